From an optimization exercise on the open Yosys and OpenROAD flow, aimed at small area and a short achievable clock period; shortcuts taken in it are not production practice. RTL that was checked went through simulation tests only; none was proved equivalent to the original. Order is by start time. A run may have started before the one above it ended, and the first run may already hold edits. The series may have gaps, and a smaller design here may also do less where the tests do not look. The RTL of runs 1 to 4, 12 and 13 was laid out without a check of its function.

==> flow/design.v <==
		module cordic_vec(clk,a0,b0,r,ang);
input signed[15:0]a0,b0;
input clk;
  output signed [15:0]r,ang;
  wire signed [15:0] a1,a2,a3,a4,a5,a6,a7,a8,a9,a10,a11,a12,a13,a14,a15,a16;
  wire signed [15:0] b1,b2,b3,b4,b5,b6,b7,b8,b9,b10,b11,b12,b13,b14,b15,b16;
  wire signed [15:0] angle_x1,angle_x2,angle_x3,angle_x4,angle_x5,angle_x6,angle_x7,angle_x8,angle_x9,angle_x10,angle_x11,angle_x12,angle_x13,angle_x14,angle_x15,angle_x16;
wire signed [15:0] v = 16'd0607;
  vec k1(clk,a0,b0,b0,4'b0,16'b0,a1,b1,angle_x1);
  vec k2(clk,a1,b1,b1,4'd1,angle_x1,a2,b2,angle_x2);
  vec k3(clk,a2,b2,b2,4'd2,angle_x2,a3,b3,angle_x3);
  vec k4(clk,a3,b3,b3,4'd3,angle_x3,a4,b4,angle_x4);
  vec k5(clk,a4,b4,b4,4'd4,angle_x4,a5,b5,angle_x5);
  vec k6(clk,a5,b5,b5,4'd5,angle_x5,a6,b6,angle_x6);
  vec k7(clk,a6,b6,b6,4'd6,angle_x6,a7,b7,angle_x7);
  vec k8(clk,a7,b7,b7,4'd7,angle_x7,a8,b8,angle_x8);
  vec k9(clk,a8,b8,b8,4'd8,angle_x8,a9,b9,angle_x9);
  vec k10(clk,a9,b9,b9,4'd9,angle_x9,a10,b10,angle_x10);
  vec k11(clk,a10,b10,b10,4'd10,angle_x10,a11,b11,angle_x11);
  vec k12(clk,a11,b11,b11,4'd11,angle_x11,a12,b12,angle_x12);
  vec k13(clk,a12,b12,b12,4'd12,angle_x12,a13,b13,angle_x13);
  vec k14(clk,a13,b13,b13,4'd13,angle_x13,a14,b14,angle_x14);
  vec k15(clk,a14,b14,b14,4'd14,angle_x14,a15,b15,angle_x15);
  vec k16(clk,a15,b15,b15,4'd15,angle_x15,a16,b16,angle_x16);
assign  r=v*a16/1000;
assign ang=angle_x16;
endmodule
  module vec(clk,a,b,z,i,angle_y,af,bf,angle_x);
    input signed [15:0]a,b,angle_y,z;
  input clk;
  input [3:0]i;
  output reg signed [15:0]af,bf,angle_x;
    wire [15:0]angle[15:0];
  assign angle[0]=16'd45000;
  assign angle[1]=16'd26570;
  assign angle[2]=16'd14040;
  assign angle[3]=16'd7130;
  assign angle[4]=16'd3580;
  assign angle[5]=16'd1790;
  assign angle[6]=16'd0895;
  assign angle[7]=16'd0448;
  assign angle[8]=16'd0224;
  assign angle[9]=16'd0112;
  assign angle[10]=16'd0056;
  assign angle[11]=16'd0028;
  assign angle[12]=16'd0013;
  assign angle[13]=16'd0007;
  assign angle[14]=16'd0003;
  assign angle[15]=16'd0001;
  always@(posedge clk)
    begin
      if(z < 0)  
   begin
     af<= a - (b>>>i);
     bf<= b + (a>>>i);
     angle_x<=angle_y-angle[i];
     end
  else
    begin
      af<=a+(b>>>i);
      bf<=b-(a>>>i);
      angle_x<=angle_y+angle[i];
      end
    end 
endmodule
==> flow/run.sh <==
#!/bin/bash
# synth_recipe.tcl (not shown) runs the flow's synth.tcl, then flattens the netlist and writes it again
# the make line also repeats each setting of config.mk as NAME=value (left out here)
make -C /OpenROAD-flow-scripts/flow DESIGN_CONFIG=/design/flow/config.mk WORK_HOME=/design/flow/orfs CLKGATE_MAP_FILE= SYNTH_SCRIPT=/design/flow/synth_recipe.tcl finish
==> flow/config.mk <==
export PLATFORM = sky130hd
export DESIGN_NAME = cordic_vec
export DESIGN_NICKNAME = cordic_vec
export VERILOG_FILES = /design/flow/design.v
export SDC_FILE = /design/flow/constraint.sdc
export NUM_CORES = 4
export LEC_CHECK = 0
export CAP_MARGIN = 20
export CORE_MARGIN = 2
export CORE_UTILIZATION = 40
export SLEW_MARGIN = 20
==> flow/constraint.sdc <==
create_clock -name core_clock -period 32.0 [get_ports {clk}]
set_input_delay 6.4000 -clock core_clock [delete_from_list [all_inputs] [get_ports {clk}]]
set_output_delay 6.4000 -clock core_clock [all_outputs]
set_load 0.01 [all_outputs]
==> results of run 1 <==
-- layer usage --
layer / track usage / vias up / wire length (um)
li1: - / 21200 / -
met1: 0.215 / 18700 / 54700
met2: 0.284 / 504 / 53800
met3: 0.0218 / 150 / 3340
met4: 0.0372 / 0 / 2330
met5: 0 / - / 0
-- worst paths after layout --
path / endpoint / slack, ns / cells after the start
max: r[6] / 3.08 / 63
min: k10.angle_x[1] / 0.32 / 0
max reg2reg: k14.af[15] / 27.53 / 17
min reg2reg: k10.angle_x[1] / 0.32 / 0
-- layout make-up --
type | instances | area [um^2]
clock buffer | 109 | 2260
clock inverter | 28 | 337
fill | 13100 | 75700
inverter | 732 | 2750
multi-input combinational | 4578 | 36900
sequential | 699 | 14000
tap | 1781 | 2230
timing repair buffer | 91 | 836
-- cells in the final DEF, fill, tap and decap left out, types with 16 or more instances in the layout --
| cell type | instances |
|---|---|
| nand3_1 | 52 |
| o21ai_1 | 16 |
| a21oi_1 | 687 |
| clkbuf_16 | 78 |
| ha_1 | 784 |
| and2_1 | 28 |
| nand2b_1 | 31 |
| o21ai_0 | 243 |
| clkbuf_8 | 19 |
| buf_4 | 28 |
| xor2_1 | 310 |
| mux2i_1 | 39 |
| a21o_1 | 174 |
| o21a_1 | 23 |
| nor2_1 | 355 |
| fa_1 | 119 |
| and3_1 | 25 |
| or3_1 | 25 |
| dfxtp_1 | 699 |
| a211oi_1 | 19 |
| a31oi_1 | 35 |
| o21bai_1 | 283 |
| nor3_1 | 114 |
| xnor2_1 | 585 |
| inv_1 | 727 |
| nor4_1 | 27 |
| nand2_1 | 200 |
| nor2b_1 | 17 |
| clkdlybuf4s50_1 | 62 |
| mux2_2 | 25 |
-- through the flow --
stage | util | hold slack [ns] | worst slack, ns | instance area, um^2
2_1_floorplan | - | 0.310 | 7.56 | 54200
3_3_place_gp | 0.420 | 0.310 | 4.48 | 56700
3_5_place_dp | 0.420 | 0.312 | 4.13 | 56700
4_1_cts | 0.439 | 0.308 | 3.30 | 59300
5_1_grt | 0.439 | 0.327 | 1.40 | 59300
6_report | 0.439 | 0.315 | 3.08 | 59300
-- critical path: cells and delay by family (launching register included) --
family	cells	cell delay, ns
AOI/OAI and AO/OA	29	10.15
xor gates and xnor gates	3	0.72
adders and majority gates	7	2.85
buffers and inverters	6	1.20
DFF	1	0.49
muxes	5	2.22
and+or+nand+nor	13	4.15
-- cells by family after synthesis --
| kind of cell | count (synthesis) | synth area share |
|---|---|---|
| mux | 72 | 0.0145 |
| xor+xnor | 903 | 0.147 |
| compound gates | 1707 | 0.205 |
| fa+ha+maj | 904 | 0.225 |
| simple gates | 991 | 0.0889 |
| buf+inv | 832 | 0.0612 |
| other cells | 1 | 0.0000692 |
| flops | 699 | 0.258 |
==> metrics.cfg, run 1 <==
[placement]
place.gp.congestion=0.866
dp.cells=7881
dp_hpwl_um=93500
io_buffers=63

[synth]
ys_seq_area_frac=0.258
ys_ff_latch=699
synth_most_common_cell=ha_1
syn_area_per_cell_um2=8.87
synth_ff_type=dfxtp_1
synth_edf_count=0
synth_area_leader_cell=dfxtp_1
syn_inst=6109
synth_warnings=1
synth_top_area_share=0.258
netlist_area_mm2=0.0542
netlist_top_cells_count=784 x ha_1, 727 x inv_1, 699 x dfxtp_1, 687 x a21oi_1, 585 x xnor2_1
synth_area_leaders=dfxtp_1 26%, ha_1 18%, xnor2_1 9.5%
netlist-cell-type-count=148
async_flop_share=0
syn_nets=7045

[clock_network]
clock_path_buffers=3
tritoncts=done
htreeDepth=3
cts_resized=0
postCtsHoldBufs=0
numCtsBuffers=78
post_cts_buffers=0
cts_sinks=699
path_clk_slew_ns=0.07
ctsRootBufferMaster=clkbuf_16
clk_latency_ns=0.66

[grt]
track_usage=0.164
grt_max_degree=57
antenna_found_initial=0
grt_overflow=0
grt_pass1_wl_um=190000
grt_pass1_vias=39200

[timing]
rsz0062_at_grt=false
layout_min_cycle_time_ns=28.92
fin_crit_sh=0.904
finalSetupTns_ns=0
hold_viol=0
fmax_mhz=34.6
drv_slew=0
worst_pin_slew_ns=1.09
relSlewSlack=0.257
finClkSkew_ns=0.0381
setup_viol=0

[floorplanning]
ios=65
row_count=135
core_area_mm2=0.135
die-area_mm2=0.138
start_util=0.402
die_w_um=372
die_y_um=372

[worst_setup_path]
worst_ep_required_time_ns=25.60
crit_path_max_fanout=14
r2r_start=k13.bf[15]
worstSetupEndpointType=output pin
startpoint=k16.af[5]
crit_arrival_ns=22.52
slowest_stage=a2111oi_0
criticalPathCategory=register to output pin
cp-start-kind=register
slowest_delay_ns=0.87

[drt]
postRouteAntennaNets=0
via_per_inst=5.06
vias=40600
drt_first_pass_iters=6
routedWlPerCell_um=14.2
drt_iter0_markers=1876
wirelength_um=114000
drc=0

[finish]
final_layout_size_suffix_gt1_frac=0.0494
final_nets=7116
area_growth_pct=9.43
antenna_cells=0
fin_cells=8018

[flow_run]
maxCapViolations=0

[min_path]
hold_start=k9.angle_x[1]
hold_path.class=register to register

[status]
status=complete, no violations

Power of run 1 is not shown: default switching activity piles up to over one toggle a cycle in this logic, so the estimate is an artifact.
==> run 2, diff against run 1 <==
==> flow/design.v (replaced) <==
module cordic_vec(clk,a0,b0,r,ang);
  input signed [15:0] a0,b0;
  input clk;
  output signed [15:0] r,ang;
  reg signed [15:0] x0r, y0r;
  always @(posedge clk) begin
    x0r <= a0;
    y0r <= b0;
  end
  genvar k;
  generate
    for (k = 1; k <= 12; k = k + 1) begin : st
      wire signed [15:0] xi, yi;
      wire [k-1:0] di;
      reg signed [15:0] x, y;
      reg [k-1:0] d;
      if (k == 1) begin : f
        assign xi = x0r;
        assign yi = y0r;
      end else begin : n
        assign xi = st[k-1].x;
        assign yi = st[k-1].y;
        assign di[k-2:0] = st[k-1].d;
      end
      assign di[k-1] = yi[15];
      always @(posedge clk) begin
        if (yi[15]) begin
          x <= xi - (yi >>> (k-1));
          y <= yi + (xi >>> (k-1));
        end else begin
          x <= xi + (yi >>> (k-1));
          y <= yi - (xi >>> (k-1));
        end
        d <= di;
      end
    end
  endgenerate
  wire signed [15:0] x12 = st[12].x, y12 = st[12].y;
  wire d12 = y12[15];
  wire signed [15:0] x13 = d12 ? x12 - (y12 >>> 12) : x12 + (y12 >>> 12);
  wire signed [15:0] y13 = d12 ? y12 + (x12 >>> 12) : y12 - (x12 >>> 12);
  wire d13 = y13[15];
  wire signed [15:0] x14 = d13 ? x13 - (y13 >>> 13) : x13 + (y13 >>> 13);
  wire signed [15:0] y14 = d13 ? y13 + (x13 >>> 13) : y13 - (x13 >>> 13);
  wire d14 = y14[15];
  wire signed [15:0] x15 = d14 ? x14 - (y14 >>> 14) : x14 + (y14 >>> 14);
  wire signed [15:0] y15 = d14 ? y14 + (x14 >>> 14) : y14 - (x14 >>> 14);
  reg signed [15:0] x15r;
  reg [15:0] dr;
  always @(posedge clk) begin
    x15r <= x15;
    dr <= {y15[15], d14, d13, d12, st[12].d};
  end
  wire [15:0] x16 = x15r + {15'd0, dr[15]};
  wire neg = x16[15];
  wire [14:0] u = x16[14:0] ^ {15{neg}};
  wire [18:0] t9 = {4'd0, u} + {1'b0, u, 3'd0};
  wire [15:0] zs = 16'd34361
    + ({16{dr[0]}}  & 16'd41072) + ({16{dr[1]}}  & 16'd12396)
    + ({16{dr[2]}}  & 16'd37456) + ({16{dr[3]}}  & 16'd51276)
    + ({16{dr[4]}}  & 16'd58376) + ({16{dr[5]}}  & 16'd61956)
    + ({16{dr[6]}}  & 16'd63746) + ({16{dr[7]}}  & 16'd64640)
    + ({16{dr[8]}}  & 16'd65088) + ({16{dr[9]}}  & 16'd65312)
    + ({16{dr[10]}} & 16'd65424) + ({16{dr[11]}} & 16'd65480)
    + ({16{dr[12]}} & 16'd65510) + ({16{dr[13]}} & 16'd65522)
    + ({16{dr[14]}} & 16'd65530) + ({16{dr[15]}} & 16'd65534);
  reg [18:0] t9r;
  reg negr;
  reg [15:0] zr;
  always @(posedge clk) begin
    t9r <= t9;
    negr <= neg;
    zr <= zs;
  end
  wire [24:0] t585 = {6'd0, t9r} + {t9r, 6'd0};
  wire [28:0] w = {4'd0, t585} + {t585, 4'd0};
  wire [21:0] t45 = {3'd0, t9r} + {1'b0, t9r, 2'd0};
  wire signed [29:0] s = $signed({1'b0, w}) + $signed({17'd0, t45[21:9]})
                       + (negr ? -30'sd6426 : 30'sd8);
  reg [15:0] rr, angr;
  always @(posedge clk) begin
    rr <= s[29:14] ^ {16{negr}};
    angr <= zr;
  end
  assign r = rr;
  assign ang = angr;
endmodule
==> metrics.cfg, run 2 <==
[placement]
dp_slack_ns=22.76  ; was 4.13 ns
dp_hpwl_um=71600  ; was 93500 um
place.gp.congestion=0.832  ; was 0.866
io_buffers=63  ; unchanged

[synth]
muxShareOfSynthArea=0.0125  ; was 0.0145
ys_seq_area_frac=0.276  ; was 0.258
ys_ff_latch=591  ; was 699
synth_area_leaders=dfxtp_1 28%, ha_1 19%, xnor2_1 9.6%  ; was dfxtp_1 26%, ha_1 18%, xnor2_1 9.5%
syn_inst=4825  ; was 6109
syn_nets=5625  ; was 7045
synth_xor_area_frac=0.132  ; was 0.147
netlist_top_cells_count=649 x ha_1, 591 x dfxtp_1, 521 x inv_1, 468 x xnor2_1, 422 x a21oi_1  ; was 784 x ha_1, 727 x inv_1, 699 x dfxtp_1, 687 x a21oi_1, 585 x xnor2_1
synth_top_family_by_area=adder cells  ; unchanged
synth_ff_type=dfxtp_1  ; unchanged
syn_area_per_cell_um2=8.87  ; about the same
synth-simple-area-share=0.111  ; was 0.0889
netlist_area_mm2=0.0428  ; was 0.0542 mm^2
synth_edf_count=0  ; unchanged
synth_warnings=1  ; unchanged
synth_most_common_cell=ha_1  ; unchanged
async_flop_share=0  ; unchanged
synth-adder-area-share=0.246  ; was 0.225
synth_area_leader_cell=dfxtp_1  ; unchanged
synth_top_area_share=0.276  ; was 0.258
netlist-cell-type-count=89  ; was 148
synth_compound_area_frac=0.171  ; was 0.205

[drt]
drt_first_pass_iters=6  ; unchanged
wirelength_um=88500  ; was 114000 um
vias=31600  ; was 40600
via_per_inst=4.96  ; was 5.06
drt_iter0_markers=1477  ; was 1876
drc=0  ; unchanged
routedWlPerCell_um=13.9  ; was 14.2 um
postRouteAntennaNets=0  ; unchanged

[finish]
largestRegisters=st.y (192), st.x (191), st.d (78)
area_growth_pct=10.9  ; was 9.43%
num-fill-cells=10400  ; was 13100
final_layout_size_suffix_gt1_frac=0.0387  ; was 0.0494
final_nets=5708  ; was 7116
final_common_cell=ha_1  ; unchanged
antenna_cells=0  ; unchanged
largest_reg_flops=192
top_register=st.y
layout_common_cells=649 x ha_1, 590 x dfxtp_1, 521 x inv_1  ; was 784 x ha_1, 727 x inv_1, 699 x dfxtp_1

[timing]
relSlewSlack=0.339  ; was 0.257
finalWorstSetupSlack_ns=22.59  ; was 3.08 ns
finalSetupTns_ns=0  ; unchanged
worst_pin_slew_ns=0.966  ; was 1.09 ns
hold_viol=0  ; unchanged
drv_slew=0  ; unchanged
fmax_mhz=106  ; was 34.6 MHz
fin_crit_sh=0.294  ; was 0.904
rsz0062_at_grt=false  ; unchanged
finClkSkew_ns=0.0180  ; was 0.0381 ns
setup_viol=0  ; unchanged
layout_min_cycle_time_ns=9.41  ; was 28.92 ns
whs_ns=0.320  ; was 0.315 ns

[grt]
antenna_found_initial=0  ; unchanged
grt_pass1_vias=30600  ; was 39200
grt_overflow=0  ; unchanged
grt_max_degree=43  ; was 57
track_usage=0.163  ; was 0.164
grt_pass1_wl_um=149000  ; was 190000 um

[worst_setup_path]
reg2reg_slack_ns=22.59  ; was 27.53 ns
endpoint=dr[15]  ; was r[6]
slowest_stage=xor2_1  ; was a2111oi_0
r2r_cells=36  ; was 17
crit_arrival_ns=9.96  ; was 22.52 ns
crit_path_max_fanout=11  ; was 14
crit_path_frequent_cell=a21oi_1
r2r_start=st[12].x[14]  ; was k13.bf[15]
slowest_delay_ns=0.73  ; was 0.87 ns
worstSetupEndpointType=register  ; was output pin
cp-start-kind=register  ; unchanged
r2r-end=dr[15]  ; was k14.af[15]
startpoint=st[12].x[14]  ; was k16.af[5]
worst_ep_required_time_ns=32.55  ; was 25.60 ns
criticalPathCategory=register to register  ; was register to output pin

[clock_network]
cts_resized=0  ; unchanged
ctsRootBufferMaster=clkbuf_16  ; unchanged
postCtsHoldBufs=0  ; unchanged
cts_sinks=591  ; was 699
post_cts_buffers=0  ; unchanged
clk_latency_ns=0.63  ; was 0.66 ns
numCtsBuffers=71  ; was 78
htreeDepth=3  ; unchanged
clock_path_buffers=3  ; unchanged
path_clk_slew_ns=0.06  ; was 0.07 ns
tritoncts=done  ; unchanged

[floorplanning]
die_w_um=331  ; was 372 um
row_count=120  ; was 135
ios=65  ; unchanged
die_y_um=331  ; was 372 um
start_util=0.402  ; about the same
die-area_mm2=0.110  ; was 0.138 mm^2
core_area_mm2=0.107  ; was 0.135 mm^2

[status]
status=complete, no violations  ; unchanged

[min_path]
hold_depth=0  ; unchanged
hold_path.class=register to register  ; unchanged

[flow_run]
maxCapViolations=0  ; unchanged

[run 2: cell count changes in the layout (fill, tap and decap cells not counted), moves of 109 or more]
cell | previous run | this run
dfxtp_1 | 699 | 590
a21oi_1 | 687 | 422
xnor2_1 | 585 | 467
inv_1 | 727 | 521
o21bai_1 | 283 | 163
ha_1 | 784 | 649
xor2_1 | 310 | 165
[run 2: worst min-delay path by stage]
stage                  from           to  slack (ns)
6_report        st[11].d[0]  st[12].d[0]        0.32
5_1_grt        st[12].d[10]       dr[10]        0.32
4_1_cts         st[11].d[0]  st[12].d[0]        0.32
3_5_place_dp          zr[3]      angr[3]        0.31
3_3_place_gp    st[12].d[2]        dr[2]        0.31
2_1_floorplan        zr[10]     angr[10]        0.31
[run 2: cells by family (layout without fill, tap and decap cells)]
family                     after synthesis  after routing
other                                    1              1
xor gates and xnor gates               637            637
muxes                                   48             48
DFF                                    591            591
and+or+nand+nor                       1012           1012
buffers and inverters                  588            724
adders and majority gates              770            770
AOI/OAI and AO/OA                     1178           1178
[run 2: critical path, delay by kind of cell (launching register included)]
kind                     cells  cell delay [ns]
AO/OA/AOI/OAI               15             3.08
AND/OR/NAND/NOR              8             1.88
XOR/XNOR                     3             1.43
adder cells (fa/ha/maj)      5             1.40
multiplexers                 3             0.86
flip-flops                   1             0.36
buffers and inverters        2             0.32
[run 2: cell type report]
| cell class | instances | area, um^2 | area share |
|---|---|---|---|
| clock buffers | 93 | 2020 | 0.0426 |
| clock inverters | 33 | 434 | 0.00914 |
| inverters | 522 | 1960 | 0.0414 |
| multi-input cells | 3646 | 28800 | 0.605 |
| flip-flops and latches | 591 | 11800 | 0.249 |
| well taps | 1403 | 1760 | 0.0370 |
| repair buffers | 76 | 728 | 0.0153 |
[run 2: layer usage]
layer  vias up  part of all wire  track usage
li1      16700                 -            -
met1     14400              0.50        0.220
met2       369              0.45        0.269
met3       121             0.029       0.0217
met4         0             0.025       0.0473
met5         -                 0            0
[run 2: stage by stage]
| step | utilization | cells | cell area [um^2] |
|---|---|---|---|
| 6_report | 0.445 | 6364 | 47500 |
| 5_1_grt | 0.445 | 6364 | 47500 |
| 4_1_cts | 0.445 | 6364 | 47500 |
| 3_5_place_dp | 0.422 | 6238 | 45000 |
| 3_3_place_gp | 0.422 | 6238 | 45000 |
| 2_1_floorplan | - | 4825 | 42800 |
Power of run 2 is left out for the same reason.
==> run 3, diff against run 2 <==
==> flow/design.v (replaced) <==
module rca #(parameter W = 16) (
  input  [W-1:0] a, b,
  input          ci,
  output [W-1:0] s
);
  wire [W:0] c;
  assign c[0] = ci;
  genvar j;
  generate
    for (j = 0; j < W; j = j + 1) begin : b_
      assign s[j] = a[j] ^ b[j] ^ c[j];
      assign c[j+1] = (a[j] & b[j]) | (c[j] & (a[j] ^ b[j]));
    end
  endgenerate
endmodule
module cstage #(parameter I = 0) (
  input  [15:0] x, y,
  output [15:0] xn, yn
);
  wire d = y[15];
  wire [15:0] ys = $signed(y) >>> I;
  wire [15:0] xs = $signed(x) >>> I;
  rca #(16) ax (.a(x), .b(ys ^ {16{d}}),  .ci(d),  .s(xn));
  rca #(16) ay (.a(y), .b(xs ^ {16{~d}}), .ci(~d), .s(yn));
endmodule
module cordic_vec(clk,a0,b0,r,ang);
  input signed [15:0] a0,b0;
  input clk;
  output signed [15:0] r,ang;
  reg [15:0] x0r, y0r;
  always @(posedge clk) begin
    x0r <= a0;
    y0r <= b0;
  end
  genvar k;
  generate
    for (k = 1; k <= 11; k = k + 1) begin : st
      wire [15:0] xi, yi, xo, yo;
      wire [k-1:0] di;
      reg [15:0] x, y;
      reg [k-1:0] d;
      if (k == 1) begin : f
        assign xi = x0r;
        assign yi = y0r;
      end else begin : n
        assign xi = st[k-1].x;
        assign yi = st[k-1].y;
        assign di[k-2:0] = st[k-1].d;
      end
      assign di[k-1] = yi[15];
      cstage #(k-1) cs (.x(xi), .y(yi), .xn(xo), .yn(yo));
      always @(posedge clk) begin
        x <= xo;
        y <= yo;
        d <= di;
      end
    end
  endgenerate
  wire [15:0] x12, y12, x13, y13;
  cstage #(11) c11 (.x(st[11].x), .y(st[11].y), .xn(x12), .yn(y12));
  cstage #(12) c12 (.x(x12), .y(y12), .xn(x13), .yn(y13));
  reg [15:0] x13r, y13r;
  reg [12:0] d13r;
  always @(posedge clk) begin
    x13r <= x13;
    y13r <= y13;
    d13r <= {y12[15], st[11].y[15], st[11].d};
  end
  wire [15:0] x14, y14, x15, y15;
  cstage #(13) c13 (.x(x13r), .y(y13r), .xn(x14), .yn(y14));
  cstage #(14) c14 (.x(x14), .y(y14), .xn(x15), .yn(y15));
  wire [15:0] x16 = x15 + {15'd0, y15[15]};
  reg [15:0] x16r;
  reg [15:0] dr;
  always @(posedge clk) begin
    x16r <= x16;
    dr <= {y15[15], y14[15], y13r[15], d13r};
  end
  wire neg = x16r[15];
  wire [14:0] u = x16r[14:0] ^ {15{neg}};
  wire [18:0] t9 = {4'd0, u} + {1'b0, u, 3'd0};
  wire [15:0] zs = 16'd34361
    + ({16{dr[0]}}  & 16'd41072) + ({16{dr[1]}}  & 16'd12396)
    + ({16{dr[2]}}  & 16'd37456) + ({16{dr[3]}}  & 16'd51276)
    + ({16{dr[4]}}  & 16'd58376) + ({16{dr[5]}}  & 16'd61956)
    + ({16{dr[6]}}  & 16'd63746) + ({16{dr[7]}}  & 16'd64640)
    + ({16{dr[8]}}  & 16'd65088) + ({16{dr[9]}}  & 16'd65312)
    + ({16{dr[10]}} & 16'd65424) + ({16{dr[11]}} & 16'd65480)
    + ({16{dr[12]}} & 16'd65510) + ({16{dr[13]}} & 16'd65522)
    + ({16{dr[14]}} & 16'd65530) + ({16{dr[15]}} & 16'd65534);
  reg [18:0] t9r;
  reg negr;
  reg [15:0] zr;
  always @(posedge clk) begin
    t9r <= t9;
    negr <= neg;
    zr <= zs;
  end
  wire [21:0] t45 = {3'd0, t9r} + {1'b0, t9r, 2'd0};
  wire signed [29:0] s = $signed({11'd0, t9r})
                       + $signed({7'd0, t9r, 4'd0})
                       + $signed({5'd0, t9r, 6'd0})
                       + $signed({1'd0, t9r, 10'd0})
                       + $signed({17'd0, t45[21:9]})
                       + (negr ? -30'sd6426 : 30'sd8);
  reg [15:0] rr, angr;
  always @(posedge clk) begin
    rr <= s[29:14] ^ {16{negr}};
    angr <= zr;
  end
  assign r = rr;
  assign ang = angr;
endmodule
==> metrics.cfg, run 3 <==
[grt]
grt_pass1_vias=18800  ; was 30600
grt_max_degree=35  ; was 43
grt_overflow=0  ; unchanged
track_usage=0.134  ; was 0.163
grt_pass1_wl_um=88300  ; was 149000 um
antenna_found_initial=0  ; unchanged

[min_path]
min_to=angr[12]  ; was st[12].d[0]
hold_depth=0  ; unchanged
hold_start=zr[12]  ; was st[11].d[0]
hold_path.class=register to register  ; unchanged

[synth]
synth_warnings=1  ; unchanged
ys_seq_area_frac=0.378  ; was 0.276
netlist_top_cells_count=709 x inv_1, 593 x dfxtp_1, 434 x fa_1, 252 x ha_1, 195 x xnor2_1  ; was 649 x ha_1, 591 x dfxtp_1, 521 x inv_1, 468 x xnor2_1, 422 x a21oi_1
synth_area_leaders=dfxtp_1 38%, fa_1 28%, ha_1 10%  ; was dfxtp_1 28%, ha_1 19%, xnor2_1 9.6%
syn_area_per_cell_um2=11.8  ; was 8.87 um^2
netlist-cell-type-count=51  ; was 89
syn_inst=2658  ; was 4825
syn_nets=3377  ; was 5625
async_flop_share=0  ; unchanged
synth_edf_count=0  ; unchanged
netlist_area_mm2=0.0314  ; was 0.0428 mm^2
synth_area_leader_cell=dfxtp_1  ; unchanged
ys_ff_latch=593  ; was 591
synth_top_area_share=0.378  ; was 0.276
synth_most_common_cell=inv_1  ; was ha_1
synth_ff_type=dfxtp_1  ; unchanged

[finish]
layout_common_cells=709 x inv_1, 591 x dfxtp_1, 434 x fa_1  ; was 649 x ha_1, 590 x dfxtp_1, 521 x inv_1
largestRegisters=st.x (176), st.y (176), st.d (66)  ; was st.y (192), st.x (191), st.d (78)
area_growth_pct=14.1  ; was 10.9%
final_common_cell=inv_1  ; was ha_1
final_layout_size_suffix_gt1_frac=0.0534  ; was 0.0387
final_nets=3494  ; was 5708
antenna_cells=0  ; unchanged

[clock_network]
path_clk_slew_ns=0.06  ; about the same
cts_resized=0  ; unchanged
ctsRootBufferMaster=clkbuf_16  ; unchanged
postCtsHoldBufs=0  ; unchanged
tritoncts=done  ; unchanged
clock_path_buffers=3  ; unchanged
clk_latency_ns=0.62  ; was 0.63 ns
cts_sinks=593  ; was 591
htreeDepth=3  ; unchanged
post_cts_buffers=0  ; unchanged
numCtsBuffers=69  ; was 71

[floorplanning]
die_y_um=284  ; was 331 um
die_w_um=284  ; was 331 um
ios=65  ; unchanged
row_count=102  ; was 120
die-area_mm2=0.0808  ; was 0.110 mm^2
core_area_mm2=0.0776  ; was 0.107 mm^2
start_util=0.405  ; was 0.402

[timing]
rsz0062_at_grt=false  ; unchanged
setup_viol=0  ; unchanged
finClkSkew_ns=0.0392  ; was 0.0180 ns
drv_slew=0  ; unchanged
fin_crit_sh=0.448  ; was 0.294
worst_pin_slew_ns=1.04  ; was 0.966 ns
finalWorstSetupSlack_ns=17.67  ; was 22.59 ns
fmax_mhz=69.8  ; was 106 MHz
hold_viol=0  ; unchanged
layout_min_cycle_time_ns=14.33  ; was 9.41 ns
finalSetupTns_ns=0  ; unchanged
relSlewSlack=0.304  ; was 0.339

[worst_setup_path]
crit_path_frequent_cell=fa_1  ; was a21oi_1
slowest_delay_ns=0.61  ; was 0.73 ns
startpoint=st[11].y[15]  ; was st[12].x[14]
slowest_stage=dfxtp_1  ; was xor2_1
r2r_start=st[11].y[15]  ; was st[12].x[14]
criticalPathCategory=register to register  ; unchanged
cp-start-kind=register  ; unchanged
r2r-end=y13r[15]  ; was dr[15]
worstSetupEndpointType=register  ; unchanged
crit_path_max_fanout=10  ; was 11
crit_arrival_ns=14.83  ; was 9.96 ns
reg2reg_slack_ns=17.67  ; was 22.59 ns
worst_ep_required_time_ns=32.50  ; was 32.55 ns
r2r_cells=33  ; was 36

[drt]
drt_iter0_markers=403  ; was 1477
drc=0  ; unchanged
vias=16300  ; was 31600
via_per_inst=4.22  ; was 4.96
wirelength_um=49900  ; was 88500 um
postRouteAntennaNets=0  ; unchanged
routedWlPerCell_um=12.9  ; was 13.9 um
drt_first_pass_iters=6  ; unchanged

[placement]
dp_slack_ns=17.57  ; was 22.76 ns
io_buffers=63  ; unchanged
place.gp.congestion=0.822  ; was 0.832
dp_hpwl_um=40200  ; was 71600 um

[flow_run]
maxCapViolations=0  ; unchanged

[status]
status=complete, no violations  ; unchanged

-- run 3: worst max path at each step --
stage | endpoint | slack [ns] | cells after the start
4_1_cts | y13r[15] | 17.51 | 33
3_5_place_dp | y13r[15] | 17.57 | 33
2_1_floorplan | y13r[15] | 18.21 | 34
5_1_grt | y13r[15] | 17.03 | 33
3_3_place_gp | y13r[15] | 17.72 | 33
6_report | y13r[15] | 17.67 | 33
-- run 3: per-stage QoR --
step	util	hold slack [ns]	cell area, um^2	instances
final	0.462	0.320	35900	3870
after global routing	0.462	0.322	35900	3870
after CTS	0.462	0.322	35900	3870
after detailed placement	0.430	0.312	33400	3744
after global placement	0.430	0.310	33400	3744
after floorplan	-	0.310	31400	2658
-- run 3: area by class of cell --
class | instances | area, um^2
Fill cell | 7159 | 41700
Timing Repair Buffer | 79 | 751
Clock inverter | 39 | 593
Multi-Input combinational cell | 1323 | 16800
Inverter | 709 | 2660
Tap cell | 1040 | 1300
Sequential cell | 593 | 11900
Clock buffer | 87 | 1910
-- run 3: per-layer routing --
| layer | global-route usage | vias to the layer above | routed length [um] |
|---|---|---|---|
| met3 | 0.0249 | 89 | 1820 |
| met4 | 0.0504 | 0 | 1500 |
| li1 | - | 8031 | - |
| met5 | 0 | - | 0 |
| met1 | 0.152 | 8052 | 20500 |
| met2 | 0.248 | 176 | 26000 |
-- run 3: cell families after synthesis --
family / share of synthesized area
AOI/OAI and AO/OA: 0.0258
xor gates and xnor gates: 0.108
adders and majority gates: 0.377
buffers and inverters: 0.0887
DFF: 0.378
muxes: 0.00482
other: 0.000119
and+or+nand+nor: 0.0176
-- run 3: critical path: cells and delay by family, from the launching register on --
kind / cells / cell delay, ns
adder cells (fa/ha/maj): 28 / 12.38
XOR/XNOR: 2 / 0.71
flip-flops: 1 / 0.61
AO/OA/AOI/OAI: 1 / 0.22
multiplexers: 1 / 0.22
buffers and inverters: 1 / 0.08
Power of run 3 is left out for the same reason.
==> run 4, diff against run 3 <==
--- a/flow/design.v
+++ b/flow/design.v
@@ -22,6 +22,46 @@
   wire [15:0] xs = $signed(x) >>> I;
   rca #(16) ax (.a(x), .b(ys ^ {16{d}}),  .ci(d),  .s(xn));
   rca #(16) ay (.a(y), .b(xs ^ {16{~d}}), .ci(~d), .s(yn));
+endmodule
+module cstage_late #(parameter I = 11) (
+  input  [15:0] x, y,
+  output [15:0] xn, yn
+);
+  localparam L = 16 - I;   
+  wire d = y[15];
+  wire [L-2:0] ox = y[14:I] ^ {(L-1){d}};
+  wire [I:0] xu = x[15:L-1];
+  wire [I:0] fx;
+  wire [L-1:0] oy = x[15:I] ^ {L{~d}};
+  wire [L:0] yl = {1'b0, y[L-1:0]} + {1'b0, oy} + {{L{1'b0}}, ~d};
+  wire e = oy[L-1];
+  wire inc = yl[L] & ~e;
+  wire dec = ~yl[L] & e;
+  wire [I-1:0] yu = y[15:L];
+  wire [I-1:0] fy;
+  genvar j;
+  generate
+    for (j = 0; j < I; j = j + 1) begin : f
+      if (j == 0) begin : z
+        assign fy[j] = inc | dec;
+      end else begin : o
+        assign fy[j] = (inc & (&yu[j-1:0])) | (dec & ~(|yu[j-1:0]));
+      end
+    end
+  endgenerate
+  assign yn = {yu ^ fy, yl[L-1:0]};
+  wire [L-1:0] xs = {1'b0, x[L-2:0]} + {1'b0, ox} + {{(L-1){1'b0}}, d};
+  wire c = xs[L-1];
+  generate
+    for (j = 0; j <= I; j = j + 1) begin : g
+      if (j == 0) begin : z
+        assign fx[j] = c;
+      end else begin : o
+        assign fx[j] = c & (&xu[j-1:0]);
+      end
+    end
+  endgenerate
+  assign xn = {xu ^ fx, xs[L-2:0]};
 endmodule
 module cordic_vec(clk,a0,b0,r,ang);
   input signed [15:0] a0,b0;
@@ -57,8 +97,8 @@
     end
   endgenerate
   wire [15:0] x12, y12, x13, y13;
-  cstage #(11) c11 (.x(st[11].x), .y(st[11].y), .xn(x12), .yn(y12));
-  cstage #(12) c12 (.x(x12), .y(y12), .xn(x13), .yn(y13));
+  cstage_late #(11) c11 (.x(st[11].x), .y(st[11].y), .xn(x12), .yn(y12));
+  cstage_late #(12) c12 (.x(x12), .y(y12), .xn(x13), .yn(y13));
   reg [15:0] x13r, y13r;
   reg [12:0] d13r;
   always @(posedge clk) begin
@@ -67,8 +107,8 @@
     d13r <= {y12[15], st[11].y[15], st[11].d};
   end
   wire [15:0] x14, y14, x15, y15;
-  cstage #(13) c13 (.x(x13r), .y(y13r), .xn(x14), .yn(y14));
-  cstage #(14) c14 (.x(x14), .y(y14), .xn(x15), .yn(y15));
+  cstage_late #(13) c13 (.x(x13r), .y(y13r), .xn(x14), .yn(y14));
+  cstage_late #(14) c14 (.x(x14), .y(y14), .xn(x15), .yn(y15));
   wire [15:0] x16 = x15 + {15'd0, y15[15]};
   reg [15:0] x16r;
   reg [15:0] dr;
==> metrics.cfg, run 4 <==
[drt]
routedWlPerCell_um=12.5  ; was 12.9 um
vias=17600  ; was 16300
drc=0  ; unchanged
drt_first_pass_iters=5  ; was 6
drt_iter0_markers=541  ; was 403
wirelength_um=51200  ; was 49900 um
postRouteAntennaNets=0  ; unchanged
via_per_inst=4.29  ; was 4.22

[synth]
ys_ff_latch=593  ; unchanged
ys_seq_area_frac=0.368  ; was 0.378
synth_ff_type=dfxtp_1  ; unchanged
synth_edf_count=0  ; unchanged
syn_area_per_cell_um2=11.1  ; was 11.8 um^2
async_flop_share=0  ; unchanged
synth_most_common_cell=inv_1  ; unchanged
syn_nets=3541  ; was 3377
synth_area_leader_cell=dfxtp_1  ; unchanged
synth_warnings=1  ; unchanged
netlist_top_cells_count=702 x inv_1, 593 x dfxtp_1, 392 x fa_1, 229 x xnor2_1, 221 x xor2_1  ; was 709 x inv_1, 593 x dfxtp_1, 434 x fa_1, 252 x ha_1, 195 x xnor2_1
syn_inst=2902  ; was 2658
synth_top_area_share=0.368  ; was 0.378
netlist_area_mm2=0.0322  ; was 0.0314 mm^2
synth_area_leaders=dfxtp_1 37%, fa_1 24%, ha_1 8.3%  ; was dfxtp_1 38%, fa_1 28%, ha_1 10%
netlist-cell-type-count=78  ; was 51

[placement]
dp_hpwl_um=41400  ; was 40200 um
io_buffers=63  ; unchanged
dp_slack_ns=24.43  ; was 17.57 ns
place.gp.congestion=0.820  ; was 0.822

[finish]
final_common_cell=inv_1  ; unchanged
multi_input_comb_area_mm2=0.0175  ; was 0.0168 mm^2
largestRegisters=st.x (176), st.y (176), st.d (66)  ; unchanged
area_growth_pct=12.9  ; was 14.1%
final_nets=3628  ; was 3494
num-fill-cells=7569  ; was 7159
regArea_mm2=0.0119  ; about the same
final_layout_size_suffix_gt1_frac=0.0500  ; was 0.0534
antenna_cells=0  ; unchanged
layout_common_cells=702 x inv_1, 592 x dfxtp_1, 392 x fa_1  ; was 709 x inv_1, 591 x dfxtp_1, 434 x fa_1

[timing]
finalWorstSetupSlack_ns=24.15  ; was 17.67 ns
drv_slew=0  ; unchanged
finClkSkew_ns=0.0477  ; was 0.0392 ns
fin_crit_sh=0.245  ; was 0.448
relSlewSlack=0.323  ; was 0.304
rsz0062_at_grt=false  ; unchanged
layout_min_cycle_time_ns=7.85  ; was 14.33 ns
hold_viol=0  ; unchanged
worst_pin_slew_ns=1.02  ; was 1.04 ns
fmax_mhz=127  ; was 69.8 MHz
setup_viol=0  ; unchanged
finalSetupTns_ns=0  ; unchanged

[clock_network]
cts_sinks=593  ; unchanged
postCtsHoldBufs=0  ; unchanged
clock_path_buffers=3  ; unchanged
post_cts_buffers=0  ; unchanged
ctsRootBufferMaster=clkbuf_16  ; unchanged
cts_resized=0  ; unchanged
htreeDepth=3  ; unchanged
numCtsBuffers=68  ; was 69
path_clk_slew_ns=0.06  ; about the same
clk_latency_ns=0.63  ; was 0.62 ns
tritoncts=done  ; unchanged

[worst_setup_path]
criticalPathCategory=register to output pin  ; was register to register
crit_family=buffers and inverters  ; was adder cells
worst_ep_required_time_ns=25.60  ; was 32.50 ns
path_cells=clkdlybuf4s50_1
cp-start-kind=register  ; unchanged
slowest_delay_ns=0.52  ; was 0.61 ns
reg2reg_slack_ns=24.41  ; was 17.67 ns
crit_path_max_fanout=1  ; was 10
path_buf_inv=1  ; unchanged
worstSetupEndpointType=output pin  ; was register
crit_arrival_ns=1.45  ; was 14.83 ns
slowest_stage=clkdlybuf4s50_1  ; was dfxtp_1

[floorplanning]
ios=65  ; unchanged
die_y_um=288  ; was 284 um
die-area_mm2=0.0829  ; was 0.0808 mm^2
start_util=0.402  ; was 0.405
die_w_um=288  ; was 284 um
row_count=104  ; was 102
core_area_mm2=0.0802  ; was 0.0776 mm^2

[grt]
track_usage=0.133  ; was 0.134
grt_pass1_wl_um=90400  ; was 88300 um
antenna_found_initial=0  ; unchanged
grt_max_degree=35  ; unchanged
grt_pass1_vias=19200  ; was 18800
grt_overflow=0  ; unchanged

[flow_run]
maxCapViolations=0  ; unchanged

[min_path]
hold_path.class=register to register  ; unchanged

[status]
status=complete, no violations  ; unchanged

==> run 4: worst paths after layout <==
kind / startpoint / end / depth (start not counted)
worst min-delay path: st[9].d[0] / st[10].d[0] / 0
worst max register to register: t9r[7] / rr[14] / 24
worst max-delay path: angr[3] / ang[3] / 1
worst min register to register: st[9].d[0] / st[10].d[0] / 0
==> run 4: final cells by class <==
| type | count | share of cell area |
|---|---|---|
| sequential | 593 | 0.326 |
| multi-input combinational | 1549 | 0.481 |
| clock buffer | 90 | 0.0523 |
| timing repair buffer | 74 | 0.0196 |
| inverter | 703 | 0.0725 |
| clock inverter | 33 | 0.0122 |
| tap | 1060 | 0.0364 |
==> run 4: logic make-up (layout without fill, tap and decap cells) <==
| family | Yosys count | after routing | synth area share |
|---|---|---|---|
| flops | 593 | 593 | 0.368 |
| buf+inv | 760 | 900 | 0.0887 |
| compound gates | 184 | 184 | 0.0379 |
| simple gates | 278 | 278 | 0.0462 |
| other cells | 1 | 1 | 0.000116 |
| xor+xnor | 451 | 451 | 0.123 |
| mux | 28 | 28 | 0.00916 |
| fa+ha+maj | 607 | 607 | 0.327 |
==> run 4: per-stage QoR <==
stage / hold WS, ns / cell area, um^2 / util / instances
detailed placement: 0.312 / 34100 / 0.425 / 3979
finish: 0.299 / 36400 / 0.454 / 4102
global route: 0.308 / 36400 / 0.454 / 4102
global placement: 0.310 / 34100 / 0.425 / 3979
CTS: 0.294 / 36400 / 0.454 / 4102
floorplan: 0.310 / 32200 / - / 2902
==> run 4: layer usage <==
| metal | vias to the layer above | global-route usage | part of all wire | routed length (um) |
|---|---|---|---|---|
| li1 | 8901 | - | - | - |
| met1 | 8462 | 0.165 | 0.45 | 22900 |
| met2 | 188 | 0.237 | 0.50 | 25600 |
| met3 | 67 | 0.0219 | 0.031 | 1600 |
| met4 | 0 | 0.0402 | 0.020 | 1030 |
| met5 | - | 0 | 0 | 0 |
Power of run 4 is left out for the same reason.
==> run 5, diff against run 4 <==
--- a/flow/design.v
+++ b/flow/design.v
@@ -18,8 +18,10 @@
   output [15:0] xn, yn
 );
   wire d = y[15];
-  wire [15:0] ys = $signed(y) >>> I;
-  wire [15:0] xs = $signed(x) >>> I;
+  wire [31:0] ye = {{16{y[15]}}, y};
+  wire [31:0] xe = {{16{x[15]}}, x};
+  wire [15:0] ys = ye[15+I:I];
+  wire [15:0] xs = xe[15+I:I];
   rca #(16) ax (.a(x), .b(ys ^ {16{d}}),  .ci(d),  .s(xn));
   rca #(16) ay (.a(y), .b(xs ^ {16{~d}}), .ci(~d), .s(yn));
 endmodule
@@ -137,12 +139,9 @@
     zr <= zs;
   end
   wire [21:0] t45 = {3'd0, t9r} + {1'b0, t9r, 2'd0};
-  wire signed [29:0] s = $signed({11'd0, t9r})
-                       + $signed({7'd0, t9r, 4'd0})
-                       + $signed({5'd0, t9r, 6'd0})
-                       + $signed({1'd0, t9r, 10'd0})
-                       + $signed({17'd0, t45[21:9]})
-                       + (negr ? -30'sd6426 : 30'sd8);
+  wire [29:0] s = {11'd0, t9r} + {7'd0, t9r, 4'd0} + {5'd0, t9r, 6'd0}
+                + {1'd0, t9r, 10'd0} + {17'd0, t45[21:9]}
+                + (negr ? 30'h3fffe6e6 : 30'd8);
   reg [15:0] rr, angr;
   always @(posedge clk) begin
     rr <= s[29:14] ^ {16{negr}};
==> metrics.cfg, run 5 <==
[min_path]
min_to=st[8].d[4]  ; was st[10].d[0]
hold_depth=0  ; unchanged
hold_start=st[7].d[4]  ; was st[9].d[0]
hold_path.class=register to register  ; unchanged

[synth]
syn_nets=3539  ; was 3541
async_flop_share=0  ; unchanged
synth_area_leaders=dfxtp_1 37%, fa_1 24%, ha_1 8.3%  ; unchanged
synth_top_area_share=0.368  ; about the same
netlist_top_cells_count=708 x inv_1, 593 x dfxtp_1, 392 x fa_1, 229 x xor2_1, 214 x ha_1  ; was 702 x inv_1, 593 x dfxtp_1, 392 x fa_1, 229 x xnor2_1, 221 x xor2_1
synth_edf_count=0  ; unchanged
netlist-cell-type-count=90  ; was 78
synth_warnings=1  ; unchanged
syn_inst=2900  ; was 2902
synth_most_common_cell=inv_1  ; unchanged
synth_ff_type=dfxtp_1  ; unchanged
netlist_area_mm2=0.0323  ; was 0.0322 mm^2
synth_area_leader_cell=dfxtp_1  ; unchanged
ys_ff_latch=593  ; unchanged
ys_seq_area_frac=0.368  ; about the same
syn_area_per_cell_um2=11.1  ; about the same

[grt]
grt_max_degree=35  ; unchanged
antenna_found_initial=0  ; unchanged
track_usage=0.134  ; was 0.133
grt_pass1_wl_um=90900  ; was 90400 um
grt_pass1_vias=19200  ; about the same
grt_overflow=0  ; unchanged

[floorplanning]
die_w_um=288  ; about the same
ios=65  ; unchanged
die-area_mm2=0.0830  ; was 0.0829 mm^2
start_util=0.403  ; was 0.402
core_area_mm2=0.0802  ; unchanged
row_count=104  ; unchanged
die_y_um=288  ; about the same

[worst_setup_path]
worstSetupEndpointType=output pin  ; unchanged
cp-start-kind=register  ; unchanged
worst_ep_required_time_ns=25.60  ; about the same
r2r_cells=16  ; was 24
slowest_stage=clkdlybuf4s50_1  ; unchanged
crit_arrival_ns=1.46  ; was 1.45 ns
path_buf_inv=1  ; unchanged
crit_family=buffers and inverters  ; unchanged
crit_path_max_fanout=1  ; unchanged
path_cells=clkdlybuf4s50_1  ; unchanged
reg2reg_slack_ns=24.72  ; was 24.41 ns
r2r-end=st[10].y[15]  ; was rr[14]
r2r_start=st[9].y[15]  ; was t9r[7]
criticalPathCategory=register to output pin  ; unchanged
slowest_delay_ns=0.53  ; was 0.52 ns

[drt]
wirelength_um=51800  ; was 51200 um
routedWlPerCell_um=12.6  ; was 12.5 um
postRouteAntennaNets=0  ; unchanged
drt-met1-wl_um=23100  ; was 22900 um
vias=17700  ; was 17600
via_per_inst=4.32  ; was 4.29
drt_iter0_markers=562  ; was 541
dr_wl_met3_um=1640  ; was 1600 um
wl_met2_um=25900  ; was 25600 um
highest_layer=met4  ; unchanged
drc=0  ; unchanged
drt_first_pass_iters=5  ; unchanged

[clock_network]
numCtsBuffers=67  ; was 68
clk_latency_ns=0.63  ; about the same
clock_path_buffers=3  ; unchanged
postCtsHoldBufs=0  ; unchanged
cts_sinks=593  ; unchanged
post_cts_buffers=0  ; unchanged
cts_resized=0  ; unchanged
ctsRootBufferMaster=clkbuf_16  ; unchanged
tritoncts=done  ; unchanged
htreeDepth=3  ; unchanged
path_clk_slew_ns=0.06  ; about the same

[flow_run]
maxCapViolations=0  ; unchanged

[finish]
fin_cells=4097  ; was 4102
area_growth_pct=12.5  ; was 12.9%
final_common_cell=inv_1  ; unchanged
final_nets=3628  ; unchanged
num-fill-cells=7516  ; was 7569
antenna_cells=0  ; unchanged
layout_common_cells=708 x inv_1, 592 x dfxtp_1, 392 x fa_1  ; was 702 x inv_1, 592 x dfxtp_1, 392 x fa_1
final_layout_size_suffix_gt1_frac=0.0504  ; was 0.0500
largestRegisters=st.x (176), st.y (176), st.d (66)  ; unchanged

[placement]
dp.cells=3980  ; was 3979
io_buffers=63  ; unchanged
place.gp.congestion=0.810  ; was 0.820
dp_hpwl_um=41100  ; was 41400 um

[timing]
setup_viol=0  ; unchanged
layout_min_cycle_time_ns=7.86  ; was 7.85 ns
relSlewSlack=0.339  ; was 0.323
fmax_mhz=127  ; about the same
fin_crit_sh=0.245  ; about the same
hold_viol=0  ; unchanged
finalSetupTns_ns=0  ; unchanged
rsz0062_at_grt=false  ; unchanged
worst_pin_slew_ns=0.989  ; was 1.02 ns
finClkSkew_ns=0.0465  ; was 0.0477 ns
drv_slew=0  ; unchanged

[status]
status=complete, no violations  ; unchanged

==> run 5: per-stage QoR <==
step                      area, um^2  worst slack [ns]  utilization  hold WS [ns]
after floorplan                32300             24.78            -         0.310
after global placement         34100             24.74        0.425         0.310
after detailed placement       34100             24.64        0.425         0.312
after CTS                      36300             24.09        0.453         0.306
after global routing           36300             24.10        0.453         0.306
final                          36300             24.14        0.453         0.312
==> run 5: layout make-up <==
class	count	area [um^2]	share of cell area
multi-input combinational	1543	17500	0.482
sequential	593	11900	0.327
inverter	709	2660	0.0733
clock buffer	83	1790	0.0492
tap	1060	1330	0.0365
timing repair buffer	75	721	0.0198
clock inverter	34	434	0.0120
==> run 5: cell families after synthesis <==
| group | after synthesis | share of synthesized area |
|---|---|---|
| XOR/XNOR | 439 | 0.120 |
| multiplexers | 20 | 0.00620 |
| other | 1 | 0.000116 |
| buffers and inverters | 764 | 0.0896 |
| AND/OR/NAND/NOR | 283 | 0.0489 |
| AO/OA/AOI/OAI | 193 | 0.0411 |
| flip-flops | 593 | 0.368 |
| adder cells (fa/ha/maj) | 607 | 0.326 |
==> run 5: worst max path at each step <==
stage	start	to	slack [ns]	depth (start not counted)
CTS	angr[9]	ang[9]	24.09	1
global placement	st[9].y[15]	st[10].y[15]	24.74	16
global route	rr[0]	r[0]	24.10	1
detailed placement	st[9].y[15]	st[10].y[15]	24.64	16
finish	angr[9]	ang[9]	24.14	1
floorplan	st[9].y[15]	st[10].y[15]	24.78	18
==> run 5: per-layer routing <==
metal | vias to the layer above | global-route usage
met5 | - | 0
met2 | 179 | 0.238
met1 | 8502 | 0.166
met3 | 84 | 0.0214
li1 | 8929 | -
met4 | 0 | 0.0437
Power of run 5 is left out for the same reason.
==> run 6, diff against run 5 <==
==> flow/design.v (replaced) <==
module rca #(parameter W = 16) (
  input  [W-1:0] a, b,
  input          ci,
  output [W-1:0] s
);
  wire [W:0] c;
  assign c[0] = ci;
  genvar j;
  generate
    for (j = 0; j < W; j = j + 1) begin : b_
      assign s[j] = a[j] ^ b[j] ^ c[j];
      assign c[j+1] = (a[j] & b[j]) | (c[j] & (a[j] ^ b[j]));
    end
  endgenerate
endmodule
module cstage #(parameter I = 0) (
  input  [15:0] x, w,
  input         d,
  output [15:0] xn, wn
);
  wire [14:0] nm = w[14:0] ^ {15{~w[15]}};    
  wire [31:0] xe = {{16{x[15]}}, x};
  wire [31:0] ne = {17'h1ffff, nm};
  wire [15:0] xs = xe[15+I:I];                 
  wire [15:0] ns = ne[15+I:I];                 
  rca #(16) ax (.a(x), .b(~ns), .ci(d), .s(xn));             
  rca #(16) aw (.a({1'b1, nm}), .b(xs), .ci(1'b0), .s(wn));  
endmodule
module cstage_late #(parameter I = 12) (
  input  [15:0] x, w,
  input         d,
  output [15:0] xn, wn
);
  localparam L = 16 - I;   
  wire [14:0] nm = w[14:0] ^ {15{~w[15]}};
  wire [14:0] m = ~nm;
  wire [L-1:0] xl = {1'b0, x[L-2:0]} + {1'b0, m[14:I]} + {{(L-1){1'b0}}, d};
  wire cx = xl[L-1];
  wire [I:0] xu = x[15:L-1];
  wire [I:0] fx;
  wire [L:0] wl = {1'b0, nm[L-1:0]} + {1'b0, x[15:I]};
  wire e = x[15];
  wire [15-L:0] wu = {1'b1, nm[14:L]};
  wire inc = wl[L] & ~e;
  wire dec = ~wl[L] & e;
  wire [15-L:0] fw;
  genvar j;
  generate
    for (j = 0; j <= I; j = j + 1) begin : g
      if (j == 0) begin : z
        assign fx[j] = cx;
      end else begin : o
        assign fx[j] = cx & (&xu[j-1:0]);
      end
    end
    for (j = 0; j <= 15 - L; j = j + 1) begin : f
      if (j == 0) begin : z
        assign fw[j] = inc | dec;
      end else begin : o
        assign fw[j] = (inc & (&wu[j-1:0])) | (dec & ~(|wu[j-1:0]));
      end
    end
  endgenerate
  assign xn = {xu ^ fx, xl[L-2:0]};
  assign wn = {wu ^ fw, wl[L-1:0]};
endmodule
module cordic_vec(clk,a0,b0,r,ang);
  input signed [15:0] a0,b0;
  input clk;
  output signed [15:0] r,ang;
  reg [15:0] x0r, w0r;
  always @(posedge clk) begin
    x0r <= a0;
    w0r <= b0;
  end
  genvar k;
  generate
    for (k = 1; k <= 12; k = k + 1) begin : st
      wire [15:0] xi, wi, xo, wo;
      wire di;                
      wire [k-1:0] dhi;
      reg [15:0] x, w;
      reg [k-1:0] dh;
      if (k == 1) begin : f
        assign xi = x0r;
        assign wi = w0r;
        assign di = w0r[15];
        assign dhi = di;
      end else begin : n
        assign xi = st[k-1].x;
        assign wi = st[k-1].w;
        assign di = st[k-1].dh[k-2] ^ ~st[k-1].w[15];
        assign dhi = {di, st[k-1].dh};
      end
      cstage #(k-1) cs (.x(xi), .w(wi), .d(di), .xn(xo), .wn(wo));
      always @(posedge clk) begin
        x <= xo;
        w <= wo;
        dh <= dhi;
      end
    end
  endgenerate
  wire d12 = st[12].dh[11] ^ ~st[12].w[15];
  wire [15:0] x13, w13, x14, w14;
  cstage_late #(12) ca (.x(st[12].x), .w(st[12].w), .d(d12), .xn(x13), .wn(w13));
  wire d13 = d12 ^ ~w13[15];
  cstage_late #(13) cb (.x(x13), .w(w13), .d(d13), .xn(x14), .wn(w14));
  reg [15:0] x14r, w14r;
  reg [13:0] dh14r;
  always @(posedge clk) begin
    x14r <= x14;
    w14r <= w14;
    dh14r <= {d13, d12, st[12].dh};
  end
  wire d14 = dh14r[13] ^ ~w14r[15];
  wire [15:0] x15, w15;
  cstage_late #(14) cc (.x(x14r), .w(w14r), .d(d14), .xn(x15), .wn(w15));
  wire d15 = d14 ^ ~w15[15];
  wire [15:0] x16 = x15 + {15'd0, d15};
  wire neg = x16[15];
  reg [14:0] ur;
  reg negr;
  reg [15:0] dr;
  always @(posedge clk) begin
    ur <= x16[14:0] ^ {15{neg}};
    negr <= neg;
    dr <= {d15, d14, dh14r};
  end
  wire sc_1 = negr ^ ur[11] ^ ur[2];
  wire sc_2 = (negr & ur[11]) | (negr & ur[2]) | (ur[11] & ur[2]);
  wire sc_3 = ur[5] ^ ~ur[7] ^ ~ur[9];
  wire sc_4 = (ur[5] & ~ur[7]) | (ur[5] & ~ur[9]) | (~ur[7] & ~ur[9]);
  wire sc_5 = 1'b1 ^ negr ^ ur[12];
  wire sc_6 = (1'b1 & negr) | (1'b1 & ur[12]) | (negr & ur[12]);
  wire sc_7 = ur[3] ^ ur[6] ^ ~ur[0];
  wire sc_8 = (ur[3] & ur[6]) | (ur[3] & ~ur[0]) | (ur[6] & ~ur[0]);
  wire sc_9 = ~ur[10] ^ ~ur[8] ^ sc_2;
  wire sc_10 = (~ur[10] & ~ur[8]) | (~ur[10] & sc_2) | (~ur[8] & sc_2);
  wire sc_11 = sc_4 ^ sc_5 ^ sc_7;
  wire sc_12 = (sc_4 & sc_5) | (sc_4 & sc_7) | (sc_5 & sc_7);
  wire sc_13 = 1'b1 ^ negr ^ ur[13];
  wire sc_14 = (1'b1 & negr) | (1'b1 & ur[13]) | (negr & ur[13]);
  wire sc_15 = ur[4] ^ ur[7] ^ ~ur[11];
  wire sc_16 = (ur[4] & ur[7]) | (ur[4] & ~ur[11]) | (ur[7] & ~ur[11]);
  wire sc_17 = ~ur[1] ^ ~ur[9] ^ sc_13;
  wire sc_18 = (~ur[1] & ~ur[9]) | (~ur[1] & sc_13) | (~ur[9] & sc_13);
  wire sc_19 = sc_15 ^ sc_6 ^ sc_8;
  wire sc_20 = (sc_15 & sc_6) | (sc_15 & sc_8) | (sc_6 & sc_8);
  wire sc_21 = sc_10 ^ sc_12 ^ sc_17;
  wire sc_22 = (sc_10 & sc_12) | (sc_10 & sc_17) | (sc_12 & sc_17);
  wire sc_23 = 1'b1 ^ ur[14] ^ ur[5];
  wire sc_24 = (1'b1 & ur[14]) | (1'b1 & ur[5]) | (ur[14] & ur[5]);
  wire sc_25 = ur[8] ^ ~ur[0] ^ ~ur[10];
  wire sc_26 = (ur[8] & ~ur[0]) | (ur[8] & ~ur[10]) | (~ur[0] & ~ur[10]);
  wire sc_27 = ~ur[12] ^ ~ur[2] ^ sc_14;
  wire sc_28 = (~ur[12] & ~ur[2]) | (~ur[12] & sc_14) | (~ur[2] & sc_14);
  wire sc_29 = sc_16 ^ sc_23 ^ sc_25;
  wire sc_30 = (sc_16 & sc_23) | (sc_16 & sc_25) | (sc_23 & sc_25);
  wire sc_31 = sc_18 ^ sc_20 ^ sc_27;
  wire sc_32 = (sc_18 & sc_20) | (sc_18 & sc_27) | (sc_20 & sc_27);
  wire sc_33 = sc_29 ^ sc_22 ^ sc_31;
  wire sc_34 = (sc_29 & sc_22) | (sc_29 & sc_31) | (sc_22 & sc_31);
  wire sc_35 = negr ^ ur[6] ^ ur[9];
  wire sc_36 = (negr & ur[6]) | (negr & ur[9]) | (ur[6] & ur[9]);
  wire sc_37 = ~ur[11] ^ ~ur[13] ^ ~ur[1];
  wire sc_38 = (~ur[11] & ~ur[13]) | (~ur[11] & ~ur[1]) | (~ur[13] & ~ur[1]);
  wire sc_39 = ~ur[3] ^ sc_24 ^ sc_26;
  wire sc_40 = (~ur[3] & sc_24) | (~ur[3] & sc_26) | (sc_24 & sc_26);
  wire sc_41 = sc_35 ^ sc_37 ^ sc_28;
  wire sc_42 = (sc_35 & sc_37) | (sc_35 & sc_28) | (sc_37 & sc_28);
  wire sc_43 = sc_30 ^ sc_39 ^ sc_32;
  wire sc_44 = (sc_30 & sc_39) | (sc_30 & sc_32) | (sc_39 & sc_32);
  wire sc_45 = sc_41 ^ sc_34 ^ sc_43;
  wire sc_46 = (sc_41 & sc_34) | (sc_41 & sc_43) | (sc_34 & sc_43);
  wire sc_47 = negr ^ ur[10] ^ ur[7];
  wire sc_48 = (negr & ur[10]) | (negr & ur[7]) | (ur[10] & ur[7]);
  wire sc_49 = ~ur[12] ^ ~ur[14] ^ ~ur[2];
  wire sc_50 = (~ur[12] & ~ur[14]) | (~ur[12] & ~ur[2]) | (~ur[14] & ~ur[2]);
  wire sc_51 = ~ur[4] ^ sc_36 ^ sc_38;
  wire sc_52 = (~ur[4] & sc_36) | (~ur[4] & sc_38) | (sc_36 & sc_38);
  wire sc_53 = sc_47 ^ sc_49 ^ sc_40;
  wire sc_54 = (sc_47 & sc_49) | (sc_47 & sc_40) | (sc_49 & sc_40);
  wire sc_55 = sc_51 ^ sc_42 ^ sc_53;
  wire sc_56 = (sc_51 & sc_42) | (sc_51 & sc_53) | (sc_42 & sc_53);
  wire sc_57 = sc_44 ^ sc_55 ^ sc_46;
  wire sc_58 = (sc_44 & sc_55) | (sc_44 & sc_46) | (sc_55 & sc_46);
  wire sc_59 = ur[11] ^ ur[8] ^ ~ur[0];
  wire sc_60 = (ur[11] & ur[8]) | (ur[11] & ~ur[0]) | (ur[8] & ~ur[0]);
  wire sc_61 = ~ur[13] ^ ~ur[3] ^ ~ur[5];
  wire sc_62 = (~ur[13] & ~ur[3]) | (~ur[13] & ~ur[5]) | (~ur[3] & ~ur[5]);
  wire sc_63 = sc_48 ^ sc_50 ^ sc_59;
  wire sc_64 = (sc_48 & sc_50) | (sc_48 & sc_59) | (sc_50 & sc_59);
  wire sc_65 = sc_61 ^ sc_52 ^ sc_63;
  wire sc_66 = (sc_61 & sc_52) | (sc_61 & sc_63) | (sc_52 & sc_63);
  wire sc_67 = sc_54 ^ sc_65 ^ sc_56;
  wire sc_68 = (sc_54 & sc_65) | (sc_54 & sc_56) | (sc_65 & sc_56);
  wire sc_69 = negr ^ ur[12] ^ ur[9];
  wire sc_70 = (negr & ur[12]) | (negr & ur[9]) | (ur[12] & ur[9]);
  wire sc_71 = ~ur[14] ^ ~ur[1] ^ ~ur[4];
  wire sc_72 = (~ur[14] & ~ur[1]) | (~ur[14] & ~ur[4]) | (~ur[1] & ~ur[4]);
  wire sc_73 = ~ur[6] ^ sc_60 ^ sc_62;
  wire sc_74 = (~ur[6] & sc_60) | (~ur[6] & sc_62) | (sc_60 & sc_62);
  wire sc_75 = sc_69 ^ sc_71 ^ sc_64;
  wire sc_76 = (sc_69 & sc_71) | (sc_69 & sc_64) | (sc_71 & sc_64);
  wire sc_77 = sc_73 ^ sc_66 ^ sc_75;
  wire sc_78 = (sc_73 & sc_66) | (sc_73 & sc_75) | (sc_66 & sc_75);
  wire sc_79 = 1'b1 ^ negr ^ ur[10];
  wire sc_80 = (1'b1 & negr) | (1'b1 & ur[10]) | (negr & ur[10]);
  wire sc_81 = ur[13] ^ ~ur[2] ^ ~ur[5];
  wire sc_82 = (ur[13] & ~ur[2]) | (ur[13] & ~ur[5]) | (~ur[2] & ~ur[5]);
  wire sc_83 = ~ur[7] ^ sc_70 ^ sc_72;
  wire sc_84 = (~ur[7] & sc_70) | (~ur[7] & sc_72) | (sc_70 & sc_72);
  wire sc_85 = sc_79 ^ sc_81 ^ sc_74;
  wire sc_86 = (sc_79 & sc_81) | (sc_79 & sc_74) | (sc_81 & sc_74);
  wire sc_87 = sc_83 ^ sc_76 ^ sc_85;
  wire sc_88 = (sc_83 & sc_76) | (sc_83 & sc_85) | (sc_76 & sc_85);
  wire sc_89 = 1'b1 ^ ur[0] ^ ur[11];
  wire sc_90 = (1'b1 & ur[0]) | (1'b1 & ur[11]) | (ur[0] & ur[11]);
  wire sc_91 = ur[14] ^ ~ur[3] ^ ~ur[6];
  wire sc_92 = (ur[14] & ~ur[3]) | (ur[14] & ~ur[6]) | (~ur[3] & ~ur[6]);
  wire sc_93 = ~ur[8] ^ sc_80 ^ sc_82;
  wire sc_94 = (~ur[8] & sc_80) | (~ur[8] & sc_82) | (sc_80 & sc_82);
  wire sc_95 = sc_89 ^ sc_91 ^ sc_84;
  wire sc_96 = (sc_89 & sc_91) | (sc_89 & sc_84) | (sc_91 & sc_84);
  wire sc_97 = sc_93 ^ sc_86 ^ sc_95;
  wire sc_98 = (sc_93 & sc_86) | (sc_93 & sc_95) | (sc_86 & sc_95);
  wire sc_99 = 1'b1 ^ ur[12] ^ ur[1];
  wire sc_100 = (1'b1 & ur[12]) | (1'b1 & ur[1]) | (ur[12] & ur[1]);
  wire sc_101 = ~ur[4] ^ ~ur[7] ^ ~ur[9];
  wire sc_102 = (~ur[4] & ~ur[7]) | (~ur[4] & ~ur[9]) | (~ur[7] & ~ur[9]);
  wire sc_103 = sc_101 ^ sc_90 ^ sc_92;
  wire sc_104 = (sc_101 & sc_90) | (sc_101 & sc_92) | (sc_90 & sc_92);
  wire sc_105 = sc_99 ^ sc_103 ^ sc_94;
  wire sc_106 = (sc_99 & sc_103) | (sc_99 & sc_94) | (sc_103 & sc_94);
  wire sc_107 = sc_105 ^ sc_96 ^ sc_98;
  wire sc_108 = (sc_105 & sc_96) | (sc_105 & sc_98) | (sc_96 & sc_98);
  wire sc_109 = 1'b1 ^ negr ^ ur[0];
  wire sc_110 = (1'b1 & negr) | (1'b1 & ur[0]) | (negr & ur[0]);
  wire sc_111 = ur[13] ^ ur[2] ^ ~ur[10];
  wire sc_112 = (ur[13] & ur[2]) | (ur[13] & ~ur[10]) | (ur[2] & ~ur[10]);
  wire sc_113 = ~ur[5] ^ ~ur[8] ^ sc_100;
  wire sc_114 = (~ur[5] & ~ur[8]) | (~ur[5] & sc_100) | (~ur[8] & sc_100);
  wire sc_115 = sc_102 ^ sc_109 ^ sc_111;
  wire sc_116 = (sc_102 & sc_109) | (sc_102 & sc_111) | (sc_109 & sc_111);
  wire sc_117 = sc_104 ^ sc_113 ^ sc_115;
  wire sc_118 = (sc_104 & sc_113) | (sc_104 & sc_115) | (sc_113 & sc_115);
  wire sc_119 = sc_106 ^ sc_117 ^ sc_108;
  wire sc_120 = (sc_106 & sc_117) | (sc_106 & sc_108) | (sc_117 & sc_108);
  wire sc_121 = 1'b1 ^ negr ^ ur[14];
  wire sc_122 = (1'b1 & negr) | (1'b1 & ur[14]) | (negr & ur[14]);
  wire sc_123 = ur[1] ^ ur[3] ^ ~ur[11];
  wire sc_124 = (ur[1] & ur[3]) | (ur[1] & ~ur[11]) | (ur[3] & ~ur[11]);
  wire sc_125 = ~ur[6] ^ ~ur[9] ^ sc_110;
  wire sc_126 = (~ur[6] & ~ur[9]) | (~ur[6] & sc_110) | (~ur[9] & sc_110);
  wire sc_127 = sc_112 ^ sc_121 ^ sc_123;
  wire sc_128 = (sc_112 & sc_121) | (sc_112 & sc_123) | (sc_121 & sc_123);
  wire sc_129 = sc_114 ^ sc_116 ^ sc_125;
  wire sc_130 = (sc_114 & sc_116) | (sc_114 & sc_125) | (sc_116 & sc_125);
  wire sc_131 = sc_127 ^ sc_118 ^ sc_129;
  wire sc_132 = (sc_127 & sc_118) | (sc_127 & sc_129) | (sc_118 & sc_129);
  wire sc_133 = 1'b1 ^ negr ^ ur[2];
  wire sc_134 = (1'b1 & negr) | (1'b1 & ur[2]) | (negr & ur[2]);
  wire sc_135 = ur[4] ^ ~ur[10] ^ ~ur[12];
  wire sc_136 = (ur[4] & ~ur[10]) | (ur[4] & ~ur[12]) | (~ur[10] & ~ur[12]);
  wire sc_137 = ~ur[7] ^ sc_122 ^ sc_124;
  wire sc_138 = (~ur[7] & sc_122) | (~ur[7] & sc_124) | (sc_122 & sc_124);
  wire sc_139 = sc_133 ^ sc_135 ^ sc_126;
  wire sc_140 = (sc_133 & sc_135) | (sc_133 & sc_126) | (sc_135 & sc_126);
  wire sc_141 = sc_128 ^ sc_137 ^ sc_130;
  wire sc_142 = (sc_128 & sc_137) | (sc_128 & sc_130) | (sc_137 & sc_130);
  wire sc_143 = sc_139 ^ sc_132 ^ sc_141;
  wire sc_144 = (sc_139 & sc_132) | (sc_139 & sc_141) | (sc_132 & sc_141);
  wire sc_145 = 1'b1 ^ negr ^ ur[3];
  wire sc_146 = (1'b1 & negr) | (1'b1 & ur[3]) | (negr & ur[3]);
  wire sc_147 = ur[5] ^ ~ur[11] ^ ~ur[13];
  wire sc_148 = (ur[5] & ~ur[11]) | (ur[5] & ~ur[13]) | (~ur[11] & ~ur[13]);
  wire sc_149 = ~ur[8] ^ sc_134 ^ sc_136;
  wire sc_150 = (~ur[8] & sc_134) | (~ur[8] & sc_136) | (sc_134 & sc_136);
  wire sc_151 = sc_145 ^ sc_147 ^ sc_138;
  wire sc_152 = (sc_145 & sc_147) | (sc_145 & sc_138) | (sc_147 & sc_138);
  wire sc_153 = sc_149 ^ sc_140 ^ sc_151;
  wire sc_154 = (sc_149 & sc_140) | (sc_149 & sc_151) | (sc_140 & sc_151);
  wire sc_155 = sc_142 ^ sc_153 ^ sc_144;
  wire sc_156 = (sc_142 & sc_153) | (sc_142 & sc_144) | (sc_153 & sc_144);
  wire sc_157 = 1'b1 ^ negr ^ ur[4];
  wire sc_158 = (1'b1 & negr) | (1'b1 & ur[4]) | (negr & ur[4]);
  wire sc_159 = ur[6] ^ ~ur[12] ^ ~ur[14];
  wire sc_160 = (ur[6] & ~ur[12]) | (ur[6] & ~ur[14]) | (~ur[12] & ~ur[14]);
  wire sc_161 = ~ur[9] ^ sc_146 ^ sc_148;
  wire sc_162 = (~ur[9] & sc_146) | (~ur[9] & sc_148) | (sc_146 & sc_148);
  wire sc_163 = sc_157 ^ sc_159 ^ sc_150;
  wire sc_164 = (sc_157 & sc_159) | (sc_157 & sc_150) | (sc_159 & sc_150);
  wire sc_165 = sc_161 ^ sc_152 ^ sc_163;
  wire sc_166 = (sc_161 & sc_152) | (sc_161 & sc_163) | (sc_152 & sc_163);
  wire sc_167 = sc_154 ^ sc_165 ^ sc_156;
  wire sc_168 = (sc_154 & sc_165) | (sc_154 & sc_156) | (sc_165 & sc_156);
  wire sc_169 = negr ^ ur[5] ^ ur[7];
  wire sc_170 = (negr & ur[5]) | (negr & ur[7]) | (ur[5] & ur[7]);
  wire sc_171 = ~ur[10] ^ ~ur[13] ^ sc_158;
  wire sc_172 = (~ur[10] & ~ur[13]) | (~ur[10] & sc_158) | (~ur[13] & sc_158);
  wire sc_173 = sc_160 ^ sc_169 ^ sc_162;
  wire sc_174 = (sc_160 & sc_169) | (sc_160 & sc_162) | (sc_169 & sc_162);
  wire sc_175 = sc_171 ^ sc_164 ^ sc_173;
  wire sc_176 = (sc_171 & sc_164) | (sc_171 & sc_173) | (sc_164 & sc_173);
  wire sc_177 = sc_166 ^ sc_175 ^ sc_168;
  wire sc_178 = (sc_166 & sc_175) | (sc_166 & sc_168) | (sc_175 & sc_168);
  wire sc_179 = 1'b1 ^ negr ^ ur[6];
  wire sc_180 = (1'b1 & negr) | (1'b1 & ur[6]) | (negr & ur[6]);
  wire sc_181 = ur[8] ^ ~ur[11] ^ ~ur[14];
  wire sc_182 = (ur[8] & ~ur[11]) | (ur[8] & ~ur[14]) | (~ur[11] & ~ur[14]);
  wire sc_183 = sc_170 ^ sc_179 ^ sc_181;
  wire sc_184 = (sc_170 & sc_179) | (sc_170 & sc_181) | (sc_179 & sc_181);
  wire sc_185 = sc_172 ^ sc_183 ^ sc_174;
  wire sc_186 = (sc_172 & sc_183) | (sc_172 & sc_174) | (sc_183 & sc_174);
  wire sc_187 = sc_176 ^ sc_185 ^ sc_178;
  wire sc_188 = (sc_176 & sc_185) | (sc_176 & sc_178) | (sc_185 & sc_178);
  wire sc_189 = negr ^ ur[7] ^ ur[9];
  wire sc_190 = (negr & ur[7]) | (negr & ur[9]) | (ur[7] & ur[9]);
  wire sc_191 = ~ur[12] ^ sc_180 ^ sc_182;
  wire sc_192 = (~ur[12] & sc_180) | (~ur[12] & sc_182) | (sc_180 & sc_182);
  wire sc_193 = sc_189 ^ sc_184 ^ sc_191;
  wire sc_194 = (sc_189 & sc_184) | (sc_189 & sc_191) | (sc_184 & sc_191);
  wire sc_195 = sc_193 ^ sc_186 ^ sc_188;
  wire sc_196 = (sc_193 & sc_186) | (sc_193 & sc_188) | (sc_186 & sc_188);
  wire sc_197 = 1'b1 ^ negr ^ ur[10];
  wire sc_198 = (1'b1 & negr) | (1'b1 & ur[10]) | (negr & ur[10]);
  wire sc_199 = ur[8] ^ ~ur[13] ^ sc_190;
  wire sc_200 = (ur[8] & ~ur[13]) | (ur[8] & sc_190) | (~ur[13] & sc_190);
  wire sc_201 = sc_197 ^ sc_192 ^ sc_199;
  wire sc_202 = (sc_197 & sc_192) | (sc_197 & sc_199) | (sc_192 & sc_199);
  wire sc_203 = sc_194 ^ sc_201 ^ sc_196;
  wire sc_204 = (sc_194 & sc_201) | (sc_194 & sc_196) | (sc_201 & sc_196);
  wire sc_205 = 1'b1 ^ negr ^ ur[11];
  wire sc_206 = (1'b1 & negr) | (1'b1 & ur[11]) | (negr & ur[11]);
  wire sc_207 = ur[9] ^ ~ur[14] ^ sc_198;
  wire sc_208 = (ur[9] & ~ur[14]) | (ur[9] & sc_198) | (~ur[14] & sc_198);
  wire sc_209 = sc_205 ^ sc_200 ^ sc_207;
  wire sc_210 = (sc_205 & sc_200) | (sc_205 & sc_207) | (sc_200 & sc_207);
  wire sc_211 = sc_202 ^ sc_209 ^ sc_204;
  wire sc_212 = (sc_202 & sc_209) | (sc_202 & sc_204) | (sc_209 & sc_204);
  wire sc_213 = negr ^ ur[10] ^ ur[12];
  wire sc_214 = (negr & ur[10]) | (negr & ur[12]) | (ur[10] & ur[12]);
  wire sc_215 = sc_206 ^ sc_213 ^ sc_208;
  wire sc_216 = (sc_206 & sc_213) | (sc_206 & sc_208) | (sc_213 & sc_208);
  wire sc_217 = sc_210 ^ sc_215 ^ sc_212;
  wire sc_218 = (sc_210 & sc_215) | (sc_210 & sc_212) | (sc_215 & sc_212);
  wire sc_219 = 1'b1 ^ negr ^ ur[11];
  wire sc_220 = (1'b1 & negr) | (1'b1 & ur[11]) | (negr & ur[11]);
  wire sc_221 = ur[13] ^ sc_214 ^ sc_219;
  wire sc_222 = (ur[13] & sc_214) | (ur[13] & sc_219) | (sc_214 & sc_219);
  wire sc_223 = sc_221 ^ sc_216 ^ sc_218;
  wire sc_224 = (sc_221 & sc_216) | (sc_221 & sc_218) | (sc_216 & sc_218);
  wire sc_225 = 1'b1 ^ negr ^ ur[12];
  wire sc_226 = (1'b1 & negr) | (1'b1 & ur[12]) | (negr & ur[12]);
  wire sc_227 = ur[14] ^ sc_220 ^ sc_225;
  wire sc_228 = (ur[14] & sc_220) | (ur[14] & sc_225) | (sc_220 & sc_225);
  wire sc_229 = sc_222 ^ sc_227 ^ sc_224;
  wire sc_230 = (sc_222 & sc_227) | (sc_222 & sc_224) | (sc_227 & sc_224);
  wire sc_231 = 1'b1 ^ negr ^ ur[13];
  wire sc_232 = (1'b1 & negr) | (1'b1 & ur[13]) | (negr & ur[13]);
  wire sc_233 = sc_226 ^ sc_231 ^ sc_228;
  wire sc_234 = (sc_226 & sc_231) | (sc_226 & sc_228) | (sc_231 & sc_228);
  wire sc_235 = 1'b1 ^ negr ^ ur[14];
  wire sc_236 = (1'b1 & negr) | (1'b1 & ur[14]) | (negr & ur[14]);
  wire sc_237 = sc_232 ^ sc_235 ^ sc_234;
  wire sc_238 = (sc_232 & sc_235) | (sc_232 & sc_234) | (sc_235 & sc_234);
  wire sc_239 = 1'b1 ^ negr ^ sc_236;
  wire sc_240 = (1'b1 & negr) | (1'b1 & sc_236) | (negr & sc_236);
  wire sc_241 = 1'b1 ^ negr ^ sc_240;
  wire sc_242 = (1'b1 & negr) | (1'b1 & sc_240) | (negr & sc_240);
  wire [38:0] sc_243 = {sc_241, sc_238, sc_237, sc_230, sc_229, sc_223, sc_217, sc_211, sc_203, sc_195, sc_187, sc_177, sc_167, sc_155, sc_143, sc_120, sc_119, sc_107, sc_88, sc_78, sc_68, sc_58, sc_57, sc_45, sc_33, sc_19, sc_9, sc_1, 1'b0, 1'b1, 1'b1, 1'b1, 1'b1, 1'b1, 1'b1, 1'b1, 1'b1, 1'b1, 1'b1};
  wire [38:0] sc_244 = {1'b0, sc_239, 1'b0, sc_233, 1'b0, 1'b0, 1'b0, 1'b0, 1'b0, 1'b0, 1'b0, 1'b0, 1'b0, 1'b0, 1'b0, sc_131, 1'b0, 1'b0, sc_97, sc_87, sc_77, sc_67, 1'b0, 1'b0, 1'b0, sc_21, sc_11, sc_3, 1'b0, 1'b0, 1'b0, 1'b0, 1'b0, 1'b0, 1'b0, 1'b0, 1'b0, 1'b0, 1'b0};
  wire [38:0] sc_245 = sc_243 + sc_244;
  wire zs_1 = dr[13] ^ dr[14] ^ dr[6];
  wire zs_2 = (dr[13] & dr[14]) | (dr[13] & dr[6]) | (dr[14] & dr[6]);
  wire zs_3 = ~dr[12] ^ ~dr[15] ^ zs_1;
  wire zs_4 = (~dr[12] & ~dr[15]) | (~dr[12] & zs_1) | (~dr[15] & zs_1);
  wire zs_5 = 1'b1 ^ dr[5] ^ ~dr[1];
  wire zs_6 = (1'b1 & dr[5]) | (1'b1 & ~dr[1]) | (dr[5] & ~dr[1]);
  wire zs_7 = ~dr[3] ^ zs_2 ^ zs_5;
  wire zs_8 = (~dr[3] & zs_2) | (~dr[3] & zs_5) | (zs_2 & zs_5);
  wire zs_9 = dr[11] ^ dr[12] ^ dr[4];
  wire zs_10 = (dr[11] & dr[12]) | (dr[11] & dr[4]) | (dr[12] & dr[4]);
  wire zs_11 = ~dr[14] ^ zs_6 ^ zs_9;
  wire zs_12 = (~dr[14] & zs_6) | (~dr[14] & zs_9) | (zs_6 & zs_9);
  wire zs_13 = 1'b1 ^ dr[10] ^ dr[2];
  wire zs_14 = (1'b1 & dr[10]) | (1'b1 & dr[2]) | (dr[10] & dr[2]);
  wire zs_15 = dr[3] ^ ~dr[0] ^ ~dr[13];
  wire zs_16 = (dr[3] & ~dr[0]) | (dr[3] & ~dr[13]) | (~dr[0] & ~dr[13]);
  wire zs_17 = ~dr[1] ^ zs_10 ^ zs_13;
  wire zs_18 = (~dr[1] & zs_10) | (~dr[1] & zs_13) | (zs_10 & zs_13);
  wire zs_19 = zs_15 ^ zs_12 ^ zs_17;
  wire zs_20 = (zs_15 & zs_12) | (zs_15 & zs_17) | (zs_12 & zs_17);
  wire zs_21 = dr[9] ^ ~dr[12] ^ zs_14;
  wire zs_22 = (dr[9] & ~dr[12]) | (dr[9] & zs_14) | (~dr[12] & zs_14);
  wire zs_23 = zs_16 ^ zs_18 ^ zs_21;
  wire zs_24 = (zs_16 & zs_18) | (zs_16 & zs_21) | (zs_18 & zs_21);
  wire zs_25 = dr[2] ^ dr[3] ^ dr[8];
  wire zs_26 = (dr[2] & dr[3]) | (dr[2] & dr[8]) | (dr[3] & dr[8]);
  wire zs_27 = ~dr[11] ^ zs_25 ^ zs_22;
  wire zs_28 = (~dr[11] & zs_25) | (~dr[11] & zs_22) | (zs_25 & zs_22);
  wire zs_29 = dr[0] ^ dr[1] ^ dr[7];
  wire zs_30 = (dr[0] & dr[1]) | (dr[0] & dr[7]) | (dr[1] & dr[7]);
  wire zs_31 = ~dr[10] ^ zs_26 ^ zs_29;
  wire zs_32 = (~dr[10] & zs_26) | (~dr[10] & zs_29) | (zs_26 & zs_29);
  wire zs_33 = dr[6] ^ ~dr[9] ^ zs_30;
  wire zs_34 = (dr[6] & ~dr[9]) | (dr[6] & zs_30) | (~dr[9] & zs_30);
  wire zs_35 = 1'b1 ^ dr[2] ^ dr[5];
  wire zs_36 = (1'b1 & dr[2]) | (1'b1 & dr[5]) | (dr[2] & dr[5]);
  wire zs_37 = ~dr[8] ^ zs_35 ^ zs_34;
  wire zs_38 = (~dr[8] & zs_35) | (~dr[8] & zs_34) | (zs_35 & zs_34);
  wire zs_39 = 1'b1 ^ dr[4] ^ ~dr[7];
  wire zs_40 = (1'b1 & dr[4]) | (1'b1 & ~dr[7]) | (dr[4] & ~dr[7]);
  wire zs_41 = zs_36 ^ zs_39 ^ zs_38;
  wire zs_42 = (zs_36 & zs_39) | (zs_36 & zs_38) | (zs_39 & zs_38);
  wire zs_43 = dr[3] ^ ~dr[6] ^ zs_40;
  wire zs_44 = (dr[3] & ~dr[6]) | (dr[3] & zs_40) | (~dr[6] & zs_40);
  wire zs_45 = 1'b1 ^ dr[2] ^ ~dr[1];
  wire zs_46 = (1'b1 & dr[2]) | (1'b1 & ~dr[1]) | (dr[2] & ~dr[1]);
  wire zs_47 = ~dr[5] ^ zs_45 ^ zs_44;
  wire zs_48 = (~dr[5] & zs_45) | (~dr[5] & zs_44) | (zs_45 & zs_44);
  wire zs_49 = 1'b1 ^ dr[0] ^ ~dr[4];
  wire zs_50 = (1'b1 & dr[0]) | (1'b1 & ~dr[4]) | (dr[0] & ~dr[4]);
  wire zs_51 = zs_46 ^ zs_49 ^ zs_48;
  wire zs_52 = (zs_46 & zs_49) | (zs_46 & zs_48) | (zs_49 & zs_48);
  wire zs_53 = 1'b1 ^ dr[1] ^ ~dr[3];
  wire zs_54 = (1'b1 & dr[1]) | (1'b1 & ~dr[3]) | (dr[1] & ~dr[3]);
  wire zs_55 = zs_50 ^ zs_53 ^ zs_52;
  wire zs_56 = (zs_50 & zs_53) | (zs_50 & zs_52) | (zs_53 & zs_52);
  wire zs_57 = dr[0] ^ ~dr[2] ^ zs_54;
  wire zs_58 = (dr[0] & ~dr[2]) | (dr[0] & zs_54) | (~dr[2] & zs_54);
  wire [15:0] zs_59 = {zs_56, zs_55, zs_51, zs_47, zs_42, zs_41, zs_37, zs_32, zs_28, zs_24, zs_20, zs_19, zs_8, zs_4, zs_3, 1'b1};
  wire [15:0] zs_60 = {zs_57, 1'b0, 1'b0, 1'b0, zs_43, 1'b0, 1'b0, zs_33, zs_31, zs_27, zs_23, 1'b0, zs_11, zs_7, 1'b0, 1'b0};
  wire [15:0] zs_61 = zs_59 + zs_60;
  reg [15:0] rr, angr;
  always @(posedge clk) begin
    rr <= sc_245[38:23] ^ {16{negr}};
    angr <= zs_61;
  end
  assign r = rr;
  assign ang = angr;
endmodule
==> metrics.cfg, run 6 <==
[synth]
synth_area_leaders=dfxtp_1 42%, fa_1 28%, xor2_1 6.7%  ; was dfxtp_1 37%, fa_1 24%, ha_1 8.3%
synth_edf_count=0  ; unchanged
synth_area_leader_cell=dfxtp_1  ; unchanged
syn_nets=2882  ; was 3539
synth_top_area_share=0.417  ; was 0.368
syn_area_per_cell_um2=12.6  ; was 11.1 um^2
netlist_top_cells_count=603 x dfxtp_1, 463 x inv_1, 411 x fa_1, 220 x xor2_1, 139 x xnor2_1  ; was 708 x inv_1, 593 x dfxtp_1, 392 x fa_1, 229 x xor2_1, 214 x ha_1
synth_warnings=1  ; unchanged
synth_ff_type=dfxtp_1  ; unchanged
syn_inst=2303  ; was 2900
netlist-cell-type-count=74  ; was 90
ys_seq_area_frac=0.417  ; was 0.368
netlist_area_mm2=0.0289  ; was 0.0323 mm^2
synth_most_common_cell=dfxtp_1  ; was inv_1
ys_ff_latch=603  ; was 593
async_flop_share=0  ; unchanged

[drt]
routedWlPerCell_um=14.0  ; was 12.6 um
drt_first_pass_iters=5  ; unchanged
drt_iter0_markers=385  ; was 562
via_per_inst=4.27  ; was 4.32
wirelength_um=47600  ; was 51800 um
vias=14500  ; was 17700
drc=0  ; unchanged
postRouteAntennaNets=0  ; unchanged

[finish]
final_layout_size_suffix_gt1_frac=0.0536  ; was 0.0504
final_nets=2977  ; was 3628
antenna_cells=0  ; unchanged
layout_common_cells=603 x dfxtp_1, 463 x inv_1, 411 x fa_1  ; was 708 x inv_1, 592 x dfxtp_1, 392 x fa_1
utilization=0.459  ; was 0.453
regArea_mm2=0.0121  ; was 0.0119 mm^2
multi_input_comb_area_mm2=0.0149  ; was 0.0175 mm^2
final_common_cell=dfxtp_1  ; was inv_1
area_growth_pct=13.4  ; was 12.5%
largestRegisters=st.w (192), st.x (192), st.dh (78)  ; was st.x (176), st.y (176), st.d (66)
num-fill-cells=6423  ; was 7516

[grt]
grt_max_degree=44  ; was 35
track_usage=0.136  ; was 0.134
antenna_found_initial=0  ; unchanged
grt_pass1_wl_um=81000  ; was 90900 um
grt_pass1_vias=16400  ; was 19200
grt_overflow=0  ; unchanged

[placement]
io_buffers=63  ; unchanged
place.gp.congestion=0.806  ; was 0.810
dp_hpwl_um=38700  ; was 41100 um

[clock_network]
ctsRootBufferMaster=clkbuf_16  ; unchanged
clk_latency_ns=0.59  ; was 0.63 ns
path_clk_slew_ns=0.05  ; was 0.06 ns
post_cts_buffers=0  ; unchanged
clock_path_buffers=3  ; unchanged
cts_sinks=603  ; was 593
htreeDepth=3  ; unchanged
tritoncts=done  ; unchanged
cts_resized=0  ; unchanged
numCtsBuffers=66  ; was 67
postCtsHoldBufs=0  ; unchanged

[worst_setup_path]
cp-start-kind=register  ; unchanged
crit_path_max_fanout=22  ; was 1
worst_ep_required_time_ns=32.46  ; was 25.60 ns
crit_arrival_ns=9.44  ; was 1.46 ns
worstSetupEndpointType=register  ; was output pin
criticalPathCategory=register to register  ; was register to output pin

[floorplanning]
core_area_mm2=0.0715  ; was 0.0802 mm^2
die_y_um=273  ; was 288 um
ios=65  ; unchanged
die-area_mm2=0.0745  ; was 0.0830 mm^2
die_w_um=273  ; was 288 um
start_util=0.405  ; was 0.403
row_count=98  ; was 104

[timing]
fin_crit_sh=0.280  ; was 0.245
setup_viol=0  ; unchanged
whs_ns=0.322  ; was 0.312 ns
finClkSkew_ns=0.0171  ; was 0.0465 ns
rsz0062_at_grt=false  ; unchanged
drv_slew=0  ; unchanged
finalSetupTns_ns=0  ; unchanged
layout_min_cycle_time_ns=8.97  ; was 7.86 ns
fmax_mhz=111  ; was 127 MHz
relSlewSlack=0.334  ; was 0.339
worst_pin_slew_ns=0.998  ; was 0.989 ns
hold_viol=0  ; unchanged

[flow_run]
maxCapViolations=0  ; unchanged

[status]
status=complete, no violations  ; unchanged

[min_path]
hold_path.class=register to register  ; unchanged

==> run 6: changes by cell type after synthesis, moves of 12 or more <==
cell,change
nor3_1,-23
buf_1,-12
xnor2_1,-70
mux2i_1,-16
inv_1,-245
nand2_1,-23
ha_1,-79
fa_1,+19
o21ai_0,-14
a21oi_1,-42
nor2_1,-34
==> run 6: logic make-up after synthesis <==
kind of cell	share of synthesized area
other	0.000130
AOI/OAI and AO/OA	0.0234
and+or+nand+nor	0.0371
DFF	0.417
muxes	0.00216
buffers and inverters	0.0675
adders and majority gates	0.343
xor gates and xnor gates	0.109
==> run 6: layout make-up <==
type	instances	share of cell area
Clock inverter	15	0.00626
Clock buffer	101	0.0601
Timing Repair Buffer	73	0.0215
Tap cell	950	0.0362
Sequential cell	603	0.368
Inverter	463	0.0530
Multi-Input combinational cell	1191	0.455
==> run 6: per-layer routing <==
| metal | vias to the layer above | GRT usage | share of wire |
|---|---|---|---|
| met5 | - | 0 | 0 |
| met4 | 0 | 0.0437 | 0.026 |
| met3 | 80 | 0.0254 | 0.029 |
| met2 | 168 | 0.253 | 0.54 |
| met1 | 7119 | 0.158 | 0.41 |
| li1 | 7118 | - | - |
==> run 6: path summary, 6_finish.rpt <==
check | startpoint | endpoint | slack [ns] | cells past startpoint
setup / recovery | negr | rr[15] | 23.03 | 24
hold / removal | st[7].dh[2] | st[8].dh[2] | 0.32 | 0
setup reg to reg | negr | rr[15] | 23.03 | 24
hold reg to reg | st[7].dh[2] | st[8].dh[2] | 0.32 | 0
==> run 6: stage by stage <==
step | cells | area [um^2] | setup WS (ns)
floorplan | 2303 | 28900 | 22.75
global placement | 3280 | 30600 | 23.03
detailed placement | 3280 | 30600 | 22.96
CTS | 3396 | 32800 | 22.94
global route | 3396 | 32800 | 22.60
finish | 3396 | 32800 | 23.03
==> run 6: critical path, stage by stage, from the launching register on <==
cell and delay [ns]:
dfxtp_1 0.30, buf_4 0.34, inv_1 0.40, ha_1 0.42, fa_1 0.50, inv_1 0.05, fa_1 0.44, fa_1 0.43
fa_1 0.43, fa_1 0.46, fa_1 0.46, fa_1 0.46, fa_1 0.47, fa_1 0.47, fa_1 0.46, fa_1 0.47
fa_1 0.46, fa_1 0.42, inv_1 0.08, fa_1 0.44, nand4b_1 0.19, o31a_1 0.27, nor2_1 0.17, a21oi_1 0.11
xnor2_1 0.13
Power of run 6 is left out for the same reason.
==> run 7, diff against run 6 <==
==> flow/design.v (replaced) <==
module rca #(parameter W = 16) (
  input  [W-1:0] a, b,
  input          ci,
  output [W-1:0] s
);
  wire [W:0] c;
  assign c[0] = ci;
  genvar j;
  generate
    for (j = 0; j < W; j = j + 1) begin : b_
      assign s[j] = a[j] ^ b[j] ^ c[j];
      assign c[j+1] = (a[j] & b[j]) | (c[j] & (a[j] ^ b[j]));
    end
  endgenerate
endmodule
module cstage #(parameter I = 0) (
  input  [15:0] x, w,
  input         d,
  output [15:0] xn, wn
);
  wire [14:0] nm = w[14:0] ^ {15{~w[15]}};    
  wire [31:0] xe = {{16{x[15]}}, x};
  wire [31:0] ne = {17'h1ffff, nm};
  wire [15:0] xs = xe[15+I:I];                 
  wire [15:0] ns = ne[15+I:I];                 
  rca #(16) ax (.a(x), .b(~ns), .ci(d), .s(xn));             
  rca #(16) aw (.a({1'b1, nm}), .b(xs), .ci(1'b0), .s(wn));  
endmodule
module cstage_late #(parameter I = 12) (
  input  [15:0] x, w,
  input         d,
  output [15:0] xn, wn
);
  localparam L = 16 - I;   
  wire [14:0] nm = w[14:0] ^ {15{~w[15]}};
  wire [14:0] m = ~nm;
  wire [L-1:0] xl = {1'b0, x[L-2:0]} + {1'b0, m[14:I]} + {{(L-1){1'b0}}, d};
  wire cx = xl[L-1];
  wire [I:0] xu = x[15:L-1];
  wire [I:0] fx;
  wire [L:0] wl = {1'b0, nm[L-1:0]} + {1'b0, x[15:I]};
  wire e = x[15];
  wire [15-L:0] wu = {1'b1, nm[14:L]};
  wire inc = wl[L] & ~e;
  wire dec = ~wl[L] & e;
  wire [15-L:0] fw;
  genvar j;
  generate
    for (j = 0; j <= I; j = j + 1) begin : g
      if (j == 0) begin : z
        assign fx[j] = cx;
      end else begin : o
        assign fx[j] = cx & (&xu[j-1:0]);
      end
    end
    for (j = 0; j <= 15 - L; j = j + 1) begin : f
      if (j == 0) begin : z
        assign fw[j] = inc | dec;
      end else begin : o
        assign fw[j] = (inc & (&wu[j-1:0])) | (dec & ~(|wu[j-1:0]));
      end
    end
  endgenerate
  assign xn = {xu ^ fx, xl[L-2:0]};
  assign wn = {wu ^ fw, wl[L-1:0]};
endmodule
module cordic_vec(clk,a0,b0,r,ang);
  input signed [15:0] a0,b0;
  input clk;
  output signed [15:0] r,ang;
  reg [15:0] x0r, w0r;
  always @(posedge clk) begin
    x0r <= a0;
    w0r <= b0;
  end
  genvar k;
  generate
    for (k = 1; k <= 12; k = k + 1) begin : st
      wire [15:0] xi, wi, xo, wo;
      wire di;                
      wire [k-1:0] dhi;
      reg [15:0] x, w;
      reg [k-1:0] dh;
      if (k == 1) begin : f
        assign xi = x0r;
        assign wi = w0r;
        assign di = w0r[15];
        assign dhi = di;
      end else begin : n
        assign xi = st[k-1].x;
        assign wi = st[k-1].w;
        assign di = st[k-1].dh[k-2] ^ ~st[k-1].w[15];
        assign dhi = {di, st[k-1].dh};
      end
      cstage #(k-1) cs (.x(xi), .w(wi), .d(di), .xn(xo), .wn(wo));
      always @(posedge clk) begin
        x <= xo;
        w <= wo;
        dh <= dhi;
      end
    end
  endgenerate
  wire d12 = st[12].dh[11] ^ ~st[12].w[15];
  wire [15:0] x13, w13, x14, w14;
  cstage_late #(12) ca (.x(st[12].x), .w(st[12].w), .d(d12), .xn(x13), .wn(w13));
  wire d13 = d12 ^ ~w13[15];
  cstage_late #(13) cb (.x(x13), .w(w13), .d(d13), .xn(x14), .wn(w14));
  reg [15:0] x14r, w14r;
  reg [13:0] dh14r;
  always @(posedge clk) begin
    x14r <= x14;
    w14r <= w14;
    dh14r <= {d13, d12, st[12].dh};
  end
  wire d14 = dh14r[13] ^ ~w14r[15];
  wire [15:0] x15, w15;
  cstage_late #(14) cc (.x(x14r), .w(w14r), .d(d14), .xn(x15), .wn(w15));
  wire d15 = d14 ^ ~w15[15];
  wire [15:0] x16 = x15 + {15'd0, d15};
  wire neg = x16[15];
  reg [14:0] ur;
  reg negr;
  reg [15:0] dr;
  always @(posedge clk) begin
    ur <= x16[14:0] ^ {15{neg}};
    negr <= neg;
    dr <= {d15, d14, dh14r};
  end
  wire sc_1 = ur[12] ^ ~ur[10] ^ ~ur[8];
  wire sc_2 = (ur[12] & ~ur[10]) | (ur[12] & ~ur[8]) | (~ur[10] & ~ur[8]);
  wire sc_3 = ur[13] ^ ~ur[11] ^ ~ur[9];
  wire sc_4 = (ur[13] & ~ur[11]) | (ur[13] & ~ur[9]) | (~ur[11] & ~ur[9]);
  wire sc_5 = ur[7] ^ ur[4];
  wire sc_6 = ur[7] & ur[4];
  wire sc_7 = ur[14] ^ ~ur[12] ^ ~ur[10];
  wire sc_8 = (ur[14] & ~ur[12]) | (ur[14] & ~ur[10]) | (~ur[12] & ~ur[10]);
  wire sc_9 = ur[8] ^ ur[5] ^ ~ur[2];
  wire sc_10 = (ur[8] & ur[5]) | (ur[8] & ~ur[2]) | (ur[5] & ~ur[2]);
  wire sc_11 = ~ur[13] ^ ~ur[11] ^ ur[9];
  wire sc_12 = (~ur[13] & ~ur[11]) | (~ur[13] & ur[9]) | (~ur[11] & ur[9]);
  wire sc_13 = ur[6] ^ ~ur[3];
  wire sc_14 = ur[6] & ~ur[3];
  wire sc_15 = ~ur[14] ^ ~ur[12] ^ ur[10];
  wire sc_16 = (~ur[14] & ~ur[12]) | (~ur[14] & ur[10]) | (~ur[12] & ur[10]);
  wire sc_17 = ur[7] ^ ~ur[4];
  wire sc_18 = ur[7] & ~ur[4];
  wire sc_19 = ~ur[13] ^ ur[11] ^ ur[8];
  wire sc_20 = (~ur[13] & ur[11]) | (~ur[13] & ur[8]) | (ur[11] & ur[8]);
  wire sc_21 = ~ur[14] ^ ur[12] ^ ur[9];
  wire sc_22 = (~ur[14] & ur[12]) | (~ur[14] & ur[9]) | (ur[12] & ur[9]);
  wire sc_23 = ur[13] ^ ur[10] ^ ~ur[7];
  wire sc_24 = (ur[13] & ur[10]) | (ur[13] & ~ur[7]) | (ur[10] & ~ur[7]);
  wire sc_25 = ur[14] ^ ur[11] ^ ~ur[8];
  wire sc_26 = (ur[14] & ur[11]) | (ur[14] & ~ur[8]) | (ur[11] & ~ur[8]);
  wire sc_27 = ur[12] ^ ~ur[9];
  wire sc_28 = ur[12] & ~ur[9];
  wire sc_29 = ur[13] ^ ~ur[10] ^ ~ur[8];
  wire sc_30 = (ur[13] & ~ur[10]) | (ur[13] & ~ur[8]) | (~ur[10] & ~ur[8]);
  wire sc_31 = ~ur[5] ^ ur[2];
  wire sc_32 = ~ur[5] & ur[2];
  wire sc_33 = ur[14] ^ ~ur[11] ^ ~ur[9];
  wire sc_34 = (ur[14] & ~ur[11]) | (ur[14] & ~ur[9]) | (~ur[11] & ~ur[9]);
  wire sc_35 = ~ur[6] ^ ur[3] ^ ur[1];
  wire sc_36 = (~ur[6] & ur[3]) | (~ur[6] & ur[1]) | (ur[3] & ur[1]);
  wire sc_37 = ~ur[12] ^ ~ur[10] ^ ~ur[7];
  wire sc_38 = (~ur[12] & ~ur[10]) | (~ur[12] & ~ur[7]) | (~ur[10] & ~ur[7]);
  wire sc_39 = ur[4] ^ ur[2];
  wire sc_40 = ur[4] & ur[2];
  wire sc_41 = ~ur[13] ^ ~ur[11] ^ ~ur[8];
  wire sc_42 = (~ur[13] & ~ur[11]) | (~ur[13] & ~ur[8]) | (~ur[11] & ~ur[8]);
  wire sc_43 = ur[5] ^ ur[3];
  wire sc_44 = ur[5] & ur[3];
  wire sc_45 = ~ur[14] ^ ~ur[12] ^ ~ur[9];
  wire sc_46 = (~ur[14] & ~ur[12]) | (~ur[14] & ~ur[9]) | (~ur[12] & ~ur[9]);
  wire sc_47 = ur[6] ^ ur[4];
  wire sc_48 = ur[6] & ur[4];
  wire sc_49 = ~ur[13] ^ ~ur[10];
  wire sc_50 = ~ur[13] & ~ur[10];
  wire sc_51 = ~ur[14] ^ ~ur[11];
  wire sc_52 = ~ur[14] & ~ur[11];
  wire sc_53 = ur[11] ^ ~ur[9] ^ ~ur[7];
  wire sc_54 = (ur[11] & ~ur[9]) | (ur[11] & ~ur[7]) | (~ur[9] & ~ur[7]);
  wire sc_55 = sc_1 ^ ur[6] ^ ur[3];
  wire sc_56 = (sc_1 & ur[6]) | (sc_1 & ur[3]) | (ur[6] & ur[3]);
  wire sc_57 = ~ur[0] ^ negr;
  wire sc_58 = ~ur[0] & negr;
  wire sc_59 = sc_2 ^ sc_3 ^ sc_5;
  wire sc_60 = (sc_2 & sc_3) | (sc_2 & sc_5) | (sc_3 & sc_5);
  wire sc_61 = ~ur[1] ^ negr ^ 1'b1;
  wire sc_62 = (~ur[1] & negr) | (~ur[1] & 1'b1) | (negr & 1'b1);
  wire sc_63 = sc_4 ^ sc_6 ^ sc_7;
  wire sc_64 = (sc_4 & sc_6) | (sc_4 & sc_7) | (sc_6 & sc_7);
  wire sc_65 = sc_9 ^ ~ur[0] ^ 1'b1;
  wire sc_66 = (sc_9 & ~ur[0]) | (sc_9 & 1'b1) | (~ur[0] & 1'b1);
  wire sc_67 = sc_8 ^ sc_10 ^ sc_11;
  wire sc_68 = (sc_8 & sc_10) | (sc_8 & sc_11) | (sc_10 & sc_11);
  wire sc_69 = sc_13 ^ ~ur[1] ^ negr;
  wire sc_70 = (sc_13 & ~ur[1]) | (sc_13 & negr) | (~ur[1] & negr);
  wire sc_71 = sc_12 ^ sc_14 ^ sc_15;
  wire sc_72 = (sc_12 & sc_14) | (sc_12 & sc_15) | (sc_14 & sc_15);
  wire sc_73 = sc_17 ^ ~ur[2] ^ negr;
  wire sc_74 = (sc_17 & ~ur[2]) | (sc_17 & negr) | (~ur[2] & negr);
  wire sc_75 = sc_16 ^ sc_18 ^ sc_19;
  wire sc_76 = (sc_16 & sc_18) | (sc_16 & sc_19) | (sc_18 & sc_19);
  wire sc_77 = ~ur[5] ^ ~ur[3] ^ ~ur[0];
  wire sc_78 = (~ur[5] & ~ur[3]) | (~ur[5] & ~ur[0]) | (~ur[3] & ~ur[0]);
  wire sc_79 = sc_20 ^ sc_21 ^ ~ur[6];
  wire sc_80 = (sc_20 & sc_21) | (sc_20 & ~ur[6]) | (sc_21 & ~ur[6]);
  wire sc_81 = ~ur[4] ^ ~ur[1] ^ negr;
  wire sc_82 = (~ur[4] & ~ur[1]) | (~ur[4] & negr) | (~ur[1] & negr);
  wire sc_83 = sc_22 ^ sc_23 ^ ~ur[5];
  wire sc_84 = (sc_22 & sc_23) | (sc_22 & ~ur[5]) | (sc_23 & ~ur[5]);
  wire sc_85 = ~ur[2] ^ negr ^ 1'b1;
  wire sc_86 = (~ur[2] & negr) | (~ur[2] & 1'b1) | (negr & 1'b1);
  wire sc_87 = sc_24 ^ sc_25 ^ ~ur[6];
  wire sc_88 = (sc_24 & sc_25) | (sc_24 & ~ur[6]) | (sc_25 & ~ur[6]);
  wire sc_89 = ~ur[3] ^ ur[0] ^ 1'b1;
  wire sc_90 = (~ur[3] & ur[0]) | (~ur[3] & 1'b1) | (ur[0] & 1'b1);
  wire sc_91 = sc_26 ^ sc_27 ^ ~ur[7];
  wire sc_92 = (sc_26 & sc_27) | (sc_26 & ~ur[7]) | (sc_27 & ~ur[7]);
  wire sc_93 = ~ur[4] ^ ur[1] ^ 1'b1;
  wire sc_94 = (~ur[4] & ur[1]) | (~ur[4] & 1'b1) | (ur[1] & 1'b1);
  wire sc_95 = sc_28 ^ sc_29 ^ sc_31;
  wire sc_96 = (sc_28 & sc_29) | (sc_28 & sc_31) | (sc_29 & sc_31);
  wire sc_97 = ur[0] ^ negr ^ 1'b1;
  wire sc_98 = (ur[0] & negr) | (ur[0] & 1'b1) | (negr & 1'b1);
  wire sc_99 = sc_30 ^ sc_32 ^ sc_33;
  wire sc_100 = (sc_30 & sc_32) | (sc_30 & sc_33) | (sc_32 & sc_33);
  wire sc_101 = sc_35 ^ negr ^ 1'b1;
  wire sc_102 = (sc_35 & negr) | (sc_35 & 1'b1) | (negr & 1'b1);
  wire sc_103 = sc_34 ^ sc_36 ^ sc_37;
  wire sc_104 = (sc_34 & sc_36) | (sc_34 & sc_37) | (sc_36 & sc_37);
  wire sc_105 = sc_39 ^ negr ^ 1'b1;
  wire sc_106 = (sc_39 & negr) | (sc_39 & 1'b1) | (negr & 1'b1);
  wire sc_107 = sc_38 ^ sc_40 ^ sc_41;
  wire sc_108 = (sc_38 & sc_40) | (sc_38 & sc_41) | (sc_40 & sc_41);
  wire sc_109 = sc_43 ^ negr ^ 1'b1;
  wire sc_110 = (sc_43 & negr) | (sc_43 & 1'b1) | (negr & 1'b1);
  wire sc_111 = sc_42 ^ sc_44 ^ sc_45;
  wire sc_112 = (sc_42 & sc_44) | (sc_42 & sc_45) | (sc_44 & sc_45);
  wire sc_113 = sc_47 ^ negr ^ 1'b1;
  wire sc_114 = (sc_47 & negr) | (sc_47 & 1'b1) | (negr & 1'b1);
  wire sc_115 = sc_46 ^ sc_48 ^ sc_49;
  wire sc_116 = (sc_46 & sc_48) | (sc_46 & sc_49) | (sc_48 & sc_49);
  wire sc_117 = ur[7] ^ ur[5] ^ negr;
  wire sc_118 = (ur[7] & ur[5]) | (ur[7] & negr) | (ur[5] & negr);
  wire sc_119 = sc_50 ^ sc_51 ^ ur[8];
  wire sc_120 = (sc_50 & sc_51) | (sc_50 & ur[8]) | (sc_51 & ur[8]);
  wire sc_121 = ur[6] ^ negr ^ 1'b1;
  wire sc_122 = (ur[6] & negr) | (ur[6] & 1'b1) | (negr & 1'b1);
  wire sc_123 = sc_52 ^ ~ur[12] ^ ur[9];
  wire sc_124 = (sc_52 & ~ur[12]) | (sc_52 & ur[9]) | (~ur[12] & ur[9]);
  wire sc_125 = ur[7] ^ negr;
  wire sc_126 = ur[7] & negr;
  wire sc_127 = ~ur[13] ^ ur[10] ^ ur[8];
  wire sc_128 = (~ur[13] & ur[10]) | (~ur[13] & ur[8]) | (ur[10] & ur[8]);
  wire sc_129 = negr ^ 1'b1;
  wire sc_130 = negr & 1'b1;
  wire sc_131 = ~ur[14] ^ ur[11] ^ ur[9];
  wire sc_132 = (~ur[14] & ur[11]) | (~ur[14] & ur[9]) | (ur[11] & ur[9]);
  wire sc_133 = negr ^ 1'b1;
  wire sc_134 = negr & 1'b1;
  wire sc_135 = ur[12] ^ ur[10];
  wire sc_136 = ur[12] & ur[10];
  wire sc_137 = ur[13] ^ ur[11];
  wire sc_138 = ur[13] & ur[11];
  wire sc_139 = ur[14] ^ ur[12];
  wire sc_140 = ur[14] & ur[12];
  wire sc_141 = sc_53 ^ ur[5];
  wire sc_142 = sc_53 & ur[5];
  wire sc_143 = sc_54 ^ sc_55 ^ sc_57;
  wire sc_144 = (sc_54 & sc_55) | (sc_54 & sc_57) | (sc_55 & sc_57);
  wire sc_145 = sc_56 ^ sc_58 ^ sc_59;
  wire sc_146 = (sc_56 & sc_58) | (sc_56 & sc_59) | (sc_58 & sc_59);
  wire sc_147 = sc_60 ^ sc_62 ^ sc_63;
  wire sc_148 = (sc_60 & sc_62) | (sc_60 & sc_63) | (sc_62 & sc_63);
  wire sc_149 = sc_64 ^ sc_66 ^ sc_67;
  wire sc_150 = (sc_64 & sc_66) | (sc_64 & sc_67) | (sc_66 & sc_67);
  wire sc_151 = sc_68 ^ sc_70 ^ sc_71;
  wire sc_152 = (sc_68 & sc_70) | (sc_68 & sc_71) | (sc_70 & sc_71);
  wire sc_153 = sc_72 ^ sc_74 ^ sc_75;
  wire sc_154 = (sc_72 & sc_74) | (sc_72 & sc_75) | (sc_74 & sc_75);
  wire sc_155 = sc_76 ^ sc_78 ^ sc_79;
  wire sc_156 = (sc_76 & sc_78) | (sc_76 & sc_79) | (sc_78 & sc_79);
  wire sc_157 = sc_80 ^ sc_82 ^ sc_83;
  wire sc_158 = (sc_80 & sc_82) | (sc_80 & sc_83) | (sc_82 & sc_83);
  wire sc_159 = sc_84 ^ sc_86 ^ sc_87;
  wire sc_160 = (sc_84 & sc_86) | (sc_84 & sc_87) | (sc_86 & sc_87);
  wire sc_161 = sc_88 ^ sc_90 ^ sc_91;
  wire sc_162 = (sc_88 & sc_90) | (sc_88 & sc_91) | (sc_90 & sc_91);
  wire sc_163 = sc_92 ^ sc_94 ^ sc_95;
  wire sc_164 = (sc_92 & sc_94) | (sc_92 & sc_95) | (sc_94 & sc_95);
  wire sc_165 = sc_96 ^ sc_98 ^ sc_99;
  wire sc_166 = (sc_96 & sc_98) | (sc_96 & sc_99) | (sc_98 & sc_99);
  wire sc_167 = sc_100 ^ sc_102 ^ sc_103;
  wire sc_168 = (sc_100 & sc_102) | (sc_100 & sc_103) | (sc_102 & sc_103);
  wire sc_169 = sc_104 ^ sc_106 ^ sc_107;
  wire sc_170 = (sc_104 & sc_106) | (sc_104 & sc_107) | (sc_106 & sc_107);
  wire sc_171 = sc_108 ^ sc_110 ^ sc_111;
  wire sc_172 = (sc_108 & sc_110) | (sc_108 & sc_111) | (sc_110 & sc_111);
  wire sc_173 = sc_112 ^ sc_114 ^ sc_115;
  wire sc_174 = (sc_112 & sc_114) | (sc_112 & sc_115) | (sc_114 & sc_115);
  wire sc_175 = sc_116 ^ sc_118 ^ sc_119;
  wire sc_176 = (sc_116 & sc_118) | (sc_116 & sc_119) | (sc_118 & sc_119);
  wire sc_177 = sc_120 ^ sc_122 ^ sc_123;
  wire sc_178 = (sc_120 & sc_122) | (sc_120 & sc_123) | (sc_122 & sc_123);
  wire sc_179 = sc_124 ^ sc_126 ^ sc_127;
  wire sc_180 = (sc_124 & sc_126) | (sc_124 & sc_127) | (sc_126 & sc_127);
  wire sc_181 = sc_128 ^ sc_130 ^ sc_131;
  wire sc_182 = (sc_128 & sc_130) | (sc_128 & sc_131) | (sc_130 & sc_131);
  wire sc_183 = sc_132 ^ sc_134 ^ sc_135;
  wire sc_184 = (sc_132 & sc_134) | (sc_132 & sc_135) | (sc_134 & sc_135);
  wire sc_185 = sc_136 ^ sc_137 ^ negr;
  wire sc_186 = (sc_136 & sc_137) | (sc_136 & negr) | (sc_137 & negr);
  wire sc_187 = sc_138 ^ sc_139 ^ negr;
  wire sc_188 = (sc_138 & sc_139) | (sc_138 & negr) | (sc_139 & negr);
  wire sc_189 = sc_140 ^ ur[13] ^ negr;
  wire sc_190 = (sc_140 & ur[13]) | (sc_140 & negr) | (ur[13] & negr);
  wire sc_191 = ur[14] ^ negr;
  wire sc_192 = ur[14] & negr;
  wire sc_193 = sc_141 ^ ur[2];
  wire sc_194 = sc_141 & ur[2];
  wire sc_195 = sc_142 ^ sc_143 ^ 1'b1;
  wire sc_196 = (sc_142 & sc_143) | (sc_142 & 1'b1) | (sc_143 & 1'b1);
  wire sc_197 = sc_144 ^ sc_145 ^ sc_61;
  wire sc_198 = (sc_144 & sc_145) | (sc_144 & sc_61) | (sc_145 & sc_61);
  wire sc_199 = sc_146 ^ sc_147 ^ sc_65;
  wire sc_200 = (sc_146 & sc_147) | (sc_146 & sc_65) | (sc_147 & sc_65);
  wire sc_201 = sc_148 ^ sc_149 ^ sc_69;
  wire sc_202 = (sc_148 & sc_149) | (sc_148 & sc_69) | (sc_149 & sc_69);
  wire sc_203 = sc_150 ^ sc_151 ^ sc_73;
  wire sc_204 = (sc_150 & sc_151) | (sc_150 & sc_73) | (sc_151 & sc_73);
  wire sc_205 = sc_152 ^ sc_153 ^ sc_77;
  wire sc_206 = (sc_152 & sc_153) | (sc_152 & sc_77) | (sc_153 & sc_77);
  wire sc_207 = sc_154 ^ sc_155 ^ sc_81;
  wire sc_208 = (sc_154 & sc_155) | (sc_154 & sc_81) | (sc_155 & sc_81);
  wire sc_209 = sc_156 ^ sc_157 ^ sc_85;
  wire sc_210 = (sc_156 & sc_157) | (sc_156 & sc_85) | (sc_157 & sc_85);
  wire sc_211 = sc_158 ^ sc_159 ^ sc_89;
  wire sc_212 = (sc_158 & sc_159) | (sc_158 & sc_89) | (sc_159 & sc_89);
  wire sc_213 = sc_160 ^ sc_161 ^ sc_93;
  wire sc_214 = (sc_160 & sc_161) | (sc_160 & sc_93) | (sc_161 & sc_93);
  wire sc_215 = sc_162 ^ sc_163 ^ sc_97;
  wire sc_216 = (sc_162 & sc_163) | (sc_162 & sc_97) | (sc_163 & sc_97);
  wire sc_217 = sc_164 ^ sc_165 ^ sc_101;
  wire sc_218 = (sc_164 & sc_165) | (sc_164 & sc_101) | (sc_165 & sc_101);
  wire sc_219 = sc_166 ^ sc_167 ^ sc_105;
  wire sc_220 = (sc_166 & sc_167) | (sc_166 & sc_105) | (sc_167 & sc_105);
  wire sc_221 = sc_168 ^ sc_169 ^ sc_109;
  wire sc_222 = (sc_168 & sc_169) | (sc_168 & sc_109) | (sc_169 & sc_109);
  wire sc_223 = sc_170 ^ sc_171 ^ sc_113;
  wire sc_224 = (sc_170 & sc_171) | (sc_170 & sc_113) | (sc_171 & sc_113);
  wire sc_225 = sc_172 ^ sc_173 ^ sc_117;
  wire sc_226 = (sc_172 & sc_173) | (sc_172 & sc_117) | (sc_173 & sc_117);
  wire sc_227 = sc_174 ^ sc_175 ^ sc_121;
  wire sc_228 = (sc_174 & sc_175) | (sc_174 & sc_121) | (sc_175 & sc_121);
  wire sc_229 = sc_176 ^ sc_177 ^ sc_125;
  wire sc_230 = (sc_176 & sc_177) | (sc_176 & sc_125) | (sc_177 & sc_125);
  wire sc_231 = sc_178 ^ sc_179 ^ sc_129;
  wire sc_232 = (sc_178 & sc_179) | (sc_178 & sc_129) | (sc_179 & sc_129);
  wire sc_233 = sc_180 ^ sc_181 ^ sc_133;
  wire sc_234 = (sc_180 & sc_181) | (sc_180 & sc_133) | (sc_181 & sc_133);
  wire sc_235 = sc_182 ^ sc_183 ^ negr;
  wire sc_236 = (sc_182 & sc_183) | (sc_182 & negr) | (sc_183 & negr);
  wire sc_237 = sc_184 ^ sc_185 ^ 1'b1;
  wire sc_238 = (sc_184 & sc_185) | (sc_184 & 1'b1) | (sc_185 & 1'b1);
  wire sc_239 = sc_186 ^ sc_187 ^ 1'b1;
  wire sc_240 = (sc_186 & sc_187) | (sc_186 & 1'b1) | (sc_187 & 1'b1);
  wire sc_241 = sc_188 ^ sc_189 ^ 1'b1;
  wire sc_242 = (sc_188 & sc_189) | (sc_188 & 1'b1) | (sc_189 & 1'b1);
  wire sc_243 = sc_190 ^ sc_191 ^ 1'b1;
  wire sc_244 = (sc_190 & sc_191) | (sc_190 & 1'b1) | (sc_191 & 1'b1);
  wire sc_245 = sc_192 ^ negr ^ 1'b1;
  wire sc_246 = (sc_192 & negr) | (sc_192 & 1'b1) | (negr & 1'b1);
  wire sc_247 = negr ^ 1'b1;
  wire sc_248 = negr & 1'b1;
  wire [38:0] sc_249 = {sc_246, sc_244, sc_242, sc_240, sc_238, sc_236, sc_234, sc_232, sc_230, sc_228, sc_226, sc_224, sc_222, sc_220, sc_218, sc_216, sc_214, sc_212, sc_210, sc_208, sc_206, sc_204, sc_202, sc_200, sc_198, sc_196, sc_194, sc_193, 1'b0, 1'b1, 1'b1, 1'b1, 1'b1, 1'b1, 1'b1, 1'b1, 1'b1, 1'b1, 1'b1};
  wire [38:0] sc_250 = {sc_247, sc_245, sc_243, sc_241, sc_239, sc_237, sc_235, sc_233, sc_231, sc_229, sc_227, sc_225, sc_223, sc_221, sc_219, sc_217, sc_215, sc_213, sc_211, sc_209, sc_207, sc_205, sc_203, sc_201, sc_199, sc_197, sc_195, negr, 1'b0, 1'b0, 1'b0, 1'b0, 1'b0, 1'b0, 1'b0, 1'b0, 1'b0, 1'b0, 1'b0};
  wire [38:0] sc_251 = sc_249 + sc_250;
  wire zs_1 = ~dr[0] ^ ~dr[1];
  wire zs_2 = ~dr[0] & ~dr[1];
  wire zs_3 = dr[6] ^ ~dr[12];
  wire zs_4 = dr[6] & ~dr[12];
  wire zs_5 = ~dr[1] ^ ~dr[3];
  wire zs_6 = ~dr[1] & ~dr[3];
  wire zs_7 = dr[4] ^ dr[11];
  wire zs_8 = dr[4] & dr[11];
  wire zs_9 = zs_1 ^ dr[2] ^ dr[3];
  wire zs_10 = (zs_1 & dr[2]) | (zs_1 & dr[3]) | (dr[2] & dr[3]);
  wire zs_11 = dr[10] ^ ~dr[13];
  wire zs_12 = dr[10] & ~dr[13];
  wire zs_13 = zs_2 ^ dr[9];
  wire zs_14 = zs_2 & dr[9];
  wire zs_15 = dr[2] ^ dr[3];
  wire zs_16 = dr[2] & dr[3];
  wire zs_17 = dr[0] ^ dr[1];
  wire zs_18 = dr[0] & dr[1];
  wire zs_19 = zs_3 ^ dr[13];
  wire zs_20 = zs_3 & dr[13];
  wire zs_21 = zs_4 ^ zs_5 ^ dr[5];
  wire zs_22 = (zs_4 & zs_5) | (zs_4 & dr[5]) | (zs_5 & dr[5]);
  wire zs_23 = zs_6 ^ zs_7 ^ dr[12];
  wire zs_24 = (zs_6 & zs_7) | (zs_6 & dr[12]) | (zs_7 & dr[12]);
  wire zs_25 = zs_8 ^ zs_9 ^ zs_11;
  wire zs_26 = (zs_8 & zs_9) | (zs_8 & zs_11) | (zs_9 & zs_11);
  wire zs_27 = zs_10 ^ zs_12 ^ zs_13;
  wire zs_28 = (zs_10 & zs_12) | (zs_10 & zs_13) | (zs_12 & zs_13);
  wire zs_29 = zs_14 ^ zs_15 ^ dr[8];
  wire zs_30 = (zs_14 & zs_15) | (zs_14 & dr[8]) | (zs_15 & dr[8]);
  wire zs_31 = zs_16 ^ zs_17 ^ dr[7];
  wire zs_32 = (zs_16 & zs_17) | (zs_16 & dr[7]) | (zs_17 & dr[7]);
  wire zs_33 = zs_18 ^ dr[6];
  wire zs_34 = zs_18 & dr[6];
  wire zs_35 = dr[2] ^ dr[5] ^ ~dr[8];
  wire zs_36 = (dr[2] & dr[5]) | (dr[2] & ~dr[8]) | (dr[5] & ~dr[8]);
  wire zs_37 = dr[4] ^ ~dr[7];
  wire zs_38 = dr[4] & ~dr[7];
  wire zs_39 = ~dr[1] ^ dr[2];
  wire zs_40 = ~dr[1] & dr[2];
  wire zs_41 = dr[0] ^ ~dr[4];
  wire zs_42 = dr[0] & ~dr[4];
  wire zs_43 = dr[1] ^ ~dr[3];
  wire zs_44 = dr[1] & ~dr[3];
  wire zs_45 = zs_19 ^ dr[14];
  wire zs_46 = zs_19 & dr[14];
  wire zs_47 = zs_20 ^ zs_21 ^ 1'b1;
  wire zs_48 = (zs_20 & zs_21) | (zs_20 & 1'b1) | (zs_21 & 1'b1);
  wire zs_49 = zs_22 ^ zs_23 ^ ~dr[14];
  wire zs_50 = (zs_22 & zs_23) | (zs_22 & ~dr[14]) | (zs_23 & ~dr[14]);
  wire zs_51 = zs_24 ^ zs_25 ^ 1'b1;
  wire zs_52 = (zs_24 & zs_25) | (zs_24 & 1'b1) | (zs_25 & 1'b1);
  wire zs_53 = zs_26 ^ zs_27 ^ ~dr[12];
  wire zs_54 = (zs_26 & zs_27) | (zs_26 & ~dr[12]) | (zs_27 & ~dr[12]);
  wire zs_55 = zs_28 ^ zs_29 ^ ~dr[11];
  wire zs_56 = (zs_28 & zs_29) | (zs_28 & ~dr[11]) | (zs_29 & ~dr[11]);
  wire zs_57 = zs_30 ^ zs_31 ^ ~dr[10];
  wire zs_58 = (zs_30 & zs_31) | (zs_30 & ~dr[10]) | (zs_31 & ~dr[10]);
  wire zs_59 = zs_32 ^ zs_33 ^ ~dr[9];
  wire zs_60 = (zs_32 & zs_33) | (zs_32 & ~dr[9]) | (zs_33 & ~dr[9]);
  wire zs_61 = zs_34 ^ zs_35 ^ 1'b1;
  wire zs_62 = (zs_34 & zs_35) | (zs_34 & 1'b1) | (zs_35 & 1'b1);
  wire zs_63 = zs_36 ^ zs_37 ^ 1'b1;
  wire zs_64 = (zs_36 & zs_37) | (zs_36 & 1'b1) | (zs_37 & 1'b1);
  wire zs_65 = zs_38 ^ dr[3] ^ ~dr[6];
  wire zs_66 = (zs_38 & dr[3]) | (zs_38 & ~dr[6]) | (dr[3] & ~dr[6]);
  wire zs_67 = zs_39 ^ ~dr[5] ^ 1'b1;
  wire zs_68 = (zs_39 & ~dr[5]) | (zs_39 & 1'b1) | (~dr[5] & 1'b1);
  wire zs_69 = zs_40 ^ zs_41 ^ 1'b1;
  wire zs_70 = (zs_40 & zs_41) | (zs_40 & 1'b1) | (zs_41 & 1'b1);
  wire zs_71 = zs_42 ^ zs_43 ^ 1'b1;
  wire zs_72 = (zs_42 & zs_43) | (zs_42 & 1'b1) | (zs_43 & 1'b1);
  wire zs_73 = zs_44 ^ dr[0] ^ ~dr[2];
  wire zs_74 = (zs_44 & dr[0]) | (zs_44 & ~dr[2]) | (dr[0] & ~dr[2]);
  wire [15:0] zs_75 = {zs_72, zs_70, zs_68, zs_66, zs_64, zs_62, zs_60, zs_58, zs_56, zs_54, zs_52, zs_50, zs_48, zs_46, zs_45, 1'b1};
  wire [15:0] zs_76 = {zs_73, zs_71, zs_69, zs_67, zs_65, zs_63, zs_61, zs_59, zs_57, zs_55, zs_53, zs_51, zs_49, zs_47, ~dr[15], 1'b0};
  wire [15:0] zs_77 = zs_75 + zs_76;
  reg [15:0] rr, angr;
  always @(posedge clk) begin
    rr <= sc_251[38:23] ^ {16{negr}};
    angr <= zs_77;
  end
  assign r = rr;
  assign ang = angr;
endmodule
==> metrics.cfg, run 7 <==
[status]
status=complete, no violations  ; unchanged

[grt]
grt_pass1_vias=17300  ; was 16400
grt_pass1_wl_um=81600  ; was 81000 um
antenna_found_initial=0  ; unchanged
grt_max_degree=42  ; was 44
track_usage=0.129  ; was 0.136
grt_overflow=0  ; unchanged

[worst_setup_path]
crit_path_max_fanout=1  ; was 22
reg2reg_slack_ns=24.44  ; was 23.03 ns
path_cells=clkdlybuf4s50_1  ; was buf_4 -> inv_1 -> ha_1 -> fa_1 -> inv_1 -> fa_1 -> fa_1 -> fa_1 -> fa_1 -> fa_1 -> fa_1 -> fa_1 -> fa_1 -> fa_1 -> fa_1 -> fa_1 -> fa_1 -> inv_1 -> fa_1 -> nand4b_1 -> o31a_1 -> nor2_1 -> a21oi_1 -> xnor2_1
r2r-end=st[1].w[15]  ; was rr[15]
path_buf_inv=1  ; was 4
slowest_delay_ns=0.53  ; was 0.50 ns
crit_arrival_ns=1.46  ; was 9.44 ns
slowest_stage=clkdlybuf4s50_1  ; was fa_1
worst_ep_required_time_ns=25.60  ; was 32.46 ns
r2r_cells=18  ; was 24
cp-start-kind=register  ; unchanged
criticalPathCategory=register to output pin  ; was register to register
crit_family=buffers and inverters  ; was adder cells
worstSetupEndpointType=output pin  ; was register
r2r_start=w0r[15]  ; was negr

[drt]
drt_iter0_markers=500  ; was 385
drt_first_pass_iters=5  ; unchanged
drc=0  ; unchanged
routedWlPerCell_um=12.9  ; was 14.0 um
vias=15600  ; was 14500
postRouteAntennaNets=0  ; unchanged
via_per_inst=4.31  ; was 4.27
wirelength_um=46500  ; was 47600 um

[clock_network]
path_clk_slew_ns=0.06  ; was 0.05 ns
htreeDepth=3  ; unchanged
ctsRootBufferMaster=clkbuf_16  ; unchanged
clk_latency_ns=0.62  ; was 0.59 ns
clock_path_buffers=3  ; unchanged
post_cts_buffers=0  ; unchanged
tritoncts=done  ; unchanged
postCtsHoldBufs=0  ; unchanged
cts_sinks=603  ; unchanged
numCtsBuffers=68  ; was 66
cts_resized=0  ; unchanged

[floorplanning]
die_w_um=278  ; was 273 um
die-area_mm2=0.0770  ; was 0.0745 mm^2
ios=65  ; unchanged
row_count=100  ; was 98
die_y_um=278  ; was 273 um
core_area_mm2=0.0742  ; was 0.0715 mm^2
start_util=0.403  ; was 0.405

[synth]
synth_area_leader_cell=dfxtp_1  ; unchanged
netlist-cell-type-count=79  ; was 74
synth_area_leaders=dfxtp_1 40%, fa_1 26%, ha_1 8.4%  ; was dfxtp_1 42%, fa_1 28%, xor2_1 6.7%
synth_warnings=1  ; unchanged
netlist_top_cells_count=603 x dfxtp_1, 562 x inv_1, 388 x fa_1, 221 x xor2_1, 201 x ha_1  ; was 603 x dfxtp_1, 463 x inv_1, 411 x fa_1, 220 x xor2_1, 139 x xnor2_1
syn_inst=2490  ; was 2303
netlist_area_mm2=0.0299  ; was 0.0289 mm^2
async_flop_share=0  ; unchanged
ys_ff_latch=603  ; unchanged
synth_top_area_share=0.403  ; was 0.417
synth_edf_count=0  ; unchanged
syn_area_per_cell_um2=12.0  ; was 12.6 um^2
syn_nets=3112  ; was 2882
synth_ff_type=dfxtp_1  ; unchanged
ys_seq_area_frac=0.403  ; was 0.417
synth_most_common_cell=dfxtp_1  ; unchanged

[timing]
hold_viol=0  ; unchanged
rsz0062_at_grt=false  ; unchanged
setup_viol=0  ; unchanged
layout_min_cycle_time_ns=7.86  ; was 8.97 ns
finClkSkew_ns=0.0344  ; was 0.0171 ns
fin_crit_sh=0.246  ; was 0.280
relSlewSlack=0.377  ; was 0.334
worst_pin_slew_ns=0.933  ; was 0.998 ns
drv_slew=0  ; unchanged
finalSetupTns_ns=0  ; unchanged
fmax_mhz=127  ; was 111 MHz

[finish]
final_nets=3211  ; was 2977
largestRegisters=st.w (192), st.x (192), st.dh (78)  ; unchanged
final_layout_size_suffix_gt1_frac=0.0553  ; was 0.0536
final_common_cell=dfxtp_1  ; unchanged
layout_common_cells=602 x dfxtp_1, 562 x inv_1, 388 x fa_1  ; was 603 x dfxtp_1, 463 x inv_1, 411 x fa_1
area_growth_pct=13.4  ; about the same
antenna_cells=0  ; unchanged

[placement]
io_buffers=63  ; unchanged
place.gp.congestion=0.830  ; was 0.806
dp_hpwl_um=37700  ; was 38700 um

[min_path]
hold_start=dh14r[12]  ; was st[7].dh[2]
hold_path.class=register to register  ; unchanged
min_to=dr[12]  ; was st[8].dh[2]
hold_depth=0  ; unchanged

[flow_run]
maxCapViolations=0  ; unchanged

## run 7: cell types whose count changed in the layout (fill, tap and decap cells not counted), moves of 6 or more
cell / previous run / this run
inv_1: 463 / 562
ha_1: 135 / 201
fa_1: 411 / 388
a21oi_1: 21 / 36
o21ai_0: 13 / 25
xnor2_1: 139 / 128
nand4_1: 7 / 17
a21o_1: 9 / 17
clkbuf_8: 19 / 13
nand2_1: 33 / 39
nand3_1: 27 / 21
nor2_1: 26 / 32
or2_2: 1 / 7
## run 7: cell type report
type                       instances  area, um^2
tap                              969        1210
multi-input combinational       1283       15500
inverter                         562        2110
sequential                       603       12100
clock inverter                    24         367
fill                            6707       40300
clock buffer                      99        1950
timing repair buffer              71         691
## run 7: metal layers
metal,vias up,part of all wire,GRT usage
met4,0,0.025,0.0445
met1,7623,0.42,0.153
met5,-,0,0
met3,87,0.031,0.0248
li1,7677,-,-
met2,175,0.52,0.232
## run 7: worst max path at each step
stage                  from      endpoint  cells past startpoint
2_1_floorplan       w0r[15]   st[1].w[15]                     20
3_3_place_gp   st[10].w[15]  st[11].w[15]                     18
3_5_place_dp    st[9].w[15]  st[10].w[15]                     18
4_1_cts             angr[5]        ang[5]                      1
5_1_grt             w0r[15]   st[1].w[15]                     18
6_report            angr[5]        ang[5]                      1
## run 7: cell families (layout without fill, tap and decap cells)
group,Yosys count,count (layout),synth area share
buffers and inverters,604,756,0.0772
flip-flops,603,603,0.403
adder cells (fa/ha/maj),591,591,0.344
XOR/XNOR,352,352,0.104
other,1,1,0.000125
AO/OA/AOI/OAI,133,133,0.0315
AND/OR/NAND/NOR,198,198,0.0365
multiplexers,8,8,0.00318
## run 7: stage by stage
stage	cell area [um^2]	worst slack [ns]	hold WS, ns	instances	util
after floorplan	29900	24.43	0.310	2490	-
after global placement	31600	24.50	0.310	3488	0.426
after detailed placement	31600	24.37	0.312	3488	0.426
after CTS	33900	24.09	0.300	3611	0.457
after global routing	33900	24.04	0.314	3611	0.457
final	33900	24.14	0.301	3611	0.457
## run 7: worst reg2reg max path, cell delays in order, from the launching register on
cell and delay [ns]:
dfxtp_1 0.93, xnor2_1 0.20, ha_1 0.18, inv_1 0.05, fa_1 0.42, fa_1 0.44
fa_1 0.43, fa_1 0.42, fa_1 0.42, fa_1 0.42, fa_1 0.42, fa_1 0.42
fa_1 0.42, fa_1 0.42, fa_1 0.43, fa_1 0.43, fa_1 0.42, fa_1 0.41
xor2_1 0.16
Power of run 7 is left out for the same reason.
==> run 8, diff against run 7 <==
==> flow/design.v (replaced) <==
module rca #(parameter W = 16) (
  input  [W-1:0] a, b,
  input          ci,
  output [W-1:0] s
);
  wire [W:0] c;
  assign c[0] = ci;
  genvar j;
  generate
    for (j = 0; j < W; j = j + 1) begin : b_
      assign s[j] = a[j] ^ b[j] ^ c[j];
      assign c[j+1] = (a[j] & b[j]) | (c[j] & (a[j] ^ b[j]));
    end
  endgenerate
endmodule
module cstage #(parameter I = 0) (
  input  [15:0] x, w,
  input         d,
  output [15:0] xn, wn
);
  wire [14:0] nm = w[14:0] ^ {15{~w[15]}};    
  wire [31:0] xe = {{16{x[15]}}, x};
  wire [31:0] ne = {17'h1ffff, nm};
  wire [15:0] xs = xe[15+I:I];                 
  wire [15:0] ns = ne[15+I:I];                 
  rca #(16) ax (.a(x), .b(~ns), .ci(d), .s(xn));             
  rca #(16) aw (.a({1'b1, nm}), .b(xs), .ci(1'b0), .s(wn));  
endmodule
module cstage_late #(parameter I = 12) (
  input  [15:0] x, w,
  input         d,
  output [15:0] xn, wn
);
  localparam L = 16 - I;   
  wire [14:0] nm = w[14:0] ^ {15{~w[15]}};
  wire [14:0] m = ~nm;
  wire [L-1:0] xl = {1'b0, x[L-2:0]} + {1'b0, m[14:I]} + {{(L-1){1'b0}}, d};
  wire cx = xl[L-1];
  wire [I:0] xu = x[15:L-1];
  wire [I:0] fx;
  wire [L:0] wl = {1'b0, nm[L-1:0]} + {1'b0, x[15:I]};
  wire e = x[15];
  wire [15-L:0] wu = {1'b1, nm[14:L]};
  wire inc = wl[L] & ~e;
  wire dec = ~wl[L] & e;
  wire [15-L:0] fw;
  genvar j;
  generate
    for (j = 0; j <= I; j = j + 1) begin : g
      if (j == 0) begin : z
        assign fx[j] = cx;
      end else begin : o
        assign fx[j] = cx & (&xu[j-1:0]);
      end
    end
    for (j = 0; j <= 15 - L; j = j + 1) begin : f
      if (j == 0) begin : z
        assign fw[j] = inc | dec;
      end else begin : o
        assign fw[j] = (inc & (&wu[j-1:0])) | (dec & ~(|wu[j-1:0]));
      end
    end
  endgenerate
  assign xn = {xu ^ fx, xl[L-2:0]};
  assign wn = {wu ^ fw, wl[L-1:0]};
endmodule
module cordic_vec(clk,a0,b0,r,ang);
  input signed [15:0] a0,b0;
  input clk;
  output signed [15:0] r,ang;
  reg [15:0] x0r, w0r;
  always @(posedge clk) begin
    x0r <= a0;
    w0r <= b0;
  end
  genvar k;
  generate
    for (k = 1; k <= 12; k = k + 1) begin : st
      wire [15:0] xi, wi, xo, wo;
      wire di;                
      wire [k-1:0] dhi;
      reg [15:0] x, w;
      reg [k-1:0] dh;
      if (k == 1) begin : f
        assign xi = x0r;
        assign wi = w0r;
        assign di = w0r[15];
        assign dhi = di;
      end else begin : n
        assign xi = st[k-1].x;
        assign wi = st[k-1].w;
        assign di = st[k-1].dh[k-2] ^ ~st[k-1].w[15];
        assign dhi = {di, st[k-1].dh};
      end
      cstage #(k-1) cs (.x(xi), .w(wi), .d(di), .xn(xo), .wn(wo));
      always @(posedge clk) begin
        x <= xo;
        w <= wo;
        dh <= dhi;
      end
    end
  endgenerate
  wire d12 = st[12].dh[11] ^ ~st[12].w[15];
  wire [15:0] x13, w13, x14, w14;
  cstage_late #(12) ca (.x(st[12].x), .w(st[12].w), .d(d12), .xn(x13), .wn(w13));
  wire d13 = d12 ^ ~w13[15];
  cstage_late #(13) cb (.x(x13), .w(w13), .d(d13), .xn(x14), .wn(w14));
  reg [15:0] x14r, w14r;
  reg [13:0] dh14r;
  always @(posedge clk) begin
    x14r <= x14;
    w14r <= w14;
    dh14r <= {d13, d12, st[12].dh};
  end
  wire d14 = dh14r[13] ^ ~w14r[15];
  wire [15:0] x15, w15;
  cstage_late #(14) cc (.x(x14r), .w(w14r), .d(d14), .xn(x15), .wn(w15));
  wire d15 = d14 ^ ~w15[15];
  wire [15:0] x16 = x15 + {15'd0, d15};
  reg [15:0] xr;
  reg [15:0] dr;
  always @(posedge clk) begin
    xr <= x16;
    dr <= {d15, d14, dh14r};
  end
  wire sc_1 = xr[11] ^ ~xr[9] ^ ~xr[7];
  wire sc_2 = (xr[11] & ~xr[9]) | (~xr[7] & (xr[11] ^ ~xr[9]));
  wire sc_3 = xr[5] ^ xr[2] ^ 1'b1;
  wire sc_4 = (xr[5] & xr[2]) | (1'b1 & (xr[5] ^ xr[2]));
  wire sc_5 = xr[12] ^ ~xr[10] ^ ~xr[8];
  wire sc_6 = (xr[12] & ~xr[10]) | (~xr[8] & (xr[12] ^ ~xr[10]));
  wire sc_7 = xr[6] ^ xr[3] ^ ~xr[0];
  wire sc_8 = (xr[6] & xr[3]) | (~xr[0] & (xr[6] ^ xr[3]));
  wire sc_9 = xr[13] ^ ~xr[11] ^ ~xr[9];
  wire sc_10 = (xr[13] & ~xr[11]) | (~xr[9] & (xr[13] ^ ~xr[11]));
  wire sc_11 = xr[7] ^ xr[4] ^ ~xr[1];
  wire sc_12 = (xr[7] & xr[4]) | (~xr[1] & (xr[7] ^ xr[4]));
  wire sc_13 = xr[14] ^ ~xr[12] ^ ~xr[10];
  wire sc_14 = (xr[14] & ~xr[12]) | (~xr[10] & (xr[14] ^ ~xr[12]));
  wire sc_15 = xr[8] ^ xr[5] ^ ~xr[2];
  wire sc_16 = (xr[8] & xr[5]) | (~xr[2] & (xr[8] ^ xr[5]));
  wire sc_17 = ~xr[0] ^ xr[15] ^ 1'b1;
  wire sc_18 = (~xr[0] & xr[15]) | (1'b1 & (~xr[0] ^ xr[15]));
  wire sc_19 = ~xr[15] ^ ~xr[13] ^ ~xr[11];
  wire sc_20 = (~xr[15] & ~xr[13]) | (~xr[11] & (~xr[15] ^ ~xr[13]));
  wire sc_21 = xr[9] ^ xr[6] ^ ~xr[3];
  wire sc_22 = (xr[9] & xr[6]) | (~xr[3] & (xr[9] ^ xr[6]));
  wire sc_23 = ~xr[1] ^ xr[15] ^ 1'b1;
  wire sc_24 = (~xr[1] & xr[15]) | (1'b1 & (~xr[1] ^ xr[15]));
  wire sc_25 = ~xr[14] ^ ~xr[12] ^ xr[10];
  wire sc_26 = (~xr[14] & ~xr[12]) | (xr[10] & (~xr[14] ^ ~xr[12]));
  wire sc_27 = xr[7] ^ ~xr[4] ^ ~xr[2];
  wire sc_28 = (xr[7] & ~xr[4]) | (~xr[2] & (xr[7] ^ ~xr[4]));
  wire sc_29 = xr[15] ^ ~xr[13] ^ xr[11];
  wire sc_30 = (xr[15] & ~xr[13]) | (xr[11] & (xr[15] ^ ~xr[13]));
  wire sc_31 = xr[8] ^ ~xr[5] ^ ~xr[3];
  wire sc_32 = (xr[8] & ~xr[5]) | (~xr[3] & (xr[8] ^ ~xr[5]));
  wire sc_33 = ~xr[0] ^ xr[15] ^ 1'b1;
  wire sc_34 = (~xr[0] & xr[15]) | (1'b1 & (~xr[0] ^ xr[15]));
  wire sc_35 = ~xr[14] ^ xr[12] ^ xr[9];
  wire sc_36 = (~xr[14] & xr[12]) | (xr[9] & (~xr[14] ^ xr[12]));
  wire sc_37 = ~xr[6] ^ ~xr[4] ^ ~xr[1];
  wire sc_38 = (~xr[6] & ~xr[4]) | (~xr[1] & (~xr[6] ^ ~xr[4]));
  wire sc_39 = xr[15] ^ xr[13] ^ xr[10];
  wire sc_40 = (xr[15] & xr[13]) | (xr[10] & (xr[15] ^ xr[13]));
  wire sc_41 = ~xr[7] ^ ~xr[5] ^ ~xr[2];
  wire sc_42 = (~xr[7] & ~xr[5]) | (~xr[2] & (~xr[7] ^ ~xr[5]));
  wire sc_43 = xr[14] ^ xr[11] ^ ~xr[8];
  wire sc_44 = (xr[14] & xr[11]) | (~xr[8] & (xr[14] ^ xr[11]));
  wire sc_45 = ~xr[6] ^ ~xr[3] ^ xr[0];
  wire sc_46 = (~xr[6] & ~xr[3]) | (xr[0] & (~xr[6] ^ ~xr[3]));
  wire sc_47 = ~xr[15] ^ xr[12] ^ ~xr[9];
  wire sc_48 = (~xr[15] & xr[12]) | (~xr[9] & (~xr[15] ^ xr[12]));
  wire sc_49 = ~xr[7] ^ ~xr[4] ^ xr[1];
  wire sc_50 = (~xr[7] & ~xr[4]) | (xr[1] & (~xr[7] ^ ~xr[4]));
  wire sc_51 = xr[13] ^ ~xr[10] ^ ~xr[8];
  wire sc_52 = (xr[13] & ~xr[10]) | (~xr[8] & (xr[13] ^ ~xr[10]));
  wire sc_53 = ~xr[5] ^ xr[2] ^ xr[0];
  wire sc_54 = (~xr[5] & xr[2]) | (xr[0] & (~xr[5] ^ xr[2]));
  wire sc_55 = xr[14] ^ ~xr[11] ^ ~xr[9];
  wire sc_56 = (xr[14] & ~xr[11]) | (~xr[9] & (xr[14] ^ ~xr[11]));
  wire sc_57 = ~xr[6] ^ xr[3] ^ xr[1];
  wire sc_58 = (~xr[6] & xr[3]) | (xr[1] & (~xr[6] ^ xr[3]));
  wire sc_59 = ~xr[15] ^ ~xr[12] ^ ~xr[10];
  wire sc_60 = (~xr[15] & ~xr[12]) | (~xr[10] & (~xr[15] ^ ~xr[12]));
  wire sc_61 = ~xr[7] ^ xr[4] ^ xr[2];
  wire sc_62 = (~xr[7] & xr[4]) | (xr[2] & (~xr[7] ^ xr[4]));
  wire sc_63 = ~xr[13] ^ ~xr[11] ^ ~xr[8];
  wire sc_64 = (~xr[13] & ~xr[11]) | (~xr[8] & (~xr[13] ^ ~xr[11]));
  wire sc_65 = xr[5] ^ xr[3] ^ 1'b1;
  wire sc_66 = (xr[5] & xr[3]) | (1'b1 & (xr[5] ^ xr[3]));
  wire sc_67 = ~xr[14] ^ ~xr[12] ^ ~xr[9];
  wire sc_68 = (~xr[14] & ~xr[12]) | (~xr[9] & (~xr[14] ^ ~xr[12]));
  wire sc_69 = xr[6] ^ xr[4] ^ 1'b1;
  wire sc_70 = (xr[6] & xr[4]) | (1'b1 & (xr[6] ^ xr[4]));
  wire sc_71 = xr[15] ^ ~xr[13] ^ ~xr[10];
  wire sc_72 = (xr[15] & ~xr[13]) | (~xr[10] & (xr[15] ^ ~xr[13]));
  wire sc_73 = ~xr[14] ^ ~xr[11] ^ xr[8];
  wire sc_74 = (~xr[14] & ~xr[11]) | (xr[8] & (~xr[14] ^ ~xr[11]));
  wire sc_75 = xr[15] ^ ~xr[12] ^ xr[9];
  wire sc_76 = (xr[15] & ~xr[12]) | (xr[9] & (xr[15] ^ ~xr[12]));
  wire sc_77 = ~xr[13] ^ xr[10] ^ xr[8];
  wire sc_78 = (~xr[13] & xr[10]) | (xr[8] & (~xr[13] ^ xr[10]));
  wire sc_79 = ~xr[14] ^ xr[11] ^ xr[9];
  wire sc_80 = (~xr[14] & xr[11]) | (xr[9] & (~xr[14] ^ xr[11]));
  wire sc_81 = xr[15] ^ xr[12] ^ xr[10];
  wire sc_82 = (xr[15] & xr[12]) | (xr[10] & (xr[15] ^ xr[12]));
  wire sc_83 = xr[13] ^ xr[11] ^ 1'b1;
  wire sc_84 = (xr[13] & xr[11]) | (1'b1 & (xr[13] ^ xr[11]));
  wire sc_85 = xr[14] ^ xr[12] ^ 1'b1;
  wire sc_86 = (xr[14] & xr[12]) | (1'b1 & (xr[14] ^ xr[12]));
  wire sc_87 = sc_2 ^ sc_4 ^ sc_5;
  wire sc_88 = (sc_2 & sc_4) | (sc_5 & (sc_2 ^ sc_4));
  wire sc_89 = sc_6 ^ sc_8 ^ sc_9;
  wire sc_90 = (sc_6 & sc_8) | (sc_9 & (sc_6 ^ sc_8));
  wire sc_91 = sc_11 ^ xr[15] ^ 1'b1;
  wire sc_92 = (sc_11 & xr[15]) | (1'b1 & (sc_11 ^ xr[15]));
  wire sc_93 = sc_10 ^ sc_12 ^ sc_13;
  wire sc_94 = (sc_10 & sc_12) | (sc_13 & (sc_10 ^ sc_12));
  wire sc_95 = sc_14 ^ sc_16 ^ sc_18;
  wire sc_96 = (sc_14 & sc_16) | (sc_18 & (sc_14 ^ sc_16));
  wire sc_97 = sc_19 ^ sc_21 ^ sc_23;
  wire sc_98 = (sc_19 & sc_21) | (sc_23 & (sc_19 ^ sc_21));
  wire sc_99 = sc_20 ^ sc_22 ^ sc_24;
  wire sc_100 = (sc_20 & sc_22) | (sc_24 & (sc_20 ^ sc_22));
  wire sc_101 = sc_25 ^ sc_27 ^ xr[15];
  wire sc_102 = (sc_25 & sc_27) | (xr[15] & (sc_25 ^ sc_27));
  wire sc_103 = sc_26 ^ sc_28 ^ sc_29;
  wire sc_104 = (sc_26 & sc_28) | (sc_29 & (sc_26 ^ sc_28));
  wire sc_105 = sc_30 ^ sc_32 ^ sc_34;
  wire sc_106 = (sc_30 & sc_32) | (sc_34 & (sc_30 ^ sc_32));
  wire sc_107 = sc_35 ^ sc_37 ^ xr[15];
  wire sc_108 = (sc_35 & sc_37) | (xr[15] & (sc_35 ^ sc_37));
  wire sc_109 = sc_36 ^ sc_38 ^ sc_39;
  wire sc_110 = (sc_36 & sc_38) | (sc_39 & (sc_36 ^ sc_38));
  wire sc_111 = sc_40 ^ sc_42 ^ sc_43;
  wire sc_112 = (sc_40 & sc_42) | (sc_43 & (sc_40 ^ sc_42));
  wire sc_113 = sc_45 ^ xr[15] ^ 1'b1;
  wire sc_114 = (sc_45 & xr[15]) | (1'b1 & (sc_45 ^ xr[15]));
  wire sc_115 = sc_44 ^ sc_46 ^ sc_47;
  wire sc_116 = (sc_44 & sc_46) | (sc_47 & (sc_44 ^ sc_46));
  wire sc_117 = sc_48 ^ sc_50 ^ sc_51;
  wire sc_118 = (sc_48 & sc_50) | (sc_51 & (sc_48 ^ sc_50));
  wire sc_119 = sc_53 ^ xr[15] ^ 1'b1;
  wire sc_120 = (sc_53 & xr[15]) | (1'b1 & (sc_53 ^ xr[15]));
  wire sc_121 = sc_52 ^ sc_54 ^ sc_55;
  wire sc_122 = (sc_52 & sc_54) | (sc_55 & (sc_52 ^ sc_54));
  wire sc_123 = sc_56 ^ sc_58 ^ sc_59;
  wire sc_124 = (sc_56 & sc_58) | (sc_59 & (sc_56 ^ sc_58));
  wire sc_125 = sc_60 ^ sc_62 ^ sc_63;
  wire sc_126 = (sc_60 & sc_62) | (sc_63 & (sc_60 ^ sc_62));
  wire sc_127 = sc_64 ^ sc_66 ^ sc_67;
  wire sc_128 = (sc_64 & sc_66) | (sc_67 & (sc_64 ^ sc_66));
  wire sc_129 = sc_68 ^ sc_70 ^ sc_71;
  wire sc_130 = (sc_68 & sc_70) | (sc_71 & (sc_68 ^ sc_70));
  wire sc_131 = sc_72 ^ sc_73 ^ xr[6];
  wire sc_132 = (sc_72 & sc_73) | (xr[6] & (sc_72 ^ sc_73));
  wire sc_133 = sc_74 ^ sc_75 ^ xr[7];
  wire sc_134 = (sc_74 & sc_75) | (xr[7] & (sc_74 ^ sc_75));
  wire sc_135 = sc_76 ^ sc_77 ^ 1'b1;
  wire sc_136 = (sc_76 & sc_77) | (1'b1 & (sc_76 ^ sc_77));
  wire sc_137 = sc_78 ^ sc_79 ^ 1'b1;
  wire sc_138 = (sc_78 & sc_79) | (1'b1 & (sc_78 ^ sc_79));
  wire sc_139 = sc_86 ^ ~xr[15] ^ xr[13];
  wire sc_140 = (sc_86 & ~xr[15]) | (xr[13] & (sc_86 ^ ~xr[15]));
  wire sc_141 = sc_88 ^ sc_89 ^ sc_91;
  wire sc_142 = (sc_88 & sc_89) | (sc_91 & (sc_88 ^ sc_89));
  wire sc_143 = sc_90 ^ sc_92 ^ sc_93;
  wire sc_144 = (sc_90 & sc_92) | (sc_93 & (sc_90 ^ sc_92));
  wire sc_145 = sc_94 ^ sc_95 ^ sc_97;
  wire sc_146 = (sc_94 & sc_95) | (sc_97 & (sc_94 ^ sc_95));
  wire sc_147 = sc_96 ^ sc_98 ^ sc_99;
  wire sc_148 = (sc_96 & sc_98) | (sc_99 & (sc_96 ^ sc_98));
  wire sc_149 = sc_100 ^ sc_102 ^ sc_103;
  wire sc_150 = (sc_100 & sc_102) | (sc_103 & (sc_100 ^ sc_102));
  wire sc_151 = sc_104 ^ sc_105 ^ sc_107;
  wire sc_152 = (sc_104 & sc_105) | (sc_107 & (sc_104 ^ sc_105));
  wire sc_153 = sc_106 ^ sc_108 ^ sc_109;
  wire sc_154 = (sc_106 & sc_108) | (sc_109 & (sc_106 ^ sc_108));
  wire sc_155 = sc_110 ^ sc_111 ^ sc_113;
  wire sc_156 = (sc_110 & sc_111) | (sc_113 & (sc_110 ^ sc_111));
  wire sc_157 = sc_112 ^ sc_114 ^ sc_115;
  wire sc_158 = (sc_112 & sc_114) | (sc_115 & (sc_112 ^ sc_114));
  wire sc_159 = sc_116 ^ sc_117 ^ sc_119;
  wire sc_160 = (sc_116 & sc_117) | (sc_119 & (sc_116 ^ sc_117));
  wire sc_161 = sc_118 ^ sc_120 ^ sc_121;
  wire sc_162 = (sc_118 & sc_120) | (sc_121 & (sc_118 ^ sc_120));
  wire sc_163 = sc_122 ^ sc_123 ^ sc_61;
  wire sc_164 = (sc_122 & sc_123) | (sc_61 & (sc_122 ^ sc_123));
  wire sc_165 = sc_124 ^ sc_125 ^ sc_65;
  wire sc_166 = (sc_124 & sc_125) | (sc_65 & (sc_124 ^ sc_125));
  wire sc_167 = sc_126 ^ sc_127 ^ sc_69;
  wire sc_168 = (sc_126 & sc_127) | (sc_69 & (sc_126 ^ sc_127));
  wire sc_169 = sc_128 ^ sc_129 ^ xr[7];
  wire sc_170 = (sc_128 & sc_129) | (xr[7] & (sc_128 ^ sc_129));
  wire sc_171 = sc_130 ^ sc_131 ^ 1'b1;
  wire sc_172 = (sc_130 & sc_131) | (1'b1 & (sc_130 ^ sc_131));
  wire sc_173 = sc_138 ^ sc_80 ^ sc_81;
  wire sc_174 = (sc_138 & sc_80) | (sc_81 & (sc_138 ^ sc_80));
  wire sc_175 = sc_140 ^ xr[14] ^ 1'b1;
  wire sc_176 = (sc_140 & xr[14]) | (1'b1 & (sc_140 ^ xr[14]));
  wire sc_177 = sc_142 ^ sc_143 ^ sc_15;
  wire sc_178 = (sc_142 & sc_143) | (sc_15 & (sc_142 ^ sc_143));
  wire sc_179 = sc_146 ^ sc_147 ^ sc_101;
  wire sc_180 = (sc_146 & sc_147) | (sc_101 & (sc_146 ^ sc_147));
  wire sc_181 = sc_148 ^ sc_149 ^ sc_31;
  wire sc_182 = (sc_148 & sc_149) | (sc_31 & (sc_148 ^ sc_149));
  wire sc_183 = sc_150 ^ sc_151 ^ 1'b1;
  wire sc_184 = (sc_150 & sc_151) | (1'b1 & (sc_150 ^ sc_151));
  wire sc_185 = sc_152 ^ sc_153 ^ sc_41;
  wire sc_186 = (sc_152 & sc_153) | (sc_41 & (sc_152 ^ sc_153));
  wire sc_187 = sc_156 ^ sc_157 ^ sc_49;
  wire sc_188 = (sc_156 & sc_157) | (sc_49 & (sc_156 ^ sc_157));
  wire sc_189 = sc_160 ^ sc_161 ^ sc_57;
  wire sc_190 = (sc_160 & sc_161) | (sc_57 & (sc_160 ^ sc_161));
  wire sc_191 = sc_168 ^ sc_169 ^ xr[5];
  wire sc_192 = (sc_168 & sc_169) | (xr[5] & (sc_168 ^ sc_169));
  wire sc_193 = sc_172 ^ sc_132 ^ sc_133;
  wire sc_194 = (sc_172 & sc_132) | (sc_133 & (sc_172 ^ sc_132));
  wire sc_195 = sc_174 ^ sc_82 ^ sc_83;
  wire sc_196 = (sc_174 & sc_82) | (sc_83 & (sc_174 ^ sc_82));
  wire sc_197 = sc_178 ^ sc_144 ^ sc_145;
  wire sc_198 = (sc_178 & sc_144) | (sc_145 & (sc_178 ^ sc_144));
  wire sc_199 = sc_180 ^ sc_181 ^ sc_33;
  wire sc_200 = (sc_180 & sc_181) | (sc_33 & (sc_180 ^ sc_181));
  wire sc_201 = sc_184 ^ sc_185 ^ xr[15];
  wire sc_202 = (sc_184 & sc_185) | (xr[15] & (sc_184 ^ sc_185));
  wire sc_203 = sc_186 ^ sc_154 ^ sc_155;
  wire sc_204 = (sc_186 & sc_154) | (sc_155 & (sc_186 ^ sc_154));
  wire sc_205 = sc_188 ^ sc_158 ^ sc_159;
  wire sc_206 = (sc_188 & sc_158) | (sc_159 & (sc_188 ^ sc_158));
  wire sc_207 = sc_190 ^ sc_162 ^ sc_163;
  wire sc_208 = (sc_190 & sc_162) | (sc_163 & (sc_190 ^ sc_162));
  wire sc_209 = sc_192 ^ sc_170 ^ sc_171;
  wire sc_210 = (sc_192 & sc_170) | (sc_171 & (sc_192 ^ sc_170));
  wire sc_211 = sc_194 ^ sc_134 ^ sc_135;
  wire sc_212 = (sc_194 & sc_134) | (sc_135 & (sc_194 ^ sc_134));
  wire sc_213 = sc_196 ^ sc_84 ^ sc_85;
  wire sc_214 = (sc_196 & sc_84) | (sc_85 & (sc_196 ^ sc_84));
  wire sc_215 = sc_198 ^ sc_179 ^ 1'b1;
  wire sc_216 = (sc_198 & sc_179) | (1'b1 & (sc_198 ^ sc_179));
  wire sc_217 = sc_200 ^ sc_182 ^ sc_183;
  wire sc_218 = (sc_200 & sc_182) | (sc_183 & (sc_200 ^ sc_182));
  wire sc_219 = sc_204 ^ sc_187 ^ xr[15];
  wire sc_220 = (sc_204 & sc_187) | (xr[15] & (sc_204 ^ sc_187));
  wire sc_221 = sc_206 ^ sc_189 ^ 1'b1;
  wire sc_222 = (sc_206 & sc_189) | (1'b1 & (sc_206 ^ sc_189));
  wire sc_223 = sc_208 ^ sc_164 ^ sc_165;
  wire sc_224 = (sc_208 & sc_164) | (sc_165 & (sc_208 ^ sc_164));
  wire sc_225 = sc_212 ^ sc_136 ^ sc_137;
  wire sc_226 = (sc_212 & sc_136) | (sc_137 & (sc_212 ^ sc_136));
  wire sc_227 = sc_224 ^ sc_166 ^ sc_167;
  wire sc_228 = (sc_224 & sc_166) | (sc_167 & (sc_224 ^ sc_166));
  wire [38:0] sc_229 = {1'b1, sc_176, sc_175, sc_214, sc_213, sc_195, sc_226, sc_225, sc_211, sc_210, sc_209, sc_228, sc_227, sc_223, sc_222, sc_221, sc_220, sc_219, sc_202, sc_218, sc_217, sc_216, sc_215, sc_197, sc_177, sc_141, sc_87, sc_1, 1'b0, 1'b1, 1'b1, 1'b1, 1'b1, 1'b1, 1'b1, 1'b1, 1'b1, 1'b1, 1'b1};
  wire [38:0] sc_230 = {1'b0, ~xr[15], 1'b0, sc_139, 1'b0, 1'b0, sc_173, 1'b0, 1'b0, sc_193, 1'b0, sc_191, 1'b0, 1'b0, sc_207, 1'b0, sc_205, 1'b0, sc_203, sc_201, 1'b0, sc_199, 1'b0, 1'b0, sc_17, 1'b0, sc_7, sc_3, 1'b0, 1'b0, 1'b0, 1'b0, 1'b0, 1'b0, 1'b0, 1'b0, 1'b0, 1'b0, 1'b0};
  wire [38:0] sc_231 = sc_229 + sc_230;
  wire zs_1 = dr[6] ^ ~dr[12] ^ dr[13];
  wire zs_2 = (dr[6] & ~dr[12]) | (dr[13] & (dr[6] ^ ~dr[12]));
  wire zs_3 = ~dr[1] ^ ~dr[3] ^ dr[5];
  wire zs_4 = (~dr[1] & ~dr[3]) | (dr[5] & (~dr[1] ^ ~dr[3]));
  wire zs_5 = dr[4] ^ dr[11] ^ dr[12];
  wire zs_6 = (dr[4] & dr[11]) | (dr[12] & (dr[4] ^ dr[11]));
  wire zs_7 = ~dr[0] ^ ~dr[1] ^ dr[2];
  wire zs_8 = (~dr[0] & ~dr[1]) | (dr[2] & (~dr[0] ^ ~dr[1]));
  wire zs_9 = dr[3] ^ dr[10] ^ ~dr[13];
  wire zs_10 = (dr[3] & dr[10]) | (~dr[13] & (dr[3] ^ dr[10]));
  wire zs_11 = dr[2] ^ dr[3] ^ dr[8];
  wire zs_12 = (dr[2] & dr[3]) | (dr[8] & (dr[2] ^ dr[3]));
  wire zs_13 = dr[0] ^ dr[1] ^ dr[7];
  wire zs_14 = (dr[0] & dr[1]) | (dr[7] & (dr[0] ^ dr[1]));
  wire zs_15 = dr[2] ^ dr[5] ^ ~dr[8];
  wire zs_16 = (dr[2] & dr[5]) | (~dr[8] & (dr[2] ^ dr[5]));
  wire zs_17 = dr[4] ^ ~dr[7] ^ 1'b1;
  wire zs_18 = (dr[4] & ~dr[7]) | (1'b1 & (dr[4] ^ ~dr[7]));
  wire zs_19 = ~dr[1] ^ dr[2] ^ ~dr[5];
  wire zs_20 = (~dr[1] & dr[2]) | (~dr[5] & (~dr[1] ^ dr[2]));
  wire zs_21 = dr[0] ^ ~dr[4] ^ 1'b1;
  wire zs_22 = (dr[0] & ~dr[4]) | (1'b1 & (dr[0] ^ ~dr[4]));
  wire zs_23 = dr[1] ^ ~dr[3] ^ 1'b1;
  wire zs_24 = (dr[1] & ~dr[3]) | (1'b1 & (dr[1] ^ ~dr[3]));
  wire zs_25 = zs_1 ^ dr[14] ^ ~dr[15];
  wire zs_26 = (zs_1 & dr[14]) | (~dr[15] & (zs_1 ^ dr[14]));
  wire zs_27 = zs_2 ^ zs_3 ^ 1'b1;
  wire zs_28 = (zs_2 & zs_3) | (1'b1 & (zs_2 ^ zs_3));
  wire zs_29 = zs_4 ^ zs_5 ^ ~dr[14];
  wire zs_30 = (zs_4 & zs_5) | (~dr[14] & (zs_4 ^ zs_5));
  wire zs_31 = zs_6 ^ zs_7 ^ zs_9;
  wire zs_32 = (zs_6 & zs_7) | (zs_9 & (zs_6 ^ zs_7));
  wire zs_33 = zs_8 ^ zs_10 ^ dr[9];
  wire zs_34 = (zs_8 & zs_10) | (dr[9] & (zs_8 ^ zs_10));
  wire zs_35 = zs_12 ^ zs_13 ^ ~dr[10];
  wire zs_36 = (zs_12 & zs_13) | (~dr[10] & (zs_12 ^ zs_13));
  wire zs_37 = zs_14 ^ dr[6] ^ ~dr[9];
  wire zs_38 = (zs_14 & dr[6]) | (~dr[9] & (zs_14 ^ dr[6]));
  wire zs_39 = zs_18 ^ dr[3] ^ ~dr[6];
  wire zs_40 = (zs_18 & dr[3]) | (~dr[6] & (zs_18 ^ dr[3]));
  wire zs_41 = zs_24 ^ dr[0] ^ ~dr[2];
  wire zs_42 = (zs_24 & dr[0]) | (~dr[2] & (zs_24 ^ dr[0]));
  wire zs_43 = zs_30 ^ zs_31 ^ 1'b1;
  wire zs_44 = (zs_30 & zs_31) | (1'b1 & (zs_30 ^ zs_31));
  wire zs_45 = zs_32 ^ zs_33 ^ ~dr[12];
  wire zs_46 = (zs_32 & zs_33) | (~dr[12] & (zs_32 ^ zs_33));
  wire zs_47 = zs_34 ^ zs_11 ^ ~dr[11];
  wire zs_48 = (zs_34 & zs_11) | (~dr[11] & (zs_34 ^ zs_11));
  wire zs_49 = zs_38 ^ zs_15 ^ 1'b1;
  wire zs_50 = (zs_38 & zs_15) | (1'b1 & (zs_38 ^ zs_15));
  wire zs_51 = zs_40 ^ zs_19 ^ 1'b1;
  wire zs_52 = (zs_40 & zs_19) | (1'b1 & (zs_40 ^ zs_19));
  wire zs_53 = zs_50 ^ zs_16 ^ zs_17;
  wire zs_54 = (zs_50 & zs_16) | (zs_17 & (zs_50 ^ zs_16));
  wire zs_55 = zs_52 ^ zs_20 ^ zs_21;
  wire zs_56 = (zs_52 & zs_20) | (zs_21 & (zs_52 ^ zs_20));
  wire zs_57 = zs_56 ^ zs_22 ^ zs_23;
  wire zs_58 = (zs_56 & zs_22) | (zs_23 & (zs_56 ^ zs_22));
  wire [15:0] zs_59 = {zs_58, zs_57, zs_55, zs_51, zs_54, zs_53, zs_49, zs_36, zs_48, zs_46, zs_44, zs_43, zs_28, zs_26, zs_25, 1'b1};
  wire [15:0] zs_60 = {zs_41, 1'b0, 1'b0, 1'b0, zs_39, 1'b0, 1'b0, zs_37, zs_35, zs_47, zs_45, 1'b0, zs_29, zs_27, 1'b0, 1'b0};
  wire [15:0] zs_61 = zs_59 + zs_60;
  reg [15:0] rr, angr;
  always @(posedge clk) begin
    rr <= sc_231[38:23];
    angr <= zs_61;
  end
  assign r = rr;
  assign ang = angr;
endmodule
==> metrics.cfg, run 8 <==
[clock_network]
numCtsBuffers=59  ; was 68
clk_latency_ns=0.63  ; was 0.62 ns
post_cts_buffers=0  ; unchanged
htreeDepth=2  ; was 3
cts_sinks=603  ; unchanged
cts_resized=0  ; unchanged
clock_path_buffers=3  ; unchanged
path_clk_slew_ns=0.06  ; about the same
tritoncts=done  ; unchanged
ctsRootBufferMaster=clkbuf_16  ; unchanged
postCtsHoldBufs=0  ; unchanged

[finish]
antenna_cells=0  ; unchanged
multi_input_comb_area_mm2=0.0145  ; was 0.0155 mm^2
num-fill-cells=6387  ; was 6707
area_growth_pct=13.7  ; was 13.4%
final_layout_size_suffix_gt1_frac=0.0576  ; was 0.0553
layout_common_cells=603 x dfxtp_1, 493 x inv_1, 405 x fa_1  ; was 602 x dfxtp_1, 562 x inv_1, 388 x fa_1
regArea_mm2=0.0121  ; about the same
final_common_cell=dfxtp_1  ; unchanged
final_nets=2960  ; was 3211
largestRegisters=st.w (192), st.x (192), st.dh (78)  ; unchanged

[timing]
finalSetupTns_ns=0  ; unchanged
setup_viol=0  ; unchanged
rsz0062_at_grt=false  ; unchanged
relSlewSlack=0.405  ; was 0.377
finClkSkew_ns=0.0357  ; was 0.0344 ns
drv_slew=0  ; unchanged
fin_crit_sh=0.246  ; about the same
layout_min_cycle_time_ns=7.87  ; was 7.86 ns
fmax_mhz=127  ; about the same
worst_pin_slew_ns=0.891  ; was 0.933 ns
hold_viol=0  ; unchanged

[worst_setup_path]
cp-start-kind=register  ; unchanged
path_buf_inv=1  ; unchanged
worstSetupEndpointType=output pin  ; unchanged
crit_family=buffers and inverters  ; unchanged
crit_path_max_fanout=1  ; unchanged
slowest_stage=clkdlybuf4s50_1  ; unchanged
crit_arrival_ns=1.47  ; was 1.46 ns
criticalPathCategory=register to output pin  ; unchanged
worst_ep_required_time_ns=25.60  ; about the same
slowest_delay_ns=0.53  ; about the same
path_cells=clkdlybuf4s50_1  ; unchanged

[drt]
drt_first_pass_iters=5  ; unchanged
drc=0  ; unchanged
wirelength_um=44900  ; was 46500 um
drt_iter0_markers=522  ; was 500
postRouteAntennaNets=0  ; unchanged
vias=14300  ; was 15600
via_per_inst=4.22  ; was 4.31
routedWlPerCell_um=13.3  ; was 12.9 um

[floorplanning]
die_y_um=271  ; was 278 um
start_util=0.402  ; was 0.403
core_area_mm2=0.0711  ; was 0.0742 mm^2
die-area_mm2=0.0737  ; was 0.0770 mm^2
row_count=98  ; was 100
die_w_um=271  ; was 278 um
ios=65  ; unchanged

[grt]
track_usage=0.128  ; was 0.129
grt_pass1_vias=16000  ; was 17300
antenna_found_initial=3  ; was 0
grt_pass1_wl_um=77200  ; was 81600 um
grt_max_degree=34  ; was 42
grt_overflow=0  ; unchanged

[synth]
async_flop_share=0  ; unchanged
syn_area_per_cell_um2=12.5  ; was 12.0 um^2
netlist_top_cells_count=603 x dfxtp_1, 493 x inv_1, 405 x fa_1, 240 x xor2_1, 142 x ha_1  ; was 603 x dfxtp_1, 562 x inv_1, 388 x fa_1, 221 x xor2_1, 201 x ha_1
synth_top_area_share=0.422  ; was 0.403
netlist-cell-type-count=76  ; was 79
synth_ff_type=dfxtp_1  ; unchanged
ys_ff_latch=603  ; unchanged
ys_seq_area_frac=0.422  ; was 0.403
syn_nets=2867  ; was 3112
netlist_area_mm2=0.0286  ; was 0.0299 mm^2
synth_edf_count=0  ; unchanged
synth_warnings=1  ; unchanged
synth_area_leader_cell=dfxtp_1  ; unchanged
syn_inst=2287  ; was 2490
synth_area_leaders=dfxtp_1 42%, fa_1 28%, xor2_1 7.3%  ; was dfxtp_1 40%, fa_1 26%, ha_1 8.4%
synth_most_common_cell=dfxtp_1  ; unchanged

[placement]
io_buffers=63  ; unchanged
dp_hpwl_um=36500  ; was 37700 um
place.gp.congestion=0.827  ; was 0.830

[flow_run]
maxCapViolations=0  ; unchanged

[status]
status=complete, no violations  ; unchanged

[min_path]
hold_path.class=register to register  ; unchanged

[run 8: changes by cell type in the layout (fill, tap and decap cells not counted), moves of 7 or more]
cell       change
clkbuf_1      -14
clkbuf_16      -9
inv_1         -69
nand2b_1       -7
ha_1          -59
xor2_1        +19
bufinv_16     +10
clkinv_2       +8
fa_1          +17
o21ai_0       -13
xnor2_1       -47
a21oi_1       -16
[run 8: through the flow]
step                 util  hold WS [ns]  cell area, um^2  cells  setup WS [ns]
CTS                 0.457         0.274            32500   3381          24.06
finish              0.457         0.294            32500   3381          24.13
global placement    0.426         0.311            30300   3269          24.49
global route        0.457         0.304            32500   3381          23.94
floorplan               -         0.310            28600   2287          24.43
detailed placement  0.426         0.312            30300   3269          24.35
[run 8: worst paths after layout]
kind,end,depth (start not counted),from,slack (ns)
worst max-delay path,ang[15],1,angr[15],24.13
worst min-delay path,dh14r[6],0,st[12].dh[6],0.29
worst max register to register,st[1].w[15],18,w0r[15],24.40
worst min register to register,dh14r[6],0,st[12].dh[6],0.29
[run 8: cell type report]
class | count | area share
Clock inverter | 37 | 0.0180
Tap cell | 950 | 0.0365
Inverter | 493 | 0.0569
Timing Repair Buffer | 69 | 0.0208
Clock buffer | 75 | 0.0509
Sequential cell | 603 | 0.371
Multi-Input combinational cell | 1154 | 0.446
[run 8: routing by layer]
metal,part of all wire,track usage
met4,0.024,0.0372
met1,0.41,0.150
met2,0.54,0.239
met3,0.032,0.0220
met5,0.00045,0
[run 8: cell families (layout without fill, tap and decap cells)]
kind of cell	Yosys count	count (layout)	synth area share
buffers and inverters	530	674	0.0712
other	1	1	0.000131
muxes	9	9	0.00380
DFF	603	603	0.422
and+or+nand+nor	183	183	0.0342
adders and majority gates	548	548	0.346
xor gates and xnor gates	322	322	0.0988
AOI/OAI and AO/OA	91	91	0.0242
Power of run 8 is left out for the same reason.
==> run 9, diff against run 8 <==
==> flow/flow/run.sh (new file) <==
#!/bin/bash
# The standard layout, except that the port buffers are plain buffers
# (sky130_fd_sc_hd__buf_1) instead of the delay cells buffer_ports picks
# by default.
set -euo pipefail
bash standard.sh "BUFFER_PORTS_ARGS=-buffer_cell sky130_fd_sc_hd__buf_1" finish > standard_flow.log 2>&1
==> flow/standard.sh (new file) <==
#!/bin/bash
# synth_recipe.tcl (not shown) runs the flow's synth.tcl, then flattens the netlist and writes it again
# the make line also repeats each setting of config.mk as NAME=value (left out here)
make -C /OpenROAD-flow-scripts/flow DESIGN_CONFIG=/design/flow/config.mk WORK_HOME=/design/flow/orfs CLKGATE_MAP_FILE= SYNTH_SCRIPT=/design/flow/synth_recipe.tcl "${@:-finish}"
removed: flow/run.sh
==> metrics.cfg, run 9 <==
[finish]
antenna_cells=0  ; unchanged
area_growth_pct=12.0  ; was 13.7%
final_nets=2960  ; unchanged
final_layout_size_suffix_gt1_frac=0.0540  ; was 0.0576
final_common_cell=dfxtp_1  ; unchanged
layout_common_cells=603 x dfxtp_1, 493 x inv_1, 405 x fa_1  ; unchanged
final_area_mm2=0.0321  ; was 0.0325 mm^2
largestRegisters=st.w (192), st.x (192), st.dh (78)  ; unchanged

[synth]
ys_ff_latch=603  ; unchanged
synth_area_leader_cell=dfxtp_1  ; unchanged
synth_ff_type=dfxtp_1  ; unchanged
synth_warnings=1  ; unchanged
netlist_top_cells_count=603 x dfxtp_1, 493 x inv_1, 405 x fa_1, 240 x xor2_1, 142 x ha_1  ; unchanged
synth_area_leaders=dfxtp_1 42%, fa_1 28%, xor2_1 7.3%  ; unchanged
netlist_area_mm2=0.0286  ; unchanged
syn_area_per_cell_um2=12.5  ; unchanged
syn_inst=2287  ; unchanged
async_flop_share=0  ; unchanged
synth_most_common_cell=dfxtp_1  ; unchanged
netlist-cell-type-count=76  ; unchanged
synth_top_area_share=0.422  ; unchanged
synth_edf_count=0  ; unchanged
syn_nets=2867  ; unchanged
ys_seq_area_frac=0.422  ; unchanged

[drt]
drc=0  ; unchanged
routedWlPerCell_um=13.1  ; was 13.3 um
postRouteAntennaNets=0  ; unchanged
vias=14300  ; about the same
via_per_inst=4.23  ; was 4.22
drt_iter0_markers=416  ; was 522
wirelength_um=44100  ; was 44900 um
drt_first_pass_iters=4  ; was 5

[grt]
grt_overflow=0  ; unchanged
track_usage=0.127  ; was 0.128
antenna_found_initial=2  ; was 3
grt_pass1_wl_um=76500  ; was 77200 um
grt_max_degree=34  ; unchanged
grt_pass1_vias=15900  ; was 16000

[timing]
finClkSkew_ns=0.0490  ; was 0.0357 ns
worst_pin_slew_ns=0.879  ; was 0.891 ns
relSlewSlack=0.413  ; was 0.405
hold_viol=0  ; unchanged
fmax_mhz=133  ; was 127 MHz
finalSetupTns_ns=0  ; unchanged
setup_viol=0  ; unchanged
drv_slew=0  ; unchanged
fin_crit_sh=0.236  ; was 0.246
layout_min_cycle_time_ns=7.54  ; was 7.87 ns
rsz0062_at_grt=false  ; unchanged

[flow_run]
maxCapViolations=0  ; unchanged

[clock_network]
clock_path_buffers=3  ; unchanged
postCtsHoldBufs=0  ; unchanged
cts_sinks=603  ; unchanged
post_cts_buffers=0  ; unchanged
cts_resized=0  ; unchanged
ctsRootBufferMaster=clkbuf_16  ; unchanged
tritoncts=done  ; unchanged
clk_latency_ns=0.65  ; was 0.63 ns
path_clk_slew_ns=0.06  ; about the same
numCtsBuffers=59  ; unchanged
htreeDepth=2  ; unchanged

[floorplanning]
die-area_mm2=0.0737  ; unchanged
die_w_um=271  ; unchanged
die_y_um=271  ; unchanged
row_count=98  ; unchanged
start_util=0.402  ; unchanged
ios=65  ; unchanged
core_area_mm2=0.0711  ; unchanged

[worst_setup_path]
path_cells=xnor2_1 -> ha_1 -> inv_1 -> fa_1 -> fa_1 -> fa_1 -> fa_1 -> fa_1 -> fa_1 -> fa_1 -> fa_1 -> fa_1 -> fa_1 -> fa_1 -> fa_1 -> fa_1 -> fa_1 -> xor2_1  ; was clkdlybuf4s50_1
cp-start-kind=register  ; unchanged
slowest_delay_ns=0.84  ; was 0.53 ns
startpoint=st[9].w[15]  ; was angr[15]
path_buf_inv=1  ; unchanged
crit_path_frequent_cell=fa_1
criticalPathCategory=register to register  ; was register to output pin
worst_ep_required_time_ns=32.48  ; was 25.60 ns
crit_arrival_ns=8.02  ; was 1.47 ns
slowest_stage=dfxtp_1  ; was clkdlybuf4s50_1
worstSetupEndpointType=register  ; was output pin
crit_family=adder cells  ; was buffers and inverters
r2r_start=st[9].w[15]  ; was w0r[15]
crit_path_max_fanout=16  ; was 1

[status]
status=complete, no violations  ; unchanged

[placement]
dp_hpwl_um=36300  ; was 36500 um
io_buffers=63  ; unchanged
place.gp.congestion=0.832  ; was 0.827
placed_area_mm2=0.0299  ; was 0.0303 mm^2

[min_path]
hold_path.class=register to register  ; unchanged
hold_start=dh14r[7]  ; was st[12].dh[6]

-- run 9: area by class of cell --
type,instances,area (um^2)
clock buffer,84,1720
clock inverter,25,439
fill,6492,39100
inverter,493,1850
multi-input combinational,1154,14500
sequential,603,12100
tap,950,1190
timing repair buffer,69,282
-- run 9: per-stage QoR --
stage | worst slack [ns] | util | hold WS (ns) | cells
6_report | 24.46 | 0.451 | 0.292 | 3378
4_1_cts | 24.35 | 0.451 | 0.277 | 3378
2_1_floorplan | 24.43 | - | 0.310 | 2287
3_5_place_dp | 24.39 | 0.420 | 0.312 | 3269
5_1_grt | 24.01 | 0.451 | 0.281 | 3378
3_3_place_gp | 24.47 | 0.420 | 0.311 | 3269
-- run 9: final timing paths --
check | endpoint | slack (ns) | cells past startpoint
setup / recovery | st[10].w[15] | 24.46 | 18
hold / removal | dr[7] | 0.29 | 0
setup reg to reg | st[10].w[15] | 24.46 | 18
hold reg to reg | dr[7] | 0.29 | 0
-- run 9: layer usage --
metal  track usage  wire length (um)  vias up
met5             0                 0        -
met3        0.0196              1180       67
met4        0.0385               943        0
met1         0.151             18300     7059
li1              -                 -     7010
met2         0.233             23700      138
-- run 9: cell families (layout without fill, tap and decap cells) --
family                   Yosys count  count (layout)  synth area share
multiplexers                       9               9           0.00380
XOR/XNOR                         322             322            0.0988
adder cells (fa/ha/maj)          548             548             0.346
AO/OA/AOI/OAI                     91              91            0.0242
flip-flops                       603             603             0.422
buffers and inverters            530             671            0.0712
AND/OR/NAND/NOR                  183             183            0.0342
other                              1               1          0.000131
Power of run 9 is left out for the same reason.
==> run 10, diff against run 9 <==
==> flow/flow/run.sh (replaced) <==
#!/bin/bash
# The standard layout with two changes:
#  1. after the standard synthesis, flow/polarity.py re-balances the
#     inverters around full adders and XOR gates (each full adder may work on
#     complemented values, each XOR may become an XNOR); registers and all
#     other cells are untouched;
#  2. the port buffers are plain buffers (sky130_fd_sc_hd__buf_1) instead of
#     the delay cells buffer_ports picks by default.
set -euo pipefail
R=orfs/results/sky130hd/cordic_vec/base
bash standard.sh synth > standard_synth.log 2>&1
cp $R/1_2_yosys.v $R/1_2_yosys.standard.v
python3 flow/polarity.py $R/1_2_yosys.standard.v $R/1_2_yosys.v > polarity.log 2>&1
rm -f $R/1_synth.odb $R/1_synth.sdc
bash standard.sh "BUFFER_PORTS_ARGS=-buffer_cell sky130_fd_sc_hd__buf_1" finish > standard_flow.log 2>&1
==> flow/flow/polarity.py (new file) <==
#!/usr/bin/env python3
"""Re-balance inverters around full adders and XOR gates in a mapped sky130hd
netlist (Yosys write_verilog output, flat, no assigns).

A full adder is self-dual, FA(~a,~b,~c) = (~sum,~cout), and an XOR/XNOR gate
absorbs an inversion on any pin by switching between XOR and XNOR.  The
script chooses, for every full adder, whether it works on the true or the
complemented values, and for every XOR/XNOR gate which polarity it outputs,
so that as few inverters as possible are needed; then it removes the old
inverters and inserts the needed ones.  Flip-flops and all other cells keep
exactly the signals they had.

usage: polarity.py in.v out.v
"""
import re, sys, collections

src = open(sys.argv[1]).read()
cell_re = re.compile(r'^\s*(sky130_fd_sc_hd__\w+)\s+(\S+)\s*\((.*?)\);\s*$', re.S | re.M)
pin_re = re.compile(r'\.(\w+)\(\s*(.*?)\s*\)(?=\s*[,)]|\s*$)', re.S)

OUT_PINS = {'Y', 'X', 'SUM', 'COUT', 'Q', 'Q_N', 'HI', 'LO'}
cells = []   # [type, name, {pin: net}, order]
for m in cell_re.finditer(src):
    t, n, body = m.group(1), m.group(2), m.group(3)
    pins = collections.OrderedDict()
    for pm in re.finditer(r'\.(\w+)\(([^()]*)\)', body):
        pins[pm.group(1)] = pm.group(2).strip()
    cells.append([t, n, pins, m.span()])

ports_out = set()
for m in re.finditer(r'^\s*output\s+(\[\d+:\d+\]\s+)?(\S+);', src, re.M):
    rng, name = m.group(1), m.group(2)
    if rng:
        hi, lo = map(int, re.findall(r'\d+', rng))
        for i in range(min(hi, lo), max(hi, lo) + 1):
            ports_out.add('%s[%d]' % (name, i))
    else:
        ports_out.add(name)

def short(t): return t.replace('sky130_fd_sc_hd__', '')
def is_inv(t): return re.match(r'sky130_fd_sc_hd__(inv|clkinv)_\d+$', t) is not None
def is_fa(t): return re.match(r'sky130_fd_sc_hd__fa_\d+$', t) is not None
def xor_kind(t):
    m = re.match(r'sky130_fd_sc_hd__(xor|xnor)([23])_(\d+)$', t)
    return m.groups() if m else None

driver = {}
for c in cells:
    for p, n in c[2].items():
        if p in OUT_PINS: driver[n] = c

# removable inverters: output is not a port
inv_in = {}
for c in cells:
    if is_inv(c[0]) and c[2]['Y'] not in ports_out:
        inv_in[c[2]['Y']] = c[2]['A']

def resolve(n):
    p = 0
    while n in inv_in:
        n = inv_in[n]; p ^= 1
    return n, p

# consumers: list of (cell, pin, base, parity)
kind = {}
for c in cells:
    if is_inv(c[0]) and c[2]['Y'] in inv_in: kind[id(c)] = 'rm'
    elif is_fa(c[0]): kind[id(c)] = 'fa'
    elif xor_kind(c[0]): kind[id(c)] = 'xor'
    else: kind[id(c)] = 'fix'

uses = collections.defaultdict(list)   # base -> [(cellidx, pin, parity)]
for ci, c in enumerate(cells):
    if kind[id(c)] == 'rm': continue
    for p, n in c[2].items():
        if p in OUT_PINS: continue
        if n.startswith("1'b") or n == '': continue
        b, par = resolve(n)
        uses[b].append((ci, p, par))
# port outputs driven through removable inverters would lose their driver:
for n in ports_out:
    assert n not in inv_in

# state
flip = [0] * len(cells)          # FA orientation
def prod_par(b):
    """parity (relative to the logical base) carried by the physical net b"""
    c = driver.get(b)
    if c is None: return 0
    k = kind[id(c)]
    if k == 'fa': return flip[cells.index(c)] if False else flip[cidx[id(c)]]
    return 0
cidx = {id(c): i for i, c in enumerate(cells)}
xor_out = {}   # base -> chosen parity for xor-driven bases
def demands(b):
    d = set()
    for ci, p, par in uses[b]:
        k = kind[id(cells[ci])]
        if k == 'xor': continue
        if k == 'fa': d.add(par ^ flip[ci])
        else: d.add(par)
    return d
def cost(b):
    d = demands(b)
    c = driver.get(b)
    if c is not None and kind[id(c)] == 'xor':
        return 1 if len(d) == 2 else 0
    P = prod_par(b)
    return 1 if (P ^ 1) in d else 0

bases = set(uses.keys())
fa_list = [i for i, c in enumerate(cells) if kind[id(c)] == 'fa']
def fa_bases(i):
    c = cells[i]
    s = set()
    for p in ('A', 'B', 'CIN'):
        n = c[2][p]
        if not n.startswith("1'b"): s.add(resolve(n)[0])
    for p in ('SUM', 'COUT'):
        s.add(c[2][p])
    return s
# outputs of FAs that drive ports cannot flip
noflip = set()
for i in fa_list:
    for p in ('SUM', 'COUT'):
        if cells[i][2][p] in ports_out: noflip.add(i)
    for p in ('A', 'B', 'CIN'):
        if cells[i][2][p].startswith("1'b"): noflip.add(i)

before = sum(cost(b) for b in bases)
improved = True; rounds = 0
while improved and rounds < 50:
    improved = False; rounds += 1
    for i in fa_list:
        if i in noflip: continue
        bs = fa_bases(i)
        c0 = sum(cost(b) for b in bs)
        flip[i] ^= 1
        c1 = sum(cost(b) for b in bs)
        if c1 < c0: improved = True
        else: flip[i] ^= 1
after = sum(cost(b) for b in bases)
n_old = sum(1 for c in cells if kind[id(c)] == 'rm')
sys.stderr.write("inverters: removable %d, needed before %d, after %d (%d rounds)\n" % (n_old, before, after, rounds))

# rewrite
def esc(n):
    return n + ' ' if n.startswith('\\') else n
newnet = {}
extra = []
def inv_net(b):
    if b not in newnet:
        nn = 'pol_%d_' % len(newnet)
        newnet[b] = nn
        extra.append((nn, b))
    return newnet[b]
# physical parity of each base
phys = {}
for b in bases:
    c = driver.get(b)
    if c is not None and kind[id(c)] == 'xor':
        d = demands(b)
        phys[b] = min(d) if len(d) == 1 else 0
    else:
        phys[b] = prod_par(b)
def net_for(b, want):
    return b if phys.get(b, 0) == want else inv_net(b)
out = []
pos = 0
for ci, c in enumerate(cells):
    t, name, pins, (s, e) = c
    out.append(src[pos:s]); pos = e
    k = kind[id(c)]
    if k == 'rm':
        continue
    newpins = collections.OrderedDict()
    if k == 'xor':
        xk = xor_kind(t)
        tot = 1 if xk[0] == 'xnor' else 0
        for p, n in pins.items():
            if p in OUT_PINS:
                newpins[p] = n
                tot ^= phys.get(n, 0)
            elif n.startswith("1'b"):
                newpins[p] = n
            else:
                b, par = resolve(n)
                pb = phys.get(b, 0)
                newpins[p] = b          # physical b carries logical b ^ pb; want b ^ par
                tot ^= par ^ pb
        t = 'sky130_fd_sc_hd__%s%s_%s' % ('xnor' if tot else 'xor', xk[1], xk[2])
        outp = 'Y' if (tot and xk[1] == '2') else 'X'
        onet = [n for p, n in newpins.items() if p in OUT_PINS][0]
        newpins = collections.OrderedDict((p, n) for p, n in newpins.items() if p not in OUT_PINS)
        newpins[outp] = onet
    else:
        f = flip[ci] if k == 'fa' else 0
        for p, n in pins.items():
            if p in OUT_PINS or n.startswith("1'b"):
                newpins[p] = n
            else:
                b, par = resolve(n)
                newpins[p] = net_for(b, par ^ f)
    body = ",\n".join("    .%s(%s)" % (p, esc(n)) for p, n in newpins.items())
    out.append("%s %s (\n%s\n  );" % (t, name, body))
out.append(src[pos:])
txt = "".join(out)
decl = "".join("  wire %s;\n" % nn for nn, b in extra)
insts = "".join("  sky130_fd_sc_hd__inv_1 pol_inv_%d (\n    .A(%s),\n    .Y(%s)\n  );\n" % (i, esc(b), nn)
                for i, (nn, b) in enumerate(extra))
# declare the new wires after the port list and add the inverters before endmodule
txt = re.sub(r'(module\s+\w+\s*\([^;]*\);\n)', lambda m: m.group(1) + decl, txt, count=1)
idx = txt.rindex('endmodule')
txt = txt[:idx] + insts + txt[idx:]
open(sys.argv[2], 'w').write(txt)
sys.stderr.write("inverters written: %d (was %d)\n" % (len(extra), n_old))
==> metrics.cfg, run 10 <==
[drt]
postRouteAntennaNets=0  ; unchanged
via_per_inst=4.38  ; was 4.23
drc=0  ; unchanged
routedWlPerCell_um=14.1  ; was 13.1 um
vias=13400  ; was 14300
drt_iter0_markers=538  ; was 416
wirelength_um=43200  ; was 44100 um
drt_first_pass_iters=4  ; unchanged

[placement]
io_buffers=63  ; unchanged
placed_area_mm2=0.0288  ; was 0.0299 mm^2
dp_hpwl_um=35300  ; was 36300 um
place.gp.congestion=0.869  ; was 0.832

[worst_setup_path]
crit_path_frequent_cell=fa_1  ; unchanged
r2r_start=w0r[15]  ; was st[9].w[15]
crit_path_max_fanout=18  ; was 16
worstSetupEndpointType=register  ; unchanged
path_cells=xor2_1 -> inv_1 -> fa_1 -> fa_1 -> fa_1 -> fa_1 -> fa_1 -> fa_1 -> fa_1 -> fa_1 -> fa_1 -> fa_1 -> fa_1 -> fa_1 -> fa_1 -> fa_1 -> xnor2_1  ; was xnor2_1 -> ha_1 -> inv_1 -> fa_1 -> fa_1 -> fa_1 -> fa_1 -> fa_1 -> fa_1 -> fa_1 -> fa_1 -> fa_1 -> fa_1 -> fa_1 -> fa_1 -> fa_1 -> fa_1 -> xor2_1
r2r-end=st[1].w[15]  ; was st[10].w[15]
reg2reg_slack_ns=24.43  ; was 24.46 ns
criticalPathCategory=register to register  ; unchanged
crit_arrival_ns=8.11  ; was 8.02 ns
r2r_cells=17  ; was 18
cp-start-kind=register  ; unchanged
worst_ep_required_time_ns=32.54  ; was 32.48 ns
slowest_delay_ns=0.87  ; was 0.84 ns
slowest_stage=dfxtp_1  ; unchanged

[timing]
finClkSkew_ns=0.0513  ; was 0.0490 ns
setup_viol=0  ; unchanged
finalSetupTns_ns=0  ; unchanged
fmax_mhz=132  ; was 133 MHz
drv_slew=0  ; unchanged
hold_viol=0  ; unchanged
rsz0062_at_grt=false  ; unchanged
fin_crit_sh=0.237  ; was 0.236
whs_ns=0.280  ; was 0.292 ns
worst_pin_slew_ns=0.948  ; was 0.879 ns
layout_min_cycle_time_ns=7.57  ; was 7.54 ns
relSlewSlack=0.367  ; was 0.413

[grt]
antenna_found_initial=1  ; was 2
grt_max_degree=34  ; unchanged
track_usage=0.128  ; was 0.127
grt_pass1_vias=15100  ; was 15900
grt_pass1_wl_um=73200  ; was 76500 um
grt_overflow=0  ; unchanged

[finish]
largestRegisters=st.w (192), st.x (192), st.dh (78)  ; unchanged
final_area_mm2=0.0310  ; was 0.0321 mm^2
final_layout_size_suffix_gt1_frac=0.0613  ; was 0.0540
utilization=0.453  ; was 0.451
num-fill-cells=6108  ; was 6492
final_common_cell=dfxtp_1  ; unchanged
final_nets=2703  ; was 2960
antenna_cells=0  ; unchanged
area_growth_pct=12.1  ; was 12.0%
layout_common_cells=603 x dfxtp_1, 405 x fa_1, 237 x inv_1  ; was 603 x dfxtp_1, 493 x inv_1, 405 x fa_1

[synth]
synth_warnings=1  ; unchanged
syn_nets=2611  ; was 2867
syn_area_per_cell_um2=13.6  ; was 12.5 um^2
syn_inst=2031  ; was 2287
netlist_area_mm2=0.0277  ; was 0.0286 mm^2

[flow_run]
maxCapViolations=0  ; unchanged

[floorplanning]
core_area_mm2=0.0685  ; was 0.0711 mm^2
die-area_mm2=0.0713  ; was 0.0737 mm^2
row_count=96  ; was 98
die_w_um=267  ; was 271 um
start_util=0.404  ; was 0.402
ios=65  ; unchanged
die_y_um=267  ; was 271 um

[clock_network]
cts_resized=0  ; unchanged
htreeDepth=2  ; unchanged
postCtsHoldBufs=0  ; unchanged
post_cts_buffers=0  ; unchanged
ctsRootBufferMaster=clkbuf_16  ; unchanged
clock_path_buffers=3  ; unchanged
clk_latency_ns=0.65  ; about the same
cts_sinks=603  ; unchanged
numCtsBuffers=60  ; was 59
path_clk_slew_ns=0.06  ; about the same
tritoncts=done  ; unchanged

[min_path]
hold_path.class=register to register  ; unchanged
hold_start=st[12].dh[8]  ; was dh14r[7]
hold_depth=0  ; unchanged
min_to=dh14r[8]  ; was dr[7]

[status]
status=complete, no violations  ; unchanged

[run 10: worst max-delay path by stage]
stage / slack (ns) / end / from
final: 24.43 / st[1].w[15] / w0r[15]
after detailed placement: 24.31 / st[1].w[15] / w0r[15]
after global placement: 24.48 / st[1].w[15] / w0r[15]
after CTS: 24.30 / st[1].w[15] / w0r[15]
after floorplan: 24.43 / st[1].w[15] / w0r[15]
after global routing: 24.01 / st[1].w[15] / w0r[15]
[run 10: cell type report]
class | instances | area, um^2 | area share
Clock buffer | 78 | 1690 | 0.0545
Clock inverter | 31 | 464 | 0.0150
Inverter | 237 | 890 | 0.0287
Multi-Input combinational cell | 1154 | 14500 | 0.468
Sequential cell | 603 | 12100 | 0.390
Tap cell | 882 | 1100 | 0.0356
Timing Repair Buffer | 67 | 267 | 0.00860
[run 10: layer usage]
metal | part of all wire | vias to the layer above | GRT usage | routed length, um
met3 | 0.031 | 78 | 0.0207 | 1320
met5 | 0 | - | 0 | 0
li1 | - | 6480 | - | -
met4 | 0.023 | 0 | 0.0374 | 1000
met1 | 0.41 | 6681 | 0.150 | 17500
met2 | 0.54 | 140 | 0.240 | 23300
[run 10: stage by stage]
step           cells  setup slack, ns
6_report        3052            24.43
5_1_grt         3052            24.01
4_1_cts         3052            24.30
3_5_place_dp    2943            24.31
3_3_place_gp    2943            24.48
2_1_floorplan   2031            24.43
[run 10: worst max-delay path: cells and delay by family (launching register included)]
kind                       cells  cell delay, ns
buffers and inverters          1            0.11
xor gates and xnor gates       2            0.42
adders and majority gates     14            6.05
DFF                            1            0.87
Power of run 10 is left out for the same reason.
==> run 11, diff against run 10 <==
--- a/flow/flow/polarity.py
+++ b/flow/flow/polarity.py
@@ -128,17 +128,34 @@
         if cells[i][2][p].startswith("1'b"): noflip.add(i)
 
 before = sum(cost(b) for b in bases)
-improved = True; rounds = 0
-while improved and rounds < 50:
-    improved = False; rounds += 1
+fab = {i: fa_bases(i) for i in fa_list}
+def greedy(order):
+    improved = True; rounds = 0
+    while improved and rounds < 50:
+        improved = False; rounds += 1
+        for i in order:
+            if i in noflip: continue
+            bs = fab[i]
+            c0 = sum(cost(b) for b in bs)
+            flip[i] ^= 1
+            c1 = sum(cost(b) for b in bs)
+            if c1 < c0: improved = True
+            elif c1 == c0 and rnd.random() < 0.3: pass
+            else: flip[i] ^= 1
+    return rounds
+import random
+rnd = random.Random(1)
+rounds = greedy(fa_list)
+best = sum(cost(b) for b in bases); best_flip = list(flip)
+# perturb and re-descend a few times (deterministic seed)
+for it in range(300):
     for i in fa_list:
-        if i in noflip: continue
-        bs = fa_bases(i)
-        c0 = sum(cost(b) for b in bs)
-        flip[i] ^= 1
-        c1 = sum(cost(b) for b in bs)
-        if c1 < c0: improved = True
-        else: flip[i] ^= 1
+        if i not in noflip and rnd.random() < 0.1: flip[i] ^= 1
+    greedy(fa_list if it % 2 else list(reversed(fa_list)))
+    c = sum(cost(b) for b in bases)
+    if c < best: best = c; best_flip = list(flip)
+    else: flip[:] = best_flip
+flip[:] = best_flip
 after = sum(cost(b) for b in bases)
 n_old = sum(1 for c in cells if kind[id(c)] == 'rm')
 sys.stderr.write("inverters: removable %d, needed before %d, after %d (%d rounds)\n" % (n_old, before, after, rounds))
==> metrics.cfg, run 11 <==
[status]
status=complete, no violations  ; unchanged

[drt]
vias=13300  ; was 13400
drc=0  ; unchanged
via_per_inst=4.39  ; was 4.38
drt_first_pass_iters=4  ; unchanged
postRouteAntennaNets=0  ; unchanged
routedWlPerCell_um=14.1  ; about the same
wirelength_um=42700  ; was 43200 um
drt_iter0_markers=354  ; was 538

[floorplanning]
die-area_mm2=0.0710  ; was 0.0713 mm^2
core_area_mm2=0.0685  ; unchanged
die_y_um=267  ; about the same
die_w_um=267  ; about the same
row_count=96  ; unchanged
ios=65  ; unchanged
start_util=0.403  ; was 0.404

[timing]
layout_min_cycle_time_ns=7.57  ; about the same
relSlewSlack=0.394  ; was 0.367
rsz0062_at_grt=false  ; unchanged
worst_pin_slew_ns=0.907  ; was 0.948 ns
finalWorstSetupSlack_ns=24.43  ; about the same
finClkSkew_ns=0.0726  ; was 0.0513 ns
fin_crit_sh=0.237  ; about the same
setup_viol=0  ; unchanged
fmax_mhz=132  ; about the same
hold_viol=0  ; unchanged
finalSetupTns_ns=0  ; unchanged
drv_slew=0  ; unchanged

[synth]
synth_warnings=1  ; unchanged
syn_area_per_cell_um2=13.7  ; was 13.6 um^2
syn_inst=2007  ; was 2031
syn_nets=2587  ; was 2611
netlist_area_mm2=0.0276  ; was 0.0277 mm^2

[finish]
layout_common_cells=603 x dfxtp_1, 405 x fa_1, 213 x inv_1  ; was 603 x dfxtp_1, 405 x fa_1, 237 x inv_1
num-fill-cells=6130  ; was 6108
largestRegisters=st.w (192), st.x (192), st.dh (78)  ; unchanged
final_common_cell=dfxtp_1  ; unchanged
area_growth_pct=12.3  ; was 12.1%
final_area_mm2=0.0310  ; about the same
antenna_cells=0  ; unchanged
fin_cells=3028  ; was 3052
final_nets=2682  ; was 2703
final_layout_size_suffix_gt1_frac=0.0629  ; was 0.0613

[worst_setup_path]
criticalPathCategory=register to register  ; unchanged
crit_path_max_fanout=16  ; was 18
worst_ep_required_time_ns=32.46  ; was 32.54 ns
cp-start-kind=register  ; unchanged
worstSetupEndpointType=register  ; unchanged
crit_arrival_ns=8.03  ; was 8.11 ns

[clock_network]
tritoncts=done  ; unchanged
numCtsBuffers=60  ; unchanged
clock_path_buffers=3  ; unchanged
post_cts_buffers=0  ; unchanged
cts_sinks=603  ; unchanged
ctsRootBufferMaster=clkbuf_16  ; unchanged
postCtsHoldBufs=0  ; unchanged
path_clk_slew_ns=0.06  ; about the same
cts_resized=0  ; unchanged
clk_latency_ns=0.66  ; was 0.65 ns
htreeDepth=2  ; unchanged

[grt]
track_usage=0.128  ; about the same
grt_pass1_vias=15100  ; about the same
grt_max_degree=34  ; unchanged
grt_overflow=0  ; unchanged
antenna_found_initial=1  ; unchanged
grt_pass1_wl_um=73700  ; was 73200 um

[placement]
place.gp.congestion=0.850  ; was 0.869
dp.cells=2922  ; was 2943
placed_area_mm2=0.0288  ; about the same
io_buffers=63  ; unchanged
dp_slack_ns=24.34  ; was 24.31 ns
dp_hpwl_um=35100  ; was 35300 um

[flow_run]
maxCapViolations=0  ; unchanged

[min_path]
hold_path.class=register to register  ; unchanged

[run 11: routing by layer]
metal	track usage	routed length [um]
met2	0.232	22300
met3	0.0212	1360
met1	0.155	17800
met4	0.0431	1230
met5	0	0
[run 11: path summary, 6_finish.rpt]
path	startpoint	end	slack [ns]	depth (start not counted)
worst min register to register	st[8].dh[6]	st[9].dh[6]	0.30	0
worst max-delay path	st[9].w[15]	st[10].w[15]	24.43	17
worst max register to register	st[9].w[15]	st[10].w[15]	24.43	17
worst min-delay path	st[8].dh[6]	st[9].dh[6]	0.30	0
[run 11: area by class of cell]
| class | instances | area, um^2 | area share |
|---|---|---|---|
| flip-flops and latches | 603 | 12100 | 0.390 |
| clock buffers | 80 | 1740 | 0.0561 |
| multi-input cells | 1154 | 14500 | 0.469 |
| inverters | 213 | 800 | 0.0258 |
| clock inverters | 26 | 449 | 0.0145 |
| repair buffers | 70 | 289 | 0.00934 |
| well taps | 882 | 1100 | 0.0357 |
[run 11: stage by stage]
| step | hold WS (ns) | utilization |
|---|---|---|
| after floorplan | 0.310 | - |
| after global placement | 0.310 | 0.420 |
| after detailed placement | 0.312 | 0.420 |
| after CTS | 0.299 | 0.452 |
| after global routing | 0.299 | 0.452 |
| final | 0.303 | 0.452 |
[run 11: critical path: stages, from the launching register on]
cell,delay (ns)
dfxtp_1,0.85
xnor2_1,0.17
ha_1,0.26
fa_1,0.42
fa_1,0.43
fa_1,0.43
fa_1,0.44
fa_1,0.43
fa_1,0.43
fa_1,0.43
fa_1,0.42
fa_1,0.43
fa_1,0.43
fa_1,0.43
fa_1,0.45
fa_1,0.43
fa_1,0.42
xnor2_1,0.14
Power of run 11 is left out for the same reason.
==> run 12, diff against run 11 <==
--- a/flow/design.v
+++ b/flow/design.v
@@ -14,11 +14,11 @@
   endgenerate
 endmodule
 module cstage #(parameter I = 0) (
-  input  [15:0] x, w,
+  input  [15:0] x,
+  input  [14:0] nm,                            
   input         d,
   output [15:0] xn, wn
 );
-  wire [14:0] nm = w[14:0] ^ {15{~w[15]}};    
   wire [31:0] xe = {{16{x[15]}}, x};
   wire [31:0] ne = {17'h1ffff, nm};
   wire [15:0] xs = xe[15+I:I];                 
@@ -68,31 +68,35 @@
   input signed [15:0] a0,b0;
   input clk;
   output signed [15:0] r,ang;
-  reg [15:0] x0r, w0r;
+  reg [15:0] x0r;
+  reg [14:0] n0r;
+  reg d0r;
   always @(posedge clk) begin
     x0r <= a0;
-    w0r <= b0;
+    n0r <= b0[14:0] ^ {15{~b0[15]}};
+    d0r <= b0[15];
   end
   genvar k;
   generate
-    for (k = 1; k <= 12; k = k + 1) begin : st
-      wire [15:0] xi, wi, xo, wo;
+    for (k = 1; k <= 13; k = k + 1) begin : st
+      wire [15:0] xi, xo, wo;
+      wire [14:0] ni;         
       wire di;                
       wire [k-1:0] dhi;
       reg [15:0] x, w;
       reg [k-1:0] dh;
       if (k == 1) begin : f
         assign xi = x0r;
-        assign wi = w0r;
-        assign di = w0r[15];
+        assign ni = n0r;
+        assign di = d0r;
         assign dhi = di;
       end else begin : n
         assign xi = st[k-1].x;
-        assign wi = st[k-1].w;
+        assign ni = st[k-1].w[14:0] ^ {15{~st[k-1].w[15]}};
         assign di = st[k-1].dh[k-2] ^ ~st[k-1].w[15];
         assign dhi = {di, st[k-1].dh};
       end
-      cstage #(k-1) cs (.x(xi), .w(wi), .d(di), .xn(xo), .wn(wo));
+      cstage #(k-1) cs (.x(xi), .nm(ni), .d(di), .xn(xo), .wn(wo));
       always @(posedge clk) begin
         x <= xo;
         w <= wo;
@@ -100,28 +104,18 @@
       end
     end
   endgenerate
-  wire d12 = st[12].dh[11] ^ ~st[12].w[15];
-  wire [15:0] x13, w13, x14, w14;
-  cstage_late #(12) ca (.x(st[12].x), .w(st[12].w), .d(d12), .xn(x13), .wn(w13));
-  wire d13 = d12 ^ ~w13[15];
-  cstage_late #(13) cb (.x(x13), .w(w13), .d(d13), .xn(x14), .wn(w14));
-  reg [15:0] x14r, w14r;
-  reg [13:0] dh14r;
-  always @(posedge clk) begin
-    x14r <= x14;
-    w14r <= w14;
-    dh14r <= {d13, d12, st[12].dh};
-  end
-  wire d14 = dh14r[13] ^ ~w14r[15];
-  wire [15:0] x15, w15;
-  cstage_late #(14) cc (.x(x14r), .w(w14r), .d(d14), .xn(x15), .wn(w15));
+  wire d13 = st[13].dh[12] ^ ~st[13].w[15];
+  wire [15:0] x14, w14, x15, w15;
+  cstage_late #(13) cb (.x(st[13].x), .w(st[13].w), .d(d13), .xn(x14), .wn(w14));
+  wire d14 = d13 ^ ~w14[15];
+  cstage_late #(14) cc (.x(x14), .w(w14), .d(d14), .xn(x15), .wn(w15));
   wire d15 = d14 ^ ~w15[15];
   wire [15:0] x16 = x15 + {15'd0, d15};
   reg [15:0] xr;
   reg [15:0] dr;
   always @(posedge clk) begin
     xr <= x16;
-    dr <= {d15, d14, dh14r};
+    dr <= {d15, d14, d13, st[13].dh};
   end
   wire sc_1 = xr[11] ^ ~xr[9] ^ ~xr[7];
   wire sc_2 = (xr[11] & ~xr[9]) | (~xr[7] & (xr[11] ^ ~xr[9]));
==> metrics.cfg, run 12 <==
[status]
status=complete, no violations  ; unchanged

[timing]
fmax_mhz=108  ; was 132 MHz
layout_min_cycle_time_ns=9.22  ; was 7.57 ns
hold_viol=0  ; unchanged
worst_pin_slew_ns=0.969  ; was 0.907 ns
setup_viol=0  ; unchanged
rsz0062_at_grt=false  ; unchanged
drv_slew=0  ; unchanged
finalSetupTns_ns=0  ; unchanged
fin_crit_sh=0.288  ; was 0.237
finClkSkew_ns=0.0408  ; was 0.0726 ns
relSlewSlack=0.353  ; was 0.394

[finish]
final_common_cell=dfxtp_1  ; unchanged
final_nets=2684  ; was 2682
largestRegisters=st.w (208), st.x (208), st.dh (91)  ; was st.w (192), st.x (192), st.dh (78)
multi_input_comb_area_mm2=0.0147  ; was 0.0145 mm^2
num-fill-cells=6124  ; was 6130
layout_common_cells=602 x dfxtp_1, 420 x fa_1, 218 x inv_1  ; was 603 x dfxtp_1, 405 x fa_1, 213 x inv_1
area_growth_pct=12.4  ; was 12.3%
final_layout_size_suffix_gt1_frac=0.0674  ; was 0.0629
utilization=0.455  ; was 0.452
regArea_mm2=0.0121  ; about the same

[clock_network]
cts_sinks=602  ; was 603
postCtsHoldBufs=0  ; unchanged
post_cts_buffers=0  ; unchanged
tritoncts=done  ; unchanged
cts_resized=0  ; unchanged
ctsRootBufferMaster=clkbuf_16  ; unchanged
path_clk_slew_ns=0.06  ; about the same
clk_latency_ns=0.64  ; was 0.66 ns
numCtsBuffers=59  ; was 60
htreeDepth=2  ; unchanged
clock_path_buffers=3  ; unchanged

[synth]
synth_warnings=1  ; unchanged
syn_nets=2599  ; was 2587
syn_area_per_cell_um2=13.9  ; was 13.7 um^2
netlist_area_mm2=0.0277  ; was 0.0276 mm^2
syn_inst=1999  ; was 2007

[floorplanning]
die_y_um=267  ; about the same
die_w_um=267  ; about the same
row_count=96  ; unchanged
die-area_mm2=0.0715  ; was 0.0710 mm^2
start_util=0.404  ; was 0.403
ios=65  ; unchanged
core_area_mm2=0.0686  ; was 0.0685 mm^2

[placement]
io_buffers=63  ; unchanged
dp_hpwl_um=35700  ; was 35100 um
place.gp.congestion=0.873  ; was 0.850

[worst_setup_path]
criticalPathCategory=register to register  ; unchanged
cp-start-kind=register  ; unchanged
crit_arrival_ns=9.71  ; was 8.03 ns
worst_ep_required_time_ns=32.49  ; was 32.46 ns
crit_path_frequent_cell=ha_1  ; was fa_1
worstSetupEndpointType=register  ; unchanged
path_buf_inv=2  ; was 0
crit_path_max_fanout=36  ; was 16
slowest_delay_ns=0.62  ; was 0.85 ns
crit_family=simple AND/OR/NAND/NOR gates  ; was adder cells
slowest_stage=nor3_2  ; was dfxtp_1

[drt]
via_per_inst=4.32  ; was 4.39
drt-met1-wl_um=17900  ; was 17800 um
drt_iter0_markers=504  ; was 354
dr_wl_met3_um=1460  ; was 1360 um
drt_first_pass_iters=4  ; unchanged
postRouteAntennaNets=0  ; unchanged
highest_layer=met5  ; was met4
drc=0  ; unchanged
wirelength_um=43300  ; was 42700 um
vias=13200  ; was 13300
wl_met2_um=23000  ; was 22300 um
routedWlPerCell_um=14.1  ; about the same

[grt]
grt_overflow=0  ; unchanged
antenna_found_initial=3  ; was 1
grt_pass1_vias=15000  ; was 15100
track_usage=0.129  ; was 0.128
grt_pass1_wl_um=73900  ; was 73700 um
grt_max_degree=37  ; was 34

[min_path]
hold_path.class=register to register  ; unchanged

[flow_run]
maxCapViolations=0  ; unchanged

run 12: metrics by stage:
| step | area [um^2] | hold slack [ns] | cells | setup slack, ns |
|---|---|---|---|---|
| finish | 31200 | 0.292 | 3067 | 22.78 |
| global route | 31200 | 0.308 | 3067 | 21.91 |
| CTS | 31200 | 0.287 | 3066 | 22.85 |
| detailed placement | 29000 | 0.312 | 2954 | 22.92 |
| global placement | 29000 | 0.310 | 2954 | 23.11 |
| floorplan | 27700 | 0.310 | 1999 | 23.80 |
run 12: per-layer routing:
| metal | global-route usage | vias to the layer above |
|---|---|---|
| met3 | 0.0234 | 77 |
| met1 | 0.155 | 6625 |
| li1 | - | 6409 |
| met4 | 0.0360 | 4 |
| met2 | 0.235 | 133 |
| met5 | 0 | - |
run 12: worst paths after layout:
check,from,to,slack [ns],cells after the start
setup reg to reg,st[13].w[15],xr[14],22.78,37
setup / recovery,st[13].w[15],xr[14],22.78,37
hold reg to reg,st[8].dh[0],st[9].dh[0],0.29,0
hold / removal,st[8].dh[0],st[9].dh[0],0.29,0
run 12: final cells by class:
| class | instances | area share |
|---|---|---|
| tap | 931 | 0.0374 |
| clock inverter | 32 | 0.0161 |
| timing repair buffer | 69 | 0.00907 |
| antenna | 1 | 0.0000802 |
| inverter | 218 | 0.0262 |
| multi-input combinational | 1134 | 0.470 |
| sequential | 602 | 0.386 |
| clock buffer | 80 | 0.0544 |
run 12: worst reg2reg max path, delay by kind of cell (launching register included):
kind / cells / cell delay, ns
XOR/XNOR: 4 / 0.95
flip-flops: 1 / 0.30
adder cells (fa/ha/maj): 6 / 1.83
AO/OA/AOI/OAI: 12 / 2.08
AND/OR/NAND/NOR: 13 / 3.52
buffers and inverters: 2 / 0.44
Power of run 12 is left out for the same reason.
==> run 13, diff against run 12 <==
--- a/flow/config.mk
+++ b/flow/config.mk
@@ -8,4 +8,6 @@
 export CAP_MARGIN = 20
 export CORE_MARGIN = 2
 export CORE_UTILIZATION = 40
+export CTS_CLUSTER_DIAMETER = 120
+export CTS_CLUSTER_SIZE = 30
 export SLEW_MARGIN = 20
==> metrics.cfg, run 13 <==
[status]
status=complete, no violations  ; unchanged

[floorplanning]
ios=65  ; unchanged
die-area_mm2=0.0715  ; unchanged
row_count=96  ; unchanged
core_area_mm2=0.0686  ; unchanged
start_util=0.404  ; unchanged
die_y_um=267  ; unchanged
die_w_um=267  ; unchanged

[grt]
grt_pass1_wl_um=72000  ; was 73900 um
grt_max_degree=37  ; unchanged
grt_pass1_vias=14600  ; was 15000
antenna_found_initial=3  ; unchanged
grt_overflow=0  ; unchanged
track_usage=0.124  ; was 0.129

[finish]
final_nets=2649  ; was 2684
final_layout_size_suffix_gt1_frac=0.0322  ; was 0.0674
final_common_cell=dfxtp_1  ; unchanged
layout_common_cells=602 x dfxtp_1, 420 x fa_1, 218 x inv_1  ; unchanged
final_area_mm2=0.0296  ; was 0.0312 mm^2
utilization=0.432  ; was 0.455
area_growth_pct=6.86  ; was 12.4%
largestRegisters=st.w (208), st.x (208), st.dh (91)  ; unchanged

[synth]
synth_warnings=1  ; unchanged
netlist_area_mm2=0.0277  ; unchanged
syn_nets=2599  ; unchanged
syn_inst=1999  ; unchanged
syn_area_per_cell_um2=13.9  ; unchanged

[drt]
drt_first_pass_iters=4  ; unchanged
via_per_inst=4.36  ; was 4.32
vias=13000  ; was 13200
drc=0  ; unchanged
drt_iter0_markers=466  ; was 504
wirelength_um=42000  ; was 43300 um
postRouteAntennaNets=0  ; unchanged
routedWlPerCell_um=14.1  ; about the same

[worst_setup_path]
criticalPathCategory=register to register  ; unchanged
crit_path_max_fanout=36  ; unchanged
slowest_delay_ns=0.62  ; about the same
slowest_stage=nor4_1  ; was nor3_2
crit_path_frequent_cell=ha_1  ; unchanged
r2r_start=st[13].w[15]  ; unchanged
startpoint=st[13].w[15]  ; unchanged
reg2reg_slack_ns=22.77  ; was 22.78 ns
crit_arrival_ns=9.71  ; about the same
worstSetupEndpointType=register  ; unchanged
worst_ep_required_time_ns=32.48  ; was 32.49 ns
r2r_cells=37  ; unchanged
r2r-end=xr[14]  ; unchanged
cp-start-kind=register  ; unchanged

[clock_network]
cts_sinks=602  ; unchanged
clk_latency_ns=0.59  ; was 0.64 ns
tritoncts=done  ; unchanged
cts_resized=0  ; unchanged
ctsRootBufferMaster=clkbuf_16  ; unchanged
numCtsBuffers=24  ; was 59
path_clk_slew_ns=0.12  ; was 0.06 ns
htreeDepth=1  ; was 2
post_cts_buffers=0  ; unchanged
postCtsHoldBufs=0  ; unchanged
clock_path_buffers=3  ; unchanged

[timing]
drv_slew=0  ; unchanged
whs_ns=0.313  ; was 0.292 ns
layout_min_cycle_time_ns=9.23  ; was 9.22 ns
hold_viol=0  ; unchanged
setup_viol=0  ; unchanged
relSlewSlack=0.359  ; was 0.353
fin_crit_sh=0.288  ; about the same
rsz0062_at_grt=false  ; unchanged
worst_pin_slew_ns=0.938  ; was 0.969 ns
finClkSkew_ns=0.0281  ; was 0.0408 ns
fmax_mhz=108  ; about the same
finalSetupTns_ns=0  ; unchanged

[min_path]
hold_start=st[7].dh[4]  ; was st[8].dh[0]
hold_depth=0  ; unchanged
min_to=st[8].dh[4]  ; was st[9].dh[0]
hold_path.class=register to register  ; unchanged

[placement]
dp_hpwl_um=35700  ; unchanged
io_buffers=63  ; unchanged
place.gp.congestion=0.873  ; unchanged
placed_area_mm2=0.0290  ; unchanged

[flow_run]
maxCapViolations=0  ; unchanged

==> run 13: worst max-delay path by stage <==
stage	endpoint	slack, ns
5_1_grt	xr[14]	21.93
6_report	xr[14]	22.77
2_1_floorplan	xr[14]	23.80
4_1_cts	xr[14]	22.85
3_3_place_gp	xr[14]	23.11
3_5_place_dp	xr[14]	22.92
==> run 13: metrics by stage <==
stage / cells / worst slack [ns]
2_1_floorplan: 1999 / 23.80
3_3_place_gp: 2954 / 23.11
3_5_place_dp: 2954 / 22.92
4_1_cts: 2981 / 22.85
5_1_grt: 2982 / 21.93
6_report: 2982 / 22.77
==> run 13: metal layers <==
metal / track usage / wire, um / vias to the layer above
li1: - / - / 6280
met1: 0.155 / 17600 / 6571
met2: 0.232 / 22600 / 85
met3: 0.0164 / 1090 / 49
met4: 0.0210 / 695 / 4
met5: 0 / 27 / -
==> run 13: layout make-up <==
cell class	count	area, um^2
Fill cell	6262	38900
Multi-Input combinational cell	1134	14700
Sequential cell	602	12100
Tap cell	931	1160
Inverter	218	818
Clock buffer	24	601
Timing Repair Buffer	69	283
Clock inverter	3	52.6
Antenna cell	1	2.50
==> run 13: critical path, delay by kind of cell, from the launching register on <==
family | cells | cell delay [ns]
adders and majority gates | 6 | 1.82
buffers and inverters | 2 | 0.43
DFF | 1 | 0.33
and+or+nand+nor | 13 | 3.56
AOI/OAI and AO/OA | 12 | 2.08
xor gates and xnor gates | 4 | 0.93
Power of run 13 is left out for the same reason.
==> run 14, diff against run 13 <==
--- a/flow/design.v
+++ b/flow/design.v
@@ -78,7 +78,7 @@
   end
   genvar k;
   generate
-    for (k = 1; k <= 13; k = k + 1) begin : st
+    for (k = 1; k <= 12; k = k + 1) begin : st
       wire [15:0] xi, xo, wo;
       wire [14:0] ni;         
       wire di;                
@@ -104,18 +104,28 @@
       end
     end
   endgenerate
-  wire d13 = st[13].dh[12] ^ ~st[13].w[15];
-  wire [15:0] x14, w14, x15, w15;
-  cstage_late #(13) cb (.x(st[13].x), .w(st[13].w), .d(d13), .xn(x14), .wn(w14));
-  wire d14 = d13 ^ ~w14[15];
-  cstage_late #(14) cc (.x(x14), .w(w14), .d(d14), .xn(x15), .wn(w15));
+  wire d12 = st[12].dh[11] ^ ~st[12].w[15];
+  wire [15:0] x13, w13, x14, w14;
+  cstage_late #(12) ca (.x(st[12].x), .w(st[12].w), .d(d12), .xn(x13), .wn(w13));
+  wire d13 = d12 ^ ~w13[15];
+  cstage_late #(13) cb (.x(x13), .w(w13), .d(d13), .xn(x14), .wn(w14));
+  reg [15:0] x14r, w14r;
+  reg [13:0] dh14r;
+  always @(posedge clk) begin
+    x14r <= x14;
+    w14r <= w14;
+    dh14r <= {d13, d12, st[12].dh};
+  end
+  wire d14 = dh14r[13] ^ ~w14r[15];
+  wire [15:0] x15, w15;
+  cstage_late #(14) cc (.x(x14r), .w(w14r), .d(d14), .xn(x15), .wn(w15));
   wire d15 = d14 ^ ~w15[15];
   wire [15:0] x16 = x15 + {15'd0, d15};
   reg [15:0] xr;
   reg [15:0] dr;
   always @(posedge clk) begin
     xr <= x16;
-    dr <= {d15, d14, d13, st[13].dh};
+    dr <= {d15, d14, dh14r};
   end
   wire sc_1 = xr[11] ^ ~xr[9] ^ ~xr[7];
   wire sc_2 = (xr[11] & ~xr[9]) | (~xr[7] & (xr[11] ^ ~xr[9]));
--- a/flow/config.mk
+++ b/flow/config.mk
@@ -8,6 +8,6 @@
 export CAP_MARGIN = 20
 export CORE_MARGIN = 2
 export CORE_UTILIZATION = 40
-export CTS_CLUSTER_DIAMETER = 120
-export CTS_CLUSTER_SIZE = 30
+export CTS_CLUSTER_DIAMETER = 100
+export CTS_CLUSTER_SIZE = 24
 export SLEW_MARGIN = 20
==> metrics.cfg, run 14 <==
[clock_network]
tritoncts=done  ; unchanged
cts_resized=0  ; unchanged
post_cts_buffers=0  ; unchanged
cts_sinks=603  ; was 602
ctsRootBufferMaster=clkbuf_16  ; unchanged
path_clk_slew_ns=0.09  ; was 0.12 ns
clock_path_buffers=3  ; unchanged
postCtsHoldBufs=0  ; unchanged
numCtsBuffers=29  ; was 24
clk_latency_ns=0.61  ; was 0.59 ns
htreeDepth=1  ; unchanged

[drt]
drc=0  ; unchanged
routedWlPerCell_um=13.9  ; was 14.1 um
wirelength_um=40800  ; was 42000 um
vias=12900  ; was 13000
postRouteAntennaNets=0  ; unchanged
drt_first_pass_iters=4  ; unchanged
via_per_inst=4.38  ; was 4.36
drt_iter0_markers=396  ; was 466

[timing]
rsz0062_at_grt=false  ; unchanged
finClkSkew_ns=0.0269  ; was 0.0281 ns
relSlewSlack=0.401  ; was 0.359
setup_viol=0  ; unchanged
worst_pin_slew_ns=0.897  ; was 0.938 ns
fin_crit_sh=0.237  ; was 0.288
drv_slew=0  ; unchanged
fmax_mhz=132  ; was 108 MHz
hold_viol=0  ; unchanged
finalSetupTns_ns=0  ; unchanged
layout_min_cycle_time_ns=7.58  ; was 9.23 ns

[finish]
area_growth_pct=7.27  ; was 6.86%
final_layout_size_suffix_gt1_frac=0.0301  ; was 0.0322
layout_common_cells=603 x dfxtp_1, 406 x fa_1, 214 x inv_1  ; was 602 x dfxtp_1, 420 x fa_1, 218 x inv_1
final_common_cell=dfxtp_1  ; unchanged
largestRegisters=st.w (192), st.x (192), st.dh (78)  ; was st.w (208), st.x (208), st.dh (91)
num-fill-cells=6243  ; was 6262
antenna_cells=0  ; was 1
final_nets=2637  ; was 2649
utilization=0.432  ; about the same

[grt]
grt_overflow=0  ; unchanged
grt_pass1_vias=14500  ; was 14600
antenna_found_initial=3  ; unchanged
grt_pass1_wl_um=70000  ; was 72000 um
grt_max_degree=25  ; was 37
track_usage=0.121  ; was 0.124

[placement]
place.gp.congestion=0.814  ; was 0.873
io_buffers=63  ; unchanged
dp_hpwl_um=34200  ; was 35700 um

[worst_setup_path]
r2r_start=st[9].w[15]  ; was st[13].w[15]
endpoint=st[10].w[15]  ; was xr[14]
criticalPathCategory=register to register  ; unchanged
reg2reg_slack_ns=24.42  ; was 22.77 ns
worst_ep_required_time_ns=32.47  ; was 32.48 ns
startpoint=st[9].w[15]  ; was st[13].w[15]
crit_path_max_fanout=16  ; was 36
r2r_cells=17  ; was 37
worstSetupEndpointType=register  ; unchanged
cp-start-kind=register  ; unchanged
r2r-end=st[10].w[15]  ; was xr[14]
crit_arrival_ns=8.05  ; was 9.71 ns

[status]
status=complete, no violations  ; unchanged

[synth]
syn_nets=2575  ; was 2599
syn_area_per_cell_um2=13.8  ; was 13.9 um^2
synth_warnings=1  ; unchanged
netlist_area_mm2=0.0275  ; was 0.0277 mm^2
syn_inst=1993  ; was 1999

[floorplanning]
die-area_mm2=0.0709  ; was 0.0715 mm^2
die_y_um=266  ; was 267 um
core_area_mm2=0.0683  ; was 0.0686 mm^2
start_util=0.403  ; was 0.404
die_w_um=266  ; was 267 um
row_count=96  ; unchanged
ios=65  ; unchanged

[flow_run]
maxCapViolations=0  ; unchanged

[min_path]
hold_path.class=register to register  ; unchanged

run 14: cell types whose count changed in the layout (fill, tap and decap cells not counted), sizes merged, moves of 7 or more:
cell | before | now
and3 | 10 | 17
and2 | 4 | 12
a21oi | 23 | 16
nand2 | 22 | 37
fa | 420 | 406
mux2i | 4 | 11
xnor2 | 166 | 176
run 14: routing by layer:
metal	share of wire	up-vias	wire length [um]	GRT usage
met3	0.032	66	1310	0.0169
met4	0.023	4	923	0.0273
met2	0.52	121	21400	0.223
met5	0.00071	-	29	0
met1	0.42	6407	17200	0.150
li1	-	6266	-	-
run 14: how the worst min path moves through the flow:
stage / startpoint / to / slack, ns / cells after the start
2_1_floorplan: st[12].dh[0] / dh14r[0] / 0.31 / 0
3_5_place_dp: st[8].dh[2] / st[9].dh[2] / 0.31 / 0
4_1_cts: st[12].dh[7] / dh14r[7] / 0.32 / 0
5_1_grt: st[12].dh[9] / dh14r[9] / 0.34 / 0
3_3_place_gp: st[12].dh[0] / dh14r[0] / 0.31 / 0
6_report: st[12].dh[7] / dh14r[7] / 0.32 / 0
run 14: worst max-delay path, cell delays in order, from the launching register on:
cell and delay (ns):
dfxtp_1 0.86, xnor2_1 0.19, ha_1 0.27, fa_1 0.43
fa_1 0.43, fa_1 0.44, fa_1 0.43, fa_1 0.43
fa_1 0.43, fa_1 0.43, fa_1 0.43, fa_1 0.43
fa_1 0.42, fa_1 0.43, fa_1 0.43, fa_1 0.43
fa_1 0.42, xnor2_1 0.14
run 14: cell type report:
| cell class | count | area (um^2) | area share |
|---|---|---|---|
| repair buffers | 68 | 275 | 0.00933 |
| well taps | 882 | 1100 | 0.0374 |
| inverters | 214 | 803 | 0.0272 |
| flip-flops and latches | 603 | 12100 | 0.409 |
| multi-input cells | 1139 | 14500 | 0.490 |
| clock buffers | 29 | 726 | 0.0246 |
| clock inverters | 4 | 70.1 | 0.00237 |
run 14: stage by stage:
step	hold slack (ns)	area (um^2)	setup WS (ns)	instances
finish	0.316	29500	24.42	2939
global route	0.335	29500	24.09	2939
CTS	0.317	29500	24.35	2939
detailed placement	0.312	28700	24.37	2906
global placement	0.310	28700	24.42	2906
floorplan	0.310	27500	24.48	1993
Power of run 14 is left out for the same reason.
==> run 15, diff against run 14 <==
--- a/flow/config.mk
+++ b/flow/config.mk
@@ -8,6 +8,6 @@
 export CAP_MARGIN = 20
 export CORE_MARGIN = 2
 export CORE_UTILIZATION = 40
-export CTS_CLUSTER_DIAMETER = 100
-export CTS_CLUSTER_SIZE = 24
+export CTS_CLUSTER_DIAMETER = 120
+export CTS_CLUSTER_SIZE = 30
 export SLEW_MARGIN = 20
==> metrics.cfg, run 15 <==
[worst_setup_path]
cp-start-kind=register  ; unchanged
worstSetupEndpointType=register  ; unchanged
r2r-end=st[10].w[15]  ; unchanged
criticalPathCategory=register to register  ; unchanged
worst_ep_required_time_ns=32.46  ; was 32.47 ns
slowest_delay_ns=0.87  ; was 0.86 ns
r2r_cells=17  ; unchanged
crit_arrival_ns=8.05  ; about the same
crit_path_frequent_cell=fa_1  ; unchanged
path_cells=xnor2_1 -> ha_1 -> fa_1 -> fa_1 -> fa_1 -> fa_1 -> fa_1 -> fa_1 -> fa_1 -> fa_1 -> fa_1 -> fa_1 -> fa_1 -> fa_1 -> fa_1 -> fa_1 -> xnor2_1  ; unchanged
slowest_stage=dfxtp_1  ; unchanged
cp_num_cells=17  ; unchanged
r2r_start=st[9].w[15]  ; unchanged
crit_path_max_fanout=16  ; unchanged
reg2reg_slack_ns=24.41  ; was 24.42 ns
crit_family=adder cells  ; unchanged
path_buf_inv=0  ; unchanged

[drt]
drc=0  ; unchanged
wirelength_um=40600  ; was 40800 um
postRouteAntennaNets=0  ; unchanged
routedWlPerCell_um=13.9  ; about the same
via_per_inst=4.39  ; was 4.38
vias=12900  ; about the same
drt_iter0_markers=356  ; was 396
drt_first_pass_iters=4  ; unchanged

[synth]
syn_nets=2575  ; unchanged
syn_area_per_cell_um2=13.8  ; unchanged
synth_warnings=1  ; unchanged
netlist_area_mm2=0.0275  ; unchanged
syn_inst=1993  ; unchanged

[clock_network]
clock_path_buffers=3  ; unchanged
cts_resized=0  ; unchanged
postCtsHoldBufs=0  ; unchanged
path_clk_slew_ns=0.11  ; was 0.09 ns
tritoncts=done  ; unchanged
cts_sinks=603  ; unchanged
ctsRootBufferMaster=clkbuf_16  ; unchanged
post_cts_buffers=0  ; unchanged
htreeDepth=1  ; unchanged
clk_latency_ns=0.59  ; was 0.61 ns
numCtsBuffers=24  ; was 29

[finish]
final_nets=2632  ; was 2637
multi_input_comb_area_mm2=0.0145  ; unchanged
antenna_cells=0  ; unchanged
final_layout_size_suffix_gt1_frac=0.0278  ; was 0.0301
area_growth_pct=6.76  ; was 7.27%
final_common_cell=dfxtp_1  ; unchanged
largestRegisters=st.w (192), st.x (192), st.dh (78)  ; unchanged
num-fill-cells=6246  ; was 6243
layout_common_cells=603 x dfxtp_1, 406 x fa_1, 214 x inv_1  ; unchanged
regArea_mm2=0.0121  ; unchanged

[min_path]
hold_path.class=register to register  ; unchanged
hold_depth=0  ; unchanged
hold_start=st[11].dh[0]  ; was st[12].dh[7]
min_to=st[12].dh[0]  ; was dh14r[7]

[floorplanning]
start_util=0.403  ; unchanged
die_y_um=266  ; unchanged
row_count=96  ; unchanged
die_w_um=266  ; unchanged
ios=65  ; unchanged
die-area_mm2=0.0709  ; unchanged
core_area_mm2=0.0683  ; unchanged

[placement]
place.gp.congestion=0.814  ; unchanged
dp_hpwl_um=34200  ; unchanged
io_buffers=63  ; unchanged

[grt]
grt_max_degree=31  ; was 25
grt_overflow=0  ; unchanged
busiest_layer=met2  ; unchanged
met2_usage=0.222  ; was 0.223
grt_pass1_vias=14400  ; was 14500
track_usage=0.121  ; about the same
use_met3=0.0154  ; was 0.0169
met1_usage=0.149  ; was 0.150
grt_pass1_wl_um=69700  ; was 70000 um
antenna_found_initial=3  ; unchanged

[timing]
finClkSkew_ns=0.0220  ; was 0.0269 ns
layout_min_cycle_time_ns=7.59  ; was 7.58 ns
hold_viol=0  ; unchanged
rsz0062_at_grt=false  ; unchanged
relSlewSlack=0.391  ; was 0.401
finalSetupTns_ns=0  ; unchanged
worst_pin_slew_ns=0.912  ; was 0.897 ns
fmax_mhz=132  ; about the same
fin_crit_sh=0.237  ; about the same
drv_slew=0  ; unchanged
setup_viol=0  ; unchanged

[flow_run]
maxCapViolations=0  ; unchanged

[status]
status=complete, no violations  ; unchanged

run 15: layout make-up:
| type | instances | share of cell area |
|---|---|---|
| well taps | 882 | 0.0376 |
| clock inverters | 4 | 0.00183 |
| repair buffers | 68 | 0.00937 |
| clock buffers | 24 | 0.0204 |
| multi-input cells | 1139 | 0.492 |
| flip-flops and latches | 603 | 0.411 |
| inverters | 214 | 0.0273 |
run 15: worst max path at each step:
stage | start | to | slack (ns)
after global routing | st[9].w[15] | st[10].w[15] | 24.06
after CTS | st[9].w[15] | st[10].w[15] | 24.34
final | st[9].w[15] | st[10].w[15] | 24.41
after detailed placement | st[9].w[15] | st[10].w[15] | 24.37
after floorplan | st[9].w[15] | st[10].w[15] | 24.48
after global placement | st[9].w[15] | st[10].w[15] | 24.42
run 15: layer usage:
layer	routed length, um	part of all wire
met3	933	0.023
met2	21300	0.52
met5	27	0.00066
met1	17400	0.43
met4	985	0.024
run 15: per-stage QoR:
| stage | instances | util | cell area [um^2] | hold slack (ns) | setup slack (ns) |
|---|---|---|---|---|---|
| finish | 2934 | 0.430 | 29400 | 0.328 | 24.41 |
| global route | 2934 | 0.430 | 29400 | 0.333 | 24.06 |
| CTS | 2934 | 0.430 | 29400 | 0.330 | 24.34 |
| detailed placement | 2906 | 0.420 | 28700 | 0.312 | 24.37 |
| global placement | 2906 | 0.420 | 28700 | 0.310 | 24.42 |
| floorplan | 1993 | - | 27500 | 0.310 | 24.48 |
Power of run 15 is left out for the same reason.
==> run 16, diff against run 15 <==
--- a/flow/flow/run.sh
+++ b/flow/flow/run.sh
@@ -4,7 +4,8 @@
 #     inverters around full adders and XOR gates (each full adder may work on
 #     complemented values, each XOR may become an XNOR); registers and all
 #     other cells are untouched;
-#  2. the port buffers are plain buffers (sky130_fd_sc_hd__buf_1) instead of
+#  2. flip-flops that drive 8 or more loads get the 4x drive strength;
+#  3. the port buffers are plain buffers (sky130_fd_sc_hd__buf_1) instead of
 #     the delay cells buffer_ports picks by default.
 set -euo pipefail
 R=orfs/results/sky130hd/cordic_vec/base
--- a/flow/flow/polarity.py
+++ b/flow/flow/polarity.py
@@ -182,6 +182,31 @@
         phys[b] = prod_par(b)
 def net_for(b, want):
     return b if phys.get(b, 0) == want else inv_net(b)
+# load count of every net after the rewrite (for flip-flop drive strength)
+loadcnt = collections.Counter()
+for ci, c in enumerate(cells):
+    k = kind[id(c)]
+    if k == 'rm': continue
+    f = flip[ci] if k == 'fa' else 0
+    for p, n in c[2].items():
+        if p in OUT_PINS or n.startswith("1'b"): continue
+        b, par = resolve(n)
+        if k == 'xor': loadcnt[b] += 1
+        else: loadcnt[net_for(b, par ^ f)] += 1
+for nn, b in extra: loadcnt[b] += 1
+# buffers are removed at floorplan: count the loads behind them
+bufout = collections.defaultdict(list)
+for c in cells:
+    if re.match(r'sky130_fd_sc_hd__(clk)?buf_\d+$', c[0]):
+        bufout[c[2]['A']].append(c[2]['X'])
+def tload(n, depth=0):
+    t = loadcnt[n]
+    if depth < 6:
+        for o in bufout.get(n, []):
+            t += tload(o, depth + 1) - 1
+    return t
+BIG = 8
+upsized = 0
 out = []
 pos = 0
 for ci, c in enumerate(cells):
@@ -218,6 +243,10 @@
             else:
                 b, par = resolve(n)
                 newpins[p] = net_for(b, par ^ f)
+        # a flip-flop that drives many loads gets a stronger drive
+        if t == 'sky130_fd_sc_hd__dfxtp_1' and tload(pins['Q']) >= BIG:
+            t = 'sky130_fd_sc_hd__dfxtp_4'
+            upsized += 1
     body = ",\n".join("    .%s(%s)" % (p, esc(n)) for p, n in newpins.items())
     out.append("%s %s (\n%s\n  );" % (t, name, body))
 out.append(src[pos:])
@@ -230,4 +259,4 @@
 idx = txt.rindex('endmodule')
 txt = txt[:idx] + insts + txt[idx:]
 open(sys.argv[2], 'w').write(txt)
-sys.stderr.write("inverters written: %d (was %d)\n" % (len(extra), n_old))
+sys.stderr.write("inverters written: %d (was %d); flip-flops upsized: %d\n" % (len(extra), n_old, upsized))
==> metrics.cfg, run 16 <==
[worst_setup_path]
criticalPathCategory=register to output pin  ; was register to register
worst_ep_required_time_ns=25.60  ; was 32.46 ns
startpoint=angr[3]  ; was st[9].w[15]
path_buf_inv=1  ; was 0
cp-start-kind=register  ; unchanged
worstSetupEndpointType=output pin  ; was register
slowest_stage=dfxtp_1  ; unchanged
crit_path_max_fanout=1  ; was 16
crit_family=flip-flops  ; was adder cells
r2r_start=n0r[0]  ; was st[9].w[15]
slowest_delay_ns=0.34  ; was 0.87 ns
crit_arrival_ns=1.07  ; was 8.05 ns
path_cells=buf_1  ; was xnor2_1 -> ha_1 -> fa_1 -> fa_1 -> fa_1 -> fa_1 -> fa_1 -> fa_1 -> fa_1 -> fa_1 -> fa_1 -> fa_1 -> fa_1 -> fa_1 -> fa_1 -> fa_1 -> xnor2_1

[finish]
largestRegisters=st.w (192), st.x (192), st.dh (78)  ; unchanged
num-fill-cells=6322  ; was 6246
final_nets=2627  ; was 2632
regArea_mm2=0.0122  ; was 0.0121 mm^2
layout_common_cells=580 x dfxtp_1, 406 x fa_1, 214 x inv_1  ; was 603 x dfxtp_1, 406 x fa_1, 214 x inv_1
fin_cells=2938  ; was 2934
final_layout_size_suffix_gt1_frac=0.0360  ; was 0.0278
utilization=0.430  ; about the same
final_common_cell=dfxtp_1  ; unchanged
multi_input_comb_area_mm2=0.0145  ; unchanged
antenna_cells=0  ; unchanged
area_growth_pct=6.75  ; was 6.76%

[timing]
worst_pin_slew_ns=0.827  ; was 0.912 ns
layout_min_cycle_time_ns=7.47  ; was 7.59 ns
hold_viol=0  ; unchanged
relSlewSlack=0.447  ; was 0.391
finClkSkew_ns=0.0302  ; was 0.0220 ns
rsz0062_at_grt=false  ; unchanged
drv_slew=0  ; unchanged
setup_viol=0  ; unchanged
finalSetupTns_ns=0  ; unchanged
fmax_mhz=134  ; was 132 MHz
whs_ns=0.328  ; about the same
fin_crit_sh=0.233  ; was 0.237

[clock_network]
clk_latency_ns=0.59  ; about the same
htreeDepth=1  ; unchanged
cts_sinks=603  ; unchanged
clock_path_buffers=3  ; unchanged
numCtsBuffers=24  ; unchanged
cts_resized=0  ; unchanged
tritoncts=done  ; unchanged
ctsRootBufferMaster=clkbuf_16  ; unchanged
path_clk_slew_ns=0.11  ; about the same
postCtsHoldBufs=0  ; unchanged
post_cts_buffers=0  ; unchanged

[synth]
netlist_area_mm2=0.0276  ; was 0.0275 mm^2
syn_inst=1993  ; unchanged
synth_warnings=1  ; unchanged
syn_nets=2575  ; unchanged
syn_area_per_cell_um2=13.8  ; about the same

[placement]
place.gp.congestion=0.829  ; was 0.814
dp.cells=2901  ; was 2906
dp_hpwl_um=34500  ; was 34200 um
io_buffers=63  ; unchanged

[grt]
grt_overflow=0  ; unchanged
grt_max_degree=34  ; was 31
grt_pass1_vias=14600  ; was 14400
grt_pass1_wl_um=71200  ; was 69700 um
antenna_found_initial=2  ; was 3
track_usage=0.122  ; was 0.121

[drt]
wirelength_um=41000  ; was 40600 um
vias=12900  ; about the same
via_per_inst=4.38  ; was 4.39
drt_first_pass_iters=4  ; unchanged
postRouteAntennaNets=0  ; unchanged
routedWlPerCell_um=13.9  ; about the same
drt_iter0_markers=334  ; was 356
drc=0  ; unchanged

[floorplanning]
die_w_um=267  ; was 266 um
start_util=0.403  ; about the same
core_area_mm2=0.0685  ; was 0.0683 mm^2
ios=65  ; unchanged
row_count=96  ; unchanged
die-area_mm2=0.0711  ; was 0.0709 mm^2
die_y_um=267  ; was 266 um

[min_path]
hold_path.class=register to register  ; unchanged
hold_start=st[10].dh[2]  ; was st[11].dh[0]

[flow_run]
maxCapViolations=0  ; unchanged

[status]
status=complete, no violations  ; unchanged

run 16: through the flow:
step | cell area (um^2) | setup slack [ns]
global route | 29500 | 24.46
finish | 29500 | 24.53
detailed placement | 28800 | 24.48
CTS | 29500 | 24.47
floorplan | 27600 | 24.47
global placement | 28800 | 24.57
run 16: path summary, 6_finish.rpt:
kind             endpoint  slack (ns)  cells after the start
min          st[11].dh[2]        0.33                      0
min reg2reg  st[11].dh[2]        0.33                      0
max                ang[3]       24.53                      1
max reg2reg   st[1].x[15]       24.89                     17
run 16: final cells by class:
type,instances,share of cell area
Timing Repair Buffer,63,0.00807
Inverter,214,0.0273
Tap cell,882,0.0375
Multi-Input combinational cell,1139,0.491
Sequential cell,603,0.413
Clock inverter,3,0.00200
Clock buffer,34,0.0217
run 16: layer usage:
layer	vias to the layer above	GRT usage	wire length, um
met4	2	0.0220	725
li1	6256	-	-
met2	86	0.233	22400
met3	44	0.0170	985
met5	-	0	7
met1	6477	0.148	16900
Power of run 16 is left out for the same reason.
==> run 17, diff against run 16 <==
--- a/flow/config.mk
+++ b/flow/config.mk
@@ -8,6 +8,7 @@
 export CAP_MARGIN = 20
 export CORE_MARGIN = 2
 export CORE_UTILIZATION = 40
-export CTS_CLUSTER_DIAMETER = 120
-export CTS_CLUSTER_SIZE = 30
+export CTS_BUF_LIST = sky130_fd_sc_hd__clkbuf_8
+export CTS_CLUSTER_DIAMETER = 100
+export CTS_CLUSTER_SIZE = 20
 export SLEW_MARGIN = 20
==> metrics.cfg, run 17 <==
[status]
status=complete, no violations  ; unchanged

[synth]
netlist_area_mm2=0.0276  ; unchanged
syn_nets=2575  ; unchanged
synth_warnings=1  ; unchanged
syn_inst=1993  ; unchanged
syn_area_per_cell_um2=13.8  ; unchanged

[timing]
finalSetupTns_ns=0  ; unchanged
finClkSkew_ns=0.0203  ; was 0.0302 ns
drv_slew=0  ; unchanged
worst_pin_slew_ns=0.824  ; was 0.827 ns
rsz0062_at_grt=false  ; unchanged
relSlewSlack=0.449  ; was 0.447
fin_crit_sh=0.235  ; was 0.233
hold_viol=0  ; unchanged
setup_viol=0  ; unchanged
fmax_mhz=133  ; was 134 MHz
layout_min_cycle_time_ns=7.51  ; was 7.47 ns

[drt]
via_per_inst=4.38  ; about the same
drt_iter0_markers=395  ; was 334
drt_first_pass_iters=4  ; unchanged
vias=12900  ; about the same
routedWlPerCell_um=14.0  ; was 13.9 um
drc=0  ; unchanged
postRouteAntennaNets=0  ; unchanged
wirelength_um=41400  ; was 41000 um

[grt]
track_usage=0.125  ; was 0.122
antenna_found_initial=1  ; was 2
grt_pass1_vias=14700  ; was 14600
grt_overflow=0  ; unchanged
grt_max_degree=34  ; unchanged
grt_pass1_wl_um=71800  ; was 71200 um

[clock_network]
path_clk_slew_ns=0.12  ; was 0.11 ns
ctsRootBufferMaster=clkbuf_8  ; was clkbuf_16
postCtsHoldBufs=0  ; unchanged
cts_resized=0  ; unchanged
post_cts_buffers=0  ; unchanged
clk_latency_ns=0.62  ; was 0.59 ns
tritoncts=done  ; unchanged
numCtsBuffers=36  ; was 24
cts_sinks=603  ; unchanged
clock_path_buffers=3  ; unchanged
htreeDepth=2  ; was 1

[floorplanning]
die_w_um=267  ; unchanged
start_util=0.403  ; unchanged
row_count=96  ; unchanged
die-area_mm2=0.0711  ; unchanged
core_area_mm2=0.0685  ; unchanged
die_y_um=267  ; unchanged
ios=65  ; unchanged

[finish]
antenna_cells=0  ; unchanged
final_layout_size_suffix_gt1_frac=0.0425  ; was 0.0360
largestRegisters=st.w (192), st.x (192), st.dh (78)  ; unchanged
final_nets=2639  ; was 2627
area_growth_pct=6.46  ; was 6.75%
final_common_cell=dfxtp_1  ; unchanged
layout_common_cells=580 x dfxtp_1, 406 x fa_1, 226 x inv_1  ; was 580 x dfxtp_1, 406 x fa_1, 214 x inv_1

[worst_setup_path]
cp-start-kind=register  ; unchanged
crit_family=flip-flops  ; unchanged
cp_num_cells=1  ; unchanged
r2r_cells=17  ; unchanged
r2r-end=st[1].x[15]  ; unchanged
slowest_stage=dfxtp_1  ; unchanged
path_buf_inv=1  ; unchanged
path_cells=buf_1  ; unchanged
criticalPathCategory=register to output pin  ; unchanged
worst_ep_required_time_ns=25.60  ; about the same
startpoint=angr[3]  ; unchanged
crit_path_max_fanout=1  ; unchanged
reg2reg_slack_ns=24.88  ; was 24.89 ns
endpoint=ang[3]  ; unchanged
slowest_delay_ns=0.34  ; about the same
worstSetupEndpointType=output pin  ; unchanged
crit_arrival_ns=1.11  ; was 1.07 ns
r2r_start=n0r[0]  ; unchanged

[flow_run]
maxCapViolations=0  ; unchanged

[min_path]
hold_path.class=register to register  ; unchanged

[placement]
dp_hpwl_um=34500  ; unchanged
place.gp.congestion=0.829  ; unchanged
io_buffers=63  ; unchanged

run 17: changes by cell type in the layout (fill, tap and decap cells not counted):
cell | previous run | this run
clkbuf_8 | 0 | 36
clkbuf_16 | 24 | 0
inv_1 | 214 | 226
clkbuf_1 | 10 | 0
bufinv_16 | 0 | 1
clkinv_16 | 1 | 0
clkinv_4 | 1 | 0
clkinv_8 | 0 | 1
clkinvlp_4 | 0 | 1
inv_16 | 1 | 0
inv_6 | 0 | 1
inv_8 | 0 | 1
run 17: layer usage:
metal / vias up / share of wire / GRT usage
li1: 6284 / - / -
met1: 6498 / 0.41 / 0.148
met2: 116 / 0.54 / 0.233
met3: 51 / 0.031 / 0.0235
met4: 0 / 0.017 / 0.0270
met5: - / 0 / 0
run 17: final cells by class:
type | count | area [um^2]
Timing Repair Buffer | 63 | 238
Clock inverter | 17 | 119
Sequential cell | 603 | 12200
Multi-Input combinational cell | 1139 | 14500
Fill cell | 6345 | 39100
Inverter | 214 | 803
Clock buffer | 36 | 495
Tap cell | 882 | 1100
run 17: through the flow:
step / cells / worst slack (ns) / instance area, um^2 / hold slack [ns] / utilization
after floorplan: 1993 / 24.47 / 27600 / 0.310 / -
after global placement: 2901 / 24.57 / 28800 / 0.310 / 0.420
after detailed placement: 2901 / 24.48 / 28800 / 0.312 / 0.420
after CTS: 2954 / 24.41 / 29400 / 0.324 / 0.429
after global routing: 2954 / 24.39 / 29400 / 0.328 / 0.429
final: 2954 / 24.49 / 29400 / 0.321 / 0.429
run 17: worst min-delay path by stage:
stage / from / endpoint / cells past startpoint
2_1_floorplan: st[12].dh[0] / dh14r[0] / 0
3_3_place_gp: dh14r[1] / dr[1] / 0
3_5_place_dp: dh14r[3] / dr[3] / 0
4_1_cts: st[12].dh[4] / dh14r[4] / 0
5_1_grt: st[12].dh[4] / dh14r[4] / 0
6_report: st[12].dh[4] / dh14r[4] / 0
Power of run 17 is left out for the same reason.
==> run 18, diff against run 17 <==
==> flow/flow/run.sh (replaced) <==
#!/bin/bash
# The standard layout with two changes:
#  1. after the standard synthesis, flow/polarity.py re-balances the
#     inverters around full adders and XOR gates (each full adder may work on
#     complemented values, each XOR may become an XNOR); registers and all
#     other cells are untouched;
#  2. flip-flops that drive 8 or more loads get the 4x drive strength;
#  3. the port buffers are plain buffers (sky130_fd_sc_hd__buf_2) instead of
#     the delay cells buffer_ports picks by default.
set -euo pipefail
R=orfs/results/sky130hd/cordic_vec/base
bash standard.sh synth > standard_synth.log 2>&1
cp $R/1_2_yosys.v $R/1_2_yosys.standard.v
python3 flow/polarity.py $R/1_2_yosys.standard.v $R/1_2_yosys.v > polarity.log 2>&1
rm -f $R/1_synth.odb $R/1_synth.sdc
bash standard.sh "BUFFER_PORTS_ARGS=-buffer_cell sky130_fd_sc_hd__buf_2" finish > standard_flow.log 2>&1
--- a/flow/config.mk
+++ b/flow/config.mk
@@ -8,7 +8,6 @@
 export CAP_MARGIN = 20
 export CORE_MARGIN = 2
 export CORE_UTILIZATION = 40
-export CTS_BUF_LIST = sky130_fd_sc_hd__clkbuf_8
-export CTS_CLUSTER_DIAMETER = 100
-export CTS_CLUSTER_SIZE = 20
+export CTS_CLUSTER_DIAMETER = 120
+export CTS_CLUSTER_SIZE = 30
 export SLEW_MARGIN = 20
==> metrics.cfg, run 18 <==
[floorplanning]
core_area_mm2=0.0685  ; unchanged
ios=65  ; unchanged
die_w_um=267  ; unchanged
row_count=96  ; unchanged
die_y_um=267  ; unchanged
die-area_mm2=0.0711  ; unchanged
start_util=0.403  ; unchanged

[grt]
grt_max_degree=34  ; unchanged
grt_pass1_wl_um=71600  ; was 71800 um
grt_overflow=0  ; unchanged
grt_pass1_vias=14500  ; was 14700
antenna_found_initial=0  ; was 1
track_usage=0.123  ; was 0.125

[worst_setup_path]
crit_family=flip-flops  ; unchanged
worst_ep_required_time_ns=25.60  ; about the same
slowest_delay_ns=0.33  ; was 0.34 ns
crit_path_max_fanout=1  ; unchanged
startpoint=angr[4]  ; was angr[3]
slowest_stage=dfxtp_1  ; unchanged
criticalPathCategory=register to output pin  ; unchanged
cp-start-kind=register  ; unchanged
crit_arrival_ns=1.04  ; was 1.11 ns
cp_num_cells=1  ; unchanged
worstSetupEndpointType=output pin  ; unchanged
r2r_start=st[9].w[15]  ; was n0r[0]
r2r_cells=17  ; unchanged
path_cells=buf_2  ; was buf_1
path_buf_inv=1  ; unchanged

[drt]
postRouteAntennaNets=0  ; unchanged
drc=0  ; unchanged
via_per_inst=4.41  ; was 4.38
wl_met2_um=22500  ; was 22400 um
vias=12900  ; about the same
dr_wl_met3_um=837  ; was 1300 um
routedWlPerCell_um=14.1  ; was 14.0 um
highest_layer=met4  ; unchanged
drt_iter0_markers=375  ; was 395
drt-met1-wl_um=17400  ; was 17000 um
wirelength_um=41400  ; about the same
drt_first_pass_iters=5  ; was 4

[placement]
place.gp.congestion=0.839  ; was 0.829
dp_hpwl_um=34600  ; was 34500 um
io_buffers=63  ; unchanged

[finish]
area_growth_pct=7.00  ; was 6.46%
final_common_cell=dfxtp_1  ; unchanged
final_nets=2627  ; was 2639
largestRegisters=st.w (192), st.x (192), st.dh (78)  ; unchanged
layout_common_cells=580 x dfxtp_1, 406 x fa_1, 214 x inv_1  ; was 580 x dfxtp_1, 406 x fa_1, 226 x inv_1
final_layout_size_suffix_gt1_frac=0.0662  ; was 0.0425
antenna_cells=0  ; unchanged

[timing]
layout_min_cycle_time_ns=7.44  ; was 7.51 ns
relSlewSlack=0.429  ; was 0.449
worst_pin_slew_ns=0.854  ; was 0.824 ns
fmax_mhz=134  ; was 133 MHz
fin_crit_sh=0.233  ; was 0.235
finalSetupTns_ns=0  ; unchanged
finClkSkew_ns=0.0306  ; was 0.0203 ns
setup_viol=0  ; unchanged
drv_slew=0  ; unchanged
hold_viol=0  ; unchanged
rsz0062_at_grt=false  ; unchanged
whs_ns=0.316  ; was 0.321 ns

[flow_run]
maxCapViolations=0  ; unchanged

[synth]
synth_warnings=1  ; unchanged
netlist_area_mm2=0.0276  ; unchanged
syn_area_per_cell_um2=13.8  ; unchanged
syn_nets=2575  ; unchanged
syn_inst=1993  ; unchanged

[status]
status=complete, no violations  ; unchanged

[clock_network]
clock_path_buffers=3  ; unchanged
postCtsHoldBufs=0  ; unchanged
numCtsBuffers=24  ; was 36
tritoncts=done  ; unchanged
clk_latency_ns=0.60  ; was 0.62 ns
cts_resized=0  ; unchanged
cts_sinks=603  ; unchanged
post_cts_buffers=0  ; unchanged
ctsRootBufferMaster=clkbuf_16  ; was clkbuf_8
htreeDepth=1  ; was 2
path_clk_slew_ns=0.11  ; was 0.12 ns

[min_path]
hold_start=st[11].dh[1]  ; was st[12].dh[4]
hold_path.class=register to register  ; unchanged
hold_depth=0  ; unchanged

[run 18: cell count changes in the layout (fill, tap and decap cells not counted)]
| cell | previous run | this run |
|---|---|---|
| buf_2 | 0 | 63 |
| buf_1 | 62 | 0 |
| clkbuf_8 | 36 | 0 |
| clkbuf_16 | 0 | 24 |
| inv_1 | 226 | 214 |
| clkbuf_1 | 0 | 9 |
| bufinv_16 | 1 | 0 |
| clkbuf_2 | 1 | 0 |
| clkinv_16 | 0 | 1 |
| clkinvlp_4 | 1 | 0 |
| inv_4 | 0 | 1 |
| inv_6 | 1 | 0 |
| inv_8 | 1 | 0 |
[run 18: cell type report]
cell class	count	area (um^2)
clock buffers	33	634
well taps	882	1100
multi-input cells	1139	14500
repair buffers	63	315
fillers	6283	38900
clock inverters	3	52.6
inverters	214	803
flip-flops and latches	603	12200
[run 18: through the flow]
stage,cell area (um^2),utilization,instances,setup WS (ns)
2_1_floorplan,27600,-,1993,24.47
3_3_place_gp,28800,0.421,2901,24.94
3_5_place_dp,28800,0.421,2901,24.81
4_1_cts,29500,0.431,2937,24.52
5_1_grt,29500,0.431,2937,24.50
6_report,29500,0.431,2937,24.56
[run 18: final timing paths]
| check | end | slack (ns) |
|---|---|---|
| worst max-delay path | ang[4] | 24.56 |
| worst min-delay path | st[12].dh[1] | 0.32 |
| worst min register to register | st[12].dh[1] | 0.32 |
| worst max register to register | st[10].w[15] | 24.89 |
[run 18: per-layer routing]
layer,GRT usage,vias up
met5,0,-
met4,0.0217,0
met3,0.0153,36
met2,0.234,91
met1,0.149,6555
li1,-,6259
[run 18: worst reg2reg max path: stages (launching register included)]
cell	delay (ns)
dfxtp_4	0.52
xnor2_1	0.12
ha_1	0.23
fa_1	0.42
fa_1	0.43
fa_1	0.43
fa_1	0.43
fa_1	0.43
fa_1	0.43
fa_1	0.43
fa_1	0.43
fa_1	0.43
fa_1	0.42
fa_1	0.43
fa_1	0.43
fa_1	0.43
fa_1	0.42
xnor2_1	0.19
Power of run 18 is left out for the same reason.
==> run 19, diff against run 18 <==
==> flow/flow/run.sh (replaced) <==
#!/bin/bash
# The standard layout with two changes:
#  1. after the standard synthesis, flow/polarity.py re-balances the
#     inverters around full adders and XOR gates (each full adder may work on
#     complemented values, each XOR may become an XNOR); registers and all
#     other cells are untouched;
#  2. flip-flops that drive 8 or more loads get the 4x drive strength;
#  3. the port buffers are plain buffers (sky130_fd_sc_hd__buf_1) instead of
#     the delay cells buffer_ports picks by default.
set -euo pipefail
R=orfs/results/sky130hd/cordic_vec/base
bash standard.sh synth > standard_synth.log 2>&1
cp $R/1_2_yosys.v $R/1_2_yosys.standard.v
python3 flow/polarity.py $R/1_2_yosys.standard.v $R/1_2_yosys.v > polarity.log 2>&1
rm -f $R/1_synth.odb $R/1_synth.sdc
bash standard.sh "BUFFER_PORTS_ARGS=-buffer_cell sky130_fd_sc_hd__buf_1" finish > standard_flow.log 2>&1
--- a/flow/config.mk
+++ b/flow/config.mk
@@ -7,7 +7,7 @@
 export LEC_CHECK = 0
 export CAP_MARGIN = 20
 export CORE_MARGIN = 2
-export CORE_UTILIZATION = 40
+export CORE_UTILIZATION = 60
 export CTS_CLUSTER_DIAMETER = 120
 export CTS_CLUSTER_SIZE = 30
 export SLEW_MARGIN = 20
==> metrics.cfg, run 19 <==
[status]
status=complete, no violations  ; unchanged

[timing]
setup_viol=0  ; unchanged
hold_viol=0  ; unchanged
worst_pin_slew_ns=1.05  ; was 0.854 ns
layout_min_cycle_time_ns=7.47  ; was 7.44 ns
fmax_mhz=134  ; about the same
finalSetupTns_ns=0  ; unchanged
fin_crit_sh=0.233  ; about the same
rsz0062_at_grt=false  ; unchanged
finClkSkew_ns=0.0274  ; was 0.0306 ns
relSlewSlack=0.303  ; was 0.429
drv_slew=0  ; unchanged

[drt]
via_per_inst=4.89  ; was 4.41
routedWlPerCell_um=15.7  ; was 14.1 um
drc=0  ; unchanged
wirelength_um=41800  ; was 41400 um
postRouteAntennaNets=0  ; unchanged
drt_iter0_markers=473  ; was 375
vias=13000  ; was 12900
drt_first_pass_iters=4  ; was 5

[floorplanning]
start_util=0.608  ; was 0.403
die-area_mm2=0.0477  ; was 0.0711 mm^2
die_y_um=218  ; was 267 um
ios=65  ; unchanged
core_area_mm2=0.0454  ; was 0.0685 mm^2
die_w_um=218  ; was 267 um
row_count=78  ; was 96

[clock_network]
tritoncts=done  ; unchanged
ctsRootBufferMaster=clkbuf_16  ; unchanged
clk_latency_ns=0.61  ; was 0.60 ns
cts_sinks=603  ; unchanged
htreeDepth=1  ; unchanged
postCtsHoldBufs=0  ; unchanged
numCtsBuffers=24  ; unchanged
path_clk_slew_ns=0.11  ; about the same
clock_path_buffers=3  ; unchanged
post_cts_buffers=0  ; unchanged
cts_resized=0  ; unchanged

[finish]
final_nets=2627  ; unchanged
final_layout_size_suffix_gt1_frac=0.0355  ; was 0.0662
antenna_cells=0  ; unchanged
largestRegisters=st.w (192), st.x (192), st.dh (78)  ; unchanged
final_area_mm2=0.0291  ; was 0.0295 mm^2
final_common_cell=dfxtp_1  ; unchanged
area_growth_pct=5.48  ; was 7.00%
layout_common_cells=580 x dfxtp_1, 406 x fa_1, 214 x inv_1  ; unchanged

[worst_setup_path]
slowest_stage=dfxtp_1  ; unchanged
crit_arrival_ns=1.07  ; was 1.04 ns
slowest_delay_ns=0.33  ; about the same
worst_ep_required_time_ns=25.60  ; about the same
crit_family=flip-flops  ; unchanged
cp-start-kind=register  ; unchanged
path_cells=buf_1  ; was buf_2
criticalPathCategory=register to output pin  ; unchanged
crit_path_max_fanout=1  ; unchanged
path_buf_inv=1  ; unchanged
worstSetupEndpointType=output pin  ; unchanged

[grt]
track_usage=0.190  ; was 0.123
grt_pass1_wl_um=72000  ; was 71600 um
grt_overflow=0  ; unchanged
antenna_found_initial=0  ; unchanged
grt_max_degree=34  ; unchanged
grt_pass1_vias=14600  ; was 14500

[synth]
syn_area_per_cell_um2=13.8  ; unchanged
syn_nets=2575  ; unchanged
syn_inst=1993  ; unchanged
synth_warnings=1  ; unchanged
netlist_area_mm2=0.0276  ; unchanged

[placement]
dp_hpwl_um=34800  ; was 34600 um
io_buffers=63  ; unchanged
place.gp.congestion=0.826  ; was 0.839
placed_area_mm2=0.0284  ; was 0.0288 mm^2

[min_path]
hold_path.class=register to register  ; unchanged

[flow_run]
maxCapViolations=0  ; unchanged

-- run 19: per-stage QoR --
step	worst slack (ns)	std cells	util	hold WS [ns]
after floorplan	24.47	1993	-	0.310
after global placement	24.56	2619	0.626	0.312
after detailed placement	24.45	2619	0.626	0.312
after CTS	24.48	2654	0.642	0.312
after global routing	24.46	2654	0.642	0.332
final	24.53	2654	0.642	0.318
-- run 19: area by class of cell --
class,count,area (um^2)
fill,3484,16300
timing repair buffer,63,236
tap,600,751
inverter,214,803
multi-input combinational,1139,14500
clock buffer,32,631
clock inverter,3,68.8
sequential,603,12200
-- run 19: path summary, 6_finish.rpt --
check	from	end	slack, ns	cells past startpoint
setup / recovery	angr[9]	ang[9]	24.53	1
hold / removal	st[9].dh[1]	st[10].dh[1]	0.32	0
setup reg to reg	st[9].w[15]	st[10].w[15]	24.85	17
hold reg to reg	st[9].dh[1]	st[10].dh[1]	0.32	0
-- run 19: metal layers --
layer  GRT usage  up-vias  share of wire
met1       0.239     6583           0.42
met5           0        -              0
met4      0.0385        0          0.021
li1            -     6250              -
met3      0.0209       47          0.018
met2       0.352       89           0.54
Power of run 19 is left out for the same reason.
==> run 20, diff against run 19 <==
==> flow/design.v (replaced) <==
module rca #(parameter W = 16) (
  input  [W-1:0] a, b,
  input          ci,
  output [W-1:0] s
);
  wire [W:0] c;
  assign c[0] = ci;
  genvar j;
  generate
    for (j = 0; j < W; j = j + 1) begin : b_
      assign s[j] = a[j] ^ b[j] ^ c[j];
      assign c[j+1] = (a[j] & b[j]) | (c[j] & (a[j] ^ b[j]));
    end
  endgenerate
endmodule
module cstage #(parameter I = 0) (
  input  [15:0] x,
  input  [14:0] nm,                            
  input         d,
  output [15:0] xn, wn
);
  wire [31:0] xe = {{16{x[15]}}, x};
  wire [31:0] ne = {17'h1ffff, nm};
  wire [15:0] xs = xe[15+I:I];                 
  wire [15:0] ns = ne[15+I:I];                 
  rca #(16) ax (.a(x), .b(~ns), .ci(d), .s(xn));             
  rca #(16) aw (.a({1'b1, nm}), .b(xs), .ci(1'b0), .s(wn));  
endmodule
module cstage_late #(parameter I = 12) (
  input  [15:0] x, w,
  input         d,
  output [15:0] xn, wn
);
  localparam L = 16 - I;   
  wire [14:0] nm = w[14:0] ^ {15{~w[15]}};
  wire [14:0] m = ~nm;
  wire [L-1:0] xl = {1'b0, x[L-2:0]} + {1'b0, m[14:I]} + {{(L-1){1'b0}}, d};
  wire cx = xl[L-1];
  wire [I:0] xu = x[15:L-1];
  wire [I:0] fx;
  wire [L:0] wl = {1'b0, nm[L-1:0]} + {1'b0, x[15:I]};
  wire e = x[15];
  wire [15-L:0] wu = {1'b1, nm[14:L]};
  wire inc = wl[L] & ~e;
  wire dec = ~wl[L] & e;
  wire [15-L:0] fw;
  genvar j;
  generate
    for (j = 0; j <= I; j = j + 1) begin : g
      if (j == 0) begin : z
        assign fx[j] = cx;
      end else begin : o
        assign fx[j] = cx & (&xu[j-1:0]);
      end
    end
    for (j = 0; j <= 15 - L; j = j + 1) begin : f
      if (j == 0) begin : z
        assign fw[j] = inc | dec;
      end else begin : o
        assign fw[j] = (inc & (&wu[j-1:0])) | (dec & ~(|wu[j-1:0]));
      end
    end
  endgenerate
  assign xn = {xu ^ fx, xl[L-2:0]};
  assign wn = {wu ^ fw, wl[L-1:0]};
endmodule
module cordic_vec(clk,a0,b0,r,ang);
  input signed [15:0] a0,b0;
  input clk;
  output signed [15:0] r,ang;
  reg [15:0] x0r;
  reg [14:0] n0r;
  reg d0r;
  always @(posedge clk) begin
    x0r <= a0;
    n0r <= b0[14:0] ^ {15{~b0[15]}};
    d0r <= b0[15];
  end
  genvar k;
  generate
    for (k = 1; k <= 12; k = k + 1) begin : st
      wire [15:0] xi, xo, wo;
      wire [14:0] ni;         
      wire di;                
      wire [k-1:0] dhi;
      reg [15:0] x, w;
      reg [k-1:0] dh;
      if (k == 1) begin : f
        assign xi = x0r;
        assign ni = n0r;
        assign di = d0r;
        assign dhi = di;
      end else begin : n
        assign xi = st[k-1].x;
        assign ni = st[k-1].w[14:0] ^ {15{~st[k-1].w[15]}};
        assign di = st[k-1].dh[k-2] ^ ~st[k-1].w[15];
        assign dhi = {di, st[k-1].dh};
      end
      cstage #(k-1) cs (.x(xi), .nm(ni), .d(di), .xn(xo), .wn(wo));
      always @(posedge clk) begin
        x <= xo;
        w <= wo;
        dh <= dhi;
      end
    end
  endgenerate
  wire d12 = st[12].dh[11] ^ ~st[12].w[15];
  wire [15:0] x13, w13, x14, w14;
  cstage_late #(12) ca (.x(st[12].x), .w(st[12].w), .d(d12), .xn(x13), .wn(w13));
  wire d13 = d12 ^ ~w13[15];
  cstage_late #(13) cb (.x(x13), .w(w13), .d(d13), .xn(x14), .wn(w14));
  reg [15:0] x14r, w14r;
  reg [13:0] dh14r;
  always @(posedge clk) begin
    x14r <= x14;
    w14r <= w14;
    dh14r <= {d13, d12, st[12].dh};
  end
  wire d14 = dh14r[13] ^ ~w14r[15];
  wire [15:0] x15, w15;
  cstage_late #(14) cc (.x(x14r), .w(w14r), .d(d14), .xn(x15), .wn(w15));
  wire d15 = d14 ^ ~w15[15];
  wire [15:0] x16 = x15 + {15'd0, d15};
  reg [15:0] xr;
  reg [15:0] dr;
  always @(posedge clk) begin
    xr <= x16;
    dr <= {d15, d14, dh14r};
  end
  wire sc_1 = xr[11] ^ ~xr[9] ^ ~xr[7];
  wire sc_2 = (xr[11] & ~xr[9]) | (~xr[7] & (xr[11] ^ ~xr[9]));
  wire sc_3 = xr[5] ^ xr[2] ^ 1'b1;
  wire sc_4 = (xr[5] & xr[2]) | (1'b1 & (xr[5] ^ xr[2]));
  wire sc_5 = xr[12] ^ ~xr[10] ^ ~xr[8];
  wire sc_6 = (xr[12] & ~xr[10]) | (~xr[8] & (xr[12] ^ ~xr[10]));
  wire sc_7 = xr[6] ^ xr[3] ^ ~xr[0];
  wire sc_8 = (xr[6] & xr[3]) | (~xr[0] & (xr[6] ^ xr[3]));
  wire sc_9 = xr[13] ^ ~xr[11] ^ ~xr[9];
  wire sc_10 = (xr[13] & ~xr[11]) | (~xr[9] & (xr[13] ^ ~xr[11]));
  wire sc_11 = xr[7] ^ xr[4] ^ ~xr[1];
  wire sc_12 = (xr[7] & xr[4]) | (~xr[1] & (xr[7] ^ xr[4]));
  wire sc_13 = xr[14] ^ ~xr[12] ^ ~xr[10];
  wire sc_14 = (xr[14] & ~xr[12]) | (~xr[10] & (xr[14] ^ ~xr[12]));
  wire sc_15 = xr[8] ^ xr[5] ^ ~xr[2];
  wire sc_16 = (xr[8] & xr[5]) | (~xr[2] & (xr[8] ^ xr[5]));
  wire sc_17 = ~xr[15] ^ ~xr[13] ^ ~xr[11];
  wire sc_18 = (~xr[15] & ~xr[13]) | (~xr[11] & (~xr[15] ^ ~xr[13]));
  wire sc_19 = xr[9] ^ xr[6] ^ ~xr[3];
  wire sc_20 = (xr[9] & xr[6]) | (~xr[3] & (xr[9] ^ xr[6]));
  wire sc_21 = ~xr[14] ^ ~xr[12] ^ xr[10];
  wire sc_22 = (~xr[14] & ~xr[12]) | (xr[10] & (~xr[14] ^ ~xr[12]));
  wire sc_23 = xr[7] ^ ~xr[4] ^ ~xr[2];
  wire sc_24 = (xr[7] & ~xr[4]) | (~xr[2] & (xr[7] ^ ~xr[4]));
  wire sc_25 = xr[15] ^ ~xr[13] ^ xr[11];
  wire sc_26 = (xr[15] & ~xr[13]) | (xr[11] & (xr[15] ^ ~xr[13]));
  wire sc_27 = xr[8] ^ ~xr[5] ^ ~xr[3];
  wire sc_28 = (xr[8] & ~xr[5]) | (~xr[3] & (xr[8] ^ ~xr[5]));
  wire sc_29 = ~xr[14] ^ xr[12] ^ xr[9];
  wire sc_30 = (~xr[14] & xr[12]) | (xr[9] & (~xr[14] ^ xr[12]));
  wire sc_31 = ~xr[6] ^ ~xr[4] ^ ~xr[1];
  wire sc_32 = (~xr[6] & ~xr[4]) | (~xr[1] & (~xr[6] ^ ~xr[4]));
  wire sc_33 = xr[15] ^ xr[13] ^ xr[10];
  wire sc_34 = (xr[15] & xr[13]) | (xr[10] & (xr[15] ^ xr[13]));
  wire sc_35 = ~xr[7] ^ ~xr[5] ^ ~xr[2];
  wire sc_36 = (~xr[7] & ~xr[5]) | (~xr[2] & (~xr[7] ^ ~xr[5]));
  wire sc_37 = xr[14] ^ xr[11] ^ ~xr[8];
  wire sc_38 = (xr[14] & xr[11]) | (~xr[8] & (xr[14] ^ xr[11]));
  wire sc_39 = ~xr[6] ^ ~xr[3] ^ xr[0];
  wire sc_40 = (~xr[6] & ~xr[3]) | (xr[0] & (~xr[6] ^ ~xr[3]));
  wire sc_41 = ~xr[15] ^ xr[12] ^ ~xr[9];
  wire sc_42 = (~xr[15] & xr[12]) | (~xr[9] & (~xr[15] ^ xr[12]));
  wire sc_43 = ~xr[7] ^ ~xr[4] ^ xr[1];
  wire sc_44 = (~xr[7] & ~xr[4]) | (xr[1] & (~xr[7] ^ ~xr[4]));
  wire sc_45 = xr[13] ^ ~xr[10] ^ ~xr[8];
  wire sc_46 = (xr[13] & ~xr[10]) | (~xr[8] & (xr[13] ^ ~xr[10]));
  wire sc_47 = ~xr[5] ^ xr[2] ^ xr[0];
  wire sc_48 = (~xr[5] & xr[2]) | (xr[0] & (~xr[5] ^ xr[2]));
  wire sc_49 = xr[14] ^ ~xr[11] ^ ~xr[9];
  wire sc_50 = (xr[14] & ~xr[11]) | (~xr[9] & (xr[14] ^ ~xr[11]));
  wire sc_51 = ~xr[6] ^ xr[3] ^ xr[1];
  wire sc_52 = (~xr[6] & xr[3]) | (xr[1] & (~xr[6] ^ xr[3]));
  wire sc_53 = ~xr[15] ^ ~xr[12] ^ ~xr[10];
  wire sc_54 = (~xr[15] & ~xr[12]) | (~xr[10] & (~xr[15] ^ ~xr[12]));
  wire sc_55 = ~xr[7] ^ xr[4] ^ xr[2];
  wire sc_56 = (~xr[7] & xr[4]) | (xr[2] & (~xr[7] ^ xr[4]));
  wire sc_57 = ~xr[13] ^ ~xr[11] ^ ~xr[8];
  wire sc_58 = (~xr[13] & ~xr[11]) | (~xr[8] & (~xr[13] ^ ~xr[11]));
  wire sc_59 = xr[5] ^ xr[3] ^ 1'b1;
  wire sc_60 = (xr[5] & xr[3]) | (1'b1 & (xr[5] ^ xr[3]));
  wire sc_61 = ~xr[14] ^ ~xr[12] ^ ~xr[9];
  wire sc_62 = (~xr[14] & ~xr[12]) | (~xr[9] & (~xr[14] ^ ~xr[12]));
  wire sc_63 = xr[6] ^ xr[4] ^ 1'b1;
  wire sc_64 = (xr[6] & xr[4]) | (1'b1 & (xr[6] ^ xr[4]));
  wire sc_65 = xr[15] ^ ~xr[13] ^ ~xr[10];
  wire sc_66 = (xr[15] & ~xr[13]) | (~xr[10] & (xr[15] ^ ~xr[13]));
  wire sc_67 = ~xr[14] ^ ~xr[11] ^ xr[8];
  wire sc_68 = (~xr[14] & ~xr[11]) | (xr[8] & (~xr[14] ^ ~xr[11]));
  wire sc_69 = xr[15] ^ ~xr[12] ^ xr[9];
  wire sc_70 = (xr[15] & ~xr[12]) | (xr[9] & (xr[15] ^ ~xr[12]));
  wire sc_71 = ~xr[13] ^ xr[10] ^ xr[8];
  wire sc_72 = (~xr[13] & xr[10]) | (xr[8] & (~xr[13] ^ xr[10]));
  wire sc_73 = ~xr[14] ^ xr[11] ^ xr[9];
  wire sc_74 = (~xr[14] & xr[11]) | (xr[9] & (~xr[14] ^ xr[11]));
  wire sc_75 = xr[15] ^ xr[12] ^ xr[10];
  wire sc_76 = (xr[15] & xr[12]) | (xr[10] & (xr[15] ^ xr[12]));
  wire sc_77 = xr[13] ^ xr[11] ^ 1'b1;
  wire sc_78 = (xr[13] & xr[11]) | (1'b1 & (xr[13] ^ xr[11]));
  wire sc_79 = xr[14] ^ xr[12] ^ 1'b1;
  wire sc_80 = (xr[14] & xr[12]) | (1'b1 & (xr[14] ^ xr[12]));
  wire sc_81 = sc_2 ^ sc_4 ^ sc_5;
  wire sc_82 = (sc_2 & sc_4) | (sc_5 & (sc_2 ^ sc_4));
  wire sc_83 = sc_6 ^ sc_8 ^ sc_9;
  wire sc_84 = (sc_6 & sc_8) | (sc_9 & (sc_6 ^ sc_8));
  wire sc_85 = sc_10 ^ sc_12 ^ sc_13;
  wire sc_86 = (sc_10 & sc_12) | (sc_13 & (sc_10 ^ sc_12));
  wire sc_87 = sc_15 ^ ~xr[0] ^ 1'b1;
  wire sc_88 = (sc_15 & ~xr[0]) | (1'b1 & (sc_15 ^ ~xr[0]));
  wire sc_89 = sc_14 ^ sc_16 ^ sc_17;
  wire sc_90 = (sc_14 & sc_16) | (sc_17 & (sc_14 ^ sc_16));
  wire sc_91 = sc_19 ^ ~xr[1] ^ 1'b1;
  wire sc_92 = (sc_19 & ~xr[1]) | (1'b1 & (sc_19 ^ ~xr[1]));
  wire sc_93 = sc_18 ^ sc_20 ^ sc_21;
  wire sc_94 = (sc_18 & sc_20) | (sc_21 & (sc_18 ^ sc_20));
  wire sc_95 = sc_22 ^ sc_24 ^ sc_25;
  wire sc_96 = (sc_22 & sc_24) | (sc_25 & (sc_22 ^ sc_24));
  wire sc_97 = sc_27 ^ ~xr[0] ^ 1'b1;
  wire sc_98 = (sc_27 & ~xr[0]) | (1'b1 & (sc_27 ^ ~xr[0]));
  wire sc_99 = sc_26 ^ sc_28 ^ sc_29;
  wire sc_100 = (sc_26 & sc_28) | (sc_29 & (sc_26 ^ sc_28));
  wire sc_101 = sc_30 ^ sc_32 ^ sc_33;
  wire sc_102 = (sc_30 & sc_32) | (sc_33 & (sc_30 ^ sc_32));
  wire sc_103 = sc_34 ^ sc_36 ^ sc_37;
  wire sc_104 = (sc_34 & sc_36) | (sc_37 & (sc_34 ^ sc_36));
  wire sc_105 = sc_38 ^ sc_40 ^ sc_41;
  wire sc_106 = (sc_38 & sc_40) | (sc_41 & (sc_38 ^ sc_40));
  wire sc_107 = sc_42 ^ sc_44 ^ sc_45;
  wire sc_108 = (sc_42 & sc_44) | (sc_45 & (sc_42 ^ sc_44));
  wire sc_109 = sc_46 ^ sc_48 ^ sc_49;
  wire sc_110 = (sc_46 & sc_48) | (sc_49 & (sc_46 ^ sc_48));
  wire sc_111 = sc_51 ^ xr[15] ^ 1'b1;
  wire sc_112 = (sc_51 & xr[15]) | (1'b1 & (sc_51 ^ xr[15]));
  wire sc_113 = sc_50 ^ sc_52 ^ sc_53;
  wire sc_114 = (sc_50 & sc_52) | (sc_53 & (sc_50 ^ sc_52));
  wire sc_115 = sc_54 ^ sc_56 ^ sc_57;
  wire sc_116 = (sc_54 & sc_56) | (sc_57 & (sc_54 ^ sc_56));
  wire sc_117 = sc_58 ^ sc_60 ^ sc_61;
  wire sc_118 = (sc_58 & sc_60) | (sc_61 & (sc_58 ^ sc_60));
  wire sc_119 = sc_62 ^ sc_64 ^ sc_65;
  wire sc_120 = (sc_62 & sc_64) | (sc_65 & (sc_62 ^ sc_64));
  wire sc_121 = sc_66 ^ sc_67 ^ xr[6];
  wire sc_122 = (sc_66 & sc_67) | (xr[6] & (sc_66 ^ sc_67));
  wire sc_123 = sc_68 ^ sc_69 ^ xr[7];
  wire sc_124 = (sc_68 & sc_69) | (xr[7] & (sc_68 ^ sc_69));
  wire sc_125 = sc_70 ^ sc_71 ^ 1'b1;
  wire sc_126 = (sc_70 & sc_71) | (1'b1 & (sc_70 ^ sc_71));
  wire sc_127 = sc_72 ^ sc_73 ^ 1'b1;
  wire sc_128 = (sc_72 & sc_73) | (1'b1 & (sc_72 ^ sc_73));
  wire sc_129 = sc_80 ^ ~xr[15] ^ xr[13];
  wire sc_130 = (sc_80 & ~xr[15]) | (xr[13] & (sc_80 ^ ~xr[15]));
  wire sc_131 = sc_82 ^ sc_83 ^ sc_11;
  wire sc_132 = (sc_82 & sc_83) | (sc_11 & (sc_82 ^ sc_83));
  wire sc_133 = sc_84 ^ sc_85 ^ sc_87;
  wire sc_134 = (sc_84 & sc_85) | (sc_87 & (sc_84 ^ sc_85));
  wire sc_135 = sc_86 ^ sc_88 ^ sc_89;
  wire sc_136 = (sc_86 & sc_88) | (sc_89 & (sc_86 ^ sc_88));
  wire sc_137 = sc_90 ^ sc_92 ^ sc_93;
  wire sc_138 = (sc_90 & sc_92) | (sc_93 & (sc_90 ^ sc_92));
  wire sc_139 = sc_94 ^ sc_95 ^ sc_97;
  wire sc_140 = (sc_94 & sc_95) | (sc_97 & (sc_94 ^ sc_95));
  wire sc_141 = sc_96 ^ sc_98 ^ sc_99;
  wire sc_142 = (sc_96 & sc_98) | (sc_99 & (sc_96 ^ sc_98));
  wire sc_143 = sc_100 ^ sc_101 ^ sc_35;
  wire sc_144 = (sc_100 & sc_101) | (sc_35 & (sc_100 ^ sc_101));
  wire sc_145 = sc_102 ^ sc_103 ^ sc_39;
  wire sc_146 = (sc_102 & sc_103) | (sc_39 & (sc_102 ^ sc_103));
  wire sc_147 = sc_104 ^ sc_105 ^ sc_43;
  wire sc_148 = (sc_104 & sc_105) | (sc_43 & (sc_104 ^ sc_105));
  wire sc_149 = sc_106 ^ sc_107 ^ sc_47;
  wire sc_150 = (sc_106 & sc_107) | (sc_47 & (sc_106 ^ sc_107));
  wire sc_151 = sc_108 ^ sc_109 ^ sc_111;
  wire sc_152 = (sc_108 & sc_109) | (sc_111 & (sc_108 ^ sc_109));
  wire sc_153 = sc_110 ^ sc_112 ^ sc_113;
  wire sc_154 = (sc_110 & sc_112) | (sc_113 & (sc_110 ^ sc_112));
  wire sc_155 = sc_114 ^ sc_115 ^ sc_59;
  wire sc_156 = (sc_114 & sc_115) | (sc_59 & (sc_114 ^ sc_115));
  wire sc_157 = sc_116 ^ sc_117 ^ sc_63;
  wire sc_158 = (sc_116 & sc_117) | (sc_63 & (sc_116 ^ sc_117));
  wire sc_159 = sc_118 ^ sc_119 ^ xr[7];
  wire sc_160 = (sc_118 & sc_119) | (xr[7] & (sc_118 ^ sc_119));
  wire sc_161 = sc_120 ^ sc_121 ^ 1'b1;
  wire sc_162 = (sc_120 & sc_121) | (1'b1 & (sc_120 ^ sc_121));
  wire sc_163 = sc_128 ^ sc_74 ^ sc_75;
  wire sc_164 = (sc_128 & sc_74) | (sc_75 & (sc_128 ^ sc_74));
  wire sc_165 = sc_130 ^ xr[14] ^ 1'b1;
  wire sc_166 = (sc_130 & xr[14]) | (1'b1 & (sc_130 ^ xr[14]));
  wire sc_167 = sc_134 ^ sc_135 ^ sc_91;
  wire sc_168 = (sc_134 & sc_135) | (sc_91 & (sc_134 ^ sc_135));
  wire sc_169 = sc_136 ^ sc_137 ^ sc_23;
  wire sc_170 = (sc_136 & sc_137) | (sc_23 & (sc_136 ^ sc_137));
  wire sc_171 = sc_140 ^ sc_141 ^ sc_31;
  wire sc_172 = (sc_140 & sc_141) | (sc_31 & (sc_140 ^ sc_141));
  wire sc_173 = sc_144 ^ sc_145 ^ 1'b1;
  wire sc_174 = (sc_144 & sc_145) | (1'b1 & (sc_144 ^ sc_145));
  wire sc_175 = sc_148 ^ sc_149 ^ 1'b1;
  wire sc_176 = (sc_148 & sc_149) | (1'b1 & (sc_148 ^ sc_149));
  wire sc_177 = sc_152 ^ sc_153 ^ sc_55;
  wire sc_178 = (sc_152 & sc_153) | (sc_55 & (sc_152 ^ sc_153));
  wire sc_179 = sc_158 ^ sc_159 ^ xr[5];
  wire sc_180 = (sc_158 & sc_159) | (xr[5] & (sc_158 ^ sc_159));
  wire sc_181 = sc_162 ^ sc_122 ^ sc_123;
  wire sc_182 = (sc_162 & sc_122) | (sc_123 & (sc_162 ^ sc_122));
  wire sc_183 = sc_164 ^ sc_76 ^ sc_77;
  wire sc_184 = (sc_164 & sc_76) | (sc_77 & (sc_164 ^ sc_76));
  wire sc_185 = sc_168 ^ sc_169 ^ 1'b1;
  wire sc_186 = (sc_168 & sc_169) | (1'b1 & (sc_168 ^ sc_169));
  wire sc_187 = sc_170 ^ sc_138 ^ sc_139;
  wire sc_188 = (sc_170 & sc_138) | (sc_139 & (sc_170 ^ sc_138));
  wire sc_189 = sc_172 ^ sc_142 ^ sc_143;
  wire sc_190 = (sc_172 & sc_142) | (sc_143 & (sc_172 ^ sc_142));
  wire sc_191 = sc_174 ^ sc_146 ^ sc_147;
  wire sc_192 = (sc_174 & sc_146) | (sc_147 & (sc_174 ^ sc_146));
  wire sc_193 = sc_176 ^ sc_150 ^ sc_151;
  wire sc_194 = (sc_176 & sc_150) | (sc_151 & (sc_176 ^ sc_150));
  wire sc_195 = sc_178 ^ sc_154 ^ sc_155;
  wire sc_196 = (sc_178 & sc_154) | (sc_155 & (sc_178 ^ sc_154));
  wire sc_197 = sc_180 ^ sc_160 ^ sc_161;
  wire sc_198 = (sc_180 & sc_160) | (sc_161 & (sc_180 ^ sc_160));
  wire sc_199 = sc_182 ^ sc_124 ^ sc_125;
  wire sc_200 = (sc_182 & sc_124) | (sc_125 & (sc_182 ^ sc_124));
  wire sc_201 = sc_184 ^ sc_78 ^ sc_79;
  wire sc_202 = (sc_184 & sc_78) | (sc_79 & (sc_184 ^ sc_78));
  wire sc_203 = sc_188 ^ sc_171 ^ 1'b1;
  wire sc_204 = (sc_188 & sc_171) | (1'b1 & (sc_188 ^ sc_171));
  wire sc_205 = sc_196 ^ sc_156 ^ sc_157;
  wire sc_206 = (sc_196 & sc_156) | (sc_157 & (sc_196 ^ sc_156));
  wire sc_207 = sc_200 ^ sc_126 ^ sc_127;
  wire sc_208 = (sc_200 & sc_126) | (sc_127 & (sc_200 ^ sc_126));
  wire [38:0] sc_209 = {1'b1, sc_166, sc_165, sc_202, sc_201, sc_183, sc_208, sc_207, sc_199, sc_198, sc_197, sc_206, sc_205, sc_195, sc_194, sc_193, sc_192, sc_191, sc_190, sc_204, sc_203, sc_186, sc_185, sc_167, sc_132, sc_131, sc_81, sc_1, 1'b0, 1'b1, 1'b1, 1'b1, 1'b1, 1'b1, 1'b1, 1'b1, 1'b1, 1'b1, 1'b1};
  wire [38:0] sc_210 = {1'b0, ~xr[15], 1'b0, sc_129, 1'b0, 1'b0, sc_163, 1'b0, 1'b0, sc_181, 1'b0, sc_179, 1'b0, 1'b0, sc_177, 1'b0, sc_175, 1'b0, sc_173, sc_189, 1'b0, sc_187, 1'b0, 1'b0, sc_133, ~xr[15], sc_7, sc_3, 1'b0, 1'b0, 1'b0, 1'b0, 1'b0, 1'b0, 1'b0, 1'b0, 1'b0, 1'b0, 1'b0};
  wire [38:0] sc_211 = sc_209 + sc_210;
  wire zs_1 = dr[6] ^ ~dr[12] ^ dr[13];
  wire zs_2 = (dr[6] & ~dr[12]) | (dr[13] & (dr[6] ^ ~dr[12]));
  wire zs_3 = ~dr[1] ^ ~dr[3] ^ dr[5];
  wire zs_4 = (~dr[1] & ~dr[3]) | (dr[5] & (~dr[1] ^ ~dr[3]));
  wire zs_5 = dr[4] ^ dr[11] ^ dr[12];
  wire zs_6 = (dr[4] & dr[11]) | (dr[12] & (dr[4] ^ dr[11]));
  wire zs_7 = ~dr[0] ^ ~dr[1] ^ dr[2];
  wire zs_8 = (~dr[0] & ~dr[1]) | (dr[2] & (~dr[0] ^ ~dr[1]));
  wire zs_9 = dr[3] ^ dr[10] ^ ~dr[13];
  wire zs_10 = (dr[3] & dr[10]) | (~dr[13] & (dr[3] ^ dr[10]));
  wire zs_11 = dr[2] ^ dr[3] ^ dr[8];
  wire zs_12 = (dr[2] & dr[3]) | (dr[8] & (dr[2] ^ dr[3]));
  wire zs_13 = dr[0] ^ dr[1] ^ dr[7];
  wire zs_14 = (dr[0] & dr[1]) | (dr[7] & (dr[0] ^ dr[1]));
  wire zs_15 = dr[2] ^ dr[5] ^ ~dr[8];
  wire zs_16 = (dr[2] & dr[5]) | (~dr[8] & (dr[2] ^ dr[5]));
  wire zs_17 = dr[4] ^ ~dr[7] ^ 1'b1;
  wire zs_18 = (dr[4] & ~dr[7]) | (1'b1 & (dr[4] ^ ~dr[7]));
  wire zs_19 = ~dr[1] ^ dr[2] ^ ~dr[5];
  wire zs_20 = (~dr[1] & dr[2]) | (~dr[5] & (~dr[1] ^ dr[2]));
  wire zs_21 = dr[0] ^ ~dr[4] ^ 1'b1;
  wire zs_22 = (dr[0] & ~dr[4]) | (1'b1 & (dr[0] ^ ~dr[4]));
  wire zs_23 = dr[1] ^ ~dr[3] ^ 1'b1;
  wire zs_24 = (dr[1] & ~dr[3]) | (1'b1 & (dr[1] ^ ~dr[3]));
  wire zs_25 = zs_1 ^ dr[14] ^ ~dr[15];
  wire zs_26 = (zs_1 & dr[14]) | (~dr[15] & (zs_1 ^ dr[14]));
  wire zs_27 = zs_2 ^ zs_3 ^ 1'b1;
  wire zs_28 = (zs_2 & zs_3) | (1'b1 & (zs_2 ^ zs_3));
  wire zs_29 = zs_4 ^ zs_5 ^ ~dr[14];
  wire zs_30 = (zs_4 & zs_5) | (~dr[14] & (zs_4 ^ zs_5));
  wire zs_31 = zs_6 ^ zs_7 ^ zs_9;
  wire zs_32 = (zs_6 & zs_7) | (zs_9 & (zs_6 ^ zs_7));
  wire zs_33 = zs_8 ^ zs_10 ^ dr[9];
  wire zs_34 = (zs_8 & zs_10) | (dr[9] & (zs_8 ^ zs_10));
  wire zs_35 = zs_12 ^ zs_13 ^ ~dr[10];
  wire zs_36 = (zs_12 & zs_13) | (~dr[10] & (zs_12 ^ zs_13));
  wire zs_37 = zs_14 ^ dr[6] ^ ~dr[9];
  wire zs_38 = (zs_14 & dr[6]) | (~dr[9] & (zs_14 ^ dr[6]));
  wire zs_39 = zs_18 ^ dr[3] ^ ~dr[6];
  wire zs_40 = (zs_18 & dr[3]) | (~dr[6] & (zs_18 ^ dr[3]));
  wire zs_41 = zs_24 ^ dr[0] ^ ~dr[2];
  wire zs_42 = (zs_24 & dr[0]) | (~dr[2] & (zs_24 ^ dr[0]));
  wire zs_43 = zs_30 ^ zs_31 ^ 1'b1;
  wire zs_44 = (zs_30 & zs_31) | (1'b1 & (zs_30 ^ zs_31));
  wire zs_45 = zs_32 ^ zs_33 ^ ~dr[12];
  wire zs_46 = (zs_32 & zs_33) | (~dr[12] & (zs_32 ^ zs_33));
  wire zs_47 = zs_34 ^ zs_11 ^ ~dr[11];
  wire zs_48 = (zs_34 & zs_11) | (~dr[11] & (zs_34 ^ zs_11));
  wire zs_49 = zs_38 ^ zs_15 ^ 1'b1;
  wire zs_50 = (zs_38 & zs_15) | (1'b1 & (zs_38 ^ zs_15));
  wire zs_51 = zs_40 ^ zs_19 ^ 1'b1;
  wire zs_52 = (zs_40 & zs_19) | (1'b1 & (zs_40 ^ zs_19));
  wire zs_53 = zs_50 ^ zs_16 ^ zs_17;
  wire zs_54 = (zs_50 & zs_16) | (zs_17 & (zs_50 ^ zs_16));
  wire zs_55 = zs_52 ^ zs_20 ^ zs_21;
  wire zs_56 = (zs_52 & zs_20) | (zs_21 & (zs_52 ^ zs_20));
  wire zs_57 = zs_56 ^ zs_22 ^ zs_23;
  wire zs_58 = (zs_56 & zs_22) | (zs_23 & (zs_56 ^ zs_22));
  wire [15:0] zs_59 = {zs_58, zs_57, zs_55, zs_51, zs_54, zs_53, zs_49, zs_36, zs_48, zs_46, zs_44, zs_43, zs_28, zs_26, zs_25, 1'b1};
  wire [15:0] zs_60 = {zs_41, 1'b0, 1'b0, 1'b0, zs_39, 1'b0, 1'b0, zs_37, zs_35, zs_47, zs_45, 1'b0, zs_29, zs_27, 1'b0, 1'b0};
  wire [15:0] zs_61 = zs_59 + zs_60;
  reg [15:0] rr, angr;
  always @(posedge clk) begin
    rr <= sc_211[38:23];
    angr <= zs_61;
  end
  assign r = rr;
  assign ang = angr;
endmodule
--- a/flow/flow/run.sh
+++ b/flow/flow/run.sh
@@ -1,5 +1,5 @@
 #!/bin/bash
-# The standard layout with two changes:
+# The standard layout with three changes:
 #  1. after the standard synthesis, flow/polarity.py re-balances the
 #     inverters around full adders and XOR gates (each full adder may work on
 #     complemented values, each XOR may become an XNOR); registers and all
--- a/flow/config.mk
+++ b/flow/config.mk
@@ -7,7 +7,7 @@
 export LEC_CHECK = 0
 export CAP_MARGIN = 20
 export CORE_MARGIN = 2
-export CORE_UTILIZATION = 60
+export CORE_UTILIZATION = 40
 export CTS_CLUSTER_DIAMETER = 120
 export CTS_CLUSTER_SIZE = 30
 export SLEW_MARGIN = 20
==> metrics.cfg, run 20 <==
[floorplanning]
core_area_mm2=0.0687  ; was 0.0454 mm^2
row_count=96  ; was 78
die-area_mm2=0.0717  ; was 0.0477 mm^2
ios=65  ; unchanged
die_w_um=268  ; was 218 um
die_y_um=268  ; was 218 um
start_util=0.405  ; was 0.608

[timing]
layout_min_cycle_time_ns=7.46  ; was 7.47 ns
finClkSkew_ns=0.0424  ; was 0.0274 ns
drv_slew=0  ; unchanged
setup_viol=0  ; unchanged
finalSetupTns_ns=0  ; unchanged
fmax_mhz=134  ; about the same
worst_pin_slew_ns=1.01  ; was 1.05 ns
fin_crit_sh=0.233  ; about the same
rsz0062_at_grt=false  ; unchanged
relSlewSlack=0.325  ; was 0.303
hold_viol=0  ; unchanged

[worst_setup_path]
slowest_delay_ns=0.32  ; was 0.33 ns
cp-start-kind=register  ; unchanged
crit_family=flip-flops  ; unchanged
crit_arrival_ns=1.06  ; was 1.07 ns
path_cells=buf_1  ; unchanged
slowest_stage=dfxtp_1  ; unchanged
crit_path_max_fanout=1  ; unchanged
worst_ep_required_time_ns=25.60  ; about the same
worstSetupEndpointType=output pin  ; unchanged
path_buf_inv=1  ; unchanged
criticalPathCategory=register to output pin  ; unchanged

[finish]
final_common_cell=dfxtp_1  ; unchanged
final_layout_size_suffix_gt1_frac=0.0316  ; was 0.0355
final_nets=2681  ; was 2627
area_growth_pct=6.84  ; was 5.48%
multi_input_comb_area_mm2=0.0146  ; was 0.0145 mm^2
largestRegisters=st.w (192), st.x (192), st.dh (78)  ; unchanged
layout_common_cells=576 x dfxtp_1, 395 x fa_1, 216 x inv_1  ; was 580 x dfxtp_1, 406 x fa_1, 214 x inv_1
utilization=0.433  ; was 0.642
num-fill-cells=6369  ; was 3484
regArea_mm2=0.0122  ; about the same
antenna_cells=0  ; unchanged
fin_cells=3049  ; was 2654

[clock_network]
cts_sinks=603  ; unchanged
ctsRootBufferMaster=clkbuf_16  ; unchanged
tritoncts=done  ; unchanged
htreeDepth=1  ; unchanged
path_clk_slew_ns=0.10  ; was 0.11 ns
post_cts_buffers=0  ; unchanged
cts_resized=0  ; unchanged
clock_path_buffers=3  ; unchanged
clk_latency_ns=0.60  ; was 0.61 ns
postCtsHoldBufs=0  ; unchanged
numCtsBuffers=24  ; unchanged

[drt]
drt_first_pass_iters=4  ; unchanged
vias=13500  ; was 13000
routedWlPerCell_um=14.0  ; was 15.7 um
via_per_inst=4.43  ; was 4.89
postRouteAntennaNets=0  ; unchanged
drt_iter0_markers=540  ; was 473
wirelength_um=42700  ; was 41800 um
drc=0  ; unchanged

[min_path]
hold_path.class=register to register  ; unchanged

[grt]
grt_max_degree=50  ; was 34
grt_overflow=0  ; unchanged
antenna_found_initial=1  ; was 0
grt_pass1_wl_um=72800  ; was 72000 um
grt_pass1_vias=14800  ; was 14600
track_usage=0.125  ; was 0.190

[placement]
io_buffers=63  ; unchanged
place.gp.congestion=0.845  ; was 0.826
dp.cells=3013  ; was 2619
dp_hpwl_um=35500  ; was 34800 um

[synth]
synth_warnings=1  ; unchanged
syn_inst=2065  ; was 1993
syn_area_per_cell_um2=13.5  ; was 13.8 um^2
netlist_area_mm2=0.0278  ; was 0.0276 mm^2
syn_nets=2638  ; was 2575

[status]
status=complete, no violations  ; unchanged

[flow_run]
maxCapViolations=0  ; unchanged

run 20: path summary, 6_finish.rpt:
kind          startpoint           end  slack (ns)  cells after the start
max             angr[10]       ang[10]       24.54                      1
min          st[5].dh[2]   st[6].dh[2]        0.32                      0
max reg2reg  st[9].w[15]  st[10].w[15]       24.87                     17
min reg2reg  st[5].dh[2]   st[6].dh[2]        0.32                      0
run 20: layout make-up:
type / instances / area share
clock buffers: 33 / 0.0221
flip-flops and latches: 603 / 0.410
well taps: 931 / 0.0392
clock inverters: 3 / 0.00143
repair buffers: 63 / 0.00796
inverters: 216 / 0.0273
multi-input cells: 1200 / 0.493
run 20: layer usage:
layer | vias to the layer above | track usage | wire (um)
li1 | 6545 | - | -
met1 | 6800 | 0.155 | 17900
met2 | 113 | 0.234 | 23000
met3 | 45 | 0.0151 | 1110
met4 | 0 | 0.0225 | 653
met5 | - | 0 | 0
run 20: per-stage QoR:
| stage | worst slack (ns) | hold slack [ns] | instance area (um^2) |
|---|---|---|---|
| 2_1_floorplan | 24.47 | 0.310 | 27800 |
| 3_3_place_gp | 24.56 | 0.310 | 29000 |
| 3_5_place_dp | 24.49 | 0.312 | 29000 |
| 4_1_cts | 24.49 | 0.312 | 29700 |
| 5_1_grt | 24.46 | 0.322 | 29700 |
| 6_report | 24.54 | 0.325 | 29700 |
Power of run 20 is left out for the same reason.

==> port drivers added, routing unchanged <==
How much do the figures lean on ideal ports? The routed layouts below were timed once more, with nothing changed but the port constraints. Step 1 sets driving cells, clkbuf_16 on the clock port and buf_2 on the other inputs (assumed; they add their load-dependent delay and slew). Step 2 moves the port delays by t, midway between the first and last clock arrival at a register: inputs arrive t later, outputs are due t later. That takes back most of the time a late clock gives input paths. a / b / c = no drivers / after step 1 / after step 2; a / b = the first two.
| run | t, ns | setup slack, ns | worst setup path at the end | worst slew at a driven data input, ns | cell pins on the clock port's net |
|---|---|---|---|---|---|
| run 1 | 0.712 | 3.084 / 3.015 / 3.726 | register to output | 0.04 | 1 |
| run 2 | 0.685 | 22.590 / 22.590 / 22.590 | register to register | 0.04 | 1 |
| run 3 | 0.666 | 17.667 / 17.667 / 17.667 | register to register | 0.04 | 1 |
| run 4 | 0.663 | 24.153 / 24.097 / 24.412 | register to register | 0.05 | 1 |
| run 5 | 0.666 | 24.144 / 24.084 / 24.715 | register to register | 0.03 | 1 |
| run 6 | 0.635 | 23.028 / 23.028 / 23.028 | register to register | 0.04 | 1 |
| run 7 | 0.659 | 24.142 / 24.078 / 24.437 | register to register | 0.03 | 1 |
| run 8 | 0.676 | 24.126 / 24.069 / 24.400 | register to register | 0.03 | 1 |
| run 9 | 0.676 | 24.455 / 24.433 / 24.455 | register to register | 0.04 | 1 |
| run 10 | 0.677 | 24.432 / 24.432 / 24.432 | register to register | 0.03 | 1 |
| run 11 | 0.676 | 24.430 / 24.430 / 24.430 | register to register | 0.03 | 1 |
| run 12 | 0.676 | 22.779 / 22.779 / 22.779 | register to register | 0.04 | 1 |
| run 13 | 0.630 | 22.771 / 22.771 / 22.771 | register to register | 0.04 | 1 |
| run 14 | 0.655 | 24.416 / 24.416 / 24.416 | register to register | 0.03 | 1 |
| run 15 | 0.633 | 24.409 / 24.409 / 24.409 | register to register | 0.03 | 1 |
| run 16 | 0.639 | 24.530 / 24.475 / 24.892 | register to register | 0.04 | 1 |
| run 17 | 0.668 | 24.491 / 24.439 / 24.885 | register to register | 0.04 | 1 |
| run 18 | 0.635 | 24.558 / 24.503 / 24.887 | register to register | 0.03 | 1 |
| run 19 | 0.647 | 24.535 / 24.480 / 24.496 | input to register | 0.04 | 1 |
| run 20 | 0.634 | 24.538 / 24.482 / 24.536 | input to register | 0.03 | 1 |
After both steps every run listed still meets setup and hold. The setup slack of run 19, which loses most, moves by -0.055 ns with the drivers and by -0.039 ns with both steps.
